This is an optimization exercise on Yosys and OpenROAD, whose aim is small area and a short achievable clock period, not a production implementation.
Where RTL was checked, it was by simulation tests only, not by an equivalence proof against the original.
Runs are listed by start time; runs that overlapped did not see each other's results, and the first one shown may already differ from the original design.
Some runs may be left out. An edit can pass the tests and still lose a function that they never use.
Only the layout flow was run in runs 2 to 13, 20 to 22, 25 to 27, 31 to 37 and 39 to 42; the RTL was not checked for function there.
Power and IR drop assume default switching activity.

--- flow/run.sh ---
#!/bin/bash
# synth_recipe.tcl (not shown) runs the flow's synth.tcl, then flattens the netlist and writes it again
# the make line also repeats each setting of config.mk as NAME=value (left out here)
make -C /OpenROAD-flow-scripts/flow DESIGN_CONFIG=/design/flow/config.mk WORK_HOME=/design/flow/orfs CLKGATE_MAP_FILE= SYNTH_SCRIPT=/design/flow/synth_recipe.tcl finish
--- flow/config.mk ---
export PLATFORM = sky130hd
export DESIGN_NAME = mac
export DESIGN_NICKNAME = mac
export VERILOG_FILES = /design/flow/design.v
export SDC_FILE = /design/flow/constraint.sdc
export NUM_CORES = 4
export LEC_CHECK = 0
export CAP_MARGIN = 20
export CORE_MARGIN = 2
export CORE_UTILIZATION = 40
export SLEW_MARGIN = 20
--- flow/constraint.sdc ---
create_clock -name core_clock -period 6.5 [get_ports {clk}]
set_input_delay 1.3000 -clock core_clock [delete_from_list [all_inputs] [get_ports {clk}]]
set_output_delay 1.3000 -clock core_clock [all_outputs]
set_load 0.01 [all_outputs]
--- flow/design.v ---
module mac(A,
           B,
           C,
           D,
           clk,
           reset,
           Acc);
    input [7:0]A, B, C, D;
    input clk, reset;
    output [31:0] Acc;
    reg [31:0] Acc;
    always@(posedge clk, negedge reset)
    begin
        if (reset == 0)
            Acc <= 0;
        else
            Acc <= A * B + C * D + Acc;
    end
endmodule
==> PnR_summary.wiki, run 1 <==
{| class="wikitable"
! Metric !! Value
|-
| CTS clock-pin slew for the worst setup and hold paths || 0.05 ns
|-
| Clock Sinks || 32
|-
| Post-DR vias/cell || roughly 4.7
|-
| Max reg flops || 32
|-
| Post-DR wirelength/cell || roughly 14 um
|-
| Wire length after detailed routing || roughly 14000 um
|-
| Antenna diode instance count || 0
|-
| Filler Cell Count || between 1000 and 1500
|-
| Mapped Nets || between 800 and 900
|-
| Critical path required time || between 6 and 7 ns
|-
| Worst Setup Path Type || primary input to flop
|-
| Nature of the critical path startpoint || primary input
|-
| Die footprint || about 16000 um2
|-
| Count of mapped cells out of synthesis || 630
|-
| Number of top-level design ports || between 60 and 70
|-
| Final standard cell utilization of the core || about half
|-
| Tot GR Track Use || a little under a fifth
|-
| Result of the run || finished clean
|-
| Most frequent standard cell in the layout excluding fill and tap cells || inv_1
|-
| Core Rows || 45
|-
| Count of maximum capacitance violations || 0
|-
| Worst-Skew Late Latency || between 0.2 and 0.3 ns
|-
| Highest fanout seen on the critical path || 4
|-
| Worst hold slack || between 0.4 and 0.5 ns
|-
| Weighted congestion reported at the end of routability-driven placement || ~0.86
|-
| Drt drc || 0
|-
| Wire length of the first global-routing pass || between 20000 and 25000 um
|-
| Clock Skew || slightly below 0.006 ns
|-
| Mean area per synthesized cell || approximately 9.7 um2
|-
| Via Count || about 4500
|-
| Number of buffers on the longest clock path || 2
|-
| Final count of negative-setup-slack endpoints || 0
|-
| Final count of hold timing violations || 0
|-
| Die Width || 128 um
|-
| Cell chosen for the clock root || clkbuf_16
|-
| Starting DRT DRC Count || between 90 and 100
|-
| Sequential share of the synthesized area || 13.1%
|-
| DIE HEIGHT || approximately 130 um
|-
| Synthesized area || roughly 6100 um2
|-
| Pin slew with the least headroom to its limit || ~0.42 ns
|-
| Area occupied by multi-input gates || 4800 um2
|-
| Total CTS buffers || 5
|-
| Number of buffers inserted by post-CTS setup repair || 0
|-
| Ratio of final minimum period to clock period || a little over nine tenths
|-
| Floorplan Core Area || 15000 um2
|-
| Unique masters post-synth || 39
|-
| Synthesis-to-finish area growth || 25.1%
|-
| RSZ-0062 raised after global routing || true
|-
| Pre-antenna DRT Iters || 4
|-
| Number of port buffers || 65
|-
| Largest registers in the final layout || Acc (32)
|-
| Number of slew-limit violations in the final report || 0
|-
| Min Tclk post-route || 6.27 ns
|-
| Achievable Freq || approximately 160 MHz
|-
| Remaining Overflow, GRT || 0
|-
| Worst slew margin relative to its limit || 71.9%
|-
| Count of nets after finishing || between 900 and 1000
|-
| H-Tree Level Count || 2
|-
| Most frequent cells in the layout || inv_1 (151), fa_1 (111), and2_1 (83)
|-
| Pin count of the biggest net entering global routing || 33
|-
| Initial antenna violation count || 0
|-
| Register bit count reported by yosys || 32
|-
| Arrival time reported for the critical path endpoint || between 6 and 7 ns
|-
| Half-perimeter wire length of the detailed placement result || 12400 um
|-
| Worst min-delay path class || flop to flop
|-
| Starting density of the core || 40.6%
|-
| Clock tree from TritonCTS || built
|-
| Setup crit end kind || flop
|-
| Via count of the first global-routing pass || just over 5000
|-
| Most flop-heavy register || Acc
|-
| Warnings, synthesis || 1
|-
| Post-CTS Hold Buffers || 0
|-
| Layout cell share with drive strength beyond 1 || between 10% and 20%
|-
| Area taken by flip-flops and latches || about 800 um2
|-
| Residual antenna-violating net count after detailed routing || 0
|}
==> worst max-delay path, cell delays in order <==
cell	delay, ns
clkdlybuf4s50_1	0.51
nand2_1	0.09
fa_1	0.50
fa_1	0.51
inv_1	0.05
fa_1	0.52
fa_2	0.58
fa_1	0.46
fa_1	0.50
ha_1	0.35
o21a_1	0.24
o21ai_2	0.21
a21o_1	0.17
a31oi_4	0.11
o2111ai_1	0.23
xnor2_1	0.14
==> synth_stat cells <==
cell type | count | area [um2]
o31ai_1 | 1 | 7.51
ha_1 | 74 | 926
a211oi_2 | 3 | 37.5
a211oi_1 | 2 | 15.0
nand3_1 | 3 | 15.0
and3_1 | 2 | 12.5
a21oi_1 | 24 | 120
o21a_1 | 2 | 15.0
o21ai_0 | 4 | 20.0
nor2_1 | 11 | 41.3
o21ai_2 | 2 | 17.5
buf_2 | 1 | 5.00
dfrtp_1 | 32 | 801
xor2_1 | 12 | 105
a31oi_4 | 1 | 21.3
nand4_1 | 2 | 12.5
a31oi_1 | 2 | 12.5
nor2b_1 | 1 | 6.26
o211ai_2 | 1 | 12.5
xnor2_1 | 14 | 123
a21boi_0 | 1 | 7.51
and2_1 | 83 | 519
a21boi_1 | 1 | 7.51
nand2b_1 | 5 | 31.3
a211oi_4 | 1 | 20.0
a21o_1 | 5 | 37.5
o311ai_1 | 1 | 8.76
a41oi_1 | 1 | 8.76
o21bai_1 | 1 | 7.51
nor3_1 | 1 | 5.00
o21a_4 | 1 | 15.0
fa_1 | 112 | 2240
inv_2 | 1 | 3.75
o211ai_1 | 4 | 30.0
inv_1 | 151 | 567
o2111ai_1 | 1 | 8.76
o21ai_1 | 5 | 25.0
nand2_1 | 60 | 225
and4_1 | 1 | 8.76
==> per-layer routing <==
layer	track usage, %	wire length (um)	vias up
li1	-	-	2186
met1	25.7	6270	2187
met2	32.8	6950	73
met3	1.76	315	17
met4	5.43	244	0
met5	0	0	-
==> path summary, 6_finish.rpt <==
check                                          to  depth (start not counted)  slack, ns              start
worst max-delay path            Acc[29]$_DFF_PN0_                         16       0.23               B[7]
worst min-delay path            Acc[31]$_DFF_PN0_                          1       0.49  Acc[31]$_DFF_PN0_
worst max register to register  Acc[31]$_DFF_PN0_                         15       2.29   Acc[6]$_DFF_PN0_
worst min register to register  Acc[31]$_DFF_PN0_                          1       0.49  Acc[31]$_DFF_PN0_
max in group asynchronous        Acc[3]$_DFF_PN0_                          2       4.76              reset
min in group asynchronous       Acc[19]$_DFF_PN0_                          2       1.43              reset
==> what timing repair did <==
item,CTS,global route
gates cloned,0,0
pin swaps,6,12
gates resized for setup,32,26
endpoints found under the setup margin,18,19
==> per-stage QoR <==
| step | std cells | TNS (ns) | setup slack (ns) | instance area [um2] |
|---|---|---|---|---|
| final | 953 | 0 | 0.235 | 7630 |
| after CTS | 953 | 0 | 0.0263 | 7610 |
| after floorplan | 630 | 0 | 0.430 | 6100 |
| after global routing | 953 | -0.00158 | -0.00158 | 7630 |
| after global placement | 946 | -6.31 | -0.387 | 7470 |
| after detailed placement | 946 | -8.48 | -0.518 | 7470 |
==> cells by family (layout without fill, tap and decap cells) <==
logic type      count (synthesis)  in the layout  synth area share (%)
flops                          32             32                  13.1
simple gates                  169            169                  14.4
xor+xnor                       26             26                  3.73
compound gates                 64             64                  7.46
fa+ha+maj                     186            186                  51.9
buf+inv                       153            288                  9.43
==> area by class of cell <==
type	count	area share, %
Tap cell	188	3.08
Clock buffer	7	2.00
Timing Repair Buffer	129	14.1
Inverter	152	7.47
Multi-Input combinational cell	445	62.8
Sequential cell	32	10.5
Power of run 1 is not shown: default switching activity piles up to over one toggle a cycle in this logic, so the estimate is an artifact.
==> inputs of run 2 (changes only) <==
==> flow/design.v (replaced) <==
module mac_fa(input a, input b, input c, output s, output co);
  assign s = a ^ b ^ c;
  assign co = (a & b) | (a & c) | (b & c);
endmodule
module mac_ha(input a, input b, output s, output co);
  assign s = a ^ b;
  assign co = a & b;
endmodule
module mac(A, B, C, D, clk, reset, Acc);
  input [7:0] A, B, C, D;
  input clk, reset;
  output [31:0] Acc;
  reg [31:0] R;
  reg [7:1] Cy;
  wire p_A0B0 = ~(A[0] & B[0]);
  wire p_A0B1 = ~(A[0] & B[1]);
  wire p_A0B2 = ~(A[0] & B[2]);
  wire p_A0B3 = ~(A[0] & B[3]);
  wire p_A0B4 = ~(A[0] & B[4]);
  wire p_A0B5 = ~(A[0] & B[5]);
  wire p_A0B6 = ~(A[0] & B[6]);
  wire p_A0B7 = ~(A[0] & B[7]);
  wire p_A1B0 = ~(A[1] & B[0]);
  wire p_A1B1 = ~(A[1] & B[1]);
  wire p_A1B2 = ~(A[1] & B[2]);
  wire p_A1B3 = ~(A[1] & B[3]);
  wire p_A1B4 = ~(A[1] & B[4]);
  wire p_A1B5 = ~(A[1] & B[5]);
  wire p_A1B6 = ~(A[1] & B[6]);
  wire p_A1B7 = ~(A[1] & B[7]);
  wire p_A2B0 = ~(A[2] & B[0]);
  wire p_A2B1 = ~(A[2] & B[1]);
  wire p_A2B2 = ~(A[2] & B[2]);
  wire p_A2B3 = ~(A[2] & B[3]);
  wire p_A2B4 = ~(A[2] & B[4]);
  wire p_A2B5 = ~(A[2] & B[5]);
  wire p_A2B6 = ~(A[2] & B[6]);
  wire p_A2B7 = ~(A[2] & B[7]);
  wire p_A3B0 = ~(A[3] & B[0]);
  wire p_A3B1 = ~(A[3] & B[1]);
  wire p_A3B2 = ~(A[3] & B[2]);
  wire p_A3B3 = ~(A[3] & B[3]);
  wire p_A3B4 = ~(A[3] & B[4]);
  wire p_A3B5 = ~(A[3] & B[5]);
  wire p_A3B6 = ~(A[3] & B[6]);
  wire p_A3B7 = ~(A[3] & B[7]);
  wire p_A4B0 = ~(A[4] & B[0]);
  wire p_A4B1 = ~(A[4] & B[1]);
  wire p_A4B2 = ~(A[4] & B[2]);
  wire p_A4B3 = ~(A[4] & B[3]);
  wire p_A4B4 = ~(A[4] & B[4]);
  wire p_A4B5 = ~(A[4] & B[5]);
  wire p_A4B6 = ~(A[4] & B[6]);
  wire p_A4B7 = ~(A[4] & B[7]);
  wire p_A5B0 = ~(A[5] & B[0]);
  wire p_A5B1 = ~(A[5] & B[1]);
  wire p_A5B2 = ~(A[5] & B[2]);
  wire p_A5B3 = ~(A[5] & B[3]);
  wire p_A5B4 = ~(A[5] & B[4]);
  wire p_A5B5 = ~(A[5] & B[5]);
  wire p_A5B6 = ~(A[5] & B[6]);
  wire p_A5B7 = ~(A[5] & B[7]);
  wire p_A6B0 = ~(A[6] & B[0]);
  wire p_A6B1 = ~(A[6] & B[1]);
  wire p_A6B2 = ~(A[6] & B[2]);
  wire p_A6B3 = ~(A[6] & B[3]);
  wire p_A6B4 = ~(A[6] & B[4]);
  wire p_A6B5 = ~(A[6] & B[5]);
  wire p_A6B6 = ~(A[6] & B[6]);
  wire p_A6B7 = ~(A[6] & B[7]);
  wire p_A7B0 = ~(A[7] & B[0]);
  wire p_A7B1 = ~(A[7] & B[1]);
  wire p_A7B2 = ~(A[7] & B[2]);
  wire p_A7B3 = ~(A[7] & B[3]);
  wire p_A7B4 = ~(A[7] & B[4]);
  wire p_A7B5 = ~(A[7] & B[5]);
  wire p_A7B6 = ~(A[7] & B[6]);
  wire p_A7B7 = ~(A[7] & B[7]);
  wire p_C0D0 = ~(C[0] & D[0]);
  wire p_C0D1 = ~(C[0] & D[1]);
  wire p_C0D2 = ~(C[0] & D[2]);
  wire p_C0D3 = ~(C[0] & D[3]);
  wire p_C0D4 = ~(C[0] & D[4]);
  wire p_C0D5 = ~(C[0] & D[5]);
  wire p_C0D6 = ~(C[0] & D[6]);
  wire p_C0D7 = ~(C[0] & D[7]);
  wire p_C1D0 = ~(C[1] & D[0]);
  wire p_C1D1 = ~(C[1] & D[1]);
  wire p_C1D2 = ~(C[1] & D[2]);
  wire p_C1D3 = ~(C[1] & D[3]);
  wire p_C1D4 = ~(C[1] & D[4]);
  wire p_C1D5 = ~(C[1] & D[5]);
  wire p_C1D6 = ~(C[1] & D[6]);
  wire p_C1D7 = ~(C[1] & D[7]);
  wire p_C2D0 = ~(C[2] & D[0]);
  wire p_C2D1 = ~(C[2] & D[1]);
  wire p_C2D2 = ~(C[2] & D[2]);
  wire p_C2D3 = ~(C[2] & D[3]);
  wire p_C2D4 = ~(C[2] & D[4]);
  wire p_C2D5 = ~(C[2] & D[5]);
  wire p_C2D6 = ~(C[2] & D[6]);
  wire p_C2D7 = ~(C[2] & D[7]);
  wire p_C3D0 = ~(C[3] & D[0]);
  wire p_C3D1 = ~(C[3] & D[1]);
  wire p_C3D2 = ~(C[3] & D[2]);
  wire p_C3D3 = ~(C[3] & D[3]);
  wire p_C3D4 = ~(C[3] & D[4]);
  wire p_C3D5 = ~(C[3] & D[5]);
  wire p_C3D6 = ~(C[3] & D[6]);
  wire p_C3D7 = ~(C[3] & D[7]);
  wire p_C4D0 = ~(C[4] & D[0]);
  wire p_C4D1 = ~(C[4] & D[1]);
  wire p_C4D2 = ~(C[4] & D[2]);
  wire p_C4D3 = ~(C[4] & D[3]);
  wire p_C4D4 = ~(C[4] & D[4]);
  wire p_C4D5 = ~(C[4] & D[5]);
  wire p_C4D6 = ~(C[4] & D[6]);
  wire p_C4D7 = ~(C[4] & D[7]);
  wire p_C5D0 = ~(C[5] & D[0]);
  wire p_C5D1 = ~(C[5] & D[1]);
  wire p_C5D2 = ~(C[5] & D[2]);
  wire p_C5D3 = ~(C[5] & D[3]);
  wire p_C5D4 = ~(C[5] & D[4]);
  wire p_C5D5 = ~(C[5] & D[5]);
  wire p_C5D6 = ~(C[5] & D[6]);
  wire p_C5D7 = ~(C[5] & D[7]);
  wire p_C6D0 = ~(C[6] & D[0]);
  wire p_C6D1 = ~(C[6] & D[1]);
  wire p_C6D2 = ~(C[6] & D[2]);
  wire p_C6D3 = ~(C[6] & D[3]);
  wire p_C6D4 = ~(C[6] & D[4]);
  wire p_C6D5 = ~(C[6] & D[5]);
  wire p_C6D6 = ~(C[6] & D[6]);
  wire p_C6D7 = ~(C[6] & D[7]);
  wire p_C7D0 = ~(C[7] & D[0]);
  wire p_C7D1 = ~(C[7] & D[1]);
  wire p_C7D2 = ~(C[7] & D[2]);
  wire p_C7D3 = ~(C[7] & D[3]);
  wire p_C7D4 = ~(C[7] & D[4]);
  wire p_C7D5 = ~(C[7] & D[5]);
  wire p_C7D6 = ~(C[7] & D[6]);
  wire p_C7D7 = ~(C[7] & D[7]);
  wire s1, c2;
  wire s3, c4;
  wire s5, c6;
  wire s7, c8;
  wire s9, c10;
  wire s11, c12;
  wire s13, c14;
  wire s15, c16;
  wire s17, c18;
  wire s19, c20;
  wire s21, c22;
  wire s23, c24;
  wire s25, c26;
  wire s27, c28;
  wire s29, c30;
  wire s31, c32;
  wire s33, c34;
  wire s35, c36;
  wire s37, c38;
  wire s39, c40;
  wire s41, c42;
  wire s43, c44;
  wire s45, c46;
  wire s47, c48;
  wire s49, c50;
  wire s51, c52;
  wire s53, c54;
  wire s55, c56;
  wire s57, c58;
  wire s59, c60;
  wire s61, c62;
  wire s63, c64;
  wire s65, c66;
  wire s67, c68;
  wire s69, c70;
  wire s71, c72;
  wire s73, c74;
  wire s75, c76;
  wire s77, c78;
  wire s79, c80;
  wire s81, c82;
  wire s83, c84;
  wire s85, c86;
  wire s87, c88;
  wire s89, c90;
  wire s91, c92;
  wire s93, c94;
  wire s95, c96;
  wire s97, c98;
  wire s99, c100;
  wire s101, c102;
  wire s103, c104;
  wire s105, c106;
  wire s107, c108;
  wire s109, c110;
  wire s111, c112;
  wire s113, c114;
  wire s115, c116;
  wire s117, c118;
  wire s119, c120;
  wire s121, c122;
  wire s123, c124;
  wire s125, c126;
  wire s127, c128;
  wire s129, c130;
  wire s131, c132;
  wire s133, c134;
  wire s135, c136;
  wire s137, c138;
  wire s139, c140;
  wire s141, c142;
  wire s143, c144;
  wire s145, c146;
  wire s147, c148;
  wire s149, c150;
  wire s151, c152;
  wire s153, c154;
  wire s155, c156;
  wire s157, c158;
  wire s159, c160;
  wire s161, c162;
  wire s163, c164;
  wire s165, c166;
  wire s167, c168;
  wire s169, c170;
  wire s171, c172;
  wire s173, c174;
  wire s175, c176;
  wire s177, c178;
  wire s179, c180;
  wire s181, c182;
  wire s183, c184;
  wire s185, c186;
  wire s187, c188;
  wire s189, c190;
  wire s191, c192;
  wire s193, c194;
  wire s195, c196;
  wire s197, c198;
  wire s199, c200;
  wire s201, c202;
  wire s203, c204;
  wire s205, c206;
  wire s207, c208;
  wire s209, c210;
  wire s211, c212;
  wire s213, c214;
  wire s215, c216;
  wire s217, c218;
  wire s219, c220;
  wire s221, c222;
  wire s223, c224;
  wire s225, c226;
  wire s227, c228;
  wire s229, c230;
  wire s231, c232;
  wire s233, c234;
  wire s235, c236;
  wire s237, c238;
  wire s239, c240;
  wire s241, c242;
  wire s243, c244;
  wire s245, c246;
  wire s247, c248;
  wire s249, c250;
  wire [31:0] x = {R[31], R[30], R[29], R[28], R[27], R[26], R[25], R[24], R[23], R[22], R[21], R[20], R[19], R[18], R[17], s249, s247, s243, c224, s223, ~c190, c168, s167, c114, ~s111, c62, ~s59, ~s39, s25, ~s11, ~s3, ~p_C0D0};
  wire [31:0] y = {1'b0, 1'b0, 1'b0, Cy[7], 1'b0, 1'b0, 1'b0, Cy[6], 1'b0, 1'b0, 1'b0, Cy[5], 1'b0, 1'b0, c250, c248, c244, c236, s235, ~c208, ~s207, ~s189, ~c142, ~s141, s113, s85, s61, ~s41, ~s23, s13, ~s5, s1};
  wire [31:0] cyv = {1'b0, 1'b0, 1'b0, Cy[7], 1'b0, 1'b0, 1'b0, Cy[6], 1'b0, 1'b0, 1'b0, Cy[5], 1'b0, 1'b0, 1'b0, Cy[4], 1'b0, 1'b0, 1'b0, Cy[3], 1'b0, 1'b0, 1'b0, Cy[2], 1'b0, 1'b0, 1'b0, Cy[1], 1'b0, 1'b0, 1'b0, 1'b0};
  mac_ha u_s1 (R[0], ~p_A0B0, s1, c2);
  mac_fa u_s3 (~R[1], p_A0B1, p_A1B0, s3, c4);
  mac_fa u_s5 (p_C0D1, p_C1D0, ~c2, s5, c6);
  mac_fa u_s7 (~R[2], p_A0B2, p_A1B1, s7, c8);
  mac_fa u_s9 (p_A2B0, p_C0D2, p_C1D1, s9, c10);
  mac_fa u_s11 (p_C2D0, c4, s7, s11, c12);
  mac_ha u_s13 (~s9, ~c6, s13, c14);
  mac_fa u_s15 (~R[3], p_A0B3, p_A1B2, s15, c16);
  mac_fa u_s17 (p_A2B1, p_A3B0, p_C0D3, s17, c18);
  mac_fa u_s19 (p_C1D2, p_C2D1, p_C3D0, s19, c20);
  mac_fa u_s21 (c8, c10, s15, s21, c22);
  mac_fa u_s23 (s17, s19, c12, s23, c24);
  mac_ha u_s25 (~s21, c14, s25, c26);
  mac_fa u_s27 (R[4], Cy[1], ~p_A0B4, s27, c28);
  mac_fa u_s29 (p_A1B3, p_A2B2, p_A3B1, s29, c30);
  mac_fa u_s31 (p_A4B0, p_C0D4, p_C1D3, s31, c32);
  mac_fa u_s33 (p_C2D2, p_C3D1, p_C4D0, s33, c34);
  mac_fa u_s35 (c16, c18, c20, s35, c36);
  mac_fa u_s37 (~s27, s29, s31, s37, c38);
  mac_fa u_s39 (s33, c22, s35, s39, c40);
  mac_fa u_s41 (s37, c24, ~c26, s41, c42);
  mac_fa u_s43 (~R[5], p_A0B5, p_A1B4, s43, c44);
  mac_fa u_s45 (p_A2B3, p_A3B2, p_A4B1, s45, c46);
  mac_fa u_s47 (p_A5B0, p_C0D5, p_C1D4, s47, c48);
  mac_fa u_s49 (p_C2D3, p_C3D2, p_C4D1, s49, c50);
  mac_fa u_s51 (p_C5D0, ~c28, c30, s51, c52);
  mac_fa u_s53 (c32, c34, s43, s53, c54);
  mac_fa u_s55 (s45, s47, s49, s55, c56);
  mac_fa u_s57 (c36, c38, s51, s57, c58);
  mac_fa u_s59 (s53, s55, c40, s59, c60);
  mac_ha u_s61 (~s57, ~c42, s61, c62);
  mac_fa u_s63 (~R[6], p_A0B6, p_A1B5, s63, c64);
  mac_fa u_s65 (p_A2B4, p_A3B3, p_A4B2, s65, c66);
  mac_fa u_s67 (p_A5B1, p_A6B0, p_C0D6, s67, c68);
  mac_fa u_s69 (p_C1D5, p_C2D4, p_C3D3, s69, c70);
  mac_fa u_s71 (p_C4D2, p_C5D1, p_C6D0, s71, c72);
  mac_fa u_s73 (c44, c46, c48, s73, c74);
  mac_fa u_s75 (c50, s63, s65, s75, c76);
  mac_fa u_s77 (s67, s69, s71, s77, c78);
  mac_fa u_s79 (c52, c54, c56, s79, c80);
  mac_fa u_s81 (s73, s75, s77, s81, c82);
  mac_fa u_s83 (c58, s79, s81, s83, c84);
  mac_ha u_s85 (~c60, ~s83, s85, c86);
  mac_fa u_s87 (~R[7], p_A0B7, p_A1B6, s87, c88);
  mac_fa u_s89 (p_A2B5, p_A3B4, p_A4B3, s89, c90);
  mac_fa u_s91 (p_A5B2, p_A6B1, p_A7B0, s91, c92);
  mac_fa u_s93 (p_C0D7, p_C1D6, p_C2D5, s93, c94);
  mac_fa u_s95 (p_C3D4, p_C4D3, p_C5D2, s95, c96);
  mac_fa u_s97 (p_C6D1, p_C7D0, c64, s97, c98);
  mac_fa u_s99 (c66, c68, c70, s99, c100);
  mac_fa u_s101 (c72, s87, s89, s101, c102);
  mac_fa u_s103 (s91, s93, s95, s103, c104);
  mac_fa u_s105 (c74, c76, c78, s105, c106);
  mac_fa u_s107 (s97, s99, s101, s107, c108);
  mac_fa u_s109 (s103, c80, c82, s109, c110);
  mac_fa u_s111 (s105, s107, c84, s111, c112);
  mac_ha u_s113 (~s109, c86, s113, c114);
  mac_fa u_s115 (R[8], Cy[2], ~p_A1B7, s115, c116);
  mac_fa u_s117 (p_A2B6, p_A3B5, p_A4B4, s117, c118);
  mac_fa u_s119 (p_A5B3, p_A6B2, p_A7B1, s119, c120);
  mac_fa u_s121 (p_C1D7, p_C2D6, p_C3D5, s121, c122);
  mac_fa u_s123 (p_C4D4, p_C5D3, p_C6D2, s123, c124);
  mac_fa u_s125 (p_C7D1, c88, c90, s125, c126);
  mac_fa u_s127 (c92, c94, c96, s127, c128);
  mac_fa u_s129 (~s115, s117, s119, s129, c130);
  mac_fa u_s131 (s121, s123, c98, s131, c132);
  mac_fa u_s133 (c100, c102, c104, s133, c134);
  mac_fa u_s135 (s125, s127, s129, s135, c136);
  mac_fa u_s137 (c106, s131, c108, s137, c138);
  mac_fa u_s139 (s133, s135, c110, s139, c140);
  mac_fa u_s141 (s137, c112, s139, s141, c142);
  mac_fa u_s143 (~R[9], p_A2B7, p_A3B6, s143, c144);
  mac_fa u_s145 (p_A4B5, p_A5B4, p_A6B3, s145, c146);
  mac_fa u_s147 (p_A7B2, p_C2D7, p_C3D6, s147, c148);
  mac_fa u_s149 (p_C4D5, p_C5D4, p_C6D3, s149, c150);
  mac_fa u_s151 (p_C7D2, ~c116, c118, s151, c152);
  mac_fa u_s153 (c120, c122, c124, s153, c154);
  mac_fa u_s155 (s143, s145, s147, s155, c156);
  mac_fa u_s157 (s149, c126, c128, s157, c158);
  mac_fa u_s159 (c130, s151, s153, s159, c160);
  mac_fa u_s161 (s155, c132, c134, s161, c162);
  mac_fa u_s163 (s157, c136, s159, s163, c164);
  mac_fa u_s165 (c138, s161, s163, s165, c166);
  mac_ha u_s167 (~c140, ~s165, s167, c168);
  mac_fa u_s169 (~R[10], p_A3B7, p_A4B6, s169, c170);
  mac_fa u_s171 (p_A5B5, p_A6B4, p_A7B3, s171, c172);
  mac_fa u_s173 (p_C3D7, p_C4D6, p_C5D5, s173, c174);
  mac_fa u_s175 (p_C6D4, p_C7D3, c144, s175, c176);
  mac_fa u_s177 (c146, c148, c150, s177, c178);
  mac_fa u_s179 (s169, s171, s173, s179, c180);
  mac_fa u_s181 (c152, c154, c156, s181, c182);
  mac_fa u_s183 (s175, s177, s179, s183, c184);
  mac_fa u_s185 (c158, c160, s181, s185, c186);
  mac_fa u_s187 (s183, c162, c164, s187, c188);
  mac_fa u_s189 (s185, c166, s187, s189, c190);
  mac_fa u_s191 (~R[11], p_A4B7, p_A5B6, s191, c192);
  mac_fa u_s193 (p_A6B5, p_A7B4, p_C4D7, s193, c194);
  mac_fa u_s195 (p_C5D6, p_C6D5, p_C7D4, s195, c196);
  mac_fa u_s197 (c170, c172, c174, s197, c198);
  mac_fa u_s199 (s191, s193, s195, s199, c200);
  mac_fa u_s201 (c176, c178, c180, s201, c202);
  mac_fa u_s203 (s197, s199, c182, s203, c204);
  mac_fa u_s205 (c184, s201, c186, s205, c206);
  mac_fa u_s207 (s203, c188, s205, s207, c208);
  mac_fa u_s209 (R[12], Cy[3], ~p_A5B7, s209, c210);
  mac_fa u_s211 (p_A6B6, p_A7B5, p_C5D7, s211, c212);
  mac_fa u_s213 (p_C6D6, p_C7D5, c192, s213, c214);
  mac_fa u_s215 (c194, c196, ~s209, s215, c216);
  mac_fa u_s217 (s211, c198, c200, s217, c218);
  mac_fa u_s219 (s213, s215, c202, s219, c220);
  mac_fa u_s221 (s217, c204, s219, s221, c222);
  mac_ha u_s223 (~c206, ~s221, s223, c224);
  mac_fa u_s225 (~R[13], p_A6B7, p_A7B6, s225, c226);
  mac_fa u_s227 (p_C6D7, p_C7D6, ~c210, s227, c228);
  mac_fa u_s229 (c212, s225, c214, s229, c230);
  mac_fa u_s231 (c216, s227, c218, s231, c232);
  mac_fa u_s233 (s229, c220, s231, s233, c234);
  mac_ha u_s235 (~c222, ~s233, s235, c236);
  mac_fa u_s237 (~R[14], p_A7B7, p_C7D7, s237, c238);
  mac_fa u_s239 (c226, s237, c228, s239, c240);
  mac_fa u_s241 (c230, s239, c232, s241, c242);
  mac_ha u_s243 (~c234, ~s241, s243, c244);
  mac_fa u_s245 (~R[15], c238, c240, s245, c246);
  mac_ha u_s247 (~s245, ~c242, s247, c248);
  mac_fa u_s249 (R[16], Cy[4], ~c246, s249, c250);
  wire [4:0] blk0 = x[3:0] + y[3:0];
  wire [4:0] blk1 = x[7:4] + y[7:4];
  wire [4:0] blk2 = x[11:8] + y[11:8];
  wire [4:0] blk3 = x[15:12] + y[15:12];
  wire [4:0] blk4 = x[19:16] + y[19:16];
  wire [4:0] blk5 = x[23:20] + y[23:20];
  wire [4:0] blk6 = x[27:24] + y[27:24];
  wire [4:0] blk7 = x[31:28] + y[31:28];
  assign Acc = R + cyv;
  always @(posedge clk, negedge reset)
    if (reset == 0) begin
      R <= 0;
      Cy <= 0;
    end else begin
      R <= {blk7[3:0], blk6[3:0], blk5[3:0], blk4[3:0], blk3[3:0], blk2[3:0], blk1[3:0], blk0[3:0]};
      Cy <= {blk6[4], blk5[4], blk4[4], blk3[4], blk2[4], blk1[4], blk0[4]};
    end
endmodule
--- a/flow/config.mk
+++ b/flow/config.mk
@@ -10,2 +10,3 @@
 export CORE_UTILIZATION = 40
 export SLEW_MARGIN = 20
+export SYNTH_HIERARCHICAL = 1
==> run 2 against run 1 <==
- still clean on timing, DRC and antenna
- first-iteration DRC count up 49%
- maximum frequency up 11%
- sequential cell count up 7
- critical path depth down 1
- synthesized cell count down 12%
- final cell count down 19%
- worst hold slack worse by 0.0031 ns
- synthesized area down 5.9%
- non-clock buffer count down 64
- wire length down 6.7%
- via count down 11%
- critical path type unchanged
- critical endpoint is now Cy[3]$_DFF_PN0_
==> PnR_summary.wiki, run 2 <==
{| class="wikitable"
! Metric !! Value
|-
| Pre-antenna DRT Iters || 4 (unchanged)
|-
| Most frequent standard cell in the layout excluding fill and tap cells || nand2_1 (was inv_1)
|-
| Ratio of final minimum period to clock period || 86.9% (was 96.4%)
|-
| Result of the run || finished clean (unchanged)
|-
| Final std cell area, no fill || 6610 um2 (was 7630 um2)
|-
| Floorplan Core Area || 13900 um2 (was 15000 um2)
|-
| CTS clock-pin slew for the worst setup and hold paths || 0.06 ns (was 0.05 ns)
|-
| Pin count of the biggest net entering global routing || 40 (was 33)
|-
| Total CTS buffers || 5 (unchanged)
|-
| Post-DR wirelength/cell || 16.6 um (was 14.5 um)
|-
| Number of port buffers || 65 (unchanged)
|-
| Arrival time reported for the critical path endpoint || 5.88 ns (was 6.46 ns)
|-
| Ys async rst share || 100% (unchanged)
|-
| Number of buffers on the longest clock path || 2 (unchanged)
|-
| Warnings, synthesis || 7 (was 1)
|-
| Cell with the most instances after synthesis || nand2_1 (was inv_1)
|-
| Worst hold slack || 0.490 ns (was 0.493 ns)
|-
| Die footprint || 15300 um2 (was 16300 um2)
|-
| Worst Setup Path Type || primary input to flop (unchanged)
|-
| Number of slew-limit violations in the final report || 0 (unchanged)
|-
| Mapped Nets || 750 (was 850)
|-
| Worst hold path stage count || 1 (unchanged)
|-
| Post-place instance area || 6450 um2 (was 7470 um2)
|-
| Largest registers in the final layout || R (32), Cy (7) (was Acc (32))
|-
| Filler Cell Count || 1303 (was 1404)
|-
| H-Tree Level Count || 2 (unchanged)
|-
| Count of maximum capacitance violations || 0 (unchanged)
|-
| Count of mapped cells out of synthesis || 557 (was 630)
|-
| Die Width || 124 um (was 128 um)
|-
| Nature of the critical path startpoint || primary input (unchanged)
|-
| Number of top-level design ports || 66 (unchanged)
|-
| Post-synth top cells || nand2_1 (134), fa_1 (119), inv_1 (64), ha_1 (40), dfrtp_1 (39) (was inv_1 (151), fa_1 (112), and2_1 (83), ha_1 (74), nand2_1 (60))
|-
| Weighted congestion reported at the end of routability-driven placement || 0.883 (was 0.860)
|-
| Top cells by area, synth || fa_1 (41%), dfrtp_1 (17%), nand2_1 (8.8%) (was fa_1 (37%), ha_1 (15%), dfrtp_1 (13%))
|-
| Final TNS setup || 0 ns (unchanged)
|-
| Starting DRT DRC Count || 146 (was 98)
|-
| Achievable Freq || 177 MHz (was 160 MHz)
|-
| Register bit count reported by yosys || 39 (was 32)
|-
| Path depth of the worst reg2reg path || 14 (was 15)
|-
| Unique masters post-synth || 46 (was 39)
|-
| Area occupied by multi-input gates || 4360 um2 (was 4800 um2)
|-
| Starting density of the core || 41.2% (was 40.6%)
|-
| Layout cell share with drive strength beyond 1 || 2.85% (was 12.9%)
|-
| Register-to-register path setup slack || 2.13 ns (was 2.29 ns)
|-
| Highest fanout seen on the critical path || 8 (was 4)
|-
| Count of nets after finishing || 789 (was 985)
|-
| Core Rows || 43 (was 45)
|-
| Synthesis-to-finish area growth || 15.1% (was 25.1%)
|-
| Critical path required time || 6.73 ns (was 6.70 ns)
|-
| Via count of the first global-routing pass || 4223 (was 5126)
|-
| Clock Sinks || 39 (was 32)
|-
| Share of the synthesized area in the top cell type || 41.5% (was 36.7%)
|-
| Number of buffers inserted by post-CTS setup repair || 0 (unchanged)
|-
| Residual antenna-violating net count after detailed routing || 0 (unchanged)
|-
| Min Tclk post-route || 5.65 ns (was 6.27 ns)
|-
| Worst slew margin relative to its limit || 36.1% (was 71.9%)
|-
| Tot GR Track Use || 18.5% (was 19.0%)
|-
| Area leader, netlist || fa_1 (unchanged)
|-
| Pin slew with the least headroom to its limit || 0.959 ns (was 0.422 ns)
|-
| Post-CTS Hold Buffers || 0 (unchanged)
|-
| Wire length after detailed routing || 12900 um (was 13800 um)
|-
| Synthesized area || 5740 um2 (was 6100 um2)
|-
| Drt drc || 0 (unchanged)
|-
| Final standard cell utilization of the core || 47.4% (was 50.8%)
|-
| Clock Skew || 0.00606 ns (was 0.00590 ns)
|-
| Area taken by flip-flops and latches || 976 um2 (was 801 um2)
|-
| Most flop-heavy register || R (was Acc)
|-
| Wire length of the first global-routing pass || 21400 um (was 25000 um)
|-
| Setup crit end kind || flop (unchanged)
|-
| Worst-Skew Late Latency || 0.29 ns (was 0.27 ns)
|-
| Post_cts resized || 0 (was 32)
|-
| RSZ-0062 raised after global routing || false (was true)
|-
| Max reg flops || 32 (unchanged)
|-
| Initial antenna violation count || 0 (unchanged)
|-
| Commonest register cell after synthesis || dfrtp_1 (unchanged)
|-
| Sequential share of the synthesized area || 17.0% (was 13.1%)
|-
| Remaining Overflow, GRT || 0 (unchanged)
|-
| Cell chosen for the clock root || clkbuf_16 (unchanged)
|-
| Clock tree from TritonCTS || built (unchanged)
|-
| Number of flops mapped to enable cells by yosys || 0 (unchanged)
|-
| Post-DR vias/cell || 5.10 (was 4.68)
|-
| Mean area per synthesized cell || 10.3 um2 (was 9.69 um2)
|-
| Final count of negative-setup-slack endpoints || 0 (unchanged)
|-
| Via Count || 3956 (was 4463)
|-
| DIE HEIGHT || 124 um (was 128 um)
|-
| Antenna diode instance count || 0 (unchanged)
|-
| Final count of hold timing violations || 0 (unchanged)
|-
| Half-perimeter wire length of the detailed placement result || 11100 um (was 12400 um)
|-
| Worst min-delay path class || flop to flop (unchanged)
|-
| Most frequent cells in the layout || nand2_1 (134), fa_1 (119), inv_1 (64), clkdlybuf4s50_1 (64), ha_1 (40) (was inv_1 (151), fa_1 (111), and2_1 (83))
|}
[run 2: changes by cell type after synthesis, sizes merged, moves of 6 or more]
cell	previous run	this run
a21oi	24	10
nand2	60	134
clkbuf	0	26
nor2	11	3
buf	1	7
fa	112	119
inv	152	64
and2	83	5
xnor2	14	28
ha	74	40
dfrtp	32	39
[run 2: worst paths after layout]
check	startpoint	end
hold / removal	R[31]$_DFF_PN0_	R[31]$_DFF_PN0_
max in group asynchronous	reset	R[12]$_DFF_PN0_
setup / recovery	A[5]	Cy[3]$_DFF_PN0_
hold reg to reg	R[31]$_DFF_PN0_	R[31]$_DFF_PN0_
min in group asynchronous	reset	R[28]$_DFF_PN0_
setup reg to reg	R[6]$_DFF_PN0_	Cy[3]$_DFF_PN0_
[run 2: per-layer routing]
| metal | routed length [um] | vias up | global-route usage [%] |
|---|---|---|---|
| met5 | 0 | - | 0 |
| met4 | 137 | 0 | 3.69 |
| met3 | 500 | 12 | 3.21 |
| met2 | 6690 | 78 | 31.3 |
| met1 | 5520 | 2067 | 25.2 |
| li1 | - | 1799 | - |
[run 2: worst max-delay path, stage by stage]
cell	delay (ns)
clkdlybuf4s50_1	0.68
nand2_1	0.14
fa_1	0.53
fa_1	0.59
fa_1	0.44
fa_1	0.40
fa_1	0.40
fa_1	0.46
inv_1	0.07
ha_1	0.17
inv_1	0.06
fa_1	0.40
nor2b_1	0.12
o21ai_0	0.07
nand2b_1	0.07
[run 2: stage by stage]
step,cells,worst slack [ns]
2_1_floorplan,557,1.25
3_3_place_gp,769,0.573
3_5_place_dp,769,0.516
4_1_cts,776,0.838
5_1_grt,776,0.688
6_report,776,0.854
[run 2: layout make-up]
type / instances / area share, %
timing repair buffer: 65 / 9.77
multi-input combinational: 421 / 66.0
inverter: 64 / 3.63
clock inverter: 2 / 0.568
clock buffer: 5 / 1.89
sequential: 39 / 14.8
tap: 180 / 3.41
[run 2: kinds of logic (layout without fill, tap and decap cells)]
logic type	count (synthesis)	in the layout	synth area share, %
and+or+nand+nor	175	175	13.6
adders and majority gates	159	159	50.2
buffers and inverters	97	136	7.06
AOI/OAI and AO/OA	45	45	5.77
xor gates and xnor gates	41	41	6.25
DFF	39	39	17.0
muxes	1	1	0.174
[run 2: Yosys stat by module, one instance, submodules excluded]
module  copies in the design  cells  cell area, um2
mac                        1    432            3320
mac_fa                   114      1            20.0
mac_ha                    11      1            12.5
Power of run 2 is not shown: the default activity estimate is doubtful for this run.
==> inputs of run 3 (changes only) <==
==> flow/flow/run.sh (new file) <==
#!/bin/bash
# Standard ORFS flow (standard.sh), with the port buffers made of
# sky130_fd_sc_hd__buf_2 instead of buffer_ports' default cell.
set -o pipefail
export BUFFER_PORTS_ARGS="-buffer_cell sky130_fd_sc_hd__buf_2"
bash standard.sh finish 2>&1 | tee standard_flow.log
==> flow/standard.sh (new file) <==
#!/bin/bash
# synth_recipe.tcl (not shown) runs the flow's synth.tcl, then flattens the netlist and writes it again
# the make line also repeats each setting of config.mk as NAME=value (left out here)
make -C /OpenROAD-flow-scripts/flow DESIGN_CONFIG=/design/flow/config.mk WORK_HOME=/design/flow/orfs CLKGATE_MAP_FILE= SYNTH_SCRIPT=/design/flow/synth_recipe.tcl "${@:-finish}"
removed: flow/run.sh
==> run 3 against run 2 <==
- critical path depth shrank 1
- non-clock buffer count is the same
- wire length fell by 2.2%
- final cell count is 0.13% higher
- worst setup slack gained 0.52 ns
- maximum frequency is 10% higher
- register-to-register slack got worse by 0.06 ns
- sequential cell count did not move
- count of clock-buffer cells in the layout did not move
- global-route usage down 0.59 points
- critical path type unchanged
==> PnR_summary.wiki, run 3 <==
{| class="wikitable"
! Metric !! Value
|-
| Pre-antenna DRT Iters || 4 (unchanged)
|-
| Most flop-heavy register || R (unchanged)
|-
| Warnings, synthesis || 7 (unchanged)
|-
| Pin count of the biggest net entering global routing || 40 (unchanged)
|-
| Pin slew with the least headroom to its limit || 0.937 ns (was 0.959 ns)
|-
| Synthesis-to-finish area growth || 9.30% (was 15.1%)
|-
| DIE HEIGHT || 124 um (unchanged)
|-
| Post-CTS Hold Buffers || 0 (unchanged)
|-
| Via Count || 3945 (was 3956)
|-
| Clock Sinks || 39 (unchanged)
|-
| Remaining Overflow, GRT || 0 (unchanged)
|-
| Sequential share of the synthesized area || 17.0% (unchanged)
|-
| Largest registers in the final layout || R (32), Cy (7) (unchanged)
|-
| Area occupied by multi-input gates || 4360 um2 (unchanged)
|-
| Weighted congestion reported at the end of routability-driven placement || 0.889 (was 0.883)
|-
| Critical path required time || 6.70 ns (was 6.73 ns)
|-
| Worst Setup Path Type || primary input to flop (unchanged)
|-
| Floorplan Core Area || 13900 um2 (unchanged)
|-
| Worst min-delay path class || flop to flop (unchanged)
|-
| Worst-Skew Late Latency || 0.29 ns (about the same)
|-
| Max reg flops || 32 (unchanged)
|-
| Wire length after detailed routing || 12600 um (was 12900 um)
|-
| Total CTS buffers || 5 (unchanged)
|-
| Number of flops mapped to enable cells by yosys || 0 (unchanged)
|-
| Cell with the most instances after synthesis || nand2_1 (unchanged)
|-
| Number of port buffers || 65 (unchanged)
|-
| Residual antenna-violating net count after detailed routing || 0 (unchanged)
|-
| Die Width || 124 um (unchanged)
|-
| Synthesized area || 5740 um2 (unchanged)
|-
| H-Tree Level Count || 2 (unchanged)
|-
| Initial antenna violation count || 0 (unchanged)
|-
| Number of buffers on the longest clock path || 2 (unchanged)
|-
| Layout cell share with drive strength beyond 1 || 13.7% (was 2.85%)
|-
| Half-perimeter wire length of the detailed placement result || 10800 um (was 11100 um)
|-
| Mapped Nets || 750 (unchanged)
|-
| Tot GR Track Use || 17.9% (was 18.5%)
|-
| Filler Cell Count || 1342 (was 1303)
|-
| Clock tree from TritonCTS || built (unchanged)
|-
| Final count of hold timing violations || 0 (unchanged)
|-
| Via count of the first global-routing pass || 4157 (was 4223)
|-
| Drt drc || 0 (unchanged)
|-
| Number of buffers inserted by post-CTS setup repair || 0 (unchanged)
|-
| Achievable Freq || 195 MHz (was 177 MHz)
|-
| Top cells by area, synth || fa_1 (41%), dfrtp_1 (17%), nand2_1 (8.8%) (unchanged)
|-
| Area leader, netlist || fa_1 (unchanged)
|-
| Post-synth top cells || nand2_1 (134), fa_1 (119), inv_1 (64), ha_1 (40), dfrtp_1 (39) (unchanged)
|-
| Ys async rst share || 100% (unchanged)
|-
| RSZ-0062 raised after global routing || false (unchanged)
|-
| Starting DRT DRC Count || 147 (was 146)
|-
| Final count of negative-setup-slack endpoints || 0 (unchanged)
|-
| Count of mapped cells out of synthesis || 557 (unchanged)
|-
| Register bit count reported by yosys || 39 (unchanged)
|-
| Result of the run || finished clean (unchanged)
|-
| Worst slew margin relative to its limit || 37.5% (was 36.1%)
|-
| Count of nets after finishing || 789 (unchanged)
|-
| Most frequent cells in the layout || nand2_1 (134), fa_1 (119), buf_2 (65) (was nand2_1 (134), fa_1 (119), inv_1 (64), clkdlybuf4s50_1 (64), ha_1 (40))
|-
| Setup crit end kind || flop (unchanged)
|-
| Post-DR vias/cell || 5.08 (was 5.10)
|-
| Commonest register cell after synthesis || dfrtp_1 (unchanged)
|-
| Nature of the critical path startpoint || primary input (unchanged)
|-
| Antenna diode instance count || 0 (unchanged)
|-
| Mean area per synthesized cell || 10.3 um2 (unchanged)
|-
| Share of the synthesized area in the top cell type || 41.5% (unchanged)
|-
| Highest fanout seen on the critical path || 8 (unchanged)
|-
| Clock Skew || 0.00371 ns (was 0.00606 ns)
|-
| Most frequent standard cell in the layout excluding fill and tap cells || nand2_1 (unchanged)
|-
| Post-DR wirelength/cell || 16.2 um (was 16.6 um)
|-
| Unique masters post-synth || 46 (unchanged)
|-
| Ratio of final minimum period to clock period || 78.8% (was 86.9%)
|-
| Starting density of the core || 41.2% (unchanged)
|-
| Final TNS setup || 0 ns (unchanged)
|-
| Die footprint || 15300 um2 (unchanged)
|-
| Count of maximum capacitance violations || 0 (unchanged)
|-
| Core Rows || 43 (unchanged)
|-
| Post_cts resized || 0 (unchanged)
|-
| Area taken by flip-flops and latches || 976 um2 (unchanged)
|-
| Min Tclk post-route || 5.12 ns (was 5.65 ns)
|-
| CTS clock-pin slew for the worst setup and hold paths || 0.06 ns (about the same)
|-
| Cell chosen for the clock root || clkbuf_16 (unchanged)
|-
| Number of slew-limit violations in the final report || 0 (unchanged)
|-
| Number of top-level design ports || 66 (unchanged)
|-
| Wire length of the first global-routing pass || 20800 um (was 21400 um)
|-
| Arrival time reported for the critical path endpoint || 5.33 ns (was 5.88 ns)
|}
[run 3: cell counts after synthesis]
Identical to the previous run, type by type.
[run 3: final cells by class]
type | instances | area share [%]
Multi-Input combinational cell | 421 | 69.5
Tap cell | 180 | 3.59
Inverter | 64 | 3.83
Sequential cell | 39 | 15.5
Clock inverter | 3 | 0.379
Timing Repair Buffer | 65 | 5.18
Clock buffer | 5 | 1.99
[run 3: kinds of logic after synthesis]
logic type	share of synthesized area, %
buffers and inverters	7.06
multiplexers	0.174
AO/OA/AOI/OAI	5.77
XOR/XNOR	6.25
flip-flops	17.0
AND/OR/NAND/NOR	13.6
adder cells (fa/ha/maj)	50.2
[run 3: worst paths after layout]
kind,startpoint,to,cells after the start,slack [ns]
worst max-delay path,B[7],R[11]$_DFF_PN0_,14,1.38
worst min-delay path,R[31]$_DFF_PN0_,R[31]$_DFF_PN0_,1,0.50
worst max register to register,R[6]$_DFF_PN0_,Cy[3]$_DFF_PN0_,14,2.07
worst min register to register,R[31]$_DFF_PN0_,R[31]$_DFF_PN0_,1,0.50
max in group asynchronous,reset,R[0]$_DFF_PN0_,1,4.77
min in group asynchronous,reset,Cy[7]$_DFF_PN0_,1,1.16
[run 3: worst max-delay path, stage by stage]
cell and delay, ns:
buf_2 0.16, and2_1 0.19, fa_1 0.49, inv_1 0.06, fa_1 0.44, fa_1 0.56, fa_1 0.43, fa_1 0.49
inv_1 0.04, ha_1 0.29, ha_1 0.32, a21o_1 0.20, a21oi_1 0.19, xnor2_1 0.16
[run 3: modules after synthesis, one instance, submodules excluded]
module	times used	area, um2	flops+latches	cells
mac_ha	11	12.5	0	1
mac_fa	114	20.0	0	1
mac	1	3320	39	432
[run 3: per-layer routing]
metal,up-vias,share of wire (%),GRT usage [%]
met3,18,4.9,3.21
met2,109,52,30.3
li1,1795,-,-
met5,-,0,0
met4,0,1.9,4.19
met1,2023,41,24.0
[run 3: per-stage QoR]
stage	hold WS, ns	area, um2	utilization (%)	cells	setup slack [ns]
after global placement	0.478	6130	44.0	769	1.14
after global routing	0.527	6280	45.0	777	1.26
after CTS	0.506	6280	45.0	777	1.36
final	0.502	6280	45.0	777	1.38
after detailed placement	0.493	6130	44.0	769	1.08
after floorplan	0.465	5740	-	557	1.25
Power of run 3 is not shown: the default activity estimate is doubtful for this run.
==> inputs of run 4 (changes only) <==
==> flow/run.sh (new file) <==
#!/bin/bash
# synth_recipe.tcl (not shown) runs the flow's synth.tcl, then flattens the netlist and writes it again
# the make line also repeats each setting of config.mk as NAME=value (left out here)
make -C /OpenROAD-flow-scripts/flow DESIGN_CONFIG=/design/flow/config.mk WORK_HOME=/design/flow/orfs CLKGATE_MAP_FILE= SYNTH_SCRIPT=/design/flow/synth_recipe.tcl finish
--- a/flow/config.mk
+++ b/flow/config.mk
@@ -9,4 +9,5 @@
 export CORE_MARGIN = 2
 export CORE_UTILIZATION = 40
+export SETUP_SLACK_MARGIN = 1.0
 export SLEW_MARGIN = 20
 export SYNTH_HIERARCHICAL = 1
removed: flow/flow/run.sh
removed: flow/standard.sh
==> run 4 against run 3 <==
- clock skew is 0.0023 ns higher
- via count is 0.58% higher
- maximum frequency is 4.4% lower
- highest routed layer unchanged
==> PnR_summary.wiki, run 4 <==
{| class="wikitable"
! Metric !! Value
|-
| Final count of negative-setup-slack endpoints || 0 (unchanged)
|-
| Nature of the critical path startpoint || primary input (unchanged)
|-
| Pin slew with the least headroom to its limit || 0.959 ns (was 0.937 ns)
|-
| Core Rows || 43 (unchanged)
|-
| Min Tclk post-route || 5.36 ns (was 5.12 ns)
|-
| Synthesis-to-finish area growth || 14.6% (was 9.30%)
|-
| Global routing met3 resource utilization || 3.21% (unchanged)
|-
| Area leader, netlist || fa_1 (unchanged)
|-
| Post-DR wirelength/cell || 16.5 um (was 16.2 um)
|-
| Number of buffers on the longest clock path || 2 (unchanged)
|-
| CTS clock-pin slew for the worst setup and hold paths || 0.06 ns (about the same)
|-
| Share of the synthesized area in the top cell type || 41.5% (unchanged)
|-
| Pin count of the biggest net entering global routing || 40 (unchanged)
|-
| Pre-antenna DRT Iters || 5 (was 4)
|-
| RSZ-0062 raised after global routing || false (unchanged)
|-
| Number of slew-limit violations in the final report || 0 (unchanged)
|-
| Number of port buffers || 65 (unchanged)
|-
| Ratio of final minimum period to clock period || 82.4% (was 78.8%)
|-
| Achievable Freq || 187 MHz (was 195 MHz)
|-
| Number of buffers inserted by post-CTS setup repair || 0 (unchanged)
|-
| Result of the run || finished clean (unchanged)
|-
| Post-synth top cells || nand2_1 (134), fa_1 (119), inv_1 (64), ha_1 (40), dfrtp_1 (39) (unchanged)
|-
| Die Width || 124 um (unchanged)
|-
| Wire length of the first global-routing pass || 21300 um (was 20800 um)
|-
| Tot GR Track Use || 18.5% (was 17.9%)
|-
| Setup crit end kind || flop (unchanged)
|-
| Largest registers in the final layout || R (32), Cy (7) (unchanged)
|-
| Weighted congestion reported at the end of routability-driven placement || 0.883 (was 0.889)
|-
| Most frequent cells in the layout || nand2_1 (134), fa_1 (119), inv_1 (64) (was nand2_1 (134), fa_1 (119), buf_2 (65))
|-
| Synthesized area || 5740 um2 (unchanged)
|-
| Number of placed cells counting well taps || 769 (unchanged)
|-
| Starting density of the core || 41.2% (unchanged)
|-
| Count of nets after finishing || 789 (unchanged)
|-
| Worst min-delay path class || flop to flop (unchanged)
|-
| Mean area per synthesized cell || 10.3 um2 (unchanged)
|-
| GR Layer Usage met2 || 31.3% (was 30.3%)
|-
| Drt drc || 0 (unchanged)
|-
| DIE HEIGHT || 124 um (unchanged)
|-
| Met1 track demand over resource || 25.1% (was 24.0%)
|-
| Total CTS buffers || 5 (unchanged)
|-
| Worst slew margin relative to its limit || 36.1% (was 37.5%)
|-
| Count of mapped cells out of synthesis || 557 (unchanged)
|-
| Worst hold path stage count || 1 (unchanged)
|-
| Initial antenna violation count || 0 (unchanged)
|-
| Clock Sinks || 39 (unchanged)
|-
| Highest fanout seen on the critical path || 8 (unchanged)
|-
| Filler Cell Count || 1311 (was 1342)
|-
| Most flop-heavy register || R (unchanged)
|-
| Via count of the first global-routing pass || 4216 (was 4157)
|-
| Max reg flops || 32 (unchanged)
|-
| Die footprint || 15300 um2 (unchanged)
|-
| Wire length after detailed routing || 12800 um (was 12600 um)
|-
| Unique masters post-synth || 46 (unchanged)
|-
| Via Count || 3968 (was 3945)
|-
| Half-perimeter wire length of the detailed placement result || 11100 um (was 10800 um)
|-
| Count of maximum capacitance violations || 0 (unchanged)
|-
| Final TNS setup || 0 ns (unchanged)
|-
| Register bit count reported by yosys || 39 (unchanged)
|-
| Cell chosen for the clock root || clkbuf_16 (unchanged)
|-
| Final count of hold timing violations || 0 (unchanged)
|-
| Worst Setup Path Type || primary input to flop (unchanged)
|-
| Ys async rst share || 100% (unchanged)
|-
| Mapped Nets || 750 (unchanged)
|-
| Count of placed standard cells in the final layout, fillers left out || 776 (was 777)
|-
| Number of top-level design ports || 66 (unchanged)
|-
| Clock tree from TritonCTS || built (unchanged)
|-
| Commonest register cell after synthesis || dfrtp_1 (unchanged)
|-
| Top cells by area, synth || fa_1 (41%), dfrtp_1 (17%), nand2_1 (8.8%) (unchanged)
|-
| Post-DR vias/cell || 5.11 (was 5.08)
|-
| Antenna diode instance count || 0 (unchanged)
|-
| H-Tree Level Count || 2 (unchanged)
|-
| Warnings, synthesis || 7 (unchanged)
|-
| Starting DRT DRC Count || 134 (was 147)
|-
| Clock Skew || 0.00606 ns (was 0.00371 ns)
|-
| Worst-Skew Late Latency || 0.29 ns (about the same)
|-
| Most frequent standard cell in the layout excluding fill and tap cells || nand2_1 (unchanged)
|-
| Sequential share of the synthesized area || 17.0% (unchanged)
|-
| Residual antenna-violating net count after detailed routing || 0 (unchanged)
|-
| Critical path required time || 6.73 ns (was 6.70 ns)
|-
| Cell with the most instances after synthesis || nand2_1 (unchanged)
|-
| Path depth of the worst reg2reg path || 14 (unchanged)
|-
| Arrival time reported for the critical path endpoint || 5.59 ns (was 5.33 ns)
|-
| Remaining Overflow, GRT || 0 (unchanged)
|-
| Floorplan Core Area || 13900 um2 (unchanged)
|-
| Number of flops mapped to enable cells by yosys || 0 (unchanged)
|-
| Layout cell share with drive strength beyond 1 || 3.02% (was 13.7%)
|-
| Most used routing layer in global routing || met2 (unchanged)
|}
## run 4: area by class of cell
| type | count | area (um2) | share of cell area, % |
|---|---|---|---|
| multi-input cells | 421 | 4360 | 66.3 |
| flip-flops and latches | 39 | 976 | 14.8 |
| repair buffers | 65 | 613 | 9.32 |
| inverters | 64 | 240 | 3.65 |
| well taps | 180 | 225 | 3.42 |
| clock buffers | 5 | 125 | 1.90 |
| clock inverters | 2 | 37.5 | 0.571 |
## run 4: through the flow
stage | area [um2] | utilization, % | setup slack [ns] | hold slack [ns]
global route | 6580 | 47.2 | 1.00 | 0.513
global placement | 6450 | 46.3 | 0.573 | 0.483
floorplan | 5740 | - | 1.25 | 0.465
CTS | 6580 | 47.2 | 1.00 | 0.494
finish | 6580 | 47.2 | 1.14 | 0.490
detailed placement | 6450 | 46.3 | 0.516 | 0.483
## run 4: timing repair
item | 4_1_cts | 5_1_grt
gates resized for setup | 29 | 6
endpoints found under the setup margin | 5 | 4
hold buffers | 0 | 0
## run 4: logic make-up after synthesis
kind of cell / Yosys count / synth area share [%]
adders and majority gates: 159 / 50.2
and+or+nand+nor: 175 / 13.6
muxes: 1 / 0.174
DFF: 39 / 17.0
buffers and inverters: 97 / 7.06
AOI/OAI and AO/OA: 45 / 5.77
xor gates and xnor gates: 41 / 6.25
## run 4: Yosys stat by module, one instance, submodules excluded
module / flip-flops and latches / area [um2] / times used / cells inside
mac: 39 / 3320 / 1 / 432
mac_fa: 0 / 20.0 / 114 / 1
mac_ha: 0 / 12.5 / 11 / 1
## run 4: worst max-delay path, cell delays in order
cell and delay [ns]:
dlygate4sd2_1 0.42, nand2_1 0.14, fa_1 0.58, fa_1 0.45, fa_1 0.49, fa_1 0.40, fa_1 0.40, fa_1 0.46
inv_1 0.07, ha_1 0.17, inv_1 0.06, fa_1 0.40, nor2b_1 0.12, o21ai_0 0.07, nand2b_1 0.07
## run 4: metal layers
metal | part of all wire (%) | wire length (um) | up-vias
met3 | 3.8 | 493 | 12
met4 | 1.1 | 138 | 0
li1 | - | - | 1802
met5 | 0 | 0 | -
met2 | 52 | 6670 | 83
met1 | 43 | 5530 | 2071
## run 4: worst paths after layout
| check | start | endpoint | slack, ns |
|---|---|---|---|
| max in group asynchronous | reset | R[12]$_DFF_PN0_ | 4.74 |
| min in group asynchronous | reset | R[28]$_DFF_PN0_ | 1.16 |
| min | R[31]$_DFF_PN0_ | R[31]$_DFF_PN0_ | 0.49 |
| max reg2reg | R[6]$_DFF_PN0_ | Cy[3]$_DFF_PN0_ | 2.13 |
| max | A[2] | Cy[3]$_DFF_PN0_ | 1.14 |
| min reg2reg | R[31]$_DFF_PN0_ | R[31]$_DFF_PN0_ | 0.49 |
Power of run 4 is not shown: the default activity estimate is doubtful for this run.
## Run 5: large edit since run 4, in outline
flow/design.v: 413 -> 401 lines; modules unchanged: 2
  mac: edited, 405 -> 393 lines, not shown
removed: flow/run.sh
==> flow/flow/run.sh (new file) <==
#!/bin/bash
# Standard ORFS flow (standard.sh), with the port buffers made of
# sky130_fd_sc_hd__buf_2 instead of buffer_ports' default cell.
set -o pipefail
export BUFFER_PORTS_ARGS="-buffer_cell sky130_fd_sc_hd__buf_2"
bash standard.sh finish 2>&1 | tee standard_flow.log
==> flow/standard.sh (new file) <==
#!/bin/bash
# synth_recipe.tcl (not shown) runs the flow's synth.tcl, then flattens the netlist and writes it again
# the make line also repeats each setting of config.mk as NAME=value (left out here)
make -C /OpenROAD-flow-scripts/flow DESIGN_CONFIG=/design/flow/config.mk WORK_HOME=/design/flow/orfs CLKGATE_MAP_FILE= SYNTH_SCRIPT=/design/flow/synth_recipe.tcl "${@:-finish}"
--- a/flow/config.mk
+++ b/flow/config.mk
@@ -9,5 +9,4 @@
 export CORE_MARGIN = 2
 export CORE_UTILIZATION = 40
-export SETUP_SLACK_MARGIN = 1.0
 export SLEW_MARGIN = 20
 export SYNTH_HIERARCHICAL = 1
==> run 5 against run 4 <==
- sequential cell count fell by 4
- worst setup slack worse by 0.45 ns
- worst hold slack worse by 0.0053 ns
- non-clock buffer count grew 3
- critical path depth grew 1
- clock skew down 0.0030 ns
- synthesized cell count shrank 1.6%
- first-iteration DRC count is 38% higher
- register-to-register slack worse by 0.54 ns
- die area decreased by 5.7%
- global-route usage decreased by 0.64 points
- maximum frequency down 7.7%
- critical path type unchanged
- largest cell class unchanged
- highest routed layer unchanged
==> PnR_summary.wiki, run 5 <==
{| class="wikitable"
! Metric !! Value
|-
| Achievable Freq || 172 MHz (was 187 MHz)
|-
| Setup crit end kind || flop (unchanged)
|-
| Final count of hold timing violations || 0 (unchanged)
|-
| Tot GR Track Use || 17.8% (was 18.5%)
|-
| Critical path required time || 6.69 ns (was 6.73 ns)
|-
| Post-CTS Hold Buffers || 0 (unchanged)
|-
| Largest registers in the final layout || R (32), Cy (3) (was R (32), Cy (7))
|-
| Clock tree from TritonCTS || built (unchanged)
|-
| Pin count of the biggest net entering global routing || 36 (was 40)
|-
| Area share of and/or/nand/nor cells after synthesis || 14.9% (was 13.6%)
|-
| Post-DR vias/cell || 4.95 (was 5.11)
|-
| Worst hold path stage count || 1 (unchanged)
|-
| Worst Slack Setup Final || 0.696 ns (was 1.14 ns)
|-
| Count of maximum capacitance violations || 0 (unchanged)
|-
| Final count of negative-setup-slack endpoints || 0 (unchanged)
|-
| DIE HEIGHT || 120 um (was 124 um)
|-
| Result of the run || finished clean (unchanged)
|-
| Final TNS setup || 0 ns (unchanged)
|-
| Register bit count reported by yosys || 35 (was 39)
|-
| Clock Skew || 0.00307 ns (was 0.00606 ns)
|-
| Share of the synthesized netlist area taken by xor and xnor gates || 7.29% (was 6.25%)
|-
| Area taken by flip-flops and latches || 876 um2 (was 976 um2)
|-
| Min Tclk post-route || 5.80 ns (was 5.36 ns)
|-
| Via count of the first global-routing pass || 4139 (was 4216)
|-
| Max reg flops || 32 (unchanged)
|-
| Worst Setup Path Type || primary input to flop (unchanged)
|-
| Floorplan Core Area || 13200 um2 (was 13900 um2)
|-
| Drt drc || 0 (unchanged)
|-
| Synthesized area || 5400 um2 (was 5740 um2)
|-
| Number of port buffers || 65 (unchanged)
|-
| Unique masters post-synth || 33 (was 46)
|-
| Post_cts resized || 0 (was 29)
|-
| Remaining Overflow, GRT || 0 (unchanged)
|-
| Number of placed cells counting well taps || 748 (was 769)
|-
| Number of slew-limit violations in the final report || 0 (unchanged)
|-
| CTS clock-pin slew for the worst setup and hold paths || 0.05 ns (was 0.06 ns)
|-
| Filler Cell Count || 1296 (was 1311)
|-
| Layout cell share with drive strength beyond 1 || 14.3% (was 3.02%)
|-
| Weighted congestion reported at the end of routability-driven placement || 0.928 (was 0.883)
|-
| Count of mapped cells out of synthesis || 548 (was 557)
|-
| Core Rows || 42 (was 43)
|-
| Warnings, synthesis || 7 (unchanged)
|-
| Residual antenna-violating net count after detailed routing || 0 (unchanged)
|-
| Count of placed standard cells in the final layout, fillers left out || 755 (was 776)
|-
| Top cells by area, synth || fa_1 (43%), dfrtp_1 (16%), nand2_1 (9.7%) (was fa_1 (41%), dfrtp_1 (17%), nand2_1 (8.8%))
|-
| Starting density of the core || 40.8% (was 41.2%)
|-
| Adder-Cell Fraction of Synth Area || 50.0% (was 50.2%)
|-
| Highest fanout seen on the critical path || 8 (unchanged)
|-
| Proportion of synthesized area in mux cells || 0% (was 0.174%)
|-
| Initial antenna violation count || 0 (unchanged)
|-
| Number of buffers inserted by post-CTS setup repair || 0 (unchanged)
|-
| Post-Place Worst Slack || 0.399 ns (was 0.516 ns)
|-
| Ys async rst share || 100% (unchanged)
|-
| Pin slew with the least headroom to its limit || 0.801 ns (was 0.959 ns)
|-
| Number of buffers on the longest clock path || 2 (unchanged)
|-
| Die Width || 120 um (was 124 um)
|-
| Antenna diode instance count || 0 (unchanged)
|-
| Worst min-delay path class || flop to flop (unchanged)
|-
| Commonest register cell after synthesis || dfrtp_1 (unchanged)
|-
| Number of flops mapped to enable cells by yosys || 0 (unchanged)
|-
| Synthesis-to-finish area growth || 9.54% (was 14.6%)
|-
| Wire length after detailed routing || 11800 um (was 12800 um)
|-
| H-Tree Level Count || 2 (unchanged)
|-
| Post-DR wirelength/cell || 15.7 um (was 16.5 um)
|-
| Ratio of final minimum period to clock period || 89.3% (was 82.4%)
|-
| Number of top-level design ports || 66 (unchanged)
|-
| Pre-antenna DRT Iters || 4 (was 5)
|-
| Mapped Nets || 729 (was 750)
|-
| Via Count || 3739 (was 3968)
|-
| Sequential share of the synthesized area || 16.2% (was 17.0%)
|-
| Nature of the critical path startpoint || primary input (unchanged)
|-
| Wire length of the first global-routing pass || 20300 um (was 21300 um)
|-
| Fraction of the mapped netlist area in compound gates || 4.17% (was 5.77%)
|-
| Share of the synthesized area in the top cell type || 42.6% (was 41.5%)
|-
| Count of nets after finishing || 760 (was 789)
|-
| Final standard cell utilization of the core || 44.7% (was 47.2%)
|-
| Area occupied by multi-input gates || 4130 um2 (was 4360 um2)
|-
| Starting DRT DRC Count || 185 (was 134)
|-
| Most frequent cells in the layout || nand2_1 (139), fa_1 (115), buf_2 (65) (was nand2_1 (134), fa_1 (119), inv_1 (64))
|-
| Worst slew margin relative to its limit || 46.6% (was 36.1%)
|-
| Mean area per synthesized cell || 9.86 um2 (was 10.3 um2)
|-
| Half-perimeter wire length of the detailed placement result || 10300 um (was 11100 um)
|-
| Path depth of the worst reg2reg path || 15 (was 14)
|-
| Area leader, netlist || fa_1 (unchanged)
|-
| Clock Sinks || 35 (was 39)
|-
| RSZ-0062 raised after global routing || false (unchanged)
|-
| Most flop-heavy register || R (unchanged)
|-
| Cell with the most instances after synthesis || nand2_1 (unchanged)
|-
| Arrival time reported for the critical path endpoint || 6.00 ns (was 5.59 ns)
|-
| Largest family of logic cells by synthesized area || adder cells (unchanged)
|-
| Die footprint || 14500 um2 (was 15300 um2)
|-
| Worst-Skew Late Latency || 0.28 ns (was 0.29 ns)
|-
| Most frequent standard cell in the layout excluding fill and tap cells || nand2_1 (unchanged)
|-
| Cell chosen for the clock root || clkbuf_16 (unchanged)
|-
| Total CTS buffers || 5 (unchanged)
|-
| Post-synth top cells || nand2_1 (139), fa_1 (115), inv_1 (54), dfrtp_1 (35), clkbuf_1 (33) (was nand2_1 (134), fa_1 (119), inv_1 (64), ha_1 (40), dfrtp_1 (39))
|}
-- run 5: cell types whose count changed in the layout (fill, tap and decap cells not counted), moves of 4 or more --
cell | before | now
a21o_1 | 10 | 4
buf_2 | 1 | 65
clkdlybuf4s50_1 | 33 | 0
dfrtp_1 | 39 | 35
dlygate4sd2_1 | 26 | 0
fa_1 | 119 | 115
ha_1 | 40 | 32
inv_1 | 64 | 54
nand2_1 | 134 | 139
nor2_1 | 3 | 19
o21ai_0 | 6 | 1
xor2_1 | 13 | 18
-- run 5: path summary, 6_finish.rpt --
| path | start | endpoint | slack, ns |
|---|---|---|---|
| worst max-delay path | A[5] | R[14]$_DFF_PN0_ | 0.70 |
| worst min-delay path | R[31]$_DFF_PN0_ | R[31]$_DFF_PN0_ | 0.48 |
| worst max register to register | R[5]$_DFF_PN0_ | R[14]$_DFF_PN0_ | 1.59 |
| worst min register to register | R[31]$_DFF_PN0_ | R[31]$_DFF_PN0_ | 0.48 |
| max in group asynchronous | reset | R[12]$_DFF_PN0_ | 4.88 |
| min in group asynchronous | reset | R[4]$_DFF_PN0_ | 1.11 |
-- run 5: per-stage QoR --
step | hold WS (ns) | area (um2)
2_1_floorplan | 0.461 | 5400
5_1_grt | 0.508 | 5920
6_report | 0.485 | 5920
3_3_place_gp | 0.475 | 5780
4_1_cts | 0.490 | 5920
3_5_place_dp | 0.479 | 5780
-- run 5: cell type report --
cell class	instances	area share, %
clock buffer	6	2.35
clock inverter	1	0.0845
inverter	55	3.49
multi-input combinational	414	69.7
sequential	35	14.8
tap	176	3.72
timing repair buffer	68	5.88
-- run 5: critical path, stage by stage --
cell	delay, ns
buf_2	0.19
nand2_1	0.10
fa_1	0.51
fa_1	0.46
fa_1	0.51
fa_1	0.42
fa_1	0.40
fa_1	0.52
inv_1	0.04
ha_1	0.21
fa_1	0.41
a21o_1	0.17
a21oi_1	0.22
nor2_1	0.10
a211oi_1	0.28
xnor2_1	0.16
-- run 5: Yosys stat by module (local to each module, per instance) --
module,times used,flops+latches,cell area [um2],cells
mac,1,35,3050,427
mac_ha,9,0,12.5,1
mac_fa,112,0,20.0,1
-- run 5: kinds of logic after synthesis --
| kind of cell | Yosys count |
|---|---|
| XOR/XNOR | 45 |
| flip-flops | 35 |
| adder cells (fa/ha/maj) | 147 |
| AND/OR/NAND/NOR | 193 |
| AO/OA/AOI/OAI | 29 |
| buffers and inverters | 99 |
-- run 5: routing by layer --
metal,GRT usage (%),up-vias,wire length [um]
li1,-,1718,-
met1,24.3,1886,4880
met2,30.9,120,6060
met3,2.92,15,758
met4,2.69,0,133
met5,0,-,0
Power of run 5 is not shown: the default activity estimate is doubtful for this run.
==> inputs of run 6 (changes only) <==
--- a/flow/design.v
+++ b/flow/design.v
@@ -12,5 +12,4 @@
   output [31:0] Acc;
   reg [31:0] R;
-  reg [3:1] Cy;
   wire p_A0B0 = ~(A[0] & B[0]);
   wire p_A0B1 = ~(A[0] & B[1]);
@@ -261,8 +260,6 @@
   wire s237, c238;
   wire s239, c240;
-  wire s241, c242;
-  wire [31:0] x = {R[31], R[30], R[29], R[28], R[27], R[26], R[25], R[24], R[23], R[22], R[21], R[20], R[19], R[18], R[17], s241, ~s239, ~c232, ~s231, ~c208, ~c190, c168, s167, c114, c86, ~s83, ~s59, s41, s25, ~s11, ~s3, ~p_C0D0};
-  wire [31:0] y = {1'b0, 1'b0, 1'b0, 1'b0, 1'b0, 1'b0, 1'b0, Cy[3], 1'b0, 1'b0, 1'b0, 1'b0, 1'b0, 1'b0, c242, ~c240, ~c238, ~s237, ~c222, ~s221, ~s207, ~s189, ~c142, ~s141, s113, s85, s61, ~s39, ~s23, s13, ~s5, s1};
-  wire [31:0] cyv = {1'b0, 1'b0, 1'b0, 1'b0, 1'b0, 1'b0, 1'b0, Cy[3], 1'b0, 1'b0, 1'b0, 1'b0, 1'b0, 1'b0, 1'b0, Cy[2], 1'b0, 1'b0, 1'b0, 1'b0, 1'b0, 1'b0, 1'b0, Cy[1], 1'b0, 1'b0, 1'b0, 1'b0, 1'b0, 1'b0, 1'b0, 1'b0};
+  wire [31:0] x = {R[31], R[30], R[29], R[28], R[27], R[26], R[25], R[24], R[23], R[22], R[21], R[20], R[19], R[18], R[17], R[16], ~s239, ~c232, ~s231, ~c208, ~s207, c168, ~s165, c114, c86, ~s83, ~s59, s41, s25, ~s11, ~s3, ~p_C0D0};
+  wire [31:0] y = {1'b0, 1'b0, 1'b0, 1'b0, 1'b0, 1'b0, 1'b0, 1'b0, 1'b0, 1'b0, 1'b0, 1'b0, 1'b0, 1'b0, 1'b0, ~c240, ~c238, ~s237, ~c222, ~s221, ~c190, ~s189, s167, s141, s113, s85, s61, ~s39, ~s23, s13, ~s5, s1};
   mac_ha u_s1 (R[0], ~p_A0B0, s1, c2);
   mac_fa u_s3 (~R[1], p_A0B1, p_A1B0, s3, c4);
@@ -322,23 +319,23 @@
   mac_fa u_s111 (s107, c82, s109, s111, c112);
   mac_ha u_s113 (~c84, ~s111, s113, c114);
-  mac_fa u_s115 (R[8], Cy[1], ~p_A1B7, s115, c116);
-  mac_fa u_s117 (p_A2B6, p_A3B5, p_A4B4, s117, c118);
-  mac_fa u_s119 (p_A5B3, p_A6B2, p_A7B1, s119, c120);
-  mac_fa u_s121 (p_C1D7, p_C2D6, p_C3D5, s121, c122);
-  mac_fa u_s123 (p_C4D4, p_C5D3, p_C6D2, s123, c124);
-  mac_fa u_s125 (p_C7D1, c88, c90, s125, c126);
-  mac_fa u_s127 (c92, c94, c96, s127, c128);
-  mac_fa u_s129 (~s115, s117, s119, s129, c130);
-  mac_fa u_s131 (s121, s123, c98, s131, c132);
-  mac_fa u_s133 (c100, c102, c104, s133, c134);
-  mac_fa u_s135 (s125, s127, s129, s135, c136);
-  mac_fa u_s137 (c106, s131, c108, s137, c138);
-  mac_fa u_s139 (s133, s135, c110, s139, c140);
-  mac_fa u_s141 (s137, c112, s139, s141, c142);
+  mac_fa u_s115 (~R[8], p_A1B7, p_A2B6, s115, c116);
+  mac_fa u_s117 (p_A3B5, p_A4B4, p_A5B3, s117, c118);
+  mac_fa u_s119 (p_A6B2, p_A7B1, p_C1D7, s119, c120);
+  mac_fa u_s121 (p_C2D6, p_C3D5, p_C4D4, s121, c122);
+  mac_fa u_s123 (p_C5D3, p_C6D2, p_C7D1, s123, c124);
+  mac_fa u_s125 (c88, c90, c92, s125, c126);
+  mac_fa u_s127 (c94, c96, s115, s127, c128);
+  mac_fa u_s129 (s117, s119, s121, s129, c130);
+  mac_fa u_s131 (s123, c98, c100, s131, c132);
+  mac_fa u_s133 (c102, c104, s125, s133, c134);
+  mac_fa u_s135 (s127, s129, c106, s135, c136);
+  mac_fa u_s137 (s131, c108, s133, s137, c138);
+  mac_fa u_s139 (c110, s135, s137, s139, c140);
+  mac_ha u_s141 (~c112, ~s139, s141, c142);
   mac_fa u_s143 (~R[9], p_A2B7, p_A3B6, s143, c144);
   mac_fa u_s145 (p_A4B5, p_A5B4, p_A6B3, s145, c146);
   mac_fa u_s147 (p_A7B2, p_C2D7, p_C3D6, s147, c148);
   mac_fa u_s149 (p_C4D5, p_C5D4, p_C6D3, s149, c150);
-  mac_fa u_s151 (p_C7D2, ~c116, c118, s151, c152);
+  mac_fa u_s151 (p_C7D2, c116, c118, s151, c152);
   mac_fa u_s153 (c120, c122, c124, s153, c154);
   mac_fa u_s155 (s143, s145, s147, s155, c156);
@@ -346,7 +343,7 @@
   mac_fa u_s159 (c130, s151, s153, s159, c160);
   mac_fa u_s161 (s155, c132, c134, s161, c162);
-  mac_fa u_s163 (s157, c136, s159, s163, c164);
+  mac_fa u_s163 (s157, s159, c136, s163, c164);
   mac_fa u_s165 (c138, s161, s163, s165, c166);
-  mac_ha u_s167 (~c140, ~s165, s167, c168);
+  mac_ha u_s167 (~c140, c142, s167, c168);
   mac_fa u_s169 (~R[10], p_A3B7, p_A4B6, s169, c170);
   mac_fa u_s171 (p_A5B5, p_A6B4, p_A7B3, s171, c172);
@@ -358,6 +355,6 @@
   mac_fa u_s183 (s175, s177, s179, s183, c184);
   mac_fa u_s185 (c158, c160, s181, s185, c186);
-  mac_fa u_s187 (s183, c162, c164, s187, c188);
-  mac_fa u_s189 (s185, c166, s187, s189, c190);
+  mac_fa u_s187 (s183, c162, s185, s187, c188);
+  mac_fa u_s189 (c164, s187, c166, s189, c190);
   mac_fa u_s191 (~R[11], p_A4B7, p_A5B6, s191, c192);
   mac_fa u_s193 (p_A6B5, p_A7B4, p_C4D7, s193, c194);
@@ -385,17 +382,11 @@
   mac_fa u_s237 (c228, s235, c230, s237, c238);
   mac_fa u_s239 (~R[15], c234, c236, s239, c240);
-  mac_ha u_s241 (R[16], Cy[2], s241, c242);
-  wire [8:0] blk0 = x[7:0] + y[7:0];
-  wire [8:0] blk1 = x[15:8] + y[15:8];
-  wire [8:0] blk2 = x[23:16] + y[23:16];
-  wire [8:0] blk3 = x[31:24] + y[31:24];
-  assign Acc = R + cyv;
+  wire [32:0] blk0 = x[31:0] + y[31:0];
+  assign Acc = R;
   always @(posedge clk, negedge reset)
     if (reset == 0) begin
       R <= 0;
-      Cy <= 0;
     end else begin
-      R <= {blk3[7:0], blk2[7:0], blk1[7:0], blk0[7:0]};
-      Cy <= {blk2[8], blk1[8], blk0[8]};
+      R <= {blk0[31:0]};
     end
 endmodule
==> run 6 against run 5 <==
- still clean on timing, DRC and antenna
- wire length is 11% higher
- sequential cell count is 3 lower
- synthesized cell count is 0.55% higher
- via count is 8.4% higher
- global-route usage is 1.6 points higher
- final cell count is 3.0% higher
- sequential share of layout area is 1.3 points lower
- worst hold slack worse by 0.0020 ns
- critical endpoint is now R[18]$_DFF_PN0_
==> PnR_summary.wiki, run 6 <==
{| class="wikitable"
! Metric !! Value
|-
| Layout cell share with drive strength beyond 1 || 17.0% (was 14.3%)
|-
| Most frequent standard cell in the layout excluding fill and tap cells || nand2_1 (unchanged)
|-
| Worst slew margin relative to its limit || 49.4% (was 46.6%)
|-
| Pre-antenna DRT Iters || 6 (was 4)
|-
| Final count of negative-setup-slack endpoints || 0 (unchanged)
|-
| Area taken by flip-flops and latches || 801 um2 (was 876 um2)
|-
| Met1 WL || 5820 um (was 4880 um)
|-
| Pin count of the biggest net entering global routing || 33 (was 36)
|-
| Wire length after detailed routing || 13100 um (was 11800 um)
|-
| Total buffers and inverters traversed by the critical path || 3 (was 2)
|-
| Final standard cell utilization of the core || 46.5% (was 44.7%)
|-
| Min Tclk post-route || 6.13 ns (was 5.80 ns)
|-
| Number of slew-limit violations in the final report || 0 (unchanged)
|-
| Register bit count reported by yosys || 32 (was 35)
|-
| Post-CTS Hold Buffers || 0 (unchanged)
|-
| Max reg flops || 32 (unchanged)
|-
| Path depth of the worst reg2reg path || 16 (was 15)
|-
| Hold Path Sink || R[31]$_DFF_PN0_ (unchanged)
|-
| Routed met2 length || 6240 um (was 6060 um)
|-
| Dominant cell type by count on the critical path || fa_1 (unchanged)
|-
| Highest fanout seen on the critical path || 8 (unchanged)
|-
| Ratio of final minimum period to clock period || 94.3% (was 89.3%)
|-
| RSZ-0062 raised after global routing || false (unchanged)
|-
| Cell with the most instances after synthesis || nand2_1 (unchanged)
|-
| Hold_sp || R[31]$_DFF_PN0_ (unchanged)
|-
| Result of the run || finished clean (unchanged)
|-
| Count of nets after finishing || 777 (was 760)
|-
| Pin slew with the least headroom to its limit || 0.759 ns (was 0.801 ns)
|-
| Top metal layer carrying routed signals || met4 (unchanged)
|-
| Area leader, netlist || fa_1 (unchanged)
|-
| Post-synth top cells || nand2_1 (150), fa_1 (112), inv_1 (53), clkbuf_1 (32), dfrtp_1 (32) (was nand2_1 (139), fa_1 (115), inv_1 (54), dfrtp_1 (35), clkbuf_1 (33))
|-
| Warnings, synthesis || 7 (unchanged)
|-
| Total CTS buffers || 5 (unchanged)
|-
| Clock Skew || 0.00767 ns (was 0.00307 ns)
|-
| Wire length of the first global-routing pass || 21500 um (was 20300 um)
|-
| Ys async rst share || 100% (unchanged)
|-
| Sequential share of the synthesized area || 15.2% (was 16.2%)
|-
| Achievable Freq || 163 MHz (was 172 MHz)
|-
| Post-DR wirelength/cell || 16.8 um (was 15.7 um)
|-
| Synthesized area || 5250 um2 (was 5400 um2)
|-
| DIE HEIGHT || 119 um (was 120 um)
|-
| Number of flops mapped to enable cells by yosys || 0 (unchanged)
|-
| Slowest cell on the critical path || or4_4 (was fa_1)
|-
| Area occupied by multi-input gates || 4080 um2 (was 4130 um2)
|-
| Worst hold slack || 0.483 ns (was 0.485 ns)
|-
| Number of port buffers || 65 (unchanged)
|-
| Core Rows || 41 (was 42)
|-
| Final count of hold timing violations || 0 (unchanged)
|-
| Peak per-stage delay on the critical path || 0.55 ns (was 0.52 ns)
|-
| Starting DRT DRC Count || 313 (was 185)
|-
| Weighted congestion reported at the end of routability-driven placement || 0.954 (was 0.928)
|-
| Register-to-register path setup slack || 1.23 ns (was 1.59 ns)
|-
| Drt drc || 0 (unchanged)
|-
| CTS clock-pin slew for the worst setup and hold paths || 0.05 ns (about the same)
|-
| Tot GR Track Use || 19.4% (was 17.8%)
|-
| Most frequent cells in the layout || nand2_1 (150), fa_1 (112), buf_2 (65) (was nand2_1 (139), fa_1 (115), buf_2 (65))
|-
| Post-DR vias/cell || 5.21 (was 4.95)
|-
| Count of maximum capacitance violations || 0 (unchanged)
|-
| Worst path top cell family by delay || adder cells (unchanged)
|-
| Residual antenna-violating net count after detailed routing || 0 (unchanged)
|-
| Post_cts resized || 0 (unchanged)
|-
| Nature of the critical path startpoint || primary input (unchanged)
|-
| Clock Sinks || 32 (was 35)
|-
| Commonest register cell after synthesis || dfrtp_1 (unchanged)
|-
| Via Count || 4054 (was 3739)
|-
| Number of top-level design ports || 66 (unchanged)
|-
| Floorplan Core Area || 12700 um2 (was 13200 um2)
|-
| Half-perimeter wire length of the detailed placement result || 11400 um (was 10300 um)
|-
| Mean area per synthesized cell || 9.53 um2 (was 9.86 um2)
|-
| Remaining Overflow, GRT || 0 (unchanged)
|-
| Worst-Skew Late Latency || 0.28 ns (about the same)
|-
| Worst Slack Setup Final || 0.370 ns (was 0.696 ns)
|-
| Worst min-delay path class || flop to flop (unchanged)
|-
| Filler Cell Count || 1279 (was 1296)
|-
| Synthesis-to-finish area growth || 12.7% (was 9.54%)
|-
| Clock tree from TritonCTS || built (unchanged)
|-
| Number of buffers on the longest clock path || 2 (unchanged)
|-
| Setup crit end kind || flop (unchanged)
|-
| Most flop-heavy register || R (unchanged)
|-
| Largest registers in the final layout || R (32) (was R (32), Cy (3))
|-
| Post-Place Worst Slack || 0.0886 ns (was 0.399 ns)
|-
| Reg-to-Reg End || R[18]$_DFF_PN0_ (was R[14]$_DFF_PN0_)
|-
| Cells traversed along the worst timing path || buf_2, nand2_1, fa_1, fa_1, fa_1, fa_1, fa_1, fa_1, fa_1, inv_1, ha_1, and4_1, inv_1, or4_4, a21oi_2, o21ai_1, xnor2_1 (was buf_2, nand2_1, fa_1, fa_1, fa_1, fa_1, fa_1, fa_1, inv_1, ha_1, fa_1, a21o_1, a21oi_1, nor2_1, a211oi_1, xnor2_1)
|-
| Worst hold path stage count || 1 (unchanged)
|-
| Final TNS setup || 0 ns (unchanged)
|-
| Arrival time reported for the critical path endpoint || 6.28 ns (was 6.00 ns)
|-
| Count of mapped cells out of synthesis || 551 (was 548)
|-
| Critical path required time || 6.65 ns (was 6.69 ns)
|-
| Startpoint of the most critical register-to-register path || R[6]$_DFF_PN0_ (was R[5]$_DFF_PN0_)
|-
| Worst Setup Path Type || primary input to flop (unchanged)
|-
| Die footprint || 14100 um2 (was 14500 um2)
|-
| Top cells by area, synth || fa_1 (43%), dfrtp_1 (15%), nand2_1 (11%) (was fa_1 (43%), dfrtp_1 (16%), nand2_1 (9.7%))
|-
| Amount of wire on met3 after detailed routing || 793 um (was 758 um)
|-
| Starting density of the core || 41.3% (was 40.8%)
|-
| Antenna diode instance count || 0 (unchanged)
|-
| Cell chosen for the clock root || clkbuf_16 (unchanged)
|-
| Unique masters post-synth || 51 (was 33)
|-
| Die Width || 119 um (was 120 um)
|-
| Via count of the first global-routing pass || 4237 (was 4139)
|-
| H-Tree Level Count || 2 (unchanged)
|-
| Number of buffers inserted by post-CTS setup repair || 0 (unchanged)
|-
| Initial antenna violation count || 0 (unchanged)
|-
| Mapped Nets || 723 (was 729)
|-
| Share of the synthesized area in the top cell type || 42.7% (was 42.6%)
|}
run 6: worst max path at each step:
stage                     startpoint              end  slack, ns  cells after the start
after floorplan                 A[5]  R[20]$_DFF_PN0_       0.25                     17
after global placement          C[2]  R[18]$_DFF_PN0_       0.14                     17
final                           A[0]  R[18]$_DFF_PN0_       0.37                     17
after CTS                       A[0]  R[18]$_DFF_PN0_       0.37                     17
after global routing            C[2]  R[20]$_DFF_PN0_       0.16                     17
after detailed placement        A[0]  R[18]$_DFF_PN0_       0.09                     17
run 6: kinds of logic (layout without fill, tap and decap cells):
family | count (synthesis) | in the layout | synth area share [%]
simple gates | 197 | 197 | 15.9
buf+inv | 91 | 146 | 7.03
compound gates | 67 | 67 | 8.58
fa+ha+maj | 138 | 138 | 48.9
xor+xnor | 26 | 26 | 4.34
flops | 32 | 32 | 15.2
run 6: through the flow:
| step | std cells | area, um2 |
|---|---|---|
| after global routing | 778 | 5920 |
| after CTS | 778 | 5920 |
| after floorplan | 551 | 5250 |
| after detailed placement | 770 | 5770 |
| after global placement | 770 | 5770 |
| final | 778 | 5920 |
run 6: final cells by class:
| class | count | area share [%] |
|---|---|---|
| Timing Repair Buffer | 85 | 8.03 |
| Sequential cell | 32 | 13.5 |
| Inverter | 53 | 3.36 |
| Tap cell | 172 | 3.63 |
| Clock inverter | 2 | 0.169 |
| Clock buffer | 6 | 2.35 |
| Multi-Input combinational cell | 428 | 68.9 |
run 6: worst register-to-register path: cells and delay by family (launching register included):
kind,cells,cell delay [ns]
AOI/OAI and AO/OA,2,0.28
xor gates and xnor gates,1,0.14
adders and majority gates,8,3.43
buffers and inverters,3,0.20
DFF,1,0.35
and+or+nand+nor,2,0.76
run 6: layer usage:
| metal | global-route usage, % | vias to the layer above |
|---|---|---|
| li1 | - | 1837 |
| met1 | 28.5 | 2042 |
| met2 | 30.4 | 157 |
| met3 | 3.43 | 18 |
| met4 | 3.57 | 0 |
| met5 | 0 | - |
run 6: modules after synthesis (local to each module, per instance):
module / copies in the design / flip-flops and latches / area, um2
mac_ha: 9 / 0 / 12.5
mac_fa: 111 / 0 / 20.0
mac: 1 / 32 / 2920
Power of run 6 is not shown: default switching activity piles up to over one toggle a cycle in this logic, so the estimate is an artifact.
--- run 7: outline of the changes from run 6 ---
flow/design.v: 392 -> 423 lines; modules unchanged: 1
  mac_xor: new, 3 lines
  mac: edited, 384 -> 416 lines, shown in part
  removed: mac_ha
==> module mac_xor as of run 7 <==
module mac_xor(input a, input b, output s);
  assign s = a ^ b;
endmodule
==> module mac, changes in run 7, first 10 of 233 lines <==
@@ -4,4 +4,5 @@
   output [31:0] Acc;
   reg [31:0] R;
+  reg [6:0] V;
   wire p_A0B0 = ~(A[0] & B[0]);
   wire p_A0B1 = ~(A[0] & B[1]);
@@ -252,7 +253,13 @@
   wire s237, c238;
   wire s239, c240;
-  wire [31:0] x = {R[31], R[30], R[29], R[28], R[27], R[26], R[25], R[24], R[23], R[22], R[21], R[20], R[19], R[18], R[17], R[16], ~s239, ~c232, ~s231, ~c208, ~s207, c168, ~s165, c114, c86, ~s83, ~s59, s41, s25, ~s11, ~s3, ~p_C0D0};
--- a/flow/config.mk
+++ b/flow/config.mk
@@ -8,5 +8,6 @@
 export CAP_MARGIN = 20
 export CORE_MARGIN = 2
-export CORE_UTILIZATION = 40
+export CORE_UTILIZATION = 60
+export SETUP_SLACK_MARGIN = 1.5
 export SLEW_MARGIN = 20
 export SYNTH_HIERARCHICAL = 1
==> run 7 against run 6 <==
- still clean on timing, DRC and antenna
- first-iteration DRC count fell by 35%
- sequential share of layout area rose by 2.3 points
- core utilization rose by 21 points
- maximum frequency rose by 25%
- non-clock buffer count fell by 20
- count of clock-buffer cells in the layout fell by 1
- register-to-register slack improved by 1.1 ns
- die area fell by 27%
- critical endpoint is now V[2]$_DFF_PN0_
==> PnR_summary.wiki, run 7 <==
{| class="wikitable"
! Metric !! Value
|-
| Pin count of the biggest net entering global routing || 40 (was 33)
|-
| Via Count || 4017 (was 4054)
|-
| Worst path top cell family by delay || adder cells (unchanged)
|-
| Commonest register cell after synthesis || dfrtp_1 (unchanged)
|-
| Cells traversed along the worst timing path || clkbuf_4, nand2_1, fa_1, fa_1, fa_1, fa_1, fa_2, fa_1, inv_1, ha_1, inv_1, fa_2, nor2b_1, o21ai_1, nand2b_1 (was buf_2, nand2_1, fa_1, fa_1, fa_1, fa_1, fa_1, fa_1, fa_1, inv_1, ha_1, and4_1, inv_1, or4_4, a21oi_2, o21ai_1, xnor2_1)
|-
| Number of slew-limit violations in the final report || 0 (unchanged)
|-
| Die Width || 101 um (was 119 um)
|-
| Antenna diode instance count || 0 (unchanged)
|-
| Hold_sp || R[31]$_DFF_PN0_ (unchanged)
|-
| Total buffers and inverters traversed by the critical path || 3 (unchanged)
|-
| Cell with the most instances after synthesis || nand2_1 (unchanged)
|-
| Register bit count reported by yosys || 39 (was 32)
|-
| Total CTS buffers || 5 (unchanged)
|-
| Sequential share of the synthesized area || 17.3% (was 15.2%)
|-
| Clock tree from TritonCTS || built (unchanged)
|-
| Number of buffers inserted by post-CTS setup repair || 0 (unchanged)
|-
| Initial antenna violation count || 0 (unchanged)
|-
| Critical path required time || 6.73 ns (was 6.65 ns)
|-
| Count of maximum capacitance violations || 0 (unchanged)
|-
| Worst min-delay path class || flop to flop (unchanged)
|-
| Via count of the first global-routing pass || 4203 (was 4237)
|-
| Final count of hold timing violations || 0 (unchanged)
|-
| Mapped Nets || 741 (was 723)
|-
| Min Tclk post-route || 4.91 ns (was 6.13 ns)
|-
| Post_cts resized || 0 (unchanged)
|-
| Startpoint of the most critical register-to-register path || R[9]$_DFF_PN0_ (was R[6]$_DFF_PN0_)
|-
| Number of top-level design ports || 66 (unchanged)
|-
| Floorplan Core Area || 9200 um2 (was 12700 um2)
|-
| Core Rows || 35 (was 41)
|-
| Peak per-stage delay on the critical path || 0.54 ns (was 0.55 ns)
|-
| Path depth of the worst reg2reg path || 14 (was 16)
|-
| Number of buffers on the longest clock path || 2 (unchanged)
|-
| Half-perimeter wire length of the detailed placement result || 10800 um (was 11400 um)
|-
| Post-synth top cells || nand2_1 (134), fa_1 (119), inv_1 (53), dfrtp_1 (39), clkbuf_1 (31) (was nand2_1 (150), fa_1 (112), inv_1 (53), clkbuf_1 (32), dfrtp_1 (32))
|-
| CTS clock-pin slew for the worst setup and hold paths || 0.09 ns (was 0.05 ns)
|-
| Drt drc || 0 (unchanged)
|-
| Number of port buffers || 65 (unchanged)
|-
| Warnings, synthesis || 7 (unchanged)
|-
| H-Tree Level Count || 2 (unchanged)
|-
| Count of placed standard cells in the final layout, fillers left out || 708 (was 778)
|-
| RSZ-0062 raised after global routing || true (was false)
|-
| Residual antenna-violating net count after detailed routing || 0 (unchanged)
|-
| Dominant cell type by count on the critical path || fa_1 (unchanged)
|-
| Register-to-register path setup slack || 2.32 ns (was 1.23 ns)
|-
| Synthesis-to-finish area growth || 9.16% (was 12.7%)
|-
| Setup crit end kind || flop (unchanged)
|-
| Result of the run || finished clean (unchanged)
|-
| Number of flops mapped to enable cells by yosys || 0 (unchanged)
|-
| Filler Cell Count || 783 (was 1279)
|-
| Number of placed cells counting well taps || 700 (was 770)
|-
| Most frequent standard cell in the layout excluding fill and tap cells || nand2_1 (unchanged)
|-
| Remaining Overflow, GRT || 0 (unchanged)
|-
| Die footprint || 10200 um2 (was 14100 um2)
|-
| Hold Path Sink || R[31]$_DFF_PN0_ (unchanged)
|-
| Post-DR wirelength/cell || 17.9 um (was 16.8 um)
|-
| Weighted congestion reported at the end of routability-driven placement || 0.876 (was 0.954)
|-
| Clock Sinks || 39 (was 32)
|-
| Slowest cell on the critical path || fa_1 (was or4_4)
|-
| Worst-Skew Late Latency || 0.30 ns (was 0.28 ns)
|-
| Most frequent cells in the layout || nand2_1 (134), fa_1 (99), inv_1 (52) (was nand2_1 (150), fa_1 (112), buf_2 (65))
|-
| Max reg flops || 32 (unchanged)
|-
| Count of mapped cells out of synthesis || 559 (was 551)
|-
| Synthesized area || 5650 um2 (was 5250 um2)
|-
| Final count of negative-setup-slack endpoints || 0 (unchanged)
|-
| Wire length after detailed routing || 12700 um (was 13100 um)
|-
| Mean area per synthesized cell || 10.1 um2 (was 9.53 um2)
|-
| Nature of the critical path startpoint || primary input (unchanged)
|-
| Layout cell share with drive strength beyond 1 || 17.4% (was 17.0%)
|-
| Top cells by area, synth || fa_1 (42%), dfrtp_1 (17%), nand2_1 (8.9%) (was fa_1 (43%), dfrtp_1 (15%), nand2_1 (11%))
|-
| Achievable Freq || 204 MHz (was 163 MHz)
|-
| Share of the synthesized area in the top cell type || 42.1% (was 42.7%)
|-
| Pre-antenna DRT Iters || 5 (was 6)
|-
| Ys async rst share || 100% (unchanged)
|-
| Tot GR Track Use || 26.9% (was 19.4%)
|-
| Worst hold path stage count || 1 (unchanged)
|-
| Final TNS setup || 0 ns (unchanged)
|-
| Highest fanout seen on the critical path || 8 (unchanged)
|-
| Pin slew with the least headroom to its limit || 0.861 ns (was 0.759 ns)
|-
| Most flop-heavy register || R (unchanged)
|-
| Ratio of final minimum period to clock period || 75.5% (was 94.3%)
|-
| Worst Setup Path Type || primary input to flop (unchanged)
|-
| Cell chosen for the clock root || clkbuf_8 (was clkbuf_16)
|-
| Reg-to-Reg End || V[3]$_DFF_PN0_ (was R[18]$_DFF_PN0_)
|-
| Starting DRT DRC Count || 202 (was 313)
|-
| Largest registers in the final layout || R (32), V (7) (was R (32))
|-
| Arrival time reported for the critical path endpoint || 5.14 ns (was 6.28 ns)
|-
| DIE HEIGHT || 101 um (was 119 um)
|-
| Starting density of the core || 61.5% (was 41.3%)
|-
| Wire length of the first global-routing pass || 20800 um (was 21500 um)
|-
| Post-CTS Hold Buffers || 0 (unchanged)
|-
| Worst slew margin relative to its limit || 42.6% (was 49.4%)
|-
| Post-DR vias/cell || 5.67 (was 5.21)
|-
| Unique masters post-synth || 41 (was 51)
|-
| Clock Skew || 0.0127 ns (was 0.00767 ns)
|-
| Area leader, netlist || fa_1 (unchanged)
|-
| Count of nets after finishing || 778 (was 777)
|}
-- run 7: through the flow --
| step | hold WS (ns) | util [%] | cell area [um2] | setup slack (ns) |
|---|---|---|---|---|
| floorplan | 0.464 | - | 5750 | 1.47 |
| global placement | 0.479 | 65.3 | 6010 | 1.23 |
| detailed placement | 0.488 | 65.3 | 6010 | 1.19 |
| CTS | 0.502 | 66.3 | 6100 | 1.52 |
| global route | 0.527 | 67.1 | 6170 | 1.49 |
| finish | 0.500 | 67.1 | 6170 | 1.59 |
-- run 7: layer usage --
metal / up-vias / wire length [um] / GRT usage [%]
met5: - / 0 / 0
met4: 0 / 302 / 8.00
met2: 143 / 6650 / 46.0
met3: 26 / 678 / 3.19
li1: 1792 / - / -
met1: 2056 / 5070 / 36.4
-- run 7: how the worst max path moves through the flow --
stage / from / to / slack, ns / depth (start not counted)
2_1_floorplan: A[4] / V[2]$_DFF_PN0_ / 1.47 / 13
3_3_place_gp: B[7] / V[2]$_DFF_PN0_ / 1.23 / 14
3_5_place_dp: B[7] / V[2]$_DFF_PN0_ / 1.19 / 14
4_1_cts: A[4] / V[3]$_DFF_PN0_ / 1.52 / 15
5_1_grt: A[1] / V[2]$_DFF_PN0_ / 1.49 / 15
6_report: B[4] / V[2]$_DFF_PN0_ / 1.59 / 15
-- run 7: cell families (layout without fill, tap and decap cells) --
group | count (synthesis) | after routing | synth area share [%]
AOI/OAI and AO/OA | 39 | 39 | 4.98
xor gates and xnor gates | 52 | 52 | 8.06
adders and majority gates | 148 | 148 | 48.6
buffers and inverters | 88 | 126 | 6.11
DFF | 39 | 39 | 17.3
and+or+nand+nor | 193 | 193 | 15.0
-- run 7: per-module statistics from Yosys, one instance, submodules excluded --
module | copies in the design | cells inside | cell area [um2]
mac_fa | 114 | 1 | 20.0
mac | 1 | 434 | 3270
mac_xor | 11 | 1 | 8.76
-- run 7: worst register-to-register path: cells and delay by family (launching register included) --
kind / cells / cell delay, ns
flip-flops: 1 / 0.46
buffers and inverters: 3 / 0.26
AND/OR/NAND/NOR: 2 / 0.18
adder cells (fa/ha/maj): 8 / 3.14
AO/OA/AOI/OAI: 1 / 0.08
-- run 7: final cells by class --
| class | instances | area, um2 | area share (%) |
|---|---|---|---|
| flip-flops and latches | 39 | 976 | 15.8 |
| clock inverters | 3 | 23.8 | 0.385 |
| multi-input cells | 432 | 4400 | 71.3 |
| inverters | 53 | 199 | 3.22 |
| repair buffers | 65 | 365 | 5.92 |
| well taps | 111 | 139 | 2.25 |
| clock buffers | 5 | 68.8 | 1.12 |
Power of run 7 is not shown: the default activity estimate is doubtful for this run.
==> inputs of run 8 (changes only) <==
--- a/flow/config.mk
+++ b/flow/config.mk
@@ -9,5 +9,4 @@
 export CORE_MARGIN = 2
 export CORE_UTILIZATION = 60
-export SETUP_SLACK_MARGIN = 1.5
 export SLEW_MARGIN = 20
 export SYNTH_HIERARCHICAL = 1
==> run 8 against run 7 <==
- critical path depth unchanged
- worst setup slack worse by 0.17 ns
- core utilization down 1.2 points
- critical path type unchanged
==> PnR_summary.wiki, run 8 <==
{| class="wikitable"
! Metric !! Value
|-
| Number of slew-limit violations in the final report || 0 (unchanged)
|-
| Dominant cell type by count on the critical path || fa_1 (unchanged)
|-
| Antenna diode instance count || 0 (unchanged)
|-
| Sequential share of the synthesized area || 17.3% (unchanged)
|-
| Ys async rst share || 100% (unchanged)
|-
| Pre-antenna DRT Iters || 4 (was 5)
|-
| Worst Setup Path Type || primary input to flop (unchanged)
|-
| Pin count of the biggest net entering global routing || 40 (unchanged)
|-
| Starting DRT DRC Count || 135 (was 202)
|-
| Startpoint of the most critical register-to-register path || R[6]$_DFF_PN0_ (was R[9]$_DFF_PN0_)
|-
| Unique masters post-synth || 41 (unchanged)
|-
| DIE HEIGHT || 101 um (unchanged)
|-
| Remaining Overflow, GRT || 0 (unchanged)
|-
| Total CTS buffers || 5 (unchanged)
|-
| Worst-Skew Late Latency || 0.30 ns (about the same)
|-
| Worst min-delay path class || flop to flop (unchanged)
|-
| Number of flops mapped to enable cells by yosys || 0 (unchanged)
|-
| Clock tree from TritonCTS || built (unchanged)
|-
| Number of buffers on the longest clock path || 2 (unchanged)
|-
| Wire length after detailed routing || 12200 um (was 12700 um)
|-
| Starting density of the core || 61.5% (unchanged)
|-
| Floorplan Core Area || 9200 um2 (unchanged)
|-
| Most frequent cells in the layout || nand2_1 (134), fa_1 (119), buf_2 (65) (was nand2_1 (134), fa_1 (99), inv_1 (52))
|-
| Most flop-heavy register || R (unchanged)
|-
| Slowest cell on the critical path || fa_1 (unchanged)
|-
| Hold_sp || R[31]$_DFF_PN0_ (unchanged)
|-
| Final count of negative-setup-slack endpoints || 0 (unchanged)
|-
| Count of mapped cells out of synthesis || 559 (unchanged)
|-
| Ratio of final minimum period to clock period || 78.2% (was 75.5%)
|-
| Achievable Freq || 197 MHz (was 204 MHz)
|-
| Register bit count reported by yosys || 39 (unchanged)
|-
| Synthesis-to-finish area growth || 7.26% (was 9.16%)
|-
| Layout cell share with drive strength beyond 1 || 13.6% (was 17.4%)
|-
| Count of maximum capacitance violations || 0 (unchanged)
|-
| Initial antenna violation count || 0 (unchanged)
|-
| Mean area per synthesized cell || 10.1 um2 (unchanged)
|-
| Via Count || 3939 (was 4017)
|-
| Synthesized area || 5650 um2 (unchanged)
|-
| Share of the synthesized area in the top cell type || 42.1% (unchanged)
|-
| Number of port buffers || 65 (unchanged)
|-
| Reg-to-Reg End || V[2]$_DFF_PN0_ (was V[3]$_DFF_PN0_)
|-
| Worst slew margin relative to its limit || 40.1% (was 42.6%)
|-
| Post-CTS Hold Buffers || 0 (unchanged)
|-
| Highest fanout seen on the critical path || 9 (was 8)
|-
| Final std cell area, no fill || 6060 um2 (was 6170 um2)
|-
| Worst hold slack || 0.519 ns (was 0.500 ns)
|-
| Result of the run || finished clean (unchanged)
|-
| Most frequent standard cell in the layout excluding fill and tap cells || nand2_1 (unchanged)
|-
| Cells traversed along the worst timing path || buf_2, nand2_1, fa_1, fa_1, fa_1, fa_1, fa_1, fa_1, inv_1, ha_1, inv_1, fa_1, nor2b_1, o21ai_0, nand2b_1 (was clkbuf_4, nand2_1, fa_1, fa_1, fa_1, fa_1, fa_2, fa_1, inv_1, ha_1, inv_1, fa_2, nor2b_1, o21ai_1, nand2b_1)
|-
| Residual antenna-violating net count after detailed routing || 0 (unchanged)
|-
| Warnings, synthesis || 7 (unchanged)
|-
| Weighted congestion reported at the end of routability-driven placement || 0.928 (was 0.876)
|-
| Post-place instance area || 5970 um2 (was 6010 um2)
|-
| Nature of the critical path startpoint || primary input (unchanged)
|-
| Drt drc || 0 (unchanged)
|-
| Die Width || 101 um (unchanged)
|-
| Min Tclk post-route || 5.08 ns (was 4.91 ns)
|-
| Post_cts resized || 0 (unchanged)
|-
| Core Rows || 35 (unchanged)
|-
| Post-DR vias/cell || 5.56 (was 5.67)
|-
| Count of nets after finishing || 778 (unchanged)
|-
| Final standard cell utilization of the core || 65.9% (was 67.1%)
|-
| Mapped Nets || 741 (unchanged)
|-
| Commonest register cell after synthesis || dfrtp_1 (unchanged)
|-
| Half-perimeter wire length of the detailed placement result || 10400 um (was 10800 um)
|-
| Number of buffers inserted by post-CTS setup repair || 0 (unchanged)
|-
| Cell with the most instances after synthesis || nand2_1 (unchanged)
|-
| Pin slew with the least headroom to its limit || 0.898 ns (was 0.861 ns)
|-
| Cell chosen for the clock root || clkbuf_8 (unchanged)
|-
| Hold Path Sink || R[31]$_DFF_PN0_ (unchanged)
|-
| Area leader, netlist || fa_1 (unchanged)
|-
| Wire length of the first global-routing pass || 20000 um (was 20800 um)
|-
| CTS clock-pin slew for the worst setup and hold paths || 0.10 ns (was 0.09 ns)
|-
| Final TNS setup || 0 ns (unchanged)
|-
| Setup crit end kind || flop (unchanged)
|-
| Largest registers in the final layout || R (32), V (7) (unchanged)
|-
| Max reg flops || 32 (unchanged)
|-
| Top cells by area, synth || fa_1 (42%), dfrtp_1 (17%), nand2_1 (8.9%) (unchanged)
|-
| Post-synth top cells || nand2_1 (134), fa_1 (119), inv_1 (53), dfrtp_1 (39), clkbuf_1 (31) (unchanged)
|-
| Critical path required time || 6.73 ns (about the same)
|-
| Arrival time reported for the critical path endpoint || 5.31 ns (was 5.14 ns)
|-
| Peak per-stage delay on the critical path || 0.57 ns (was 0.54 ns)
|-
| Post-DR wirelength/cell || 17.2 um (was 17.9 um)
|-
| Register-to-register path setup slack || 2.19 ns (was 2.32 ns)
|-
| Die footprint || 10200 um2 (unchanged)
|-
| Total buffers and inverters traversed by the critical path || 3 (unchanged)
|-
| Via count of the first global-routing pass || 4084 (was 4203)
|-
| Final count of hold timing violations || 0 (unchanged)
|-
| Number of cells on the critical path || 15 (unchanged)
|-
| Worst path top cell family by delay || adder cells (unchanged)
|-
| Filler Cell Count || 787 (was 783)
|-
| Worst hold path stage count || 1 (unchanged)
|-
| H-Tree Level Count || 2 (unchanged)
|-
| Clock Sinks || 39 (unchanged)
|-
| Clock Skew || 0.0155 ns (was 0.0127 ns)
|-
| RSZ-0062 raised after global routing || false (was true)
|-
| Tot GR Track Use || 25.6% (was 26.9%)
|-
| Path depth of the worst reg2reg path || 14 (unchanged)
|-
| Number of top-level design ports || 66 (unchanged)
|}
==> run 8: metrics by stage <==
step | cells | setup slack (ns)
after global routing | 708 | 1.29
after CTS | 708 | 1.42
final | 708 | 1.42
after detailed placement | 700 | 1.12
after floorplan | 559 | 1.29
after global placement | 700 | 1.21
==> run 8: final cells by class <==
type | count | area, um2 | area share, %
Sequential cell | 39 | 976 | 16.1
Inverter | 53 | 199 | 3.28
Clock inverter | 3 | 23.8 | 0.392
Clock buffer | 5 | 68.8 | 1.13
Tap cell | 111 | 139 | 2.29
Timing Repair Buffer | 65 | 325 | 5.37
Multi-Input combinational cell | 432 | 4330 | 71.4
==> run 8: modules after synthesis (local to each module, per instance) <==
module	flip-flops and latches	copies in the design
mac	39	1
mac_xor	0	11
mac_fa	0	114
==> run 8: worst max path at each step <==
stage,from,end,slack [ns]
floorplan,A[0],V[2]$_DFF_PN0_,1.29
global placement,A[0],V[2]$_DFF_PN0_,1.21
detailed placement,A[0],V[2]$_DFF_PN0_,1.12
CTS,A[0],V[2]$_DFF_PN0_,1.42
global route,A[2],V[3]$_DFF_PN0_,1.29
finish,A[0],V[2]$_DFF_PN0_,1.42
==> run 8: cell families (layout without fill, tap and decap cells) <==
group | after synthesis | after routing | synth area share [%]
buf+inv | 88 | 126 | 6.11
xor+xnor | 52 | 52 | 8.06
compound gates | 39 | 39 | 4.98
simple gates | 193 | 193 | 15.0
flops | 39 | 39 | 17.3
fa+ha+maj | 148 | 148 | 48.6
==> run 8: metal layers <==
layer  routed length (um)  vias up  track usage [%]
met5                    0        -                0
met2                 6360       94             43.9
met4                  171        0             5.20
li1                     -     1797                -
met3                  404       15             2.91
met1                 5230     2033             35.5
Power of run 8 is not shown: the default activity estimate is doubtful for this run.
--- run 9: outline of the changes from run 8 ---
flow/design.v: 423 -> 432 lines; modules unchanged: 2
  mac: edited, 416 -> 425 lines, shown in part
==> module mac, changes in run 9, first 12 of 294 lines <==
@@ -4,5 +4,6 @@
   output [31:0] Acc;
   reg [31:0] R;
-  reg [6:0] V;
+  reg [0:0] V;
+  reg [9:0] W;
   wire p_A0B0 = ~(A[0] & B[0]);
   wire p_A0B1 = ~(A[0] & B[1]);
@@ -258,6 +259,12 @@
   wire s247, c248;
   wire s249, c250;
-  wire [31:0] x = {R[31], R[30], R[29], R[28], R[27], R[26], R[25], R[24], R[23], R[22], R[21], R[20], R[19], R[18], R[17], s249, s247, s243, c224, s223, ~c190, c168, s167, ~s139, ~s113, ~s85, ~s59, ~s39, s25, s13, ~s3, (C[0] & D[0])};
--- a/flow/config.mk
+++ b/flow/config.mk
@@ -9,4 +9,5 @@
 export CORE_MARGIN = 2
 export CORE_UTILIZATION = 60
+export SETUP_SLACK_MARGIN = 1.5
 export SLEW_MARGIN = 20
 export SYNTH_HIERARCHICAL = 1
==> run 9 against run 8 <==
- still clean
- via count up 1.1%
- wire length up 3.2%
- worst setup slack better by 0.22 ns
- critical path type unchanged
- critical endpoint is now W[4]$_DFF_PN0_
==> PnR_summary.wiki, run 9 <==
{| class="wikitable"
! Metric !! Value
|-
| Result of the run || finished clean (unchanged)
|-
| Final count of negative-setup-slack endpoints || 0 (unchanged)
|-
| Cells traversed along the worst timing path || buf_2, nand2_1, fa_1, fa_1, fa_1, fa_1, fa_1, nor4_1, nand2b_1, fa_1, inv_1 (was buf_2, nand2_1, fa_1, fa_1, fa_1, fa_1, fa_1, fa_1, inv_1, ha_1, inv_1, fa_1, nor2b_1, o21ai_0, nand2b_1)
|-
| Wire length of the first global-routing pass || 20200 um (was 20000 um)
|-
| Via count of the first global-routing pass || 4121 (was 4084)
|-
| Worst Setup Path Type || primary input to flop (unchanged)
|-
| Clock tree from TritonCTS || built (unchanged)
|-
| Unique masters post-synth || 45 (was 41)
|-
| Count of mapped cells out of synthesis || 580 (was 559)
|-
| Sequential share of the synthesized area || 18.3% (was 17.3%)
|-
| Wire length after detailed routing || 12600 um (was 12200 um)
|-
| Synthesized area || 5890 um2 (was 5650 um2)
|-
| Total buffers and inverters traversed by the critical path || 2 (was 3)
|-
| Pre-antenna DRT Iters || 4 (unchanged)
|-
| Largest registers in the final layout || R (32), W (10), V (1) (was R (32), V (7))
|-
| Dominant cell type by count on the critical path || fa_1 (unchanged)
|-
| Clock Skew || 0.0138 ns (was 0.0155 ns)
|-
| Pin count of the biggest net entering global routing || 44 (was 40)
|-
| Final standard cell utilization of the core || 65.4% (was 65.9%)
|-
| Number of buffers inserted by post-CTS setup repair || 0 (unchanged)
|-
| Worst slew margin relative to its limit || 58.0% (was 40.1%)
|-
| Number of flops mapped to enable cells by yosys || 0 (unchanged)
|-
| Arrival time reported for the critical path endpoint || 5.06 ns (was 5.31 ns)
|-
| Core Rows || 36 (was 35)
|-
| Setup crit end kind || flop (unchanged)
|-
| Most frequent cells in the layout || nand2_1 (132), fa_1 (125), inv_1 (69) (was nand2_1 (134), fa_1 (119), buf_2 (65))
|-
| Initial antenna violation count || 0 (unchanged)
|-
| Final std cell area, no fill || 6300 um2 (was 6060 um2)
|-
| Peak per-stage delay on the critical path || 0.57 ns (about the same)
|-
| Ratio of final minimum period to clock period || 74.8% (was 78.2%)
|-
| Starting density of the core || 61.1% (was 61.5%)
|-
| Cell chosen for the clock root || clkbuf_8 (unchanged)
|-
| Die Width || 103 um (was 101 um)
|-
| Layout cell share with drive strength beyond 1 || 13.5% (was 13.6%)
|-
| Via Count || 3983 (was 3939)
|-
| DIE HEIGHT || 103 um (was 101 um)
|-
| Critical path required time || 6.70 ns (was 6.73 ns)
|-
| Clock Sinks || 43 (was 39)
|-
| Min Tclk post-route || 4.86 ns (was 5.08 ns)
|-
| Post-synth top cells || nand2_1 (132), fa_1 (125), inv_1 (69), dfrtp_1 (43), clkbuf_1 (32) (was nand2_1 (134), fa_1 (119), inv_1 (53), dfrtp_1 (39), clkbuf_1 (31))
|-
| Warnings, synthesis || 7 (unchanged)
|-
| Mean area per synthesized cell || 10.2 um2 (was 10.1 um2)
|-
| Total CTS buffers || 5 (unchanged)
|-
| Worst min-delay path class || flop to flop (unchanged)
|-
| H-Tree Level Count || 2 (unchanged)
|-
| Number of slew-limit violations in the final report || 0 (unchanged)
|-
| Post-place instance area || 6200 um2 (was 5970 um2)
|-
| Half-perimeter wire length of the detailed placement result || 10700 um (was 10400 um)
|-
| Floorplan Core Area || 9640 um2 (was 9200 um2)
|-
| Top cells by area, synth || fa_1 (42%), dfrtp_1 (18%), nand2_1 (8.4%) (was fa_1 (42%), dfrtp_1 (17%), nand2_1 (8.9%))
|-
| Tot GR Track Use || 25.7% (was 25.6%)
|-
| Drt drc || 0 (unchanged)
|-
| Pin slew with the least headroom to its limit || 0.630 ns (was 0.898 ns)
|-
| CTS clock-pin slew for the worst setup and hold paths || 0.10 ns (about the same)
|-
| Worst hold slack || 0.490 ns (was 0.519 ns)
|-
| Most flop-heavy register || R (unchanged)
|-
| Highest fanout seen on the critical path || 9 (unchanged)
|-
| Number of top-level design ports || 66 (unchanged)
|-
| Final TNS setup || 0 ns (unchanged)
|-
| Number of port buffers || 65 (unchanged)
|-
| Number of buffers on the longest clock path || 2 (unchanged)
|-
| RSZ-0062 raised after global routing || false (unchanged)
|-
| Max reg flops || 32 (unchanged)
|-
| Share of the synthesized area in the top cell type || 42.5% (was 42.1%)
|-
| Nature of the critical path startpoint || primary input (unchanged)
|-
| Post-DR wirelength/cell || 16.8 um (was 17.2 um)
|-
| Post-CTS Hold Buffers || 0 (unchanged)
|-
| Synthesis-to-finish area growth || 7.03% (was 7.26%)
|-
| Slowest cell on the critical path || fa_1 (unchanged)
|-
| Worst path top cell family by delay || adder cells (unchanged)
|-
| Die footprint || 10600 um2 (was 10200 um2)
|-
| Antenna diode instance count || 0 (unchanged)
|-
| Remaining Overflow, GRT || 0 (unchanged)
|-
| Worst-Skew Late Latency || 0.31 ns (was 0.30 ns)
|-
| Count of nets after finishing || 798 (was 778)
|-
| Weighted congestion reported at the end of routability-driven placement || 0.899 (was 0.928)
|-
| Area leader, netlist || fa_1 (unchanged)
|-
| Mapped Nets || 766 (was 741)
|-
| Residual antenna-violating net count after detailed routing || 0 (unchanged)
|-
| Final count of hold timing violations || 0 (unchanged)
|-
| Count of maximum capacitance violations || 0 (unchanged)
|-
| Commonest register cell after synthesis || dfrtp_1 (unchanged)
|-
| Register bit count reported by yosys || 43 (was 39)
|-
| Most frequent standard cell in the layout excluding fill and tap cells || nand2_1 (unchanged)
|-
| Post-DR vias/cell || 5.34 (was 5.56)
|-
| Achievable Freq || 206 MHz (was 197 MHz)
|-
| Ys async rst share || 100% (unchanged)
|-
| Post_cts resized || 0 (unchanged)
|-
| Cell with the most instances after synthesis || nand2_1 (unchanged)
|-
| Starting DRT DRC Count || 131 (was 135)
|}
[run 9: cell type report]
class / count / area (um2)
inverters: 69 / 259
repair buffers: 65 / 328
flip-flops and latches: 43 / 1080
fillers: 812 / 3340
clock inverters: 3 / 26.3
multi-input cells: 428 / 4380
clock buffers: 5 / 68.8
well taps: 133 / 166
[run 9: Yosys stat by module (local to each module, per instance)]
module   times used  cells inside  flops+latches  area (um2)
mac               1           449             43        3380
mac_fa          121             1              0        20.0
mac_xor          10             1              0        8.76
[run 9: cells by family after synthesis]
| kind of cell | after synthesis | synth area share, % |
|---|---|---|
| fa+ha+maj | 152 | 48.2 |
| compound gates | 43 | 5.29 |
| xor+xnor | 49 | 7.29 |
| simple gates | 184 | 13.5 |
| flops | 43 | 18.3 |
| buf+inv | 109 | 7.37 |
[run 9: path summary, 6_finish.rpt]
path	slack [ns]	depth (start not counted)	end	start
worst max-delay path	1.64	11	W[4]$_DFF_PN0_	A[0]
worst min-delay path	0.49	1	R[31]$_DFF_PN0_	R[31]$_DFF_PN0_
worst max register to register	1.98	11	W[4]$_DFF_PN0_	R[6]$_DFF_PN0_
worst min register to register	0.49	1	R[31]$_DFF_PN0_	R[31]$_DFF_PN0_
max in group asynchronous	5.15	1	R[13]$_DFF_PN0_	reset
min in group asynchronous	0.96	1	R[26]$_DFF_PN0_	reset
[run 9: worst register-to-register path: cells and delay by family (launching register included)]
kind,cells,cell delay [ns]
fa+ha+maj,7,3.32
simple gates,2,0.58
flops,1,0.41
buf+inv,2,0.12
[run 9: through the flow]
step | instances | setup slack, ns
3_5_place_dp | 738 | 1.31
2_1_floorplan | 580 | 1.53
6_report | 746 | 1.64
3_3_place_gp | 738 | 1.42
5_1_grt | 746 | 1.53
4_1_cts | 746 | 1.64
[run 9: per-layer routing]
layer / track usage (%) / wire, um / up-vias
li1: - / - / 1823
met1: 37.1 / 5340 / 2010
met2: 41.2 / 6230 / 134
met3: 3.73 / 745 / 16
met4: 7.69 / 240 / 0
met5: 0 / 0 / -
Power of run 9 is not shown: the default activity estimate is doubtful for this run.
## Run 10: large edit since run 9, in outline
flow/design.v: 432 -> 431 lines; modules unchanged: 2
  mac: edited, 425 -> 424 lines, shown in part
==> module mac, changes in run 10, first 16 of 290 lines <==
@@ -4,6 +4,6 @@
   output [31:0] Acc;
   reg [31:0] R;
-  reg [0:0] V;
-  reg [9:0] W;
+  reg [2:0] V;
+  reg [5:0] W;
   wire p_A0B0 = ~(A[0] & B[0]);
   wire p_A0B1 = ~(A[0] & B[1]);
@@ -263,8 +263,6 @@
   wire s255, c256;
   wire s257, c258;
-  wire s259, c260;
-  wire s261, c262;
-  wire [31:0] x = {R[31], R[30], R[29], R[28], R[27], R[26], R[25], R[24], R[23], R[22], R[21], R[20], R[19], R[18], R[17], s261, ~s259, ~s255, ~s247, ~s235, ~s219, ~c174, ~s175, ~s145, ~s117, ~s87, ~s61, s41, s25, s13, ~s3, (C[0] & D[0])};
-  wire [31:0] y = {1'b0, 1'b0, 1'b0, 1'b0, 1'b0, 1'b0, 1'b0, 1'b0, 1'b0, 1'b0, 1'b0, 1'b0, 1'b0, 1'b0, c262, ~c260, ~c256, ~c248, ~c236, ~c220, ~c200, ~s199, ~s173, ~s147, ~s115, ~s85, ~s59, ~s39, ~s23, ~s11, ~s5, ~s1};
==> run 10 against run 9 <==
- global-route usage is 0.38 points lower
- clock skew hardly changed
- maximum frequency is 2.0% higher
- design area is 1.8% lower
- non-clock buffer count stayed put
- highest routed layer unchanged
- largest cell class unchanged
- worst hold slack better by 0.0080 ns
- first-iteration DRC count is 40% higher
==> PnR_summary.wiki, run 10 <==
{| class="wikitable"
! Metric !! Value
|-
| Most frequent standard cell in the layout excluding fill and tap cells || nand2_1 (unchanged)
|-
| Ys async rst share || 100% (unchanged)
|-
| Weighted congestion reported at the end of routability-driven placement || 0.884 (was 0.899)
|-
| Startpoint of the most critical register-to-register path || R[8]$_DFF_PN0_ (was R[6]$_DFF_PN0_)
|-
| Register bit count reported by yosys || 41 (was 43)
|-
| Post-synth top cells || nand2_1 (131), fa_1 (122), inv_1 (54), dfrtp_1 (41), ha_1 (29) (was nand2_1 (132), fa_1 (125), inv_1 (69), dfrtp_1 (43), clkbuf_1 (32))
|-
| Cell with the most instances after synthesis || nand2_1 (unchanged)
|-
| Synthesis-to-finish area growth || 7.34% (was 7.03%)
|-
| Die footprint || 10400 um2 (was 10600 um2)
|-
| Warnings, synthesis || 7 (unchanged)
|-
| Tot GR Track Use || 25.3% (was 25.7%)
|-
| Top cells by area, synth || fa_1 (42%), dfrtp_1 (18%), nand2_1 (8.5%) (was fa_1 (42%), dfrtp_1 (18%), nand2_1 (8.4%))
|-
| Register-to-register path setup slack || 1.73 ns (was 1.98 ns)
|-
| Hold Path Sink || R[31]$_DFF_PN0_ (unchanged)
|-
| Remaining Overflow, GRT || 0 (unchanged)
|-
| Sequential share of the synthesized area || 17.8% (was 18.3%)
|-
| Initial antenna violation count || 0 (unchanged)
|-
| Nature of the critical path startpoint || flop (was primary input)
|-
| Area leader, netlist || fa_1 (unchanged)
|-
| Worst Setup Path Type || flop to flop (was primary input to flop)
|-
| Clock tree from TritonCTS || built (unchanged)
|-
| Clock Skew || 0.0141 ns (was 0.0138 ns)
|-
| DIE HEIGHT || 102 um (was 103 um)
|-
| Pre-antenna DRT Iters || 4 (unchanged)
|-
| Synthesized area || 5770 um2 (was 5890 um2)
|-
| Post-CTS Hold Buffers || 0 (unchanged)
|-
| Hold_sp || R[31]$_DFF_PN0_ (unchanged)
|-
| Number of buffers on the longest clock path || 2 (unchanged)
|-
| Count of mapped cells out of synthesis || 558 (was 580)
|-
| Pin slew with the least headroom to its limit || 0.917 ns (was 0.630 ns)
|-
| H-Tree Level Count || 2 (unchanged)
|-
| Commonest register cell after synthesis || dfrtp_1 (unchanged)
|-
| Mapped Nets || 743 (was 766)
|-
| Core Rows || 35 (was 36)
|-
| Wire length after detailed routing || 11800 um (was 12600 um)
|-
| Result of the run || finished clean (unchanged)
|-
| Final TNS setup || 0 ns (unchanged)
|-
| Via count of the first global-routing pass || 4121 (unchanged)
|-
| Path depth of the worst reg2reg path || 16 (was 11)
|-
| Starting density of the core || 62.1% (was 61.1%)
|-
| Ratio of final minimum period to clock period || 73.3% (was 74.8%)
|-
| Worst slew margin relative to its limit || 38.8% (was 58.0%)
|-
| Setup crit end kind || flop (unchanged)
|-
| Layout cell share with drive strength beyond 1 || 15.6% (was 13.5%)
|-
| Largest registers in the final layout || R (32), W (6), V (3) (was R (32), W (10), V (1))
|-
| Final count of negative-setup-slack endpoints || 0 (unchanged)
|-
| Via Count || 3852 (was 3983)
|-
| Mean area per synthesized cell || 10.3 um2 (was 10.2 um2)
|-
| Arrival time reported for the critical path endpoint || 5.01 ns (was 5.06 ns)
|-
| Reg-to-Reg End || V[2]$_DFF_PN0_ (was W[4]$_DFF_PN0_)
|-
| Worst min-delay path class || flop to flop (unchanged)
|-
| Unique masters post-synth || 42 (was 45)
|-
| Starting DRT DRC Count || 183 (was 131)
|-
| Number of port buffers || 65 (unchanged)
|-
| Worst-Skew Late Latency || 0.30 ns (was 0.31 ns)
|-
| Cell chosen for the clock root || clkbuf_8 (unchanged)
|-
| Number of slew-limit violations in the final report || 0 (unchanged)
|-
| Final count of hold timing violations || 0 (unchanged)
|-
| Count of nets after finishing || 780 (was 798)
|-
| Worst hold slack || 0.498 ns (was 0.490 ns)
|-
| Max reg flops || 32 (unchanged)
|-
| Floorplan Core Area || 9280 um2 (was 9640 um2)
|-
| Clock Sinks || 41 (was 43)
|-
| Number of flops mapped to enable cells by yosys || 0 (unchanged)
|-
| Min Tclk post-route || 4.77 ns (was 4.86 ns)
|-
| Number of placed cells counting well taps || 717 (was 738)
|-
| Count of maximum capacitance violations || 0 (unchanged)
|-
| Total CTS buffers || 5 (unchanged)
|-
| CTS clock-pin slew for the worst setup and hold paths || 0.09 ns (was 0.10 ns)
|-
| Achievable Freq || 210 MHz (was 206 MHz)
|-
| Number of top-level design ports || 66 (unchanged)
|-
| Worst hold path stage count || 1 (unchanged)
|-
| Residual antenna-violating net count after detailed routing || 0 (unchanged)
|-
| Post-DR wirelength/cell || 16.3 um (was 16.8 um)
|-
| Most frequent cells in the layout || nand2_1 (131), fa_1 (120), buf_2 (65) (was nand2_1 (132), fa_1 (125), inv_1 (69))
|-
| Critical path required time || 6.74 ns (was 6.70 ns)
|-
| Share of the synthesized area in the top cell type || 42.4% (was 42.5%)
|-
| Count of placed standard cells in the final layout, fillers left out || 725 (was 746)
|-
| Highest fanout seen on the critical path || 2 (was 9)
|-
| Half-perimeter wire length of the detailed placement result || 10400 um (was 10700 um)
|-
| Antenna diode instance count || 0 (unchanged)
|-
| Post-DR vias/cell || 5.31 (was 5.34)
|-
| Drt drc || 0 (unchanged)
|-
| RSZ-0062 raised after global routing || false (unchanged)
|-
| Most flop-heavy register || R (unchanged)
|-
| Die Width || 102 um (was 103 um)
|-
| Wire length of the first global-routing pass || 20000 um (was 20200 um)
|-
| Pin count of the biggest net entering global routing || 42 (was 44)
|}
[run 10: cell count changes after synthesis, moves of 4 or more]
cell,previous run,this run
nor2_2,0,6
clkbuf_1,32,28
and2_1,10,5
a21oi_1,12,5
nand4_1,2,9
nand3_1,5,13
inv_1,69,54
[run 10: kinds of logic (layout without fill, tap and decap cells)]
logic type	count (synthesis)	after routing	share of synthesized area (%)
buffers and inverters	89	127	6.23
AOI/OAI and AO/OA	27	27	4.10
adders and majority gates	151	151	48.7
DFF	41	41	17.8
and+or+nand+nor	197	197	15.2
xor gates and xnor gates	53	53	8.05
[run 10: per-stage QoR]
step | area, um2 | worst slack (ns) | utilization, %
2_1_floorplan | 5770 | 1.53 | -
3_3_place_gp | 6100 | 1.45 | 65.7
3_5_place_dp | 6100 | 1.42 | 65.7
4_1_cts | 6180 | 1.58 | 66.6
5_1_grt | 6190 | 1.55 | 66.7
6_report | 6190 | 1.73 | 66.7
[run 10: repair_timing]
item | CTS | global route
resized for setup | 0 | 2
endpoints found under the setup margin | 0 | 1
setup buffers | 0 | 0
[run 10: worst max-delay path, cell delays in order, from the launching register on]
cell and delay, ns:
dfrtp_1 0.43, fa_2 0.40, fa_2 0.36, fa_1 0.52, inv_1 0.07, fa_1 0.37, fa_1 0.39, fa_1 0.45
fa_1 0.39, fa_1 0.36, inv_1 0.07, ha_1 0.17, inv_1 0.06, fa_1 0.40, nor2b_1 0.12, o21ai_0 0.08
nand2b_1 0.07
[run 10: cell type report]
| type | count | area [um2] |
|---|---|---|
| Multi-Input combinational cell | 428 | 4390 |
| Clock buffer | 6 | 72.6 |
| Tap cell | 129 | 161 |
| Clock inverter | 2 | 15.0 |
| Inverter | 54 | 203 |
| Timing Repair Buffer | 65 | 325 |
| Fill cell | 786 | 3100 |
| Sequential cell | 41 | 1030 |
[run 10: how the worst max path moves through the flow]
stage          cells past startpoint  slack [ns]        endpoint            from
3_5_place_dp                      15        1.42  V[2]$_DFF_PN0_            A[2]
3_3_place_gp                      15        1.45  V[2]$_DFF_PN0_            A[2]
2_1_floorplan                     15        1.53  V[2]$_DFF_PN0_            A[2]
5_1_grt                           16        1.55  V[2]$_DFF_PN0_  R[8]$_DFF_PN0_
4_1_cts                           16        1.58  V[2]$_DFF_PN0_  R[8]$_DFF_PN0_
6_report                          16        1.73  V[2]$_DFF_PN0_  R[8]$_DFF_PN0_
[run 10: metal layers]
layer | up-vias | GRT usage (%) | share of wire, %
met2 | 96 | 43.3 | 53
li1 | 1783 | - | -
met4 | 0 | 6.36 | 1.7
met3 | 16 | 2.33 | 3.6
met5 | - | 0 | 0
met1 | 1957 | 35.6 | 41
[run 10: Yosys stat by module (local to each module, per instance)]
module,cells,flip-flops and latches,area (um2),times used
mac,429,41,3310,1
mac_fa,1,0,20.0,118
mac_xor,1,0,8.76,11
Power of run 10 is not shown: the default activity estimate is doubtful for this run.
## Run 11: large edit since run 10, in outline
flow/design.v: 431 -> 456 lines; modules unchanged: 2
  mac_x3: new, 3 lines
  mac_mj: new, 3 lines
  mac: edited, 424 -> 443 lines, shown in part
==> module mac_x3 as of run 11 <==
module mac_x3(input a, input b, input c, output s);
  assign s = a ^ b ^ c;
endmodule
==> module mac_mj as of run 11 <==
module mac_mj(input a, input b, input c, output co);
  assign co = (a & b) | (a & c) | (b & c);
endmodule
==> module mac, changes in run 11, first 11 of 306 lines <==
@@ -5,5 +5,5 @@
   reg [31:0] R;
   reg [2:0] V;
-  reg [5:0] W;
+  reg [9:0] W;
   wire p_A0B0 = ~(A[0] & B[0]);
   wire p_A0B1 = ~(A[0] & B[1]);
@@ -263,6 +263,8 @@
   wire s255, c256;
   wire s257, c258;
-  wire [31:0] x = {R[31], R[30], R[29], R[28], R[27], R[26], R[25], R[24], R[23], R[22], R[21], R[20], R[19], R[18], R[17], ~s257, s255, s251, ~s243, ~c216, ~s215, ~c170, ~s171, ~s141, ~s113, ~s85, ~s59, ~s39, s25, s13, ~s3, (C[0] & D[0])};
==> run 11 against run 10 <==
- clock skew increased by 0.00070 ns
- synthesized cell count up 7.0%
- final cell count grew 5.7%
- register-to-register slack better by 0.65 ns
- wire length grew 14%
- first-iteration DRC count increased by 36%
- core utilization shrank 1.5 points
- die area up 7.7%
==> PnR_summary.wiki, run 11 <==
{| class="wikitable"
! Metric !! Value
|-
| Cell chosen for the clock root || clkbuf_8 (unchanged)
|-
| Post-DR vias/cell || 5.62 (was 5.31)
|-
| Clock Sinks || 45 (was 41)
|-
| Register bit count reported by yosys || 45 (was 41)
|-
| Residual antenna-violating net count after detailed routing || 0 (unchanged)
|-
| Number of buffers inserted by post-CTS setup repair || 0 (unchanged)
|-
| Cell with the most instances after synthesis || nand2_1 (unchanged)
|-
| Worst hold slack || 0.510 ns (was 0.498 ns)
|-
| Cells traversed along the worst timing path || ha_1, ha_1, fa_1, a21o_1, a221oi_4, o32ai_2, o31ai_1, xnor2_1, buf_2 (was fa_2, fa_2, fa_1, inv_1, fa_1, fa_1, fa_1, fa_1, fa_1, inv_1, ha_1, inv_1, fa_1, nor2b_1, o21ai_0, nand2b_1)
|-
| Via count of the first global-routing pass || 4635 (was 4121)
|-
| Layout cell share with drive strength beyond 1 || 16.0% (was 15.6%)
|-
| Unique masters post-synth || 43 (was 42)
|-
| Number of slew-limit violations in the final report || 0 (unchanged)
|-
| Starting density of the core || 61.1% (was 62.1%)
|-
| Most flop-heavy register || R (unchanged)
|-
| Total CTS buffers || 5 (unchanged)
|-
| Clock Skew || 0.0148 ns (was 0.0141 ns)
|-
| Clock tree from TritonCTS || built (unchanged)
|-
| Critical path required time || 5.20 ns (was 6.74 ns)
|-
| Floorplan Core Area || 10200 um2 (was 9280 um2)
|-
| Min Tclk post-route || 4.41 ns (was 4.77 ns)
|-
| Ys async rst share || 100% (unchanged)
|-
| Count of mapped cells out of synthesis || 597 (was 558)
|-
| Number of flops mapped to enable cells by yosys || 0 (unchanged)
|-
| Post_cts resized || 0 (unchanged)
|-
| Number of buffers on the longest clock path || 2 (unchanged)
|-
| Top cells by area, synth || fa_1 (35%), dfrtp_1 (18%), nand2_1 (7.7%) (was fa_1 (42%), dfrtp_1 (18%), nand2_1 (8.5%))
|-
| Ratio of final minimum period to clock period || 67.8% (was 73.3%)
|-
| Path depth of the worst reg2reg path || 10 (was 16)
|-
| Most frequent cells in the layout || nand2_1 (128), fa_1 (109), buf_2 (64) (was nand2_1 (131), fa_1 (120), buf_2 (65))
|-
| Highest fanout seen on the critical path || 6 (was 2)
|-
| Initial antenna violation count || 0 (unchanged)
|-
| Achievable Freq || 227 MHz (was 210 MHz)
|-
| Wire length of the first global-routing pass || 22500 um (was 20000 um)
|-
| Max reg flops || 32 (unchanged)
|-
| Tot GR Track Use || 26.2% (was 25.3%)
|-
| Synthesized area || 6230 um2 (was 5770 um2)
|-
| H-Tree Level Count || 2 (unchanged)
|-
| Worst path top cell family by delay || compound AO/OA/AOI/OAI gates (was adder cells)
|-
| Result of the run || finished clean (unchanged)
|-
| Most frequent standard cell in the layout excluding fill and tap cells || nand2_1 (unchanged)
|-
| Nature of the critical path startpoint || flop (unchanged)
|-
| DIE HEIGHT || 106 um (was 102 um)
|-
| Number of top-level design ports || 66 (unchanged)
|-
| Peak per-stage delay on the critical path || 0.42 ns (was 0.52 ns)
|-
| Dominant cell type by count on the critical path || ha_1 (was fa_1)
|-
| Post-synth top cells || nand2_1 (128), fa_1 (109), inv_1 (60), dfrtp_1 (45) (was nand2_1 (131), fa_1 (122), inv_1 (54), dfrtp_1 (41), ha_1 (29))
|-
| Setup crit end kind || primary output (was flop)
|-
| Antenna diode instance count || 0 (unchanged)
|-
| Pin count of the biggest net entering global routing || 46 (was 42)
|-
| Number of port buffers || 65 (unchanged)
|-
| GR Layer Usage met2 || 45.5% (was 43.3%)
|-
| Filler Cell Count || 888 (was 786)
|-
| Sequential share of the synthesized area || 18.1% (was 17.8%)
|-
| Weighted congestion reported at the end of routability-driven placement || 0.888 (was 0.884)
|-
| Worst-Skew Late Latency || 0.31 ns (was 0.30 ns)
|-
| Wire length after detailed routing || 13500 um (was 11800 um)
|-
| Worst Setup Path Type || flop to primary output (was flop to flop)
|-
| Worst setup path startpoint || R[7]$_DFF_PN0_ (was R[8]$_DFF_PN0_)
|-
| Hold Path Sink || R[31]$_DFF_PN0_ (unchanged)
|-
| Total buffers and inverters traversed by the critical path || 1 (was 3)
|-
| Post-CTS Hold Buffers || 0 (unchanged)
|-
| Share of the synthesized area in the top cell type || 35.0% (was 42.4%)
|-
| Mean area per synthesized cell || 10.4 um2 (was 10.3 um2)
|-
| Die Width || 106 um (was 102 um)
|-
| Final TNS setup || 0 ns (unchanged)
|-
| Count of maximum capacitance violations || 0 (unchanged)
|-
| Register-to-register path setup slack || 2.38 ns (was 1.73 ns)
|-
| Met1 track demand over resource || 33.9% (was 35.6%)
|-
| Half-perimeter wire length of the detailed placement result || 11300 um (was 10400 um)
|-
| Post-DR wirelength/cell || 17.6 um (was 16.3 um)
|-
| Pre-antenna DRT Iters || 6 (was 4)
|-
| Arrival time reported for the critical path endpoint || 3.11 ns (was 5.01 ns)
|-
| Final count of negative-setup-slack endpoints || 0 (unchanged)
|-
| Final count of hold timing violations || 0 (unchanged)
|-
| Pin slew with the least headroom to its limit || 0.590 ns (was 0.917 ns)
|-
| Slowest cell on the critical path || dfrtp_1 (was fa_1)
|-
| Largest registers in the final layout || R (32), W (10), V (3) (was R (32), W (6), V (3))
|-
| Remaining Overflow, GRT || 0 (unchanged)
|-
| Most used routing layer in global routing || met2 (unchanged)
|-
| Worst hold path stage count || 1 (unchanged)
|-
| Core Rows || 37 (was 35)
|-
| Worst slew margin relative to its limit || 60.7% (was 38.8%)
|-
| RSZ-0062 raised after global routing || false (unchanged)
|-
| Hold_sp || R[31]$_DFF_PN0_ (unchanged)
|-
| Die footprint || 11200 um2 (was 10400 um2)
|-
| Warnings, synthesis || 7 (unchanged)
|-
| Via Count || 4304 (was 3852)
|-
| Starting DRT DRC Count || 248 (was 183)
|-
| Startpoint of the most critical register-to-register path || R[6]$_DFF_PN0_ (was R[8]$_DFF_PN0_)
|-
| Mapped Nets || 772 (was 743)
|-
| Count of nets after finishing || 804 (was 780)
|-
| Synthesis-to-finish area growth || 6.65% (was 7.34%)
|-
| Drt drc || 0 (unchanged)
|-
| Worst min-delay path class || flop to flop (unchanged)
|-
| Reg-to-Reg End || W[4]$_DFF_PN0_ (was V[2]$_DFF_PN0_)
|-
| Area leader, netlist || fa_1 (unchanged)
|-
| Global routing met3 resource utilization || 3.71% (was 2.33%)
|-
| CTS clock-pin slew for the worst setup and hold paths || 0.10 ns (was 0.09 ns)
|-
| Commonest register cell after synthesis || dfrtp_1 (unchanged)
|}
run 11: cell types whose count changed after synthesis, sizes merged, moves of 5 or more:
cell / previous run / this run
xor3: 0 / 16
o211ai: 0 / 5
inv: 54 / 60
nand4: 9 / 3
xnor2: 27 / 22
fa: 122 / 109
a21oi: 6 / 13
nand3: 14 / 9
xor2: 26 / 19
maj3: 0 / 16
run 11: kinds of logic after synthesis:
kind of cell | after synthesis | share of synthesized area (%)
buffers and inverters | 100 | 6.47
AND/OR/NAND/NOR | 188 | 12.9
adder cells (fa/ha/maj) | 157 | 44.4
AO/OA/AOI/OAI | 50 | 6.25
flip-flops | 45 | 18.1
XOR/XNOR | 57 | 11.9
run 11: area by class of cell:
| cell class | count | area (um2) | share of cell area [%] |
|---|---|---|---|
| well taps | 136 | 170 | 2.56 |
| clock inverters | 3 | 25.0 | 0.377 |
| inverters | 60 | 225 | 3.39 |
| repair buffers | 65 | 328 | 4.94 |
| multi-input cells | 452 | 4700 | 70.7 |
| flip-flops and latches | 45 | 1130 | 17.0 |
| clock buffers | 5 | 68.8 | 1.04 |
run 11: worst max path at each step:
stage                     end  slack, ns  cells after the start
6_report              Acc[31]       2.09                      9
5_1_grt               Acc[31]       1.87                      9
4_1_cts               Acc[31]       2.06                      9
3_5_place_dp   W[5]$_DFF_PN0_       2.05                      9
3_3_place_gp   W[5]$_DFF_PN0_       2.12                      9
2_1_floorplan  W[5]$_DFF_PN0_       2.19                      9
run 11: Yosys stat by module, one instance, submodules excluded:
module | area, um2 | copies in the design | flops+latches
mac_mj | 11.3 | 16 | 0
mac_fa | 20.0 | 105 | 0
mac_xor | 8.76 | 10 | 0
mac | 3480 | 1 | 45
mac_x3 | 23.8 | 16 | 0
run 11: per-layer routing:
metal  part of all wire [%]  vias up
li1                       -     1948
met1                     40     2191
met2                     53      131
met3                    3.9       34
met4                    3.1        0
met5                      0        -
run 11: per-stage QoR:
| step | worst slack, ns | area (um2) | utilization [%] | instances |
|---|---|---|---|---|
| 2_1_floorplan | 2.19 | 6230 | - | 597 |
| 3_3_place_gp | 2.12 | 6540 | 64.3 | 758 |
| 5_1_grt | 1.87 | 6640 | 65.2 | 766 |
| 6_report | 2.09 | 6640 | 65.2 | 766 |
| 3_5_place_dp | 2.05 | 6540 | 64.3 | 758 |
| 4_1_cts | 2.06 | 6640 | 65.2 | 766 |
Power of run 11 is not shown: the default activity estimate is doubtful for this run.
==> inputs of run 12 (changes only) <==
--- a/flow/design.v
+++ b/flow/design.v
@@ -17,5 +17,5 @@
   output [31:0] Acc;
   reg [31:0] R;
-  reg [2:0] V;
+  reg [1:0] V;
   reg [9:0] W;
   wire p_A0B0 = ~(A[0] & B[0]);
@@ -279,5 +279,5 @@
   wire s261, c262;
   wire [31:0] x = {R[31], R[30], R[29], R[28], R[27], R[26], R[25], R[24], R[23], R[22], R[21], R[20], R[19], R[18], R[17], s261, ~s259, ~s255, ~s247, ~s235, ~s219, c176, c148, ~c116, ~s115, ~s85, ~s59, s41, s25, s13, ~s3, (C[0] & D[0])};
-  wire [31:0] y = {1'b0, 1'b0, 1'b0, 1'b0, 1'b0, 1'b0, 1'b0, 1'b0, 1'b0, V[2], 1'b0, 1'b0, 1'b0, V[1], c262, ~c260, ~c256, ~c248, ~c236, ~c220, ~c200, ~s199, s175, ~s147, ~s117, ~s87, ~s61, ~s39, ~s23, ~s11, ~s5, ~s1};
+  wire [31:0] y = {1'b0, 1'b0, 1'b0, 1'b0, 1'b0, 1'b0, 1'b0, 1'b0, 1'b0, 1'b0, 1'b0, V[1], 1'b0, 1'b0, c262, ~c260, ~c256, ~c248, ~c236, ~c220, ~c200, ~s199, s175, ~s147, ~s117, ~s87, ~s61, ~s39, ~s23, ~s11, ~s5, ~s1};
   mac_xor u_s1 (R[0], p_A0B0, s1);
   assign c2 = R[0] & ~p_A0B0;
@@ -438,8 +438,7 @@
   assign c262 = R[16] & c258;
   wire [6:0] blk0 = x[5:0] + y[5:0];
-  wire [2:0] blk2 = x[17:16] + y[17:16];
-  wire [4:0] blk3 = x[21:18] + y[21:18];
-  wire [10:0] blk4 = x[31:22] + y[31:22];
-  wire [31:0] vv = {1'b0, 1'b0, 1'b0, 1'b0, 1'b0, 1'b0, 1'b0, 1'b0, 1'b0, V[2], 1'b0, 1'b0, 1'b0, V[1], 1'b0, 1'b0, 1'b0, 1'b0, 1'b0, 1'b0, 1'b0, 1'b0, 1'b0, 1'b0, 1'b0, V[0], 1'b0, 1'b0, 1'b0, 1'b0, 1'b0, 1'b0};
+  wire [4:0] blk2 = x[19:16] + y[19:16];
+  wire [12:0] blk3 = x[31:20] + y[31:20];
+  wire [31:0] vv = {1'b0, 1'b0, 1'b0, 1'b0, 1'b0, 1'b0, 1'b0, 1'b0, 1'b0, 1'b0, 1'b0, V[1], 1'b0, 1'b0, 1'b0, 1'b0, 1'b0, 1'b0, 1'b0, 1'b0, 1'b0, 1'b0, 1'b0, 1'b0, 1'b0, V[0], 1'b0, 1'b0, 1'b0, 1'b0, 1'b0, 1'b0};
   wire [31:0] wv = {1'b0, 1'b0, 1'b0, 1'b0, 1'b0, 1'b0, 1'b0, 1'b0, 1'b0, 1'b0, 1'b0, 1'b0, 1'b0, 1'b0, 1'b0, 1'b0, W[9], W[8], W[7], W[6], W[5], W[4], W[3], W[2], W[1], W[0], 1'b0, 1'b0, 1'b0, 1'b0, 1'b0, 1'b0};
   assign Acc = R + vv + wv;
@@ -450,6 +449,6 @@
       W <= 0;
     end else begin
-      R <= {blk4[9], blk4[8], blk4[7], blk4[6], blk4[5], blk4[4], blk4[3], blk4[2], blk4[1], blk4[0], blk3[3], blk3[2], blk3[1], blk3[0], blk2[1], blk2[0], x[15], x[14], x[13], x[12], x[11], x[10], x[9], x[8], x[7], x[6], blk0[5], blk0[4], blk0[3], blk0[2], blk0[1], blk0[0]};
-      V <= {blk3[4], blk2[2], blk0[6]};
+      R <= {blk3[11], blk3[10], blk3[9], blk3[8], blk3[7], blk3[6], blk3[5], blk3[4], blk3[3], blk3[2], blk3[1], blk3[0], blk2[3], blk2[2], blk2[1], blk2[0], x[15], x[14], x[13], x[12], x[11], x[10], x[9], x[8], x[7], x[6], blk0[5], blk0[4], blk0[3], blk0[2], blk0[1], blk0[0]};
+      V <= {blk2[4], blk0[6]};
       W <= {y[15], y[14], y[13], y[12], y[11], y[10], y[9], y[8], y[7], y[6]};
     end
==> run 12 against run 11 <==
- worst hold slack got worse by 0.017 ns
- synthesized area shrank 2.9%
- core utilization up 1.5 points
- global-route usage is 0.61 points higher
- sequential share of layout area is 0.075 points lower
- synthesized cell count decreased by 2.2%
- largest cell class unchanged
==> PnR_summary.wiki, run 12 <==
{| class="wikitable"
! Metric !! Value
|-
| Result of the run || finished clean (unchanged)
|-
| Post_cts resized || 0 (unchanged)
|-
| Synthesis-to-finish area growth || 7.89% (was 6.65%)
|-
| Top cells by area, synth || fa_1 (36%), dfrtp_1 (18%), nand2_1 (8.3%) (was fa_1 (35%), dfrtp_1 (18%), nand2_1 (7.7%))
|-
| Mapped Nets || 757 (was 772)
|-
| Post-DR wirelength/cell || 17.8 um (was 17.6 um)
|-
| Tot GR Track Use || 26.8% (was 26.2%)
|-
| Worst Slack Setup Final || 1.95 ns (was 2.09 ns)
|-
| Layout cell share with drive strength beyond 1 || 15.2% (was 16.0%)
|-
| Clock tree from TritonCTS || built (unchanged)
|-
| Clock Sinks || 44 (was 45)
|-
| Floorplan Core Area || 9770 um2 (was 10200 um2)
|-
| Via Count || 4178 (was 4304)
|-
| Nature of the critical path startpoint || flop (unchanged)
|-
| CTS clock-pin slew for the worst setup and hold paths || 0.09 ns (was 0.10 ns)
|-
| Filler Cell Count || 828 (was 888)
|-
| Worst Setup Path Type || flop to primary output (unchanged)
|-
| Synthesized area || 6040 um2 (was 6230 um2)
|-
| Total CTS buffers || 5 (unchanged)
|-
| Post-Place Worst Slack || 2.05 ns (about the same)
|-
| Wire length after detailed routing || 13500 um (about the same)
|-
| Drt drc || 0 (unchanged)
|-
| Count of maximum capacitance violations || 0 (unchanged)
|-
| Number of slew-limit violations in the final report || 0 (unchanged)
|-
| Via count of the first global-routing pass || 4478 (was 4635)
|-
| Area share of and/or/nand/nor cells after synthesis || 13.3% (was 12.9%)
|-
| Share of the synthesized netlist area taken by xor and xnor gates || 13.1% (was 11.9%)
|-
| Register bit count reported by yosys || 44 (was 45)
|-
| Number of buffers on the longest clock path || 2 (unchanged)
|-
| Half-perimeter wire length of the detailed placement result || 11300 um (about the same)
|-
| H-Tree Level Count || 2 (unchanged)
|-
| Fraction of the mapped netlist area in compound gates || 3.62% (was 6.25%)
|-
| Post-synth top cells || nand2_1 (133), fa_1 (109), inv_1 (67), dfrtp_1 (44), xnor2_1 (31) (was nand2_1 (128), fa_1 (109), inv_1 (60), dfrtp_1 (45))
|-
| Commonest register cell after synthesis || dfrtp_1 (unchanged)
|-
| Worst hold slack || 0.493 ns (was 0.510 ns)
|-
| Starting density of the core || 61.8% (was 61.1%)
|-
| Post-CTS Hold Buffers || 0 (unchanged)
|-
| Unique masters post-synth || 31 (was 43)
|-
| Arrival time reported for the critical path endpoint || 3.25 ns (was 3.11 ns)
|-
| Max reg flops || 32 (unchanged)
|-
| Largest family of logic cells by synthesized area || adder cells (unchanged)
|-
| DIE HEIGHT || 104 um (was 106 um)
|-
| Count of nets after finishing || 798 (was 804)
|-
| Most frequent standard cell in the layout excluding fill and tap cells || nand2_1 (unchanged)
|-
| Die Width || 104 um (was 106 um)
|-
| Post-place instance area || 6400 um2 (was 6540 um2)
|-
| Worst min-delay path class || flop to flop (unchanged)
|-
| Count of mapped cells out of synthesis || 584 (was 597)
|-
| Pre-antenna DRT Iters || 5 (was 6)
|-
| Ratio of final minimum period to clock period || 70.0% (was 67.8%)
|-
| Pin count of the biggest net entering global routing || 45 (was 46)
|-
| Highest fanout seen on the critical path || 5 (was 6)
|-
| Antenna diode instance count || 0 (unchanged)
|-
| Critical path required time || 5.20 ns (about the same)
|-
| Cell chosen for the clock root || clkbuf_8 (unchanged)
|-
| Clock Skew || 0.00999 ns (was 0.0148 ns)
|-
| Min Tclk post-route || 4.55 ns (was 4.41 ns)
|-
| Worst slew margin relative to its limit || 62.1% (was 60.7%)
|-
| Die footprint || 10900 um2 (was 11200 um2)
|-
| Final count of hold timing violations || 0 (unchanged)
|-
| Final count of negative-setup-slack endpoints || 0 (unchanged)
|-
| Number of flops mapped to enable cells by yosys || 0 (unchanged)
|-
| Most frequent cells in the layout || nand2_1 (133), fa_1 (109), inv_1 (67) (was nand2_1 (128), fa_1 (109), buf_2 (64))
|-
| Sequential share of the synthesized area || 18.2% (was 18.1%)
|-
| Setup crit end kind || primary output (unchanged)
|-
| Wire length of the first global-routing pass || 22800 um (was 22500 um)
|-
| Starting DRT DRC Count || 192 (was 248)
|-
| Number of top-level design ports || 66 (unchanged)
|-
| Largest registers in the final layout || R (32), W (10), V (2) (was R (32), W (10), V (3))
|-
| Post-DR vias/cell || 5.50 (was 5.62)
|-
| RSZ-0062 raised after global routing || false (unchanged)
|-
| Cell with the most instances after synthesis || nand2_1 (unchanged)
|-
| Warnings, synthesis || 7 (unchanged)
|-
| Final TNS setup || 0 ns (unchanged)
|-
| Most flop-heavy register || R (unchanged)
|-
| Pin slew with the least headroom to its limit || 0.569 ns (was 0.590 ns)
|-
| Share of the synthesized area in the top cell type || 36.1% (was 35.0%)
|-
| Weighted congestion reported at the end of routability-driven placement || 0.886 (was 0.888)
|-
| Area leader, netlist || fa_1 (unchanged)
|-
| Final std cell area, no fill || 6520 um2 (was 6640 um2)
|-
| Achievable Freq || 220 MHz (was 227 MHz)
|-
| Remaining Overflow, GRT || 0 (unchanged)
|-
| Mean area per synthesized cell || 10.4 um2 (about the same)
|-
| Ys async rst share || 100% (unchanged)
|-
| Number of port buffers || 65 (unchanged)
|-
| Initial antenna violation count || 0 (unchanged)
|-
| Residual antenna-violating net count after detailed routing || 0 (unchanged)
|-
| Worst-Skew Late Latency || 0.30 ns (was 0.31 ns)
|-
| Adder-Cell Fraction of Synth Area || 45.3% (was 44.4%)
|-
| Proportion of synthesized area in mux cells || 0% (unchanged)
|-
| Number of buffers inserted by post-CTS setup repair || 0 (unchanged)
|-
| Core Rows || 36 (was 37)
|}
[run 12: cell types whose count changed after synthesis, moves of 3 or more]
| cell | change |
|---|---|
| or4_1 | -3 |
| xnor2_1 | +9 |
| inv_1 | +7 |
| clkbuf_1 | -7 |
| xor2_1 | -3 |
| nand2_1 | +5 |
| o31ai_1 | -3 |
[run 12: critical path, cell delays in order, from the launching register on]
cell and delay, ns:
dfrtp_1 0.38, inv_1 0.07, fa_1 0.42, inv_1 0.08, ha_1 0.16, inv_1 0.06, fa_1 0.40, nand2b_1 0.18
a21oi_1 0.24, o21bai_1 0.11, a21oi_1 0.37, o211ai_1 0.17, xnor2_1 0.16, buf_2 0.15
[run 12: logic make-up after synthesis]
logic type	count (synthesis)
AOI/OAI and AO/OA	34
xor gates and xnor gates	63
adders and majority gates	155
buffers and inverters	98
DFF	44
and+or+nand+nor	190
[run 12: routing by layer]
metal	vias to the layer above	part of all wire (%)	wire [um]	track usage, %
met2	160	50	6770	43.7
met5	-	0	0	0
met3	18	6.9	930	4.14
met4	0	0.73	99	5.98
li1	1888	-	-	-
met1	2112	42	5720	38.3
[run 12: worst paths after layout]
path                                       from              end  slack, ns  cells after the start
worst max-delay path             R[6]$_DFF_PN0_          Acc[31]       1.95                     13
worst min-delay path            R[31]$_DFF_PN0_  R[31]$_DFF_PN0_       0.49                      1
worst max register to register   R[6]$_DFF_PN0_   W[4]$_DFF_PN0_       2.40                     10
worst min register to register  R[31]$_DFF_PN0_  R[31]$_DFF_PN0_       0.49                      1
max in group asynchronous                 reset   W[5]$_DFF_PN0_       5.12                      1
min in group asynchronous                 reset  R[30]$_DFF_PN0_       0.99                      1
[run 12: Yosys stat by module (local to each module, per instance)]
module | times used | flip-flops and latches
mac | 1 | 44
mac_x3 | 16 | 0
mac_fa | 105 | 0
mac_xor | 10 | 0
mac_mj | 16 | 0
[run 12: area by class of cell]
class	count	area (um2)	share of cell area [%]
Clock buffer	6	82.6	1.27
Inverter	67	251	3.86
Timing Repair Buffer	65	328	5.03
Sequential cell	44	1100	16.9
Multi-Input combinational cell	442	4550	69.8
Clock inverter	2	38.8	0.595
Tap cell	133	166	2.55
[run 12: stage by stage]
stage	util [%]	instances
after global routing	66.7	759
after floorplan	-	584
after detailed placement	65.5	751
final	66.7	759
after global placement	65.5	751
after CTS	66.7	759
Power of run 12 is not shown: the default activity estimate is doubtful for this run.
==> run 13: too many edits to list; what changed since run 12 <==
flow/design.v: 455 -> 456 lines; modules unchanged: 4
  mac: edited, 442 -> 443 lines, not shown
==> run 13 against run 12 <==
- first-iteration DRC count fell by 16%
- largest cell class unchanged
- sequential share of layout area grew 0.18 points
- critical endpoint is now W[4]$_DFF_PN0_
- still clean
- sequential cell count unchanged
- global-route usage is 1.7 points higher
- maximum frequency up 8.1%
==> PnR_summary.wiki, run 13 <==
{| class="wikitable"
! Metric !! Value
|-
| Result of the run || finished clean (unchanged)
|-
| Highest fanout seen on the critical path || 8 (was 5)
|-
| Ys async rst share || 100% (unchanged)
|-
| Post-synth top cells || nand2_1 (135), fa_1 (106), inv_1 (52), dfrtp_1 (44), clkbuf_1 (37) (was nand2_1 (133), fa_1 (109), inv_1 (67), dfrtp_1 (44), xnor2_1 (31))
|-
| Number of buffers inserted by post-CTS setup repair || 0 (unchanged)
|-
| Post_cts resized || 0 (unchanged)
|-
| Most frequent cells in the layout || nand2_1 (135), fa_1 (106), buf_2 (65) (was nand2_1 (133), fa_1 (109), inv_1 (67))
|-
| Post-DR wirelength/cell || 18.9 um (was 17.8 um)
|-
| Drt drc || 0 (unchanged)
|-
| Proportion of synthesized area in mux cells || 0% (unchanged)
|-
| Count of placed standard cells in the final layout, fillers left out || 751 (was 759)
|-
| Most frequent standard cell in the layout excluding fill and tap cells || nand2_1 (unchanged)
|-
| Number of placed cells counting well taps || 743 (was 751)
|-
| Floorplan Core Area || 9770 um2 (unchanged)
|-
| Number of top-level design ports || 66 (unchanged)
|-
| Number of flops mapped to enable cells by yosys || 0 (unchanged)
|-
| Layout cell share with drive strength beyond 1 || 16.2% (was 15.2%)
|-
| Pin count of the biggest net entering global routing || 45 (unchanged)
|-
| Number of slew-limit violations in the final report || 0 (unchanged)
|-
| Achievable Freq || 238 MHz (was 220 MHz)
|-
| Via count of the first global-routing pass || 4641 (was 4478)
|-
| Final TNS setup || 0 ns (unchanged)
|-
| Max reg flops || 32 (unchanged)
|-
| Clock tree from TritonCTS || built (unchanged)
|-
| Warnings, synthesis || 7 (unchanged)
|-
| Fraction of the mapped netlist area in compound gates || 4.99% (was 3.62%)
|-
| Largest registers in the final layout || R (32), W (10), V (2) (unchanged)
|-
| Most flop-heavy register || R (unchanged)
|-
| DIE HEIGHT || 104 um (about the same)
|-
| Adder-Cell Fraction of Synth Area || 43.0% (was 45.3%)
|-
| Number of buffers on the longest clock path || 2 (unchanged)
|-
| Pre-antenna DRT Iters || 4 (was 5)
|-
| Unique masters post-synth || 37 (was 31)
|-
| Final standard cell utilization of the core || 66.0% (was 66.7%)
|-
| Count of nets after finishing || 778 (was 798)
|-
| Final count of hold timing violations || 0 (unchanged)
|-
| Total CTS buffers || 5 (unchanged)
|-
| Total buffers and inverters traversed by the critical path || 2 (was 4)
|-
| Clock Sinks || 44 (unchanged)
|-
| Cells traversed along the worst timing path || buf_2, nand2_1, fa_1, fa_1, fa_1, xor3_1, xor3_1, maj3_2, maj3_2, inv_1 (was inv_1, fa_1, inv_1, ha_1, inv_1, fa_1, nand2b_1, a21oi_1, o21bai_1, a21oi_1, o211ai_1, xnor2_1, buf_2)
|-
| Share of the synthesized netlist area taken by xor and xnor gates || 13.8% (was 13.1%)
|-
| Worst-Skew Late Latency || 0.32 ns (was 0.30 ns)
|-
| H-Tree Level Count || 2 (unchanged)
|-
| Worst Slack Setup Final || 2.29 ns (was 1.95 ns)
|-
| Mean area per synthesized cell || 10.3 um2 (was 10.4 um2)
|-
| CTS clock-pin slew for the worst setup and hold paths || 0.10 ns (was 0.09 ns)
|-
| Pin slew with the least headroom to its limit || 0.629 ns (was 0.569 ns)
|-
| Worst min-delay path class || flop to flop (unchanged)
|-
| Sequential share of the synthesized area || 18.3% (was 18.2%)
|-
| Synthesis-to-finish area growth || 7.15% (was 7.89%)
|-
| Die footprint || 10900 um2 (about the same)
|-
| Setup crit end kind || flop (was primary output)
|-
| Wire length of the first global-routing pass || 23700 um (was 22800 um)
|-
| Mapped Nets || 748 (was 757)
|-
| Wire length after detailed routing || 14200 um (was 13500 um)
|-
| Count of mapped cells out of synthesis || 587 (was 584)
|-
| Synthesized area || 6020 um2 (was 6040 um2)
|-
| Remaining Overflow, GRT || 0 (unchanged)
|-
| RSZ-0062 raised after global routing || false (unchanged)
|-
| Starting density of the core || 61.6% (was 61.8%)
|-
| Dominant cell type by count on the critical path || fa_1 (was inv_1)
|-
| Starting DRT DRC Count || 161 (was 192)
|-
| Register bit count reported by yosys || 44 (unchanged)
|-
| Commonest register cell after synthesis || dfrtp_1 (unchanged)
|-
| Area share of and/or/nand/nor cells after synthesis || 13.7% (was 13.3%)
|-
| Post-DR vias/cell || 5.59 (was 5.50)
|-
| Core Rows || 36 (unchanged)
|-
| Half-perimeter wire length of the detailed placement result || 11500 um (was 11300 um)
|-
| Post-Place Worst Slack || 1.98 ns (was 2.05 ns)
|-
| Worst Setup Path Type || primary input to flop (was flop to primary output)
|-
| Clock Skew || 0.0180 ns (was 0.00999 ns)
|-
| Nature of the critical path startpoint || primary input (was flop)
|-
| Antenna diode instance count || 0 (unchanged)
|-
| Top cells by area, synth || fa_1 (35%), dfrtp_1 (18%), nand2_1 (8.4%) (was fa_1 (36%), dfrtp_1 (18%), nand2_1 (8.3%))
|-
| Largest family of logic cells by synthesized area || adder cells (unchanged)
|-
| Final count of negative-setup-slack endpoints || 0 (unchanged)
|-
| Min Tclk post-route || 4.21 ns (was 4.55 ns)
|-
| Critical path required time || 6.75 ns (was 5.20 ns)
|-
| Initial antenna violation count || 0 (unchanged)
|-
| Worst slew margin relative to its limit || 58.1% (was 62.1%)
|-
| Die Width || 104 um (about the same)
|-
| Tot GR Track Use || 28.5% (was 26.8%)
|-
| Post-CTS Hold Buffers || 0 (unchanged)
|-
| Share of the synthesized area in the top cell type || 35.2% (was 36.1%)
|-
| Cell chosen for the clock root || clkbuf_8 (unchanged)
|-
| Ratio of final minimum period to clock period || 64.8% (was 70.0%)
|-
| Residual antenna-violating net count after detailed routing || 0 (unchanged)
|-
| Count of maximum capacitance violations || 0 (unchanged)
|-
| Weighted congestion reported at the end of routability-driven placement || 0.932 (was 0.886)
|-
| Area leader, netlist || fa_1 (unchanged)
|-
| Slowest cell on the critical path || fa_1 (unchanged)
|-
| Worst path top cell family by delay || adder cells (unchanged)
|-
| Peak per-stage delay on the critical path || 0.47 ns (was 0.42 ns)
|-
| Cell with the most instances after synthesis || nand2_1 (unchanged)
|-
| Via Count || 4199 (was 4178)
|-
| Number of port buffers || 65 (unchanged)
|-
| Arrival time reported for the critical path endpoint || 4.46 ns (was 3.25 ns)
|}
run 13: cell count changes in the layout (fill, tap and decap cells not counted), sizes merged, moves of 9 or more:
| cell | change |
|---|---|
| xnor2 | -14 |
| xor2 | +13 |
| a21oi | +9 |
| inv | -14 |
| ha | -9 |
run 13: per-module statistics from Yosys (local to each module, per instance):
module	copies in the design	cells inside
mac_mj	18	1
mac_x3	18	1
mac_xor	9	1
mac	1	438
mac_fa	104	1
run 13: path summary, 6_finish.rpt:
path / startpoint / to / slack, ns / depth (start not counted)
max: D[3] / W[4]$_DFF_PN0_ / 2.29 / 10
min: R[31]$_DFF_PN0_ / R[31]$_DFF_PN0_ / 0.50 / 1
max reg2reg: R[8]$_DFF_PN0_ / W[4]$_DFF_PN0_ / 3.18 / 8
min reg2reg: R[31]$_DFF_PN0_ / R[31]$_DFF_PN0_ / 0.50 / 1
max in group asynchronous: reset / R[16]$_DFF_PN0_ / 5.00 / 2
min in group asynchronous: reset / R[1]$_DFF_PN0_ / 1.06 / 2
run 13: through the flow:
stage / hold WS (ns) / instance area (um2)
after detailed placement: 0.491 / 6340
after global placement: 0.480 / 6340
after CTS: 0.508 / 6450
final: 0.502 / 6450
after floorplan: 0.465 / 6020
after global routing: 0.525 / 6450
run 13: layout make-up:
type	count	area (um2)
inverter	52	195
tap	133	166
timing repair buffer	66	333
fill	817	3320
clock inverter	3	46.3
multi-input combinational	448	4540
sequential	44	1100
clock buffer	5	68.8
run 13: cell families (layout without fill, tap and decap cells):
group / count (synthesis) / count (layout)
compound gates: 46 / 46
xor+xnor: 64 / 64
fa+ha+maj: 145 / 145
buf+inv: 95 / 126
flops: 44 / 44
simple gates: 193 / 193
run 13: metal layers:
layer  up-vias  global-route usage, %  share of wire (%)
li1       1882                      -                  -
met1      2158                   38.9                 43
met2       137                   47.4                 49
met3        22                   6.14                6.6
met4         0                   6.47                1.5
met5         -                      0                  0
Power of run 13 is not shown: the default activity estimate is doubtful for this run.
==> inputs of run 14 (changes only) <==
--- a/flow/design.v
+++ b/flow/design.v
@@ -18,5 +18,5 @@
   reg [31:0] R;
   reg [1:0] V;
-  reg [9:0] W;
+  reg [8:0] W;
   wire p_A0B0 = ~(A[0] & B[0]);
   wire p_A0B1 = ~(A[0] & B[1]);
@@ -279,5 +279,5 @@
   wire s261, c262;
   wire [31:0] x = {R[31], R[30], R[29], R[28], R[27], R[26], R[25], R[24], R[23], R[22], R[21], R[20], R[19], R[18], R[17], s261, ~s259, ~s255, ~s247, ~s235, ~s219, c176, c148, c118, c88, s87, ~s59, s41, s25, s13, ~s3, (C[0] & D[0])};
-  wire [31:0] y = {1'b0, 1'b0, 1'b0, 1'b0, 1'b0, 1'b0, 1'b0, 1'b0, 1'b0, 1'b0, V[1], 1'b0, 1'b0, 1'b0, c262, ~c260, ~c256, ~c248, ~c236, ~c220, ~c200, ~s199, s175, s147, s117, 1'b0, ~s61, ~s39, ~s23, ~s11, ~s5, ~s1};
+  wire [31:0] y = {1'b0, 1'b0, 1'b0, 1'b0, 1'b0, 1'b0, 1'b0, 1'b0, 1'b0, 1'b0, 1'b0, V[1], 1'b0, 1'b0, c262, ~c260, ~c256, ~c248, ~c236, ~c220, ~c200, ~s199, s175, s147, s117, 1'b0, ~s61, ~s39, ~s23, ~s11, ~s5, ~s1};
   mac_xor u_s1 (R[0], p_A0B0, s1);
   assign c2 = R[0] & ~p_A0B0;
@@ -437,10 +437,11 @@
   mac_fa u_s257 (R[15], W[8], c250, s257, c258);
   mac_fa u_s259 (c252, ~s257, c254, s259, c260);
-  mac_fa u_s261 (R[16], W[9], c258, s261, c262);
+  mac_xor u_s261 (R[16], c258, s261);
+  assign c262 = R[16] & c258;
   wire [6:0] blk0 = x[5:0] + y[5:0];
-  wire [4:0] blk2 = x[20:17] + y[20:17];
-  wire [11:0] blk3 = x[31:21] + y[31:21];
-  wire [31:0] vv = {1'b0, 1'b0, 1'b0, 1'b0, 1'b0, 1'b0, 1'b0, 1'b0, 1'b0, 1'b0, V[1], 1'b0, 1'b0, 1'b0, 1'b0, 1'b0, 1'b0, 1'b0, 1'b0, 1'b0, 1'b0, 1'b0, 1'b0, 1'b0, 1'b0, V[0], 1'b0, 1'b0, 1'b0, 1'b0, 1'b0, 1'b0};
-  wire [31:0] wv = {1'b0, 1'b0, 1'b0, 1'b0, 1'b0, 1'b0, 1'b0, 1'b0, 1'b0, 1'b0, 1'b0, 1'b0, 1'b0, 1'b0, 1'b0, W[9], W[8], W[7], W[6], W[5], W[4], W[3], W[2], W[1], W[0], 1'b0, 1'b0, 1'b0, 1'b0, 1'b0, 1'b0, 1'b0};
+  wire [4:0] blk2 = x[19:16] + y[19:16];
+  wire [12:0] blk3 = x[31:20] + y[31:20];
+  wire [31:0] vv = {1'b0, 1'b0, 1'b0, 1'b0, 1'b0, 1'b0, 1'b0, 1'b0, 1'b0, 1'b0, 1'b0, V[1], 1'b0, 1'b0, 1'b0, 1'b0, 1'b0, 1'b0, 1'b0, 1'b0, 1'b0, 1'b0, 1'b0, 1'b0, 1'b0, V[0], 1'b0, 1'b0, 1'b0, 1'b0, 1'b0, 1'b0};
+  wire [31:0] wv = {1'b0, 1'b0, 1'b0, 1'b0, 1'b0, 1'b0, 1'b0, 1'b0, 1'b0, 1'b0, 1'b0, 1'b0, 1'b0, 1'b0, 1'b0, 1'b0, W[8], W[7], W[6], W[5], W[4], W[3], W[2], W[1], W[0], 1'b0, 1'b0, 1'b0, 1'b0, 1'b0, 1'b0, 1'b0};
   assign Acc = R + (vv | wv);
   always @(posedge clk, negedge reset)
@@ -450,7 +451,7 @@
       W <= 0;
     end else begin
-      R <= {blk3[10], blk3[9], blk3[8], blk3[7], blk3[6], blk3[5], blk3[4], blk3[3], blk3[2], blk3[1], blk3[0], blk2[3], blk2[2], blk2[1], blk2[0], x[16], x[15], x[14], x[13], x[12], x[11], x[10], x[9], x[8], x[7], x[6], blk0[5], blk0[4], blk0[3], blk0[2], blk0[1], blk0[0]};
+      R <= {blk3[11], blk3[10], blk3[9], blk3[8], blk3[7], blk3[6], blk3[5], blk3[4], blk3[3], blk3[2], blk3[1], blk3[0], blk2[3], blk2[2], blk2[1], blk2[0], x[15], x[14], x[13], x[12], x[11], x[10], x[9], x[8], x[7], x[6], blk0[5], blk0[4], blk0[3], blk0[2], blk0[1], blk0[0]};
       V <= {blk2[4], blk0[6]};
-      W <= {y[16], y[15], y[14], y[13], y[12], y[11], y[10], y[9], y[8], y[7]};
+      W <= {y[15], y[14], y[13], y[12], y[11], y[10], y[9], y[8], y[7]};
     end
 endmodule
==> run 14 against run 13 <==
- still clean on timing, DRC and antenna
- global-route usage grew 0.24 points
- sequential cell count is 1 lower
- synthesized area fell by 1.0%
- maximum frequency hardly changed
- critical path type unchanged
- critical endpoint unchanged
- highest routed layer unchanged
==> PnR_summary.wiki, run 14 <==
{| class="wikitable"
! Metric !! Value
|-
| Result of the run || finished clean (unchanged)
|-
| Peak per-stage delay on the critical path || 0.53 ns (was 0.47 ns)
|-
| Worst slew margin relative to its limit || 60.1% (was 58.1%)
|-
| Pin count of the biggest net entering global routing || 44 (was 45)
|-
| Worst path top cell family by delay || adder cells (unchanged)
|-
| Clock Skew || 0.00290 ns (was 0.0180 ns)
|-
| Drt drc || 0 (unchanged)
|-
| Tot GR Track Use || 28.7% (was 28.5%)
|-
| Number of buffers on the longest clock path || 2 (unchanged)
|-
| Cell chosen for the clock root || clkbuf_8 (unchanged)
|-
| Max reg flops || 32 (unchanged)
|-
| Warnings, synthesis || 7 (unchanged)
|-
| Residual antenna-violating net count after detailed routing || 0 (unchanged)
|-
| Number of port buffers || 65 (unchanged)
|-
| Min Tclk post-route || 4.21 ns (about the same)
|-
| Number of flops mapped to enable cells by yosys || 0 (unchanged)
|-
| Count of placed standard cells in the final layout, fillers left out || 748 (was 751)
|-
| Proportion of synthesized area in mux cells || 0% (unchanged)
|-
| Nature of the critical path startpoint || primary input (unchanged)
|-
| Antenna diode instance count || 0 (unchanged)
|-
| Floorplan Core Area || 9730 um2 (was 9770 um2)
|-
| Worst Setup Path Type || primary input to flop (unchanged)
|-
| Top metal layer carrying routed signals || met4 (unchanged)
|-
| Largest family of logic cells by synthesized area || adder cells (unchanged)
|-
| RSZ-0062 raised after global routing || false (unchanged)
|-
| Area leader, netlist || fa_1 (unchanged)
|-
| Count of maximum capacitance violations || 0 (unchanged)
|-
| Post-synth top cells || nand2_1 (133), fa_1 (106), inv_1 (56), dfrtp_1 (43), xnor2_1 (26) (was nand2_1 (135), fa_1 (106), inv_1 (52), dfrtp_1 (44), clkbuf_1 (37))
|-
| Worst hold path stage count || 1 (unchanged)
|-
| Worst-Skew Late Latency || 0.29 ns (was 0.32 ns)
|-
| Most frequent cells in the layout || nand2_1 (133), fa_1 (106), buf_2 (64) (was nand2_1 (135), fa_1 (106), buf_2 (65))
|-
| Mapped Nets || 732 (was 748)
|-
| Half-perimeter wire length of the detailed placement result || 11600 um (was 11500 um)
|-
| Unique masters post-synth || 42 (was 37)
|-
| Final count of hold timing violations || 0 (unchanged)
|-
| Critical path required time || 6.74 ns (was 6.75 ns)
|-
| Adder-Cell Fraction of Synth Area || 43.2% (was 43.0%)
|-
| Layout cell share with drive strength beyond 1 || 15.8% (was 16.2%)
|-
| Weighted congestion reported at the end of routability-driven placement || 0.922 (was 0.932)
|-
| Sequential share of the synthesized area || 18.1% (was 18.3%)
|-
| Final count of negative-setup-slack endpoints || 0 (unchanged)
|-
| Setup crit end kind || flop (unchanged)
|-
| H-Tree Level Count || 2 (unchanged)
|-
| Via Count || 4130 (was 4199)
|-
| Most frequent standard cell in the layout excluding fill and tap cells || nand2_1 (unchanged)
|-
| Number of top-level design ports || 66 (unchanged)
|-
| Post-DR wirelength/cell || 18.5 um (was 18.9 um)
|-
| Achievable Freq || 237 MHz (was 238 MHz)
|-
| Cell with the most instances after synthesis || nand2_1 (unchanged)
|-
| Post-place instance area || 6310 um2 (was 6340 um2)
|-
| Fraction of the mapped netlist area in compound gates || 4.68% (was 4.99%)
|-
| Wire length after detailed routing || 13900 um (was 14200 um)
|-
| Synthesized area || 5960 um2 (was 6020 um2)
|-
| Starting DRT DRC Count || 220 (was 161)
|-
| Worst min-delay path class || flop to flop (unchanged)
|-
| CTS clock-pin slew for the worst setup and hold paths || 0.08 ns (was 0.10 ns)
|-
| Core Rows || 36 (unchanged)
|-
| Pin slew with the least headroom to its limit || 0.599 ns (was 0.629 ns)
|-
| Slowest cell on the critical path || fa_1 (unchanged)
|-
| Remaining Overflow, GRT || 0 (unchanged)
|-
| Starting density of the core || 61.3% (was 61.6%)
|-
| Amount of wire on met3 after detailed routing || 930 um (was 931 um)
|-
| Top cells by area, synth || fa_1 (36%), dfrtp_1 (18%), nand2_1 (8.4%) (was fa_1 (35%), dfrtp_1 (18%), nand2_1 (8.4%))
|-
| Final std cell area, no fill || 6400 um2 (was 6450 um2)
|-
| Share of the synthesized area in the top cell type || 35.6% (was 35.2%)
|-
| Die Width || 104 um (about the same)
|-
| Cells traversed along the worst timing path || buf_2, nand2_1, fa_1, fa_1, fa_1, xor3_1, xor3_1, maj3_2, maj3_2, inv_1 (unchanged)
|-
| Routed met2 length || 6730 um (was 7020 um)
|-
| Count of mapped cells out of synthesis || 572 (was 587)
|-
| Initial antenna violation count || 0 (unchanged)
|-
| Number of cells on the critical path || 10 (unchanged)
|-
| Ys async rst share || 100% (unchanged)
|-
| Share of the synthesized netlist area taken by xor and xnor gates || 14.4% (was 13.8%)
|-
| Highest fanout seen on the critical path || 8 (unchanged)
|-
| Total CTS buffers || 5 (unchanged)
|-
| Ratio of final minimum period to clock period || 64.8% (about the same)
|-
| Commonest register cell after synthesis || dfrtp_1 (unchanged)
|-
| Clock tree from TritonCTS || built (unchanged)
|-
| Worst hold slack || 0.502 ns (about the same)
|-
| Path depth of the worst reg2reg path || 9 (was 8)
|-
| DIE HEIGHT || 104 um (about the same)
|-
| Arrival time reported for the critical path endpoint || 4.46 ns (about the same)
|-
| Clock Sinks || 43 (was 44)
|-
| Number of slew-limit violations in the final report || 0 (unchanged)
|-
| Mean area per synthesized cell || 10.4 um2 (was 10.3 um2)
|-
| Register bit count reported by yosys || 43 (was 44)
|-
| Number of placed cells counting well taps || 740 (was 743)
|-
| Total buffers and inverters traversed by the critical path || 2 (unchanged)
|-
| Post-CTS Hold Buffers || 0 (unchanged)
|-
| Number of buffers inserted by post-CTS setup repair || 0 (unchanged)
|-
| Post_cts resized || 0 (unchanged)
|-
| Met1 WL || 5950 um (was 6040 um)
|-
| Count of nets after finishing || 774 (was 778)
|-
| Dominant cell type by count on the critical path || fa_1 (unchanged)
|-
| Die footprint || 10700 um2 (was 10900 um2)
|-
| Most flop-heavy register || R (unchanged)
|-
| Final TNS setup || 0 ns (unchanged)
|-
| Largest registers in the final layout || R (32), W (9), V (2) (was R (32), W (10), V (2))
|-
| Area share of and/or/nand/nor cells after synthesis || 13.9% (was 13.7%)
|-
| Via count of the first global-routing pass || 4600 (was 4641)
|-
| Post-DR vias/cell || 5.52 (was 5.59)
|-
| Pre-antenna DRT Iters || 4 (unchanged)
|-
| Wire length of the first global-routing pass || 24000 um (was 23700 um)
|-
| Synthesis-to-finish area growth || 7.43% (was 7.15%)
|}
[run 14: cell types whose count changed after synthesis, sizes merged, moves of 4 or more]
cell and change:
xor2 -6, a21oi -13, inv +4, clkbuf -14, nand3 +4, xnor2 +9
[run 14: routing by layer]
layer | vias to the layer above | GRT usage, %
met3 | 19 | 5.60
met4 | 0 | 7.63
met5 | - | 0
met2 | 144 | 46.9
met1 | 2097 | 39.9
li1 | 1870 | -
[run 14: stage by stage]
step	setup WS, ns	utilization [%]
floorplan	2.14	-
global placement	2.00	64.9
detailed placement	1.99	64.9
CTS	2.30	65.8
global route	2.22	65.8
finish	2.29	65.8
[run 14: worst register-to-register path: stages (launching register included)]
cell and delay, ns:
dfrtp_1 0.35, inv_1 0.09, fa_1 0.46, fa_1 0.42, fa_1 0.46, fa_1 0.43
maj3_2 0.35, maj3_2 0.34, maj3_2 0.31, inv_1 0.05
[run 14: worst paths after layout]
path                       slack [ns]            start         endpoint
max                              2.29             B[6]   W[4]$_DFF_PN0_
min                              0.50  R[31]$_DFF_PN0_  R[31]$_DFF_PN0_
max reg2reg                      3.20   R[5]$_DFF_PN0_   W[4]$_DFF_PN0_
min reg2reg                      0.50  R[31]$_DFF_PN0_  R[31]$_DFF_PN0_
max in group asynchronous        5.09            reset   W[5]$_DFF_PN0_
min in group asynchronous        1.00            reset   W[4]$_DFF_PN0_
[run 14: area by class of cell]
class | instances | area [um2]
clock buffer | 6 | 72.6
clock inverter | 2 | 12.5
fill | 826 | 3330
inverter | 56 | 210
multi-input combinational | 443 | 4540
sequential | 43 | 1080
tap | 133 | 166
timing repair buffer | 65 | 328
[run 14: modules after synthesis, one instance, submodules excluded]
| module | flip-flops and latches | cells inside |
|---|---|---|
| mac | 43 | 423 |
| mac_fa | 0 | 1 |
| mac_mj | 0 | 1 |
| mac_x3 | 0 | 1 |
| mac_xor | 0 | 1 |
[run 14: cell families after synthesis]
logic type	count (synthesis)
AND/OR/NAND/NOR	194
XOR/XNOR	67
flip-flops	43
buffers and inverters	86
adder cells (fa/ha/maj)	144
AO/OA/AOI/OAI	38
Power of run 14 is not shown: the default activity estimate is doubtful for this run.
==> inputs of run 15 (changes only) <==
--- a/flow/config.mk
+++ b/flow/config.mk
@@ -9,5 +9,5 @@
 export CORE_MARGIN = 2
 export CORE_UTILIZATION = 60
-export SETUP_SLACK_MARGIN = 1.5
+export SETUP_SLACK_MARGIN = 2.5
 export SLEW_MARGIN = 20
 export SYNTH_HIERARCHICAL = 1
==> run 15 against run 14 <==
- clock skew up 0.0083 ns
- non-clock buffer count grew 11
- final cell count increased by 1.5%
- register-to-register slack improved by 0.16 ns
- die area did not move
- worst hold slack better by 0.0014 ns
- worst setup slack better by 0.20 ns
- count of clock-buffer cells in the layout up 1
- critical path type unchanged
- critical endpoint unchanged
==> PnR_summary.wiki, run 15 <==
{| class="wikitable"
! Metric !! Value
|-
| Synthesis-to-finish area growth || 16.1% (was 7.43%)
|-
| Unique masters post-synth || 42 (unchanged)
|-
| Worst Setup Path Type || primary input to flop (unchanged)
|-
| Drt drc || 0 (unchanged)
|-
| Count of maximum capacitance violations || 0 (unchanged)
|-
| Worst setup path startpoint || A[2] (was B[6])
|-
| Max reg flops || 32 (unchanged)
|-
| Most frequent standard cell in the layout excluding fill and tap cells || nand2_1 (unchanged)
|-
| Cell chosen for the clock root || clkbuf_8 (unchanged)
|-
| Critical path required time || 6.74 ns (about the same)
|-
| Weighted congestion reported at the end of routability-driven placement || 0.925 (was 0.922)
|-
| Top cells by area, synth || fa_1 (36%), dfrtp_1 (18%), nand2_1 (8.4%) (unchanged)
|-
| Number of top-level design ports || 66 (unchanged)
|-
| Core Rows || 36 (unchanged)
|-
| Global routing met3 resource utilization || 5.03% (was 5.60%)
|-
| DIE HEIGHT || 104 um (unchanged)
|-
| Warnings, synthesis || 7 (unchanged)
|-
| Dominant cell type by count on the critical path || fa_2 (was fa_1)
|-
| Pin count of the biggest net entering global routing || 44 (unchanged)
|-
| Sequential share of the synthesized area || 18.1% (unchanged)
|-
| Floorplan Core Area || 9730 um2 (unchanged)
|-
| Register-to-register path setup slack || 3.36 ns (was 3.20 ns)
|-
| Wire length of the first global-routing pass || 23700 um (was 24000 um)
|-
| Wire length after detailed routing || 14200 um (was 13900 um)
|-
| GR Layer Usage met2 || 49.7% (was 46.9%)
|-
| Half-perimeter wire length of the detailed placement result || 11500 um (was 11600 um)
|-
| Reg-to-Reg End || W[4]$_DFF_PN0_ (unchanged)
|-
| Starting DRT DRC Count || 174 (was 220)
|-
| Number of port buffers || 65 (unchanged)
|-
| Via Count || 4210 (was 4130)
|-
| Worst min-delay path class || flop to flop (unchanged)
|-
| Post-DR vias/cell || 5.55 (was 5.52)
|-
| Number of cells on the critical path || 10 (unchanged)
|-
| Final TNS setup || 0 ns (unchanged)
|-
| Remaining Overflow, GRT || 0 (unchanged)
|-
| Die Width || 104 um (unchanged)
|-
| Starting density of the core || 61.3% (unchanged)
|-
| Post-CTS Hold Buffers || 0 (unchanged)
|-
| Commonest register cell after synthesis || dfrtp_1 (unchanged)
|-
| Ratio of final minimum period to clock period || 61.8% (was 64.8%)
|-
| Worst path top cell family by delay || adder cells (unchanged)
|-
| Post-DR wirelength/cell || 18.7 um (was 18.5 um)
|-
| Via count of the first global-routing pass || 4567 (was 4600)
|-
| Mean area per synthesized cell || 10.4 um2 (unchanged)
|-
| Met1 track demand over resource || 35.9% (was 39.9%)
|-
| Post-synth top cells || nand2_1 (133), fa_1 (106), inv_1 (56), dfrtp_1 (43), xnor2_1 (26) (unchanged)
|-
| Number of slew-limit violations in the final report || 0 (unchanged)
|-
| Pin slew with the least headroom to its limit || 0.572 ns (was 0.599 ns)
|-
| Most flop-heavy register || R (unchanged)
|-
| Worst slew margin relative to its limit || 61.9% (was 60.1%)
|-
| Setup crit end kind || flop (unchanged)
|-
| H-Tree Level Count || 2 (unchanged)
|-
| Highest fanout seen on the critical path || 8 (unchanged)
|-
| Final standard cell utilization of the core || 71.1% (was 65.8%)
|-
| Pre-antenna DRT Iters || 5 (was 4)
|-
| Tot GR Track Use || 28.5% (was 28.7%)
|-
| Result of the run || finished clean (unchanged)
|-
| Final std cell area, no fill || 6920 um2 (was 6400 um2)
|-
| Number of flops mapped to enable cells by yosys || 0 (unchanged)
|-
| Peak per-stage delay on the critical path || 0.46 ns (was 0.53 ns)
|-
| Synthesized area || 5960 um2 (unchanged)
|-
| Post-place instance area || 6390 um2 (was 6310 um2)
|-
| RSZ-0062 raised after global routing || true (was false)
|-
| Total buffers and inverters traversed by the critical path || 2 (unchanged)
|-
| Total CTS buffers || 5 (unchanged)
|-
| Ys async rst share || 100% (unchanged)
|-
| Final count of negative-setup-slack endpoints || 0 (unchanged)
|-
| Path depth of the worst reg2reg path || 9 (unchanged)
|-
| Share of the synthesized area in the top cell type || 35.6% (unchanged)
|-
| Clock Sinks || 43 (unchanged)
|-
| Slowest cell on the critical path || fa_2 (was fa_1)
|-
| Register bit count reported by yosys || 43 (unchanged)
|-
| Area leader, netlist || fa_1 (unchanged)
|-
| Largest registers in the final layout || R (32), W (9), V (2) (unchanged)
|-
| Mapped Nets || 732 (unchanged)
|-
| Startpoint of the most critical register-to-register path || R[5]$_DFF_PN0_ (unchanged)
|-
| Capture point of the worst path || W[4]$_DFF_PN0_ (unchanged)
|-
| Min Tclk post-route || 4.02 ns (was 4.21 ns)
|-
| Nature of the critical path startpoint || primary input (unchanged)
|-
| Cells traversed along the worst timing path || buf_6, nand2_4, fa_2, fa_2, fa_2, xor3_1, xor3_1, maj3_2, maj3_2, inv_2 (was buf_2, nand2_1, fa_1, fa_1, fa_1, xor3_1, xor3_1, maj3_2, maj3_2, inv_1)
|-
| Number of buffers on the longest clock path || 2 (unchanged)
|-
| Achievable Freq || 249 MHz (was 237 MHz)
|-
| Initial antenna violation count || 0 (unchanged)
|-
| Clock tree from TritonCTS || built (unchanged)
|-
| Count of mapped cells out of synthesis || 572 (unchanged)
|-
| Final count of hold timing violations || 0 (unchanged)
|-
| Most used routing layer in global routing || met2 (unchanged)
|-
| Layout cell share with drive strength beyond 1 || 26.7% (was 15.8%)
|-
| Die footprint || 10700 um2 (unchanged)
|-
| Count of nets after finishing || 785 (was 774)
|-
| Cell with the most instances after synthesis || nand2_1 (unchanged)
|-
| Residual antenna-violating net count after detailed routing || 0 (unchanged)
|-
| Worst-Skew Late Latency || 0.30 ns (was 0.29 ns)
|-
| Clock Skew || 0.0112 ns (was 0.00290 ns)
|-
| Arrival time reported for the critical path endpoint || 4.26 ns (was 4.46 ns)
|-
| Antenna diode instance count || 0 (unchanged)
|-
| CTS clock-pin slew for the worst setup and hold paths || 0.08 ns (about the same)
|-
| Most frequent cells in the layout || nand2_1 (110), fa_1 (79), inv_1 (55) (was nand2_1 (133), fa_1 (106), buf_2 (64))
|}
## run 15: cell counts after synthesis
No cell type changed its count.
## run 15: routing by layer
metal  part of all wire, %  routed length (um)
met5                     0                   0
met4                   2.9                 406
met2                    53                7540
met3                   6.1                 861
met1                    38                5360
## run 15: per-module statistics from Yosys, one instance, submodules excluded
module / times used / cells / flip-flops and latches
mac_mj: 18 / 1 / 0
mac: 1 / 423 / 43
mac_x3: 18 / 1 / 0
mac_fa: 103 / 1 / 0
mac_xor: 10 / 1 / 0
## run 15: stage by stage
stage                     hold WS [ns]  std cells  setup slack [ns]
after floorplan                  0.465        572              2.33
after global placement           0.482        740              2.12
after detailed placement         0.484        740              2.09
after CTS                        0.513        750              2.46
after global routing             0.530        759              2.41
final                            0.503        759              2.48
## run 15: timing repair
item	CTS	global route
cloned	0	0
resized for setup	39	78
pin swaps	9	30
setup buffers	2	9
endpoints found under the setup margin	8	18
## run 15: worst min path at each step
| stage | start | to | slack (ns) | cells past startpoint |
|---|---|---|---|---|
| after floorplan | R[31]$_DFF_PN0_ | R[31]$_DFF_PN0_ | 0.47 | 1 |
| after global placement | R[31]$_DFF_PN0_ | R[31]$_DFF_PN0_ | 0.48 | 1 |
| after detailed placement | R[31]$_DFF_PN0_ | R[31]$_DFF_PN0_ | 0.48 | 1 |
| after CTS | R[31]$_DFF_PN0_ | R[31]$_DFF_PN0_ | 0.51 | 1 |
| after global routing | R[25]$_DFF_PN0_ | R[25]$_DFF_PN0_ | 0.53 | 1 |
| final | R[31]$_DFF_PN0_ | R[31]$_DFF_PN0_ | 0.50 | 1 |
## run 15: logic make-up after synthesis
| family | after synthesis | share of synthesized area [%] |
|---|---|---|
| buffers and inverters | 86 | 5.82 |
| DFF | 43 | 18.1 |
| AOI/OAI and AO/OA | 38 | 4.68 |
| and+or+nand+nor | 194 | 13.9 |
| xor gates and xnor gates | 67 | 14.4 |
| adders and majority gates | 144 | 43.2 |
## run 15: layout make-up
cell class | count | area [um2]
multi-input combinational | 443 | 4720
fill | 762 | 2810
sequential | 43 | 1080
timing repair buffer | 76 | 639
inverter | 56 | 210
tap | 133 | 166
clock buffer | 7 | 96.3
clock inverter | 1 | 7.51
Power of run 15 is not shown: the default activity estimate is doubtful for this run.
==> inputs of run 16 (changes only) <==
==> flow/flow/run.sh (replaced) <==
#!/bin/bash
# Standard ORFS flow (standard.sh), with the port buffers made of
# sky130_fd_sc_hd__buf_2 instead of buffer_ports' default cell, and power
# recovery (downsizing gates off the critical paths) after global routing.
set -o pipefail
export BUFFER_PORTS_ARGS="-buffer_cell sky130_fd_sc_hd__buf_2"
export RECOVER_POWER=100
bash standard.sh finish 2>&1 | tee standard_flow.log
--- a/flow/config.mk
+++ b/flow/config.mk
@@ -9,5 +9,5 @@
 export CORE_MARGIN = 2
 export CORE_UTILIZATION = 60
-export SETUP_SLACK_MARGIN = 2.5
+export SETUP_SLACK_MARGIN = 1.5
 export SLEW_MARGIN = 20
 export SYNTH_HIERARCHICAL = 1
==> run 16 against run 15 <==
- the layout now fails its checks (max-capacitance violations, max-slew violations)
- sequential share of layout area is 1.4 points higher
- worst hold slack got worse by 0.00099 ns
- worst setup slack got worse by 0.47 ns
- count of clock-buffer cells in the layout down 1
==> PnR_summary.wiki, run 16 <==
{| class="wikitable"
! Metric !! Value
|-
| Via count of the first global-routing pass || 4600 (was 4567)
|-
| Layout cell share with drive strength beyond 1 || 8.94% (was 26.7%)
|-
| Final count of negative-setup-slack endpoints || 0 (unchanged)
|-
| Via Count || 4164 (was 4210)
|-
| Starting DRT DRC Count || 224 (was 174)
|-
| Remaining Overflow, GRT || 0 (unchanged)
|-
| Min Tclk post-route || 4.49 ns (was 4.02 ns)
|-
| Synthesis-to-finish area growth || 6.19% (was 16.1%)
|-
| Tot GR Track Use || 28.7% (was 28.5%)
|-
| Area leader, netlist || fa_1 (unchanged)
|-
| Count of nets after finishing || 774 (was 785)
|-
| Number of slew-limit violations in the final report || 44 (was 0)
|-
| Highest fanout seen on the critical path || 8 (unchanged)
|-
| Warnings, synthesis || 7 (unchanged)
|-
| Number of buffers on the longest clock path || 2 (unchanged)
|-
| Number of top-level design ports || 66 (unchanged)
|-
| Count of placed standard cells in the final layout, fillers left out || 748 (was 759)
|-
| H-Tree Level Count || 2 (unchanged)
|-
| Count of maximum capacitance violations || 1 (was 0)
|-
| Commonest register cell after synthesis || dfrtp_1 (unchanged)
|-
| Number of buffers inserted by post-CTS setup repair || 0 (was 2)
|-
| Pre-antenna DRT Iters || 4 (was 5)
|-
| CTS clock-pin slew for the worst setup and hold paths || 0.08 ns (about the same)
|-
| Cell with the most instances after synthesis || nand2_1 (unchanged)
|-
| DIE HEIGHT || 104 um (unchanged)
|-
| Final TNS setup || 0 ns (unchanged)
|-
| Nature of the critical path startpoint || primary input (unchanged)
|-
| Die footprint || 10700 um2 (unchanged)
|-
| Ratio of final minimum period to clock period || 69.0% (was 61.8%)
|-
| Mapped Nets || 732 (unchanged)
|-
| Post-DR wirelength/cell || 18.7 um (about the same)
|-
| Mean area per synthesized cell || 10.4 um2 (unchanged)
|-
| Wire length of the first global-routing pass || 24000 um (was 23700 um)
|-
| Cells traversed along the worst timing path || clkbuf_1, nand2_1, fa_1, fa_1, fa_1, xor3_1, xor3_1, maj3_1, maj3_2, inv_1 (was buf_6, nand2_4, fa_2, fa_2, fa_2, xor3_1, xor3_1, maj3_2, maj3_2, inv_2)
|-
| Floorplan Core Area || 9730 um2 (unchanged)
|-
| Worst path top cell family by delay || adder cells (unchanged)
|-
| Reasons for failing layout checks || max-capacitance violations, max-slew violations
|-
| Post-place instance area || 6310 um2 (was 6390 um2)
|-
| Register bit count reported by yosys || 43 (unchanged)
|-
| Peak per-stage delay on the critical path || 0.54 ns (was 0.46 ns)
|-
| Result of the run || failed layout checks (was finished clean)
|-
| Total buffers and inverters traversed by the critical path || 2 (unchanged)
|-
| Share of the synthesized area in the top cell type || 35.6% (unchanged)
|-
| Cell chosen for the clock root || clkbuf_8 (unchanged)
|-
| Drt drc || 0 (unchanged)
|-
| Worst slew margin relative to its limit || -65.6% (was 61.9%)
|-
| Worst Setup Path Type || primary input to flop (unchanged)
|-
| Clock Skew || 0.00544 ns (was 0.0112 ns)
|-
| Residual antenna-violating net count after detailed routing || 0 (unchanged)
|-
| Die Width || 104 um (unchanged)
|-
| Synthesized area || 5960 um2 (unchanged)
|-
| Achievable Freq || 223 MHz (was 249 MHz)
|-
| Top cells by area, synth || fa_1 (36%), dfrtp_1 (18%), nand2_1 (8.4%) (unchanged)
|-
| Unique masters post-synth || 42 (unchanged)
|-
| Final std cell area, no fill || 6330 um2 (was 6920 um2)
|-
| Clock Sinks || 43 (unchanged)
|-
| Largest registers in the final layout || R (32), W (9), V (2) (unchanged)
|-
| Most frequent cells in the layout || nand2_1 (133), fa_1 (106), inv_1 (56) (was nand2_1 (110), fa_1 (79), inv_1 (55))
|-
| Wire length after detailed routing || 14000 um (was 14200 um)
|-
| Count of mapped cells out of synthesis || 572 (unchanged)
|-
| Most frequent standard cell in the layout excluding fill and tap cells || nand2_1 (unchanged)
|-
| Pin slew with the least headroom to its limit || 2.48 ns (was 0.572 ns)
|-
| Post-CTS Hold Buffers || 0 (unchanged)
|-
| Half-perimeter wire length of the detailed placement result || 11600 um (was 11500 um)
|-
| Arrival time reported for the critical path endpoint || 4.73 ns (was 4.26 ns)
|-
| Initial antenna violation count || 0 (unchanged)
|-
| Starting density of the core || 61.3% (unchanged)
|-
| Worst min-delay path class || flop to flop (unchanged)
|-
| Setup crit end kind || flop (unchanged)
|-
| Worst-Skew Late Latency || 0.30 ns (about the same)
|-
| Post_cts resized || 0 (was 39)
|-
| Post-DR vias/cell || 5.57 (was 5.55)
|-
| Final count of hold timing violations || 0 (unchanged)
|-
| Slowest cell on the critical path || fa_1 (was fa_2)
|-
| Weighted congestion reported at the end of routability-driven placement || 0.922 (was 0.925)
|-
| Number of flops mapped to enable cells by yosys || 0 (unchanged)
|-
| Dominant cell type by count on the critical path || fa_1 (was fa_2)
|-
| Max reg flops || 32 (unchanged)
|-
| Post-synth top cells || nand2_1 (133), fa_1 (106), inv_1 (56), dfrtp_1 (43), xnor2_1 (26) (unchanged)
|-
| Clock tree from TritonCTS || built (unchanged)
|-
| RSZ-0062 raised after global routing || false (was true)
|-
| Number of placed cells counting well taps || 740 (unchanged)
|-
| Total CTS buffers || 5 (unchanged)
|-
| Core Rows || 36 (unchanged)
|-
| Antenna diode instance count || 0 (unchanged)
|-
| Pin count of the biggest net entering global routing || 44 (unchanged)
|-
| Sequential share of the synthesized area || 18.1% (unchanged)
|-
| Critical path required time || 6.74 ns (about the same)
|-
| Most flop-heavy register || R (unchanged)
|-
| Ys async rst share || 100% (unchanged)
|-
| Number of port buffers || 65 (unchanged)
|}
## run 16: Yosys stat by module (local to each module, per instance)
module | cells | times used
mac | 423 | 1
mac_x3 | 1 | 18
mac_fa | 1 | 103
mac_xor | 1 | 10
mac_mj | 1 | 18
## run 16: stage by stage
step	worst slack [ns]	util (%)	hold WS, ns
4_1_cts	2.30	65.8	0.505
2_1_floorplan	2.14	-	0.465
5_1_grt	1.88	65.0	0.519
3_3_place_gp	2.00	64.9	0.480
6_report	2.01	65.0	0.502
3_5_place_dp	1.99	64.9	0.491
## run 16: layer usage
layer	global-route usage (%)	wire, um
met4	7.63	259
met5	0	0
met1	39.9	5920
met2	46.9	6770
met3	5.60	1000
## run 16: worst register-to-register path, cell delays in order, from the launching register on
cell     delay, ns
dfrtp_1       0.35
inv_1         0.09
fa_1          0.46
fa_1          0.42
fa_1          0.46
fa_1          0.43
maj3_1        0.41
maj3_1        0.41
maj3_2        0.32
inv_1         0.05
## run 16: final timing paths
path | start | endpoint | slack, ns | depth (start not counted)
max | B[6] | W[4]$_DFF_PN0_ | 2.01 | 10
min | R[31]$_DFF_PN0_ | R[31]$_DFF_PN0_ | 0.50 | 1
max reg2reg | R[5]$_DFF_PN0_ | W[4]$_DFF_PN0_ | 3.06 | 9
min reg2reg | R[31]$_DFF_PN0_ | R[31]$_DFF_PN0_ | 0.50 | 1
max in group asynchronous | reset | W[5]$_DFF_PN0_ | 3.32 | 1
min in group asynchronous | reset | W[4]$_DFF_PN0_ | 1.77 | 1
## run 16: final cells by class
type / instances / area [um2]
multi-input cells: 443 / 4500
fillers: 856 / 3400
flip-flops and latches: 43 / 1080
repair buffers: 65 / 287
inverters: 56 / 210
well taps: 133 / 166
clock buffers: 6 / 72.6
clock inverters: 2 / 12.5
## run 16: cell families after synthesis
kind of cell	synth area share, %
simple gates	13.9
fa+ha+maj	43.2
buf+inv	5.82
xor+xnor	14.4
flops	18.1
compound gates	4.68
Power of run 16 is not shown: the default activity estimate is doubtful for this run.
## Run 17: large edit since run 16, in outline
flow/design.v: 457 -> 454 lines; modules unchanged: 4
  mac: edited, 444 -> 441 lines, shown in part
==> module mac, changes in run 17, first 4 of 184 lines <==
@@ -265,16 +265,16 @@
   wire s259, c260;
   wire s261, c262;
-  wire [31:0] x = {R[31], R[30], R[29], R[28], R[27], R[26], R[25], R[24], R[23], R[22], R[21], R[20], R[19], R[18], R[17], s261, ~s259, ~s255, ~s247, ~s235, ~s219, c176, c148, c118, c88, s87, ~s59, s41, s25, s13, ~s3, (C[0] & D[0])};
==> flow/flow/run.sh (replaced) <==
#!/bin/bash
# Standard ORFS flow (standard.sh), with the port buffers made of
# sky130_fd_sc_hd__buf_2 instead of buffer_ports' default cell.
set -o pipefail
export BUFFER_PORTS_ARGS="-buffer_cell sky130_fd_sc_hd__buf_2"
bash standard.sh finish 2>&1 | tee standard_flow.log
--- a/flow/config.mk
+++ b/flow/config.mk
@@ -8,5 +8,5 @@
 export CAP_MARGIN = 20
 export CORE_MARGIN = 2
-export CORE_UTILIZATION = 60
+export CORE_UTILIZATION = 75
 export SETUP_SLACK_MARGIN = 1.5
 export SLEW_MARGIN = 20
==> run 17 against run 16 <==
- the run now finishes clean
- core utilization rose by 17 points
- clock skew rose by 0.014 ns
- critical path depth did not move
- die area fell by 20%
- worst hold slack barely moved
- count of clock-buffer cells in the layout fell by 1
- sequential share of layout area rose by 0.50 points
- sequential cell count did not move
- first-iteration DRC count fell by 27%
- wire length fell by 10%
- design area fell by 0.71%
- largest cell class unchanged
==> PnR_summary.wiki, run 17 <==
{| class="wikitable"
! Metric !! Value
|-
| Result of the run || finished clean (was failed layout checks)
|-
| Count of mapped cells out of synthesis || 563 (was 572)
|-
| GR Layer Usage met2 || 58.1% (was 46.9%)
|-
| Register-to-register path setup slack || 3.25 ns (was 3.06 ns)
|-
| Pin count of the biggest net entering global routing || 44 (unchanged)
|-
| Sequential share of the synthesized area || 18.6% (was 18.1%)
|-
| Wire length after detailed routing || 12600 um (was 14000 um)
|-
| Warnings, synthesis || 7 (unchanged)
|-
| Worst hold path stage count || 1 (unchanged)
|-
| Core Rows || 32 (was 36)
|-
| Worst slew margin relative to its limit || 61.5% (was -65.6%)
|-
| Highest fanout seen on the critical path || 5 (was 8)
|-
| DIE HEIGHT || 92.8 um (was 104 um)
|-
| Startpoint of the most critical register-to-register path || R[3]$_DFF_PN1_ (was R[5]$_DFF_PN0_)
|-
| Half-perimeter wire length of the detailed placement result || 10200 um (was 11600 um)
|-
| Path depth of the worst reg2reg path || 7 (was 9)
|-
| Wire length of the first global-routing pass || 21300 um (was 24000 um)
|-
| Largest registers in the final layout || R (32), W (9), V (2) (unchanged)
|-
| Pre-antenna DRT Iters || 5 (was 4)
|-
| RSZ-0062 raised after global routing || false (unchanged)
|-
| Number of top-level design ports || 66 (unchanged)
|-
| Number of port buffers || 65 (unchanged)
|-
| H-Tree Level Count || 2 (unchanged)
|-
| Achievable Freq || 239 MHz (was 223 MHz)
|-
| Final standard cell utilization of the core || 81.7% (was 65.0%)
|-
| Reg-to-Reg End || R[6]$_DFF_PN0_ (was W[4]$_DFF_PN0_)
|-
| Most used routing layer in global routing || met2 (unchanged)
|-
| Clock Skew || 0.0194 ns (was 0.00544 ns)
|-
| Worst-Skew Late Latency || 0.32 ns (was 0.30 ns)
|-
| Cells traversed along the worst timing path || ha_1, inv_1, fa_1, nand2b_1, a21oi_4, o21bai_4, a2111oi_4, o21ai_0, xnor2_1, buf_2 (was clkbuf_1, nand2_1, fa_1, fa_1, fa_1, xor3_1, xor3_1, maj3_1, maj3_2, inv_1)
|-
| Commonest register cell after synthesis || dfrtp_1 (unchanged)
|-
| Hold_sp || R[31]$_DFF_PN0_ (unchanged)
|-
| Top cells by area, synth || fa_1 (37%), dfrtp_1 (10%), nand2_1 (8.5%) (was fa_1 (36%), dfrtp_1 (18%), nand2_1 (8.4%))
|-
| Number of slew-limit violations in the final report || 0 (was 44)
|-
| Most frequent cells in the layout || nand2_1 (134), fa_1 (110), buf_2 (64) (was nand2_1 (133), fa_1 (106), inv_1 (56))
|-
| Most flop-heavy register || R (unchanged)
|-
| Number of buffers inserted by post-CTS setup repair || 0 (unchanged)
|-
| Number of buffers on the longest clock path || 2 (unchanged)
|-
| CTS clock-pin slew for the worst setup and hold paths || 0.09 ns (was 0.08 ns)
|-
| Hold Path Sink || R[31]$_DFF_PN0_ (unchanged)
|-
| Die Width || 92.8 um (was 104 um)
|-
| Max reg flops || 32 (unchanged)
|-
| Peak per-stage delay on the critical path || 0.48 ns (was 0.54 ns)
|-
| Synthesis-to-finish area growth || 6.31% (was 6.19%)
|-
| Slowest cell on the critical path || a2111oi_4 (was fa_1)
|-
| Cell with the most instances after synthesis || nand2_1 (unchanged)
|-
| Mapped Nets || 727 (was 732)
|-
| Setup crit end kind || primary output (was flop)
|-
| Layout cell share with drive strength beyond 1 || 19.1% (was 8.94%)
|-
| Clock Sinks || 43 (unchanged)
|-
| Largest family of logic cells by synthesized area || adder cells (unchanged)
|-
| Synthesized area || 5910 um2 (was 5960 um2)
|-
| Arrival time reported for the critical path endpoint || 2.89 ns (was 4.73 ns)
|-
| Min Tclk post-route || 4.19 ns (was 4.49 ns)
|-
| Register bit count reported by yosys || 43 (unchanged)
|-
| Total CTS buffers || 5 (unchanged)
|-
| Final count of hold timing violations || 0 (unchanged)
|-
| Unique masters post-synth || 40 (was 42)
|-
| Ratio of final minimum period to clock period || 64.5% (was 69.0%)
|-
| Cell chosen for the clock root || clkbuf_8 (unchanged)
|-
| Mean area per synthesized cell || 10.5 um2 (was 10.4 um2)
|-
| Proportion of synthesized area in mux cells || 0% (unchanged)
|-
| Area leader, netlist || fa_1 (unchanged)
|-
| Post-synth top cells || nand2_1 (134), fa_1 (110), inv_1 (50), clkbuf_1 (33), xor2_1 (28) (was nand2_1 (133), fa_1 (106), inv_1 (56), dfrtp_1 (43), xnor2_1 (26))
|-
| Post_cts resized || 0 (unchanged)
|-
| Ys async rst share || 100% (unchanged)
|-
| Post-DR vias/cell || 5.90 (was 5.57)
|-
| Critical path required time || 5.20 ns (was 6.74 ns)
|-
| Initial antenna violation count || 0 (unchanged)
|-
| Global routing met3 resource utilization || 4.96% (was 5.60%)
|-
| Share of the synthesized area in the top cell type || 37.3% (was 35.6%)
|-
| Worst Setup Path Type || flop to primary output (was primary input to flop)
|-
| Via Count || 4129 (was 4164)
|-
| Clock tree from TritonCTS || built (unchanged)
|-
| Number of flops mapped to enable cells by yosys || 0 (unchanged)
|-
| Drt drc || 0 (unchanged)
|-
| Antenna diode instance count || 0 (unchanged)
|-
| Nature of the critical path startpoint || flop (was primary input)
|-
| Count of maximum capacitance violations || 0 (was 1)
|-
| Die footprint || 8610 um2 (was 10700 um2)
|-
| Remaining Overflow, GRT || 0 (unchanged)
|-
| Most frequent standard cell in the layout excluding fill and tap cells || nand2_1 (unchanged)
|-
| Count of nets after finishing || 761 (was 774)
|-
| Area share of and/or/nand/nor cells after synthesis || 12.5% (was 13.9%)
|-
| Starting density of the core || 76.9% (was 61.3%)
|-
| Tot GR Track Use || 32.6% (was 28.7%)
|-
| Via count of the first global-routing pass || 4532 (was 4600)
|-
| Residual antenna-violating net count after detailed routing || 0 (unchanged)
|-
| Final TNS setup || 0 ns (unchanged)
|-
| Worst min-delay path class || flop to flop (unchanged)
|-
| Post-CTS Hold Buffers || 0 (unchanged)
|-
| Pin slew with the least headroom to its limit || 0.578 ns (was 2.48 ns)
|-
| Weighted congestion reported at the end of routability-driven placement || 0.944 (was 0.922)
|-
| Share of the synthesized netlist area taken by xor and xnor gates || 13.0% (was 14.4%)
|-
| Post-DR wirelength/cell || 17.9 um (was 18.7 um)
|-
| Adder-Cell Fraction of Synth Area || 44.2% (was 43.2%)
|-
| Floorplan Core Area || 7690 um2 (was 9730 um2)
|-
| Starting DRT DRC Count || 164 (was 224)
|-
| Final count of negative-setup-slack endpoints || 0 (unchanged)
|-
| Met1 track demand over resource || 39.7% (was 39.9%)
|-
| Fraction of the mapped netlist area in compound gates || 5.52% (was 4.68%)
|}
-- run 17: through the flow --
step,instance area [um2],cells,hold slack [ns],setup slack [ns]
3_3_place_gp,6190,692,0.483,2.10
6_report,6280,700,0.502,2.31
4_1_cts,6280,700,0.505,2.30
5_1_grt,6280,700,0.527,2.15
3_5_place_dp,6190,692,0.488,2.03
2_1_floorplan,5910,563,0.465,2.17
-- run 17: how the worst max path moves through the flow --
stage / end / slack, ns / depth (start not counted) / start
floorplan: W[2]$_DFF_PN0_ / 2.17 / 9 / A[4]
global placement: W[2]$_DFF_PN0_ / 2.10 / 9 / B[0]
detailed placement: W[4]$_DFF_PN1_ / 2.03 / 9 / A[0]
CTS: Acc[28] / 2.30 / 10 / V[0]$_DFF_PN0_
global route: Acc[28] / 2.15 / 10 / V[0]$_DFF_PN0_
finish: Acc[28] / 2.31 / 10 / V[0]$_DFF_PN0_
-- run 17: area by class of cell --
| cell class | count | area [um2] |
|---|---|---|
| Multi-Input combinational cell | 432 | 4450 |
| Fill cell | 458 | 1400 |
| Sequential cell | 43 | 1100 |
| Timing Repair Buffer | 65 | 328 |
| Inverter | 50 | 188 |
| Tap cell | 102 | 128 |
| Clock buffer | 5 | 68.8 |
| Clock inverter | 3 | 23.8 |
-- run 17: cells by family after synthesis --
kind of cell,count (synthesis)
fa+ha+maj,144
simple gates,181
buf+inv,88
xor+xnor,64
flops,43
compound gates,43
-- run 17: Yosys stat by module, one instance, submodules excluded --
module,copies in the design,area (um2),cells inside
mac_mj,14,11.3,1
mac_xor,10,8.76,1
mac,1,3190,418
mac_fa,107,20.0,1
mac_x3,14,23.8,1
-- run 17: metal layers --
metal / part of all wire, % / up-vias
met1: 37 / 2097
met5: 0 / -
met3: 6.3 / 42
li1: - / 1810
met2: 53 / 180
met4: 3.7 / 0
-- run 17: worst max-delay path: cells and delay by family, from the launching register on --
kind / cells / cell delay (ns)
compound gates: 4 / 0.97
fa+ha+maj: 2 / 0.59
flops: 1 / 0.42
simple gates: 1 / 0.22
buf+inv: 2 / 0.21
xor+xnor: 1 / 0.17
Power of run 17 is not shown: the default activity estimate is doubtful for this run.
==> inputs of run 18 (changes only) <==
--- a/flow/config.mk
+++ b/flow/config.mk
@@ -6,7 +6,8 @@
 export NUM_CORES = 4
 export LEC_CHECK = 0
+export ABC_AREA = 1
 export CAP_MARGIN = 20
 export CORE_MARGIN = 2
-export CORE_UTILIZATION = 75
+export CORE_UTILIZATION = 60
 export SETUP_SLACK_MARGIN = 1.5
 export SLEW_MARGIN = 20
==> run 18 against run 17 <==
- wire length rose by 41%
- final cell count rose by 61%
- non-clock buffer count did not move
- maximum frequency rose by 3.3%
- worst setup slack improved by 0.13 ns
- design area rose by 17%
- sequential cell count did not move
- highest routed layer unchanged
==> PnR_summary.wiki, run 18 <==
{| class="wikitable"
! Metric !! Value
|-
| Startpoint of the most critical register-to-register path || R[3]$_DFF_PN1_ (unchanged)
|-
| Number of slew-limit violations in the final report || 0 (unchanged)
|-
| Floorplan Core Area || 11000 um2 (was 7690 um2)
|-
| Post-DR vias/cell || 5.37 (was 5.90)
|-
| Worst-Skew Late Latency || 0.30 ns (was 0.32 ns)
|-
| Wire length after detailed routing || 17700 um (was 12600 um)
|-
| Drt drc || 0 (unchanged)
|-
| Ys async rst share || 100% (unchanged)
|-
| Dominant cell type by count on the critical path || fa_1
|-
| Mean area per synthesized cell || 7.21 um2 (was 10.5 um2)
|-
| Max reg flops || 32 (unchanged)
|-
| Setup crit end kind || flop (was primary output)
|-
| Worst hold path stage count || 1 (unchanged)
|-
| Achievable Freq || 246 MHz (was 239 MHz)
|-
| Die footprint || 12300 um2 (was 8610 um2)
|-
| Arrival time reported for the critical path endpoint || 4.29 ns (was 2.89 ns)
|-
| Via Count || 6055 (was 4129)
|-
| Initial antenna violation count || 0 (unchanged)
|-
| Number of port buffers || 65 (unchanged)
|-
| Critical path required time || 6.73 ns (was 5.20 ns)
|-
| Nature of the critical path startpoint || primary input (was flop)
|-
| Count of nets after finishing || 1151 (was 761)
|-
| Worst slew margin relative to its limit || 58.0% (was 61.5%)
|-
| Cell chosen for the clock root || clkbuf_16 (was clkbuf_8)
|-
| Commonest register cell after synthesis || dfrtp_1 (unchanged)
|-
| Final count of negative-setup-slack endpoints || 0 (unchanged)
|-
| Filler Cell Count || 946 (was 458)
|-
| Final standard cell utilization of the core || 67.2% (was 81.7%)
|-
| Most flop-heavy register || R (unchanged)
|-
| Count of placed standard cells in the final layout, fillers left out || 1128 (was 700)
|-
| Register bit count reported by yosys || 43 (unchanged)
|-
| Top cells by area, synth || fa_1 (32%), nand2_1 (23%), inv_1 (9.6%) (was fa_1 (37%), dfrtp_1 (10%), nand2_1 (8.5%))
|-
| Area taken by flip-flops and latches || 1100 um2 (unchanged)
|-
| Synthesized area || 6830 um2 (was 5910 um2)
|-
| Clock tree from TritonCTS || built (unchanged)
|-
| Core Rows || 38 (was 32)
|-
| Weighted congestion reported at the end of routability-driven placement || 0.922 (was 0.944)
|-
| Sequential share of the synthesized area || 16.1% (was 18.6%)
|-
| Tot GR Track Use || 30.7% (was 32.6%)
|-
| Worst Setup Path Type || primary input to flop (was flop to primary output)
|-
| Synthesis-to-finish area growth || 8.00% (was 6.31%)
|-
| Cells traversed along the worst timing path || buf_2, nand2_1, fa_1, fa_1, or2_2, fa_1, inv_1, ha_1, nand2_1, inv_1, nand4_1, nand3_1, xor2_1 (was ha_1, inv_1, fa_1, nand2b_1, a21oi_4, o21bai_4, a2111oi_4, o21ai_0, xnor2_1, buf_2)
|-
| Worst hold slack || 0.532 ns (was 0.502 ns)
|-
| Pin count of the biggest net entering global routing || 44 (unchanged)
|-
| Pre-antenna DRT Iters || 5 (unchanged)
|-
| Final count of hold timing violations || 0 (unchanged)
|-
| Pin slew with the least headroom to its limit || 0.630 ns (was 0.578 ns)
|-
| Die Width || 111 um (was 92.8 um)
|-
| DIE HEIGHT || 111 um (was 92.8 um)
|-
| Most frequent cells in the layout || nand2_1 (414), inv_1 (174), fa_1 (110) (was nand2_1 (134), fa_1 (110), buf_2 (64))
|-
| Post-DR wirelength/cell || 15.7 um (was 17.9 um)
|-
| Result of the run || finished clean (unchanged)
|-
| Starting density of the core || 62.2% (was 76.9%)
|-
| Half-perimeter wire length of the detailed placement result || 14700 um (was 10200 um)
|-
| Clock Sinks || 43 (unchanged)
|-
| Post_cts resized || 0 (unchanged)
|-
| Largest registers in the final layout || R (32), W (9), V (2) (unchanged)
|-
| Wire length of the first global-routing pass || 30100 um (was 21300 um)
|-
| Residual antenna-violating net count after detailed routing || 0 (unchanged)
|-
| Hold Path Sink || R[30]$_DFF_PN0_ (was R[31]$_DFF_PN0_)
|-
| Number of flops mapped to enable cells by yosys || 0 (unchanged)
|-
| Post-synth top cells || nand2_1 (414), inv_1 (174), fa_1 (110), nand3_1 (42) (was nand2_1 (134), fa_1 (110), inv_1 (50), clkbuf_1 (33), xor2_1 (28))
|-
| Min Tclk post-route || 4.06 ns (was 4.19 ns)
|-
| Number of top-level design ports || 66 (unchanged)
|-
| Slowest cell on the critical path || fa_1 (was a2111oi_4)
|-
| Path depth of the worst reg2reg path || 11 (was 7)
|-
| Peak per-stage delay on the critical path || 0.51 ns (was 0.48 ns)
|-
| Number of buffers on the longest clock path || 2 (unchanged)
|-
| Warnings, synthesis || 7 (unchanged)
|-
| H-Tree Level Count || 2 (unchanged)
|-
| Cell with the most instances after synthesis || nand2_1 (unchanged)
|-
| Register-to-register path setup slack || 3.30 ns (was 3.25 ns)
|-
| Area occupied by multi-input gates || 4950 um2 (was 4450 um2)
|-
| Number of buffers inserted by post-CTS setup repair || 0 (unchanged)
|-
| Layout cell share with drive strength beyond 1 || 12.7% (was 19.1%)
|-
| CTS clock-pin slew for the worst setup and hold paths || 0.07 ns (was 0.09 ns)
|-
| Worst min-delay path class || flop to flop (unchanged)
|-
| Remaining Overflow, GRT || 0 (unchanged)
|-
| Total CTS buffers || 5 (unchanged)
|-
| Count of mapped cells out of synthesis || 947 (was 563)
|-
| Antenna diode instance count || 0 (unchanged)
|-
| Share of the synthesized area in the top cell type || 32.2% (was 37.3%)
|-
| Highest fanout seen on the critical path || 9 (was 5)
|-
| Reg-to-Reg End || R[5]$_DFF_PN1_ (was R[6]$_DFF_PN0_)
|-
| Number of placed cells counting well taps || 1120 (was 692)
|-
| Via count of the first global-routing pass || 6234 (was 4532)
|-
| RSZ-0062 raised after global routing || false (unchanged)
|-
| Clock Skew || 0.00611 ns (was 0.0194 ns)
|-
| Area leader, netlist || fa_1 (unchanged)
|-
| Count of maximum capacitance violations || 0 (unchanged)
|-
| Most frequent standard cell in the layout excluding fill and tap cells || nand2_1 (unchanged)
|-
| Ratio of final minimum period to clock period || 62.5% (was 64.5%)
|-
| Mapped Nets || 1111 (was 727)
|-
| Unique masters post-synth || 28 (was 40)
|-
| Starting DRT DRC Count || 480 (was 164)
|-
| Post-CTS Hold Buffers || 0 (unchanged)
|-
| Final TNS setup || 0 ns (unchanged)
|-
| Hold_sp || R[30]$_DFF_PN0_ (was R[31]$_DFF_PN0_)
|}
[run 18: cell types whose count changed after synthesis, sizes merged, moves of 14 or more]
cell / previous run / this run
nor2: 18 / 38
inv: 50 / 175
maj3: 14 / 0
xor3: 14 / 0
xnor2: 22 / 4
nand2: 134 / 421
nand3: 10 / 56
[run 18: final cells by class]
cell class	count	area share (%)
multi-input cells	697	67.2
flip-flops and latches	43	14.9
inverters	175	8.90
repair buffers	65	4.44
well taps	140	2.37
clock buffers	6	2.03
clock inverters	2	0.187
[run 18: how the worst max path moves through the flow]
stage | start | end | slack, ns | cells after the start
2_1_floorplan | A[0] | R[5]$_DFF_PN1_ | 2.30 | 13
3_3_place_gp | B[6] | R[18]$_DFF_PN0_ | 2.25 | 11
3_5_place_dp | B[0] | R[5]$_DFF_PN1_ | 2.17 | 13
4_1_cts | B[0] | R[5]$_DFF_PN1_ | 2.47 | 13
5_1_grt | B[0] | R[5]$_DFF_PN1_ | 2.28 | 13
6_report | B[0] | R[5]$_DFF_PN1_ | 2.44 | 13
[run 18: logic make-up (layout without fill, tap and decap cells)]
group           after synthesis  after routing  synth area share (%)
buf+inv                     207            248                  11.4
xor+xnor                     26             26                  3.33
fa+ha+maj                   130            130                  35.9
flops                        43             43                  16.1
simple gates                528            528                  32.2
compound gates               13             13                  1.12
[run 18: through the flow]
step	instance area, um2	setup WS [ns]
floorplan	6830	2.30
global placement	7210	2.25
detailed placement	7210	2.17
CTS	7380	2.47
global route	7380	2.28
finish	7380	2.44
[run 18: worst max-delay path, delay by kind of cell]
kind | cells | cell delay (ns)
xor+xnor | 1 | 0.15
buf+inv | 3 | 0.32
fa+ha+maj | 4 | 1.81
simple gates | 5 | 0.70
[run 18: layer usage]
metal,track usage [%],vias up,share of wire (%)
met5,0,-,0
met4,11.8,0,3.5
met3,6.23,54,7.3
met2,48.7,275,47
met1,42.0,2893,42
li1,-,2833,-
[run 18: modules after synthesis, one instance, submodules excluded]
module | flip-flops and latches | times used | cells
mac | 43 | 1 | 608
mac_fa | 0 | 107 | 1
mac_mj | 0 | 14 | 4
mac_x3 | 0 | 14 | 9
mac_xor | 0 | 10 | 5
Power of run 18 is not shown: the default activity estimate is doubtful for this run.
==> inputs of run 19 (changes only) <==
--- a/flow/config.mk
+++ b/flow/config.mk
@@ -6,5 +6,4 @@
 export NUM_CORES = 4
 export LEC_CHECK = 0
-export ABC_AREA = 1
 export CAP_MARGIN = 20
 export CORE_MARGIN = 2
==> run 19 against run 18 <==
- design area is 14% lower
- worst setup slack got worse by 0.080 ns
- first-iteration DRC count decreased by 58%
- wire length shrank 28%
- synthesized area shrank 13%
- sequential cell count is the same
- core utilization fell by 1.8 points
- die area shrank 13%
- register-to-register slack got worse by 0.06 ns
- sequential share of layout area increased by 2.5 points
- global-route usage is 4.3 points lower
==> PnR_summary.wiki, run 19 <==
{| class="wikitable"
! Metric !! Value
|-
| Via Count || 3964 (was 6055)
|-
| Worst hold path stage count || 1 (unchanged)
|-
| Warnings, synthesis || 7 (unchanged)
|-
| Most flop-heavy register || R (unchanged)
|-
| Die footprint || 10700 um2 (was 12300 um2)
|-
| Drt drc || 0 (unchanged)
|-
| Final count of negative-setup-slack endpoints || 0 (unchanged)
|-
| Antenna diode instance count || 0 (unchanged)
|-
| Worst Setup Path Type || flop to primary output (was primary input to flop)
|-
| Weighted congestion reported at the end of routability-driven placement || 0.908 (was 0.922)
|-
| Post-DR wirelength/cell || 17.3 um (was 15.7 um)
|-
| Clock tree from TritonCTS || built (unchanged)
|-
| Count of nets after finishing || 761 (was 1151)
|-
| Mean area per synthesized cell || 10.5 um2 (was 7.21 um2)
|-
| Commonest register cell after synthesis || dfrtp_1 (unchanged)
|-
| Worst hold slack || 0.495 ns (was 0.532 ns)
|-
| Final count of hold timing violations || 0 (unchanged)
|-
| Arrival time reported for the critical path endpoint || 2.84 ns (was 4.29 ns)
|-
| Hold_sp || R[31]$_DFF_PN0_ (was R[30]$_DFF_PN0_)
|-
| Pin slew with the least headroom to its limit || 0.575 ns (was 0.630 ns)
|-
| Count of mapped cells out of synthesis || 563 (was 947)
|-
| Most frequent standard cell in the layout excluding fill and tap cells || nand2_1 (unchanged)
|-
| Count of maximum capacitance violations || 0 (unchanged)
|-
| DIE HEIGHT || 103 um (was 111 um)
|-
| Max reg flops || 32 (unchanged)
|-
| Die Width || 103 um (was 111 um)
|-
| Share of the synthesized area in the top cell type || 37.3% (was 32.2%)
|-
| Number of slew-limit violations in the final report || 0 (unchanged)
|-
| Pre-antenna DRT Iters || 4 (was 5)
|-
| Post_cts resized || 0 (unchanged)
|-
| Number of buffers inserted by post-CTS setup repair || 0 (unchanged)
|-
| Nature of the critical path startpoint || flop (was primary input)
|-
| Achievable Freq || 242 MHz (was 246 MHz)
|-
| Number of buffers on the longest clock path || 2 (unchanged)
|-
| Worst-Skew Late Latency || 0.31 ns (was 0.30 ns)
|-
| Count of placed standard cells in the final layout, fillers left out || 731 (was 1128)
|-
| Synthesis-to-finish area growth || 7.05% (was 8.00%)
|-
| Largest registers in the final layout || R (32), W (9), V (2) (unchanged)
|-
| Post-place instance area || 6230 um2 (was 7210 um2)
|-
| Hold Path Sink || R[31]$_DFF_PN0_ (was R[30]$_DFF_PN0_)
|-
| Ratio of final minimum period to clock period || 63.7% (was 62.5%)
|-
| Core Rows || 36 (was 38)
|-
| Mapped Nets || 727 (was 1111)
|-
| Area leader, netlist || fa_1 (unchanged)
|-
| Cell chosen for the clock root || clkbuf_8 (was clkbuf_16)
|-
| CTS clock-pin slew for the worst setup and hold paths || 0.10 ns (was 0.07 ns)
|-
| Total CTS buffers || 5 (unchanged)
|-
| Filler Cell Count || 811 (was 946)
|-
| Reg-to-Reg End || R[18]$_DFF_PN0_ (was R[5]$_DFF_PN1_)
|-
| Number of port buffers || 65 (unchanged)
|-
| Pin count of the biggest net entering global routing || 44 (unchanged)
|-
| Worst min-delay path class || flop to flop (unchanged)
|-
| RSZ-0062 raised after global routing || false (unchanged)
|-
| Starting density of the core || 61.0% (was 62.2%)
|-
| Ys async rst share || 100% (unchanged)
|-
| Number of top-level design ports || 66 (unchanged)
|-
| Final std cell area, no fill || 6330 um2 (was 7380 um2)
|-
| Most frequent cells in the layout || nand2_1 (134), fa_1 (110), buf_2 (64) (was nand2_1 (414), inv_1 (174), fa_1 (110))
|-
| Clock Skew || 0.0229 ns (was 0.00611 ns)
|-
| Critical path required time || 5.20 ns (was 6.73 ns)
|-
| Top cells by area, synth || fa_1 (37%), dfrtp_1 (10%), nand2_1 (8.5%) (was fa_1 (32%), nand2_1 (23%), inv_1 (9.6%))
|-
| Tot GR Track Use || 26.4% (was 30.7%)
|-
| Residual antenna-violating net count after detailed routing || 0 (unchanged)
|-
| Starting DRT DRC Count || 201 (was 480)
|-
| Sequential share of the synthesized area || 18.6% (was 16.1%)
|-
| Min Tclk post-route || 4.14 ns (was 4.06 ns)
|-
| Register-to-register path setup slack || 3.24 ns (was 3.30 ns)
|-
| Half-perimeter wire length of the detailed placement result || 10600 um (was 14700 um)
|-
| Cell with the most instances after synthesis || nand2_1 (unchanged)
|-
| Startpoint of the most critical register-to-register path || W[6]$_DFF_PN1_ (was R[3]$_DFF_PN1_)
|-
| Highest fanout seen on the critical path || 5 (was 9)
|-
| Post-CTS Hold Buffers || 0 (unchanged)
|-
| Worst slew margin relative to its limit || 61.7% (was 58.0%)
|-
| Number of flops mapped to enable cells by yosys || 0 (unchanged)
|-
| Wire length after detailed routing || 12700 um (was 17700 um)
|-
| Layout cell share with drive strength beyond 1 || 19.1% (was 12.7%)
|-
| Clock Sinks || 43 (unchanged)
|-
| Final TNS setup || 0 ns (unchanged)
|-
| Via count of the first global-routing pass || 4228 (was 6234)
|-
| Remaining Overflow, GRT || 0 (unchanged)
|-
| Wire length of the first global-routing pass || 20900 um (was 30100 um)
|-
| Post-DR vias/cell || 5.42 (was 5.37)
|-
| Result of the run || finished clean (unchanged)
|-
| Setup crit end kind || primary output (was flop)
|-
| Floorplan Core Area || 9680 um2 (was 11000 um2)
|-
| Initial antenna violation count || 0 (unchanged)
|-
| Number of placed cells counting well taps || 723 (was 1120)
|-
| H-Tree Level Count || 2 (unchanged)
|-
| Post-synth top cells || nand2_1 (134), fa_1 (110), inv_1 (50), clkbuf_1 (33), xor2_1 (28) (was nand2_1 (414), inv_1 (174), fa_1 (110), nand3_1 (42))
|-
| Unique masters post-synth || 40 (was 28)
|-
| Synthesized area || 5910 um2 (was 6830 um2)
|-
| Register bit count reported by yosys || 43 (unchanged)
|-
| Path depth of the worst reg2reg path || 9 (was 11)
|}
## run 19: cell count changes after synthesis, sizes merged, moves of 18 or more
cell,change
nand2,-287
nand3,-46
xnor2,+18
inv,-125
nor2,-20
## run 19: layout make-up
type	instances	area [um2]	share of cell area (%)
Timing Repair Buffer	65	328	5.18
Multi-Input combinational cell	432	4450	70.3
Inverter	50	188	2.97
Clock inverter	2	15.0	0.237
Sequential cell	43	1100	17.4
Tap cell	133	166	2.63
Clock buffer	6	82.6	1.31
## run 19: critical path, stage by stage, from the launching register on
cell and delay, ns:
dfstp_2 0.56, inv_1 0.05, ha_1 0.35, a21o_1 0.15, a21oi_1 0.06, o21ai_0 0.44, o21ai_1 0.29, a211oi_1 0.33
xor2_1 0.16, buf_2 0.14
## run 19: worst max-delay path by stage
stage	from	endpoint	slack (ns)	cells past startpoint
3_5_place_dp	A[4]	W[2]$_DFF_PN0_	2.06	9
5_1_grt	V[0]$_DFF_PN0_	Acc[30]	2.13	10
2_1_floorplan	A[4]	W[2]$_DFF_PN0_	2.17	9
6_report	W[7]$_DFF_PN1_	Acc[31]	2.36	9
3_3_place_gp	A[0]	W[4]$_DFF_PN1_	2.10	9
4_1_cts	V[0]$_DFF_PN0_	Acc[30]	2.32	10
## run 19: layer usage
layer / global-route usage (%) / part of all wire [%]
met1: 33.5 / 40
met2: 47.9 / 54
met3: 3.16 / 3.4
met4: 7.49 / 2.5
met5: 0 / 0
## run 19: cells by family (layout without fill, tap and decap cells)
logic type,after synthesis,after routing,synth area share [%]
AO/OA/AOI/OAI,43,43,5.53
adder cells (fa/ha/maj),144,144,44.2
buffers and inverters,88,123,6.14
AND/OR/NAND/NOR,181,181,12.5
XOR/XNOR,64,64,13.0
flip-flops,43,43,18.6
## run 19: through the flow
stage / setup WS [ns] / utilization, %
floorplan: 2.17 / -
global placement: 2.10 / 64.3
detailed placement: 2.06 / 64.3
CTS: 2.32 / 65.3
global route: 2.13 / 65.3
finish: 2.36 / 65.3
## run 19: per-module statistics from Yosys (local to each module, per instance)
| module | copies in the design | flip-flops and latches | cells |
|---|---|---|---|
| mac | 1 | 43 | 418 |
| mac_xor | 10 | 0 | 1 |
| mac_fa | 107 | 0 | 1 |
| mac_x3 | 14 | 0 | 1 |
| mac_mj | 14 | 0 | 1 |
Power of run 19 is not shown: the default activity estimate is doubtful for this run.
==> inputs of run 20 (changes only) <==
--- a/flow/design.v
+++ b/flow/design.v
@@ -278,16 +278,16 @@
   wire s259, c260;
   wire s261, c262;
-  wire [31:0] x = {R[31], R[30], R[29], R[28], R[27], R[26], R[25], R[24], R[23], R[22], R[21], R[20], R[19], R[18], ~R[17], s261, s259, s255, s247, s235, s219, c176, c148, c118, c88, s87, ~s61, s41, s25, s13, ~s3, (C[0] & D[0])};
-  wire [31:0] y = {1'b0, 1'b0, 1'b0, 1'b0, 1'b0, 1'b0, 1'b0, 1'b0, 1'b0, 1'b0, 1'b0, V[1], 1'b0, 1'b0, c262, ~c260, c256, c248, c236, c220, c200, s199, s175, s147, s117, 1'b0, ~s59, ~s39, ~s23, ~s11, ~s5, s1};
+  wire [31:0] x = {R[31], R[30], R[29], R[28], R[27], R[26], R[25], R[24], R[23], R[22], R[21], R[20], R[19], R[18], R[17], s261, ~s259, ~s255, ~s247, ~s235, ~s219, c176, c148, c118, c88, s87, ~s61, s41, s25, s13, ~s3, (C[0] & D[0])};
+  wire [31:0] y = {1'b0, 1'b0, 1'b0, 1'b0, 1'b0, 1'b0, 1'b0, 1'b0, 1'b0, 1'b0, 1'b0, V[1], 1'b0, 1'b0, c262, ~c260, ~c256, ~c248, ~c236, ~c220, ~c200, ~s199, s175, s147, s117, 1'b0, ~s59, ~s39, ~s23, ~s11, ~s5, ~s1};
   mac_xor u_s1 (R[0], p_A0B0, s1);
-  assign c2 = ~R[0] & ~p_A0B0;
-  mac_fa u_s3 (R[1], p_A0B1, p_A1B0, s3, c4);
+  assign c2 = R[0] & ~p_A0B0;
+  mac_fa u_s3 (~R[1], p_A0B1, p_A1B0, s3, c4);
   mac_fa u_s5 (p_C0D1, p_C1D0, ~c2, s5, c6);
-  mac_fa u_s7 (R[2], p_A0B2, p_A1B1, s7, c8);
+  mac_fa u_s7 (~R[2], p_A0B2, p_A1B1, s7, c8);
   mac_fa u_s9 (p_A2B0, p_C0D2, p_C1D1, s9, c10);
   mac_fa u_s11 (p_C2D0, c4, s7, s11, c12);
   mac_xor u_s13 (s9, c6, s13);
   assign c14 = ~s9 & ~c6;
-  mac_fa u_s15 (R[3], p_A0B3, p_A1B2, s15, c16);
+  mac_fa u_s15 (~R[3], p_A0B3, p_A1B2, s15, c16);
   mac_fa u_s17 (p_A2B1, p_A3B0, p_C0D3, s17, c18);
   mac_fa u_s19 (p_C1D2, p_C2D1, p_C3D0, s19, c20);
@@ -296,5 +296,5 @@
   mac_xor u_s25 (c12, s21, s25);
   assign c26 = ~c12 & ~s21;
-  mac_fa u_s27 (R[4], p_A0B4, p_A1B3, s27, c28);
+  mac_fa u_s27 (~R[4], p_A0B4, p_A1B3, s27, c28);
   mac_fa u_s29 (p_A2B2, p_A3B1, p_A4B0, s29, c30);
   mac_fa u_s31 (p_C0D4, p_C1D3, p_C2D2, s31, c32);
@@ -305,5 +305,5 @@
   mac_xor u_s41 (c24, s37, s41);
   assign c42 = ~c24 & ~s37;
-  mac_fa u_s43 (R[5], p_A0B5, p_A1B4, s43, c44);
+  mac_fa u_s43 (~R[5], p_A0B5, p_A1B4, s43, c44);
   mac_fa u_s45 (p_A2B3, p_A3B2, p_A4B1, s45, c46);
   mac_fa u_s47 (p_A5B0, p_C0D5, p_C1D4, s47, c48);
@@ -383,11 +383,11 @@
   mac_xor u_s175 (c146, s173, s175);
   assign c176 = ~c146 & ~s173;
-  mac_fa u_s177 (W[3], ~R[10], p_A3B7, s177, c178);
+  mac_fa u_s177 (R[10], W[3], (A[3] & B[7]), s177, c178);
   mac_fa u_s179 (p_A4B6, p_A5B5, p_A6B4, s179, c180);
   mac_fa u_s181 (p_A7B3, p_C3D7, p_C4D6, s181, c182);
   mac_fa u_s183 (p_C5D5, p_C6D4, p_C7D3, s183, c184);
   mac_fa u_s185 (c152, c154, c156, s185, c186);
-  mac_fa u_s187 (s177, s179, ~c150, s187, c188);
-  mac_fa u_s189 (s181, s183, c158, s189, c190);
+  mac_fa u_s187 (s179, s181, ~c150, s187, c188);
+  mac_fa u_s189 (s183, ~s177, c158, s189, c190);
   mac_fa u_s191 (c160, c162, s185, s191, c192);
   mac_fa u_s193 (s187, c164, s189, s193, c194);
@@ -397,10 +397,10 @@
   mac_x3 u_s199 (c172, s197, c174, s199);
   mac_mj u_c200 (c172, s197, c174, c200);
-  mac_fa u_s201 (R[11], W[4], p_A4B7, s201, c202);
+  mac_fa u_s201 (R[11], W[4], (A[4] & B[7]), s201, c202);
   mac_fa u_s203 (p_A5B6, p_A6B5, p_A7B4, s203, c204);
   mac_fa u_s205 (p_C4D7, p_C5D6, p_C6D5, s205, c206);
-  mac_fa u_s207 (p_C7D4, c178, c180, s207, c208);
-  mac_fa u_s209 (c182, c184, s201, s209, c210);
-  mac_fa u_s211 (s203, s205, c186, s211, c212);
+  mac_fa u_s207 (p_C7D4, c180, c182, s207, c208);
+  mac_fa u_s209 (c184, s203, ~c178, s209, c210);
+  mac_fa u_s211 (s205, ~s201, c186, s211, c212);
   mac_fa u_s213 (s207, c188, s209, s213, c214);
   mac_fa u_s215 (c190, s211, c192, s215, c216);
@@ -409,9 +409,9 @@
   mac_x3 u_s219 (c196, s217, c198, s219);
   mac_mj u_c220 (c196, s217, c198, c220);
-  mac_fa u_s221 (R[12], W[5], p_A5B7, s221, c222);
+  mac_fa u_s221 (R[12], W[5], (A[5] & B[7]), s221, c222);
   mac_fa u_s223 (p_A6B6, p_A7B5, p_C5D7, s223, c224);
-  mac_fa u_s225 (p_C6D6, p_C7D5, c202, s225, c226);
-  mac_fa u_s227 (c204, c206, s221, s227, c228);
-  mac_fa u_s229 (s223, c208, s225, s229, c230);
+  mac_fa u_s225 (p_C6D6, p_C7D5, c204, s225, c226);
+  mac_fa u_s227 (c206, s223, ~c202, s227, c228);
+  mac_fa u_s229 (~s221, c208, s225, s229, c230);
   mac_fa u_s231 (c210, s227, c212, s231, c232);
   mac_x3 u_s233 (s229, c214, s231, s233);
@@ -419,34 +419,34 @@
   mac_x3 u_s235 (c216, s233, c218, s235);
   mac_mj u_c236 (c216, s233, c218, c236);
-  mac_fa u_s237 (R[13], W[6], p_A6B7, s237, c238);
+  mac_fa u_s237 (R[13], W[6], (A[6] & B[7]), s237, c238);
   mac_fa u_s239 (p_A7B6, p_C6D7, p_C7D6, s239, c240);
-  mac_fa u_s241 (c222, c224, s237, s241, c242);
-  mac_fa u_s243 (s239, c226, c228, s243, c244);
+  mac_fa u_s241 (c224, s239, ~c222, s241, c242);
+  mac_fa u_s243 (~s237, c226, c228, s243, c244);
   mac_fa u_s245 (s241, c230, s243, s245, c246);
   mac_x3 u_s247 (c232, s245, c234, s247);
   mac_mj u_c248 (c232, s245, c234, c248);
-  mac_fa u_s249 (R[14], W[7], p_A7B7, s249, c250);
-  mac_fa u_s251 (p_C7D7, c238, c240, s251, c252);
-  mac_fa u_s253 (s249, c242, s251, s253, c254);
+  mac_fa u_s249 (R[14], W[7], (A[7] & B[7]), s249, c250);
+  mac_fa u_s251 (p_C7D7, c240, ~c238, s251, c252);
+  mac_fa u_s253 (~s249, c242, s251, s253, c254);
   mac_x3 u_s255 (c244, s253, c246, s255);
   mac_mj u_c256 (c244, s253, c246, c256);
   mac_fa u_s257 (R[15], W[8], c250, s257, c258);
-  mac_fa u_s259 (c252, s257, c254, s259, c260);
+  mac_fa u_s259 (c252, ~s257, c254, s259, c260);
   mac_xor u_s261 (R[16], c258, s261);
-  assign c262 = ~R[16] & ~c258;
+  assign c262 = R[16] & c258;
   wire [6:0] blk0 = x[5:0] + y[5:0];
   wire [4:0] blk2 = x[19:16] + y[19:16];
   wire [12:0] blk3 = x[31:20] + y[31:20];
-  wire [31:0] Rt = R ^ 32'h0003f83f;
+  wire [31:0] Rt = R ^ 32'h00000000;
   wire [31:0] vv = {1'b0, 1'b0, 1'b0, 1'b0, 1'b0, 1'b0, 1'b0, 1'b0, 1'b0, 1'b0, 1'b0, V[1], 1'b0, 1'b0, 1'b0, 1'b0, 1'b0, 1'b0, 1'b0, 1'b0, 1'b0, 1'b0, 1'b0, 1'b0, 1'b0, V[0], 1'b0, 1'b0, 1'b0, 1'b0, 1'b0, 1'b0};
-  wire [31:0] wv = {1'b0, 1'b0, 1'b0, 1'b0, 1'b0, 1'b0, 1'b0, 1'b0, 1'b0, 1'b0, 1'b0, 1'b0, 1'b0, 1'b0, 1'b0, 1'b0, W[8], W[7], W[6], W[5], W[4], W[3], W[2], W[1], W[0], 1'b0, 1'b0, 1'b0, 1'b0, 1'b0, 1'b0, 1'b0} ^ 32'h0000fc00;
+  wire [31:0] wv = {1'b0, 1'b0, 1'b0, 1'b0, 1'b0, 1'b0, 1'b0, 1'b0, 1'b0, 1'b0, 1'b0, 1'b0, 1'b0, 1'b0, 1'b0, 1'b0, W[8], W[7], W[6], W[5], W[4], W[3], W[2], W[1], W[0], 1'b0, 1'b0, 1'b0, 1'b0, 1'b0, 1'b0, 1'b0} ^ 32'h00000000;
   assign Acc = Rt + (vv | wv);
   always @(posedge clk, negedge reset)
     if (reset == 0) begin
-      R <= 32'h0003f83f;
+      R <= 32'h00000000;
       V <= 0;
-      W <= 9'h1f8;
+      W <= 9'h0;
     end else begin
-      R <= {blk3[11], blk3[10], blk3[9], blk3[8], blk3[7], blk3[6], blk3[5], blk3[4], blk3[3], blk3[2], blk3[1], blk3[0], blk2[3], blk2[2], ~blk2[1], ~blk2[0], x[15], x[14], x[13], x[12], x[11], x[10], x[9], x[8], x[7], x[6], ~blk0[5], ~blk0[4], ~blk0[3], ~blk0[2], ~blk0[1], ~blk0[0]};
+      R <= {blk3[11], blk3[10], blk3[9], blk3[8], blk3[7], blk3[6], blk3[5], blk3[4], blk3[3], blk3[2], blk3[1], blk3[0], blk2[3], blk2[2], blk2[1], blk2[0], x[15], x[14], x[13], x[12], x[11], x[10], x[9], x[8], x[7], x[6], blk0[5], blk0[4], blk0[3], blk0[2], blk0[1], blk0[0]};
       V <= {blk2[4], blk0[6]};
       W <= {y[15], y[14], y[13], y[12], y[11], y[10], y[9], y[8], y[7]};
==> run 20 against run 19 <==
- wire length grew 8.0%
- sequential share of layout area shrank 0.49 points
- critical path depth grew 1
- still clean
- global-route usage grew 1.9 points
- worst setup slack lost 0.037 ns
==> PnR_summary.wiki, run 20 <==
{| class="wikitable"
! Metric !! Value
|-
| Core Rows || 36 (unchanged)
|-
| Pin count of the biggest net entering global routing || 44 (unchanged)
|-
| Number of top-level design ports || 66 (unchanged)
|-
| Pre-antenna DRT Iters || 5 (was 4)
|-
| Worst Setup Path Type || primary input to flop (was flop to primary output)
|-
| Final std cell area, no fill || 6370 um2 (was 6330 um2)
|-
| Warnings, synthesis || 7 (unchanged)
|-
| Amount of wire on met3 after detailed routing || 875 um (was 425 um)
|-
| Final count of hold timing violations || 0 (unchanged)
|-
| Number of port buffers || 65 (unchanged)
|-
| Antenna diode instance count || 0 (unchanged)
|-
| Max reg flops || 32 (unchanged)
|-
| Residual antenna-violating net count after detailed routing || 0 (unchanged)
|-
| Drt drc || 0 (unchanged)
|-
| Arrival time reported for the critical path endpoint || 4.42 ns (was 2.84 ns)
|-
| Post-CTS Hold Buffers || 0 (unchanged)
|-
| Die footprint || 10600 um2 (was 10700 um2)
|-
| Register bit count reported by yosys || 43 (unchanged)
|-
| Most flop-heavy register || R (unchanged)
|-
| Top metal layer carrying routed signals || met4 (unchanged)
|-
| Remaining Overflow, GRT || 0 (unchanged)
|-
| Register-to-register path setup slack || 3.19 ns (was 3.24 ns)
|-
| Floorplan Core Area || 9640 um2 (was 9680 um2)
|-
| Post-synth top cells || nand2_1 (133), fa_1 (110), inv_1 (56), dfrtp_1 (43), xnor2_1 (26) (was nand2_1 (134), fa_1 (110), inv_1 (50), clkbuf_1 (33), xor2_1 (28))
|-
| Min Tclk post-route || 4.18 ns (was 4.14 ns)
|-
| Clock tree from TritonCTS || built (unchanged)
|-
| Worst min-delay path class || flop to flop (unchanged)
|-
| Mean area per synthesized cell || 10.4 um2 (was 10.5 um2)
|-
| Number of placed cells counting well taps || 736 (was 723)
|-
| H-Tree Level Count || 2 (unchanged)
|-
| Met1 WL || 5450 um (was 5110 um)
|-
| Cell chosen for the clock root || clkbuf_8 (unchanged)
|-
| Nature of the critical path startpoint || primary input (was flop)
|-
| Number of slew-limit violations in the final report || 0 (unchanged)
|-
| Count of placed standard cells in the final layout, fillers left out || 744 (was 731)
|-
| Commonest register cell after synthesis || dfrtp_1 (unchanged)
|-
| Clock Sinks || 43 (unchanged)
|-
| Highest fanout seen on the critical path || 9 (was 5)
|-
| Wire length of the first global-routing pass || 22300 um (was 20900 um)
|-
| Share of the synthesized area in the top cell type || 37.3% (about the same)
|-
| Mapped Nets || 732 (was 727)
|-
| Routed met2 length || 7030 um (was 6830 um)
|-
| Post_cts resized || 0 (unchanged)
|-
| DIE HEIGHT || 103 um (about the same)
|-
| Largest registers in the final layout || R (32), W (9), V (2) (unchanged)
|-
| Clock Skew || 0.0103 ns (was 0.0229 ns)
|-
| CTS clock-pin slew for the worst setup and hold paths || 0.08 ns (was 0.10 ns)
|-
| Post-DR wirelength/cell || 18.4 um (was 17.3 um)
|-
| Post-place instance area || 6250 um2 (was 6230 um2)
|-
| Number of buffers inserted by post-CTS setup repair || 0 (unchanged)
|-
| Via Count || 4135 (was 3964)
|-
| Post-DR vias/cell || 5.56 (was 5.42)
|-
| Ratio of final minimum period to clock period || 64.2% (was 63.7%)
|-
| Via count of the first global-routing pass || 4569 (was 4228)
|-
| Synthesized area || 5900 um2 (was 5910 um2)
|-
| RSZ-0062 raised after global routing || false (unchanged)
|-
| Count of maximum capacitance violations || 0 (unchanged)
|-
| Initial antenna violation count || 0 (unchanged)
|-
| Most frequent standard cell in the layout excluding fill and tap cells || nand2_1 (unchanged)
|-
| Worst-Skew Late Latency || 0.30 ns (was 0.31 ns)
|-
| Total CTS buffers || 5 (unchanged)
|-
| Sequential share of the synthesized area || 18.2% (was 18.6%)
|-
| Number of flops mapped to enable cells by yosys || 0 (unchanged)
|-
| Achievable Freq || 239 MHz (was 242 MHz)
|-
| Synthesis-to-finish area growth || 7.97% (was 7.05%)
|-
| Starting density of the core || 61.2% (was 61.0%)
|-
| Ys async rst share || 100% (unchanged)
|-
| Setup crit end kind || flop (was primary output)
|-
| Count of nets after finishing || 774 (was 761)
|-
| Area leader, netlist || fa_1 (unchanged)
|-
| Wire length after detailed routing || 13700 um (was 12700 um)
|-
| Die Width || 103 um (about the same)
|-
| Unique masters post-synth || 42 (was 40)
|-
| Starting DRT DRC Count || 156 (was 201)
|-
| Layout cell share with drive strength beyond 1 || 15.4% (was 19.1%)
|-
| Worst slew margin relative to its limit || 62.6% (was 61.7%)
|-
| Most frequent cells in the layout || nand2_1 (133), fa_1 (110), buf_2 (64) (was nand2_1 (134), fa_1 (110), buf_2 (64))
|-
| Critical path required time || 6.74 ns (was 5.20 ns)
|-
| Tot GR Track Use || 28.2% (was 26.4%)
|-
| Cell with the most instances after synthesis || nand2_1 (unchanged)
|-
| Top cells by area, synth || fa_1 (37%), dfrtp_1 (18%), nand2_1 (8.5%) (was fa_1 (37%), dfrtp_1 (10%), nand2_1 (8.5%))
|-
| Result of the run || finished clean (unchanged)
|-
| Weighted congestion reported at the end of routability-driven placement || 0.932 (was 0.908)
|-
| Pin slew with the least headroom to its limit || 0.562 ns (was 0.575 ns)
|-
| Final TNS setup || 0 ns (unchanged)
|-
| Count of mapped cells out of synthesis || 568 (was 563)
|-
| Number of buffers on the longest clock path || 2 (unchanged)
|-
| Half-perimeter wire length of the detailed placement result || 11300 um (was 10600 um)
|-
| Final count of negative-setup-slack endpoints || 0 (unchanged)
|}
[run 20: cell count changes after synthesis, sizes merged, moves of 5 or more]
cell	previous run	this run
and2	5	12
dfrtp	24	43
dfstp	19	0
buf	2	7
clkbuf	36	23
inv	50	56
xor2	28	23
[run 20: layout make-up]
class | instances | area (um2)
flip-flops and latches | 43 | 1080
repair buffers | 65 | 328
fillers | 829 | 3270
clock inverters | 3 | 43.8
well taps | 133 | 166
multi-input cells | 439 | 4480
inverters | 56 | 210
clock buffers | 5 | 68.8
[run 20: final timing paths]
kind                            startpoint         endpoint  cells after the start
setup / recovery                      A[0]   W[4]$_DFF_PN0_                     10
hold / removal             R[31]$_DFF_PN0_  R[31]$_DFF_PN0_                      1
setup reg to reg            R[5]$_DFF_PN0_   W[4]$_DFF_PN0_                      9
hold reg to reg            R[31]$_DFF_PN0_  R[31]$_DFF_PN0_                      1
max in group asynchronous            reset  R[12]$_DFF_PN0_                      1
min in group asynchronous            reset   R[2]$_DFF_PN0_                      1
[run 20: critical path: stages]
cell and delay (ns):
buf_2 0.20, nand2_1 0.11, fa_1 0.44, fa_1 0.42
fa_1 0.46, fa_1 0.42, maj3_2 0.35, maj3_2 0.34
maj3_2 0.31, inv_1 0.05
[run 20: modules after synthesis (local to each module, per instance)]
| module | area, um2 | copies in the design |
|---|---|---|
| mac | 3180 | 1 |
| mac_xor | 8.76 | 10 |
| mac_fa | 20.0 | 107 |
| mac_x3 | 23.8 | 14 |
| mac_mj | 11.3 | 14 |
[run 20: kinds of logic after synthesis]
group / after synthesis / share of synthesized area, %
simple gates: 194 / 14.0
flops: 43 / 18.2
compound gates: 38 / 4.73
xor+xnor: 63 / 12.9
buf+inv: 86 / 5.87
fa+ha+maj: 144 / 44.2
[run 20: through the flow]
step,setup WS (ns),hold WS [ns],util (%)
after floorplan,2.15,0.465,-
after global placement,2.05,0.480,64.9
after detailed placement,2.01,0.492,64.9
after CTS,2.32,0.508,66.1
after global routing,2.20,0.531,66.1
final,2.32,0.504,66.1
[run 20: routing by layer]
metal  global-route usage [%]  up-vias
met3                     6.03       32
met1                     35.4     2114
met4                     7.59        0
met2                     49.9      142
li1                         -     1847
met5                        0        -
Power of run 20 is not shown: the default activity estimate is doubtful for this run.
==> run 21: too many edits to list; what changed since run 20 <==
flow/design.v: 454 -> 448 lines; modules unchanged: 4
  mac: edited, 441 -> 435 lines, not shown
==> run 21 against run 20 <==
- die area down 1.4%
- via count shrank 3.5%
- wire length shrank 2.5%
- sequential share of layout area rose by 0.65 points
- clock skew increased by 0.0060 ns
- synthesized area shrank 1.5%
- count of clock-buffer cells in the layout did not move
- first-iteration DRC count rose by 7.7%
- design area fell by 1.4%
==> PnR_summary.wiki, run 21 <==
{| class="wikitable"
! Metric !! Value
|-
| Top metal layer carrying routed signals || met4 (unchanged)
|-
| Final count of hold timing violations || 0 (unchanged)
|-
| Cells traversed along the worst timing path || buf_2, nand2_1, fa_1, maj3_2, fa_1, fa_1, fa_1, xor3_1 (was buf_2, nand2_1, fa_1, fa_1, fa_1, fa_1, maj3_2, maj3_2, maj3_2, inv_1)
|-
| Final count of negative-setup-slack endpoints || 0 (unchanged)
|-
| Most frequent cells in the layout || nand2_1 (141), fa_1 (114), buf_2 (65) (was nand2_1 (133), fa_1 (110), buf_2 (64))
|-
| Top cells by area, synth || fa_1 (39%), dfstp_2 (9.5%), dfrtp_1 (9.5%) (was fa_1 (37%), dfrtp_1 (18%), nand2_1 (8.5%))
|-
| Worst hold path stage count || 1 (unchanged)
|-
| Worst Setup Path Type || primary input to flop (unchanged)
|-
| Routed met2 length || 6380 um (was 7030 um)
|-
| Remaining Overflow, GRT || 0 (unchanged)
|-
| Cell with the most instances after synthesis || nand2_1 (unchanged)
|-
| RSZ-0062 raised after global routing || false (unchanged)
|-
| Ys async rst share || 100% (unchanged)
|-
| Share of the synthesized area in the top cell type || 39.3% (was 37.3%)
|-
| Count of maximum capacitance violations || 0 (unchanged)
|-
| CTS clock-pin slew for the worst setup and hold paths || 0.10 ns (was 0.08 ns)
|-
| Starting density of the core || 62.3% (was 61.2%)
|-
| Clock Skew || 0.0163 ns (was 0.0103 ns)
|-
| Worst-Skew Late Latency || 0.31 ns (was 0.30 ns)
|-
| Clock tree from TritonCTS || built (unchanged)
|-
| Cell chosen for the clock root || clkbuf_8 (unchanged)
|-
| Area leader, netlist || fa_1 (unchanged)
|-
| Pin count of the biggest net entering global routing || 44 (unchanged)
|-
| H-Tree Level Count || 2 (unchanged)
|-
| Final TNS setup || 0 ns (unchanged)
|-
| Clock Sinks || 43 (unchanged)
|-
| Commonest register cell after synthesis || dfrtp_1 (unchanged)
|-
| Residual antenna-violating net count after detailed routing || 0 (unchanged)
|-
| Synthesis-to-finish area growth || 8.07% (was 7.97%)
|-
| Pre-antenna DRT Iters || 4 (was 5)
|-
| Post-DR vias/cell || 5.48 (was 5.56)
|-
| Total CTS buffers || 5 (unchanged)
|-
| Achievable Freq || 238 MHz (was 239 MHz)
|-
| Nature of the critical path startpoint || primary input (unchanged)
|-
| Die Width || 102 um (was 103 um)
|-
| Synthesized area || 5810 um2 (was 5900 um2)
|-
| Peak per-stage delay on the critical path || 0.55 ns (was 0.46 ns)
|-
| Post-synth top cells || nand2_1 (141), fa_1 (114), inv_1 (48), clkbuf_1 (30), xnor2_1 (26) (was nand2_1 (133), fa_1 (110), inv_1 (56), dfrtp_1 (43), xnor2_1 (26))
|-
| Max reg flops || 32 (unchanged)
|-
| Met1 WL || 5800 um (was 5450 um)
|-
| Starting DRT DRC Count || 168 (was 156)
|-
| Worst min-delay path class || flop to flop (unchanged)
|-
| Warnings, synthesis || 7 (unchanged)
|-
| Worst path top cell family by delay || adder cells (unchanged)
|-
| Register bit count reported by yosys || 43 (unchanged)
|-
| Die footprint || 10500 um2 (was 10600 um2)
|-
| Number of buffers inserted by post-CTS setup repair || 0 (unchanged)
|-
| Number of slew-limit violations in the final report || 0 (unchanged)
|-
| Wire length of the first global-routing pass || 22500 um (was 22300 um)
|-
| Via count of the first global-routing pass || 4340 (was 4569)
|-
| Wire length after detailed routing || 13400 um (was 13700 um)
|-
| Sequential share of the synthesized area || 19.0% (was 18.2%)
|-
| DIE HEIGHT || 102 um (was 103 um)
|-
| Path depth of the worst reg2reg path || 8 (was 9)
|-
| Via Count || 3992 (was 4135)
|-
| Post_cts resized || 0 (unchanged)
|-
| Total buffers and inverters traversed by the critical path || 1 (was 2)
|-
| Min Tclk post-route || 4.20 ns (was 4.18 ns)
|-
| Post-DR wirelength/cell || 18.3 um (was 18.4 um)
|-
| Drt drc || 0 (unchanged)
|-
| Count of nets after finishing || 766 (was 774)
|-
| Tot GR Track Use || 28.8% (was 28.2%)
|-
| Floorplan Core Area || 9330 um2 (was 9640 um2)
|-
| Count of mapped cells out of synthesis || 556 (was 568)
|-
| Ratio of final minimum period to clock period || 64.6% (was 64.2%)
|-
| Mapped Nets || 724 (was 732)
|-
| Dominant cell type by count on the critical path || fa_1 (unchanged)
|-
| Slowest cell on the critical path || fa_1 (unchanged)
|-
| Largest registers in the final layout || R (32), W (9), V (2) (unchanged)
|-
| Antenna diode instance count || 0 (unchanged)
|-
| Critical path required time || 6.72 ns (was 6.74 ns)
|-
| Number of top-level design ports || 66 (unchanged)
|-
| Setup crit end kind || flop (unchanged)
|-
| Number of buffers on the longest clock path || 2 (unchanged)
|-
| Highest fanout seen on the critical path || 8 (was 9)
|-
| Initial antenna violation count || 0 (unchanged)
|-
| Layout cell share with drive strength beyond 1 || 19.2% (was 15.4%)
|-
| Filler Cell Count || 753 (was 829)
|-
| Number of cells on the critical path || 8 (was 10)
|-
| Unique masters post-synth || 42 (unchanged)
|-
| Amount of wire on met3 after detailed routing || 994 um (was 875 um)
|-
| Half-perimeter wire length of the detailed placement result || 11300 um (about the same)
|-
| Mean area per synthesized cell || 10.5 um2 (was 10.4 um2)
|-
| Pin slew with the least headroom to its limit || 0.583 ns (was 0.562 ns)
|-
| Number of port buffers || 65 (unchanged)
|-
| Post-CTS Hold Buffers || 0 (unchanged)
|-
| Number of flops mapped to enable cells by yosys || 0 (unchanged)
|-
| Worst slew margin relative to its limit || 61.2% (was 62.6%)
|-
| Weighted congestion reported at the end of routability-driven placement || 0.878 (was 0.932)
|-
| Core Rows || 35 (was 36)
|-
| Arrival time reported for the critical path endpoint || 4.42 ns (about the same)
|-
| Most flop-heavy register || R (unchanged)
|-
| Most frequent standard cell in the layout excluding fill and tap cells || nand2_1 (unchanged)
|-
| Result of the run || finished clean (unchanged)
|}
run 21: changes by cell type after synthesis, moves of 7 or more:
cell      previous run  this run
and2_1              12         5
clkbuf_1            23        30
dfrtp_1             43        22
dfstp_2              0        21
inv_1               56        48
nand2_1            133       141
run 21: per-layer routing:
layer,GRT usage (%),vias up
li1,-,1795
met1,40.9,2037
met5,0,-
met4,6.05,0
met2,46.4,145
met3,6.43,15
run 21: cell families (layout without fill, tap and decap cells):
family                     after synthesis  count (layout)  share of synthesized area (%)
DFF                                     43              43                           19.0
buffers and inverters                   79             122                           5.12
xor gates and xnor gates                60              60                           11.6
AOI/OAI and AO/OA                       38              38                           4.86
adders and majority gates              144             144                           45.5
and+or+nand+nor                        192             192                           13.9
run 21: final timing paths:
kind / slack [ns] / endpoint / from
max reg2reg: 3.16 / W[1]$_DFF_PN1_ / R[3]$_DFF_PN1_
min in group asynchronous: 1.08 / R[23]$_DFF_PN0_ / reset
min: 0.51 / R[31]$_DFF_PN0_ / R[31]$_DFF_PN0_
min reg2reg: 0.51 / R[31]$_DFF_PN0_ / R[31]$_DFF_PN0_
max in group asynchronous: 5.02 / R[27]$_DFF_PN0_ / reset
max: 2.30 / R[11]$_DFF_PN1_ / D[6]
run 21: cell type report:
type                    count  area (um2)  share of cell area, %
multi-input cells         434        4410                   70.2
flip-flops and latches     43        1100                   17.5
clock inverters             3        23.8                  0.378
clock buffers               5        68.8                   1.10
repair buffers             66         333                   5.30
well taps                 129         161                   2.57
inverters                  48         180                   2.87
run 21: Yosys stat by module (local to each module, per instance):
module / cells inside / times used
mac_mj: 1 / 10
mac_fa: 1 / 111
mac: 415 / 1
mac_x3: 1 / 10
mac_xor: 1 / 10
run 21: metrics by stage:
step | cells | util, % | worst slack (ns) | hold WS, ns | cell area (um2)
floorplan | 556 | - | 2.13 | 0.461 | 5810
global placement | 720 | 66.4 | 2.07 | 0.475 | 6190
detailed placement | 720 | 66.4 | 1.99 | 0.496 | 6190
CTS | 728 | 67.4 | 2.32 | 0.512 | 6280
global route | 728 | 67.4 | 2.17 | 0.537 | 6280
finish | 728 | 67.4 | 2.30 | 0.508 | 6280
Power of run 21 is not shown: the default activity estimate is doubtful for this run.
==> inputs of run 22 (changes only) <==
--- a/flow/design.v
+++ b/flow/design.v
@@ -306,11 +306,13 @@
   assign c20 = ~c11 & ~s18;
   mac_fa u_s21 (R[5], p_A0B5, p_A1B4, s21, c21);
-  mac_fa u_s22 (p_A2B3, p_A3B2, p_A4B1, s22, c22);
+  mac_x3 u_s22 (p_A2B3, p_A3B2, p_A4B1, s22);
+  mac_mj u_c22 (p_A2B3, p_A3B2, p_A4B1, c22);
   mac_fa u_s23 (p_A5B0, p_C0D5, p_C1D4, s23, c23);
   mac_fa u_s24 (p_C2D3, p_C3D2, p_C4D1, s24, c24);
   mac_fa u_s25 (p_C5D0, c13, c14, s25, c25);
-  mac_fa u_s26 (c15, s21, s22, s26, c26);
+  mac_fa u_s26 (s22, c15, s21, s26, c26);
   mac_fa u_s27 (s23, s24, c16, s27, c27);
-  mac_fa u_s28 (c17, s25, s26, s28, c28);
+  mac_x3 u_s28 (c17, s25, s26, s28);
+  mac_mj u_c28 (c17, s25, s26, c28);
   mac_fa u_s29 (s27, c18, s28, s29, c29);
   mac_xor u_s30 (c20, c19, s30);
@@ -321,11 +323,12 @@
   mac_fa u_s34 (p_C0D6, p_C1D5, p_C2D4, s34, c34);
   mac_fa u_s35 (p_C3D3, p_C4D2, p_C5D1, s35, c35);
-  mac_fa u_s36 (p_C6D0, c21, c22, s36, c36);
+  mac_fa u_s36 (p_C6D0, c22, c21, s36, c36);
   mac_fa u_s37 (c23, c24, ~s31, s37, c37);
   mac_fa u_s38 (s32, s33, s34, s38, c38);
   mac_fa u_s39 (s35, c25, s36, s39, c39);
   mac_fa u_s40 (c26, s37, s38, s40, c40);
-  mac_fa u_s41 (c27, s39, c28, s41, c41);
-  mac_fa u_s42 (s40, ~c30, c29, s42, c42);
+  mac_fa u_s41 (c27, c28, s39, s41, c41);
+  mac_x3 u_s42 (s40, c29, ~c30, s42);
+  mac_mj u_c42 (s40, c29, ~c30, c42);
   mac_xor u_s43 (s41, s42, s43);
   assign c43 = ~s41 & ~s42;
@@ -346,5 +349,6 @@
   mac_x3 u_s56 (c39, s54, c40, s56);
   mac_mj u_c56 (c39, s54, c40, c56);
-  mac_fa u_s57 (s55, s56, c41, s57, c57);
+  mac_x3 u_s57 (s55, s56, c41, s57);
+  mac_mj u_c57 (s55, s56, c41, c57);
   mac_xor u_s58 (c42, s57, s58);
   assign c58 = ~c42 & ~s57;
@@ -360,6 +364,8 @@
   mac_fa u_s68 (c50, s64, ~c51, s68, c68);
   mac_fa u_s69 (c52, s65, s66, s69, c69);
-  mac_fa u_s70 (s67, c53, c54, s70, c70);
-  mac_fa u_s71 (s68, s69, c55, s71, c71);
+  mac_x3 u_s70 (s67, c53, c54, s70);
+  mac_mj u_c70 (s67, c53, c54, c70);
+  mac_x3 u_s71 (s68, s69, c55, s71);
+  mac_mj u_c71 (s68, s69, c55, c71);
   mac_fa u_s72 (s70, c56, s71, s72, c72);
   mac_xor u_s73 (c57, c58, s73);
@@ -373,11 +379,12 @@
   mac_fa u_s80 (c63, s75, ~s74, s80, c80);
   mac_fa u_s81 (s76, s77, s78, s81, c81);
-  mac_fa u_s82 (c64, c65, c66, s82, c82);
+  mac_x3 u_s82 (c64, c65, c66, s82);
+  mac_mj u_c82 (c64, c65, c66, c82);
   mac_fa u_s83 (c67, s79, s80, s83, c83);
-  mac_fa u_s84 (s81, s82, c68, s84, c84);
+  mac_fa u_s84 (s82, s81, c68, s84, c84);
   mac_x3 u_s85 (c69, s83, c70, s85);
   mac_mj u_c85 (c69, s83, c70, c85);
-  mac_x3 u_s86 (s84, c71, s85, s86);
-  mac_mj u_c86 (s84, c71, s85, c86);
+  mac_x3 u_s86 (c71, s84, s85, s86);
+  mac_mj u_c86 (c71, s84, s85, c86);
   mac_xor u_s87 (c72, s86, s87);
   assign c87 = ~c72 & ~s86;
@@ -393,7 +400,8 @@
   mac_mj u_c95 (s92, c79, c80, c95);
   mac_fa u_s96 (s93, c81, s94, s96, c96);
-  mac_fa u_s97 (s95, c82, c83, s97, c97);
-  mac_x3 u_s98 (s96, c84, s97, s98);
-  mac_mj u_c98 (s96, c84, s97, c98);
+  mac_x3 u_s97 (c82, s95, c83, s97);
+  mac_mj u_c97 (c82, s95, c83, c97);
+  mac_x3 u_s98 (s97, s96, c84, s98);
+  mac_mj u_c98 (s97, s96, c84, c98);
   mac_x3 u_s99 (c85, s98, c86, s99);
   mac_mj u_c99 (c85, s98, c86, c99);
@@ -406,5 +414,6 @@
   mac_fa u_s106 (s103, c93, s104, s106, c106);
   mac_fa u_s107 (s105, c94, c95, s107, c107);
-  mac_fa u_s108 (s106, c96, s107, s108, c108);
+  mac_x3 u_s108 (s106, c96, s107, s108);
+  mac_mj u_c108 (s106, c96, s107, c108);
   mac_x3 u_s109 (c97, s108, c98, s109);
   mac_mj u_c109 (c97, s108, c98, c109);
@@ -416,5 +425,6 @@
   mac_fa u_s115 (c104, s113, c105, s115, c115);
   mac_fa u_s116 (s114, c106, s115, s116, c116);
-  mac_fa u_s117 (c107, s116, c108, s117, c117);
+  mac_x3 u_s117 (c107, s116, c108, s117);
+  mac_mj u_c117 (c107, s116, c108, c117);
   mac_fa u_s118 (R[13], W[6], p_A6B7, s118, c118);
   mac_fa u_s119 (p_A7B6, p_C6D7, p_C7D6, s119, c119);
==> run 22 against run 21 <==
- critical path depth unchanged
- sequential share of layout area decreased by 0.39 points
- count of clock-buffer cells in the layout grew 1
- design area grew 2.3%
- critical path type unchanged
- critical endpoint is now W[4]$_DFF_PN1_
==> PnR_summary.wiki, run 22 <==
{| class="wikitable"
! Metric !! Value
|-
| Result of the run || finished clean (unchanged)
|-
| Floorplan Core Area || 9730 um2 (was 9330 um2)
|-
| Most flop-heavy register || R (unchanged)
|-
| Final TNS setup || 0 ns (unchanged)
|-
| Min Tclk post-route || 4.23 ns (was 4.20 ns)
|-
| Max reg flops || 32 (unchanged)
|-
| Cell chosen for the clock root || clkbuf_8 (unchanged)
|-
| Count of mapped cells out of synthesis || 566 (was 556)
|-
| Worst Setup Path Type || primary input to flop (unchanged)
|-
| Starting DRT DRC Count || 180 (was 168)
|-
| Total CTS buffers || 5 (unchanged)
|-
| Share of the synthesized area in the top cell type || 34.9% (was 39.3%)
|-
| Post_cts resized || 0 (unchanged)
|-
| Via Count || 4077 (was 3992)
|-
| Residual antenna-violating net count after detailed routing || 0 (unchanged)
|-
| Layout cell share with drive strength beyond 1 || 20.2% (was 19.2%)
|-
| Ratio of final minimum period to clock period || 65.1% (was 64.6%)
|-
| Initial antenna violation count || 0 (unchanged)
|-
| Number of top-level design ports || 66 (unchanged)
|-
| Register bit count reported by yosys || 43 (unchanged)
|-
| Worst-Skew Late Latency || 0.30 ns (was 0.31 ns)
|-
| Count of maximum capacitance violations || 0 (unchanged)
|-
| Count of nets after finishing || 765 (was 766)
|-
| Number of flops mapped to enable cells by yosys || 0 (unchanged)
|-
| Slowest cell on the critical path || fa_1 (unchanged)
|-
| RSZ-0062 raised after global routing || false (unchanged)
|-
| Cells traversed along the worst timing path || buf_2, nand2_1, fa_1, fa_1, fa_1, xor3_1, maj3_2, maj3_2 (was buf_2, nand2_1, fa_1, maj3_2, fa_1, fa_1, fa_1, xor3_1)
|-
| Wire length of the first global-routing pass || 23300 um (was 22500 um)
|-
| Met1 WL || 5930 um (was 5800 um)
|-
| Post-DR vias/cell || 5.50 (was 5.48)
|-
| Worst path top cell family by delay || adder cells (unchanged)
|-
| Number of buffers on the longest clock path || 2 (unchanged)
|-
| Worst slew margin relative to its limit || 61.0% (was 61.2%)
|-
| Clock Skew || 0.0120 ns (was 0.0163 ns)
|-
| Register-to-register path setup slack || 3.20 ns (was 3.16 ns)
|-
| Starting density of the core || 61.3% (was 62.3%)
|-
| Post-CTS Hold Buffers || 0 (unchanged)
|-
| Mean area per synthesized cell || 10.5 um2 (about the same)
|-
| Core Rows || 36 (was 35)
|-
| Highest fanout seen on the critical path || 8 (unchanged)
|-
| Ys async rst share || 100% (unchanged)
|-
| Drt drc || 0 (unchanged)
|-
| Arrival time reported for the critical path endpoint || 4.46 ns (was 4.42 ns)
|-
| Mapped Nets || 724 (unchanged)
|-
| Sequential share of the synthesized area || 18.5% (was 19.0%)
|-
| Final count of negative-setup-slack endpoints || 0 (unchanged)
|-
| Via count of the first global-routing pass || 4530 (was 4340)
|-
| Antenna diode instance count || 0 (unchanged)
|-
| Top cells by area, synth || fa_1 (35%), dfstp_2 (9.3%), dfrtp_1 (9.2%) (was fa_1 (39%), dfstp_2 (9.5%), dfrtp_1 (9.5%))
|-
| CTS clock-pin slew for the worst setup and hold paths || 0.09 ns (was 0.10 ns)
|-
| Die Width || 104 um (was 102 um)
|-
| Remaining Overflow, GRT || 0 (unchanged)
|-
| Critical path required time || 6.73 ns (was 6.72 ns)
|-
| Clock tree from TritonCTS || built (unchanged)
|-
| Nature of the critical path startpoint || primary input (unchanged)
|-
| Pin count of the biggest net entering global routing || 44 (unchanged)
|-
| Worst min-delay path class || flop to flop (unchanged)
|-
| Most frequent cells in the layout || nand2_1 (141), fa_1 (104), buf_2 (64) (was nand2_1 (141), fa_1 (114), buf_2 (65))
|-
| DIE HEIGHT || 104 um (was 102 um)
|-
| Wire length after detailed routing || 13600 um (was 13400 um)
|-
| Peak per-stage delay on the critical path || 0.60 ns (was 0.55 ns)
|-
| Clock Sinks || 43 (unchanged)
|-
| Routed met2 length || 6310 um (was 6380 um)
|-
| Top metal layer carrying routed signals || met4 (unchanged)
|-
| H-Tree Level Count || 2 (unchanged)
|-
| Unique masters post-synth || 42 (unchanged)
|-
| Setup crit end kind || flop (unchanged)
|-
| Pre-antenna DRT Iters || 4 (unchanged)
|-
| Number of port buffers || 65 (unchanged)
|-
| Amount of wire on met3 after detailed routing || 1150 um (was 994 um)
|-
| Largest registers in the final layout || R (32), W (9), V (2) (unchanged)
|-
| Number of slew-limit violations in the final report || 0 (unchanged)
|-
| Cell with the most instances after synthesis || nand2_1 (unchanged)
|-
| Weighted congestion reported at the end of routability-driven placement || 0.892 (was 0.878)
|-
| Post-synth top cells || nand2_1 (141), fa_1 (104), inv_1 (48), clkbuf_1 (30), xnor2_1 (26) (was nand2_1 (141), fa_1 (114), inv_1 (48), clkbuf_1 (30), xnor2_1 (26))
|-
| Dominant cell type by count on the critical path || fa_1 (unchanged)
|-
| Synthesized area || 5960 um2 (was 5810 um2)
|-
| Final count of hold timing violations || 0 (unchanged)
|-
| Total buffers and inverters traversed by the critical path || 1 (unchanged)
|-
| Warnings, synthesis || 7 (unchanged)
|-
| Area leader, netlist || fa_1 (unchanged)
|-
| Half-perimeter wire length of the detailed placement result || 11100 um (was 11300 um)
|-
| Die footprint || 10800 um2 (was 10500 um2)
|-
| Post-DR wirelength/cell || 18.4 um (was 18.3 um)
|-
| Commonest register cell after synthesis || dfrtp_1 (unchanged)
|-
| Synthesis-to-finish area growth || 7.74% (was 8.07%)
|-
| Tot GR Track Use || 27.8% (was 28.8%)
|-
| Pin slew with the least headroom to its limit || 0.586 ns (was 0.583 ns)
|-
| Most frequent standard cell in the layout excluding fill and tap cells || nand2_1 (unchanged)
|-
| Achievable Freq || 236 MHz (was 238 MHz)
|-
| Number of buffers inserted by post-CTS setup repair || 0 (unchanged)
|}
run 22: cell count changes after synthesis, sizes merged:
| cell | before | now |
|---|---|---|
| maj3 | 10 | 20 |
| xor3 | 10 | 20 |
| fa | 114 | 104 |
run 22: worst paths after layout:
check                                start              end  cells after the start
setup / recovery                      A[5]   W[4]$_DFF_PN1_                      8
hold / removal             R[31]$_DFF_PN0_  R[31]$_DFF_PN0_                      1
setup reg to reg            R[9]$_DFF_PN0_   W[4]$_DFF_PN1_                      7
hold reg to reg            R[31]$_DFF_PN0_  R[31]$_DFF_PN0_                      1
max in group asynchronous            reset  R[30]$_DFF_PN0_                      1
min in group asynchronous            reset   W[0]$_DFF_PN0_                      1
run 22: cells by family after synthesis:
logic type      share of synthesized area [%]
xor+xnor                                 15.3
buf+inv                                  4.99
simple gates                             13.6
flops                                    18.5
compound gates                           4.74
fa+ha+maj                                42.9
run 22: Yosys stat by module, one instance, submodules excluded:
module	copies in the design	cells inside
mac_x3	20	1
mac_fa	101	1
mac_xor	10	1
mac	1	415
mac_mj	20	1
run 22: stage by stage:
stage	instance area (um2)	utilization (%)	instances	setup slack (ns)	hold WS, ns
after floorplan	5960	-	566	2.21	0.461
after global placement	6340	65.1	733	2.03	0.475
after detailed placement	6340	65.1	733	2.01	0.488
after CTS	6420	66.0	741	2.32	0.505
after global routing	6420	66.0	741	2.25	0.521
final	6420	66.0	741	2.27	0.502
run 22: cell type report:
cell class	count	area, um2
clock buffer	6	72.6
clock inverter	2	12.5
fill	803	3300
inverter	48	180
multi-input combinational	444	4560
sequential	43	1100
tap	133	166
timing repair buffer	65	328
run 22: layer usage:
| layer | up-vias | global-route usage [%] |
|---|---|---|
| li1 | 1849 | - |
| met1 | 2043 | 39.3 |
| met2 | 163 | 44.0 |
| met3 | 22 | 6.73 |
| met4 | 0 | 6.95 |
| met5 | - | 0 |
run 22: worst register-to-register path, delay by kind of cell, from the launching register on:
family	cells	cell delay (ns)
buffers and inverters	1	0.06
adders and majority gates	5	2.27
DFF	1	0.42
xor gates and xnor gates	1	0.48
Power of run 22 is not shown: the default activity estimate is doubtful for this run.
==> inputs of run 23 (changes only) <==
==> flow/design.v: back to that of run 17 <==
--- a/flow/config.mk
+++ b/flow/config.mk
@@ -9,5 +9,5 @@
 export CORE_MARGIN = 2
 export CORE_UTILIZATION = 60
-export SETUP_SLACK_MARGIN = 1.5
+export SETUP_SLACK_MARGIN = 2.6
 export SLEW_MARGIN = 20
 export SYNTH_HIERARCHICAL = 1
==> run 23 against run 22 <==
- still clean
- global-route usage fell by 0.30 points
- register-to-register slack improved by 0.16 ns
- sequential share of layout area shrank 1.8 points
- die area decreased by 0.86%
- sequential cell count unchanged
- synthesized cell count shrank 0.53%
- final cell count rose by 1.6%
- critical path depth grew 3
- first-iteration DRC count up 17%
- core utilization increased by 8.0 points
- critical endpoint is now Acc[30]
- largest cell class unchanged
- highest routed layer unchanged
==> PnR_summary.wiki, run 23 <==
{| class="wikitable"
! Metric !! Value
|-
| Result of the run || finished clean (unchanged)
|-
| Cell chosen for the clock root || clkbuf_8 (unchanged)
|-
| Worst slew margin relative to its limit || 35.7% (was 61.0%)
|-
| Unique masters post-synth || 40 (was 42)
|-
| Ratio of final minimum period to clock period || 61.2% (was 65.1%)
|-
| Drt drc || 0 (unchanged)
|-
| Worst Slack Setup Final || 2.52 ns (was 2.27 ns)
|-
| Ys async rst share || 100% (unchanged)
|-
| Global routing met3 resource utilization || 2.89% (was 6.73%)
|-
| Number of flops mapped to enable cells by yosys || 0 (unchanged)
|-
| Arrival time reported for the critical path endpoint || 2.68 ns (was 4.46 ns)
|-
| Commonest register cell after synthesis || dfrtp_1 (unchanged)
|-
| Nature of the critical path startpoint || flop (was primary input)
|-
| Total CTS buffers || 5 (unchanged)
|-
| Area taken by flip-flops and latches || 1100 um2 (about the same)
|-
| Critical path required time || 5.20 ns (was 6.73 ns)
|-
| Min Tclk post-route || 3.98 ns (was 4.23 ns)
|-
| Cell with the most instances after synthesis || nand2_1 (unchanged)
|-
| Area share of and/or/nand/nor cells after synthesis || 12.5% (was 13.6%)
|-
| Share of the synthesized area in the top cell type || 37.3% (was 34.9%)
|-
| Slowest cell on the critical path || dfrtp_1 (was fa_1)
|-
| Most frequent standard cell in the layout excluding fill and tap cells || nand2_1 (unchanged)
|-
| Area occupied by multi-input gates || 4820 um2 (was 4560 um2)
|-
| Register bit count reported by yosys || 43 (unchanged)
|-
| Final count of hold timing violations || 0 (unchanged)
|-
| Clock Sinks || 43 (unchanged)
|-
| Cells traversed along the worst timing path || ha_4, inv_2, fa_2, nand2b_4, a21oi_4, o21bai_4, a2111oi_4, buf_6, o2111ai_2, xnor2_1, buf_2 (was buf_2, nand2_1, fa_1, fa_1, fa_1, xor3_1, maj3_2, maj3_2)
|-
| Starting density of the core || 61.0% (was 61.3%)
|-
| Highest fanout seen on the critical path || 5 (was 8)
|-
| Share of the synthesized netlist area taken by xor and xnor gates || 13.0% (was 15.3%)
|-
| Wire length of the first global-routing pass || 21800 um (was 23300 um)
|-
| Count of mapped cells out of synthesis || 563 (was 566)
|-
| Synthesized area || 5910 um2 (was 5960 um2)
|-
| Mapped Nets || 727 (was 724)
|-
| Die footprint || 10700 um2 (was 10800 um2)
|-
| Final TNS setup || 0 ns (unchanged)
|-
| Final count of negative-setup-slack endpoints || 0 (unchanged)
|-
| DIE HEIGHT || 103 um (was 104 um)
|-
| Met1 track demand over resource || 35.6% (was 39.3%)
|-
| Most flop-heavy register || R (unchanged)
|-
| Count of placed standard cells in the final layout, fillers left out || 753 (was 741)
|-
| Most used routing layer in global routing || met2 (unchanged)
|-
| Peak per-stage delay on the critical path || 0.41 ns (was 0.60 ns)
|-
| Number of placed cells counting well taps || 723 (was 733)
|-
| Pin count of the biggest net entering global routing || 44 (unchanged)
|-
| Synthesis-to-finish area growth || 21.4% (was 7.74%)
|-
| Via count of the first global-routing pass || 4465 (was 4530)
|-
| Warnings, synthesis || 7 (unchanged)
|-
| Floorplan Core Area || 9680 um2 (was 9730 um2)
|-
| Post-synth top cells || nand2_1 (134), fa_1 (110), inv_1 (50), clkbuf_1 (33), xor2_1 (28) (was nand2_1 (141), fa_1 (104), inv_1 (48), clkbuf_1 (30), xnor2_1 (26))
|-
| Antenna diode instance count || 0 (unchanged)
|-
| Post-DR vias/cell || 5.56 (was 5.50)
|-
| Initial antenna violation count || 0 (unchanged)
|-
| Largest registers in the final layout || R (32), W (9), V (2) (unchanged)
|-
| H-Tree Level Count || 2 (unchanged)
|-
| Wire length after detailed routing || 13600 um (about the same)
|-
| Fraction of the mapped netlist area in compound gates || 5.52% (was 4.74%)
|-
| Mean area per synthesized cell || 10.5 um2 (about the same)
|-
| Core Rows || 36 (unchanged)
|-
| Worst-Skew Late Latency || 0.31 ns (was 0.30 ns)
|-
| Worst Setup Path Type || flop to primary output (was primary input to flop)
|-
| Proportion of synthesized area in mux cells || 0% (unchanged)
|-
| Weighted congestion reported at the end of routability-driven placement || 0.883 (was 0.892)
|-
| Max reg flops || 32 (unchanged)
|-
| Layout cell share with drive strength beyond 1 || 35.5% (was 20.2%)
|-
| Clock tree from TritonCTS || built (unchanged)
|-
| Most frequent cells in the layout || nand2_1 (112), fa_1 (70), inv_1 (47) (was nand2_1 (141), fa_1 (104), buf_2 (64))
|-
| Number of slew-limit violations in the final report || 0 (unchanged)
|-
| RSZ-0062 raised after global routing || true (was false)
|-
| Number of top-level design ports || 66 (unchanged)
|-
| Count of maximum capacitance violations || 0 (unchanged)
|-
| Count of nets after finishing || 783 (was 765)
|-
| CTS clock-pin slew for the worst setup and hold paths || 0.10 ns (was 0.09 ns)
|-
| Post-Place Worst Slack || 2.10 ns (was 2.01 ns)
|-
| Achievable Freq || 251 MHz (was 236 MHz)
|-
| Top cells by area, synth || fa_1 (37%), dfrtp_1 (10%), nand2_1 (8.5%) (was fa_1 (35%), dfstp_2 (9.3%), dfrtp_1 (9.2%))
|-
| Adder-Cell Fraction of Synth Area || 44.2% (was 42.9%)
|-
| Residual antenna-violating net count after detailed routing || 0 (unchanged)
|-
| Remaining Overflow, GRT || 0 (unchanged)
|-
| Filler Cell Count || 717 (was 803)
|-
| Pre-antenna DRT Iters || 4 (unchanged)
|-
| Largest family of logic cells by synthesized area || adder cells (unchanged)
|-
| Sequential share of the synthesized area || 18.6% (was 18.5%)
|-
| Number of buffers on the longest clock path || 2 (unchanged)
|-
| Area leader, netlist || fa_1 (unchanged)
|-
| Post-DR wirelength/cell || 18.1 um (was 18.4 um)
|-
| Clock Skew || 0.0108 ns (was 0.0120 ns)
|-
| Half-perimeter wire length of the detailed placement result || 10800 um (was 11100 um)
|-
| Number of port buffers || 65 (unchanged)
|-
| Post-CTS Hold Buffers || 0 (unchanged)
|-
| Starting DRT DRC Count || 210 (was 180)
|-
| Tot GR Track Use || 27.5% (was 27.8%)
|-
| GR Layer Usage met2 || 48.4% (was 44.0%)
|-
| Die Width || 103 um (was 104 um)
|-
| Setup crit end kind || primary output (was flop)
|-
| Pin slew with the least headroom to its limit || 0.965 ns (was 0.586 ns)
|-
| Worst min-delay path class || flop to flop (unchanged)
|-
| Via Count || 4190 (was 4077)
|}
## run 23: cell count changes in the layout (fill, tap and decap cells not counted), moves of 7 or more
cell / previous run / this run
buf_4: 1 / 22
ha_1: 20 / 11
buf_6: 0 / 10
nand2_4: 0 / 9
buf_12: 0 / 12
nand2_1: 141 / 112
ha_4: 0 / 8
buf_8: 0 / 7
fa_1: 104 / 70
buf_2: 64 / 36
fa_2: 0 / 40
nand2_2: 0 / 13
## run 23: what timing repair did
item | in CTS | in global routing
setup buffers | 11 | 11
gates resized for setup | 77 | 70
pin swaps | 12 | 19
setup endpoints to repair | 21 | 23
## run 23: layer usage
layer	vias to the layer above	share of wire (%)
met5	-	0
met4	0	4.1
met3	47	4.7
met2	138	54
met1	2147	38
li1	1858	-
## run 23: worst paths after layout
check	startpoint	end	slack (ns)	depth (start not counted)
setup / recovery	R[6]$_DFF_PN0_	Acc[30]	2.52	11
hold / removal	R[31]$_DFF_PN0_	R[31]$_DFF_PN0_	0.51	1
setup reg to reg	R[7]$_DFF_PN0_	W[2]$_DFF_PN0_	3.36	8
hold reg to reg	R[31]$_DFF_PN0_	R[31]$_DFF_PN0_	0.51	1
max in group asynchronous	reset	R[10]$_DFF_PN0_	4.76	1
min in group asynchronous	reset	R[31]$_DFF_PN0_	1.13	1
## run 23: worst max-delay path: cells and delay by family (launching register included)
family,cells,cell delay (ns)
adder cells (fa/ha/maj),2,0.52
AND/OR/NAND/NOR,1,0.17
XOR/XNOR,1,0.18
buffers and inverters,3,0.37
flip-flops,1,0.41
AO/OA/AOI/OAI,4,0.73
## run 23: cell families (layout without fill, tap and decap cells)
family / count (synthesis) / count (layout)
simple gates: 181 / 181
fa+ha+maj: 144 / 144
buf+inv: 88 / 145
xor+xnor: 64 / 64
compound gates: 43 / 43
flops: 43 / 43
## run 23: per-module statistics from Yosys, one instance, submodules excluded
module	cell area [um2]	flip-flops and latches	copies in the design
mac	3190	43	1
mac_fa	20.0	0	107
mac_mj	11.3	0	14
mac_x3	23.8	0	14
mac_xor	8.76	0	10
## run 23: through the flow
stage / area (um2) / util (%) / hold slack (ns)
after global placement: 6370 / 65.8 / 0.483
after floorplan: 6380 / - / 0.465
after detailed placement: 6370 / 65.8 / 0.493
after CTS: 6800 / 70.2 / 0.512
final: 7170 / 74.1 / 0.507
after global routing: 7170 / 74.1 / 0.521
## run 23: cell type report
class                           instances  share of cell area, %
Tap cell                              133                   2.32
Timing Repair Buffer                   87                   11.2
Clock inverter                          3                  0.331
Clock buffer                            5                  0.959
Multi-Input combinational cell        432                   67.2
Sequential cell                        43                   15.3
Inverter                               50                   2.62
Power of run 23 is not shown: the default activity estimate is doubtful for this run.
==> inputs of run 24 (changes only) <==
--- a/flow/config.mk
+++ b/flow/config.mk
@@ -9,5 +9,5 @@
 export CORE_MARGIN = 2
 export CORE_UTILIZATION = 60
-export SETUP_SLACK_MARGIN = 2.6
+export SETUP_SLACK_MARGIN = 2.45
 export SLEW_MARGIN = 20
 export SYNTH_HIERARCHICAL = 1
==> run 24 against run 23 <==
- synthesized area did not move
- synthesized cell count did not move
- sequential cell count did not move
- non-clock buffer count fell by 14
- maximum frequency fell by 1.1%
- design area fell by 7.3%
- die area did not move
- sequential share of layout area rose by 1.2 points
- critical path depth fell by 2
- first-iteration DRC count fell by 35%
- critical path type is now primary input to flop
- largest cell class unchanged
- highest routed layer unchanged
==> PnR_summary.wiki, run 24 <==
{| class="wikitable"
! Metric !! Value
|-
| Routed met2 length || 7290 um (was 7300 um)
|-
| Highest fanout seen on the critical path || 7 (was 5)
|-
| CTS clock-pin slew for the worst setup and hold paths || 0.10 ns (about the same)
|-
| Commonest register cell after synthesis || dfrtp_1 (unchanged)
|-
| Count of nets after finishing || 769 (was 783)
|-
| Post-DR wirelength/cell || 18.1 um (about the same)
|-
| Capture point of the worst path || W[3]$_DFF_PN1_ (was Acc[30])
|-
| Synthesis-to-finish area growth || 12.4% (was 21.4%)
|-
| Result of the run || finished clean (unchanged)
|-
| Number of port buffers || 65 (unchanged)
|-
| Top metal layer carrying routed signals || met4 (unchanged)
|-
| Number of flops mapped to enable cells by yosys || 0 (unchanged)
|-
| Count of mapped cells out of synthesis || 563 (unchanged)
|-
| Path depth of the worst reg2reg path || 7 (was 8)
|-
| Most frequent cells in the layout || nand2_1 (128), fa_1 (86), inv_1 (47) (was nand2_1 (112), fa_1 (70), inv_1 (47))
|-
| Total CTS buffers || 5 (unchanged)
|-
| Initial antenna violation count || 0 (unchanged)
|-
| Area leader, netlist || fa_1 (unchanged)
|-
| Layout cell share with drive strength beyond 1 || 27.4% (was 35.5%)
|-
| Unique masters post-synth || 40 (unchanged)
|-
| Critical path required time || 6.73 ns (was 5.20 ns)
|-
| Final TNS setup || 0 ns (unchanged)
|-
| Cell with the most instances after synthesis || nand2_1 (unchanged)
|-
| Wire length after detailed routing || 13400 um (was 13600 um)
|-
| Pin count of the biggest net entering global routing || 44 (unchanged)
|-
| Residual antenna-violating net count after detailed routing || 0 (unchanged)
|-
| Drt drc || 0 (unchanged)
|-
| Post-place instance area || 6290 um2 (was 6370 um2)
|-
| Cell chosen for the clock root || clkbuf_8 (unchanged)
|-
| Mean area per synthesized cell || 10.5 um2 (unchanged)
|-
| Worst hold slack || 0.506 ns (was 0.507 ns)
|-
| Largest registers in the final layout || R (32), W (9), V (2) (unchanged)
|-
| Final std cell area, no fill || 6650 um2 (was 7170 um2)
|-
| Worst-Skew Late Latency || 0.31 ns (about the same)
|-
| Nature of the critical path startpoint || primary input (was flop)
|-
| Startpoint of the most critical register-to-register path || R[8]$_DFF_PN0_ (was R[7]$_DFF_PN0_)
|-
| RSZ-0062 raised after global routing || true (unchanged)
|-
| Pre-antenna DRT Iters || 5 (was 4)
|-
| Warnings, synthesis || 7 (unchanged)
|-
| Reg-to-Reg End || W[3]$_DFF_PN1_ (was W[2]$_DFF_PN0_)
|-
| Starting density of the core || 61.0% (unchanged)
|-
| Wire length of the first global-routing pass || 21300 um (was 21800 um)
|-
| Floorplan Core Area || 9680 um2 (unchanged)
|-
| Setup crit end kind || flop (was primary output)
|-
| Via Count || 4029 (was 4190)
|-
| Min Tclk post-route || 4.02 ns (was 3.98 ns)
|-
| Worst slew margin relative to its limit || 62.3% (was 35.7%)
|-
| Half-perimeter wire length of the detailed placement result || 11000 um (was 10800 um)
|-
| Synthesized area || 5910 um2 (unchanged)
|-
| Max reg flops || 32 (unchanged)
|-
| Ratio of final minimum period to clock period || 61.9% (was 61.2%)
|-
| Worst setup path startpoint || B[7] (was R[6]$_DFF_PN0_)
|-
| Post-DR vias/cell || 5.45 (was 5.56)
|-
| Peak per-stage delay on the critical path || 0.59 ns (was 0.41 ns)
|-
| Count of maximum capacitance violations || 0 (unchanged)
|-
| Mapped Nets || 727 (unchanged)
|-
| H-Tree Level Count || 2 (unchanged)
|-
| Clock Sinks || 43 (unchanged)
|-
| Weighted congestion reported at the end of routability-driven placement || 0.983 (was 0.883)
|-
| Pin slew with the least headroom to its limit || 0.566 ns (was 0.965 ns)
|-
| Most flop-heavy register || R (unchanged)
|-
| Die footprint || 10700 um2 (unchanged)
|-
| Via count of the first global-routing pass || 4241 (was 4465)
|-
| Clock Skew || 0.0160 ns (was 0.0108 ns)
|-
| Filler Cell Count || 811 (was 717)
|-
| Cells traversed along the worst timing path || buf_12, and2_4, fa_2, inv_2, fa_2, fa_2, xor3_1, maj3_2, xor3_1 (was ha_4, inv_2, fa_2, nand2b_4, a21oi_4, o21bai_4, a2111oi_4, buf_6, o2111ai_2, xnor2_1, buf_2)
|-
| Achievable Freq || 249 MHz (was 251 MHz)
|-
| Ys async rst share || 100% (unchanged)
|-
| DIE HEIGHT || 103 um (unchanged)
|-
| Clock tree from TritonCTS || built (unchanged)
|-
| Dominant cell type by count on the critical path || fa_2
|-
| Final count of negative-setup-slack endpoints || 0 (unchanged)
|-
| Worst min-delay path class || flop to flop (unchanged)
|-
| Number of top-level design ports || 66 (unchanged)
|-
| Starting DRT DRC Count || 137 (was 210)
|-
| Post-synth top cells || nand2_1 (134), fa_1 (110), inv_1 (50), clkbuf_1 (33), xor2_1 (28) (unchanged)
|-
| Number of buffers on the longest clock path || 2 (unchanged)
|-
| Register bit count reported by yosys || 43 (unchanged)
|-
| Slowest cell on the critical path || fa_2 (was dfrtp_1)
|-
| Met1 WL || 5300 um (was 5120 um)
|-
| Die Width || 103 um (unchanged)
|-
| Number of placed cells counting well taps || 723 (unchanged)
|-
| Share of the synthesized area in the top cell type || 37.3% (unchanged)
|-
| Sequential share of the synthesized area || 18.6% (unchanged)
|-
| Arrival time reported for the critical path endpoint || 4.25 ns (was 2.68 ns)
|-
| Register-to-register path setup slack || 3.26 ns (was 3.36 ns)
|-
| Most frequent standard cell in the layout excluding fill and tap cells || nand2_1 (unchanged)
|-
| Top cells by area, synth || fa_1 (37%), dfrtp_1 (10%), nand2_1 (8.5%) (unchanged)
|-
| Core Rows || 36 (unchanged)
|-
| Amount of wire on met3 after detailed routing || 459 um (was 637 um)
|-
| Worst Setup Path Type || primary input to flop (was flop to primary output)
|-
| Number of slew-limit violations in the final report || 0 (unchanged)
|-
| Tot GR Track Use || 27.2% (was 27.5%)
|-
| Antenna diode instance count || 0 (unchanged)
|-
| Remaining Overflow, GRT || 0 (unchanged)
|-
| Final count of hold timing violations || 0 (unchanged)
|-
| Count of placed standard cells in the final layout, fillers left out || 739 (was 753)
|}
-- run 24: cell counts after synthesis --
No cell type changed its count.
-- run 24: routing by layer --
metal | global-route usage [%] | vias to the layer above
li1 | - | 1826
met1 | 33.8 | 2064
met2 | 49.5 | 115
met3 | 4.30 | 24
met4 | 8.00 | 0
met5 | 0 | -
-- run 24: per-module statistics from Yosys, one instance, submodules excluded --
module   area, um2  times used  flip-flops and latches  cells
mac_fa        20.0         107                       0      1
mac_xor       8.76          10                       0      1
mac_mj        11.3          14                       0      1
mac_x3        23.8          14                       0      1
mac           3190           1                      43    418
-- run 24: cell families (layout without fill, tap and decap cells) --
logic type | Yosys count | count (layout) | synth area share [%]
buf+inv | 88 | 131 | 6.14
simple gates | 181 | 181 | 12.5
xor+xnor | 64 | 64 | 13.0
flops | 43 | 43 | 18.6
fa+ha+maj | 144 | 144 | 44.2
compound gates | 43 | 43 | 5.53
-- run 24: what timing repair did --
action / CTS / global route
pin swaps: 3 / 22
setup buffers: 4 / 4
endpoints found under the setup margin: 7 / 19
gates resized for setup: 6 / 68
hold buffers: 0 / 0
-- run 24: per-stage QoR --
step                      setup slack, ns  utilization [%]
after floorplan                      2.33                -
after global placement               2.14             65.0
after detailed placement             2.12             65.0
after CTS                            2.43             66.8
after global routing                 2.42             68.6
final                                2.48             68.6
-- run 24: final cells by class --
class | instances | area (um2) | area share (%)
clock buffers | 5 | 68.8 | 1.04
clock inverters | 3 | 43.8 | 0.659
inverters | 50 | 188 | 2.82
multi-input cells | 432 | 4600 | 69.2
flip-flops and latches | 43 | 1100 | 16.5
well taps | 133 | 166 | 2.50
repair buffers | 73 | 478 | 7.19
-- run 24: worst min-delay path by stage --
stage,start,to,slack [ns],cells past startpoint
2_1_floorplan,R[31]$_DFF_PN0_,R[31]$_DFF_PN0_,0.46,1
3_3_place_gp,R[31]$_DFF_PN0_,R[31]$_DFF_PN0_,0.48,1
3_5_place_dp,R[31]$_DFF_PN0_,R[31]$_DFF_PN0_,0.50,1
4_1_cts,R[31]$_DFF_PN0_,R[31]$_DFF_PN0_,0.51,1
5_1_grt,R[31]$_DFF_PN0_,R[31]$_DFF_PN0_,0.52,1
6_report,R[31]$_DFF_PN0_,R[31]$_DFF_PN0_,0.51,1
-- run 24: critical path, delay by kind of cell --
kind	cells	cell delay, ns
xor gates and xnor gates	2	0.81
buffers and inverters	2	0.15
and+or+nand+nor	1	0.16
adders and majority gates	4	1.84
Power of run 24 is not shown: the default activity estimate is doubtful for this run.
--- run 25: outline of the changes from run 24 ---
flow/design.v: 454 -> 509 lines; modules unchanged: 4
  mac: edited, 441 -> 496 lines, not shown
--- a/flow/config.mk
+++ b/flow/config.mk
@@ -9,5 +9,5 @@
 export CORE_MARGIN = 2
 export CORE_UTILIZATION = 60
-export SETUP_SLACK_MARGIN = 2.45
+export SETUP_SLACK_MARGIN = 1.5
 export SLEW_MARGIN = 20
 export SYNTH_HIERARCHICAL = 1
==> run 25 against run 24 <==
- wire length decreased by 6.7%
- sequential share of layout area increased by 1.2 points
- worst setup slack got worse by 0.14 ns
- non-clock buffer count decreased by 7
- core utilization decreased by 1.8 points
- via count decreased by 4.8%
- highest routed layer unchanged
- first-iteration DRC count decreased by 5.1%
- largest cell class unchanged
==> PnR_summary.wiki, run 25 <==
{| class="wikitable"
! Metric !! Value
|-
| Synthesized area || 5760 um2 (was 5910 um2)
|-
| Area taken by flip-flops and latches || 1100 um2 (unchanged)
|-
| CTS clock-pin slew for the worst setup and hold paths || 0.10 ns (about the same)
|-
| Register bit count reported by yosys || 43 (unchanged)
|-
| Pin count of the biggest net entering global routing || 44 (unchanged)
|-
| Post_cts resized || 0 (was 6)
|-
| Register-to-register path setup slack || 3.17 ns (was 3.26 ns)
|-
| Most frequent cells in the layout || nand2_1 (132), fa_1 (112), buf_2 (65) (was nand2_1 (128), fa_1 (86), inv_1 (47))
|-
| Post-Place Worst Slack || 2.04 ns (was 2.12 ns)
|-
| Worst Slack Setup Final || 2.34 ns (was 2.48 ns)
|-
| Mean area per synthesized cell || 10.8 um2 (was 10.5 um2)
|-
| Synthesis-to-finish area growth || 7.76% (was 12.4%)
|-
| Proportion of synthesized area in mux cells || 0% (unchanged)
|-
| Clock tree from TritonCTS || built (unchanged)
|-
| Most frequent standard cell in the layout excluding fill and tap cells || nand2_1 (unchanged)
|-
| Warnings, synthesis || 7 (unchanged)
|-
| Ys async rst share || 100% (unchanged)
|-
| Max reg flops || 32 (unchanged)
|-
| Critical path required time || 6.74 ns (was 6.73 ns)
|-
| Final count of hold timing violations || 0 (unchanged)
|-
| Starting density of the core || 62.0% (was 61.0%)
|-
| Worst min-delay path class || flop to flop (unchanged)
|-
| Post-DR wirelength/cell || 17.9 um (was 18.1 um)
|-
| Result of the run || finished clean (unchanged)
|-
| Antenna diode instance count || 0 (unchanged)
|-
| Post-place instance area || 6110 um2 (was 6290 um2)
|-
| Initial antenna violation count || 0 (unchanged)
|-
| Pre-antenna DRT Iters || 4 (was 5)
|-
| Cell chosen for the clock root || clkbuf_8 (unchanged)
|-
| Drt drc || 0 (unchanged)
|-
| Worst setup path startpoint || A[0] (was B[7])
|-
| Die Width || 102 um (was 103 um)
|-
| Adder-Cell Fraction of Synth Area || 44.4% (was 44.2%)
|-
| Arrival time reported for the critical path endpoint || 4.40 ns (was 4.25 ns)
|-
| Number of flops mapped to enable cells by yosys || 0 (unchanged)
|-
| Startpoint of the most critical register-to-register path || R[3]$_DFF_PN1_ (was R[8]$_DFF_PN0_)
|-
| DIE HEIGHT || 102 um (was 103 um)
|-
| Floorplan Core Area || 9280 um2 (was 9680 um2)
|-
| Ratio of final minimum period to clock period || 64.0% (was 61.9%)
|-
| Count of mapped cells out of synthesis || 531 (was 563)
|-
| Via count of the first global-routing pass || 4173 (was 4241)
|-
| Number of slew-limit violations in the final report || 0 (unchanged)
|-
| Min Tclk post-route || 4.16 ns (was 4.02 ns)
|-
| Worst hold path stage count || 1 (unchanged)
|-
| Filler Cell Count || 759 (was 811)
|-
| Post-CTS Hold Buffers || 0 (unchanged)
|-
| RSZ-0062 raised after global routing || false (was true)
|-
| Commonest register cell after synthesis || dfrtp_1 (unchanged)
|-
| Nature of the critical path startpoint || primary input (unchanged)
|-
| Number of port buffers || 65 (unchanged)
|-
| Worst hold slack || 0.466 ns (was 0.506 ns)
|-
| Total CTS buffers || 5 (unchanged)
|-
| Setup crit end kind || flop (unchanged)
|-
| Sequential share of the synthesized area || 19.1% (was 18.6%)
|-
| Layout cell share with drive strength beyond 1 || 21.9% (was 27.4%)
|-
| Area occupied by multi-input gates || 4390 um2 (was 4600 um2)
|-
| Largest family of logic cells by synthesized area || adder cells (unchanged)
|-
| Die footprint || 10400 um2 (was 10700 um2)
|-
| Path depth of the worst reg2reg path || 8 (was 7)
|-
| Post-synth top cells || nand2_1 (132), fa_1 (112), inv_1 (35), clkbuf_1 (32), xor2_1 (31) (was nand2_1 (134), fa_1 (110), inv_1 (50), clkbuf_1 (33), xor2_1 (28))
|-
| Final std cell area, no fill || 6210 um2 (was 6650 um2)
|-
| Share of the synthesized area in the top cell type || 38.9% (was 37.3%)
|-
| Reg-to-Reg End || W[1]$_DFF_PN1_ (was W[3]$_DFF_PN1_)
|-
| Residual antenna-violating net count after detailed routing || 0 (unchanged)
|-
| Achievable Freq || 240 MHz (was 249 MHz)
|-
| Worst Setup Path Type || primary input to flop (unchanged)
|-
| Number of top-level design ports || 66 (unchanged)
|-
| Final count of negative-setup-slack endpoints || 0 (unchanged)
|-
| Number of buffers on the longest clock path || 2 (unchanged)
|-
| Clock Sinks || 43 (unchanged)
|-
| Post-DR vias/cell || 5.48 (was 5.45)
|-
| Worst-Skew Late Latency || 0.31 ns (about the same)
|-
| Highest fanout seen on the critical path || 9 (was 7)
|-
| Core Rows || 35 (was 36)
|-
| Starting DRT DRC Count || 130 (was 137)
|-
| Wire length of the first global-routing pass || 20900 um (was 21300 um)
|-
| Area leader, netlist || fa_1 (unchanged)
|-
| Area share of and/or/nand/nor cells after synthesis || 14.4% (was 12.5%)
|-
| Count of maximum capacitance violations || 0 (unchanged)
|-
| Remaining Overflow, GRT || 0 (unchanged)
|-
| Mapped Nets || 688 (was 727)
|-
| H-Tree Level Count || 2 (unchanged)
|-
| Worst slew margin relative to its limit || 61.6% (was 62.3%)
|-
| Fraction of the mapped netlist area in compound gates || 3.22% (was 5.52%)
|-
| Weighted congestion reported at the end of routability-driven placement || 0.881 (was 0.983)
|-
| Half-perimeter wire length of the detailed placement result || 10400 um (was 11000 um)
|-
| Capture point of the worst path || W[1]$_DFF_PN1_ (was W[3]$_DFF_PN1_)
|-
| Pin slew with the least headroom to its limit || 0.576 ns (was 0.566 ns)
|-
| Cell with the most instances after synthesis || nand2_1 (unchanged)
|-
| Most flop-heavy register || R (unchanged)
|-
| Via Count || 3834 (was 4029)
|-
| Clock Skew || 0.0129 ns (was 0.0160 ns)
|-
| Final TNS setup || 0 ns (unchanged)
|-
| Largest registers in the final layout || R (32), W (9), V (2) (unchanged)
|-
| Share of the synthesized netlist area taken by xor and xnor gates || 14.1% (was 13.0%)
|-
| Count of nets after finishing || 726 (was 769)
|-
| Tot GR Track Use || 26.8% (was 27.2%)
|-
| Top cells by area, synth || fa_1 (39%), dfrtp_1 (10%), dfstp_2 (8.7%) (was fa_1 (37%), dfrtp_1 (10%), nand2_1 (8.5%))
|-
| Unique masters post-synth || 40 (unchanged)
|-
| Wire length after detailed routing || 12500 um (was 13400 um)
|-
| Number of buffers inserted by post-CTS setup repair || 0 (was 4)
|}
## run 25: cell types whose count changed in the layout (fill, tap and decap cells not counted), moves of 5 or more
cell      previous run  this run
buf_2               39        65
clkbuf_4             8         0
fa_1                86       112
inv_1               47        35
fa_2                24         0
ha_1                17        11
buf_4               21         1
a21o_1               9         2
nor2_1              18        13
## run 25: worst min-delay path by stage
stage | startpoint | end | slack, ns
3_5_place_dp | V[1]$_DFF_PN0_ | R[20]$_DFF_PN0_ | 0.47
3_3_place_gp | V[1]$_DFF_PN0_ | R[20]$_DFF_PN0_ | 0.45
5_1_grt | V[1]$_DFF_PN0_ | R[20]$_DFF_PN0_ | 0.50
4_1_cts | V[1]$_DFF_PN0_ | R[20]$_DFF_PN0_ | 0.46
2_1_floorplan | R[21]$_DFF_PN0_ | R[21]$_DFF_PN0_ | 0.44
6_report | V[1]$_DFF_PN0_ | R[20]$_DFF_PN0_ | 0.47
## run 25: layout make-up
type / instances / area share (%)
Clock inverter: 3 / 0.423
Multi-Input combinational cell: 418 / 70.7
Clock buffer: 5 / 1.11
Timing Repair Buffer: 66 / 5.36
Inverter: 35 / 2.12
Sequential cell: 43 / 17.7
Tap cell: 129 / 2.60
## run 25: stage by stage
step | util (%) | instances
floorplan | - | 531
global placement | 65.8 | 691
finish | 66.8 | 699
global route | 66.8 | 699
CTS | 66.8 | 699
detailed placement | 65.8 | 691
## run 25: routing by layer
metal | vias to the layer above | track usage [%] | routed length, um
met5 | - | 0 | 0
met4 | 0 | 6.36 | 216
met3 | 16 | 3.21 | 585
met2 | 128 | 47.0 | 6470
met1 | 1965 | 36.1 | 5240
li1 | 1725 | - | -
## run 25: Yosys stat by module, one instance, submodules excluded
module / cell area (um2) / cells inside / flip-flops and latches / copies in the design
mac_mj: 11.3 / 1 / 0 / 16
mac_x3: 23.8 / 1 / 0 / 16
mac_fa: 20.0 / 1 / 0 / 111
mac_xor: 8.76 / 1 / 0 / 26
mac: 2750 / 362 / 43 / 1
## run 25: worst max-delay path: stages
cell and delay [ns]:
buf_2 0.21, nand2_1 0.11, fa_1 0.53, fa_1 0.43, or2_2 0.32, fa_1 0.40, or3_1 0.36, fa_1 0.43
nor2_1 0.13, xor2_1 0.17
## run 25: cell families (layout without fill, tap and decap cells)
kind of cell | Yosys count | count (layout)
AO/OA/AOI/OAI | 24 | 24
XOR/XNOR | 65 | 65
adder cells (fa/ha/maj) | 139 | 139
buffers and inverters | 70 | 109
flip-flops | 43 | 43
AND/OR/NAND/NOR | 190 | 190
Power of run 25 is not shown: the default activity estimate is doubtful for this run.
==> inputs of run 26 (changes only) <==
--- a/flow/design.v
+++ b/flow/design.v
@@ -303,6 +303,5 @@
   assign c0 = R[0] & (A[0] & B[0]);
   mac_fa u_s1 (R[1], p_A0B1, p_A1B0, s1, c1);
-  mac_x3 u_s2 (p_C0D1, p_C1D0, ~c0, s2);
-  mac_mj u_c2 (p_C0D1, p_C1D0, ~c0, c2);
+  mac_fa u_s2 (p_C0D1, p_C1D0, ~c0, s2, c2);
   mac_fa u_s3 (R[2], p_A0B2, p_A1B1, s3, c3);
   mac_fa u_s4 (p_A2B0, p_C0D2, p_C1D1, s4, c4);
@@ -333,6 +332,5 @@
   mac_fa u_s26 (c15, s21, s22, s26, c26);
   mac_fa u_s27 (s23, s24, c16, s27, c27);
-  mac_x3 u_s28 (c17, s25, s26, s28);
-  mac_mj u_c28 (c17, s25, s26, c28);
+  mac_fa u_s28 (c17, s25, s26, s28, c28);
   mac_fa u_s29 (s27, c18, s28, s29, c29);
   mac_xor u_s30 (c20, c19, s30);
@@ -349,6 +347,6 @@
   mac_fa u_s39 (s35, c25, s36, s39, c39);
   mac_fa u_s40 (c26, s38, s37, s40, c40);
-  mac_fa u_s41 (c27, c28, s39, s41, c41);
-  mac_fa u_s42 (s40, c29, ~c30, s42, c42);
+  mac_fa u_s41 (c27, s39, c28, s41, c41);
+  mac_fa u_s42 (s40, ~c30, c29, s42, c42);
   mac_xor u_s43 (s41, s42, s43);
   assign c43 = ~s41 & ~s42;
@@ -367,7 +365,6 @@
   mac_mj u_c54 (c38, c37, s50, c54);
   mac_fa u_s55 (s51, s52, s53, s55, c55);
-  mac_x3 u_s56 (s54, c39, c40, s56);
-  mac_mj u_c56 (s54, c39, c40, c56);
-  mac_fa u_s57 (s55, s56, c41, s57, c57);
+  mac_fa u_s56 (s54, c39, c40, s56, c56);
+  mac_fa u_s57 (s55, c41, s56, s57, c57);
   mac_xor u_s58 (c42, s57, s58);
   assign c58 = ~c42 & ~s57;
@@ -417,8 +414,7 @@
   mac_fa u_s96 (s93, c81, s94, s96, c96);
   mac_fa u_s97 (s95, c82, c83, s97, c97);
-  mac_x3 u_s98 (s96, c84, s97, s98);
-  mac_mj u_c98 (s96, c84, s97, c98);
-  mac_x3 u_s99 (c85, s98, c86, s99);
-  mac_mj u_c99 (c85, s98, c86, c99);
+  mac_fa u_s98 (s96, c84, s97, s98, c98);
+  mac_x3 u_s99 (c85, c86, s98, s99);
+  mac_mj u_c99 (c85, c86, s98, c99);
   mac_fa u_s100 (R[11], W[4], p_A4B7, s100, c100);
   mac_fa u_s101 (p_A5B6, p_A6B5, p_A7B4, s101, c101);
@@ -429,6 +425,5 @@
   mac_fa u_s106 (s103, c93, s104, s106, c106);
   mac_fa u_s107 (s105, c94, c95, s107, c107);
-  mac_x3 u_s108 (s106, c96, s107, s108);
-  mac_mj u_c108 (s106, c96, s107, c108);
+  mac_fa u_s108 (s106, c96, s107, s108, c108);
   mac_x3 u_s109 (c97, s108, c98, s109);
   mac_mj u_c109 (c97, s108, c98, c109);
@@ -457,7 +452,7 @@
   mac_xor u_s131 (p_C0D0, s0, s131);
   assign c131 = (C[0] & D[0]) & ~s0;
-  mac_fa u_s132 (~c131, s2, s1, s132, c132);
-  mac_fa u_s133 (~s6, c132, s5, s133, c133);
-  mac_fa u_s134 (s11, ~s12, c133, s134, c134);
+  mac_fa u_s132 (~c131, s1, s2, s132, c132);
+  mac_fa u_s133 (~s6, s5, c132, s133, c133);
+  mac_fa u_s134 (~s12, s11, c133, s134, c134);
   mac_fa u_s135 (~s20, s19, c134, s135, c135);
   mac_x3 u_s136 (s30, s29, c135, s136);
@@ -465,6 +460,5 @@
   mac_xor u_s137 (s130, c129, s137);
   assign c137 = ~s130 & ~c129;
-  mac_x3 u_s138 (R[17], c130, c137, s138);
-  mac_mj u_c138 (R[17], c130, c137, c138);
+  mac_fa u_s138 (R[17], c130, c137, s138, c138);
   mac_xor u_s139 (R[18], c138, s139);
   assign c139 = R[18] & c138;
==> run 26 against run 25 <==
- first-iteration DRC count grew 15%
- core utilization fell by 0.45 points
- worst hold slack improved by 0.012 ns
- clock skew up 0.0022 ns
- sequential share of layout area is 0.29 points higher
- maximum frequency shrank 2.0%
- critical path type unchanged
==> PnR_summary.wiki, run 26 <==
{| class="wikitable"
! Metric !! Value
|-
| Number of slew-limit violations in the final report || 0 (unchanged)
|-
| Mapped Nets || 688 (unchanged)
|-
| Most frequent standard cell in the layout excluding fill and tap cells || nand2_1 (unchanged)
|-
| Mean area per synthesized cell || 10.8 um2 (about the same)
|-
| Number of top-level design ports || 66 (unchanged)
|-
| Min Tclk post-route || 4.25 ns (was 4.16 ns)
|-
| Half-perimeter wire length of the detailed placement result || 10400 um (about the same)
|-
| Most flop-heavy register || R (unchanged)
|-
| Final count of negative-setup-slack endpoints || 0 (unchanged)
|-
| Final std cell area, no fill || 6110 um2 (was 6210 um2)
|-
| Post-CTS Hold Buffers || 0 (unchanged)
|-
| Clock Sinks || 43 (unchanged)
|-
| Post-synth top cells || nand2_1 (132), fa_1 (118), inv_1 (35), clkbuf_1 (32), xor2_1 (31) (was nand2_1 (132), fa_1 (112), inv_1 (35), clkbuf_1 (32), xor2_1 (31))
|-
| Floorplan Core Area || 9200 um2 (was 9280 um2)
|-
| Filler Cell Count || 761 (was 759)
|-
| Peak per-stage delay on the critical path || 0.51 ns (was 0.53 ns)
|-
| Worst Slack Setup Final || 2.25 ns (was 2.34 ns)
|-
| Dominant cell type by count on the critical path || fa_1 (unchanged)
|-
| Clock Skew || 0.0151 ns (was 0.0129 ns)
|-
| Largest registers in the final layout || R (32), W (9), V (2) (unchanged)
|-
| Synthesis-to-finish area growth || 7.70% (was 7.76%)
|-
| Via count of the first global-routing pass || 4343 (was 4173)
|-
| Number of flops mapped to enable cells by yosys || 0 (unchanged)
|-
| Ratio of final minimum period to clock period || 65.3% (was 64.0%)
|-
| Amount of wire on met3 after detailed routing || 550 um (was 585 um)
|-
| Total CTS buffers || 5 (unchanged)
|-
| Worst-Skew Late Latency || 0.31 ns (about the same)
|-
| Arrival time reported for the critical path endpoint || 4.48 ns (was 4.40 ns)
|-
| Post_cts resized || 0 (unchanged)
|-
| H-Tree Level Count || 2 (unchanged)
|-
| Most frequent cells in the layout || nand2_1 (132), fa_1 (118), buf_2 (64) (was nand2_1 (132), fa_1 (112), buf_2 (65))
|-
| Share of the synthesized area in the top cell type || 41.7% (was 38.9%)
|-
| Remaining Overflow, GRT || 0 (unchanged)
|-
| Number of port buffers || 65 (unchanged)
|-
| Total buffers and inverters traversed by the critical path || 1 (unchanged)
|-
| Synthesized area || 5670 um2 (was 5760 um2)
|-
| Post-place instance area || 5990 um2 (was 6110 um2)
|-
| Max reg flops || 32 (unchanged)
|-
| Layout cell share with drive strength beyond 1 || 21.0% (was 21.9%)
|-
| Count of nets after finishing || 725 (was 726)
|-
| Residual antenna-violating net count after detailed routing || 0 (unchanged)
|-
| Die footprint || 10200 um2 (was 10400 um2)
|-
| Wire length of the first global-routing pass || 21500 um (was 20900 um)
|-
| Antenna diode instance count || 0 (unchanged)
|-
| Tot GR Track Use || 28.0% (was 26.8%)
|-
| Clock tree from TritonCTS || built (unchanged)
|-
| Starting density of the core || 61.6% (was 62.0%)
|-
| Weighted congestion reported at the end of routability-driven placement || 0.880 (was 0.881)
|-
| Register-to-register path setup slack || 3.11 ns (was 3.17 ns)
|-
| Pin count of the biggest net entering global routing || 44 (unchanged)
|-
| Top metal layer carrying routed signals || met4 (unchanged)
|-
| CTS clock-pin slew for the worst setup and hold paths || 0.09 ns (was 0.10 ns)
|-
| Count of maximum capacitance violations || 0 (unchanged)
|-
| Wire length after detailed routing || 12500 um (about the same)
|-
| Slowest cell on the critical path || fa_1 (unchanged)
|-
| Worst min-delay path class || flop to flop (unchanged)
|-
| Critical path required time || 6.73 ns (was 6.74 ns)
|-
| Count of mapped cells out of synthesis || 525 (was 531)
|-
| Cells traversed along the worst timing path || buf_2, nand2_1, fa_1, fa_1, or2_2, fa_1, or3_1, fa_1, nor2_1, xor2_1 (unchanged)
|-
| Result of the run || finished clean (unchanged)
|-
| Number of buffers inserted by post-CTS setup repair || 0 (unchanged)
|-
| Ys async rst share || 100% (unchanged)
|-
| Number of buffers on the longest clock path || 2 (unchanged)
|-
| Core Rows || 35 (unchanged)
|-
| Worst Setup Path Type || primary input to flop (unchanged)
|-
| Nature of the critical path startpoint || primary input (unchanged)
|-
| Post-DR wirelength/cell || 18.6 um (was 17.9 um)
|-
| Post-Place Worst Slack || 1.96 ns (was 2.04 ns)
|-
| Post-DR vias/cell || 5.55 (was 5.48)
|-
| Area leader, netlist || fa_1 (unchanged)
|-
| Final TNS setup || 0 ns (unchanged)
|-
| Setup crit end kind || flop (unchanged)
|-
| Warnings, synthesis || 7 (unchanged)
|-
| DIE HEIGHT || 101 um (was 102 um)
|-
| Final count of hold timing violations || 0 (unchanged)
|-
| Worst slew margin relative to its limit || 62.1% (was 61.6%)
|-
| Register bit count reported by yosys || 43 (unchanged)
|-
| Initial antenna violation count || 0 (unchanged)
|-
| Unique masters post-synth || 40 (unchanged)
|-
| Starting DRT DRC Count || 149 (was 130)
|-
| Worst path top cell family by delay || adder cells (unchanged)
|-
| Achievable Freq || 236 MHz (was 240 MHz)
|-
| Area occupied by multi-input gates || 4300 um2 (was 4390 um2)
|-
| RSZ-0062 raised after global routing || false (unchanged)
|-
| Top cells by area, synth || fa_1 (42%), dfrtp_1 (11%), dfstp_2 (8.8%) (was fa_1 (39%), dfrtp_1 (10%), dfstp_2 (8.7%))
|-
| Drt drc || 0 (unchanged)
|-
| Cell chosen for the clock root || clkbuf_8 (unchanged)
|-
| Highest fanout seen on the critical path || 8 (was 9)
|-
| Die Width || 101 um (was 102 um)
|-
| Sequential share of the synthesized area || 19.4% (was 19.1%)
|-
| Commonest register cell after synthesis || dfrtp_1 (unchanged)
|-
| Pin slew with the least headroom to its limit || 0.569 ns (was 0.576 ns)
|-
| Area taken by flip-flops and latches || 1100 um2 (unchanged)
|-
| Cell with the most instances after synthesis || nand2_1 (unchanged)
|-
| Routed met2 length || 6410 um (was 6470 um)
|-
| Pre-antenna DRT Iters || 6 (was 4)
|-
| Met1 WL || 5190 um (was 5240 um)
|-
| Via Count || 3739 (was 3834)
|}
run 26: layout make-up:
class                      instances  area share [%]
clock inverter                     3           0.717
timing repair buffer              65            5.37
clock buffer                       5            1.13
inverter                          35            2.15
sequential                        43            18.0
multi-input combinational        412            70.3
tap                              111            2.27
run 26: modules after synthesis (local to each module, per instance):
module   flops+latches  times used
mac                 43           1
mac_fa               0         117
mac_mj               0          10
mac_x3               0          10
mac_xor              0          26
run 26: routing by layer:
| layer | up-vias | GRT usage [%] |
|---|---|---|
| li1 | 1686 | - |
| met1 | 1920 | 37.8 |
| met2 | 106 | 47.3 |
| met3 | 27 | 4.00 |
| met4 | 0 | 9.15 |
| met5 | - | 0 |
run 26: stage by stage:
step | hold slack [ns] | utilization (%) | cells
4_1_cts | 0.477 | 66.4 | 674
6_report | 0.477 | 66.4 | 674
5_1_grt | 0.493 | 66.4 | 674
3_3_place_gp | 0.452 | 65.1 | 666
3_5_place_dp | 0.463 | 65.1 | 666
2_1_floorplan | 0.440 | - | 525
run 26: final timing paths:
check                      cells after the start              end       startpoint
max                                           10   W[1]$_DFF_PN1_             A[2]
min                                            1  R[20]$_DFF_PN0_  R[20]$_DFF_PN0_
max reg2reg                                    8   W[1]$_DFF_PN1_   R[3]$_DFF_PN1_
min reg2reg                                    1  R[20]$_DFF_PN0_  R[20]$_DFF_PN0_
max in group asynchronous                      1   W[7]$_DFF_PN1_            reset
min in group asynchronous                      1   R[0]$_DFF_PN0_            reset
run 26: cell families after synthesis:
group           count (synthesis)  share of synthesized area (%)
compound gates                 24                           3.27
xor+xnor                       59                           11.8
fa+ha+maj                     139                           46.1
buf+inv                        70                           4.83
flops                          43                           19.4
simple gates                  190                           14.7
Power of run 26 is not shown: the default activity estimate is doubtful for this run.
--- run 27: outline of the changes from run 26 ---
flow/design.v: 503 -> 743 lines; modules unchanged: 4
  mac: edited, 490 -> 730 lines, not shown
==> run 27 against run 26 <==
- global-route usage increased by 0.96 points
- highest routed layer unchanged
- via count decreased by 0.45%
- critical path type is now flop to primary output
- synthesized cell count decreased by 4.8%
- core utilization decreased by 0.17 points
- maximum frequency decreased by 5.8%
- worst setup slack got worse by 0.26 ns
- critical endpoint is now Acc[23]
- synthesized area decreased by 1.9%
- critical path depth decreased by 1
- wire length increased by 3.8%
- non-clock buffer count unchanged
- design area decreased by 1.2%
==> PnR_summary.wiki, run 27 <==
{| class="wikitable"
! Metric !! Value
|-
| Result of the run || finished clean (unchanged)
|-
| Floorplan Core Area || 9110 um2 (was 9200 um2)
|-
| Post-synth top cells || nand2_1 (135), fa_1 (111), xor2_1 (48), clkbuf_1 (30), dfrtp_1 (24) (was nand2_1 (132), fa_1 (118), inv_1 (35), clkbuf_1 (32), xor2_1 (31))
|-
| Number of slew-limit violations in the final report || 0 (unchanged)
|-
| Post_cts resized || 0 (unchanged)
|-
| Worst min-delay path class || flop to flop (unchanged)
|-
| Number of placed cells counting well taps || 645 (was 666)
|-
| Area leader, netlist || fa_1 (unchanged)
|-
| Cell with the most instances after synthesis || nand2_1 (unchanged)
|-
| Cell chosen for the clock root || clkbuf_8 (unchanged)
|-
| Post-DR wirelength/cell || 19.9 um (was 18.6 um)
|-
| Residual antenna-violating net count after detailed routing || 0 (unchanged)
|-
| Most flop-heavy register || R (unchanged)
|-
| DIE HEIGHT || 100 um (was 101 um)
|-
| Pre-antenna DRT Iters || 5 (was 6)
|-
| Unique masters post-synth || 35 (was 40)
|-
| Highest fanout seen on the critical path || 5 (was 8)
|-
| Die Width || 100 um (was 101 um)
|-
| Largest registers in the final layout || R (32), W (9), V (2) (unchanged)
|-
| Total CTS buffers || 5 (unchanged)
|-
| Post-Place Worst Slack || 2.02 ns (was 1.96 ns)
|-
| Register bit count reported by yosys || 43 (unchanged)
|-
| Synthesis-to-finish area growth || 8.41% (was 7.70%)
|-
| Post-DR vias/cell || 5.70 (was 5.55)
|-
| Count of placed standard cells in the final layout, fillers left out || 653 (was 674)
|-
| Clock Skew || 0.0136 ns (was 0.0151 ns)
|-
| Half-perimeter wire length of the detailed placement result || 10400 um (about the same)
|-
| Layout cell share with drive strength beyond 1 || 21.0% (about the same)
|-
| Ys async rst share || 100% (unchanged)
|-
| Number of top-level design ports || 66 (unchanged)
|-
| Most frequent cells in the layout || nand2_1 (135), fa_1 (111), buf_2 (64) (was nand2_1 (132), fa_1 (118), buf_2 (64))
|-
| Wire length after detailed routing || 13000 um (was 12500 um)
|-
| Final count of hold timing violations || 0 (unchanged)
|-
| Commonest register cell after synthesis || dfrtp_1 (unchanged)
|-
| Worst Slack Setup Final || 1.99 ns (was 2.25 ns)
|-
| Number of port buffers || 65 (unchanged)
|-
| Final TNS setup || 0 ns (unchanged)
|-
| Remaining Overflow, GRT || 0 (unchanged)
|-
| Via Count || 3722 (was 3739)
|-
| Min Tclk post-route || 4.51 ns (was 4.25 ns)
|-
| Antenna diode instance count || 0 (unchanged)
|-
| Critical path required time || 5.20 ns (was 6.73 ns)
|-
| Drt drc || 0 (unchanged)
|-
| Clock Sinks || 43 (unchanged)
|-
| Tot GR Track Use || 28.9% (was 28.0%)
|-
| Via count of the first global-routing pass || 4155 (was 4343)
|-
| Pin slew with the least headroom to its limit || 0.864 ns (was 0.569 ns)
|-
| Nature of the critical path startpoint || flop (was primary input)
|-
| Post-CTS Hold Buffers || 0 (unchanged)
|-
| Share of the synthesized area in the top cell type || 39.9% (was 41.7%)
|-
| Most frequent standard cell in the layout excluding fill and tap cells || nand2_1 (unchanged)
|-
| H-Tree Level Count || 2 (unchanged)
|-
| Final count of negative-setup-slack endpoints || 0 (unchanged)
|-
| Clock tree from TritonCTS || built (unchanged)
|-
| Met1 track demand over resource || 35.4% (was 37.8%)
|-
| Setup crit end kind || primary output (was flop)
|-
| Starting density of the core || 61.1% (was 61.6%)
|-
| Core Rows || 35 (unchanged)
|-
| Mapped Nets || 652 (was 688)
|-
| Weighted congestion reported at the end of routability-driven placement || 0.928 (was 0.880)
|-
| Max reg flops || 32 (unchanged)
|-
| Pin count of the biggest net entering global routing || 44 (unchanged)
|-
| Die footprint || 10100 um2 (was 10200 um2)
|-
| RSZ-0062 raised after global routing || false (unchanged)
|-
| Ratio of final minimum period to clock period || 69.3% (was 65.3%)
|-
| Worst slew margin relative to its limit || 42.0% (was 62.1%)
|-
| Count of mapped cells out of synthesis || 500 (was 525)
|-
| Most used routing layer in global routing || met2 (unchanged)
|-
| Number of buffers inserted by post-CTS setup repair || 0 (unchanged)
|-
| Warnings, synthesis || 7 (unchanged)
|-
| Top cells by area, synth || fa_1 (40%), dfrtp_1 (11%), nand2_1 (9.1%) (was fa_1 (42%), dfrtp_1 (11%), dfstp_2 (8.8%))
|-
| Global routing met3 resource utilization || 5.43% (was 4.00%)
|-
| Achievable Freq || 222 MHz (was 236 MHz)
|-
| Initial antenna violation count || 0 (unchanged)
|-
| Number of flops mapped to enable cells by yosys || 0 (unchanged)
|-
| CTS clock-pin slew for the worst setup and hold paths || 0.10 ns (was 0.09 ns)
|-
| Count of nets after finishing || 693 (was 725)
|-
| Arrival time reported for the critical path endpoint || 3.21 ns (was 4.48 ns)
|-
| GR Layer Usage met2 || 50.5% (was 47.3%)
|-
| Wire length of the first global-routing pass || 21500 um (about the same)
|-
| Worst Setup Path Type || flop to primary output (was primary input to flop)
|-
| Worst-Skew Late Latency || 0.32 ns (was 0.31 ns)
|-
| Sequential share of the synthesized area || 19.8% (was 19.4%)
|-
| Starting DRT DRC Count || 252 (was 149)
|-
| Mean area per synthesized cell || 11.1 um2 (was 10.8 um2)
|-
| Count of maximum capacitance violations || 0 (unchanged)
|-
| Synthesized area || 5560 um2 (was 5670 um2)
|-
| Number of buffers on the longest clock path || 2 (unchanged)
|}
run 27: modules after synthesis (local to each module, per instance):
| module | area (um2) | flops+latches |
|---|---|---|
| mac_fa | 20.0 | 0 |
| mac_x3 | 23.8 | 0 |
| mac | 2460 | 43 |
| mac_xor | 8.76 | 0 |
| mac_mj | 11.3 | 0 |
run 27: cell type report:
cell class	instances	area [um2]
clock buffer	6	82.6
multi-input combinational	405	4270
inverter	21	78.8
timing repair buffer	65	328
clock inverter	2	38.8
tap	111	139
sequential	43	1100
fill	752	3080
run 27: cells by family (layout without fill, tap and decap cells):
kind of cell	after synthesis	in the layout	synth area share (%)
flops	43	43	19.8
xor+xnor	71	71	15.5
buf+inv	52	94	3.58
compound gates	16	16	2.02
simple gates	178	178	13.3
fa+ha+maj	140	140	45.9
run 27: routing by layer:
layer | vias up | part of all wire [%]
met5 | - | 0
met4 | 0 | 3.6
met3 | 34 | 5.7
met2 | 146 | 53
met1 | 1915 | 38
li1 | 1627 | -
run 27: metrics by stage:
stage | util [%] | hold WS [ns] | instance area, um2
detailed placement | 64.9 | 0.484 | 5910
floorplan | - | 0.458 | 5560
global route | 66.2 | 0.517 | 6030
global placement | 64.9 | 0.472 | 5910
CTS | 66.2 | 0.500 | 6030
finish | 66.2 | 0.495 | 6030
run 27: critical path, stage by stage, from the launching register on:
cell	delay [ns]
dfstp_2	0.63
nor2_1	0.09
maj3_1	0.38
a211oi_1	0.70
o22a_1	0.29
o21ai_0	0.15
and2_1	0.18
ha_1	0.18
xor2_1	0.14
buf_2	0.15
run 27: final timing paths:
path / from / to / slack (ns) / depth (start not counted)
min in group asynchronous: reset / R[0]$_DFF_PN0_ / 0.97 / 1
max in group asynchronous: reset / R[29]$_DFF_PN0_ / 5.11 / 1
max: W[1]$_DFF_PN1_ / Acc[23] / 1.99 / 9
min reg2reg: R[31]$_DFF_PN0_ / R[31]$_DFF_PN0_ / 0.50 / 1
max reg2reg: R[3]$_DFF_PN1_ / W[1]$_DFF_PN1_ / 3.11 / 8
min: R[31]$_DFF_PN0_ / R[31]$_DFF_PN0_ / 0.50 / 1
Power of run 27 is not shown: the default activity estimate is doubtful for this run.
==> inputs of run 28 (changes only) <==
--- a/flow/design.v
+++ b/flow/design.v
@@ -303,6 +303,5 @@
   assign c0 = R[0] & (A[0] & B[0]);
   mac_fa u_s1 (R[1], p_A0B1, p_A1B0, s1, c1);
-  mac_x3 u_s2 (p_C0D1, p_C1D0, ~c0, s2);
-  mac_mj u_c2 (p_C0D1, p_C1D0, ~c0, c2);
+  mac_fa u_s2 (p_C0D1, p_C1D0, ~c0, s2, c2);
   mac_fa u_s3 (R[2], p_A0B2, p_A1B1, s3, c3);
   mac_fa u_s4 (p_A2B0, p_C0D2, p_C1D1, s4, c4);
@@ -333,6 +332,5 @@
   mac_fa u_s26 (c15, s21, s22, s26, c26);
   mac_fa u_s27 (s23, s24, c16, s27, c27);
-  mac_x3 u_s28 (c17, s25, s26, s28);
-  mac_mj u_c28 (c17, s25, s26, c28);
+  mac_fa u_s28 (c17, s25, s26, s28, c28);
   mac_fa u_s29 (s27, c18, s28, s29, c29);
   mac_xor u_s30 (c20, c19, s30);
@@ -349,6 +347,6 @@
   mac_fa u_s39 (s35, c25, s36, s39, c39);
   mac_fa u_s40 (c26, s38, s37, s40, c40);
-  mac_fa u_s41 (c27, c28, s39, s41, c41);
-  mac_fa u_s42 (s40, c29, ~c30, s42, c42);
+  mac_fa u_s41 (c27, s39, c28, s41, c41);
+  mac_fa u_s42 (s40, ~c30, c29, s42, c42);
   mac_xor u_s43 (s41, s42, s43);
   assign c43 = ~s41 & ~s42;
@@ -367,7 +365,6 @@
   mac_mj u_c54 (c38, c37, s50, c54);
   mac_fa u_s55 (s51, s52, s53, s55, c55);
-  mac_x3 u_s56 (s54, c39, c40, s56);
-  mac_mj u_c56 (s54, c39, c40, c56);
-  mac_fa u_s57 (s55, s56, c41, s57, c57);
+  mac_fa u_s56 (s54, c39, c40, s56, c56);
+  mac_fa u_s57 (s55, c41, s56, s57, c57);
   mac_xor u_s58 (c42, s57, s58);
   assign c58 = ~c42 & ~s57;
@@ -417,8 +414,7 @@
   mac_fa u_s96 (s93, c81, s94, s96, c96);
   mac_fa u_s97 (s95, c82, c83, s97, c97);
-  mac_x3 u_s98 (s96, c84, s97, s98);
-  mac_mj u_c98 (s96, c84, s97, c98);
-  mac_x3 u_s99 (c85, s98, c86, s99);
-  mac_mj u_c99 (c85, s98, c86, c99);
+  mac_fa u_s98 (s96, c84, s97, s98, c98);
+  mac_x3 u_s99 (c85, c86, s98, s99);
+  mac_mj u_c99 (c85, c86, s98, c99);
   mac_fa u_s100 (R[11], W[4], p_A4B7, s100, c100);
   mac_fa u_s101 (p_A5B6, p_A6B5, p_A7B4, s101, c101);
@@ -429,6 +425,5 @@
   mac_fa u_s106 (s103, c93, s104, s106, c106);
   mac_fa u_s107 (s105, c94, c95, s107, c107);
-  mac_x3 u_s108 (s106, c96, s107, s108);
-  mac_mj u_c108 (s106, c96, s107, c108);
+  mac_fa u_s108 (s106, c96, s107, s108, c108);
   mac_x3 u_s109 (c97, s108, c98, s109);
   mac_mj u_c109 (c97, s108, c98, c109);
@@ -457,7 +452,7 @@
   mac_xor u_s131 (p_C0D0, s0, s131);
   assign c131 = (C[0] & D[0]) & ~s0;
-  mac_fa u_s132 (~c131, s2, s1, s132, c132);
-  mac_fa u_s133 (~s6, c132, s5, s133, c133);
-  mac_fa u_s134 (s11, ~s12, c133, s134, c134);
+  mac_fa u_s132 (~c131, s1, s2, s132, c132);
+  mac_fa u_s133 (~s6, s5, c132, s133, c133);
+  mac_fa u_s134 (~s12, s11, c133, s134, c134);
   mac_fa u_s135 (~s20, s19, c134, s135, c135);
   mac_x3 u_s136 (s30, s29, c135, s136);
@@ -465,6 +460,5 @@
   mac_xor u_s137 (s130, c129, s137);
   assign c137 = ~s130 & ~c129;
-  mac_x3 u_s138 (R[17], c130, c137, s138);
-  mac_mj u_c138 (R[17], c130, c137, c138);
+  mac_fa u_s138 (R[17], c130, c137, s138, c138);
   mac_xor u_s139 (R[18], c138, s139);
   assign c139 = R[18] & c138;
==> run 28 against run 27 <==
- still clean on timing, DRC and antenna
- final cell count shrank 1.4%
- global-route usage is 0.84 points lower
- synthesized area decreased by 1.6%
- wire length shrank 5.3%
- count of clock-buffer cells in the layout is the same
- worst hold slack got worse by 0.0099 ns
==> PnR_summary.wiki, run 28 <==
{| class="wikitable"
! Metric !! Value
|-
| Arrival time reported for the critical path endpoint || 2.97 ns (was 3.21 ns)
|-
| Number of buffers on the longest clock path || 2 (unchanged)
|-
| Post-DR wirelength/cell || 19.1 um (was 19.9 um)
|-
| Antenna diode instance count || 0 (unchanged)
|-
| Total buffers and inverters traversed by the critical path || 1 (unchanged)
|-
| Min Tclk post-route || 4.27 ns (was 4.51 ns)
|-
| Clock Skew || 0.00901 ns (was 0.0136 ns)
|-
| Share of the synthesized area in the top cell type || 42.8% (was 39.9%)
|-
| Worst path top cell family by delay || compound AO/OA/AOI/OAI gates (unchanged)
|-
| Nature of the critical path startpoint || flop (unchanged)
|-
| Count of maximum capacitance violations || 0 (unchanged)
|-
| Highest fanout seen on the critical path || 5 (unchanged)
|-
| Mapped Nets || 652 (unchanged)
|-
| Die Width || 99.5 um (was 100 um)
|-
| Number of top-level design ports || 66 (unchanged)
|-
| Ratio of final minimum period to clock period || 65.6% (was 69.3%)
|-
| Worst-Skew Late Latency || 0.30 ns (was 0.32 ns)
|-
| Max reg flops || 32 (unchanged)
|-
| Worst slew margin relative to its limit || 35.3% (was 42.0%)
|-
| Number of buffers inserted by post-CTS setup repair || 0 (unchanged)
|-
| Register bit count reported by yosys || 43 (unchanged)
|-
| Initial antenna violation count || 0 (unchanged)
|-
| Via count of the first global-routing pass || 4095 (was 4155)
|-
| Post-synth top cells || nand2_1 (135), fa_1 (117), xor2_1 (48), clkbuf_1 (30), dfrtp_1 (24) (was nand2_1 (135), fa_1 (111), xor2_1 (48), clkbuf_1 (30), dfrtp_1 (24))
|-
| Count of mapped cells out of synthesis || 494 (was 500)
|-
| Weighted congestion reported at the end of routability-driven placement || 0.943 (was 0.928)
|-
| Layout cell share with drive strength beyond 1 || 20.0% (was 21.0%)
|-
| Commonest register cell after synthesis || dfrtp_1 (unchanged)
|-
| Starting density of the core || 62.5% (was 61.1%)
|-
| Cell with the most instances after synthesis || nand2_1 (unchanged)
|-
| Post-CTS Hold Buffers || 0 (unchanged)
|-
| Drt drc || 0 (unchanged)
|-
| Final count of hold timing violations || 0 (unchanged)
|-
| Area leader, netlist || fa_1 (unchanged)
|-
| Critical path required time || 5.20 ns (about the same)
|-
| Residual antenna-violating net count after detailed routing || 0 (unchanged)
|-
| Post-Place Worst Slack || 1.99 ns (was 2.02 ns)
|-
| Synthesis-to-finish area growth || 7.77% (was 8.41%)
|-
| DIE HEIGHT || 99.5 um (was 100 um)
|-
| Peak per-stage delay on the critical path || 0.62 ns (was 0.70 ns)
|-
| Total CTS buffers || 5 (unchanged)
|-
| Top cells by area, synth || fa_1 (43%), dfrtp_1 (11%), nand2_1 (9.3%) (was fa_1 (40%), dfrtp_1 (11%), nand2_1 (9.1%))
|-
| Number of port buffers || 65 (unchanged)
|-
| Sequential share of the synthesized area || 20.1% (was 19.8%)
|-
| Worst Setup Path Type || flop to primary output (unchanged)
|-
| Cells traversed along the worst timing path || nor2_1, maj3_1, a211oi_1, o22a_1, o31a_1, nor3_2, ha_1, xor2_1, buf_2 (was nor2_1, maj3_1, a211oi_1, o22a_1, o21ai_0, and2_1, ha_1, xor2_1, buf_2)
|-
| Core Rows || 34 (was 35)
|-
| Clock tree from TritonCTS || built (unchanged)
|-
| Number of flops mapped to enable cells by yosys || 0 (unchanged)
|-
| Setup crit end kind || primary output (unchanged)
|-
| Ys async rst share || 100% (unchanged)
|-
| Largest registers in the final layout || R (32), W (9), V (2) (unchanged)
|-
| Most frequent standard cell in the layout excluding fill and tap cells || nand2_1 (unchanged)
|-
| Die footprint || 9900 um2 (was 10100 um2)
|-
| Floorplan Core Area || 8760 um2 (was 9110 um2)
|-
| Clock Sinks || 43 (unchanged)
|-
| Wire length of the first global-routing pass || 20900 um (was 21500 um)
|-
| Final TNS setup || 0 ns (unchanged)
|-
| Half-perimeter wire length of the detailed placement result || 10100 um (was 10400 um)
|-
| Most flop-heavy register || R (unchanged)
|-
| Via Count || 3630 (was 3722)
|-
| Final count of negative-setup-slack endpoints || 0 (unchanged)
|-
| Pre-antenna DRT Iters || 5 (unchanged)
|-
| Worst min-delay path class || flop to flop (unchanged)
|-
| Number of slew-limit violations in the final report || 0 (unchanged)
|-
| Synthesized area || 5470 um2 (was 5560 um2)
|-
| Mean area per synthesized cell || 11.1 um2 (about the same)
|-
| Pin slew with the least headroom to its limit || 0.970 ns (was 0.864 ns)
|-
| Result of the run || finished clean (unchanged)
|-
| Tot GR Track Use || 28.1% (was 28.9%)
|-
| Pin count of the biggest net entering global routing || 44 (unchanged)
|-
| Slowest cell on the critical path || dfstp_2 (was a211oi_1)
|-
| Count of nets after finishing || 693 (unchanged)
|-
| Achievable Freq || 234 MHz (was 222 MHz)
|-
| RSZ-0062 raised after global routing || false (unchanged)
|-
| Cell chosen for the clock root || clkbuf_8 (unchanged)
|-
| Wire length after detailed routing || 12300 um (was 13000 um)
|-
| Post_cts resized || 0 (unchanged)
|-
| Remaining Overflow, GRT || 0 (unchanged)
|-
| CTS clock-pin slew for the worst setup and hold paths || 0.09 ns (was 0.10 ns)
|-
| H-Tree Level Count || 2 (unchanged)
|-
| Starting DRT DRC Count || 152 (was 252)
|-
| Unique masters post-synth || 35 (unchanged)
|-
| Worst Slack Setup Final || 2.23 ns (was 1.99 ns)
|-
| Warnings, synthesis || 7 (unchanged)
|-
| Most frequent cells in the layout || nand2_1 (135), fa_1 (117), buf_2 (65) (was nand2_1 (135), fa_1 (111), buf_2 (64))
|-
| Post-DR vias/cell || 5.64 (was 5.70)
|}
## run 28: changes by cell type after synthesis
cell    delta
maj3_2     -6
fa_1       +6
xor3_1     -6
## run 28: kinds of logic (layout without fill, tap and decap cells)
kind of cell               count (synthesis)  count (layout)  share of synthesized area [%]
xor gates and xnor gates                  65              65                           13.1
buffers and inverters                     52              94                           3.63
adders and majority gates                140             140                           47.6
and+or+nand+nor                          178             178                           13.5
AOI/OAI and AO/OA                         16              16                           2.06
DFF                                       43              43                           20.1
## run 28: stage by stage
stage | hold WS, ns | instance area [um2] | cells | utilization (%)
finish | 0.486 | 5900 | 644 | 67.3
global route | 0.524 | 5900 | 644 | 67.3
CTS | 0.494 | 5900 | 644 | 67.3
detailed placement | 0.479 | 5810 | 636 | 66.3
global placement | 0.472 | 5810 | 636 | 66.3
floorplan | 0.458 | 5470 | 494 | -
## run 28: layer usage
| layer | share of wire [%] | wire length [um] | global-route usage [%] | vias to the layer above |
|---|---|---|---|---|
| met4 | 2.8 | 347 | 8.22 | 0 |
| met5 | 0 | 0 | 0 | - |
| li1 | - | - | - | 1597 |
| met1 | 39 | 4750 | 35.7 | 1864 |
| met3 | 6.2 | 759 | 4.57 | 24 |
| met2 | 52 | 6440 | 50.1 | 145 |
## run 28: final timing paths
kind / cells after the start / start / slack (ns) / endpoint
max: 9 / W[1]$_DFF_PN1_ / 2.23 / Acc[31]
min: 1 / R[31]$_DFF_PN0_ / 0.49 / R[31]$_DFF_PN0_
max reg2reg: 8 / R[3]$_DFF_PN1_ / 3.07 / W[1]$_DFF_PN1_
min reg2reg: 1 / R[31]$_DFF_PN0_ / 0.49 / R[31]$_DFF_PN0_
max in group asynchronous: 1 / reset / 4.74 / V[1]$_DFF_PN0_
min in group asynchronous: 1 / reset / 1.13 / R[0]$_DFF_PN0_
## run 28: per-module statistics from Yosys, one instance, submodules excluded
module   cells  times used  cell area [um2]  flip-flops and latches
mac        320           1             2460                      43
mac_mj       1          10             11.3                       0
mac_fa       1         117             20.0                       0
mac_x3       1          10             23.8                       0
mac_xor      1          37             8.76                       0
## run 28: cell type report
cell class	instances	area (um2)
clock inverter	2	12.5
timing repair buffer	65	325
fill	721	2860
tap	108	135
inverter	21	78.8
multi-input combinational	399	4180
sequential	43	1100
clock buffer	6	72.6
Power of run 28 is not shown: the default activity estimate is doubtful for this run.
==> inputs of run 29 (changes only) <==
==> flow/flow/run.sh (replaced) <==
#!/bin/bash
# Standard ORFS flow (standard.sh) with other port buffer cells:
# sky130_fd_sc_hd__buf_2 on the inputs (instead of buffer_ports' default
# cell), sky130_fd_sc_hd__buf_1 on the outputs (added right after global
# placement by flow/post_gpl.tcl).
set -o pipefail
export BUFFER_PORTS_ARGS="-inputs -buffer_cell sky130_fd_sc_hd__buf_2"
export POST_GLOBAL_PLACE_TCL="$PWD/flow/post_gpl.tcl"
bash standard.sh finish 2>&1 | tee standard_flow.log
==> flow/flow/post_gpl.tcl (new file) <==
# Buffer every output port with a sky130_fd_sc_hd__buf_1.
buffer_ports -outputs -buffer_cell sky130_fd_sc_hd__buf_1
==> run 29 against run 28 <==
- final cell count did not move
- die area did not move
- still clean
- count of clock-buffer cells in the layout fell by 1
- design area fell by 0.21%
- via count fell by 1.8%
- clock skew barely moved
- worst hold slack improved by 0.0078 ns
- sequential share of layout area barely moved
- highest routed layer unchanged
- synthesized cell count did not move
- register-to-register slack improved by 0.08 ns
- core utilization fell by 0.14 points
- global-route usage fell by 0.70 points
==> PnR_summary.wiki, run 29 <==
{| class="wikitable"
! Metric !! Value
|-
| Max reg flops || 32 (unchanged)
|-
| Achievable Freq || 236 MHz (was 234 MHz)
|-
| Number of top-level design ports || 66 (unchanged)
|-
| CTS clock-pin slew for the worst setup and hold paths || 0.09 ns (about the same)
|-
| Most frequent cells in the layout || nand2_1 (135), fa_1 (117), xor2_1 (48) (was nand2_1 (135), fa_1 (117), buf_2 (65))
|-
| Number of buffers inserted by post-CTS setup repair || 0 (unchanged)
|-
| Count of placed standard cells in the final layout, fillers left out || 644 (unchanged)
|-
| Number of flops mapped to enable cells by yosys || 0 (unchanged)
|-
| Post-synth top cells || nand2_1 (135), fa_1 (117), xor2_1 (48), clkbuf_1 (30), dfrtp_1 (24) (unchanged)
|-
| Clock Skew || 0.00897 ns (was 0.00901 ns)
|-
| Post-DR wirelength/cell || 18.6 um (was 19.1 um)
|-
| Drt drc || 0 (unchanged)
|-
| Remaining Overflow, GRT || 0 (unchanged)
|-
| Commonest register cell after synthesis || dfrtp_1 (unchanged)
|-
| Final count of negative-setup-slack endpoints || 0 (unchanged)
|-
| Nature of the critical path startpoint || flop (unchanged)
|-
| DIE HEIGHT || 99.5 um (unchanged)
|-
| Half-perimeter wire length of the detailed placement result || 9770 um (was 10100 um)
|-
| Worst Setup Path Type || flop to primary output (unchanged)
|-
| Area leader, netlist || fa_1 (unchanged)
|-
| Post-CTS Hold Buffers || 0 (unchanged)
|-
| Total buffers and inverters traversed by the critical path || 1 (unchanged)
|-
| Total CTS buffers || 5 (unchanged)
|-
| Die Width || 99.5 um (unchanged)
|-
| Number of port buffers || 65 (unchanged)
|-
| Critical path required time || 5.20 ns (about the same)
|-
| Top cells by area, synth || fa_1 (43%), dfrtp_1 (11%), nand2_1 (9.3%) (unchanged)
|-
| Starting density of the core || 62.5% (unchanged)
|-
| Core Rows || 34 (unchanged)
|-
| Sequential share of the synthesized area || 20.1% (unchanged)
|-
| Slowest cell on the critical path || dfstp_2 (unchanged)
|-
| Worst-Skew Late Latency || 0.30 ns (about the same)
|-
| Starting DRT DRC Count || 157 (was 152)
|-
| Register-to-register path setup slack || 3.15 ns (was 3.07 ns)
|-
| Cell with the most instances after synthesis || nand2_1 (unchanged)
|-
| Tot GR Track Use || 27.4% (was 28.1%)
|-
| Worst min-delay path class || flop to flop (unchanged)
|-
| Most flop-heavy register || R (unchanged)
|-
| Result of the run || finished clean (unchanged)
|-
| Wire length after detailed routing || 11900 um (was 12300 um)
|-
| Final TNS setup || 0 ns (unchanged)
|-
| Initial antenna violation count || 0 (unchanged)
|-
| Routed met2 length || 6160 um (was 6440 um)
|-
| Share of the synthesized area in the top cell type || 42.8% (unchanged)
|-
| Via Count || 3566 (was 3630)
|-
| Number of slew-limit violations in the final report || 0 (unchanged)
|-
| Count of maximum capacitance violations || 0 (unchanged)
|-
| Synthesized area || 5470 um2 (unchanged)
|-
| Number of buffers on the longest clock path || 2 (unchanged)
|-
| Number of placed cells counting well taps || 636 (unchanged)
|-
| Clock tree from TritonCTS || built (unchanged)
|-
| Post-DR vias/cell || 5.54 (was 5.64)
|-
| Final standard cell utilization of the core || 67.2% (was 67.3%)
|-
| Ratio of final minimum period to clock period || 65.3% (was 65.6%)
|-
| Antenna diode instance count || 0 (unchanged)
|-
| Top metal layer carrying routed signals || met4 (unchanged)
|-
| Synthesis-to-finish area growth || 7.54% (was 7.77%)
|-
| Via count of the first global-routing pass || 4106 (was 4095)
|-
| Min Tclk post-route || 4.24 ns (was 4.27 ns)
|-
| Worst slew margin relative to its limit || 35.2% (was 35.3%)
|-
| Register bit count reported by yosys || 43 (unchanged)
|-
| H-Tree Level Count || 2 (unchanged)
|-
| Largest registers in the final layout || R (32), W (9), V (2) (unchanged)
|-
| Pin count of the biggest net entering global routing || 44 (unchanged)
|-
| Arrival time reported for the critical path endpoint || 2.94 ns (was 2.97 ns)
|-
| Highest fanout seen on the critical path || 5 (unchanged)
|-
| Ys async rst share || 100% (unchanged)
|-
| Setup crit end kind || primary output (unchanged)
|-
| Floorplan Core Area || 8760 um2 (unchanged)
|-
| Peak per-stage delay on the critical path || 0.62 ns (about the same)
|-
| Met1 WL || 4960 um (was 4750 um)
|-
| Most frequent standard cell in the layout excluding fill and tap cells || nand2_1 (unchanged)
|-
| Amount of wire on met3 after detailed routing || 481 um (was 759 um)
|-
| Warnings, synthesis || 7 (unchanged)
|-
| Mean area per synthesized cell || 11.1 um2 (unchanged)
|-
| Final count of hold timing violations || 0 (unchanged)
|-
| Wire length of the first global-routing pass || 20700 um (was 20900 um)
|-
| Cell chosen for the clock root || clkbuf_8 (unchanged)
|-
| Clock Sinks || 43 (unchanged)
|-
| Count of mapped cells out of synthesis || 494 (unchanged)
|-
| Cells traversed along the worst timing path || nor2_1, maj3_1, a211oi_1, o22a_1, o31a_1, nor3_2, ha_1, xor2_1, buf_1 (was nor2_1, maj3_1, a211oi_1, o22a_1, o31a_1, nor3_2, ha_1, xor2_1, buf_2)
|-
| Layout cell share with drive strength beyond 1 || 14.2% (was 20.0%)
|-
| Mapped Nets || 652 (unchanged)
|-
| RSZ-0062 raised after global routing || false (unchanged)
|-
| Pin slew with the least headroom to its limit || 0.973 ns (was 0.970 ns)
|-
| Post_cts resized || 0 (unchanged)
|-
| Unique masters post-synth || 35 (unchanged)
|-
| Worst path top cell family by delay || compound AO/OA/AOI/OAI gates (unchanged)
|-
| Residual antenna-violating net count after detailed routing || 0 (unchanged)
|-
| Count of nets after finishing || 693 (unchanged)
|-
| Pre-antenna DRT Iters || 4 (was 5)
|-
| Die footprint || 9900 um2 (unchanged)
|}
## run 29: cell counts after synthesis
Identical to the previous run, type by type.
## run 29: final cells by class
type,count,area (um2)
well taps,108,135
inverters,21,78.8
multi-input cells,399,4180
clock buffers,5,68.8
flip-flops and latches,43,1100
fillers,698,2880
clock inverters,3,43.8
repair buffers,65,285
## run 29: final timing paths
check	start	endpoint	depth (start not counted)
hold reg to reg	R[31]$_DFF_PN0_	R[31]$_DFF_PN0_	1
min in group asynchronous	reset	R[0]$_DFF_PN0_	1
max in group asynchronous	reset	W[2]$_DFF_PN0_	1
hold / removal	R[31]$_DFF_PN0_	R[31]$_DFF_PN0_	1
setup reg to reg	R[3]$_DFF_PN1_	W[1]$_DFF_PN1_	8
setup / recovery	W[1]$_DFF_PN1_	Acc[31]	9
## run 29: per-layer routing
| layer | vias to the layer above | track usage [%] |
|---|---|---|
| met2 | 108 | 47.3 |
| met5 | - | 0 |
| met1 | 1837 | 36.7 |
| met3 | 22 | 3.51 |
| met4 | 0 | 8.43 |
| li1 | 1599 | - |
## run 29: Yosys stat by module, one instance, submodules excluded
module,flops+latches,times used,cells inside
mac_x3,0,10,1
mac,43,1,320
mac_fa,0,117,1
mac_mj,0,10,1
mac_xor,0,37,1
## run 29: cells by family (layout without fill, tap and decap cells)
kind of cell | Yosys count | count (layout) | share of synthesized area (%)
flip-flops | 43 | 43 | 20.1
adder cells (fa/ha/maj) | 140 | 140 | 47.6
AND/OR/NAND/NOR | 178 | 178 | 13.5
buffers and inverters | 52 | 94 | 3.63
XOR/XNOR | 65 | 65 | 13.1
AO/OA/AOI/OAI | 16 | 16 | 2.06
## run 29: through the flow
stage / worst slack [ns] / hold slack [ns] / cell area (um2)
after floorplan: 2.12 / 0.458 / 5470
after global placement: 2.02 / 0.472 / 5650
after detailed placement: 1.95 / 0.487 / 5770
after CTS: 2.26 / 0.500 / 5890
after global routing: 1.99 / 0.530 / 5890
final: 2.26 / 0.493 / 5890
Power of run 29 is not shown: the default activity estimate is doubtful for this run.
==> inputs of run 30 (changes only) <==
==> flow/flow/run.sh (replaced) <==
#!/bin/bash
# Standard ORFS flow (standard.sh), with the port buffers made of
# sky130_fd_sc_hd__buf_2 instead of buffer_ports' default cell.
set -o pipefail
export BUFFER_PORTS_ARGS="-buffer_cell sky130_fd_sc_hd__buf_2"
bash standard.sh finish 2>&1 | tee standard_flow.log
--- a/flow/config.mk
+++ b/flow/config.mk
@@ -8,5 +8,5 @@
 export CAP_MARGIN = 20
 export CORE_MARGIN = 2
-export CORE_UTILIZATION = 60
+export CORE_UTILIZATION = 70
 export SETUP_SLACK_MARGIN = 1.5
 export SLEW_MARGIN = 20
removed: flow/flow/post_gpl.tcl
==> run 30 against run 29 <==
- sequential share of layout area is essentially flat
- core utilization increased by 9.9 points
- clock skew shrank 0.0019 ns
- count of clock-buffer cells in the layout increased by 1
- wire length is 1.2% higher
- still clean
- design area about the same
- worst setup slack worse by 0.011 ns
==> PnR_summary.wiki, run 30 <==
{| class="wikitable"
! Metric !! Value
|-
| Register-to-register path setup slack || 3.08 ns (was 3.15 ns)
|-
| Worst-Skew Late Latency || 0.31 ns (was 0.30 ns)
|-
| Count of maximum capacitance violations || 0 (unchanged)
|-
| Core Rows || 32 (was 34)
|-
| Cell chosen for the clock root || clkbuf_8 (unchanged)
|-
| Pre-antenna DRT Iters || 5 (was 4)
|-
| Floorplan Core Area || 7650 um2 (was 8760 um2)
|-
| Path depth of the worst reg2reg path || 6 (was 8)
|-
| Count of nets after finishing || 693 (unchanged)
|-
| Tot GR Track Use || 32.3% (was 27.4%)
|-
| CTS clock-pin slew for the worst setup and hold paths || 0.09 ns (about the same)
|-
| Ratio of final minimum period to clock period || 65.4% (was 65.3%)
|-
| Largest registers in the final layout || R (32), W (9), V (2) (unchanged)
|-
| Min Tclk post-route || 4.25 ns (was 4.24 ns)
|-
| Ys async rst share || 100% (unchanged)
|-
| Final TNS setup || 0 ns (unchanged)
|-
| Total CTS buffers || 5 (unchanged)
|-
| Synthesis-to-finish area growth || 7.63% (was 7.54%)
|-
| Final count of negative-setup-slack endpoints || 0 (unchanged)
|-
| Post_cts resized || 0 (unchanged)
|-
| Most frequent cells in the layout || nand2_1 (135), fa_1 (117), buf_2 (65) (was nand2_1 (135), fa_1 (117), xor2_1 (48))
|-
| Most flop-heavy register || R (unchanged)
|-
| Die Width || 92.4 um (was 99.5 um)
|-
| Hold Path Sink || R[31]$_DFF_PN0_ (unchanged)
|-
| Starting density of the core || 71.6% (was 62.5%)
|-
| Filler Cell Count || 541 (was 698)
|-
| Critical path required time || 5.20 ns (about the same)
|-
| Achievable Freq || 235 MHz (was 236 MHz)
|-
| Unique masters post-synth || 35 (unchanged)
|-
| Number of flops mapped to enable cells by yosys || 0 (unchanged)
|-
| Mapped Nets || 652 (unchanged)
|-
| Count of mapped cells out of synthesis || 494 (unchanged)
|-
| Die footprint || 8540 um2 (was 9900 um2)
|-
| Drt drc || 0 (unchanged)
|-
| Post-DR wirelength/cell || 19.0 um (was 18.6 um)
|-
| Initial antenna violation count || 0 (unchanged)
|-
| Max reg flops || 32 (unchanged)
|-
| Area leader, netlist || fa_1 (unchanged)
|-
| Sequential share of the synthesized area || 20.1% (unchanged)
|-
| Post-synth top cells || nand2_1 (135), fa_1 (117), xor2_1 (48), clkbuf_1 (30), dfrtp_1 (24) (unchanged)
|-
| Pin slew with the least headroom to its limit || 0.969 ns (was 0.973 ns)
|-
| Post-DR vias/cell || 5.84 (was 5.54)
|-
| Starting DRT DRC Count || 207 (was 157)
|-
| Number of buffers on the longest clock path || 2 (unchanged)
|-
| Most frequent standard cell in the layout excluding fill and tap cells || nand2_1 (unchanged)
|-
| Reg-to-Reg End || W[3]$_DFF_PN1_ (was W[1]$_DFF_PN1_)
|-
| Layout cell share with drive strength beyond 1 || 20.0% (was 14.2%)
|-
| Nature of the critical path startpoint || flop (unchanged)
|-
| Setup crit end kind || primary output (unchanged)
|-
| Highest fanout seen on the critical path || 5 (unchanged)
|-
| Worst Setup Path Type || flop to primary output (unchanged)
|-
| Via Count || 3726 (was 3566)
|-
| Result of the run || finished clean (unchanged)
|-
| Worst slew margin relative to its limit || 35.4% (was 35.2%)
|-
| Warnings, synthesis || 7 (unchanged)
|-
| Post-CTS Hold Buffers || 0 (unchanged)
|-
| Top cells by area, synth || fa_1 (43%), dfrtp_1 (11%), nand2_1 (9.3%) (unchanged)
|-
| Wire length of the first global-routing pass || 20500 um (was 20700 um)
|-
| Startpoint of the most critical register-to-register path || W[1]$_DFF_PN1_ (was R[3]$_DFF_PN1_)
|-
| Commonest register cell after synthesis || dfrtp_1 (unchanged)
|-
| Share of the synthesized area in the top cell type || 42.8% (unchanged)
|-
| Final count of hold timing violations || 0 (unchanged)
|-
| Clock Sinks || 43 (unchanged)
|-
| Number of top-level design ports || 66 (unchanged)
|-
| Weighted congestion reported at the end of routability-driven placement || ~0.93
|-
| Pin count of the biggest net entering global routing || 44 (unchanged)
|-
| Cell with the most instances after synthesis || nand2_1 (unchanged)
|-
| Residual antenna-violating net count after detailed routing || 0 (unchanged)
|-
| Number of port buffers || 65 (unchanged)
|-
| Arrival time reported for the critical path endpoint || 2.95 ns (was 2.94 ns)
|-
| DIE HEIGHT || 92.4 um (was 99.5 um)
|-
| Antenna diode instance count || 0 (unchanged)
|-
| Remaining Overflow, GRT || 0 (unchanged)
|-
| Via count of the first global-routing pass || 4041 (was 4106)
|-
| Worst hold path stage count || 1 (unchanged)
|-
| Half-perimeter wire length of the detailed placement result || 10000 um (was 9770 um)
|-
| Wire length after detailed routing || 12100 um (was 11900 um)
|-
| Mean area per synthesized cell || 11.1 um2 (unchanged)
|-
| Number of buffers inserted by post-CTS setup repair || 0 (unchanged)
|-
| Synthesized area || 5470 um2 (unchanged)
|-
| RSZ-0062 raised after global routing || false (unchanged)
|-
| Worst min-delay path class || flop to flop (unchanged)
|-
| Number of slew-limit violations in the final report || 0 (unchanged)
|-
| Register bit count reported by yosys || 43 (unchanged)
|-
| H-Tree Level Count || 2 (unchanged)
|-
| Hold_sp || R[31]$_DFF_PN0_ (unchanged)
|-
| Clock tree from TritonCTS || built (unchanged)
|-
| Clock Skew || 0.00702 ns (was 0.00897 ns)
|}
[run 30: cell counts after synthesis]
Identical to the previous run, type by type.
[run 30: area by class of cell]
cell class | count | area, um2 | area share [%]
Clock buffer | 6 | 72.6 | 1.23
Clock inverter | 2 | 12.5 | 0.212
Inverter | 21 | 78.8 | 1.34
Multi-Input combinational cell | 399 | 4180 | 70.9
Sequential cell | 43 | 1100 | 18.7
Tap cell | 102 | 128 | 2.17
Timing Repair Buffer | 65 | 325 | 5.52
[run 30: cell families after synthesis]
family	count (synthesis)	synth area share (%)
AO/OA/AOI/OAI	16	2.06
AND/OR/NAND/NOR	178	13.5
XOR/XNOR	65	13.1
adder cells (fa/ha/maj)	140	47.6
buffers and inverters	52	3.63
flip-flops	43	20.1
[run 30: per-module statistics from Yosys (local to each module, per instance)]
module / cells inside / flip-flops and latches / times used
mac_fa: 1 / 0 / 117
mac: 320 / 43 / 1
mac_x3: 1 / 0 / 10
mac_mj: 1 / 0 / 10
mac_xor: 1 / 0 / 37
[run 30: layer usage]
layer | global-route usage, % | wire [um]
met5 | 0 | 0
met2 | 55.3 | 6360
met3 | 5.21 | 597
met1 | 41.4 | 4550
met4 | 13.6 | 580
[run 30: worst max-delay path by stage]
stage	startpoint	cells after the start	end
after detailed placement	B[3]	10	W[1]$_DFF_PN1_
after CTS	W[1]$_DFF_PN1_	9	Acc[23]
after global placement	B[3]	10	W[1]$_DFF_PN1_
final	W[1]$_DFF_PN1_	9	Acc[23]
after global routing	W[1]$_DFF_PN1_	9	Acc[31]
after floorplan	A[0]	9	R[6]$_DFF_PN0_
[run 30: critical path, cell delays in order (launching register included)]
cell and delay (ns):
dfstp_2 0.63, nor2_1 0.09, maj3_1 0.39, a211oi_1 0.42
o22a_1 0.28, o21ai_0 0.16, and2_1 0.19, ha_1 0.19
xor2_1 0.14, buf_2 0.15
[run 30: through the flow]
| step | util (%) | hold WS [ns] | setup WS, ns | cells | cell area [um2] |
|---|---|---|---|---|---|
| floorplan | - | 0.458 | 2.12 | 494 | 5470 |
| global placement | 75.9 | 0.472 | 2.08 | 630 | 5810 |
| detailed placement | 75.9 | 0.487 | 2.03 | 630 | 5810 |
| CTS | 77.0 | 0.501 | 2.23 | 638 | 5890 |
| global route | 77.0 | 0.526 | 2.02 | 638 | 5890 |
| finish | 77.0 | 0.494 | 2.25 | 638 | 5890 |
Power of run 30 is not shown: the default activity estimate is doubtful for this run.
==> inputs of run 31 (changes only) <==
--- a/flow/design.v
+++ b/flow/design.v
@@ -303,5 +303,6 @@
   assign c0 = R[0] & (A[0] & B[0]);
   mac_fa u_s1 (R[1], p_A0B1, p_A1B0, s1, c1);
-  mac_fa u_s2 (p_C0D1, p_C1D0, ~c0, s2, c2);
+  mac_x3 u_s2 (p_C0D1, p_C1D0, ~c0, s2);
+  mac_mj u_c2 (p_C0D1, p_C1D0, ~c0, c2);
   mac_fa u_s3 (R[2], p_A0B2, p_A1B1, s3, c3);
   mac_fa u_s4 (p_A2B0, p_C0D2, p_C1D1, s4, c4);
@@ -322,7 +323,8 @@
   mac_fa u_s17 (c8, c9, s13, s17, c17);
   mac_fa u_s18 (s14, s15, s16, s18, c18);
-  mac_fa u_s19 (c10, s17, ~c12, s19, c19);
-  mac_xor u_s20 (c11, s18, s20);
-  assign c20 = ~c11 & ~s18;
+  mac_x3 u_s19 (c10, s17, ~c12, s19);
+  mac_mj u_c19 (c10, s17, ~c12, c19);
+  mac_xor u_s20 (s18, c11, s20);
+  assign c20 = ~s18 & ~c11;
   mac_fa u_s21 (R[5], p_A0B5, p_A1B4, s21, c21);
   mac_fa u_s22 (p_A2B3, p_A3B2, p_A4B1, s22, c22);
@@ -348,5 +350,6 @@
   mac_fa u_s40 (c26, s38, s37, s40, c40);
   mac_fa u_s41 (c27, s39, c28, s41, c41);
-  mac_fa u_s42 (s40, ~c30, c29, s42, c42);
+  mac_x3 u_s42 (s40, c29, ~c30, s42);
+  mac_mj u_c42 (s40, c29, ~c30, c42);
   mac_xor u_s43 (s41, s42, s43);
   assign c43 = ~s41 & ~s42;
@@ -367,6 +370,6 @@
   mac_fa u_s56 (s54, c39, c40, s56, c56);
   mac_fa u_s57 (s55, c41, s56, s57, c57);
-  mac_xor u_s58 (c42, s57, s58);
-  assign c58 = ~c42 & ~s57;
+  mac_xor u_s58 (s57, c42, s58);
+  assign c58 = ~s57 & ~c42;
   mac_fa u_s59 (R[8], W[1], p_A1B7, s59, c59);
   mac_fa u_s60 (p_A2B6, p_A3B5, p_A4B4, s60, c60);
@@ -414,7 +417,8 @@
   mac_fa u_s96 (s93, c81, s94, s96, c96);
   mac_fa u_s97 (s95, c82, c83, s97, c97);
-  mac_fa u_s98 (s96, c84, s97, s98, c98);
-  mac_x3 u_s99 (c85, c86, s98, s99);
-  mac_mj u_c99 (c85, c86, s98, c99);
+  mac_x3 u_s98 (s96, c84, s97, s98);
+  mac_mj u_c98 (s96, c84, s97, c98);
+  mac_x3 u_s99 (c85, s98, c86, s99);
+  mac_mj u_c99 (c85, s98, c86, c99);
   mac_fa u_s100 (R[11], W[4], p_A4B7, s100, c100);
   mac_fa u_s101 (p_A5B6, p_A6B5, p_A7B4, s101, c101);
@@ -453,7 +457,7 @@
   assign c131 = (C[0] & D[0]) & ~s0;
   mac_fa u_s132 (~c131, s1, s2, s132, c132);
-  mac_fa u_s133 (~s6, s5, c132, s133, c133);
+  mac_fa u_s133 (s5, ~s6, c132, s133, c133);
   mac_fa u_s134 (~s12, s11, c133, s134, c134);
-  mac_fa u_s135 (~s20, s19, c134, s135, c135);
+  mac_fa u_s135 (s19, ~s20, c134, s135, c135);
   mac_x3 u_s136 (s30, s29, c135, s136);
   mac_mj u_c136 (s30, s29, c135, c136);
@@ -462,32 +466,32 @@
   mac_fa u_s138 (R[17], c130, c137, s138, c138);
   mac_xor u_s139 (R[18], c138, s139);
-  assign c139 = R[18] & c138;
+  assign c139 = ~R[18] & c138;
   mac_xor u_s140 (R[19], c139, s140);
-  assign c140 = R[19] & c139;
+  assign c140 = ~(R[19] & c139);
   mac_xor u_s141 (R[20], V[1], s141);
-  assign c141 = R[20] & V[1];
+  assign c141 = ~R[20] & ~V[1];
   mac_xor u_s142 (R[21], c141, s142);
-  assign c142 = R[21] & c141;
+  assign c142 = ~R[21] & c141;
   mac_xor u_s143 (R[22], c142, s143);
-  assign c143 = R[22] & c142;
+  assign c143 = ~(R[22] & c142);
   mac_xor u_s144 (R[23], c143, s144);
-  assign c144 = R[23] & c143;
+  assign c144 = R[23] & ~c143;
   mac_xor u_s145 (R[24], c144, s145);
-  assign c145 = R[24] & c144;
+  assign c145 = ~(R[24] & c144);
   mac_xor u_s146 (R[25], c145, s146);
-  assign c146 = R[25] & c145;
+  assign c146 = R[25] & ~c145;
   mac_xor u_s147 (R[26], c146, s147);
-  assign c147 = R[26] & c146;
+  assign c147 = ~(R[26] & c146);
   mac_xor u_s148 (R[27], c147, s148);
-  assign c148 = R[27] & c147;
+  assign c148 = R[27] & ~c147;
   mac_xor u_s149 (R[28], c148, s149);
-  assign c149 = R[28] & c148;
+  assign c149 = ~(R[28] & c148);
   mac_xor u_s150 (R[29], c149, s150);
-  assign c150 = R[29] & c149;
+  assign c150 = R[29] & ~c149;
   mac_xor u_s151 (R[30], c150, s151);
-  assign c151 = R[30] & c150;
+  assign c151 = ~(R[30] & c150);
   mac_xor u_s152 (R[31], c151, s152);
-  assign c152 = R[31] & c151;
-  wire [31:0] z = {1'b0, 1'b0, 1'b0, 1'b0, 1'b0, 1'b0, 1'b0, 1'b0, 1'b0, 1'b0, 1'b0, V[1], 1'b0, 1'b0, 1'b0, 1'b0, ~W[8], ~W[7], ~W[6], ~W[5], ~W[4], ~W[3], W[2], ~W[1], W[0], ~V[0], 1'b0, 1'b0, 1'b0, 1'b0, 1'b0, 1'b0};
+  assign c152 = R[31] & ~c151;
+  wire [31:0] z = {1'b0, 1'b0, 1'b0, 1'b0, 1'b0, 1'b0, 1'b0, 1'b0, 1'b0, 1'b0, 1'b0, ~V[1], 1'b0, 1'b0, 1'b0, 1'b0, ~W[8], ~W[7], ~W[6], ~W[5], ~W[4], ~W[3], W[2], ~W[1], W[0], ~V[0], 1'b0, 1'b0, 1'b0, 1'b0, 1'b0, 1'b0};
   wire [31:0] h, g, t;
   assign h[0] = R[0];
@@ -565,7 +569,7 @@
   assign g[17] = 1'b0;
   assign t[17] = R[17];
-  assign h[18] = R[18];
+  assign h[18] = ~R[18];
   assign g[18] = 1'b0;
-  assign t[18] = R[18];
+  assign t[18] = ~R[18];
   assign h[19] = R[19];
   assign g[19] = 1'b0;
@@ -574,9 +578,9 @@
   mac_xor u_h20 (R[20], V[1], h20r);
   assign h[20] = h20r;
-  assign g[20] = R[20] & V[1];
-  assign t[20] = R[20] | V[1];
-  assign h[21] = R[21];
+  assign g[20] = ~R[20] & ~V[1];
+  assign t[20] = ~R[20] | ~V[1];
+  assign h[21] = ~R[21];
   assign g[21] = 1'b0;
-  assign t[21] = R[21];
+  assign t[21] = ~R[21];
   assign h[22] = R[22];
   assign g[22] = 1'b0;
@@ -727,9 +731,9 @@
   always @(posedge clk, negedge reset)
     if (reset == 0) begin
-      R <= 32'h0000f93e;
-      V <= 2'h1;
+      R <= 32'h0034f93e;
+      V <= 2'h3;
       W <= 9'h1fa;
     end else begin
-      R <= {s152, s151, s150, s149, s148, s147, s146, s145, s144, s143, s142, s141, s140, s139, s138, s137, s129, s127, s123, s117, s109, c87, c73, s72, c43, s43, s136, s135, s134, s133, s132, s131};
+      R <= {~s152, s151, ~s150, s149, ~s148, s147, ~s146, s145, ~s144, s143, s142, ~s141, s140, s139, s138, s137, s129, s127, s123, s117, s109, c87, c73, s72, c43, s43, s136, s135, s134, s133, s132, s131};
       V <= {c140, c136};
       W <= {c127, c123, c117, c109, c99, s99, s87, s73, s58};
--- a/flow/config.mk
+++ b/flow/config.mk
@@ -8,5 +8,5 @@
 export CAP_MARGIN = 20
 export CORE_MARGIN = 2
-export CORE_UTILIZATION = 70
+export CORE_UTILIZATION = 60
 export SETUP_SLACK_MARGIN = 1.5
 export SLEW_MARGIN = 20
==> run 31 against run 30 <==
- highest routed layer unchanged
- core utilization down 11 points
- final cell count up 3.1%
- global-route usage down 4.3 points
- wire length up 6.0%
- clock skew grew 0.018 ns
- worst hold slack improved by 0.0073 ns
- non-clock buffer count up 1
- critical path type unchanged
- maximum frequency rose by 0.64%
- sequential share of layout area fell by 0.47 points
- sequential cell count unchanged
==> PnR_summary.wiki, run 31 <==
{| class="wikitable"
! Metric !! Value
|-
| Clock Sinks || 43 (unchanged)
|-
| Min Tclk post-route || 4.23 ns (was 4.25 ns)
|-
| Worst Setup Path Type || flop to primary output (unchanged)
|-
| H-Tree Level Count || 2 (unchanged)
|-
| Critical path required time || 5.20 ns (about the same)
|-
| Most flop-heavy register || R (unchanged)
|-
| Tot GR Track Use || 28.0% (was 32.3%)
|-
| Warnings, synthesis || 7 (unchanged)
|-
| Remaining Overflow, GRT || 0 (unchanged)
|-
| Post_cts resized || 0 (unchanged)
|-
| Area occupied by multi-input gates || 4290 um2 (was 4180 um2)
|-
| Via count of the first global-routing pass || 4037 (was 4041)
|-
| Cell chosen for the clock root || clkbuf_8 (unchanged)
|-
| Total CTS buffers || 5 (unchanged)
|-
| Worst slew margin relative to its limit || 49.7% (was 35.4%)
|-
| Number of slew-limit violations in the final report || 0 (unchanged)
|-
| Filler Cell Count || 746 (was 541)
|-
| Pre-antenna DRT Iters || 5 (unchanged)
|-
| Core Rows || 35 (was 32)
|-
| Worst hold slack || 0.501 ns (was 0.494 ns)
|-
| Post-CTS Hold Buffers || 0 (unchanged)
|-
| Post-place instance area || 5960 um2 (was 5810 um2)
|-
| Largest registers in the final layout || R (32), W (9), V (2) (unchanged)
|-
| Half-perimeter wire length of the detailed placement result || 10100 um (was 10000 um)
|-
| Wire length after detailed routing || 12800 um (was 12100 um)
|-
| Floorplan Core Area || 9150 um2 (was 7650 um2)
|-
| Weighted congestion reported at the end of routability-driven placement || 0.882 (was 0.927)
|-
| Commonest register cell after synthesis || dfstp_2 (was dfrtp_1)
|-
| DIE HEIGHT || 101 um (was 92.4 um)
|-
| Share of the synthesized area in the top cell type || 40.3% (was 42.8%)
|-
| Area taken by flip-flops and latches || 1100 um2 (about the same)
|-
| Post-DR wirelength/cell || 19.5 um (was 19.0 um)
|-
| Final count of hold timing violations || 0 (unchanged)
|-
| Starting DRT DRC Count || 132 (was 207)
|-
| Count of maximum capacitance violations || 0 (unchanged)
|-
| Clock Skew || 0.0246 ns (was 0.00702 ns)
|-
| Via Count || 3706 (was 3726)
|-
| Wire length of the first global-routing pass || 21000 um (was 20500 um)
|-
| Pin slew with the least headroom to its limit || 0.755 ns (was 0.969 ns)
|-
| Top cells by area, synth || fa_1 (40%), dfstp_2 (11%), nand2_1 (9.5%) (was fa_1 (43%), dfrtp_1 (11%), nand2_1 (9.3%))
|-
| Area leader, netlist || fa_1 (unchanged)
|-
| Number of buffers on the longest clock path || 2 (unchanged)
|-
| Nature of the critical path startpoint || flop (unchanged)
|-
| Most frequent standard cell in the layout excluding fill and tap cells || nand2_1 (unchanged)
|-
| Worst-Skew Late Latency || 0.32 ns (was 0.31 ns)
|-
| Initial antenna violation count || 0 (unchanged)
|-
| Achievable Freq || 237 MHz (was 235 MHz)
|-
| Antenna diode instance count || 0 (unchanged)
|-
| Worst min-delay path class || flop to flop (unchanged)
|-
| Final TNS setup || 0 ns (unchanged)
|-
| Synthesis-to-finish area growth || 8.06% (was 7.63%)
|-
| Clock tree from TritonCTS || built (unchanged)
|-
| Starting density of the core || 61.4% (was 71.6%)
|-
| Final count of negative-setup-slack endpoints || 0 (unchanged)
|-
| Ratio of final minimum period to clock period || 65.0% (was 65.4%)
|-
| Residual antenna-violating net count after detailed routing || 0 (unchanged)
|-
| Number of flops mapped to enable cells by yosys || 0 (unchanged)
|-
| Drt drc || 0 (unchanged)
|-
| Number of buffers inserted by post-CTS setup repair || 0 (unchanged)
|-
| Die Width || 101 um (was 92.4 um)
|-
| Setup crit end kind || primary output (unchanged)
|-
| Pin count of the biggest net entering global routing || 44 (unchanged)
|-
| Result of the run || finished clean (unchanged)
|-
| Mean area per synthesized cell || 11.1 um2 (about the same)
|-
| Sequential share of the synthesized area || 19.7% (was 20.1%)
|-
| Count of mapped cells out of synthesis || 505 (was 494)
|-
| Post-synth top cells || nand2_1 (142), fa_1 (113), xor2_1 (48), clkbuf_1 (31), inv_1 (26) (was nand2_1 (135), fa_1 (117), xor2_1 (48), clkbuf_1 (30), dfrtp_1 (24))
|-
| Post-DR vias/cell || 5.63 (was 5.84)
|-
| Most frequent cells in the layout || nand2_1 (142), fa_1 (113), buf_2 (65) (was nand2_1 (135), fa_1 (117), buf_2 (65))
|-
| Highest fanout seen on the critical path || 6 (was 5)
|-
| Number of port buffers || 65 (unchanged)
|-
| Mapped Nets || 659 (was 652)
|-
| Final std cell area, no fill || 6070 um2 (was 5890 um2)
|-
| Count of nets after finishing || 700 (was 693)
|-
| Cell with the most instances after synthesis || nand2_1 (unchanged)
|-
| Layout cell share with drive strength beyond 1 || 22.5% (was 20.0%)
|-
| Die footprint || 10200 um2 (was 8540 um2)
|-
| CTS clock-pin slew for the worst setup and hold paths || 0.10 ns (was 0.09 ns)
|-
| Number of top-level design ports || 66 (unchanged)
|-
| RSZ-0062 raised after global routing || false (unchanged)
|-
| Synthesized area || 5620 um2 (was 5470 um2)
|-
| Unique masters post-synth || 36 (was 35)
|-
| Register bit count reported by yosys || 43 (unchanged)
|-
| Arrival time reported for the critical path endpoint || 2.93 ns (was 2.95 ns)
|-
| Max reg flops || 32 (unchanged)
|-
| Ys async rst share || 100% (unchanged)
|}
-- run 31: cells by family after synthesis --
logic type                 share of synthesized area [%]
and+or+nand+nor                                     13.7
AOI/OAI and AO/OA                                   2.16
DFF                                                 19.7
buffers and inverters                               3.94
xor gates and xnor gates                            14.6
adders and majority gates                           45.9
-- run 31: final timing paths --
path / from / end / slack (ns) / depth (start not counted)
worst min-delay path: R[22]$_DFF_PN0_ / R[22]$_DFF_PN0_ / 0.50 / 1
min in group asynchronous: reset / R[0]$_DFF_PN0_ / 0.88 / 1
worst max register to register: W[1]$_DFF_PN1_ / W[3]$_DFF_PN1_ / 3.12 / 6
worst min register to register: R[22]$_DFF_PN0_ / R[22]$_DFF_PN0_ / 0.50 / 1
worst max-delay path: R[13]$_DFF_PN1_ / Acc[31] / 2.27 / 7
max in group asynchronous: reset / W[3]$_DFF_PN1_ / 5.04 / 2
-- run 31: area by class of cell --
class / count / share of cell area [%]
inverter: 26 / 1.61
multi-input combinational: 404 / 70.7
sequential: 43 / 18.2
timing repair buffer: 66 / 5.69
clock buffer: 5 / 1.13
clock inverter: 3 / 0.392
tap: 111 / 2.29
-- run 31: critical path: stages, from the launching register on --
cell and delay [ns]:
dfstp_2 0.42, a222oi_1 0.71, a311oi_4 0.23, o32a_4 0.48, nor4_4 0.29, ha_1 0.20, xor2_1 0.14, buf_2 0.15
-- run 31: stage by stage --
| step | worst slack (ns) | std cells | utilization, % |
|---|---|---|---|
| 4_1_cts | 2.26 | 657 | 66.1 |
| 5_1_grt | 2.08 | 658 | 66.3 |
| 3_5_place_dp | 2.02 | 649 | 65.1 |
| 2_1_floorplan | 2.16 | 505 | - |
| 3_3_place_gp | 2.06 | 649 | 65.1 |
| 6_report | 2.27 | 658 | 66.3 |
-- run 31: modules after synthesis, one instance, submodules excluded --
module	area [um2]	flip-flops and latches
mac_xor	8.76	0
mac_mj	11.3	0
mac_x3	23.8	0
mac_fa	20.0	0
mac	2540	43
-- run 31: layer usage --
metal | vias to the layer above | global-route usage, % | share of wire, %
met4 | 0 | 7.06 | 2.2
met2 | 115 | 48.8 | 53
met3 | 24 | 4.37 | 4.7
li1 | 1639 | - | -
met1 | 1928 | 36.9 | 40
met5 | - | 0 | 0
Power of run 31 is not shown: the default activity estimate is doubtful for this run.
==> inputs of run 32 (changes only) <==
--- a/flow/design.v
+++ b/flow/design.v
@@ -323,6 +323,5 @@
   mac_fa u_s17 (c8, c9, s13, s17, c17);
   mac_fa u_s18 (s14, s15, s16, s18, c18);
-  mac_x3 u_s19 (c10, s17, ~c12, s19);
-  mac_mj u_c19 (c10, s17, ~c12, c19);
+  mac_fa u_s19 (c10, s17, ~c12, s19, c19);
   mac_xor u_s20 (s18, c11, s20);
   assign c20 = ~s18 & ~c11;
@@ -345,8 +344,7 @@
   mac_fa u_s36 (p_C6D0, c21, c22, s36, c36);
   mac_fa u_s37 (c23, c24, s31, s37, c37);
-  mac_x3 u_s38 (s32, s33, s34, s38);
-  mac_mj u_c38 (s32, s33, s34, c38);
+  mac_fa u_s38 (s32, s33, s34, s38, c38);
   mac_fa u_s39 (s35, c25, s36, s39, c39);
-  mac_fa u_s40 (c26, s38, s37, s40, c40);
+  mac_fa u_s40 (c26, s37, s38, s40, c40);
   mac_fa u_s41 (c27, s39, c28, s41, c41);
   mac_x3 u_s42 (s40, c29, ~c30, s42);
@@ -365,6 +363,6 @@
   mac_x3 u_s53 (s48, s49, c36, s53);
   mac_mj u_c53 (s48, s49, c36, c53);
-  mac_x3 u_s54 (c38, c37, s50, s54);
-  mac_mj u_c54 (c38, c37, s50, c54);
+  mac_x3 u_s54 (c37, s50, c38, s54);
+  mac_mj u_c54 (c37, s50, c38, c54);
   mac_fa u_s55 (s51, s52, s53, s55, c55);
   mac_fa u_s56 (s54, c39, c40, s56, c56);
@@ -401,6 +399,6 @@
   mac_x3 u_s85 (c69, s83, c70, s85);
   mac_mj u_c85 (c69, s83, c70, c85);
-  mac_x3 u_s86 (s84, s85, c71, s86);
-  mac_mj u_c86 (s84, s85, c71, c86);
+  mac_x3 u_s86 (s84, c71, s85, s86);
+  mac_mj u_c86 (s84, c71, s85, c86);
   mac_xor u_s87 (c72, s86, s87);
   assign c87 = ~c72 & ~s86;
@@ -409,16 +407,14 @@
   mac_fa u_s90 (p_A7B3, p_C3D7, p_C4D6, s90, c90);
   mac_fa u_s91 (p_C5D5, p_C6D4, p_C7D3, s91, c91);
-  mac_x3 u_s92 (c75, c76, c77, s92);
-  mac_mj u_c92 (c75, c76, c77, c92);
+  mac_fa u_s92 (c75, c76, c77, s92, c92);
   mac_fa u_s93 (s88, s89, ~c74, s93, c93);
   mac_fa u_s94 (s90, s91, c78, s94, c94);
-  mac_x3 u_s95 (s92, c79, c80, s95);
-  mac_mj u_c95 (s92, c79, c80, c95);
+  mac_x3 u_s95 (c79, s92, c80, s95);
+  mac_mj u_c95 (c79, s92, c80, c95);
   mac_fa u_s96 (s93, c81, s94, s96, c96);
   mac_fa u_s97 (s95, c82, c83, s97, c97);
-  mac_x3 u_s98 (s96, c84, s97, s98);
-  mac_mj u_c98 (s96, c84, s97, c98);
-  mac_x3 u_s99 (c85, s98, c86, s99);
-  mac_mj u_c99 (c85, s98, c86, c99);
+  mac_fa u_s98 (s96, c84, s97, s98, c98);
+  mac_x3 u_s99 (c85, c86, s98, s99);
+  mac_mj u_c99 (c85, c86, s98, c99);
   mac_fa u_s100 (R[11], W[4], p_A4B7, s100, c100);
   mac_fa u_s101 (p_A5B6, p_A6B5, p_A7B4, s101, c101);
@@ -428,5 +424,5 @@
   mac_fa u_s105 (s101, s102, c92, s105, c105);
   mac_fa u_s106 (s103, c93, s104, s106, c106);
-  mac_fa u_s107 (s105, c94, c95, s107, c107);
+  mac_fa u_s107 (c94, c95, s105, s107, c107);
   mac_fa u_s108 (s106, c96, s107, s108, c108);
   mac_x3 u_s109 (c97, s108, c98, s109);
@@ -459,5 +455,5 @@
   mac_fa u_s133 (s5, ~s6, c132, s133, c133);
   mac_fa u_s134 (~s12, s11, c133, s134, c134);
-  mac_fa u_s135 (s19, ~s20, c134, s135, c135);
+  mac_fa u_s135 (~s20, s19, c134, s135, c135);
   mac_x3 u_s136 (s30, s29, c135, s136);
   mac_mj u_c136 (s30, s29, c135, c136);
==> run 32 against run 31 <==
- global-route usage fell by 1.4 points
- largest cell class unchanged
- wire length fell by 6.6%
- sequential cell count did not move
- die area fell by 1.0%
- non-clock buffer count did not move
- synthesized cell count fell by 0.79%
- design area fell by 0.33%
- critical endpoint is now W[1]$_DFF_PN1_
- still clean on timing, DRC and antenna
- clock skew fell by 0.015 ns
- core utilization rose by 0.099 points
- critical path depth rose by 2
- final cell count fell by 0.61%
- sequential share of layout area rose by 0.060 points
==> PnR_summary.wiki, run 32 <==
{| class="wikitable"
! Metric !! Value
|-
| Hold Path Sink || R[30]$_DFF_PN0_ (was R[22]$_DFF_PN0_)
|-
| Via Count || 3611 (was 3706)
|-
| Achievable Freq || 239 MHz (was 237 MHz)
|-
| Hold_sp || R[30]$_DFF_PN0_ (was R[22]$_DFF_PN0_)
|-
| Worst Setup Path Type || primary input to flop (was flop to primary output)
|-
| Filler Cell Count || 742 (was 746)
|-
| Wire length of the first global-routing pass || 20000 um (was 21000 um)
|-
| Number of port buffers || 65 (unchanged)
|-
| Largest registers in the final layout || R (32), W (9), V (2) (unchanged)
|-
| Clock Skew || 0.00915 ns (was 0.0246 ns)
|-
| Unique masters post-synth || 36 (unchanged)
|-
| Final standard cell utilization of the core || 66.4% (was 66.3%)
|-
| Warnings, synthesis || 7 (unchanged)
|-
| Clock Sinks || 43 (unchanged)
|-
| Cell chosen for the clock root || clkbuf_8 (unchanged)
|-
| Ys async rst share || 100% (unchanged)
|-
| Number of buffers inserted by post-CTS setup repair || 0 (unchanged)
|-
| Area occupied by multi-input gates || 4230 um2 (was 4290 um2)
|-
| Floorplan Core Area || 9110 um2 (was 9150 um2)
|-
| Total CTS buffers || 5 (unchanged)
|-
| Worst hold slack || 0.499 ns (was 0.501 ns)
|-
| Wire length after detailed routing || 12000 um (was 12800 um)
|-
| Cell with the most instances after synthesis || nand2_1 (unchanged)
|-
| Layout cell share with drive strength beyond 1 || 21.7% (was 22.5%)
|-
| Result of the run || finished clean (unchanged)
|-
| Via count of the first global-routing pass || 3866 (was 4037)
|-
| Final TNS setup || 0 ns (unchanged)
|-
| Count of placed standard cells in the final layout, fillers left out || 654 (was 658)
|-
| Worst-Skew Late Latency || 0.31 ns (was 0.32 ns)
|-
| Number of flops mapped to enable cells by yosys || 0 (unchanged)
|-
| Die footprint || 10100 um2 (was 10200 um2)
|-
| Remaining Overflow, GRT || 0 (unchanged)
|-
| Ratio of final minimum period to clock period || 64.5% (was 65.0%)
|-
| Synthesis-to-finish area growth || 8.87% (was 8.06%)
|-
| Pre-antenna DRT Iters || 6 (was 5)
|-
| Worst min-delay path class || flop to flop (unchanged)
|-
| Register bit count reported by yosys || 43 (unchanged)
|-
| Number of buffers on the longest clock path || 2 (unchanged)
|-
| Post-CTS Hold Buffers || 0 (unchanged)
|-
| Highest fanout seen on the critical path || 8 (was 6)
|-
| Min Tclk post-route || 4.19 ns (was 4.23 ns)
|-
| Path depth of the worst reg2reg path || 8 (was 6)
|-
| Area taken by flip-flops and latches || 1100 um2 (unchanged)
|-
| CTS clock-pin slew for the worst setup and hold paths || 0.08 ns (was 0.10 ns)
|-
| Synthesized area || 5560 um2 (was 5620 um2)
|-
| Sequential share of the synthesized area || 19.9% (was 19.7%)
|-
| Number of placed cells counting well taps || 645 (was 649)
|-
| Post-DR vias/cell || 5.52 (was 5.63)
|-
| Most flop-heavy register || R (unchanged)
|-
| Startpoint of the most critical register-to-register path || R[6]$_DFF_PN0_ (was W[1]$_DFF_PN1_)
|-
| Share of the synthesized area in the top cell type || 42.1% (was 40.3%)
|-
| Clock tree from TritonCTS || built (unchanged)
|-
| Antenna diode instance count || 0 (unchanged)
|-
| Initial antenna violation count || 0 (unchanged)
|-
| Starting DRT DRC Count || 180 (was 132)
|-
| Final count of hold timing violations || 0 (unchanged)
|-
| Drt drc || 0 (unchanged)
|-
| Most frequent standard cell in the layout excluding fill and tap cells || nand2_1 (unchanged)
|-
| Half-perimeter wire length of the detailed placement result || 9900 um (was 10100 um)
|-
| Top cells by area, synth || fa_1 (42%), dfstp_2 (11%), nand2_1 (9.6%) (was fa_1 (40%), dfstp_2 (11%), nand2_1 (9.5%))
|-
| Nature of the critical path startpoint || primary input (was flop)
|-
| Residual antenna-violating net count after detailed routing || 0 (unchanged)
|-
| Die Width || 100 um (was 101 um)
|-
| Number of slew-limit violations in the final report || 0 (unchanged)
|-
| Most frequent cells in the layout || nand2_1 (142), fa_1 (117), buf_2 (65) (was nand2_1 (142), fa_1 (113), buf_2 (65))
|-
| Worst setup path startpoint || B[5] (was R[13]$_DFF_PN1_)
|-
| DIE HEIGHT || 100 um (was 101 um)
|-
| Tot GR Track Use || 26.6% (was 28.0%)
|-
| Critical path required time || 6.73 ns (was 5.20 ns)
|-
| Register-to-register path setup slack || 3.10 ns (was 3.12 ns)
|-
| Starting density of the core || 61.0% (was 61.4%)
|-
| Count of maximum capacitance violations || 0 (unchanged)
|-
| Arrival time reported for the critical path endpoint || 4.42 ns (was 2.93 ns)
|-
| Reg-to-Reg End || W[1]$_DFF_PN1_ (was W[3]$_DFF_PN1_)
|-
| Count of nets after finishing || 700 (unchanged)
|-
| RSZ-0062 raised after global routing || false (unchanged)
|-
| Commonest register cell after synthesis || dfstp_2 (unchanged)
|-
| Mapped Nets || 659 (unchanged)
|-
| Worst slew margin relative to its limit || 61.0% (was 49.7%)
|-
| Final count of negative-setup-slack endpoints || 0 (unchanged)
|-
| Max reg flops || 32 (unchanged)
|-
| Post_cts resized || 0 (unchanged)
|-
| Weighted congestion reported at the end of routability-driven placement || 0.897 (was 0.882)
|-
| Number of top-level design ports || 66 (unchanged)
|-
| Pin count of the biggest net entering global routing || 44 (unchanged)
|-
| Area leader, netlist || fa_1 (unchanged)
|-
| H-Tree Level Count || 2 (unchanged)
|-
| Core Rows || 35 (unchanged)
|-
| Setup crit end kind || flop (was primary output)
|-
| Worst hold path stage count || 1 (unchanged)
|-
| Pin slew with the least headroom to its limit || 0.580 ns (was 0.755 ns)
|-
| Count of mapped cells out of synthesis || 501 (was 505)
|-
| Mean area per synthesized cell || 11.1 um2 (about the same)
|-
| Post-synth top cells || nand2_1 (142), fa_1 (117), xor2_1 (48), clkbuf_1 (31), inv_1 (26) (was nand2_1 (142), fa_1 (113), xor2_1 (48), clkbuf_1 (31), inv_1 (26))
|-
| Post-DR wirelength/cell || 18.3 um (was 19.5 um)
|}
run 32: kinds of logic (layout without fill, tap and decap cells):
group,count (synthesis),in the layout,synth area share [%]
adder cells (fa/ha/maj),141,141,47.1
buffers and inverters,58,100,3.98
XOR/XNOR,65,65,13.1
AND/OR/NAND/NOR,183,183,13.8
flip-flops,43,43,19.9
AO/OA/AOI/OAI,11,11,2.18
run 32: cell type report:
cell class | count | share of cell area (%)
Sequential cell | 43 | 18.3
Inverter | 26 | 1.61
Timing Repair Buffer | 66 | 5.71
Multi-Input combinational cell | 400 | 69.9
Tap cell | 111 | 2.29
Clock buffer | 6 | 1.20
Clock inverter | 2 | 0.992
run 32: critical path, cell delays in order:
cell	delay, ns
buf_2	0.19
nand2_1	0.12
fa_1	0.47
fa_1	0.55
xor3_1	0.44
fa_1	0.56
fa_1	0.46
nor2_1	0.14
xor2_1	0.18
run 32: modules after synthesis, one instance, submodules excluded:
module	copies in the design	cells	flops+latches
mac	1	327	43
mac_mj	10	1	0
mac_x3	10	1	0
mac_fa	117	1	0
mac_xor	37	1	0
run 32: layer usage:
| metal | global-route usage (%) | share of wire [%] | vias up | wire length [um] |
|---|---|---|---|---|
| li1 | - | - | 1617 | - |
| met1 | 34.8 | 40 | 1855 | 4780 |
| met2 | 45.7 | 53 | 108 | 6350 |
| met3 | 3.83 | 3.8 | 31 | 458 |
| met4 | 9.59 | 3.3 | 0 | 391 |
| met5 | 0 | 0 | - | 0 |
run 32: worst max path at each step:
stage	to	slack [ns]	cells after the start
finish	W[1]$_DFF_PN1_	2.31	9
global route	Acc[31]	2.13	9
CTS	Acc[31]	2.31	9
detailed placement	R[11]$_DFF_PN1_	1.98	8
global placement	R[11]$_DFF_PN1_	2.03	8
floorplan	W[4]$_DFF_PN1_	2.06	8
run 32: metrics by stage:
stage	setup slack (ns)	area [um2]
final	2.31	6050
after global routing	2.13	6050
after CTS	2.31	6030
after detailed placement	1.98	5900
after global placement	2.03	5900
after floorplan	2.06	5560
Power of run 32 is not shown: the default activity estimate is doubtful for this run.
## Run 33: large edit since run 32, in outline
flow/design.v: 737 -> 737 lines; modules unchanged: 4
  mac: edited, 724 -> 724 lines, not shown
==> run 33 against run 32 <==
- worst setup slack lost 0.15 ns
- still clean
- synthesized cell count grew 8.2%
- final cell count grew 6.0%
- first-iteration DRC count shrank 18%
- highest routed layer unchanged
- non-clock buffer count shrank 1
- wire length shrank 2.3%
- die area grew 2.2%
- critical endpoint is now W[3]$_DFF_PN0_
- maximum frequency shrank 3.5%
- clock skew shrank 0.0029 ns
==> PnR_summary.wiki, run 33 <==
{| class="wikitable"
! Metric !! Value
|-
| Result of the run || finished clean (unchanged)
|-
| Worst min-delay path class || flop to flop (unchanged)
|-
| Final count of negative-setup-slack endpoints || 0 (unchanged)
|-
| Cell chosen for the clock root || clkbuf_8 (unchanged)
|-
| Die Width || 101 um (was 100 um)
|-
| Via count of the first global-routing pass || 4147 (was 3866)
|-
| Initial antenna violation count || 0 (unchanged)
|-
| Final count of hold timing violations || 0 (unchanged)
|-
| Number of buffers inserted by post-CTS setup repair || 0 (unchanged)
|-
| Synthesis-to-finish area growth || 8.12% (was 8.87%)
|-
| H-Tree Level Count || 2 (unchanged)
|-
| Half-perimeter wire length of the detailed placement result || 9950 um (was 9900 um)
|-
| Post_cts resized || 0 (unchanged)
|-
| Count of maximum capacitance violations || 0 (unchanged)
|-
| Arrival time reported for the critical path endpoint || 4.58 ns (was 4.42 ns)
|-
| Number of port buffers || 65 (unchanged)
|-
| Antenna diode instance count || 0 (unchanged)
|-
| Hold_sp || R[19]$_DFF_PN0_ (was R[30]$_DFF_PN0_)
|-
| Peak per-stage delay on the critical path || 0.60 ns (was 0.56 ns)
|-
| Hold Path Sink || V[1]$_DFF_PN1_ (was R[30]$_DFF_PN0_)
|-
| Worst Slack Setup Final || 2.16 ns (was 2.31 ns)
|-
| Die footprint || 10300 um2 (was 10100 um2)
|-
| Reg-to-Reg End || W[1]$_DFF_PN0_ (was W[1]$_DFF_PN1_)
|-
| Starting density of the core || 61.8% (was 61.0%)
|-
| Amount of wire on met3 after detailed routing || 444 um (was 458 um)
|-
| Synthesized area || 5680 um2 (was 5560 um2)
|-
| Pre-antenna DRT Iters || 5 (was 6)
|-
| Drt drc || 0 (unchanged)
|-
| Startpoint of the most critical register-to-register path || R[6]$_DFF_PN0_ (unchanged)
|-
| Clock Skew || 0.00628 ns (was 0.00915 ns)
|-
| Commonest register cell after synthesis || dfrtp_1 (was dfstp_2)
|-
| Max reg flops || 32 (unchanged)
|-
| Worst-Skew Late Latency || 0.29 ns (was 0.31 ns)
|-
| Register-to-register path setup slack || 3.00 ns (was 3.10 ns)
|-
| Share of the synthesized area in the top cell type || 41.2% (was 42.1%)
|-
| Starting DRT DRC Count || 147 (was 180)
|-
| Wire length after detailed routing || 11700 um (was 12000 um)
|-
| RSZ-0062 raised after global routing || false (unchanged)
|-
| Layout cell share with drive strength beyond 1 || 18.2% (was 21.7%)
|-
| Worst Setup Path Type || primary input to flop (unchanged)
|-
| Highest fanout seen on the critical path || 8 (unchanged)
|-
| Cells traversed along the worst timing path || buf_2, nand2_1, fa_1, fa_1, fa_1, xor3_1, fa_1, xor3_1, inv_1 (was buf_2, nand2_1, fa_1, fa_1, xor3_1, fa_1, fa_1, nor2_1, xor2_1)
|-
| Mean area per synthesized cell || 10.5 um2 (was 11.1 um2)
|-
| Number of flops mapped to enable cells by yosys || 0 (unchanged)
|-
| Clock tree from TritonCTS || built (unchanged)
|-
| Met1 WL || 4640 um (was 4780 um)
|-
| Post-synth top cells || nand2_1 (133), fa_1 (117), inv_1 (57), xor2_1 (50), dfrtp_1 (33) (was nand2_1 (142), fa_1 (117), xor2_1 (48), clkbuf_1 (31), inv_1 (26))
|-
| Worst hold path stage count || 1 (unchanged)
|-
| Top metal layer carrying routed signals || met4 (unchanged)
|-
| Achievable Freq || 230 MHz (was 239 MHz)
|-
| Most frequent cells in the layout || nand2_1 (133), fa_1 (117), buf_2 (65) (was nand2_1 (142), fa_1 (117), buf_2 (65))
|-
| Mapped Nets || 700 (was 659)
|-
| Final TNS setup || 0 ns (unchanged)
|-
| Nature of the critical path startpoint || primary input (unchanged)
|-
| Critical path required time || 6.73 ns (about the same)
|-
| Remaining Overflow, GRT || 0 (unchanged)
|-
| Clock Sinks || 43 (unchanged)
|-
| Post-DR wirelength/cell || 16.9 um (was 18.3 um)
|-
| Most flop-heavy register || R (unchanged)
|-
| Count of mapped cells out of synthesis || 542 (was 501)
|-
| Slowest cell on the critical path || fa_1 (unchanged)
|-
| Ratio of final minimum period to clock period || 66.8% (was 64.5%)
|-
| Routed met2 length || 6400 um (was 6350 um)
|-
| Min Tclk post-route || 4.34 ns (was 4.19 ns)
|-
| DIE HEIGHT || 101 um (was 100 um)
|-
| Worst slew margin relative to its limit || 35.2% (was 61.0%)
|-
| Residual antenna-violating net count after detailed routing || 0 (unchanged)
|-
| Weighted congestion reported at the end of routability-driven placement || 0.862 (was 0.897)
|-
| Register bit count reported by yosys || 43 (unchanged)
|-
| Pin slew with the least headroom to its limit || 0.972 ns (was 0.580 ns)
|-
| Total CTS buffers || 5 (unchanged)
|-
| Via Count || 3748 (was 3611)
|-
| Dominant cell type by count on the critical path || fa_1 (unchanged)
|-
| Area leader, netlist || fa_1 (unchanged)
|-
| Number of slew-limit violations in the final report || 0 (unchanged)
|-
| Pin count of the biggest net entering global routing || 44 (unchanged)
|-
| Unique masters post-synth || 42 (was 36)
|-
| Tot GR Track Use || 26.0% (was 26.6%)
|-
| Most frequent standard cell in the layout excluding fill and tap cells || nand2_1 (unchanged)
|-
| Path depth of the worst reg2reg path || 9 (was 8)
|-
| Top cells by area, synth || fa_1 (41%), dfrtp_1 (15%), nand2_1 (8.8%) (was fa_1 (42%), dfstp_2 (11%), nand2_1 (9.6%))
|-
| Cell with the most instances after synthesis || nand2_1 (unchanged)
|-
| Post-DR vias/cell || 5.41 (was 5.52)
|-
| Count of nets after finishing || 739 (was 700)
|-
| Warnings, synthesis || 7 (unchanged)
|-
| Ys async rst share || 100% (unchanged)
|-
| Core Rows || 35 (unchanged)
|-
| Post-Place Worst Slack || 1.83 ns (was 1.98 ns)
|-
| Sequential share of the synthesized area || 19.2% (was 19.9%)
|-
| Number of buffers on the longest clock path || 2 (unchanged)
|-
| Post-CTS Hold Buffers || 0 (unchanged)
|-
| Largest registers in the final layout || R (32), W (9), V (2) (unchanged)
|-
| Floorplan Core Area || 9200 um2 (was 9110 um2)
|-
| Wire length of the first global-routing pass || 20300 um (was 20000 um)
|-
| Number of top-level design ports || 66 (unchanged)
|-
| CTS clock-pin slew for the worst setup and hold paths || 0.08 ns (about the same)
|-
| Setup crit end kind || flop (unchanged)
|}
[run 33: changes by cell type after synthesis, sizes merged, moves of 4 or more]
cell	before	now
and2	2	8
nand2	142	134
dfstp	23	10
dfrtp	20	33
nor2	15	23
inv	26	58
a31oi	0	4
[run 33: area by class of cell]
type / count / area, um2
inverter: 58 / 218
timing repair buffer: 65 / 325
clock inverter: 2 / 60.1
multi-input combinational: 408 / 4240
fill: 727 / 3050
tap: 111 / 139
sequential: 43 / 1090
clock buffer: 6 / 72.6
[run 33: per-layer routing]
metal,track usage (%),vias to the layer above
met5,0,-
met4,5.93,0
met3,3.59,14
met2,46.0,94
met1,34.5,1934
li1,-,1706
[run 33: how the worst max path moves through the flow]
stage | cells past startpoint | slack [ns] | startpoint | to
floorplan | 9 | 1.95 | B[3] | W[3]$_DFF_PN0_
global placement | 9 | 1.90 | B[3] | R[11]$_DFF_PN0_
detailed placement | 10 | 1.83 | A[0] | W[1]$_DFF_PN0_
CTS | 9 | 2.16 | A[5] | W[3]$_DFF_PN0_
global route | 10 | 2.05 | A[0] | W[1]$_DFF_PN0_
finish | 9 | 2.16 | A[5] | W[3]$_DFF_PN0_
[run 33: metrics by stage]
stage | utilization (%) | hold slack (ns) | area, um2 | std cells
CTS | 66.8 | 0.497 | 6150 | 693
global placement | 65.4 | 0.478 | 6010 | 685
finish | 66.8 | 0.492 | 6150 | 693
floorplan | - | 0.448 | 5680 | 542
global route | 66.8 | 0.514 | 6150 | 693
detailed placement | 65.4 | 0.485 | 6010 | 685
[run 33: cells by family (layout without fill, tap and decap cells)]
kind of cell               after synthesis  in the layout  synth area share [%]
AOI/OAI and AO/OA                       18             18                  2.58
xor gates and xnor gates                65             65                  12.7
adders and majority gates              138            138                  45.5
buffers and inverters                   91            131                  6.21
DFF                                     43             43                  19.2
and+or+nand+nor                        187            187                  14.0
[run 33: worst max-delay path: cells and delay by family]
kind	cells	cell delay, ns
xor+xnor	2	0.86
fa+ha+maj	4	2.07
buf+inv	2	0.25
simple gates	1	0.11
[run 33: Yosys stat by module (local to each module, per instance)]
| module | cell area, um2 | copies in the design |
|---|---|---|
| mac | 2670 | 1 |
| mac_fa | 20.0 | 117 |
| mac_mj | 11.3 | 10 |
| mac_x3 | 23.8 | 10 |
| mac_xor | 8.76 | 37 |
Power of run 33 is not shown: the default activity estimate is doubtful for this run.
==> inputs of run 34 (changes only) <==
--- a/flow/design.v
+++ b/flow/design.v
@@ -363,7 +363,8 @@
   mac_x3 u_s53 (s48, s49, c36, s53);
   mac_mj u_c53 (s48, s49, c36, c53);
-  mac_fa u_s54 (c37, s50, c38, s54, c54);
+  mac_x3 u_s54 (c37, s50, c38, s54);
+  mac_mj u_c54 (c37, s50, c38, c54);
   mac_fa u_s55 (s51, s52, s53, s55, c55);
-  mac_fa u_s56 (c39, s54, c40, s56, c56);
+  mac_fa u_s56 (s54, c39, c40, s56, c56);
   mac_fa u_s57 (s55, c41, s56, s57, c57);
   mac_xor u_s58 (s57, c42, s58);
@@ -399,6 +400,6 @@
   mac_x3 u_s85 (c69, ~s83, c70, s85);
   mac_mj u_c85 (c69, ~s83, c70, c85);
-  mac_x3 u_s86 (s84, c71, s85, s86);
-  mac_mj u_c86 (s84, c71, s85, c86);
+  mac_x3 u_s86 (s84, s85, c71, s86);
+  mac_mj u_c86 (s84, s85, c71, c86);
   mac_xor u_s87 (c72, s86, s87);
   assign c87 = ~c72 & ~s86;
@@ -414,5 +415,6 @@
   mac_x3 u_s97 (c82, s95, ~c83, s97);
   mac_mj u_c97 (c82, s95, ~c83, c97);
-  mac_fa u_s98 (s96, s97, c84, s98, c98);
+  mac_x3 u_s98 (s96, s97, c84, s98);
+  mac_mj u_c98 (s96, s97, c84, c98);
   mac_x3 u_s99 (c85, s98, c86, s99);
   mac_mj u_c99 (c85, s98, c86, c99);
@@ -427,5 +429,5 @@
   mac_mj u_c107 (c94, s105, c95, c107);
   mac_fa u_s108 (~s106, s107, c96, s108, c108);
-  mac_fa u_s109 (c97, s108, c98, s109, c109);
+  mac_fa u_s109 (c97, c98, s108, s109, c109);
   mac_fa u_s110 (R[12], W[5], (A[5] & B[7]), s110, c110);
   mac_fa u_s111 (p_A6B6, p_A7B5, p_C5D7, s111, c111);
@@ -444,9 +446,10 @@
   mac_fa u_s123 (c115, ~s122, c116, s123, c123);
   mac_fa u_s124 (R[14], W[7], (A[7] & B[7]), s124, c124);
-  mac_fa u_s125 (p_C7D7, c119, ~c118, s125, c125);
-  mac_fa u_s126 (s124, c120, ~s125, s126, c126);
+  mac_x3 u_s125 (p_C7D7, c119, ~c118, s125);
+  mac_mj u_c125 (p_C7D7, c119, ~c118, c125);
+  mac_fa u_s126 (s124, ~s125, c120, s126, c126);
   mac_fa u_s127 (c121, ~s126, c122, s127, c127);
   mac_fa u_s128 (R[15], W[8], c124, s128, c128);
-  mac_fa u_s129 (s128, ~c125, c126, s129, c129);
+  mac_fa u_s129 (~c125, s128, c126, s129, c129);
   mac_xor u_s130 (R[16], c128, s130);
   assign c130 = ~(R[16] & c128);
@@ -457,5 +460,6 @@
   mac_fa u_s134 (~s12, s11, c133, s134, c134);
   mac_fa u_s135 (~s20, s19, c134, s135, c135);
-  mac_fa u_s136 (s30, s29, c135, s136, c136);
+  mac_x3 u_s136 (s30, s29, c135, s136);
+  mac_mj u_c136 (s30, s29, c135, c136);
   mac_xor u_s137 (s130, c129, s137);
   assign c137 = ~(s130 & c129);
==> run 34 against run 33 <==
- still clean
- synthesized area up 1.1%
- wire length up 4.5%
- global-route usage up 0.52 points
- via count up 2.8%
- sequential share of layout area down 0.11 points
- worst setup slack better by 0.087 ns
- register-to-register slack better by 0.06 ns
- synthesized cell count up 0.74%
- clock skew up 0.0067 ns
==> PnR_summary.wiki, run 34 <==
{| class="wikitable"
! Metric !! Value
|-
| Result of the run || finished clean (unchanged)
|-
| Worst-Skew Late Latency || 0.31 ns (was 0.29 ns)
|-
| Routed met2 length || 6440 um (was 6400 um)
|-
| Initial antenna violation count || 0 (unchanged)
|-
| Clock Sinks || 43 (unchanged)
|-
| Number of port buffers || 65 (unchanged)
|-
| Worst slew margin relative to its limit || 61.6% (was 35.2%)
|-
| Antenna diode instance count || 0 (unchanged)
|-
| Most flop-heavy register || R (unchanged)
|-
| Drt drc || 0 (unchanged)
|-
| Register bit count reported by yosys || 43 (unchanged)
|-
| Final count of negative-setup-slack endpoints || 0 (unchanged)
|-
| Number of top-level design ports || 66 (unchanged)
|-
| Clock tree from TritonCTS || built (unchanged)
|-
| Post-DR vias/cell || 5.39 (was 5.41)
|-
| Post-synth top cells || nand2_1 (133), fa_1 (113), inv_1 (57), xor2_1 (50), dfrtp_1 (33) (was nand2_1 (133), fa_1 (117), inv_1 (57), xor2_1 (50), dfrtp_1 (33))
|-
| Dominant cell type by count on the critical path || fa_1 (unchanged)
|-
| CTS clock-pin slew for the worst setup and hold paths || 0.09 ns (was 0.08 ns)
|-
| Clock Skew || 0.0130 ns (was 0.00628 ns)
|-
| Worst Setup Path Type || primary input to flop (unchanged)
|-
| Die Width || 102 um (was 101 um)
|-
| Area taken by flip-flops and latches || 1090 um2 (unchanged)
|-
| Largest registers in the final layout || R (32), W (9), V (2) (unchanged)
|-
| Warnings, synthesis || 7 (unchanged)
|-
| Wire length of the first global-routing pass || 20600 um (was 20300 um)
|-
| Die footprint || 10400 um2 (was 10300 um2)
|-
| Core Rows || 35 (unchanged)
|-
| Via Count || 3854 (was 3748)
|-
| Layout cell share with drive strength beyond 1 || 18.8% (was 18.2%)
|-
| Mean area per synthesized cell || 10.5 um2 (about the same)
|-
| Max reg flops || 32 (unchanged)
|-
| Top cells by area, synth || fa_1 (39%), dfrtp_1 (14%), nand2_1 (8.7%) (was fa_1 (41%), dfrtp_1 (15%), nand2_1 (8.8%))
|-
| Sequential share of the synthesized area || 19.0% (was 19.2%)
|-
| Highest fanout seen on the critical path || 8 (unchanged)
|-
| DIE HEIGHT || 102 um (was 101 um)
|-
| Top metal layer carrying routed signals || met4 (unchanged)
|-
| Tot GR Track Use || 26.5% (was 26.0%)
|-
| Share of the synthesized area in the top cell type || 39.4% (was 41.2%)
|-
| Pre-antenna DRT Iters || 4 (was 5)
|-
| Min Tclk post-route || 4.26 ns (was 4.34 ns)
|-
| Synthesis-to-finish area growth || 7.65% (was 8.12%)
|-
| Most frequent standard cell in the layout excluding fill and tap cells || nand2_1 (unchanged)
|-
| Post_cts resized || 0 (unchanged)
|-
| Cell chosen for the clock root || clkbuf_8 (unchanged)
|-
| Met1 WL || 4850 um (was 4640 um)
|-
| Mapped Nets || 700 (unchanged)
|-
| Critical path required time || 6.71 ns (was 6.73 ns)
|-
| Slowest cell on the critical path || fa_1 (unchanged)
|-
| Count of mapped cells out of synthesis || 546 (was 542)
|-
| Amount of wire on met3 after detailed routing || 605 um (was 444 um)
|-
| Floorplan Core Area || 9280 um2 (was 9200 um2)
|-
| Number of flops mapped to enable cells by yosys || 0 (unchanged)
|-
| Half-perimeter wire length of the detailed placement result || 10100 um (was 9950 um)
|-
| Remaining Overflow, GRT || 0 (unchanged)
|-
| Number of buffers on the longest clock path || 2 (unchanged)
|-
| Final TNS setup || 0 ns (unchanged)
|-
| Total buffers and inverters traversed by the critical path || 2 (unchanged)
|-
| Post-CTS Hold Buffers || 0 (unchanged)
|-
| Worst path top cell family by delay || adder cells (unchanged)
|-
| Synthesized area || 5740 um2 (was 5680 um2)
|-
| Starting DRT DRC Count || 158 (was 147)
|-
| Ratio of final minimum period to clock period || 65.5% (was 66.8%)
|-
| Cell with the most instances after synthesis || nand2_1 (unchanged)
|-
| Weighted congestion reported at the end of routability-driven placement || 0.906 (was 0.862)
|-
| Via count of the first global-routing pass || 4129 (was 4147)
|-
| Residual antenna-violating net count after detailed routing || 0 (unchanged)
|-
| RSZ-0062 raised after global routing || false (unchanged)
|-
| Number of slew-limit violations in the final report || 0 (unchanged)
|-
| Area occupied by multi-input gates || 4300 um2 (was 4240 um2)
|-
| Nature of the critical path startpoint || primary input (unchanged)
|-
| Area leader, netlist || fa_1 (unchanged)
|-
| Wire length after detailed routing || 12200 um (was 11700 um)
|-
| Count of maximum capacitance violations || 0 (unchanged)
|-
| Total CTS buffers || 5 (unchanged)
|-
| Pin slew with the least headroom to its limit || 0.577 ns (was 0.972 ns)
|-
| Post-DR wirelength/cell || 17.1 um (was 16.9 um)
|-
| Number of buffers inserted by post-CTS setup repair || 0 (unchanged)
|-
| Starting density of the core || 61.9% (was 61.8%)
|-
| Worst min-delay path class || flop to flop (unchanged)
|-
| Commonest register cell after synthesis || dfrtp_1 (unchanged)
|-
| Achievable Freq || 235 MHz (was 230 MHz)
|-
| Arrival time reported for the critical path endpoint || 4.46 ns (was 4.58 ns)
|-
| Pin count of the biggest net entering global routing || 44 (unchanged)
|-
| Peak per-stage delay on the critical path || 0.59 ns (was 0.60 ns)
|-
| Setup crit end kind || flop (unchanged)
|-
| Count of nets after finishing || 739 (unchanged)
|-
| Final count of hold timing violations || 0 (unchanged)
|-
| Ys async rst share || 100% (unchanged)
|-
| Cells traversed along the worst timing path || buf_2, nand2_1, fa_1, fa_1, fa_1, xor3_1, maj3_2, fa_1, inv_1 (was buf_2, nand2_1, fa_1, fa_1, fa_1, xor3_1, fa_1, xor3_1, inv_1)
|-
| H-Tree Level Count || 2 (unchanged)
|-
| Unique masters post-synth || 42 (unchanged)
|-
| Filler Cell Count || 788 (was 727)
|-
| Most frequent cells in the layout || nand2_1 (133), fa_1 (113), buf_2 (64) (was nand2_1 (133), fa_1 (117), buf_2 (65))
|}
run 34: cell families after synthesis:
family | synth area share (%)
xor gates and xnor gates | 14.2
AOI/OAI and AO/OA | 2.55
and+or+nand+nor | 13.8
buffers and inverters | 6.14
DFF | 19.0
adders and majority gates | 44.4
run 34: Yosys stat by module, one instance, submodules excluded:
| module | area [um2] | times used | flops+latches | cells inside |
|---|---|---|---|---|
| mac | 2670 | 1 | 43 | 368 |
| mac_mj | 11.3 | 14 | 0 | 1 |
| mac_x3 | 23.8 | 14 | 0 | 1 |
| mac_fa | 20.0 | 113 | 0 | 1 |
| mac_xor | 8.76 | 37 | 0 | 1 |
run 34: worst paths after layout:
check / slack, ns / cells after the start / endpoint / start
worst max-delay path: 2.24 / 9 / R[11]$_DFF_PN0_ / A[5]
worst min register to register: 0.50 / 1 / R[22]$_DFF_PN0_ / R[22]$_DFF_PN0_
worst min-delay path: 0.50 / 1 / R[22]$_DFF_PN0_ / R[22]$_DFF_PN0_
max in group asynchronous: 5.12 / 1 / V[1]$_DFF_PN1_ / reset
worst max register to register: 3.06 / 9 / W[1]$_DFF_PN0_ / R[6]$_DFF_PN0_
min in group asynchronous: 0.97 / 1 / R[0]$_DFF_PN0_ / reset
run 34: worst register-to-register path, stage by stage (launching register included):
cell and delay [ns]:
dfrtp_1 0.42, inv_1 0.11, fa_1 0.43, fa_1 0.59
xor3_1 0.44, fa_1 0.56, fa_1 0.45, nor2_1 0.13
xor2_1 0.14, inv_1 0.05
run 34: through the flow:
stage	hold slack [ns]	cells	cell area, um2	utilization, %	setup WS (ns)
finish	0.499	715	6180	66.6	2.24
global route	0.529	715	6180	66.6	2.13
floorplan	0.448	546	5740	-	2.00
global placement	0.475	707	6100	65.7	1.95
CTS	0.504	715	6180	66.6	2.24
detailed placement	0.492	707	6100	65.7	1.91
run 34: final cells by class:
| type | count | share of cell area [%] |
|---|---|---|
| Timing Repair Buffer | 65 | 5.30 |
| Sequential cell | 43 | 17.6 |
| Tap cell | 129 | 2.61 |
| Clock buffer | 6 | 1.17 |
| Inverter | 58 | 3.52 |
| Multi-Input combinational cell | 412 | 69.6 |
| Clock inverter | 2 | 0.202 |
run 34: layer usage:
metal / global-route usage (%) / vias up
met4: 8.21 / 0
met3: 3.69 / 21
met2: 45.8 / 124
li1: - / 1733
met1: 35.3 / 1976
met5: 0 / -
Power of run 34 is not shown: the default activity estimate is doubtful for this run.
## Run 35: large edit since run 34, in outline
flow/design.v: 741 -> 740 lines; modules unchanged: 4
  mac: edited, 728 -> 727 lines, not shown
==> run 35 against run 34 <==
- sequential share of layout area up 0.85 points
- first-iteration DRC count decreased by 13%
- wire length up 3.3%
- global-route usage up 2.0 points
- design area shrank 3.6%
==> PnR_summary.wiki, run 35 <==
{| class="wikitable"
! Metric !! Value
|-
| Via count of the first global-routing pass || 4100 (was 4129)
|-
| Final count of negative-setup-slack endpoints || 0 (unchanged)
|-
| Min Tclk post-route || 4.25 ns (was 4.26 ns)
|-
| RSZ-0062 raised after global routing || false (unchanged)
|-
| Tot GR Track Use || 28.5% (was 26.5%)
|-
| Area share of and/or/nand/nor cells after synthesis || 13.4% (was 13.8%)
|-
| Worst slew margin relative to its limit || 35.7% (was 61.6%)
|-
| Cell with the most instances after synthesis || nand2_1 (unchanged)
|-
| Ratio of final minimum period to clock period || 65.4% (was 65.5%)
|-
| Die footprint || 9980 um2 (was 10400 um2)
|-
| Layout cell share with drive strength beyond 1 || 20.6% (was 18.8%)
|-
| Clock tree from TritonCTS || built (unchanged)
|-
| Residual antenna-violating net count after detailed routing || 0 (unchanged)
|-
| Initial antenna violation count || 0 (unchanged)
|-
| Achievable Freq || 235 MHz (about the same)
|-
| Pin slew with the least headroom to its limit || 0.965 ns (was 0.577 ns)
|-
| Highest fanout seen on the critical path || 5 (was 8)
|-
| Total CTS buffers || 5 (unchanged)
|-
| Largest family of logic cells by synthesized area || adder cells (unchanged)
|-
| Wire length of the first global-routing pass || 21300 um (was 20600 um)
|-
| Worst min-delay path class || flop to flop (unchanged)
|-
| Top cells by area, synth || fa_1 (41%), dfrtp_1 (11%), nand2_1 (9.2%) (was fa_1 (39%), dfrtp_1 (14%), nand2_1 (8.7%))
|-
| Drt drc || 0 (unchanged)
|-
| Number of slew-limit violations in the final report || 0 (unchanged)
|-
| Post-DR vias/cell || 5.68 (was 5.39)
|-
| Max reg flops || 32 (unchanged)
|-
| Wire length after detailed routing || 12600 um (was 12200 um)
|-
| Synthesized area || 5520 um2 (was 5740 um2)
|-
| Most frequent standard cell in the layout excluding fill and tap cells || nand2_1 (unchanged)
|-
| Filler Cell Count || 698 (was 788)
|-
| Count of placed standard cells in the final layout, fillers left out || 647 (was 715)
|-
| Adder-Cell Fraction of Synth Area || 46.7% (was 44.4%)
|-
| Ys async rst share || 100% (unchanged)
|-
| Mean area per synthesized cell || 11.1 um2 (was 10.5 um2)
|-
| Proportion of synthesized area in mux cells || 0% (unchanged)
|-
| Most frequent cells in the layout || nand2_1 (135), fa_1 (114), buf_2 (65) (was nand2_1 (133), fa_1 (113), buf_2 (64))
|-
| Arrival time reported for the critical path endpoint || 2.95 ns (was 4.46 ns)
|-
| Count of mapped cells out of synthesis || 497 (was 546)
|-
| Warnings, synthesis || 7 (unchanged)
|-
| CTS clock-pin slew for the worst setup and hold paths || 0.10 ns (was 0.09 ns)
|-
| Via Count || 3672 (was 3854)
|-
| Remaining Overflow, GRT || 0 (unchanged)
|-
| Core Rows || 34 (was 35)
|-
| Clock Skew || 0.00827 ns (was 0.0130 ns)
|-
| Worst Setup Path Type || flop to primary output (was primary input to flop)
|-
| Number of placed cells counting well taps || 639 (was 707)
|-
| Number of buffers inserted by post-CTS setup repair || 0 (unchanged)
|-
| Result of the run || finished clean (unchanged)
|-
| Final count of hold timing violations || 0 (unchanged)
|-
| Weighted congestion reported at the end of routability-driven placement || 0.933 (was 0.906)
|-
| Post-CTS Hold Buffers || 0 (unchanged)
|-
| Number of port buffers || 65 (unchanged)
|-
| Pre-antenna DRT Iters || 5 (was 4)
|-
| Nature of the critical path startpoint || flop (was primary input)
|-
| Floorplan Core Area || 8810 um2 (was 9280 um2)
|-
| Share of the synthesized netlist area taken by xor and xnor gates || 14.3% (was 14.2%)
|-
| Number of flops mapped to enable cells by yosys || 0 (unchanged)
|-
| Post-DR wirelength/cell || 19.5 um (was 17.1 um)
|-
| DIE HEIGHT || 99.9 um (was 102 um)
|-
| Starting density of the core || 62.7% (was 61.9%)
|-
| Die Width || 99.9 um (was 102 um)
|-
| Count of nets after finishing || 693 (was 739)
|-
| Fraction of the mapped netlist area in compound gates || 2.04% (was 2.55%)
|-
| Share of the synthesized area in the top cell type || 41.4% (was 39.4%)
|-
| Synthesis-to-finish area growth || 7.96% (was 7.65%)
|-
| Register bit count reported by yosys || 43 (unchanged)
|-
| Worst-Skew Late Latency || 0.30 ns (was 0.31 ns)
|-
| Unique masters post-synth || 35 (was 42)
|-
| Half-perimeter wire length of the detailed placement result || 10700 um (was 10100 um)
|-
| Commonest register cell after synthesis || dfrtp_1 (unchanged)
|-
| Most flop-heavy register || R (unchanged)
|-
| Critical path required time || 5.20 ns (was 6.71 ns)
|-
| Antenna diode instance count || 0 (unchanged)
|-
| Cell chosen for the clock root || clkbuf_8 (unchanged)
|-
| Starting DRT DRC Count || 138 (was 158)
|-
| Post_cts resized || 0 (unchanged)
|-
| Mapped Nets || 652 (was 700)
|-
| H-Tree Level Count || 2 (unchanged)
|-
| Clock Sinks || 43 (unchanged)
|-
| Setup crit end kind || primary output (was flop)
|-
| Largest registers in the final layout || R (32), W (9), V (2) (unchanged)
|-
| Final TNS setup || 0 ns (unchanged)
|-
| Number of buffers on the longest clock path || 2 (unchanged)
|-
| Pin count of the biggest net entering global routing || 44 (unchanged)
|-
| Area leader, netlist || fa_1 (unchanged)
|-
| Count of maximum capacitance violations || 0 (unchanged)
|-
| Number of top-level design ports || 66 (unchanged)
|-
| Post-synth top cells || nand2_1 (135), fa_1 (114), xor2_1 (48), clkbuf_1 (30), dfrtp_1 (24) (was nand2_1 (133), fa_1 (113), inv_1 (57), xor2_1 (50), dfrtp_1 (33))
|-
| Sequential share of the synthesized area || 19.9% (was 19.0%)
|}
## run 35: cell types whose count changed in the layout (fill, tap and decap cells not counted), moves of 3 or more
cell | previous run | this run
and3_1 | 1 | 4
dfrtp_1 | 33 | 24
nor2_1 | 23 | 14
dfstp_2 | 10 | 19
inv_1 | 57 | 21
a31oi_1 | 4 | 1
## run 35: metal layers
metal | global-route usage (%) | routed length, um | up-vias
met5 | 0 | 0 | -
met4 | 8.96 | 417 | 0
met3 | 2.99 | 537 | 26
met2 | 52.1 | 6830 | 136
met1 | 36.0 | 4850 | 1894
li1 | - | - | 1616
## run 35: cell type report
type	instances	area, um2	share of cell area, %
clock buffer	6	82.6	1.39
clock inverter	2	16.3	0.273
inverter	21	78.8	1.32
multi-input combinational	402	4220	70.8
sequential	43	1100	18.5
tap	108	135	2.27
timing repair buffer	65	325	5.46
## run 35: kinds of logic after synthesis
group / Yosys count
AND/OR/NAND/NOR: 178
adder cells (fa/ha/maj): 140
XOR/XNOR: 68
buffers and inverters: 52
flip-flops: 43
AO/OA/AOI/OAI: 16
## run 35: worst max-delay path, stage by stage, from the launching register on
cell and delay [ns]:
dfstp_2 0.62, nor2_1 0.09, maj3_1 0.37, a211oi_1 0.43, o22a_1 0.28, o31a_1 0.28
nor3_2 0.09, ha_1 0.19, xor2_1 0.15, buf_2 0.14
## run 35: stage by stage
stage	area (um2)	hold WS, ns	utilization (%)	setup slack, ns
floorplan	5520	0.458	-	2.12
global placement	5860	0.472	66.5	2.06
detailed placement	5860	0.477	66.5	2.01
CTS	5960	0.494	67.7	2.25
global route	5960	0.518	67.7	2.09
finish	5960	0.489	67.7	2.25
## run 35: modules after synthesis, one instance, submodules excluded
module / cells / flops+latches / times used / area [um2]
mac: 320 / 43 / 1 / 2460
mac_x3: 1 / 0 / 13 / 23.8
mac_fa: 1 / 0 / 114 / 20.0
mac_mj: 1 / 0 / 13 / 11.3
mac_xor: 1 / 0 / 37 / 8.76
## run 35: final timing paths
path	from	end	slack [ns]	cells past startpoint
max	W[1]$_DFF_PN1_	Acc[31]	2.25	9
min	R[31]$_DFF_PN0_	R[31]$_DFF_PN0_	0.49	1
max reg2reg	R[9]$_DFF_PN0_	R[11]$_DFF_PN1_	3.07	7
min reg2reg	R[31]$_DFF_PN0_	R[31]$_DFF_PN0_	0.49	1
max in group asynchronous	reset	R[17]$_DFF_PN0_	4.76	1
min in group asynchronous	reset	R[0]$_DFF_PN0_	1.13	1
Power of run 35 is not shown: the default activity estimate is doubtful for this run.
==> inputs of run 36 (changes only) <==
--- a/flow/design.v
+++ b/flow/design.v
@@ -343,8 +343,7 @@
   mac_fa u_s36 (p_C6D0, c21, c22, s36, c36);
   mac_fa u_s37 (c23, c24, s31, s37, c37);
-  mac_x3 u_s38 (s32, s33, s34, s38);
-  mac_mj u_c38 (s32, s33, s34, c38);
+  mac_fa u_s38 (s32, s33, s34, s38, c38);
   mac_fa u_s39 (s35, c25, s36, s39, c39);
-  mac_fa u_s40 (c26, s38, s37, s40, c40);
+  mac_fa u_s40 (c26, s37, s38, s40, c40);
   mac_fa u_s41 (c27, s39, c28, s41, c41);
   mac_fa u_s42 (s40, ~c30, c29, s42, c42);
@@ -360,12 +359,9 @@
   mac_fa u_s51 (c34, c35, ~s44, s51, c51);
   mac_fa u_s52 (s45, s46, s47, s52, c52);
-  mac_x3 u_s53 (s48, s49, c36, s53);
-  mac_mj u_c53 (s48, s49, c36, c53);
-  mac_x3 u_s54 (c38, c37, s50, s54);
-  mac_mj u_c54 (c38, c37, s50, c54);
+  mac_fa u_s53 (s48, s49, c36, s53, c53);
+  mac_fa u_s54 (c37, s50, c38, s54, c54);
   mac_fa u_s55 (s51, s52, s53, s55, c55);
-  mac_x3 u_s56 (s54, c39, c40, s56);
-  mac_mj u_c56 (s54, c39, c40, c56);
-  mac_fa u_s57 (s55, s56, c41, s57, c57);
+  mac_fa u_s56 (c39, s54, c40, s56, c56);
+  mac_fa u_s57 (s55, c41, s56, s57, c57);
   mac_xor u_s58 (c42, s57, s58);
   assign c58 = ~c42 & ~s57;
@@ -397,8 +393,6 @@
   mac_fa u_s83 (c67, s79, s80, s83, c83);
   mac_fa u_s84 (s81, c68, s82, s84, c84);
-  mac_x3 u_s85 (c69, s83, c70, s85);
-  mac_mj u_c85 (c69, s83, c70, c85);
-  mac_x3 u_s86 (s84, s85, c71, s86);
-  mac_mj u_c86 (s84, s85, c71, c86);
+  mac_fa u_s85 (c69, s83, c70, s85, c85);
+  mac_fa u_s86 (s84, c71, s85, s86, c86);
   mac_xor u_s87 (c72, s86, s87);
   assign c87 = ~c72 & ~s86;
@@ -407,16 +401,12 @@
   mac_fa u_s90 (p_A7B3, p_C3D7, p_C4D6, s90, c90);
   mac_fa u_s91 (p_C5D5, p_C6D4, p_C7D3, s91, c91);
-  mac_x3 u_s92 (c75, c76, c77, s92);
-  mac_mj u_c92 (c75, c76, c77, c92);
+  mac_fa u_s92 (c75, c76, c77, s92, c92);
   mac_fa u_s93 (s88, s89, ~c74, s93, c93);
   mac_fa u_s94 (s90, s91, c78, s94, c94);
-  mac_x3 u_s95 (s92, c79, c80, s95);
-  mac_mj u_c95 (s92, c79, c80, c95);
+  mac_fa u_s95 (c79, s92, c80, s95, c95);
   mac_fa u_s96 (s93, c81, s94, s96, c96);
-  mac_fa u_s97 (s95, c82, c83, s97, c97);
-  mac_x3 u_s98 (s96, c84, s97, s98);
-  mac_mj u_c98 (s96, c84, s97, c98);
-  mac_x3 u_s99 (c85, s98, c86, s99);
-  mac_mj u_c99 (c85, s98, c86, c99);
+  mac_fa u_s97 (c82, c83, s95, s97, c97);
+  mac_fa u_s98 (s96, c84, s97, s98, c98);
+  mac_fa u_s99 (c85, s98, c86, s99, c99);
   mac_fa u_s100 (R[11], W[4], p_A4B7, s100, c100);
   mac_fa u_s101 (p_A5B6, p_A6B5, p_A7B4, s101, c101);
@@ -426,8 +416,7 @@
   mac_fa u_s105 (s101, s102, c92, s105, c105);
   mac_fa u_s106 (s103, c93, s104, s106, c106);
-  mac_fa u_s107 (s105, c94, c95, s107, c107);
+  mac_fa u_s107 (c94, s105, c95, s107, c107);
   mac_fa u_s108 (s106, c96, s107, s108, c108);
-  mac_x3 u_s109 (c97, s108, c98, s109);
-  mac_mj u_c109 (c97, s108, c98, c109);
+  mac_fa u_s109 (c97, s108, c98, s109, c109);
   mac_fa u_s110 (R[12], W[5], p_A5B7, s110, c110);
   mac_fa u_s111 (p_A6B6, p_A7B5, p_C5D7, s111, c111);
@@ -458,10 +447,8 @@
   mac_fa u_s134 (~s12, s11, c133, s134, c134);
   mac_fa u_s135 (~s20, s19, c134, s135, c135);
-  mac_x3 u_s136 (s30, s29, c135, s136);
-  mac_mj u_c136 (s30, s29, c135, c136);
+  mac_fa u_s136 (s30, s29, c135, s136, c136);
   mac_xor u_s137 (s130, c129, s137);
   assign c137 = ~s130 & ~c129;
-  mac_x3 u_s138 (R[17], c130, c137, s138);
-  mac_mj u_c138 (R[17], c130, c137, c138);
+  mac_fa u_s138 (R[17], c130, c137, s138, c138);
   mac_xor u_s139 (R[18], c138, s139);
   assign c139 = R[18] & c138;
==> run 36 against run 35 <==
- worst hold slack improved by 0.0015 ns
- critical path type is now primary input to flop
- wire length decreased by 9.3%
- synthesized cell count rose by 1.0%
- global-route usage shrank 2.3 points
- design area down 0.92%
- core utilization is 0.30 points lower
- highest routed layer unchanged
- critical endpoint is now W[3]$_DFF_PN1_
- largest cell class unchanged
- sequential share of layout area grew 0.17 points
==> PnR_summary.wiki, run 36 <==
{| class="wikitable"
! Metric !! Value
|-
| Number of port buffers || 65 (unchanged)
|-
| Post-DR wirelength/cell || 17.6 um (was 19.5 um)
|-
| Sequential share of the synthesized area || 20.3% (was 19.9%)
|-
| Via count of the first global-routing pass || 3950 (was 4100)
|-
| Layout cell share with drive strength beyond 1 || 18.9% (was 20.6%)
|-
| Synthesis-to-finish area growth || 8.86% (was 7.96%)
|-
| Highest fanout seen on the critical path || 9 (was 5)
|-
| Synthesized area || 5420 um2 (was 5520 um2)
|-
| Total CTS buffers || 5 (unchanged)
|-
| Area occupied by multi-input gates || 4120 um2 (was 4220 um2)
|-
| Via Count || 3621 (was 3672)
|-
| Area leader, netlist || fa_1 (unchanged)
|-
| Pre-antenna DRT Iters || 5 (unchanged)
|-
| Worst-Skew Late Latency || 0.31 ns (was 0.30 ns)
|-
| Half-perimeter wire length of the detailed placement result || 9660 um (was 10700 um)
|-
| Cell chosen for the clock root || clkbuf_8 (unchanged)
|-
| Dominant cell type by count on the critical path || fa_1
|-
| Area taken by flip-flops and latches || 1100 um2 (unchanged)
|-
| Nature of the critical path startpoint || primary input (was flop)
|-
| Result of the run || finished clean (unchanged)
|-
| Post-CTS Hold Buffers || 0 (unchanged)
|-
| Tot GR Track Use || 26.2% (was 28.5%)
|-
| Final TNS setup || 0 ns (unchanged)
|-
| Post-DR vias/cell || 5.55 (was 5.68)
|-
| Worst setup path startpoint || B[0] (was W[1]$_DFF_PN1_)
|-
| Filler Cell Count || 700 (was 698)
|-
| Remaining Overflow, GRT || 0 (unchanged)
|-
| Slowest cell on the critical path || fa_1 (was dfstp_2)
|-
| Count of nets after finishing || 711 (was 693)
|-
| Achievable Freq || 220 MHz (was 235 MHz)
|-
| Pin slew with the least headroom to its limit || 0.949 ns (was 0.965 ns)
|-
| Floorplan Core Area || 8760 um2 (was 8810 um2)
|-
| Number of flops mapped to enable cells by yosys || 0 (unchanged)
|-
| Worst min-delay path class || flop to flop (unchanged)
|-
| Wire length of the first global-routing pass || 19400 um (was 21300 um)
|-
| Clock tree from TritonCTS || built (unchanged)
|-
| Post-synth top cells || nand2_1 (136), fa_1 (127), xor2_1 (48), clkbuf_1 (30), dfrtp_1 (24) (was nand2_1 (135), fa_1 (114), xor2_1 (48), clkbuf_1 (30), dfrtp_1 (24))
|-
| Clock Skew || 0.0237 ns (was 0.00827 ns)
|-
| Critical path required time || 6.74 ns (was 5.20 ns)
|-
| Die Width || 99.1 um (was 99.9 um)
|-
| H-Tree Level Count || 2 (unchanged)
|-
| Drt drc || 0 (unchanged)
|-
| Max reg flops || 32 (unchanged)
|-
| Wire length after detailed routing || 11500 um (was 12600 um)
|-
| Most frequent standard cell in the layout excluding fill and tap cells || nand2_1 (unchanged)
|-
| RSZ-0062 raised after global routing || false (unchanged)
|-
| Starting DRT DRC Count || 192 (was 138)
|-
| Number of buffers inserted by post-CTS setup repair || 0 (unchanged)
|-
| Commonest register cell after synthesis || dfrtp_1 (unchanged)
|-
| Ys async rst share || 100% (unchanged)
|-
| Weighted congestion reported at the end of routability-driven placement || 0.887 (was 0.933)
|-
| Number of slew-limit violations in the final report || 0 (unchanged)
|-
| Unique masters post-synth || 39 (was 35)
|-
| Top cells by area, synth || fa_1 (47%), dfrtp_1 (11%), nand2_1 (9.4%) (was fa_1 (41%), dfrtp_1 (11%), nand2_1 (9.2%))
|-
| Pin count of the biggest net entering global routing || 44 (unchanged)
|-
| Worst slew margin relative to its limit || 36.7% (was 35.7%)
|-
| Worst Setup Path Type || primary input to flop (was flop to primary output)
|-
| Most frequent cells in the layout || nand2_1 (136), fa_1 (127), buf_2 (65) (was nand2_1 (135), fa_1 (114), buf_2 (65))
|-
| CTS clock-pin slew for the worst setup and hold paths || 0.11 ns (was 0.10 ns)
|-
| Ratio of final minimum period to clock period || 69.8% (was 65.4%)
|-
| Warnings, synthesis || 7 (unchanged)
|-
| Final count of negative-setup-slack endpoints || 0 (unchanged)
|-
| Mean area per synthesized cell || 10.8 um2 (was 11.1 um2)
|-
| Largest registers in the final layout || R (32), W (9), V (2) (unchanged)
|-
| Most flop-heavy register || R (unchanged)
|-
| Register bit count reported by yosys || 43 (unchanged)
|-
| Mapped Nets || 670 (was 652)
|-
| Number of top-level design ports || 66 (unchanged)
|-
| Arrival time reported for the critical path endpoint || 4.77 ns (was 2.95 ns)
|-
| Initial antenna violation count || 0 (unchanged)
|-
| Count of maximum capacitance violations || 0 (unchanged)
|-
| Core Rows || 34 (unchanged)
|-
| Die footprint || 9810 um2 (was 9980 um2)
|-
| Count of mapped cells out of synthesis || 502 (was 497)
|-
| Peak per-stage delay on the critical path || 0.49 ns (was 0.62 ns)
|-
| Startpoint of the most critical register-to-register path || R[6]$_DFF_PN0_ (was R[9]$_DFF_PN0_)
|-
| Final count of hold timing violations || 0 (unchanged)
|-
| Antenna diode instance count || 0 (unchanged)
|-
| Cell with the most instances after synthesis || nand2_1 (unchanged)
|-
| Share of the synthesized area in the top cell type || 46.9% (was 41.4%)
|-
| Min Tclk post-route || 4.54 ns (was 4.25 ns)
|-
| Cells traversed along the worst timing path || buf_2, nand2_1, fa_1, fa_1, fa_1, fa_1, fa_1, fa_1, fa_1 (was nor2_1, maj3_1, a211oi_1, o22a_1, o31a_1, nor3_2, ha_1, xor2_1, buf_2)
|-
| Residual antenna-violating net count after detailed routing || 0 (unchanged)
|-
| DIE HEIGHT || 99.1 um (was 99.9 um)
|-
| Post_cts resized || 0 (unchanged)
|-
| Number of buffers on the longest clock path || 2 (unchanged)
|-
| Starting density of the core || 61.9% (was 62.7%)
|-
| Clock Sinks || 43 (unchanged)
|-
| Setup crit end kind || flop (was primary output)
|-
| Hold_sp || R[31]$_DFF_PN0_ (unchanged)
|}
## run 36: cell count changes in the layout (fill, tap and decap cells not counted), sizes merged, moves of 2 or more
cell | previous run | this run
xor3 | 13 | 0
inv | 21 | 23
a21oi | 2 | 7
fa | 114 | 127
maj3 | 19 | 6
nor2 | 14 | 18
bufinv | 0 | 2
nand3 | 2 | 6
## run 36: modules after synthesis, one instance, submodules excluded
module,cell area (um2),cells,times used
mac_xor,8.76,1,37
mac,2560,338,1
mac_fa,20.0,1,127
## run 36: worst paths after layout
check,end,slack (ns),cells past startpoint
setup / recovery,W[3]$_DFF_PN1_,1.96,9
min in group asynchronous,R[0]$_DFF_PN0_,1.11,1
hold reg to reg,R[31]$_DFF_PN0_,0.49,1
hold / removal,R[31]$_DFF_PN0_,0.49,1
setup reg to reg,W[3]$_DFF_PN1_,2.72,8
max in group asynchronous,R[10]$_DFF_PN0_,4.78,1
## run 36: stage by stage
step / setup slack, ns / cells / utilization (%) / hold slack [ns] / area [um2]
global route: 1.86 / 652 / 67.4 / 0.521 / 5900
detailed placement: 1.64 / 644 / 65.8 / 0.481 / 5760
CTS: 1.95 / 652 / 67.4 / 0.499 / 5900
global placement: 1.73 / 644 / 65.8 / 0.474 / 5760
finish: 1.96 / 652 / 67.4 / 0.491 / 5900
floorplan: 1.77 / 502 / - / 0.458 / 5420
## run 36: metal layers
layer / wire length [um] / share of wire, % / track usage (%)
met1: 4660 / 41 / 35.2
met2: 5950 / 52 / 44.3
met3: 479 / 4.2 / 3.62
met4: 368 / 3.2 / 9.17
met5: 0 / 0 / 0
## run 36: cell type report
class | instances | area share, %
multi-input cells | 406 | 69.8
clock inverters | 3 | 1.21
repair buffers | 65 | 5.51
inverters | 22 | 1.40
well taps | 108 | 2.29
flip-flops and latches | 43 | 18.6
clock buffers | 5 | 1.17
## run 36: worst max-delay path, delay by kind of cell
| kind | cells | cell delay, ns |
|---|---|---|
| and+or+nand+nor | 1 | 0.12 |
| buffers and inverters | 1 | 0.19 |
| adders and majority gates | 7 | 3.16 |
## run 36: cells by family after synthesis
family	synth area share, %
adder cells (fa/ha/maj)	49.7
flip-flops	20.3
buffers and inverters	3.74
XOR/XNOR	8.72
AO/OA/AOI/OAI	2.70
AND/OR/NAND/NOR	14.9
Power of run 36 is not shown: the default activity estimate is doubtful for this run.
==> inputs of run 37 (changes only) <==
--- a/flow/design.v
+++ b/flow/design.v
@@ -359,5 +359,6 @@
   mac_fa u_s51 (c34, c35, ~s44, s51, c51);
   mac_fa u_s52 (s45, s46, s47, s52, c52);
-  mac_fa u_s53 (s48, s49, c36, s53, c53);
+  mac_x3 u_s53 (s48, s49, c36, s53);
+  mac_mj u_c53 (s48, s49, c36, c53);
   mac_fa u_s54 (c37, s50, c38, s54, c54);
   mac_fa u_s55 (s51, s52, s53, s55, c55);
@@ -393,5 +394,6 @@
   mac_fa u_s83 (c67, s79, s80, s83, c83);
   mac_fa u_s84 (s81, c68, s82, s84, c84);
-  mac_fa u_s85 (c69, s83, c70, s85, c85);
+  mac_x3 u_s85 (c69, s83, c70, s85);
+  mac_mj u_c85 (c69, s83, c70, c85);
   mac_fa u_s86 (s84, c71, s85, s86, c86);
   mac_xor u_s87 (c72, s86, s87);
@@ -408,5 +410,6 @@
   mac_fa u_s97 (c82, c83, s95, s97, c97);
   mac_fa u_s98 (s96, c84, s97, s98, c98);
-  mac_fa u_s99 (c85, s98, c86, s99, c99);
+  mac_x3 u_s99 (c85, s98, c86, s99);
+  mac_mj u_c99 (c85, s98, c86, c99);
   mac_fa u_s100 (R[11], W[4], p_A4B7, s100, c100);
   mac_fa u_s101 (p_A5B6, p_A6B5, p_A7B4, s101, c101);
@@ -418,5 +421,6 @@
   mac_fa u_s107 (c94, s105, c95, s107, c107);
   mac_fa u_s108 (s106, c96, s107, s108, c108);
-  mac_fa u_s109 (c97, s108, c98, s109, c109);
+  mac_x3 u_s109 (c97, s108, c98, s109);
+  mac_mj u_c109 (c97, s108, c98, c109);
   mac_fa u_s110 (R[12], W[5], p_A5B7, s110, c110);
   mac_fa u_s111 (p_A6B6, p_A7B5, p_C5D7, s111, c111);
==> run 37 against run 36 <==
- worst setup slack gained 0.23 ns
- wire length rose by 4.7%
- first-iteration DRC count fell by 22%
- non-clock buffer count unchanged
- synthesized cell count decreased by 2.8%
- critical endpoint is now Acc[27]
- final cell count decreased by 2.1%
- count of clock-buffer cells in the layout did not move
- register-to-register slack better by 0.32 ns
- sequential share of layout area increased by 0.19 points
- maximum frequency grew 5.5%
==> PnR_summary.wiki, run 37 <==
{| class="wikitable"
! Metric !! Value
|-
| Cells traversed along the worst timing path || nor2_1, maj3_1, a211oi_1, o22a_1, o31a_1, nor2_1, ha_1, xor2_1, buf_2 (was buf_2, nand2_1, fa_1, fa_1, fa_1, fa_1, fa_1, fa_1, fa_1)
|-
| Nature of the critical path startpoint || flop (was primary input)
|-
| Filler Cell Count || 698 (was 700)
|-
| CTS clock-pin slew for the worst setup and hold paths || 0.09 ns (was 0.11 ns)
|-
| Ys async rst share || 100% (unchanged)
|-
| Path depth of the worst reg2reg path || 6 (was 8)
|-
| Clock tree from TritonCTS || built (unchanged)
|-
| Total CTS buffers || 5 (unchanged)
|-
| Largest registers in the final layout || R (32), W (9), V (2) (unchanged)
|-
| Highest fanout seen on the critical path || 5 (was 9)
|-
| Synthesis-to-finish area growth || 8.53% (was 8.86%)
|-
| Min Tclk post-route || 4.30 ns (was 4.54 ns)
|-
| Area leader, netlist || fa_1 (unchanged)
|-
| Warnings, synthesis || 7 (unchanged)
|-
| Count of nets after finishing || 693 (was 711)
|-
| Post-CTS Hold Buffers || 0 (unchanged)
|-
| Hold_sp || R[31]$_DFF_PN0_ (unchanged)
|-
| Number of placed cells counting well taps || 630 (was 644)
|-
| Post-Place Worst Slack || 1.92 ns (was 1.64 ns)
|-
| Most frequent standard cell in the layout excluding fill and tap cells || nand2_1 (unchanged)
|-
| Via Count || 3579 (was 3621)
|-
| Initial antenna violation count || 0 (unchanged)
|-
| Clock Sinks || 43 (unchanged)
|-
| Weighted congestion reported at the end of routability-driven placement || 0.957 (was 0.887)
|-
| Most flop-heavy register || R (unchanged)
|-
| Mapped Nets || 652 (was 670)
|-
| Via count of the first global-routing pass || 3927 (was 3950)
|-
| H-Tree Level Count || 2 (unchanged)
|-
| Count of mapped cells out of synthesis || 488 (was 502)
|-
| Number of buffers inserted by post-CTS setup repair || 0 (unchanged)
|-
| RSZ-0062 raised after global routing || false (unchanged)
|-
| Remaining Overflow, GRT || 0 (unchanged)
|-
| Reg-to-Reg End || W[3]$_DFF_PN1_ (unchanged)
|-
| Share of the synthesized area in the top cell type || 45.7% (was 46.9%)
|-
| Core Rows || 34 (unchanged)
|-
| Post-place instance area || 5720 um2 (was 5760 um2)
|-
| Worst-Skew Late Latency || 0.31 ns (about the same)
|-
| Synthesized area || 5380 um2 (was 5420 um2)
|-
| Worst path top cell family by delay || compound AO/OA/AOI/OAI gates (was adder cells)
|-
| Number of buffers on the longest clock path || 2 (unchanged)
|-
| Arrival time reported for the critical path endpoint || 3.00 ns (was 4.77 ns)
|-
| Count of maximum capacitance violations || 0 (unchanged)
|-
| Achievable Freq || 232 MHz (was 220 MHz)
|-
| Post-synth top cells || nand2_1 (135), fa_1 (123), xor2_1 (48), clkbuf_1 (30), dfrtp_1 (24) (was nand2_1 (136), fa_1 (127), xor2_1 (48), clkbuf_1 (30), dfrtp_1 (24))
|-
| Pin slew with the least headroom to its limit || 0.573 ns (was 0.949 ns)
|-
| Floorplan Core Area || 8720 um2 (was 8760 um2)
|-
| Power density of the placed cells || between 500 and 600 nW/um2
|-
| DIE HEIGHT || 98.7 um (was 99.1 um)
|-
| Tot GR Track Use || 27.8% (was 26.2%)
|-
| Worst slew margin relative to its limit || 61.8% (was 36.7%)
|-
| Worst Slack Setup Final || 2.20 ns (was 1.96 ns)
|-
| Number of flops mapped to enable cells by yosys || 0 (unchanged)
|-
| Result of the run || finished clean (unchanged)
|-
| Dominant cell type by count on the critical path || nor2_1 (was fa_1)
|-
| Cell with the most instances after synthesis || nand2_1 (unchanged)
|-
| Cell chosen for the clock root || clkbuf_8 (unchanged)
|-
| Startpoint of the most critical register-to-register path || W[1]$_DFF_PN1_ (was R[6]$_DFF_PN0_)
|-
| Wire length of the first global-routing pass || 20400 um (was 19400 um)
|-
| Critical path required time || 5.20 ns (was 6.74 ns)
|-
| Die Width || 98.7 um (was 99.1 um)
|-
| Total buffers and inverters traversed by the critical path || 1 (unchanged)
|-
| Drt drc || 0 (unchanged)
|-
| Final TNS setup || 0 ns (unchanged)
|-
| Final count of negative-setup-slack endpoints || 0 (unchanged)
|-
| Starting DRT DRC Count || 149 (was 192)
|-
| Residual antenna-violating net count after detailed routing || 0 (unchanged)
|-
| Commonest register cell after synthesis || dfrtp_1 (unchanged)
|-
| Count of placed standard cells in the final layout, fillers left out || 638 (was 652)
|-
| Antenna diode instance count || 0 (unchanged)
|-
| Pin count of the biggest net entering global routing || 44 (unchanged)
|-
| Hold Path Sink || R[31]$_DFF_PN0_ (unchanged)
|-
| Clock Skew || 0.00350 ns (was 0.0237 ns)
|-
| VDD IR max || between 0.3 and 0.4 mV
|-
| Worst hold slack || 0.497 ns (was 0.491 ns)
|-
| Pre-antenna DRT Iters || 6 (was 5)
|-
| Mean area per synthesized cell || 11.0 um2 (was 10.8 um2)
|-
| Half-perimeter wire length of the detailed placement result || 9790 um (was 9660 um)
|-
| Starting density of the core || 61.7% (was 61.9%)
|-
| Ratio of final minimum period to clock period || 66.2% (was 69.8%)
|-
| Setup crit end kind || primary output (was flop)
|-
| Leakage power of the design || approximately 2.5 nW
|-
| Post_cts resized || 0 (unchanged)
|-
| Number of top-level design ports || 66 (unchanged)
|-
| Max reg flops || 32 (unchanged)
|-
| Number of port buffers || 65 (unchanged)
|-
| Worst hold path stage count || 1 (unchanged)
|-
| Final count of hold timing violations || 0 (unchanged)
|-
| Peak per-stage delay on the critical path || 0.61 ns (was 0.49 ns)
|-
| Die footprint || 9750 um2 (was 9810 um2)
|-
| Layout cell share with drive strength beyond 1 || 19.2% (was 18.9%)
|-
| Worst Setup Path Type || flop to primary output (was primary input to flop)
|-
| Most frequent cells in the layout || nand2_1 (135), fa_1 (123), buf_2 (64) (was nand2_1 (136), fa_1 (127), buf_2 (65))
|-
| Register-to-register path setup slack || 3.04 ns (was 2.72 ns)
|-
| Sequential share of the synthesized area || 20.4% (was 20.3%)
|-
| Worst min-delay path class || flop to flop (unchanged)
|-
| Slowest cell on the critical path || dfstp_2 (was fa_1)
|-
| Register bit count reported by yosys || 43 (unchanged)
|-
| Top cells by area, synth || fa_1 (46%), dfrtp_1 (11%), nand2_1 (9.4%) (was fa_1 (47%), dfrtp_1 (11%), nand2_1 (9.4%))
|-
| Number of slew-limit violations in the final report || 0 (unchanged)
|-
| Wire length after detailed routing || 12000 um (was 11500 um)
|-
| Final std cell area, no fill || 5840 um2 (was 5900 um2)
|-
| Post-DR wirelength/cell || 18.8 um (was 17.6 um)
|-
| Unique masters post-synth || 35 (was 39)
|-
| Post-DR vias/cell || 5.61 (was 5.55)
|}
## run 37: cell count changes after synthesis, moves of 3 or more
cell / previous run / this run
a21oi_1: 6 / 2
fa_1: 127 / 123
maj3_2: 2 / 5
nand3_1: 6 / 2
nor2_1: 18 / 14
xor3_1: 0 / 4
## run 37: cell type report
type                            count  area (um2)  share of cell area [%]
Clock inverter                      3        47.5                   0.814
Tap cell                          108         135                    2.31
Multi-Input combinational cell    393        4090                    69.9
Clock buffer                        5        68.8                    1.18
Sequential cell                    43        1100                    18.8
Inverter                           21        78.8                    1.35
Timing Repair Buffer               65         328                    5.61
## run 37: per-layer routing
metal | global-route usage, % | vias to the layer above | share of wire, %
li1 | - | 1563 | -
met2 | 47.1 | 138 | 52
met5 | 0 | - | 0
met3 | 3.83 | 24 | 6.2
met4 | 7.38 | 0 | 2.1
met1 | 38.5 | 1854 | 39
## run 37: where the power goes
group / switching, mW / internal (mW) / total [mW] / leakage [nW]
Clock: 0.109 / 0.117 / 0.226 / 0.0587
Combinational: 1.23 / 1.31 / 2.54 / 1.98
Sequential: 0.158 / 0.498 / 0.656 / 0.512
Total: 1.49 / 1.93 / 3.42 / 2.55
## run 37: how the worst max path moves through the flow
stage | depth (start not counted) | start | endpoint
final | 9 | W[1]$_DFF_PN1_ | Acc[27]
after detailed placement | 8 | B[7] | W[3]$_DFF_PN1_
after global placement | 8 | B[7] | W[3]$_DFF_PN1_
after CTS | 9 | W[1]$_DFF_PN1_ | Acc[27]
after floorplan | 8 | A[3] | W[3]$_DFF_PN1_
after global routing | 9 | W[1]$_DFF_PN1_ | Acc[23]
## run 37: Yosys stat by module (local to each module, per instance)
module / copies in the design / flops+latches
mac_xor: 37 / 0
mac_x3: 4 / 0
mac_fa: 123 / 0
mac_mj: 4 / 0
mac: 1 / 43
## run 37: metrics by stage
| step | util [%] | total power, mW |
|---|---|---|
| 2_1_floorplan | - | 2.62 |
| 4_1_cts | 67.0 | 3.47 |
| 3_3_place_gp | 65.6 | 3.17 |
| 3_5_place_dp | 65.6 | 3.21 |
| 5_1_grt | 67.0 | 3.83 |
| 6_report | 67.0 | 3.42 |
## run 37: kinds of logic (layout without fill, tap and decap cells)
family,Yosys count,count (layout),synth area share (%)
AND/OR/NAND/NOR,178,178,13.7
adder cells (fa/ha/maj),140,140,49.3
XOR/XNOR,59,59,10.7
buffers and inverters,52,94,3.70
flip-flops,43,43,20.4
AO/OA/AOI/OAI,16,16,2.09
==> inputs of run 38 (changes only) <==
--- a/flow/design.v
+++ b/flow/design.v
@@ -361,7 +361,8 @@
   mac_x3 u_s53 (s48, s49, c36, s53);
   mac_mj u_c53 (s48, s49, c36, c53);
-  mac_fa u_s54 (c37, s50, c38, s54, c54);
+  mac_x3 u_s54 (c37, s50, c38, s54);
+  mac_mj u_c54 (c37, s50, c38, c54);
   mac_fa u_s55 (s51, s52, s53, s55, c55);
-  mac_fa u_s56 (c39, s54, c40, s56, c56);
+  mac_fa u_s56 (s54, c39, c40, s56, c56);
   mac_fa u_s57 (s55, c41, s56, s57, c57);
   mac_xor u_s58 (c42, s57, s58);
@@ -406,7 +407,8 @@
   mac_fa u_s93 (s88, s89, ~c74, s93, c93);
   mac_fa u_s94 (s90, s91, c78, s94, c94);
-  mac_fa u_s95 (c79, s92, c80, s95, c95);
+  mac_x3 u_s95 (c79, s92, c80, s95);
+  mac_mj u_c95 (c79, s92, c80, c95);
   mac_fa u_s96 (s93, c81, s94, s96, c96);
-  mac_fa u_s97 (c82, c83, s95, s97, c97);
+  mac_fa u_s97 (s95, c82, c83, s97, c97);
   mac_fa u_s98 (s96, c84, s97, s98, c98);
   mac_x3 u_s99 (c85, s98, c86, s99);
@@ -419,5 +421,5 @@
   mac_fa u_s105 (s101, s102, c92, s105, c105);
   mac_fa u_s106 (s103, c93, s104, s106, c106);
-  mac_fa u_s107 (c94, s105, c95, s107, c107);
+  mac_fa u_s107 (c94, c95, s105, s107, c107);
   mac_fa u_s108 (s106, c96, s107, s108, c108);
   mac_x3 u_s109 (c97, s108, c98, s109);
@@ -451,5 +453,6 @@
   mac_fa u_s134 (~s12, s11, c133, s134, c134);
   mac_fa u_s135 (~s20, s19, c134, s135, c135);
-  mac_fa u_s136 (s30, s29, c135, s136, c136);
+  mac_x3 u_s136 (s30, s29, c135, s136);
+  mac_mj u_c136 (s30, s29, c135, c136);
   mac_xor u_s137 (s130, c129, s137);
   assign c137 = ~s130 & ~c129;
==> run 38 against run 37 <==
- non-clock buffer count unchanged
- synthesized cell count increased by 0.61%
- register-to-register slack about the same
- critical path type is now primary input to flop
==> PnR_summary.wiki, run 38 <==
{| class="wikitable"
! Metric !! Value
|-
| Most frequent cells in the layout || nand2_1 (135), fa_1 (120), buf_2 (64) (was nand2_1 (135), fa_1 (123), buf_2 (64))
|-
| Worst slew margin relative to its limit || 61.6% (was 61.8%)
|-
| Register bit count reported by yosys || 43 (unchanged)
|-
| Post_cts resized || 0 (unchanged)
|-
| Worst path top cell family by delay || adder cells (was compound AO/OA/AOI/OAI gates)
|-
| Floorplan Core Area || 8760 um2 (was 8720 um2)
|-
| Result of the run || finished clean (unchanged)
|-
| Total CTS buffers || 5 (unchanged)
|-
| Top cells by area, synth || fa_1 (44%), dfrtp_1 (11%), nand2_1 (9.3%) (was fa_1 (46%), dfrtp_1 (11%), nand2_1 (9.4%))
|-
| Most flop-heavy register || R (unchanged)
|-
| Critical path required time || 6.72 ns (was 5.20 ns)
|-
| Count of maximum capacitance violations || 0 (unchanged)
|-
| Worst min-delay path class || flop to flop (unchanged)
|-
| Peak per-stage delay on the critical path || 0.58 ns (was 0.61 ns)
|-
| Antenna diode instance count || 0 (unchanged)
|-
| Number of flops mapped to enable cells by yosys || 0 (unchanged)
|-
| Achievable Freq || 233 MHz (was 232 MHz)
|-
| Sequential share of the synthesized area || 20.3% (was 20.4%)
|-
| Number of placed cells counting well taps || 633 (was 630)
|-
| Max reg flops || 32 (unchanged)
|-
| Total buffers and inverters traversed by the critical path || 1 (unchanged)
|-
| Cells traversed along the worst timing path || buf_2, nand2_1, fa_1, fa_1, xor3_1, fa_1, fa_1, xor3_1 (was nor2_1, maj3_1, a211oi_1, o22a_1, o31a_1, nor2_1, ha_1, xor2_1, buf_2)
|-
| Clock Skew || 0.0114 ns (was 0.00350 ns)
|-
| Ys async rst share || 100% (unchanged)
|-
| Dominant cell type by count on the critical path || fa_1 (was nor2_1)
|-
| Unique masters post-synth || 35 (unchanged)
|-
| Post-DR wirelength/cell || 19.3 um (was 18.8 um)
|-
| Starting density of the core || 62.0% (was 61.7%)
|-
| Slowest cell on the critical path || fa_1 (was dfstp_2)
|-
| Initial antenna violation count || 0 (unchanged)
|-
| Synthesized area || 5430 um2 (was 5380 um2)
|-
| Final count of negative-setup-slack endpoints || 0 (unchanged)
|-
| Weighted congestion reported at the end of routability-driven placement || 0.970 (was 0.957)
|-
| Residual antenna-violating net count after detailed routing || 0 (unchanged)
|-
| Warnings, synthesis || 7 (unchanged)
|-
| Mapped Nets || 652 (unchanged)
|-
| Share of the synthesized area in the top cell type || 44.2% (was 45.7%)
|-
| Area leader, netlist || fa_1 (unchanged)
|-
| Post-synth top cells || nand2_1 (135), fa_1 (120), xor2_1 (48), clkbuf_1 (30), dfrtp_1 (24) (was nand2_1 (135), fa_1 (123), xor2_1 (48), clkbuf_1 (30), dfrtp_1 (24))
|-
| Synthesis-to-finish area growth || 7.88% (was 8.53%)
|-
| Final TNS setup || 0 ns (unchanged)
|-
| Pin slew with the least headroom to its limit || 0.576 ns (was 0.573 ns)
|-
| DIE HEIGHT || 99.1 um (was 98.7 um)
|-
| Worst Setup Path Type || primary input to flop (was flop to primary output)
|-
| Count of nets after finishing || 693 (unchanged)
|-
| Final count of hold timing violations || 0 (unchanged)
|-
| Tot GR Track Use || 28.1% (was 27.8%)
|-
| Pin count of the biggest net entering global routing || 44 (unchanged)
|-
| Wire length after detailed routing || 12400 um (was 12000 um)
|-
| Starting DRT DRC Count || 127 (was 149)
|-
| Worst-Skew Late Latency || 0.31 ns (about the same)
|-
| Die footprint || 9820 um2 (was 9750 um2)
|-
| H-Tree Level Count || 2 (unchanged)
|-
| Via Count || 3589 (was 3579)
|-
| Mean area per synthesized cell || 11.1 um2 (was 11.0 um2)
|-
| Worst hold slack || 0.493 ns (was 0.497 ns)
|-
| Number of port buffers || 65 (unchanged)
|-
| Core Rows || 34 (unchanged)
|-
| Post-CTS Hold Buffers || 0 (unchanged)
|-
| Layout cell share with drive strength beyond 1 || 19.5% (was 19.2%)
|-
| Wire length of the first global-routing pass || 20700 um (was 20400 um)
|-
| Cell chosen for the clock root || clkbuf_8 (unchanged)
|-
| Commonest register cell after synthesis || dfrtp_1 (unchanged)
|-
| Number of buffers inserted by post-CTS setup repair || 0 (unchanged)
|-
| CTS clock-pin slew for the worst setup and hold paths || 0.10 ns (was 0.09 ns)
|-
| Die Width || 99.1 um (was 98.7 um)
|-
| Min Tclk post-route || 4.30 ns (about the same)
|-
| Count of mapped cells out of synthesis || 491 (was 488)
|-
| Clock tree from TritonCTS || built (unchanged)
|-
| Most frequent standard cell in the layout excluding fill and tap cells || nand2_1 (unchanged)
|-
| Cell with the most instances after synthesis || nand2_1 (unchanged)
|-
| Remaining Overflow, GRT || 0 (unchanged)
|-
| Nature of the critical path startpoint || primary input (was flop)
|-
| Pre-antenna DRT Iters || 4 (was 6)
|-
| Number of buffers on the longest clock path || 2 (unchanged)
|-
| Via count of the first global-routing pass || 4063 (was 3927)
|-
| Highest fanout seen on the critical path || 8 (was 5)
|-
| Largest registers in the final layout || R (32), W (9), V (2) (unchanged)
|-
| Final standard cell utilization of the core || 66.8% (was 67.0%)
|-
| Filler Cell Count || 695 (was 698)
|-
| Drt drc || 0 (unchanged)
|-
| Half-perimeter wire length of the detailed placement result || 10100 um (was 9790 um)
|-
| Arrival time reported for the critical path endpoint || 4.52 ns (was 3.00 ns)
|-
| Ratio of final minimum period to clock period || 66.1% (was 66.2%)
|-
| Post-DR vias/cell || 5.60 (was 5.61)
|-
| Setup crit end kind || flop (was primary output)
|-
| RSZ-0062 raised after global routing || false (unchanged)
|-
| Count of placed standard cells in the final layout, fillers left out || 641 (was 638)
|-
| Number of top-level design ports || 66 (unchanged)
|-
| Clock Sinks || 43 (unchanged)
|-
| Number of slew-limit violations in the final report || 0 (unchanged)
|}
[run 38: per-stage QoR]
stage | worst slack, ns | area [um2]
CTS | 2.20 | 5850
finish | 2.20 | 5860
global placement | 1.94 | 5770
detailed placement | 1.88 | 5770
global route | 2.07 | 5860
floorplan | 1.95 | 5430
[run 38: final timing paths]
| check | startpoint | end | slack [ns] | cells after the start |
|---|---|---|---|---|
| setup / recovery | B[6] | W[3]$_DFF_PN1_ | 2.20 | 8 |
| hold / removal | R[30]$_DFF_PN0_ | R[30]$_DFF_PN0_ | 0.49 | 1 |
| setup reg to reg | W[1]$_DFF_PN1_ | W[3]$_DFF_PN1_ | 3.04 | 6 |
| hold reg to reg | R[30]$_DFF_PN0_ | R[30]$_DFF_PN0_ | 0.49 | 1 |
| max in group asynchronous | reset | R[13]$_DFF_PN1_ | 5.12 | 1 |
| min in group asynchronous | reset | R[0]$_DFF_PN0_ | 0.96 | 1 |
[run 38: modules after synthesis (local to each module, per instance)]
module,cells inside,area (um2)
mac,320,2460
mac_fa,1,20.0
mac_mj,1,11.3
mac_x3,1,23.8
mac_xor,1,8.76
[run 38: cell families after synthesis]
family                     Yosys count  synth area share [%]
xor gates and xnor gates            62                  11.9
DFF                                 43                  20.3
AOI/OAI and AO/OA                   16                  2.07
and+or+nand+nor                    178                  13.6
adders and majority gates          140                  48.4
buffers and inverters               52                  3.66
[run 38: final cells by class]
class | instances | area (um2) | area share [%]
sequential | 43 | 1100 | 18.8
tap | 108 | 135 | 2.31
clock buffer | 6 | 72.6 | 1.24
multi-input combinational | 396 | 4130 | 70.5
inverter | 21 | 78.8 | 1.35
timing repair buffer | 65 | 328 | 5.60
clock inverter | 2 | 12.5 | 0.214
[run 38: worst register-to-register path, delay by kind of cell (launching register included)]
family | cells | cell delay, ns
adders and majority gates | 5 | 2.34
xor gates and xnor gates | 1 | 0.42
DFF | 1 | 0.61
[run 38: metal layers]
layer | part of all wire, % | vias to the layer above | wire [um] | track usage (%)
met3 | 4.6 | 24 | 569 | 3.79
met5 | 0 | - | 0 | 0
met1 | 39 | 1868 | 4820 | 36.3
met2 | 54 | 113 | 6700 | 50.0
li1 | - | 1584 | - | -
met4 | 2.5 | 0 | 309 | 8.43
Power of run 38 is not shown: the default activity estimate is doubtful for this run.
==> inputs of run 39 (changes only) <==
--- a/flow/design.v
+++ b/flow/design.v
@@ -9,4 +9,8 @@
   assign co = (a & b) | (a & c) | (b & c);
 endmodule
+module mac_ha(input a, input b, output s, output co);
+  assign s = a ^ b;
+  assign co = a & b;
+endmodule
 module mac_xor(input a, input b, output s);
   assign s = a ^ b;
@@ -458,32 +462,18 @@
   assign c137 = ~s130 & ~c129;
   mac_fa u_s138 (R[17], c130, c137, s138, c138);
-  mac_xor u_s139 (R[18], c138, s139);
-  assign c139 = R[18] & c138;
-  mac_xor u_s140 (R[19], c139, s140);
-  assign c140 = R[19] & c139;
-  mac_xor u_s141 (R[20], V[1], s141);
-  assign c141 = R[20] & V[1];
-  mac_xor u_s142 (R[21], c141, s142);
-  assign c142 = R[21] & c141;
-  mac_xor u_s143 (R[22], c142, s143);
-  assign c143 = R[22] & c142;
-  mac_xor u_s144 (R[23], c143, s144);
-  assign c144 = R[23] & c143;
-  mac_xor u_s145 (R[24], c144, s145);
-  assign c145 = R[24] & c144;
-  mac_xor u_s146 (R[25], c145, s146);
-  assign c146 = R[25] & c145;
-  mac_xor u_s147 (R[26], c146, s147);
-  assign c147 = R[26] & c146;
-  mac_xor u_s148 (R[27], c147, s148);
-  assign c148 = R[27] & c147;
-  mac_xor u_s149 (R[28], c148, s149);
-  assign c149 = R[28] & c148;
-  mac_xor u_s150 (R[29], c149, s150);
-  assign c150 = R[29] & c149;
-  mac_xor u_s151 (R[30], c150, s151);
-  assign c151 = R[30] & c150;
-  mac_xor u_s152 (R[31], c151, s152);
-  assign c152 = R[31] & c151;
+  mac_ha u_s139 (R[18], c138, s139, c139);
+  mac_ha u_s140 (R[19], c139, s140, c140);
+  mac_ha u_s141 (R[20], V[1], s141, c141);
+  mac_ha u_s142 (R[21], c141, s142, c142);
+  mac_ha u_s143 (R[22], c142, s143, c143);
+  mac_ha u_s144 (R[23], c143, s144, c144);
+  mac_ha u_s145 (R[24], c144, s145, c145);
+  mac_ha u_s146 (R[25], c145, s146, c146);
+  mac_ha u_s147 (R[26], c146, s147, c147);
+  mac_ha u_s148 (R[27], c147, s148, c148);
+  mac_ha u_s149 (R[28], c148, s149, c149);
+  mac_ha u_s150 (R[29], c149, s150, c150);
+  mac_ha u_s151 (R[30], c150, s151, c151);
+  mac_ha u_s152 (R[31], c151, s152, c152);
   wire [31:0] z = {1'b0, 1'b0, 1'b0, 1'b0, 1'b0, 1'b0, 1'b0, 1'b0, 1'b0, 1'b0, 1'b0, V[1], 1'b0, 1'b0, 1'b0, 1'b0, ~W[8], ~W[7], ~W[6], ~W[5], ~W[4], ~W[3], W[2], ~W[1], W[0], ~V[0], 1'b0, 1'b0, 1'b0, 1'b0, 1'b0, 1'b0};
   wire [31:0] h, g, t;
==> run 39 against run 38 <==
- critical path depth did not move
- die area hardly changed
- final cell count fell by 3.0%
- wire length fell by 5.9%
- clock skew fell by 0.0076 ns
- sequential share of layout area shrank 0.096 points
- global-route usage shrank 1.9 points
- worst setup slack got worse by 0.016 ns
- critical path type unchanged
==> PnR_summary.wiki, run 39 <==
{| class="wikitable"
! Metric !! Value
|-
| Starting density of the core || 62.0% (about the same)
|-
| Clock Skew || 0.00385 ns (was 0.0114 ns)
|-
| Capture point of the worst path || W[3]$_DFF_PN1_ (unchanged)
|-
| Weighted congestion reported at the end of routability-driven placement || 0.904 (was 0.970)
|-
| Register-to-register path setup slack || 3.03 ns (was 3.04 ns)
|-
| Post-DR wirelength/cell || 18.7 um (was 19.3 um)
|-
| Clock Sinks || 43 (unchanged)
|-
| Most frequent standard cell in the layout excluding fill and tap cells || nand2_1 (unchanged)
|-
| Synthesis-to-finish area growth || 8.34% (was 7.88%)
|-
| Final count of negative-setup-slack endpoints || 0 (unchanged)
|-
| Reg-to-Reg End || W[3]$_DFF_PN1_ (unchanged)
|-
| Achievable Freq || 232 MHz (was 233 MHz)
|-
| Max reg flops || 32 (unchanged)
|-
| Ys async rst share || 100% (unchanged)
|-
| Wire length of the first global-routing pass || 19600 um (was 20700 um)
|-
| Die Width || 99.2 um (was 99.1 um)
|-
| Commonest register cell after synthesis || dfrtp_1 (unchanged)
|-
| Worst Setup Path Type || primary input to flop (unchanged)
|-
| Area leader, netlist || fa_1 (unchanged)
|-
| Pre-antenna DRT Iters || 5 (was 4)
|-
| Register bit count reported by yosys || 43 (unchanged)
|-
| Number of buffers on the longest clock path || 2 (unchanged)
|-
| Unique masters post-synth || 35 (unchanged)
|-
| Cell chosen for the clock root || clkbuf_8 (unchanged)
|-
| Cell with the most instances after synthesis || nand2_1 (unchanged)
|-
| Worst min-delay path class || flop to flop (unchanged)
|-
| Warnings, synthesis || 7 (unchanged)
|-
| CTS clock-pin slew for the worst setup and hold paths || 0.09 ns (was 0.10 ns)
|-
| Via Count || 3440 (was 3589)
|-
| Highest fanout seen on the critical path || 8 (unchanged)
|-
| Initial antenna violation count || 0 (unchanged)
|-
| Worst hold slack || 0.522 ns (was 0.493 ns)
|-
| Wire length after detailed routing || 11700 um (was 12400 um)
|-
| Startpoint of the most critical register-to-register path || R[9]$_DFF_PN0_ (was W[1]$_DFF_PN1_)
|-
| Sequential share of the synthesized area || 20.2% (was 20.3%)
|-
| Clock tree from TritonCTS || built (unchanged)
|-
| Mean area per synthesized cell || 11.5 um2 (was 11.1 um2)
|-
| Tot GR Track Use || 26.2% (was 28.1%)
|-
| Number of port buffers || 65 (unchanged)
|-
| Nature of the critical path startpoint || primary input (unchanged)
|-
| Die footprint || 9830 um2 (was 9820 um2)
|-
| Largest registers in the final layout || R (32), W (9), V (2) (unchanged)
|-
| Drt drc || 0 (unchanged)
|-
| Slowest cell on the critical path || fa_1 (unchanged)
|-
| Floorplan Core Area || 8760 um2 (unchanged)
|-
| RSZ-0062 raised after global routing || false (unchanged)
|-
| Result of the run || finished clean (unchanged)
|-
| Synthesized area || 5430 um2 (about the same)
|-
| Path depth of the worst reg2reg path || 7 (was 6)
|-
| Worst-Skew Late Latency || 0.30 ns (was 0.31 ns)
|-
| DIE HEIGHT || 99.2 um (was 99.1 um)
|-
| Half-perimeter wire length of the detailed placement result || 9770 um (was 10100 um)
|-
| Most frequent cells in the layout || nand2_1 (131), fa_1 (120), buf_2 (64) (was nand2_1 (135), fa_1 (120), buf_2 (64))
|-
| Post-CTS Hold Buffers || 0 (unchanged)
|-
| Critical path required time || 6.72 ns (about the same)
|-
| Arrival time reported for the critical path endpoint || 4.53 ns (was 4.52 ns)
|-
| Setup crit end kind || flop (unchanged)
|-
| Most flop-heavy register || R (unchanged)
|-
| Number of slew-limit violations in the final report || 0 (unchanged)
|-
| Pin slew with the least headroom to its limit || 0.561 ns (was 0.576 ns)
|-
| Cells traversed along the worst timing path || buf_2, nand2_1, fa_1, fa_1, xor3_1, fa_1, fa_1, xor3_1 (unchanged)
|-
| Min Tclk post-route || 4.31 ns (was 4.30 ns)
|-
| Peak per-stage delay on the critical path || 0.58 ns (about the same)
|-
| Remaining Overflow, GRT || 0 (unchanged)
|-
| Worst slew margin relative to its limit || 62.6% (was 61.6%)
|-
| Post-synth top cells || nand2_1 (131), fa_1 (120), xor2_1 (34), clkbuf_1 (30), dfrtp_1 (24) (was nand2_1 (135), fa_1 (120), xor2_1 (48), clkbuf_1 (30), dfrtp_1 (24))
|-
| Worst setup path startpoint || B[6] (unchanged)
|-
| Pin count of the biggest net entering global routing || 44 (unchanged)
|-
| Count of nets after finishing || 688 (was 693)
|-
| Number of buffers inserted by post-CTS setup repair || 0 (unchanged)
|-
| Core Rows || 34 (unchanged)
|-
| Number of flops mapped to enable cells by yosys || 0 (unchanged)
|-
| Ratio of final minimum period to clock period || 66.4% (was 66.1%)
|-
| Number of top-level design ports || 66 (unchanged)
|-
| Post-DR vias/cell || 5.53 (was 5.60)
|-
| Starting DRT DRC Count || 134 (was 127)
|-
| Via count of the first global-routing pass || 3851 (was 4063)
|-
| Final TNS setup || 0 ns (unchanged)
|-
| Top cells by area, synth || fa_1 (44%), dfrtp_1 (11%), dfstp_2 (9.2%) (was fa_1 (44%), dfrtp_1 (11%), nand2_1 (9.3%))
|-
| Layout cell share with drive strength beyond 1 || 21.0% (was 19.5%)
|-
| Share of the synthesized area in the top cell type || 44.2% (about the same)
|-
| Mapped Nets || 647 (was 652)
|-
| Dominant cell type by count on the critical path || fa_1 (unchanged)
|-
| H-Tree Level Count || 2 (unchanged)
|-
| Antenna diode instance count || 0 (unchanged)
|-
| Count of maximum capacitance violations || 0 (unchanged)
|-
| Total CTS buffers || 5 (unchanged)
|-
| Final count of hold timing violations || 0 (unchanged)
|-
| Count of mapped cells out of synthesis || 472 (was 491)
|-
| Residual antenna-violating net count after detailed routing || 0 (unchanged)
|-
| Post_cts resized || 0 (unchanged)
|}
run 39: worst min-delay path by stage:
stage / start / end / slack [ns] / cells after the start
detailed placement: R[30]$_DFF_PN0_ / R[30]$_DFF_PN0_ / 0.51 / 1
global placement: R[30]$_DFF_PN0_ / R[30]$_DFF_PN0_ / 0.50 / 1
global route: R[30]$_DFF_PN0_ / R[30]$_DFF_PN0_ / 0.57 / 1
finish: R[30]$_DFF_PN0_ / R[30]$_DFF_PN0_ / 0.52 / 1
floorplan: R[30]$_DFF_PN0_ / R[30]$_DFF_PN0_ / 0.48 / 1
CTS: R[30]$_DFF_PN0_ / R[30]$_DFF_PN0_ / 0.53 / 1
run 39: per-module statistics from Yosys (local to each module, per instance):
module   flops+latches  times used
mac_xor              0          23
mac_ha               0          14
mac_mj               0           7
mac                 43           1
mac_x3               0           7
mac_fa               0         120
run 39: cell type report:
cell class / count / area [um2]
Fill cell: 696 / 2880
Sequential cell: 43 / 1100
Tap cell: 108 / 135
Clock inverter: 2 / 37.5
Clock buffer: 6 / 72.6
Timing Repair Buffer: 65 / 328
Inverter: 20 / 75.1
Multi-Input combinational cell: 378 / 4140
run 39: stage by stage:
step	util (%)	worst slack, ns	cells	area [um2]
finish	67.2	2.19	622	5890
global route	67.2	2.10	622	5890
CTS	67.1	2.19	622	5880
detailed placement	65.9	1.87	614	5770
global placement	65.9	1.94	614	5770
floorplan	-	1.95	472	5430
run 39: logic make-up (layout without fill, tap and decap cells):
kind of cell | Yosys count | count (layout) | share of synthesized area, %
xor gates and xnor gates | 48 | 48 | 9.67
and+or+nand+nor | 162 | 162 | 12.2
buffers and inverters | 51 | 93 | 3.59
AOI/OAI and AO/OA | 13 | 13 | 2.53
DFF | 43 | 43 | 20.2
adders and majority gates | 155 | 155 | 51.8
run 39: worst max-delay path, delay by kind of cell:
family | cells | cell delay [ns]
xor+xnor | 2 | 0.86
fa+ha+maj | 4 | 2.08
simple gates | 1 | 0.10
buf+inv | 1 | 0.19
run 39: per-layer routing:
layer | GRT usage (%) | vias up | share of wire [%]
met5 | 0 | - | 0
met4 | 7.59 | 0 | 2.5
met3 | 3.30 | 22 | 3.4
met2 | 46.3 | 89 | 55
met1 | 34.5 | 1795 | 39
li1 | - | 1534 | -
Power of run 39 is not shown: the default activity estimate is doubtful for this run.
==> run 40: too many edits to list; what changed since run 39 <==
flow/design.v: 724 -> 732 lines; modules unchanged: 4
  mac: edited, 707 -> 719 lines, not shown
  removed: mac_ha
==> run 40 against run 39 <==
- sequential cell count down 1
- die area increased by 1.1%
- global-route usage increased by 0.34 points
- largest cell class unchanged
- non-clock buffer count did not move
- maximum frequency rose by 0.40%
- synthesized cell count rose by 5.7%
- wire length is 1.7% higher
- final cell count rose by 4.0%
- worst hold slack worse by 0.026 ns
- synthesized area grew 1.1%
- first-iteration DRC count is 84% higher
- register-to-register slack got worse by 0.06 ns
- critical path type unchanged
==> PnR_summary.wiki, run 40 <==
{| class="wikitable"
! Metric !! Value
|-
| Result of the run || finished clean (unchanged)
|-
| Slowest cell on the critical path || fa_1 (unchanged)
|-
| Total CTS buffers || 5 (unchanged)
|-
| Post-DR wirelength/cell || 18.3 um (was 18.7 um)
|-
| Number of flops mapped to enable cells by yosys || 0 (unchanged)
|-
| Number of buffers on the longest clock path || 2 (unchanged)
|-
| CTS clock-pin slew for the worst setup and hold paths || 0.09 ns (about the same)
|-
| Mapped Nets || 660 (was 647)
|-
| Peak per-stage delay on the critical path || 0.58 ns (about the same)
|-
| Min Tclk post-route || 4.30 ns (was 4.31 ns)
|-
| Cell with the most instances after synthesis || nand2_1 (unchanged)
|-
| Number of slew-limit violations in the final report || 0 (unchanged)
|-
| Unique masters post-synth || 48 (was 35)
|-
| Clock Sinks || 42 (was 43)
|-
| Max reg flops || 32 (unchanged)
|-
| Worst min-delay path class || flop to flop (unchanged)
|-
| Worst setup path startpoint || B[6] (unchanged)
|-
| Starting DRT DRC Count || 246 (was 134)
|-
| Residual antenna-violating net count after detailed routing || 0 (unchanged)
|-
| Weighted congestion reported at the end of routability-driven placement || 0.853 (was 0.904)
|-
| Wire length of the first global-routing pass || 20100 um (was 19600 um)
|-
| Post-DR vias/cell || 5.63 (was 5.53)
|-
| Core Rows || 34 (unchanged)
|-
| Count of maximum capacitance violations || 0 (unchanged)
|-
| RSZ-0062 raised after global routing || false (unchanged)
|-
| Filler Cell Count || 733 (was 696)
|-
| Post-synth top cells || nand2_1 (135), fa_1 (120), xor2_1 (46), clkbuf_1 (32), dfrtp_1 (24) (was nand2_1 (131), fa_1 (120), xor2_1 (34), clkbuf_1 (30), dfrtp_1 (24))
|-
| Post-Place Worst Slack || 1.89 ns (was 1.87 ns)
|-
| Mean area per synthesized cell || 11.0 um2 (was 11.5 um2)
|-
| Drt drc || 0 (unchanged)
|-
| Clock tree from TritonCTS || built (unchanged)
|-
| H-Tree Level Count || 2 (unchanged)
|-
| Register bit count reported by yosys || 42 (was 43)
|-
| Final count of negative-setup-slack endpoints || 0 (unchanged)
|-
| Capture point of the worst path || W[2]$_DFF_PN1_ (was W[3]$_DFF_PN1_)
|-
| Highest fanout seen on the critical path || 8 (unchanged)
|-
| Most frequent standard cell in the layout excluding fill and tap cells || nand2_1 (unchanged)
|-
| DIE HEIGHT || 99.7 um (was 99.2 um)
|-
| Starting density of the core || 62.4% (was 62.0%)
|-
| Clock Skew || 0.0137 ns (was 0.00385 ns)
|-
| Number of top-level design ports || 66 (unchanged)
|-
| Remaining Overflow, GRT || 0 (unchanged)
|-
| Nature of the critical path startpoint || primary input (unchanged)
|-
| Final count of hold timing violations || 0 (unchanged)
|-
| Critical path required time || 6.72 ns (about the same)
|-
| Achievable Freq || 233 MHz (was 232 MHz)
|-
| Most frequent cells in the layout || nand2_1 (135), fa_1 (120), buf_2 (65) (was nand2_1 (131), fa_1 (120), buf_2 (64))
|-
| Via count of the first global-routing pass || 4075 (was 3851)
|-
| Via Count || 3644 (was 3440)
|-
| Area leader, netlist || fa_1 (unchanged)
|-
| Register-to-register path setup slack || 2.97 ns (was 3.03 ns)
|-
| Worst-Skew Late Latency || 0.31 ns (was 0.30 ns)
|-
| Worst Setup Path Type || primary input to flop (unchanged)
|-
| Largest registers in the final layout || R (32), W (8), V (2) (was R (32), W (9), V (2))
|-
| Synthesis-to-finish area growth || 7.79% (was 8.34%)
|-
| Number of port buffers || 65 (unchanged)
|-
| Worst slew margin relative to its limit || 36.9% (was 62.6%)
|-
| Initial antenna violation count || 0 (unchanged)
|-
| Pre-antenna DRT Iters || 4 (was 5)
|-
| Reg-to-Reg End || R[11]$_DFF_PN1_ (was W[3]$_DFF_PN1_)
|-
| Path depth of the worst reg2reg path || 6 (was 7)
|-
| Most flop-heavy register || R (unchanged)
|-
| Half-perimeter wire length of the detailed placement result || 9700 um (was 9770 um)
|-
| Die Width || 99.7 um (was 99.2 um)
|-
| Wire length after detailed routing || 11900 um (was 11700 um)
|-
| Antenna diode instance count || 0 (unchanged)
|-
| Ys async rst share || 100% (unchanged)
|-
| Count of mapped cells out of synthesis || 499 (was 472)
|-
| Arrival time reported for the critical path endpoint || 4.51 ns (was 4.53 ns)
|-
| Cells traversed along the worst timing path || buf_2, nand2_1, fa_1, inv_1, fa_1, inv_1, fa_1, xor3_1, fa_1, xor3_1 (was buf_2, nand2_1, fa_1, fa_1, xor3_1, fa_1, fa_1, xor3_1)
|-
| Final TNS setup || 0 ns (unchanged)
|-
| Warnings, synthesis || 7 (unchanged)
|-
| Worst Slack Setup Final || 2.20 ns (was 2.19 ns)
|-
| Ratio of final minimum period to clock period || 66.1% (was 66.4%)
|-
| Post-CTS Hold Buffers || 0 (unchanged)
|-
| Count of nets after finishing || 699 (was 688)
|-
| Tot GR Track Use || 26.5% (was 26.2%)
|-
| Pin count of the biggest net entering global routing || 43 (was 44)
|-
| Cell chosen for the clock root || clkbuf_8 (unchanged)
|-
| Number of buffers inserted by post-CTS setup repair || 0 (unchanged)
|-
| Layout cell share with drive strength beyond 1 || 20.0% (was 21.0%)
|-
| Pin slew with the least headroom to its limit || 0.947 ns (was 0.561 ns)
|-
| Dominant cell type by count on the critical path || fa_1 (unchanged)
|-
| Share of the synthesized area in the top cell type || 43.7% (was 44.2%)
|-
| Setup crit end kind || flop (unchanged)
|-
| Synthesized area || 5500 um2 (was 5430 um2)
|-
| Top cells by area, synth || fa_1 (44%), dfrtp_1 (11%), nand2_1 (9.2%) (was fa_1 (44%), dfrtp_1 (11%), dfstp_2 (9.2%))
|-
| Sequential share of the synthesized area || 19.5% (was 20.2%)
|-
| Die footprint || 9940 um2 (was 9830 um2)
|-
| Floorplan Core Area || 8810 um2 (was 8760 um2)
|-
| Post_cts resized || 0 (unchanged)
|-
| Commonest register cell after synthesis || dfrtp_1 (unchanged)
|-
| Startpoint of the most critical register-to-register path || W[3]$_DFF_PN1_ (was R[9]$_DFF_PN0_)
|}
run 40: cell count changes after synthesis, moves of 4 or more:
cell and change:
nand2_1 +4, ha_1 -14, maj3_1 -5, xor2_1 +12
a211oi_1 +4, and2_1 +7, o21ai_0 +4
run 40: how the worst min path moves through the flow:
stage	end	slack, ns	startpoint	cells past startpoint
4_1_cts	R[31]$_DFF_PN0_	0.50	R[31]$_DFF_PN0_	1
6_report	R[31]$_DFF_PN0_	0.50	R[31]$_DFF_PN0_	1
5_1_grt	R[31]$_DFF_PN0_	0.52	R[31]$_DFF_PN0_	1
2_1_floorplan	R[31]$_DFF_PN0_	0.46	R[31]$_DFF_PN0_	1
3_3_place_gp	R[30]$_DFF_PN0_	0.47	R[30]$_DFF_PN0_	1
3_5_place_dp	R[31]$_DFF_PN0_	0.48	R[31]$_DFF_PN0_	1
run 40: critical path: cells and delay by family:
family,cells,cell delay (ns)
adder cells (fa/ha/maj),4,1.98
XOR/XNOR,2,0.82
buffers and inverters,3,0.30
AND/OR/NAND/NOR,1,0.10
run 40: per-stage QoR:
stage / utilization, % / cell area (um2) / instances / hold WS (ns)
detailed placement: 66.2 / 5830 / 639 / 0.482
finish: 67.3 / 5920 / 647 / 0.496
global route: 67.3 / 5920 / 647 / 0.522
floorplan: - / 5500 / 499 / 0.458
global placement: 66.2 / 5830 / 639 / 0.474
CTS: 67.3 / 5920 / 647 / 0.495
run 40: routing by layer:
layer,global-route usage (%),routed length [um]
met1,34.4,4590
met2,46.1,6360
met3,4.43,622
met4,8.54,283
met5,0,0
run 40: logic make-up (layout without fill, tap and decap cells):
family / after synthesis / after routing / synth area share (%)
compound gates: 29 / 29 / 4.24
fa+ha+maj: 138 / 138 / 47.5
flops: 42 / 42 / 19.5
buf+inv: 52 / 92 / 3.62
simple gates: 180 / 180 / 13.9
xor+xnor: 58 / 58 / 11.2
run 40: cell type report:
| type | count | area [um2] | share of cell area, % |
|---|---|---|---|
| repair buffers | 65 | 325 | 5.49 |
| inverters | 19 | 71.3 | 1.20 |
| well taps | 108 | 135 | 2.28 |
| multi-input cells | 405 | 4220 | 71.3 |
| clock inverters | 2 | 12.5 | 0.211 |
| clock buffers | 6 | 82.6 | 1.39 |
| flip-flops and latches | 42 | 1070 | 18.1 |
run 40: Yosys stat by module (local to each module, per instance):
module   cells inside  flops+latches
mac_fa              1              0
mac_x3              1              0
mac_xor             1              0
mac               329             42
mac_mj              1              0
Power of run 40 is not shown: the default activity estimate is doubtful for this run.
--- run 41: outline of the changes from run 40 ---
flow/design.v: 732 -> 735 lines; modules unchanged: 4
  mac: edited, 719 -> 722 lines, not shown
==> run 41 against run 40 <==
- still clean on timing, DRC and antenna
- worst hold slack lost 0.0072 ns
- maximum frequency decreased by 3.6%
- sequential cell count is the same
- non-clock buffer count is the same
- synthesized cell count is 2.8% lower
- register-to-register slack improved by 0.02 ns
- die area shrank 1.5%
- via count down 4.9%
- highest routed layer unchanged
==> PnR_summary.wiki, run 41 <==
{| class="wikitable"
! Metric !! Value
|-
| Warnings, synthesis || 7 (unchanged)
|-
| Initial antenna violation count || 0 (unchanged)
|-
| Worst-Skew Late Latency || 0.30 ns (was 0.31 ns)
|-
| Clock Skew || 0.0100 ns (was 0.0137 ns)
|-
| Achievable Freq || 224 MHz (was 233 MHz)
|-
| Final TNS setup || 0 ns (unchanged)
|-
| Cell with the most instances after synthesis || nand2_1 (unchanged)
|-
| Nature of the critical path startpoint || flop (was primary input)
|-
| Worst Setup Path Type || flop to primary output (was primary input to flop)
|-
| Register bit count reported by yosys || 42 (unchanged)
|-
| Number of port buffers || 65 (unchanged)
|-
| Global routing met3 resource utilization || 2.77% (was 4.43%)
|-
| Share of the synthesized area in the top cell type || 44.4% (was 43.7%)
|-
| DIE HEIGHT || 98.9 um (was 99.7 um)
|-
| Core Rows || 34 (unchanged)
|-
| Number of top-level design ports || 66 (unchanged)
|-
| Final count of hold timing violations || 0 (unchanged)
|-
| Post-CTS Hold Buffers || 0 (unchanged)
|-
| Post-Place Worst Slack || 1.88 ns (was 1.89 ns)
|-
| Ratio of final minimum period to clock period || 68.6% (was 66.1%)
|-
| Via count of the first global-routing pass || 3620 (was 4075)
|-
| Fraction of the mapped netlist area in compound gates || 1.48% (was 4.23%)
|-
| Count of mapped cells out of synthesis || 485 (was 499)
|-
| Cell chosen for the clock root || clkbuf_8 (unchanged)
|-
| CTS clock-pin slew for the worst setup and hold paths || 0.09 ns (about the same)
|-
| Die Width || 98.9 um (was 99.7 um)
|-
| Layout cell share with drive strength beyond 1 || 20.5% (was 20.0%)
|-
| Pre-antenna DRT Iters || 8 (was 4)
|-
| Number of buffers inserted by post-CTS setup repair || 0 (unchanged)
|-
| Residual antenna-violating net count after detailed routing || 0 (unchanged)
|-
| Arrival time reported for the critical path endpoint || 3.16 ns (was 4.51 ns)
|-
| Most frequent cells in the layout || nand2_1 (134), fa_1 (120), buf_2 (65) (was nand2_1 (135), fa_1 (120), buf_2 (65))
|-
| Largest family of logic cells by synthesized area || adder cells (unchanged)
|-
| Mean area per synthesized cell || 11.2 um2 (was 11.0 um2)
|-
| Share of the synthesized netlist area taken by xor and xnor gates || 11.8% (was 11.2%)
|-
| Area leader, netlist || fa_1 (unchanged)
|-
| Most frequent standard cell in the layout excluding fill and tap cells || nand2_1 (unchanged)
|-
| Number of buffers on the longest clock path || 2 (unchanged)
|-
| Starting density of the core || 62.0% (was 62.4%)
|-
| RSZ-0062 raised after global routing || false (unchanged)
|-
| Total CTS buffers || 5 (unchanged)
|-
| Top cells by area, synth || fa_1 (44%), dfrtp_1 (11%), nand2_1 (9.3%) (was fa_1 (44%), dfrtp_1 (11%), nand2_1 (9.2%))
|-
| Wire length after detailed routing || 11000 um (was 11900 um)
|-
| Largest registers in the final layout || R (32), W (8), V (2) (unchanged)
|-
| Register-to-register path setup slack || 2.99 ns (was 2.97 ns)
|-
| Area share of and/or/nand/nor cells after synthesis || 13.8% (was 13.9%)
|-
| Number of flops mapped to enable cells by yosys || 0 (unchanged)
|-
| Worst min-delay path class || flop to flop (unchanged)
|-
| Met1 track demand over resource || 34.8% (was 34.4%)
|-
| Tot GR Track Use || 24.7% (was 26.5%)
|-
| GR Layer Usage met2 || 41.7% (was 46.1%)
|-
| Clock tree from TritonCTS || built (unchanged)
|-
| Final count of negative-setup-slack endpoints || 0 (unchanged)
|-
| Ys async rst share || 100% (unchanged)
|-
| Worst slew margin relative to its limit || 36.8% (was 36.9%)
|-
| Wire length of the first global-routing pass || 18700 um (was 20100 um)
|-
| Proportion of synthesized area in mux cells || 0% (unchanged)
|-
| Count of maximum capacitance violations || 0 (unchanged)
|-
| Starting DRT DRC Count || 162 (was 246)
|-
| Antenna diode instance count || 0 (unchanged)
|-
| Synthesized area || 5410 um2 (was 5500 um2)
|-
| Count of nets after finishing || 688 (was 699)
|-
| Floorplan Core Area || 8720 um2 (was 8810 um2)
|-
| Final standard cell utilization of the core || 67.1% (was 67.3%)
|-
| Post-synth top cells || nand2_1 (134), fa_1 (120), xor2_1 (48), clkbuf_1 (30), dfrtp_1 (24) (was nand2_1 (135), fa_1 (120), xor2_1 (46), clkbuf_1 (32), dfrtp_1 (24))
|-
| Highest fanout seen on the critical path || 6 (was 8)
|-
| Clock Sinks || 42 (unchanged)
|-
| Remaining Overflow, GRT || 0 (unchanged)
|-
| Slowest cell on the critical path || dfstp_2 (was fa_1)
|-
| H-Tree Level Count || 2 (unchanged)
|-
| Pin count of the biggest net entering global routing || 43 (unchanged)
|-
| Setup crit end kind || primary output (was flop)
|-
| Worst Slack Setup Final || 2.04 ns (was 2.20 ns)
|-
| Cells traversed along the worst timing path || nor2_1, maj3_1, o31ai_2, a2bb2oi_2, maj3_4, nor3_1, maj3_1, ha_1, xor2_1, buf_2 (was buf_2, nand2_1, fa_1, inv_1, fa_1, inv_1, fa_1, xor3_1, fa_1, xor3_1)
|-
| Post-DR vias/cell || 5.46 (was 5.63)
|-
| Adder-Cell Fraction of Synth Area || 49.3% (was 47.5%)
|-
| Drt drc || 0 (unchanged)
|-
| Most used routing layer in global routing || met2 (unchanged)
|-
| Weighted congestion reported at the end of routability-driven placement || 0.816 (was 0.853)
|-
| Peak per-stage delay on the critical path || 0.61 ns (was 0.58 ns)
|-
| Die footprint || 9790 um2 (was 9940 um2)
|-
| Via Count || 3466 (was 3644)
|-
| Half-perimeter wire length of the detailed placement result || 9390 um (was 9700 um)
|-
| Max reg flops || 32 (unchanged)
|-
| Dominant cell type by count on the critical path || maj3_1 (was fa_1)
|-
| Post-DR wirelength/cell || 17.4 um (was 18.3 um)
|-
| Most flop-heavy register || R (unchanged)
|-
| Sequential share of the synthesized area || 19.8% (was 19.5%)
|-
| Pin slew with the least headroom to its limit || 0.948 ns (was 0.947 ns)
|-
| Commonest register cell after synthesis || dfrtp_1 (unchanged)
|-
| Mapped Nets || 647 (was 660)
|-
| Min Tclk post-route || 4.46 ns (was 4.30 ns)
|-
| Unique masters post-synth || 35 (was 48)
|-
| Critical path required time || 5.20 ns (was 6.72 ns)
|-
| Post_cts resized || 0 (unchanged)
|-
| Result of the run || finished clean (unchanged)
|-
| Synthesis-to-finish area growth || 8.12% (was 7.79%)
|-
| Number of slew-limit violations in the final report || 0 (unchanged)
|}
## run 41: layout make-up
class / instances / area (um2)
well taps: 108 / 135
clock inverters: 2 / 16.3
fillers: 721 / 2870
flip-flops and latches: 42 / 1070
repair buffers: 65 / 325
multi-input cells: 390 / 4130
inverters: 22 / 82.6
clock buffers: 6 / 82.6
## run 41: routing by layer
layer | share of wire [%] | up-vias
li1 | - | 1553
met1 | 40 | 1799
met2 | 54 | 98
met3 | 4.1 | 16
met4 | 2.0 | 0
met5 | 0 | -
## run 41: cells by family after synthesis
kind of cell / Yosys count
AO/OA/AOI/OAI: 8
XOR/XNOR: 61
adder cells (fa/ha/maj): 143
buffers and inverters: 53
flip-flops: 42
AND/OR/NAND/NOR: 178
## run 41: per-stage QoR
step                      instances  cell area, um2  hold WS (ns)
after CTS                       635            5850         0.495
after floorplan                 485            5410         0.458
after detailed placement        627            5750         0.479
after global routing            635            5850         0.518
final                           635            5850         0.489
after global placement          627            5750         0.476
## run 41: final timing paths
check	startpoint	to	depth (start not counted)
worst max-delay path	W[1]$_DFF_PN1_	Acc[21]	10
worst min-delay path	R[31]$_DFF_PN0_	R[31]$_DFF_PN0_	1
worst max register to register	W[5]$_DFF_PN1_	R[18]$_DFF_PN0_	9
worst min register to register	R[31]$_DFF_PN0_	R[31]$_DFF_PN0_	1
max in group asynchronous	reset	W[2]$_DFF_PN0_	1
min in group asynchronous	reset	R[27]$_DFF_PN0_	1
## run 41: critical path: cells and delay by family (launching register included)
kind / cells / cell delay [ns]
AOI/OAI and AO/OA: 2 / 0.63
DFF: 1 / 0.61
xor gates and xnor gates: 1 / 0.13
and+or+nand+nor: 2 / 0.15
adders and majority gates: 4 / 1.19
buffers and inverters: 1 / 0.14
## run 41: modules after synthesis, one instance, submodules excluded
module | cells | flops+latches | copies in the design
mac_xor | 1 | 0 | 37
mac_mj | 1 | 0 | 7
mac | 314 | 42 | 1
mac_x3 | 1 | 0 | 7
mac_fa | 1 | 0 | 120
Power of run 41 is not shown: the default activity estimate is doubtful for this run.
==> inputs of run 42 (changes only) <==
--- a/flow/design.v
+++ b/flow/design.v
@@ -18,5 +18,5 @@
   reg [31:0] R;
   reg [1:0] V;
-  reg [7:0] W;
+  reg [9:0] W;
   wire p_A0B0 = ~(A[0] & B[0]);
   wire p_A0B1 = ~(A[0] & B[1]);
@@ -299,6 +299,4 @@
   wire s150, c150;
   wire s151, c151;
-  wire s152, c152;
-  wire s153, c153;
   mac_xor u_s0 (R[0], p_A0B0, s0);
   assign c0 = R[0] & (A[0] & B[0]);
@@ -360,8 +358,10 @@
   mac_fa u_s51 (c34, c35, ~s44, s51, c51);
   mac_fa u_s52 (s45, s46, s47, s52, c52);
-  mac_fa u_s53 (s48, s49, c36, s53, c53);
-  mac_fa u_s54 (c37, s50, c38, s54, c54);
+  mac_x3 u_s53 (s48, s49, c36, s53);
+  mac_mj u_c53 (s48, s49, c36, c53);
+  mac_x3 u_s54 (c37, s50, c38, s54);
+  mac_mj u_c54 (c37, s50, c38, c54);
   mac_fa u_s55 (s51, s52, s53, s55, c55);
-  mac_fa u_s56 (c39, s54, c40, s56, c56);
+  mac_fa u_s56 (s54, c39, c40, s56, c56);
   mac_fa u_s57 (s55, c41, s56, s57, c57);
   mac_xor u_s58 (c42, s57, s58);
@@ -396,5 +396,5 @@
   mac_x3 u_s85 (c69, s83, c70, s85);
   mac_mj u_c85 (c69, s83, c70, c85);
-  mac_fa u_s86 (s84, s85, c71, s86, c86);
+  mac_fa u_s86 (s84, c71, s85, s86, c86);
   mac_xor u_s87 (c72, s86, s87);
   assign c87 = ~c72 & ~s86;
@@ -406,7 +406,8 @@
   mac_fa u_s93 (s88, s89, ~c74, s93, c93);
   mac_fa u_s94 (s90, s91, c78, s94, c94);
-  mac_fa u_s95 (c79, s92, c80, s95, c95);
+  mac_x3 u_s95 (c79, s92, c80, s95);
+  mac_mj u_c95 (c79, s92, c80, c95);
   mac_fa u_s96 (s93, c81, s94, s96, c96);
-  mac_fa u_s97 (c82, c83, s95, s97, c97);
+  mac_fa u_s97 (s95, c82, c83, s97, c97);
   mac_fa u_s98 (s96, c84, s97, s98, c98);
   mac_x3 u_s99 (c85, s98, c86, s99);
@@ -419,14 +420,14 @@
   mac_fa u_s105 (s101, s102, c92, s105, c105);
   mac_fa u_s106 (s103, c93, s104, s106, c106);
-  mac_fa u_s107 (c94, s105, c95, s107, c107);
+  mac_fa u_s107 (c94, c95, s105, s107, c107);
   mac_fa u_s108 (s106, c96, s107, s108, c108);
-  mac_fa u_s109 (c97, s108, c98, s109, c109);
+  mac_x3 u_s109 (c97, s108, c98, s109);
+  mac_mj u_c109 (c97, s108, c98, c109);
   mac_fa u_s110 (R[12], W[5], p_A5B7, s110, c110);
   mac_fa u_s111 (p_A6B6, p_A7B5, p_C5D7, s111, c111);
   mac_fa u_s112 (p_C6D6, p_C7D5, c100, s112, c112);
-  mac_x3 u_s113 (c101, c102, s110, s113);
-  mac_mj u_c113 (c101, c102, s110, c113);
+  mac_fa u_s113 (c101, c102, s110, s113, c113);
   mac_fa u_s114 (s111, c103, s112, s114, c114);
-  mac_fa u_s115 (s113, c104, c105, s115, c115);
+  mac_fa u_s115 (c104, s113, c105, s115, c115);
   mac_fa u_s116 (s114, c106, s115, s116, c116);
   mac_fa u_s117 (c107, s116, c108, s117, c117);
@@ -434,18 +435,14 @@
   mac_fa u_s119 (p_A7B6, p_C6D7, p_C7D6, s119, c119);
   mac_fa u_s120 (c110, c111, s118, s120, c120);
-  mac_fa u_s121 (s119, c113, c112, s121, c121);
-  mac_x3 u_s122 (s120, s121, c114, s122);
-  mac_mj u_c122 (s120, s121, c114, c122);
-  mac_fa u_s123 (s122, c115, c116, s123, c123);
+  mac_fa u_s121 (s119, c112, c113, s121, c121);
+  mac_fa u_s122 (s120, c114, s121, s122, c122);
+  mac_fa u_s123 (c115, s122, c116, s123, c123);
   mac_fa u_s124 (R[14], W[7], p_A7B7, s124, c124);
   mac_fa u_s125 (p_C7D7, c118, c119, s125, c125);
   mac_fa u_s126 (s124, c120, s125, s126, c126);
-  mac_x3 u_s127 (c121, s126, c122, s127);
-  mac_mj u_c127 (c121, s126, c122, c127);
-  mac_fa u_s128 (R[15], c124, c125, s128, c128);
-  mac_xor u_s129 (s128, c126, s129);
-  assign c129 = ~s128 & ~c126;
-  mac_xor u_s130 (R[16], c128, s130);
-  assign c130 = R[16] & ~c128;
+  mac_fa u_s127 (c121, s126, c122, s127, c127);
+  mac_fa u_s128 (R[15], W[8], c124, s128, c128);
+  mac_fa u_s129 (c125, s128, c126, s129, c129);
+  mac_fa u_s130 (R[16], W[9], c128, s130, c130);
   mac_xor u_s131 (p_C0D0, s0, s131);
   assign c131 = (C[0] & D[0]) & ~s0;
@@ -454,40 +451,37 @@
   mac_fa u_s134 (~s12, s11, c133, s134, c134);
   mac_fa u_s135 (~s20, s19, c134, s135, c135);
-  mac_fa u_s136 (s30, s29, c135, s136, c136);
-  mac_xor u_s137 (s129, c127, s137);
-  assign c137 = s129 & ~c127;
-  mac_x3 u_s138 (c129, ~s130, c137, s138);
-  mac_mj u_c138 (c129, ~s130, c137, c138);
-  mac_x3 u_s139 (R[17], c130, c138, s139);
-  mac_mj u_c139 (R[17], c130, c138, c139);
-  mac_xor u_s140 (R[18], c139, s140);
-  assign c140 = R[18] & c139;
-  mac_xor u_s141 (R[19], V[1], s141);
-  assign c141 = R[19] & V[1];
-  mac_xor u_s142 (R[20], c141, s142);
-  assign c142 = R[20] & c141;
-  mac_xor u_s143 (R[21], c142, s143);
-  assign c143 = R[21] & c142;
-  mac_xor u_s144 (R[22], c143, s144);
-  assign c144 = R[22] & c143;
-  mac_xor u_s145 (R[23], c144, s145);
-  assign c145 = R[23] & c144;
-  mac_xor u_s146 (R[24], c145, s146);
-  assign c146 = R[24] & c145;
-  mac_xor u_s147 (R[25], c146, s147);
-  assign c147 = R[25] & c146;
-  mac_xor u_s148 (R[26], c147, s148);
-  assign c148 = R[26] & c147;
-  mac_xor u_s149 (R[27], c148, s149);
-  assign c149 = R[27] & c148;
-  mac_xor u_s150 (R[28], c149, s150);
-  assign c150 = R[28] & c149;
-  mac_xor u_s151 (R[29], c150, s151);
-  assign c151 = R[29] & c150;
-  mac_xor u_s152 (R[30], c151, s152);
-  assign c152 = R[30] & c151;
-  mac_xor u_s153 (R[31], c152, s153);
-  assign c153 = R[31] & c152;
-  wire [31:0] z = {1'b0, 1'b0, 1'b0, 1'b0, 1'b0, 1'b0, 1'b0, 1'b0, 1'b0, 1'b0, 1'b0, 1'b0, V[1], 1'b0, 1'b0, 1'b0, 1'b0, ~W[7], ~W[6], ~W[5], ~W[4], ~W[3], W[2], ~W[1], W[0], ~V[0], 1'b0, 1'b0, 1'b0, 1'b0, 1'b0, 1'b0};
+  mac_x3 u_s136 (s30, s29, c135, s136);
+  mac_mj u_c136 (s30, s29, c135, c136);
+  mac_xor u_s137 (R[17], c130, s137);
+  assign c137 = R[17] & ~c130;
+  mac_xor u_s138 (R[18], c137, s138);
+  assign c138 = R[18] & c137;
+  mac_xor u_s139 (R[19], c138, s139);
+  assign c139 = R[19] & c138;
+  mac_xor u_s140 (R[20], c139, s140);
+  assign c140 = R[20] & c139;
+  mac_xor u_s141 (R[21], V[1], s141);
+  assign c141 = R[21] & V[1];
+  mac_xor u_s142 (R[22], c141, s142);
+  assign c142 = R[22] & c141;
+  mac_xor u_s143 (R[23], c142, s143);
+  assign c143 = R[23] & c142;
+  mac_xor u_s144 (R[24], c143, s144);
+  assign c144 = R[24] & c143;
+  mac_xor u_s145 (R[25], c144, s145);
+  assign c145 = R[25] & c144;
+  mac_xor u_s146 (R[26], c145, s146);
+  assign c146 = R[26] & c145;
+  mac_xor u_s147 (R[27], c146, s147);
+  assign c147 = R[27] & c146;
+  mac_xor u_s148 (R[28], c147, s148);
+  assign c148 = R[28] & c147;
+  mac_xor u_s149 (R[29], c148, s149);
+  assign c149 = R[29] & c148;
+  mac_xor u_s150 (R[30], c149, s150);
+  assign c150 = R[30] & c149;
+  mac_xor u_s151 (R[31], c150, s151);
+  assign c151 = R[31] & c150;
+  wire [31:0] z = {1'b0, 1'b0, 1'b0, 1'b0, 1'b0, 1'b0, 1'b0, 1'b0, 1'b0, 1'b0, V[1], 1'b0, 1'b0, 1'b0, 1'b0, ~W[9], ~W[8], ~W[7], ~W[6], ~W[5], ~W[4], ~W[3], W[2], ~W[1], W[0], ~V[0], 1'b0, 1'b0, 1'b0, 1'b0, 1'b0, 1'b0};
   wire [31:0] h, g, t;
   assign h[0] = R[0];
@@ -554,10 +548,14 @@
   assign g[14] = ~R[14] & ~W[7];
   assign t[14] = ~R[14] | ~W[7];
-  assign h[15] = ~R[15];
-  assign g[15] = 1'b0;
-  assign t[15] = ~R[15];
-  assign h[16] = R[16];
-  assign g[16] = 1'b0;
-  assign t[16] = R[16];
+  wire h15r;
+  mac_xor u_h15 (R[15], W[8], h15r);
+  assign h[15] = h15r;
+  assign g[15] = ~R[15] & ~W[8];
+  assign t[15] = ~R[15] | ~W[8];
+  wire h16r;
+  mac_xor u_h16 (R[16], W[9], h16r);
+  assign h[16] = h16r;
+  assign g[16] = ~R[16] & ~W[9];
+  assign t[16] = ~R[16] | ~W[9];
   assign h[17] = R[17];
   assign g[17] = 1'b0;
@@ -566,15 +564,15 @@
   assign g[18] = 1'b0;
   assign t[18] = R[18];
-  wire h19r;
-  mac_xor u_h19 (R[19], V[1], h19r);
-  assign h[19] = h19r;
-  assign g[19] = R[19] & V[1];
-  assign t[19] = R[19] | V[1];
+  assign h[19] = R[19];
+  assign g[19] = 1'b0;
+  assign t[19] = R[19];
   assign h[20] = R[20];
   assign g[20] = 1'b0;
   assign t[20] = R[20];
-  assign h[21] = R[21];
-  assign g[21] = 1'b0;
-  assign t[21] = R[21];
+  wire h21r;
+  mac_xor u_h21 (R[21], V[1], h21r);
+  assign h[21] = h21r;
+  assign g[21] = R[21] & V[1];
+  assign t[21] = R[21] | V[1];
   assign h[22] = R[22];
   assign g[22] = 1'b0;
@@ -725,11 +723,11 @@
   always @(posedge clk, negedge reset)
     if (reset == 0) begin
-      R <= 32'h0000f93e;
+      R <= 32'h0001f93e;
       V <= 2'h1;
-      W <= 8'hfa;
+      W <= 10'h3fa;
     end else begin
-      R <= {s153, s152, s151, s150, s149, s148, s147, s146, s145, s144, s143, s142, s141, s140, s139, s138, s137, s127, s123, s117, s109, c87, c73, s72, c43, s43, s136, s135, s134, s133, s132, s131};
+      R <= {s151, s150, s149, s148, s147, s146, s145, s144, s143, s142, s141, s140, s139, s138, ~s137, s130, s129, s127, s123, s117, s109, c87, c73, s72, c43, s43, s136, s135, s134, s133, s132, s131};
       V <= {c140, c136};
-      W <= {c123, c117, c109, c99, s99, s87, s73, s58};
+      W <= {c129, c127, c123, c117, c109, c99, s99, s87, s73, s58};
     end
 endmodule
==> run 42 against run 41 <==
- still clean
- die area increased by 3.1%
- global-route usage increased by 2.2 points
- count of clock-buffer cells in the layout unchanged
- first-iteration DRC count is 22% lower
- core utilization decreased by 1.1 points
- clock skew shrank 0.00072 ns
- sequential cell count up 2
- critical endpoint is now W[3]$_DFF_PN1_
- largest cell class unchanged
- highest routed layer unchanged
==> PnR_summary.wiki, run 42 <==
{| class="wikitable"
! Metric !! Value
|-
| Mapped Nets || 669 (was 647)
|-
| Post-synth top cells || nand2_1 (133), fa_1 (120), xor2_1 (49), clkbuf_1 (31), dfrtp_1 (23) (was nand2_1 (134), fa_1 (120), xor2_1 (48), clkbuf_1 (30), dfrtp_1 (24))
|-
| Hold Path Sink || R[31]$_DFF_PN0_ (unchanged)
|-
| Worst Setup Path Type || primary input to flop (was flop to primary output)
|-
| Path depth of the worst reg2reg path || 7 (was 9)
|-
| Total CTS buffers || 5 (unchanged)
|-
| Total buffers and inverters traversed by the critical path || 1 (unchanged)
|-
| Max reg flops || 32 (unchanged)
|-
| Register-to-register path setup slack || 3.07 ns (was 2.99 ns)
|-
| Number of flops mapped to enable cells by yosys || 0 (unchanged)
|-
| Synthesis-to-finish area growth || 8.07% (was 8.12%)
|-
| Count of mapped cells out of synthesis || 508 (was 485)
|-
| Half-perimeter wire length of the detailed placement result || 10200 um (was 9390 um)
|-
| Weighted congestion reported at the end of routability-driven placement || 0.918 (was 0.816)
|-
| CTS clock-pin slew for the worst setup and hold paths || 0.08 ns (was 0.09 ns)
|-
| Worst min-delay path class || flop to flop (unchanged)
|-
| Startpoint of the most critical register-to-register path || R[9]$_DFF_PN0_ (was W[5]$_DFF_PN1_)
|-
| Unique masters post-synth || 39 (was 35)
|-
| Count of maximum capacitance violations || 0 (unchanged)
|-
| Peak per-stage delay on the critical path || 0.58 ns (was 0.61 ns)
|-
| Post-place instance area || 5920 um2 (was 5750 um2)
|-
| Cells traversed along the worst timing path || buf_2, nand2_1, fa_1, fa_1, xor3_1, fa_1, fa_1, xor3_1 (was nor2_1, maj3_1, o31ai_2, a2bb2oi_2, maj3_4, nor3_1, maj3_1, ha_1, xor2_1, buf_2)
|-
| Drt drc || 0 (unchanged)
|-
| Worst-Skew Late Latency || 0.30 ns (about the same)
|-
| Mean area per synthesized cell || 11.0 um2 (was 11.2 um2)
|-
| Largest registers in the final layout || R (32), W (10), V (2) (was R (32), W (8), V (2))
|-
| Die Width || 100 um (was 98.9 um)
|-
| Final count of negative-setup-slack endpoints || 0 (unchanged)
|-
| Number of top-level design ports || 66 (unchanged)
|-
| Most frequent standard cell in the layout excluding fill and tap cells || nand2_1 (unchanged)
|-
| Ratio of final minimum period to clock period || 66.6% (was 68.6%)
|-
| Clock Skew || 0.00927 ns (was 0.0100 ns)
|-
| Met1 track demand over resource || 35.1% (was 34.8%)
|-
| Synthesized area || 5580 um2 (was 5410 um2)
|-
| Area leader, netlist || fa_1 (unchanged)
|-
| Achievable Freq || 231 MHz (was 224 MHz)
|-
| Most frequent cells in the layout || nand2_1 (133), fa_1 (120), buf_2 (64) (was nand2_1 (134), fa_1 (120), buf_2 (65))
|-
| Clock tree from TritonCTS || built (unchanged)
|-
| Global routing met3 resource utilization || 4.02% (was 2.77%)
|-
| Sequential share of the synthesized area || 20.2% (was 19.8%)
|-
| Ys async rst share || 100% (unchanged)
|-
| Final count of hold timing violations || 0 (unchanged)
|-
| Starting density of the core || 61.0% (was 62.0%)
|-
| Worst hold path stage count || 1 (unchanged)
|-
| Via count of the first global-routing pass || 3938 (was 3620)
|-
| Count of nets after finishing || 709 (was 688)
|-
| Min Tclk post-route || 4.33 ns (was 4.46 ns)
|-
| Post-DR wirelength/cell || 18.1 um (was 17.4 um)
|-
| Pin slew with the least headroom to its limit || 0.616 ns (was 0.948 ns)
|-
| Cell chosen for the clock root || clkbuf_8 (unchanged)
|-
| Warnings, synthesis || 7 (unchanged)
|-
| Share of the synthesized area in the top cell type || 43.0% (was 44.4%)
|-
| Starting DRT DRC Count || 127 (was 162)
|-
| Number of buffers on the longest clock path || 2 (unchanged)
|-
| Residual antenna-violating net count after detailed routing || 0 (unchanged)
|-
| Post_cts resized || 0 (unchanged)
|-
| Pre-antenna DRT Iters || 4 (was 8)
|-
| Tot GR Track Use || 26.9% (was 24.7%)
|-
| Worst hold slack || 0.483 ns (was 0.489 ns)
|-
| GR Layer Usage met2 || 46.8% (was 41.7%)
|-
| Most flop-heavy register || R (unchanged)
|-
| Die footprint || 10100 um2 (was 9790 um2)
|-
| Layout cell share with drive strength beyond 1 || 19.9% (was 20.5%)
|-
| Commonest register cell after synthesis || dfrtp_1 (unchanged)
|-
| H-Tree Level Count || 2 (unchanged)
|-
| Register bit count reported by yosys || 44 (was 42)
|-
| Core Rows || 35 (was 34)
|-
| Cell with the most instances after synthesis || nand2_1 (unchanged)
|-
| Filler Cell Count || 757 (was 721)
|-
| Number of slew-limit violations in the final report || 0 (unchanged)
|-
| Number of port buffers || 65 (unchanged)
|-
| RSZ-0062 raised after global routing || false (unchanged)
|-
| Number of buffers inserted by post-CTS setup repair || 0 (unchanged)
|-
| Number of placed cells counting well taps || 652 (was 627)
|-
| Initial antenna violation count || 0 (unchanged)
|-
| Setup crit end kind || flop (was primary output)
|-
| Clock Sinks || 44 (was 42)
|-
| Final std cell area, no fill || 6030 um2 (was 5850 um2)
|-
| Result of the run || finished clean (unchanged)
|-
| Nature of the critical path startpoint || primary input (was flop)
|-
| DIE HEIGHT || 100 um (was 98.9 um)
|-
| Hold_sp || R[31]$_DFF_PN0_ (unchanged)
|-
| Count of placed standard cells in the final layout, fillers left out || 660 (was 635)
|-
| Post-DR vias/cell || 5.50 (was 5.46)
|-
| Post-CTS Hold Buffers || 0 (unchanged)
|-
| Wire length after detailed routing || 12000 um (was 11000 um)
|-
| Floorplan Core Area || 9150 um2 (was 8720 um2)
|-
| Arrival time reported for the critical path endpoint || 4.55 ns (was 3.16 ns)
|-
| Pin count of the biggest net entering global routing || 45 (was 43)
|-
| Antenna diode instance count || 0 (unchanged)
|-
| Final TNS setup || 0 ns (unchanged)
|-
| Dominant cell type by count on the critical path || fa_1 (was maj3_1)
|-
| Worst slew margin relative to its limit || 58.6% (was 36.8%)
|-
| Highest fanout seen on the critical path || 8 (was 6)
|-
| Slowest cell on the critical path || fa_1 (was dfstp_2)
|-
| Top cells by area, synth || fa_1 (43%), dfrtp_1 (10%), dfstp_2 (9.9%) (was fa_1 (44%), dfrtp_1 (11%), nand2_1 (9.3%))
|-
| Remaining Overflow, GRT || 0 (unchanged)
|-
| Via Count || 3628 (was 3466)
|-
| Most used routing layer in global routing || met2 (unchanged)
|-
| Worst path top cell family by delay || adder cells (unchanged)
|-
| Critical path required time || 6.72 ns (was 5.20 ns)
|-
| Wire length of the first global-routing pass || 20100 um (was 18700 um)
|-
| Reg-to-Reg End || W[3]$_DFF_PN1_ (was R[18]$_DFF_PN0_)
|}
[run 42: cell types whose count changed after synthesis, sizes merged, moves of 2 or more]
| cell | delta |
|---|---|
| nor2 | +3 |
| dfstp | +3 |
| a211oi | +6 |
| nand3 | +3 |
| and2 | -2 |
| o31ai | +3 |
| and3 | +5 |
| o21ai | +5 |
[run 42: worst max-delay path by stage]
stage / startpoint / endpoint / slack (ns) / cells past startpoint
finish: A[3] / W[3]$_DFF_PN1_ / 2.17 / 8
global placement: A[3] / W[3]$_DFF_PN1_ / 1.93 / 8
floorplan: A[3] / W[3]$_DFF_PN1_ / 1.95 / 8
detailed placement: A[3] / W[3]$_DFF_PN1_ / 1.86 / 8
global route: A[3] / W[3]$_DFF_PN1_ / 2.04 / 8
CTS: A[3] / W[3]$_DFF_PN1_ / 2.18 / 8
[run 42: worst register-to-register path, cell delays in order (launching register included)]
cell	delay, ns
dfrtp_1	0.45
fa_1	0.56
inv_1	0.08
fa_1	0.45
fa_1	0.42
fa_1	0.46
fa_1	0.53
xor3_1	0.41
[run 42: stage by stage]
stage	setup WS (ns)	utilization (%)
2_1_floorplan	1.95	-
6_report	2.17	65.9
3_3_place_gp	1.93	64.7
4_1_cts	2.18	65.9
3_5_place_dp	1.86	64.7
5_1_grt	2.04	65.9
[run 42: cell families (layout without fill, tap and decap cells)]
group,Yosys count,count (layout),synth area share (%)
AOI/OAI and AO/OA,24,24,3.56
xor gates and xnor gates,61,61,11.5
adders and majority gates,141,141,47.3
buffers and inverters,53,94,3.63
DFF,44,44,20.2
and+or+nand+nor,185,185,13.9
[run 42: layout make-up]
class | instances | area, um2 | area share, %
Clock buffer | 6 | 72.6 | 1.20
Inverter | 21 | 78.8 | 1.31
Timing Repair Buffer | 65 | 328 | 5.43
Multi-Input combinational cell | 411 | 4250 | 70.5
Tap cell | 111 | 139 | 2.30
Sequential cell | 44 | 1130 | 18.7
Clock inverter | 2 | 35.0 | 0.581
[run 42: routing by layer]
layer  share of wire, %  up-vias
li1                   -     1652
met3                3.5       20
met4                3.0        0
met2                 53       88
met5                  0        -
met1                 40     1868
[run 42: modules after synthesis, one instance, submodules excluded]
module / flip-flops and latches / cell area (um2) / copies in the design / cells
mac: 44 / 2610 / 1 / 337
mac_x3: 0 / 23.8 / 7 / 1
mac_fa: 0 / 20.0 / 120 / 1
mac_mj: 0 / 11.3 / 7 / 1
mac_xor: 0 / 8.76 / 37 / 1
Power of run 42 is not shown: the default activity estimate is doubtful for this run.
==> inputs of run 43 (changes only) <==
--- a/flow/design.v
+++ b/flow/design.v
@@ -18,5 +18,5 @@
   reg [31:0] R;
   reg [1:0] V;
-  reg [9:0] W;
+  reg [8:0] W;
   wire p_A0B0 = ~(A[0] & B[0]);
   wire p_A0B1 = ~(A[0] & B[1]);
@@ -299,4 +299,5 @@
   wire s150, c150;
   wire s151, c151;
+  wire s152, c152;
   mac_xor u_s0 (R[0], p_A0B0, s0);
   assign c0 = R[0] & (A[0] & B[0]);
@@ -406,11 +407,10 @@
   mac_fa u_s93 (s88, s89, ~c74, s93, c93);
   mac_fa u_s94 (s90, s91, c78, s94, c94);
-  mac_x3 u_s95 (c79, s92, c80, s95);
-  mac_mj u_c95 (c79, s92, c80, c95);
+  mac_fa u_s95 (c79, s92, c80, s95, c95);
   mac_fa u_s96 (s93, c81, s94, s96, c96);
-  mac_fa u_s97 (s95, c82, c83, s97, c97);
+  mac_fa u_s97 (c82, c83, s95, s97, c97);
   mac_fa u_s98 (s96, c84, s97, s98, c98);
-  mac_x3 u_s99 (c85, s98, c86, s99);
-  mac_mj u_c99 (c85, s98, c86, c99);
+  mac_x3 u_s99 (c85, c86, s98, s99);
+  mac_mj u_c99 (c85, c86, s98, c99);
   mac_fa u_s100 (R[11], W[4], p_A4B7, s100, c100);
   mac_fa u_s101 (p_A5B6, p_A6B5, p_A7B4, s101, c101);
@@ -420,5 +420,5 @@
   mac_fa u_s105 (s101, s102, c92, s105, c105);
   mac_fa u_s106 (s103, c93, s104, s106, c106);
-  mac_fa u_s107 (c94, c95, s105, s107, c107);
+  mac_fa u_s107 (c94, s105, c95, s107, c107);
   mac_fa u_s108 (s106, c96, s107, s108, c108);
   mac_x3 u_s109 (c97, s108, c98, s109);
@@ -444,5 +444,6 @@
   mac_fa u_s128 (R[15], W[8], c124, s128, c128);
   mac_fa u_s129 (c125, s128, c126, s129, c129);
-  mac_fa u_s130 (R[16], W[9], c128, s130, c130);
+  mac_xor u_s130 (R[16], c128, s130);
+  assign c130 = R[16] & ~c128;
   mac_xor u_s131 (p_C0D0, s0, s131);
   assign c131 = (C[0] & D[0]) & ~s0;
@@ -453,35 +454,37 @@
   mac_x3 u_s136 (s30, s29, c135, s136);
   mac_mj u_c136 (s30, s29, c135, c136);
-  mac_xor u_s137 (R[17], c130, s137);
-  assign c137 = R[17] & ~c130;
-  mac_xor u_s138 (R[18], c137, s138);
-  assign c138 = R[18] & c137;
-  mac_xor u_s139 (R[19], c138, s139);
-  assign c139 = R[19] & c138;
-  mac_xor u_s140 (R[20], c139, s140);
-  assign c140 = R[20] & c139;
-  mac_xor u_s141 (R[21], V[1], s141);
-  assign c141 = R[21] & V[1];
-  mac_xor u_s142 (R[22], c141, s142);
-  assign c142 = R[22] & c141;
-  mac_xor u_s143 (R[23], c142, s143);
-  assign c143 = R[23] & c142;
-  mac_xor u_s144 (R[24], c143, s144);
-  assign c144 = R[24] & c143;
-  mac_xor u_s145 (R[25], c144, s145);
-  assign c145 = R[25] & c144;
-  mac_xor u_s146 (R[26], c145, s146);
-  assign c146 = R[26] & c145;
-  mac_xor u_s147 (R[27], c146, s147);
-  assign c147 = R[27] & c146;
-  mac_xor u_s148 (R[28], c147, s148);
-  assign c148 = R[28] & c147;
-  mac_xor u_s149 (R[29], c148, s149);
-  assign c149 = R[29] & c148;
-  mac_xor u_s150 (R[30], c149, s150);
-  assign c150 = R[30] & c149;
-  mac_xor u_s151 (R[31], c150, s151);
-  assign c151 = R[31] & c150;
-  wire [31:0] z = {1'b0, 1'b0, 1'b0, 1'b0, 1'b0, 1'b0, 1'b0, 1'b0, 1'b0, 1'b0, V[1], 1'b0, 1'b0, 1'b0, 1'b0, ~W[9], ~W[8], ~W[7], ~W[6], ~W[5], ~W[4], ~W[3], W[2], ~W[1], W[0], ~V[0], 1'b0, 1'b0, 1'b0, 1'b0, 1'b0, 1'b0};
+  mac_xor u_s137 (s130, c129, s137);
+  assign c137 = ~s130 & ~c129;
+  mac_x3 u_s138 (R[17], c130, c137, s138);
+  mac_mj u_c138 (R[17], c130, c137, c138);
+  mac_xor u_s139 (R[18], c138, s139);
+  assign c139 = R[18] & c138;
+  mac_xor u_s140 (R[19], c139, s140);
+  assign c140 = R[19] & c139;
+  mac_xor u_s141 (R[20], c140, s141);
+  assign c141 = R[20] & c140;
+  mac_xor u_s142 (R[21], V[1], s142);
+  assign c142 = R[21] & V[1];
+  mac_xor u_s143 (R[22], c142, s143);
+  assign c143 = R[22] & c142;
+  mac_xor u_s144 (R[23], c143, s144);
+  assign c144 = R[23] & c143;
+  mac_xor u_s145 (R[24], c144, s145);
+  assign c145 = R[24] & c144;
+  mac_xor u_s146 (R[25], c145, s146);
+  assign c146 = R[25] & c145;
+  mac_xor u_s147 (R[26], c146, s147);
+  assign c147 = R[26] & c146;
+  mac_xor u_s148 (R[27], c147, s148);
+  assign c148 = R[27] & c147;
+  mac_xor u_s149 (R[28], c148, s149);
+  assign c149 = R[28] & c148;
+  mac_xor u_s150 (R[29], c149, s150);
+  assign c150 = R[29] & c149;
+  mac_xor u_s151 (R[30], c150, s151);
+  assign c151 = R[30] & c150;
+  mac_xor u_s152 (R[31], c151, s152);
+  assign c152 = R[31] & c151;
+  wire [31:0] z = {1'b0, 1'b0, 1'b0, 1'b0, 1'b0, 1'b0, 1'b0, 1'b0, 1'b0, 1'b0, V[1], 1'b0, 1'b0, 1'b0, 1'b0, 1'b0, ~W[8], ~W[7], ~W[6], ~W[5], ~W[4], ~W[3], W[2], ~W[1], W[0], ~V[0], 1'b0, 1'b0, 1'b0, 1'b0, 1'b0, 1'b0};
   wire [31:0] h, g, t;
   assign h[0] = R[0];
@@ -553,9 +556,7 @@
   assign g[15] = ~R[15] & ~W[8];
   assign t[15] = ~R[15] | ~W[8];
-  wire h16r;
-  mac_xor u_h16 (R[16], W[9], h16r);
-  assign h[16] = h16r;
-  assign g[16] = ~R[16] & ~W[9];
-  assign t[16] = ~R[16] | ~W[9];
+  assign h[16] = R[16];
+  assign g[16] = 1'b0;
+  assign t[16] = R[16];
   assign h[17] = R[17];
   assign g[17] = 1'b0;
@@ -723,11 +724,11 @@
   always @(posedge clk, negedge reset)
     if (reset == 0) begin
-      R <= 32'h0001f93e;
+      R <= 32'h0000f93e;
       V <= 2'h1;
-      W <= 10'h3fa;
+      W <= 9'h1fa;
     end else begin
-      R <= {s151, s150, s149, s148, s147, s146, s145, s144, s143, s142, s141, s140, s139, s138, ~s137, s130, s129, s127, s123, s117, s109, c87, c73, s72, c43, s43, s136, s135, s134, s133, s132, s131};
-      V <= {c140, c136};
-      W <= {c129, c127, c123, c117, c109, c99, s99, s87, s73, s58};
+      R <= {s152, s151, s150, s149, s148, s147, s146, s145, s144, s143, s142, s141, s140, s139, s138, s137, s129, s127, s123, s117, s109, c87, c73, s72, c43, s43, s136, s135, s134, s133, s132, s131};
+      V <= {c141, c136};
+      W <= {c127, c123, c117, c109, c99, s99, s87, s73, s58};
     end
 endmodule
==> run 43 against run 42 <==
- critical path type unchanged
- synthesized area down 2.6%
- die area down 2.5%
- synthesized cell count down 3.9%
- still clean on timing, DRC and antenna
- critical path depth unchanged
- clock skew up 0.0036 ns
- wire length down 2.5%
- design area down 2.6%
- final cell count down 3.3%
- critical endpoint unchanged
- worst setup slack better by 0.075 ns
- maximum frequency up 1.8%
- register-to-register slack worse by 0.06 ns
- sequential share of layout area about the same
==> PnR_summary.wiki, run 43 <==
{| class="wikitable"
! Metric !! Value
|-
| Via Count || 3538 (was 3628)
|-
| Ys async rst share || 100% (unchanged)
|-
| H-Tree Level Count || 2 (unchanged)
|-
| Starting DRT DRC Count || 145 (was 127)
|-
| Commonest register cell after synthesis || dfrtp_1 (unchanged)
|-
| Unique masters post-synth || 39 (unchanged)
|-
| Min Tclk post-route || 4.26 ns (was 4.33 ns)
|-
| Pin count of the biggest net entering global routing || 44 (was 45)
|-
| Most flop-heavy register || R (unchanged)
|-
| Cell chosen for the clock root || clkbuf_8 (unchanged)
|-
| Synthesis-to-finish area growth || 8.07% (about the same)
|-
| Post-DR vias/cell || 5.55 (was 5.50)
|-
| Sequential share of the synthesized area || 20.2% (about the same)
|-
| Final TNS setup || 0 ns (unchanged)
|-
| Number of flops mapped to enable cells by yosys || 0 (unchanged)
|-
| Number of buffers on the longest clock path || 2 (unchanged)
|-
| RSZ-0062 raised after global routing || false (unchanged)
|-
| Cells traversed along the worst timing path || buf_2, nand2_1, fa_1, fa_1, fa_1, xor3_1, fa_1, xor3_1 (was buf_2, nand2_1, fa_1, fa_1, xor3_1, fa_1, fa_1, xor3_1)
|-
| Number of slew-limit violations in the final report || 0 (unchanged)
|-
| Half-perimeter wire length of the detailed placement result || 9820 um (was 10200 um)
|-
| Wire length after detailed routing || 11700 um (was 12000 um)
|-
| Pin slew with the least headroom to its limit || 0.949 ns (was 0.616 ns)
|-
| Number of buffers inserted by post-CTS setup repair || 0 (unchanged)
|-
| Worst-Skew Late Latency || 0.31 ns (was 0.30 ns)
|-
| Mean area per synthesized cell || 11.1 um2 (was 11.0 um2)
|-
| Share of the synthesized area in the top cell type || 44.2% (was 43.0%)
|-
| Post_cts resized || 0 (unchanged)
|-
| Count of mapped cells out of synthesis || 488 (was 508)
|-
| Count of maximum capacitance violations || 0 (unchanged)
|-
| Worst slew margin relative to its limit || 36.7% (was 58.6%)
|-
| Antenna diode instance count || 0 (unchanged)
|-
| Slowest cell on the critical path || fa_1 (unchanged)
|-
| Pre-antenna DRT Iters || 7 (was 4)
|-
| Critical path required time || 6.72 ns (about the same)
|-
| Drt drc || 0 (unchanged)
|-
| Residual antenna-violating net count after detailed routing || 0 (unchanged)
|-
| Total CTS buffers || 5 (unchanged)
|-
| Clock Sinks || 43 (was 44)
|-
| Setup crit end kind || flop (unchanged)
|-
| Via count of the first global-routing pass || 3835 (was 3938)
|-
| Number of port buffers || 65 (unchanged)
|-
| CTS clock-pin slew for the worst setup and hold paths || 0.09 ns (was 0.08 ns)
|-
| Count of nets after finishing || 691 (was 709)
|-
| Ratio of final minimum period to clock period || 65.5% (was 66.6%)
|-
| Dominant cell type by count on the critical path || fa_1 (unchanged)
|-
| Nature of the critical path startpoint || primary input (unchanged)
|-
| Result of the run || finished clean (unchanged)
|-
| Weighted congestion reported at the end of routability-driven placement || 0.881 (was 0.918)
|-
| Die footprint || 9840 um2 (was 10100 um2)
|-
| Post-DR wirelength/cell || 18.3 um (was 18.1 um)
|-
| Highest fanout seen on the critical path || 8 (unchanged)
|-
| Tot GR Track Use || 26.6% (was 26.9%)
|-
| Layout cell share with drive strength beyond 1 || 19.8% (was 19.9%)
|-
| Max reg flops || 32 (unchanged)
|-
| DIE HEIGHT || 99.2 um (was 100 um)
|-
| Post-CTS Hold Buffers || 0 (unchanged)
|-
| Peak per-stage delay on the critical path || 0.58 ns (about the same)
|-
| Final count of hold timing violations || 0 (unchanged)
|-
| Largest registers in the final layout || R (32), W (9), V (2) (was R (32), W (10), V (2))
|-
| Top cells by area, synth || fa_1 (44%), dfrtp_1 (11%), dfstp_2 (9.2%) (was fa_1 (43%), dfrtp_1 (10%), dfstp_2 (9.9%))
|-
| Most frequent standard cell in the layout excluding fill and tap cells || nand2_1 (unchanged)
|-
| Floorplan Core Area || 8760 um2 (was 9150 um2)
|-
| Number of top-level design ports || 66 (unchanged)
|-
| Remaining Overflow, GRT || 0 (unchanged)
|-
| Initial antenna violation count || 0 (unchanged)
|-
| Register bit count reported by yosys || 43 (was 44)
|-
| Cell with the most instances after synthesis || nand2_1 (unchanged)
|-
| Final count of negative-setup-slack endpoints || 0 (unchanged)
|-
| Starting density of the core || 62.1% (was 61.0%)
|-
| Warnings, synthesis || 7 (unchanged)
|-
| Post-synth top cells || nand2_1 (133), fa_1 (120), xor2_1 (48), clkbuf_1 (30), dfrtp_1 (24) (was nand2_1 (133), fa_1 (120), xor2_1 (49), clkbuf_1 (31), dfrtp_1 (23))
|-
| Wire length of the first global-routing pass || 20000 um (was 20100 um)
|-
| Core Rows || 34 (was 35)
|-
| Clock tree from TritonCTS || built (unchanged)
|-
| Achievable Freq || 235 MHz (was 231 MHz)
|-
| Worst Setup Path Type || primary input to flop (unchanged)
|-
| Arrival time reported for the critical path endpoint || 4.47 ns (was 4.55 ns)
|-
| Synthesized area || 5440 um2 (was 5580 um2)
|-
| Mapped Nets || 650 (was 669)
|-
| Area leader, netlist || fa_1 (unchanged)
|-
| Worst min-delay path class || flop to flop (unchanged)
|-
| Die Width || 99.2 um (was 100 um)
|-
| Most frequent cells in the layout || nand2_1 (133), fa_1 (120), buf_2 (65) (was nand2_1 (133), fa_1 (120), buf_2 (64))
|-
| Clock Skew || 0.0128 ns (was 0.00927 ns)
|}
[run 43: cell count changes after synthesis, sizes merged, moves of 2 or more]
cell / before / now
nand3: 5 / 3
dfstp: 21 / 19
and3: 7 / 5
o21ai: 5 / 2
o22ai: 0 / 2
o31ai: 4 / 1
a211oi: 7 / 1
nor3: 4 / 2
[run 43: modules after synthesis, one instance, submodules excluded]
module	cells inside	area, um2	flip-flops and latches	times used
mac	317	2470	43	1
mac_mj	1	11.3	0	7
mac_xor	1	8.76	0	37
mac_fa	1	20.0	0	120
mac_x3	1	23.8	0	7
[run 43: cells by family after synthesis]
kind of cell / share of synthesized area, %
buffers and inverters: 3.59
flip-flops: 20.2
AND/OR/NAND/NOR: 13.4
XOR/XNOR: 11.8
adder cells (fa/ha/maj): 48.7
AO/OA/AOI/OAI: 2.35
[run 43: path summary, 6_finish.rpt]
check	from	end	slack (ns)	depth (start not counted)
max in group asynchronous	reset	R[10]$_DFF_PN0_	4.78	1
setup reg to reg	R[9]$_DFF_PN0_	W[3]$_DFF_PN1_	3.01	7
hold reg to reg	R[31]$_DFF_PN0_	R[31]$_DFF_PN0_	0.49	1
hold / removal	R[31]$_DFF_PN0_	R[31]$_DFF_PN0_	0.49	1
setup / recovery	A[3]	W[3]$_DFF_PN1_	2.24	8
min in group asynchronous	reset	R[0]$_DFF_PN0_	1.12	1
[run 43: metrics by stage]
step           cell area (um2)  setup slack [ns]  hold WS (ns)  util, %  cells
2_1_floorplan             5440              2.07         0.458        -    488
4_1_cts                   5880              2.27         0.491     67.1    638
3_5_place_dp              5780              1.95         0.474     66.0    630
6_report                  5880              2.24         0.488     67.1    638
3_3_place_gp              5780              2.01         0.471     66.0    630
5_1_grt                   5880              2.17         0.526     67.1    638
[run 43: metal layers]
layer  global-route usage [%]  part of all wire [%]  vias to the layer above
met5                        0                     0                        -
met2                     45.5                    53                      125
li1                         -                     -                     1578
met1                     35.1                    39                     1810
met3                     3.58                   5.1                       25
met4                     10.2                   3.8                        0
[run 43: area by class of cell]
cell class | instances | area, um2
multi-input combinational | 394 | 4150
fill | 719 | 2880
sequential | 43 | 1100
timing repair buffer | 65 | 325
tap | 108 | 135
clock buffer | 6 | 82.6
inverter | 20 | 75.1
clock inverter | 2 | 16.3
[run 43: critical path: cells and delay by family]
family | cells | cell delay, ns
xor gates and xnor gates | 2 | 0.86
adders and majority gates | 4 | 2.00
buffers and inverters | 1 | 0.21
and+or+nand+nor | 1 | 0.11
Power of run 43 is not shown: the default activity estimate is doubtful for this run.

afterwards: timing with drivers on the ports:
The results above use ideal ports. As a check the final layouts listed here were re-extracted and re-timed, cells and wires unchanged. Step 1: set_driving_cell puts a clkbuf_16 on clk and a buf_2 on each other input, an assumption about the parent block. Step 2, shift: input delay + t, output delay - t, t = (earliest + latest rising clock arrival at the registers) / 2. This alone moves slack from input paths to output paths. Slacks: ideal / step 1 / step 2; pairs: ideal / step 1.
run	t, ns	setup slack, ns	worst setup path at the end	worst slew at a driven data input, ns
run 1	0.304	0.235 / 0.241 / -0.063	input to register	0.05
run 2	0.328	0.854 / 0.867 / 0.539	input to register	0.04
run 3	0.330	1.379 / 1.399 / 1.069	input to register	0.03
run 4	0.328	1.142 / 1.158 / 0.830	input to register	0.04
run 5	0.307	0.696 / 0.706 / 0.398	input to register	0.04
run 6	0.309	0.370 / 0.384 / 0.075	input to register	0.04
run 7	0.328	1.591 / 1.595 / 1.267	input to register	0.04
run 8	0.326	1.417 / 1.425 / 1.099	input to register	0.03
run 9	0.339	1.638 / 1.647 / 1.308	input to register	0.03
run 10	0.321	1.732 / 1.732 / 1.426	input to register	0.04
run 11	0.338	2.090 / 2.055 / 2.020	input to register	0.03
run 12	0.329	1.951 / 1.917 / 2.002	input to register	0.04
run 13	0.342	2.291 / 2.292 / 1.951	input to register	0.05
run 14	0.327	2.287 / 2.292 / 1.966	input to register	0.03
run 15	0.328	2.482 / 2.446 / 2.118	input to register	0.07
run 16	0.328	2.012 / 2.015 / 1.688	input to register	0.03
run 17	0.345	2.308 / 2.275 / 2.040	input to register	0.03
run 18	0.338	2.441 / 2.458 / 2.120	input to register	0.06
run 19	0.337	2.361 / 2.327 / 2.083	input to register	0.04
run 20	0.330	2.324 / 2.329 / 1.999	input to register	0.04
run 21	0.332	2.304 / 2.313 / 1.982	input to register	0.05
run 22	0.331	2.269 / 2.256 / 1.925	input to register	0.04
run 23	0.340	2.523 / 2.489 / 2.206	input to register	0.08
run 24	0.336	2.478 / 2.461 / 2.126	input to register	0.07
run 25	0.331	2.340 / 2.341 / 2.010	input to register	0.03
run 26	0.340	2.255 / 2.263 / 1.923	input to register	0.03
run 27	0.349	1.993 / 1.957 / 1.994	input to register	0.04
run 28	0.327	2.234 / 2.201 / 1.941	input to register	0.03
run 29	0.326	2.258 / 2.225 / 1.959	input to register	0.03
run 30	0.338	2.247 / 2.213 / 2.028	input to register	0.03
run 31	0.340	2.273 / 2.239 / 2.036	input to register	0.03
run 32	0.337	2.308 / 2.302 / 1.980	input to register	0.03
run 33	0.321	2.158 / 2.166 / 1.845	input to register	0.03
run 34	0.340	2.245 / 2.256 / 1.916	input to register	0.03
run 35	0.331	2.252 / 2.219 / 1.987	input to register	0.04
run 36	0.336	1.964 / 1.972 / 1.636	input to register	0.03
run 37	0.341	2.198 / 2.168 / 1.924	input to register	0.04
run 38	0.338	2.202 / 2.214 / 1.876	input to register	0.03
run 39	0.328	2.186 / 2.193 / 1.865	input to register	0.03
run 40	0.332	2.203 / 2.216 / 1.884	input to register	0.03
run 41	0.330	2.043 / 2.007 / 1.852	input to register	0.03
run 42	0.329	2.169 / 2.174 / 1.845	input to register	0.03
run 43	0.334	2.243 / 2.253 / 1.919	input to register	0.03
With both steps, setup timing fails in run 1, where it was met with ideal ports. For run 15, which loses most, drivers alone change the setup slack by -0.036 ns; drivers and shift together by -0.364 ns.
